From an optimization exercise on the open Yosys and OpenROAD flow, aimed at small area, a short achievable clock period and few clock cycles; shortcuts taken in it are not production practice. RTL that was checked went through simulation tests only; none was proved equivalent to the original. The runs stand in the order in which they began. Some may have run side by side, so a run need not build on the results above it, and the first need not be the original design. The series may have gaps, and a smaller design here may also do less where the tests do not look. For runs 2 to 15, 22, 23, 28 to 31, 35 and 37 to 39, only the layout was checked, not whether the RTL still works. Power is estimated from default activity; no workload was simulated.

**run.sh**
```bash
#!/bin/bash
# synth_recipe.tcl (not shown) runs the flow's synth.tcl, then flattens the netlist and writes it again
# the make line also repeats each setting of config.mk as NAME=value (left out here)
make -C /OpenROAD-flow-scripts/flow DESIGN_CONFIG=/design/flow/config.mk WORK_HOME=/design/flow/orfs CLKGATE_MAP_FILE= SYNTH_SCRIPT=/design/flow/synth_recipe.tcl finish
```
**config.mk**
```make
export PLATFORM = sky130hd
export DESIGN_NAME = DALU
export DESIGN_NICKNAME = DALU
export VERILOG_FILES = /design/flow/design.v
export SDC_FILE = /design/flow/constraint.sdc
export NUM_CORES = 4
export LEC_CHECK = 0
export CAP_MARGIN = 20
export CORE_MARGIN = 2
export CORE_UTILIZATION = 40
export SLEW_MARGIN = 20
```
**constraint.sdc**
```tcl
create_clock -name core_clock -period 10.0 [get_ports {clk}]
set_input_delay 2.0000 -clock core_clock [delete_from_list [all_inputs] [get_ports {clk}]]
set_output_delay 2.0000 -clock core_clock [all_outputs]
set_load 0.01 [all_outputs]
```
**design.v**
```verilog
`timescale 1ns / 1ps
module DALU(
	clk,
	rst,
	in_valid,
	instruction,
  out_valid,
  out
    );
input [18:0] instruction;
input clk,rst,in_valid;
output reg [15:0] out;
output reg out_valid;
reg signed [15:0] spart,tpart,lpart;   
reg [4:0] mode_tmp;
reg [1:0] current_state,next_state;
parameter idle=0,getinput=1,ex=2,sendout=3;
always@(posedge clk)
begin
	if(rst)current_state<=idle;
	else current_state<=next_state;
end
always@(*)
begin
	case(current_state)
		idle:next_state=getinput;		
		getinput:if(in_valid)next_state=sendout;
			else next_state=getinput;
		sendout:next_state=idle;
		default:next_state=idle;
	endcase
end
always@(posedge clk)
begin
	if(rst)
	begin
		spart<=0;
		tpart<=0;
		lpart<=0;
		mode_tmp<=0;
	end
	else if(current_state==getinput&&in_valid)
	begin
		case(instruction[18:16])
		0:
		begin
			case(instruction[3:0])
			0:begin mode_tmp<=1; spart<={{10{instruction[15]}},instruction[15:10]}; tpart<={{10{instruction[9]}},instruction[9:4]}; end
			1:begin mode_tmp<=2; spart<={{10{instruction[15]}},instruction[15:10]}; tpart<={{10{instruction[9]}},instruction[9:4]}; end
			2:begin mode_tmp<=3; spart<={{10{instruction[15]}},instruction[15:10]}; tpart<={{10{instruction[9]}},instruction[9:4]}; end
			3:begin mode_tmp<=4; spart<={{10{instruction[15]}},instruction[15:10]}; tpart<={{10{instruction[9]}},instruction[9:4]}; end
			4:begin mode_tmp<=5; spart<={{10{instruction[15]}},instruction[15:10]}; tpart<={{10{instruction[9]}},instruction[9:4]}; end
			default
			begin
				spart<=spart;
				tpart<=tpart;
				lpart<=lpart;
				mode_tmp<=mode_tmp;
			end
			endcase
		end
		1:
		begin 
			mode_tmp<=6; spart<={{10{instruction[15]}},instruction[15:10]}; tpart<={{10{instruction[9]}},instruction[9:4]};
			lpart<={{12{instruction[3]}},instruction[3:0]}; 
		end
		2:
		begin 
			mode_tmp<=7; spart<={{10{instruction[15]}},instruction[15:10]}; tpart<={{10{instruction[9]}},instruction[9:4]};
			lpart<={{12{instruction[3]}},instruction[3:0]}; 
		end
		3:begin mode_tmp<=8; spart<={{10{instruction[15]}},instruction[15:10]}; tpart<={{6{instruction[9]}},instruction[9:0]}; end
		4:begin mode_tmp<=9; spart<={{10{instruction[15]}},instruction[15:10]}; tpart<={{6{instruction[9]}},instruction[9:0]}; end
		default
		begin
			spart<=spart;
			tpart<=tpart;
			lpart<=lpart;
			mode_tmp<=mode_tmp;
		end
		endcase
	end
	else
	begin
		spart<=spart;
		tpart<=tpart;
		lpart<=lpart;
		mode_tmp<=mode_tmp;
	end
end
always@(posedge clk)
begin
	if(rst)
		out_valid<=0;
	else if(current_state==sendout)
		out_valid<=1;
	else
		out_valid<=0;
end
always@(posedge clk)
begin
	if(rst)
		out<=0;
	else if(current_state==sendout)
	begin
		case(mode_tmp)
		1: out<=spart&tpart;
		2: out<=spart|tpart;
		3: out<=spart^tpart;
		4: out<=spart+tpart;
		5: out<=spart-tpart;
		6: out<=spart*tpart*lpart;
		7: out<=(spart+tpart+lpart)*(spart+tpart+lpart);
		8: out<=spart+tpart;
	    9: out<=spart-tpart;
		default:out<=0;
		endcase
	end
	else
		out<=0;
end
endmodule
```
==> results of run 1 <==
[metrics by stage]
stage / hold slack [ps] / instance area, sq um
floorplan: 439 / 11800
global placement: 466 / 12700
detailed placement: 482 / 12700
CTS: 487 / 12800
global route: 509 / 12800
finish: 485 / 12800
[metal layers]
layer  vias up  global-route usage, %  share of wire (%)
li1       4493                      -                  -
met1      4427                   27.2                 48
met2       205                   30.6                 45
met3        41                   1.84                4.6
met4         0                   6.85                3.1
met5         -                      0                  0
[placed cells by master (no fill, tap or decap), drive strengths merged, types with 19 or more instances in the layout]
cell type and count:
dfxtp 43, mux2i 24, clkdlybuf4s50 38, nand2 98
inv 287, and2 40, xor2 19, xnor2 73
nor2 124, a21oi 55, o21ai 39, buf 19
fa 164, ha 186
[area by class of cell]
cell class / instances / share of cell area, %
multi-input cells: 1020 / 75.7
inverters: 291 / 8.53
repair buffers: 57 / 4.09
clock inverters: 3 / 0.186
clock buffers: 5 / 0.977
flip-flops and latches: 43 / 6.72
well taps: 384 / 3.75
[flip-flops by register name, indices dropped and copies added (netlist names)]
signal         flops
out_valid          1
lpart              4
mode_tmp           4
out               16
current_state      2
spart              6
tpart             10
[worst max-delay path: cells and delay by family (launching register included)]
| family | cells | cell delay [ps] |
|---|---|---|
| AOI/OAI and AO/OA | 10 | 2140 |
| xor gates and xnor gates | 7 | 1420 |
| buffers and inverters | 3 | 550 |
| and+or+nand+nor | 4 | 790 |
| adders and majority gates | 8 | 3730 |
| DFF | 1 | 640 |
[cells by family (layout without fill, tap and decap cells)]
kind of cell    count (synthesis)  count (layout)  share of synthesized area [%]
compound gates                203             203                           11.3
fa+ha+maj                     350             350                           47.7
flops                          43              43                           7.31
buf+inv                       323             356                           10.3
simple gates                  348             348                           13.8
mux                            24              24                           2.04
xor+xnor                       95              95                           7.48
[power by group]
group	internal, mW	leakage, nW	total [mW]	switching (mW)
clock network	0.0939	0.0664	0.181	0.0869
logic	0.165	5.96	0.403	0.238
registers	0.176	0.349	0.185	0.00926
[how the worst max path moves through the flow]
stage / startpoint / endpoint / slack [ps] / cells past startpoint
after floorplan: spart[14]$_SDFFE_PP0P_ / out[15]$_SDFF_PP0_ / 1680 / 28
after global placement: spart[1]$_SDFFE_PP0P_ / out[15]$_SDFF_PP0_ / 790 / 32
after detailed placement: spart[1]$_SDFFE_PP0P_ / out[15]$_SDFF_PP0_ / 740 / 32
after CTS: spart[1]$_SDFFE_PP0P_ / out[15]$_SDFF_PP0_ / 680 / 32
after global routing: spart[1]$_SDFFE_PP0P_ / out[15]$_SDFF_PP0_ / 190 / 32
final: spart[1]$_SDFFE_PP0P_ / out[15]$_SDFF_PP0_ / 630 / 32
==> results.sh, run 1 <==
export IMPL_status="complete, no violations"
export IMPL_cts_hold_buf=0
export IMPL_synth_area_leaders="fa_1, ha_1, inv_1"
export IMPL_grt_pass1_wl_um=47100
export IMPL_grt_max_degree=31
export IMPL_min_to="current_state[0]$_SDFF_PP0_"
export IMPL_firstDrtPassIters=5
export IMPL_rr_worst_depth=32
export IMPL_area_delta_synth_final_pct=8.77
export IMPL_cts_buffer_depth=2
export IMPL_hpwl_um=24300
export IMPL_cts_resized=0
export IMPL_dp_cells=1795
export IMPL_synth_fp_nets=1758
export IMPL_slew_violations=0
export IMPL_critPathSlowestCell="dfxtp_1"
export IMPL_ys_seq_area_share_pct=7.31
export IMPL_hold_depth=1
export IMPL_drc=0
export IMPL_utilization_pct=44.4
export IMPL_skew_ps=8.96
export IMPL_synth_cells=1386
export IMPL_finalCriticalPeriod_ps=9370
export IMPL_end_kind="flop"
export IMPL_worstPathRequired_ps=10220
export IMPL_crit_fanout=9
export IMPL_h_tree_depth=2
export IMPL_path_clk_slew_ps=70
export IMPL_antenna_cells=0
export IMPL_rr_endpoint="out[15]$_SDFF_PP0_"
export IMPL_crit_top_cell="fa_1"
export IMPL_overflow=0
export IMPL_multi_input_area_sq_um=9700
export IMPL_cts_setup_buffers=0
export IMPL_nets=1790
export IMPL_worst_slew_pin_slew_ps=1020
export IMPL_start_util_pct=40.8
export IMPL_synth_edf_count=0
export IMPL_first_global_vias=9323
export IMPL_hp_start="current_state[1]$_SDFF_PP0_"
export IMPL_ys_types=69
export IMPL_ys_top_cells_by_count="inv_1, ha_1, fa_1, nor2_1, nand2_1"
export IMPL_start_kind="flop"
export IMPL_total_power_mw=0.769
export IMPL_hold_class="reg -> reg"
export IMPL_cts_sinks=43
export IMPL_layout_drive_gt1_share_pct=2.68
export IMPL_antenna_found_initial=0
export IMPL_path_class="reg -> reg"
export IMPL_die_w_um=176
export IMPL_p_leak_nw=6.37
export IMPL_die_area_sq_um=30800
export IMPL_synth_async_reset_ratio_pct=0
export IMPL_drt_initial_drc_count=524
export IMPL_synthesis_area_sq_um=11800
export IMPL_yosysWarnings=1
export IMPL_port_buffers=38
export IMPL_critPathArrivalTime_ps=9590
export IMPL_avgRoutedWirePerCell_um=15.9
export IMPL_num_vias=9166
export IMPL_grt_use_total_pct=19.2
export IMPL_slowest_delay_ps=640
export IMPL_fin_ws_ps=629
export IMPL_fillers=2893
export IMPL_drt_wl_total_um=28600
export IMPL_numCtsBuffers=5
export IMPL_synth_top_area_share_pct=27.9
export IMPL_insertion_delay_ps=310
export IMPL_via_per_inst=5.08
export IMPL_stdcell_count=1803
export IMPL_cts_root_buf="clkbuf_16"
export IMPL_syn_avg_cell_area_sq_um=8.49
export IMPL_coreArea_sq_um=28900
export IMPL_yosysMostFrequentCell="inv_1"
export IMPL_final_hold_viol_count=0
export IMPL_rsz0062_at_grt="false"
export IMPL_yosysTopAreaCell="fa_1"
export IMPL_fmax_ghz=0.107
export IMPL_post_place_ws_ps=740
export IMPL_rrSetupSlack_ps=630
export IMPL_setup_viol=0
export IMPL_rows=62
export IMPL_fin_crit_sh_pct=93.7
export IMPL_dieHeight_um=176
export IMPL_ir_worst_vdd_uv=66.9
export IMPL_seq_area_sq_um=861
export IMPL_io_pins=39
export IMPL_antenna_left=0
export IMPL_powerDensity_nw_per_um2=60.1
export IMPL_gp_congestion=0.900
export IMPL_max_cap_violations=0
export IMPL_slew_headroom_pct=31.6
export IMPL_synthFlopType="dfxtp_1"
export IMPL_synth_seq_cells=43
export IMPL_r2r_start="spart[1]$_SDFFE_PP0P_"
export IMPL_fin_setup_tns_ps=0
export IMPL_cts_tree="yes"
Testbench counts, summed over its fixed seeds: cycles 48,000.
==> run 2: changes to the inputs <==
==> design.v (replaced) <==
module DALU(
	clk,
	rst,
	in_valid,
	instruction,
	out_valid,
	out
);
input clk, rst, in_valid;
input [18:0] instruction;
output reg out_valid;
output [15:0] out;
wire [2:0] op_in = instruction[18:16];
wire defined = (op_in == 3'd0) ? (instruction[3:0] <= 4'd4) : (op_in <= 3'd4);
reg [18:0] ir;
always @(posedge clk) begin
	if (rst) begin
		out_valid <= 1'b0;
		ir <= 19'd0;
	end else begin
		out_valid <= in_valid;
		if (in_valid && defined)
			ir <= instruction;
	end
end
wire [2:0] op = ir[18:16];
wire [3:0] f = ir[3:0];
wire signed [15:0] s = {{10{ir[15]}}, ir[15:10]};
wire signed [15:0] t = {{10{ir[9]}}, ir[9:4]};
wire signed [15:0] l = {{12{ir[3]}}, ir[3:0]};
wire signed [15:0] T = {{6{ir[9]}}, ir[9:0]};
wire signed [15:0] u = s + t + l;
reg [15:0] r;
always @(*) begin
	case (op)
	3'd0:
		case (f)
		4'd0: r = s & t;
		4'd1: r = s | t;
		4'd2: r = s ^ t;
		4'd3: r = s + t;
		default: r = s - t;
		endcase
	3'd1: r = s * t * l;
	3'd2: r = u * u;
	3'd3: r = s + T;
	default: r = s - T;
	endcase
end
assign out = r;
endmodule
==> run 2 against run 1 <==
  * Still clean
  * Sequential share of layout area down 2.2 points
  * Sequential power down about 50%
  * Cell area down 30%
  * Utilization up 1.5 points
  * Final cell count down 28%
  * Clock skew down 9.0 ps
  * First-iteration DRC count down 24%
  * Hold slack better by 32 ps
  * Total power up 50%
  * Largest cell class unchanged
  * Largest power group unchanged
==> results.sh, run 2 <==
export IMPL_ys_seq_area_share_pct=5.08
export IMPL_fin_setup_tns_ps=0
export IMPL_start_kind="flop"
export IMPL_area_delta_synth_final_pct=13.0
export IMPL_layout_drive_gt1_share_pct=6.43
export IMPL_firstDrtPassIters=8
export IMPL_grt_max_degree=32
export IMPL_synth_xor_area_share_pct=7.78
export IMPL_worstPathRequired_ps=8000
export IMPL_io_pins=39
export IMPL_cts_tree="yes"
export IMPL_first_global_vias=6614
export IMPL_path_class="reg -> out"
export IMPL_synth_fp_nets=1216
export IMPL_post_place_ws_ps=167
export IMPL_synth_top_family_by_area="adder cells"
export IMPL_rsz0062_at_grt="false"
export IMPL_cp_num_buf_inv=6
export IMPL_powerDensity_nw_per_um2=129
export IMPL_synthFlopType="dfxtp_1"
export IMPL_ys_top_cells_by_count="inv_1, ha_1, fa_1, nor2_1, nand2_1"
export IMPL_hold_class="reg -> reg"
export IMPL_fmax_ghz=0.104
export IMPL_synth_async_reset_ratio_pct=0
export IMPL_pwr_share_seq_pct=8.0
export IMPL_ir_worst_vdd_uv=81.2
export IMPL_fin_ws_ps=397
export IMPL_cts_buffer_depth=2
export IMPL_synth_fa_ha_area_share_pct=44.2
export IMPL_rows=51
export IMPL_ys_types=64
export IMPL_synth_top_area_share_pct=24.4
export IMPL_grt_pass1_wl_um=32500
export IMPL_antenna_left=0
export IMPL_syn_avg_cell_area_sq_um=8.10
export IMPL_coreArea_sq_um=19400
export IMPL_power_frac_comb_pct=85.1
export IMPL_path_clk_slew_ps=50
export IMPL_slowest_delay_ps=550
export IMPL_fin_crit_sh_pct=96.0
export IMPL_synth_area_leaders="fa_1, ha_1, inv_1"
export IMPL_nets=1271
export IMPL_num_vias=6549
export IMPL_dieHeight_um=144
export IMPL_crit_top_cell="fa_1"
export IMPL_hpwl_um=16900
export IMPL_synthMuxAreaShare_pct=3.64
export IMPL_synthesis_area_sq_um=7880
export IMPL_drt_wl_total_um=19600
export IMPL_yosysWarnings=1
export IMPL_antenna_cells=0
export IMPL_cts_setup_buffers=0
export IMPL_p_leak_nw=4.59
export IMPL_numCtsBuffers=3
export IMPL_status="complete, no violations"
export IMPL_total_power_mw=1.15
export IMPL_mostFrequentLayoutCells="inv_1, ha_1, fa_1"
export IMPL_yosysMostFrequentCell="inv_1"
export IMPL_synth_compound_area_share_pct=14.7
export IMPL_end_kind="output port"
export IMPL_via_per_inst=5.07
export IMPL_finalCriticalPeriod_ps=9600
export IMPL_h_tree_depth=1
export IMPL_fillers=1969
export IMPL_largest_register="ir"
export IMPL_crit_fanout=6
export IMPL_cts_sinks=20
export IMPL_critPathSlowestCell="fa_1"
export IMPL_avgRoutedWirePerCell_um=15.2
export IMPL_die_area_sq_um=20800
export IMPL_power_internal_mw=0.566
export IMPL_final_common_cell="inv_1"
export IMPL_drt_initial_drc_count=398
export IMPL_synth_cells=973
export IMPL_setup_viol=0
export IMPL_insertion_delay_ps=250
export IMPL_die_w_um=144
export IMPL_clockPowerShare_pct=6.9
export IMPL_skew_ps=0
export IMPL_p_sw_share_pct=50.8
export IMPL_drc=0
export IMPL_gp_congestion=0.898
export IMPL_largest_register_ffs=19
export IMPL_final_hold_viol_count=0
export IMPL_slew_violations=0
export IMPL_synth_seq_cells=20
export IMPL_grt_use_total_pct=19.4
export IMPL_start_util_pct=40.6
export IMPL_worst_slew_pin_slew_ps=815
export IMPL_slew_headroom_pct=45.6
export IMPL_port_buffers=38
export IMPL_crit_family="adder cells"
export IMPL_cts_resized=2
export IMPL_antenna_found_initial=0
export IMPL_yosysTopAreaCell="fa_1"
export IMPL_critPathArrivalTime_ps=7600
export IMPL_overflow=0
export IMPL_max_cap_violations=0
export IMPL_p_switching_mw=0.585
export IMPL_synth_edf_count=0
export IMPL_reg_top3="ir x19, out_valid x1"
export IMPL_cts_hold_buf=0
export IMPL_cts_root_buf="clkbuf_16"
export IMPL_yosys_area_share_simple_pct=14.7
## run 2: metal layers
metal | up-vias | wire length [um] | GRT usage (%) | share of wire, %
li1 | 3258 | - | - | -
met1 | 3112 | 9470 | 27.9 | 48
met2 | 157 | 9020 | 32.6 | 46
met3 | 22 | 910 | 1.39 | 4.6
met4 | 0 | 221 | 2.96 | 1.1
met5 | - | 0 | 0 | 0
## run 2: power by group through the flow
stage,clock [mW],combinational (mW),sequential (mW)
finish,0.0799,0.979,0.0916
CTS,0.0819,0.986,0.0913
global route,0.0843,1.12,0.0924
floorplan,0,0.717,0.0925
global placement,0,0.974,0.0927
detailed placement,0,0.979,0.0929
## run 2: per-stage QoR
step                      cells  hold slack, ps  cell area [sq um]  util (%)
after floorplan             973             539               7880         -
after global placement     1288             480               8770      45.2
after detailed placement   1288             510               8770      45.2
after CTS                  1291             525               8840      45.6
after global routing       1291             558               8900      45.9
final                      1291             517               8900      45.9
## run 2: final timing paths
| path | slack [ps] | to | cells past startpoint | startpoint |
|---|---|---|---|---|
| worst max-delay path | 400 | out[15] | 27 | ir[4]$_SDFFE_PP0P_ |
| worst min-delay path | 520 | ir[3]$_SDFFE_PP0P_ | 2 | ir[3]$_SDFFE_PP0P_ |
| worst max register to register | 8210 | ir[18]$_SDFFE_PP0P_ | 4 | ir[18]$_SDFFE_PP0P_ |
| worst min register to register | 520 | ir[3]$_SDFFE_PP0P_ | 2 | ir[3]$_SDFFE_PP0P_ |
## run 2: cell type report
type	instances	area [sq um]	area share (%)
clock buffer	3	75.1	0.843
timing repair buffer	75	657	7.38
inverter	181	679	7.63
sequential	20	403	4.53
tap	265	332	3.72
multi-input combinational	747	6760	75.9
## run 2: kinds of logic (layout without fill, tap and decap cells)
family          Yosys count  count (layout)
flops                    20              20
fa+ha+maj               221             221
buf+inv                 206             259
compound gates          171             171
xor+xnor                 70              70
simple gates            258             258
mux                      27              27
## run 2: tightest hold or removal path, stage by stage, from the launching register on
cell	delay, ps
dfxtp_1	330
mux2i_1	70
nor2_1	80
==> run 3: changes to the inputs <==
==> design.v (replaced) <==
module DALU(
	clk,
	rst,
	in_valid,
	instruction,
	out_valid,
	out
);
input clk, rst, in_valid;
input [18:0] instruction;
output reg out_valid;
output reg [15:0] out;
wire [2:0] op = instruction[18:16];
wire [3:0] f = instruction[3:0];
wire defined = (op == 3'd0) ? (f <= 4'd4) : (op <= 3'd4);
wire signed [15:0] s = {{10{instruction[15]}}, instruction[15:10]};
wire signed [15:0] t = {{10{instruction[9]}}, instruction[9:4]};
wire signed [15:0] l = {{12{instruction[3]}}, instruction[3:0]};
wire signed [15:0] T = {{6{instruction[9]}}, instruction[9:0]};
wire signed [15:0] u = s + t + l;
reg [15:0] r;
always @(*) begin
	case (op)
	3'd0:
		case (f)
		4'd0: r = s & t;
		4'd1: r = s | t;
		4'd2: r = s ^ t;
		4'd3: r = s + t;
		default: r = s - t;
		endcase
	3'd1: r = s * t * l;
	3'd2: r = u * u;
	3'd3: r = s + T;
	default: r = s - T;
	endcase
end
always @(posedge clk) begin
	if (rst) begin
		out_valid <= 1'b0;
		out <= 16'd0;
	end else begin
		out_valid <= in_valid;
		if (in_valid && defined)
			out <= r;
	end
end
endmodule
==> run 3 against run 2 <==
  * Synthesized area shrank 2.3%
  * Cell area is 4.8% lower
  * First-iteration DRC count fell by 5.3%
  * Worst setup slack better by 430 ps
  * Fmax grew 4.7%
  * Flip-flop and latch count is 3 lower
==> results.sh, run 3 <==
export IMPL_status="complete, no violations"
export IMPL_synth_async_reset_ratio_pct=0
export IMPL_worstPathRequired_ps=10160
export IMPL_slew_headroom_pct=38.1
export IMPL_max_cap_violations=0
export IMPL_synthesis_area_sq_um=7700
export IMPL_yosysTopAreaCell="fa_1"
export IMPL_numCtsBuffers=3
export IMPL_fin_setup_tns_ps=0
export IMPL_final_common_cell="inv_1"
export IMPL_coreArea_sq_um=18800
export IMPL_drt_initial_drc_count=377
export IMPL_cts_hold_buf=0
export IMPL_nets=1226
export IMPL_reg_top3="out x16, out_valid x1"
export IMPL_synth_cells=948
export IMPL_via_per_inst=5.25
export IMPL_synth_seq_cells=17
export IMPL_start_util_pct=41.0
export IMPL_port_buffers=38
export IMPL_dieHeight_um=143
export IMPL_overflow=0
export IMPL_antenna_left=0
export IMPL_path_class="in -> reg"
export IMPL_mostFrequentLayoutCells="inv_1, ha_1, fa_1"
export IMPL_die_area_sq_um=20400
export IMPL_die_w_um=143
export IMPL_finalCriticalPeriod_ps=9170
export IMPL_critPathSlowestCell="fa_1"
export IMPL_antenna_found_initial=0
export IMPL_crit_fanout=11
export IMPL_fillers=1934
export IMPL_synth_edf_count=0
export IMPL_skew_ps=0
export IMPL_hold_class="reg -> reg"
export IMPL_yosysWarnings=1
export IMPL_h_tree_depth=1
export IMPL_gp_congestion=0.937
export IMPL_first_global_vias=6263
export IMPL_end_kind="flop"
export IMPL_drt_wl_total_um=19100
export IMPL_worst_slew_pin_slew_ps=926
export IMPL_fmax_ghz=0.109
export IMPL_synth_top_area_share_pct=25.0
export IMPL_rsz0062_at_grt="false"
export IMPL_synth_fp_nets=1191
export IMPL_io_pins=39
export IMPL_insertion_delay_ps=250
export IMPL_slowest_delay_ps=620
export IMPL_drc=0
export IMPL_holdWs_ps=450
export IMPL_syn_avg_cell_area_sq_um=8.12
export IMPL_yosysMostFrequentCell="inv_1"
export IMPL_setup_viol=0
export IMPL_slew_violations=0
export IMPL_cts_root_buf="clkbuf_16"
export IMPL_num_vias=6380
export IMPL_synthFlopType="dfxtp_1"
export IMPL_cts_setup_buffers=0
export IMPL_area_delta_synth_final_pct=10.1
export IMPL_cts_buffer_depth=2
export IMPL_avgRoutedWirePerCell_um=15.7
export IMPL_cts_resized=0
export IMPL_final_hold_viol_count=0
export IMPL_synth_area_leaders="fa_1, ha_1, inv_1"
export IMPL_rrSetupSlack_ps=9090
export IMPL_critPathArrivalTime_ps=9330
export IMPL_grt_pass1_wl_um=32200
export IMPL_layout_drive_gt1_share_pct=4.28
export IMPL_ys_types=71
export IMPL_start_kind="input pin"
export IMPL_cts_tree="yes"
export IMPL_largest_register="out"
export IMPL_rows=50
export IMPL_ys_top_cells_by_count="inv_1, ha_1, fa_1, nor2_1, nand2_1"
export IMPL_crit_top_cell="inv_1"
export IMPL_fin_crit_sh_pct=91.7
export IMPL_firstDrtPassIters=4
export IMPL_cts_sinks=17
export IMPL_antenna_cells=0
export IMPL_grt_use_total_pct=19.6
export IMPL_grt_max_degree=34
export IMPL_largest_register_ffs=16
export IMPL_path_clk_slew_ps=60
export IMPL_ys_seq_area_share_pct=4.42
export IMPL_hpwl_um=16200
-- run 3: changes by cell type after synthesis, sizes merged, moves of 6 or more --
cell	change
o21ai	-8
nand2	-10
a22oi	+7
mux2i	-21
nor2b	-6
-- run 3: routing by layer --
metal / vias up / global-route usage (%) / part of all wire (%)
met2: 152 / 30.4 / 44
met5: - / 0 / 0
li1: 3167 / - / -
met4: 0 / 3.86 / 1.3
met3: 15 / 1.64 / 4.1
met1: 3046 / 30.0 / 50
-- run 3: final timing paths --
path                                            from                    to  depth (start not counted)
worst min-delay path             out[0]$_SDFFE_PP0P_   out[0]$_SDFFE_PP0P_                          2
worst max-delay path                 instruction[10]  out[14]$_SDFFE_PP0P_                         31
worst min register to register   out[0]$_SDFFE_PP0P_   out[0]$_SDFFE_PP0P_                          2
worst max register to register  out[15]$_SDFFE_PP0P_  out[15]$_SDFFE_PP0P_                          4
-- run 3: kinds of logic (layout without fill, tap and decap cells) --
logic type	Yosys count	in the layout	share of synthesized area, %
buffers and inverters	202	236	10.1
flip-flops	17	17	4.42
adder cells (fa/ha/maj)	221	221	45.3
multiplexers	6	6	1.15
AO/OA/AOI/OAI	175	175	15.8
AND/OR/NAND/NOR	255	255	15.1
XOR/XNOR	72	72	8.19
-- run 3: area by class of cell --
type                            count  area [sq um]  share of cell area [%]
Clock buffer                        4          78.8                   0.930
Inverter                          176           661                    7.79
Multi-Input combinational cell    729          6590                    77.7
Sequential cell                    17           340                    4.02
Tap cell                          234           293                    3.45
Timing Repair Buffer               56           515                    6.08
-- run 3: per-stage QoR --
step           cell area, sq um  utilization [%]  setup WS (ps)  cells
6_report                   8480             45.2            828   1216
2_1_floorplan              7700                -           1460    948
5_1_grt                    8480             45.2            212   1216
3_5_place_dp               8390             44.7            515   1212
3_3_place_gp               8390             44.7            560   1212
4_1_cts                    8470             45.1            762   1216
-- run 3: critical path: cells and delay by family --
kind	cells	cell delay (ps)
and+or+nand+nor	9	1060
xor gates and xnor gates	1	150
AOI/OAI and AO/OA	5	1260
adders and majority gates	8	3520
buffers and inverters	8	1320
Power of run 3 is left out: the tool's default activity adds up to more than one toggle a clock period on the data nets, which glitch-free logic cannot reach.
==> run 4: changes to the inputs <==
==> design.v (replaced) <==
module DALU(
	clk,
	rst,
	in_valid,
	instruction,
	out_valid,
	out
);
input clk, rst, in_valid;
input [18:0] instruction;
output reg out_valid;
output [15:0] out;
wire [2:0] op = instruction[18:16];
wire [3:0] f = instruction[3:0];
wire op0 = (op == 3'd0);
wire defined = op0 ? (f <= 4'd4) : (op <= 3'd4);
wire load = in_valid & defined;
wire [5:0] ti = instruction[9:4];
wire [3:0] li = instruction[3:0];
wire [5:0] si = instruction[15:10];
wire ld0n = li[1]; wire ld01 = li[0]; wire ld02 = li[1] & ~li[0];
wire ld1n = li[3]; wire ld11 = li[2] ^ li[1]; wire ld12 = (li[3] & ~li[2] & ~li[1]) | (~li[3] & li[2] & li[1]);
wire qr0_0 = ((ld01 & ti[0])) ^ ld0n;
wire qr0_1 = ((ld01 & ti[1]) | (ld02 & ti[0])) ^ ld0n;
wire qr0_2 = ((ld01 & ti[2]) | (ld02 & ti[1])) ^ ld0n;
wire qr0_3 = ((ld01 & ti[3]) | (ld02 & ti[2])) ^ ld0n;
wire qr0_4 = ((ld01 & ti[4]) | (ld02 & ti[3])) ^ ld0n;
wire qr0_5 = ((ld01 & ti[5]) | (ld02 & ti[4])) ^ ld0n;
wire qr0_6 = ~(((ld01 & ti[5]) | (ld02 & ti[5])) ^ ld0n);
wire qr1_0 = ((ld11 & ti[0])) ^ ld1n;
wire qr1_1 = ((ld11 & ti[1]) | (ld12 & ti[0])) ^ ld1n;
wire qr1_2 = ((ld11 & ti[2]) | (ld12 & ti[1])) ^ ld1n;
wire qr1_3 = ((ld11 & ti[3]) | (ld12 & ti[2])) ^ ld1n;
wire qr1_4 = ((ld11 & ti[4]) | (ld12 & ti[3])) ^ ld1n;
wire qr1_5 = ((ld11 & ti[5]) | (ld12 & ti[4])) ^ ld1n;
wire qr1_6 = ~(((ld11 & ti[5]) | (ld12 & ti[5])) ^ ld1n);
wire qc0 = ld1n ^ qr0_2;
wire qc1 = ld1n & qr0_2;
wire qc2 = qr0_3 ^ qr1_1;
wire qc3 = qr0_3 & qr1_1;
wire qc4 = qr0_4 ^ qr1_2;
wire qc5 = qr0_4 & qr1_2;
wire qc6 = qr0_5 ^ qr1_3;
wire qc7 = qr0_5 & qr1_3;
wire qc8 = ~(qr0_6 ^ qr1_4);
wire qc9 = qr0_6 | qr1_4;
wire qc10 = ~qr1_5;
wire [9:0] q = {1'b1, qr1_5, qc10, qc7, qc5, qc3, qc1, qr1_0, qr0_1, ld0n} + {1'b0, qr1_6, qc9, qc8, qc6, qc4, qc2, qc0, 1'b0, qr0_0};
wire [7:0] u = {{2{si[5]}}, si} + {{2{ti[5]}}, ti} + {{4{li[3]}}, li};
wire sub = op0 ? f[2] : op[2];
wire [10:0] bo = op0 ? {{5{ti[5]}}, ti} : {instruction[9], instruction[9:0]};
wire [10:0] as = {{5{si[5]}}, si} + (bo ^ {11{sub}}) + {10'd0, sub};
wire [5:0] lg = (f[1:0] == 2'd0) ? (si & ti) : (f[1:0] == 2'd1) ? (si | ti) : (si ^ ti);
reg [10:0] b_in;
reg [7:0] a_in;
always @(*) begin
	a_in = 8'd1;
	if (op == 3'd1) begin
		a_in = {{2{si[5]}}, si};
		b_in = {q[9], q};
	end else if (op == 3'd2) begin
		a_in = u;
		b_in = {{3{u[7]}}, u};
	end else if (op0 && (f[3:2] == 2'd0) && (f[1:0] != 2'd3)) begin
		b_in = {{5{lg[5]}}, lg};
	end else begin
		b_in = as;
	end
end
wire [3:0] an_in, a1_in, a2_in;
genvar g;
generate for (g = 0; g < 4; g = g + 1) begin : bd
	wire y1 = a_in[2*g+1];
	wire y0 = a_in[2*g];
	wire ym = (g == 0) ? 1'b0 : a_in[2*g-1];
	assign an_in[g] = y1 & ~(y0 & ym);
	assign a1_in[g] = y0 ^ ym;
	assign a2_in[g] = (y1 & ~y0 & ~ym) | (~y1 & y0 & ym);
end endgenerate
reg [3:0] an, a1, a2;    
reg [10:0] b;            
always @(posedge clk) begin
	if (rst)
		out_valid <= 1'b0;
	else
		out_valid <= in_valid;
end
always @(posedge clk) begin
	if (rst) begin
		an <= 4'd0;
		a1 <= 4'd0;
		a2 <= 4'd0;
	end else if (load) begin
		an <= an_in;
		a1 <= a1_in;
		a2 <= a2_in;
	end
end
always @(posedge clk) begin
	if (load)
		b <= b_in;
end
wire pr0_0 = ((a1[0] & b[0])) ^ an[0];
wire pr0_1 = ((a1[0] & b[1]) | (a2[0] & b[0])) ^ an[0];
wire pr0_2 = ((a1[0] & b[2]) | (a2[0] & b[1])) ^ an[0];
wire pr0_3 = ((a1[0] & b[3]) | (a2[0] & b[2])) ^ an[0];
wire pr0_4 = ((a1[0] & b[4]) | (a2[0] & b[3])) ^ an[0];
wire pr0_5 = ((a1[0] & b[5]) | (a2[0] & b[4])) ^ an[0];
wire pr0_6 = ((a1[0] & b[6]) | (a2[0] & b[5])) ^ an[0];
wire pr0_7 = ((a1[0] & b[7]) | (a2[0] & b[6])) ^ an[0];
wire pr0_8 = ((a1[0] & b[8]) | (a2[0] & b[7])) ^ an[0];
wire pr0_9 = ((a1[0] & b[9]) | (a2[0] & b[8])) ^ an[0];
wire pr0_10 = ((a1[0] & b[10]) | (a2[0] & b[9])) ^ an[0];
wire pr0_11 = ~(((a1[0] & b[10]) | (a2[0] & b[10])) ^ an[0]);
wire pr1_0 = ((a1[1] & b[0])) ^ an[1];
wire pr1_1 = ((a1[1] & b[1]) | (a2[1] & b[0])) ^ an[1];
wire pr1_2 = ((a1[1] & b[2]) | (a2[1] & b[1])) ^ an[1];
wire pr1_3 = ((a1[1] & b[3]) | (a2[1] & b[2])) ^ an[1];
wire pr1_4 = ((a1[1] & b[4]) | (a2[1] & b[3])) ^ an[1];
wire pr1_5 = ((a1[1] & b[5]) | (a2[1] & b[4])) ^ an[1];
wire pr1_6 = ((a1[1] & b[6]) | (a2[1] & b[5])) ^ an[1];
wire pr1_7 = ((a1[1] & b[7]) | (a2[1] & b[6])) ^ an[1];
wire pr1_8 = ((a1[1] & b[8]) | (a2[1] & b[7])) ^ an[1];
wire pr1_9 = ((a1[1] & b[9]) | (a2[1] & b[8])) ^ an[1];
wire pr1_10 = ((a1[1] & b[10]) | (a2[1] & b[9])) ^ an[1];
wire pr1_11 = ~(((a1[1] & b[10]) | (a2[1] & b[10])) ^ an[1]);
wire pr2_0 = ((a1[2] & b[0])) ^ an[2];
wire pr2_1 = ((a1[2] & b[1]) | (a2[2] & b[0])) ^ an[2];
wire pr2_2 = ((a1[2] & b[2]) | (a2[2] & b[1])) ^ an[2];
wire pr2_3 = ((a1[2] & b[3]) | (a2[2] & b[2])) ^ an[2];
wire pr2_4 = ((a1[2] & b[4]) | (a2[2] & b[3])) ^ an[2];
wire pr2_5 = ((a1[2] & b[5]) | (a2[2] & b[4])) ^ an[2];
wire pr2_6 = ((a1[2] & b[6]) | (a2[2] & b[5])) ^ an[2];
wire pr2_7 = ((a1[2] & b[7]) | (a2[2] & b[6])) ^ an[2];
wire pr2_8 = ((a1[2] & b[8]) | (a2[2] & b[7])) ^ an[2];
wire pr2_9 = ((a1[2] & b[9]) | (a2[2] & b[8])) ^ an[2];
wire pr2_10 = ((a1[2] & b[10]) | (a2[2] & b[9])) ^ an[2];
wire pr2_11 = ~(((a1[2] & b[10]) | (a2[2] & b[10])) ^ an[2]);
wire pr3_0 = ((a1[3] & b[0])) ^ an[3];
wire pr3_1 = ((a1[3] & b[1]) | (a2[3] & b[0])) ^ an[3];
wire pr3_2 = ((a1[3] & b[2]) | (a2[3] & b[1])) ^ an[3];
wire pr3_3 = ((a1[3] & b[3]) | (a2[3] & b[2])) ^ an[3];
wire pr3_4 = ((a1[3] & b[4]) | (a2[3] & b[3])) ^ an[3];
wire pr3_5 = ((a1[3] & b[5]) | (a2[3] & b[4])) ^ an[3];
wire pr3_6 = ((a1[3] & b[6]) | (a2[3] & b[5])) ^ an[3];
wire pr3_7 = ((a1[3] & b[7]) | (a2[3] & b[6])) ^ an[3];
wire pr3_8 = ((a1[3] & b[8]) | (a2[3] & b[7])) ^ an[3];
wire pr3_9 = ((a1[3] & b[9]) | (a2[3] & b[8])) ^ an[3];
wire pc0 = an[3] ^ pr0_6;
wire pc1 = an[3] & pr0_6;
wire pc2 = pr0_7 ^ pr1_5;
wire pc3 = pr0_7 & pr1_5;
wire pc4 = pr0_8 ^ pr1_6;
wire pc5 = pr0_8 & pr1_6;
wire pc6 = pr0_9 ^ pr1_7;
wire pc7 = pr0_9 & pr1_7;
wire pc8 = pr0_10 ^ pr1_8;
wire pc9 = pr0_10 & pr1_8;
wire pc10 = ~(pr0_11 ^ pr1_9);
wire pc11 = pr0_11 | pr1_9;
wire pc12 = ~pr1_10;
wire pc13 = an[2] ^ pr0_4;
wire pc14 = an[2] & pr0_4;
wire pc15 = pr0_5 ^ pr1_3;
wire pc16 = pr0_5 & pr1_3;
wire pc17 = pr1_4 ^ pr2_2 ^ pr3_0;
wire pc18 = (pr1_4 & pr2_2) | (pr1_4 & pr3_0) | (pr2_2 & pr3_0);
wire pc19 = pr2_3 ^ pr3_1 ^ pc1;
wire pc20 = (pr2_3 & pr3_1) | (pr2_3 & pc1) | (pr3_1 & pc1);
wire pc21 = pr2_4 ^ pr3_2 ^ pc3;
wire pc22 = (pr2_4 & pr3_2) | (pr2_4 & pc3) | (pr3_2 & pc3);
wire pc23 = pr2_5 ^ pr3_3 ^ pc5;
wire pc24 = (pr2_5 & pr3_3) | (pr2_5 & pc5) | (pr3_3 & pc5);
wire pc25 = pr2_6 ^ pr3_4 ^ pc7;
wire pc26 = (pr2_6 & pr3_4) | (pr2_6 & pc7) | (pr3_4 & pc7);
wire pc27 = pr2_7 ^ pr3_5 ^ pc9;
wire pc28 = (pr2_7 & pr3_5) | (pr2_7 & pc9) | (pr3_5 & pc9);
wire pc29 = pr2_8 ^ pr3_6 ^ pc12;
wire pc30 = (pr2_8 & pr3_6) | (pr2_8 & pc12) | (pr3_6 & pc12);
wire pc31 = pr1_10 ^ pr1_11 ^ pr2_9;
wire pc32 = (pr1_10 & pr1_11) | (pr1_10 & pr2_9) | (pr1_11 & pr2_9);
wire pc33 = ~pr2_10;
wire pc34 = an[1] ^ pr0_2;
wire pc35 = an[1] & pr0_2;
wire pc36 = pr0_3 ^ pr1_1;
wire pc37 = pr0_3 & pr1_1;
wire pc38 = pr1_2 ^ pr2_0 ^ pc13;
wire pc39 = (pr1_2 & pr2_0) | (pr1_2 & pc13) | (pr2_0 & pc13);
wire pc40 = pr2_1 ^ pc14 ^ pc15;
wire pc41 = (pr2_1 & pc14) | (pr2_1 & pc15) | (pc14 & pc15);
wire pc42 = pc16 ^ pc0 ^ pc17;
wire pc43 = (pc16 & pc0) | (pc16 & pc17) | (pc0 & pc17);
wire pc44 = pc2 ^ pc18 ^ pc19;
wire pc45 = (pc2 & pc18) | (pc2 & pc19) | (pc18 & pc19);
wire pc46 = pc4 ^ pc20 ^ pc21;
wire pc47 = (pc4 & pc20) | (pc4 & pc21) | (pc20 & pc21);
wire pc48 = pc6 ^ pc22 ^ pc23;
wire pc49 = (pc6 & pc22) | (pc6 & pc23) | (pc22 & pc23);
wire pc50 = pc8 ^ pc24 ^ pc25;
wire pc51 = (pc8 & pc24) | (pc8 & pc25) | (pc24 & pc25);
wire pc52 = pc10 ^ pc26 ^ pc27;
wire pc53 = (pc10 & pc26) | (pc10 & pc27) | (pc26 & pc27);
wire pc54 = pc11 ^ pc29 ^ pc28;
wire pc55 = (pc11 & pc29) | (pc11 & pc28) | (pc29 & pc28);
wire pc56 = pr3_7 ^ pc31 ^ pc30;
wire pc57 = (pr3_7 & pc31) | (pr3_7 & pc30) | (pc31 & pc30);
wire pc58 = pr3_8 ^ pc33 ^ pc32;
wire pc59 = (pr3_8 & pc33) | (pr3_8 & pc32) | (pc33 & pc32);
wire pc60 = pr2_10 ^ pr2_11 ^ pr3_9;
wire pc61 = (pr2_10 & pr2_11) | (pr2_10 & pr3_9) | (pr2_11 & pr3_9);
wire [15:0] prod_a = {pc60, pc58, pc56, pc53, pc51, pc49, pc47, pc45, pc43, pc41, pc39, pc37, pc35, pr1_0, pr0_1, an[0]};
wire [15:0] prod_b = {pc59, pc57, pc55, pc54, pc52, pc50, pc48, pc46, pc44, pc42, pc40, pc38, pc36, pc34, 1'b0, pr0_0};
assign out = prod_a + prod_b;
endmodule
==> run 4 against run 3 <==
  * Still clean
  * Critical path depth fell by 17
  * Non-clock buffer count decreased by 15
  * First-iteration DRC count grew 24%
  * Clock skew is the same
  * Critical path type is now reg -> out
  * Critical endpoint is now out[14]
==> results.sh, run 4 <==
export IMPL_antenna_cells=0
export IMPL_antenna_left=0
export IMPL_yosys_area_share_simple_pct=13.2
export IMPL_yosysTopAreaCell="ha_1"
export IMPL_fin_ws_ps=3330
export IMPL_ys_types=59
export IMPL_rr_worst_depth=2
export IMPL_drc=0
export IMPL_cts_setup_buffers=0
export IMPL_cts_buffer_depth=2
export IMPL_cts_sinks=24
export IMPL_num_vias=4967
export IMPL_mostFrequentLayoutCells="ha_1, inv_1, xnor2_1"
export IMPL_synth_cells=684
export IMPL_syn_avg_cell_area_sq_um=7.88
export IMPL_critPathArrivalTime_ps=4670
export IMPL_nets=803
export IMPL_final_area_sq_um=5900
export IMPL_synth_fp_nets=803
export IMPL_p_switching_mw=0.377
export IMPL_worst_slew_pin_slew_ps=795
export IMPL_synth_top_area_share_pct=16.2
export IMPL_yosysMostFrequentCell="ha_1"
export IMPL_status="complete, no violations"
export IMPL_slew_violations=0
export IMPL_grt_pass1_wl_um=23800
export IMPL_grt_use_total_pct=19.9
export IMPL_port_buffers=38
export IMPL_layout_drive_gt1_share_pct=2.20
export IMPL_fin_setup_tns_ps=0
export IMPL_cts_hold_buf=0
export IMPL_synth_xor_area_share_pct=14.1
export IMPL_cts_tree="yes"
export IMPL_synth_area_leaders="ha_1, fa_1, xnor2_1"
export IMPL_r2r_start="an[0]$_SDFFE_PP0P_"
export IMPL_rrSetupSlack_ps=8880
export IMPL_hold_class="reg -> reg"
export IMPL_yosysWarnings=1
export IMPL_via_per_inst=5.78
export IMPL_crit_path_start="an[0]$_SDFFE_PP0P_"
export IMPL_avgRoutedWirePerCell_um=16.2
export IMPL_cts_resized=0
export IMPL_drt_wl_total_um=14000
export IMPL_ys_seq_area_share_pct=11.0
export IMPL_rows=42
export IMPL_p_sw_share_pct=45.0
export IMPL_wl_met3_um=617
export IMPL_grt_max_degree=40
export IMPL_ir_worst_vdd_uv=64.1
export IMPL_dr_wl_met2_um=6850
export IMPL_coreArea_sq_um=13200
export IMPL_fmax_ghz=0.150
export IMPL_io_pins=39
export IMPL_synthesis_area_sq_um=5390
export IMPL_synth_edf_count=11
export IMPL_final_common_cell="ha_1"
export IMPL_gp_congestion=0.873
export IMPL_skew_ps=0
export IMPL_worstPathRequired_ps=8000
export IMPL_rr_endpoint="an[0]$_SDFFE_PP0P_"
export IMPL_first_global_vias=4880
export IMPL_setup_viol=0
export IMPL_synth_async_reset_ratio_pct=0
export IMPL_power_internal_mw=0.461
export IMPL_start_kind="flop"
export IMPL_h_tree_depth=1
export IMPL_firstDrtPassIters=5
export IMPL_largest_register="b"
export IMPL_cts_root_buf="clkbuf_16"
export IMPL_post_place_ws_ps=3610
export IMPL_crit_fanout=14
export IMPL_die_w_um=120
export IMPL_finalCriticalPeriod_ps=6670
export IMPL_synth_top_family_by_area="adder cells"
export IMPL_antenna_found_initial=0
export IMPL_synth_seq_cells=24
export IMPL_path_class="reg -> out"
export IMPL_slew_headroom_pct=46.8
export IMPL_fin_crit_sh_pct=66.7
export IMPL_cp_endpoint="out[14]"
export IMPL_stdcell_count=859
export IMPL_detailed_place_area_sq_um=5820
export IMPL_powerDensity_nw_per_um2=142
export IMPL_largest_register_ffs=11
export IMPL_dieHeight_um=120
export IMPL_insertion_delay_ps=250
export IMPL_area_delta_synth_final_pct=9.42
export IMPL_dp_cells=855
export IMPL_power_frac_comb_pct=72.2
export IMPL_synth_compound_area_share_pct=25.6
export IMPL_clockPowerShare_pct=10.2
export IMPL_wl_met1_um=6350
export IMPL_pwr_share_seq_pct=17.6
export IMPL_die_area_sq_um=14400
export IMPL_max_cap_violations=0
export IMPL_p_leak_nw=2.47
export IMPL_final_hold_viol_count=0
export IMPL_rsz0062_at_grt="false"
export IMPL_synth_fa_ha_area_share_pct=26.6
export IMPL_start_util_pct=40.9
export IMPL_ys_top_cells_by_count="ha_1, inv_1, xnor2_1, a21oi_1, nand2_1"
export IMPL_top_layer="met4"
export IMPL_synthMuxAreaShare_pct=1.88
export IMPL_drt_initial_drc_count=469
export IMPL_hpwl_um=11200
export IMPL_path_clk_slew_ps=60
export IMPL_fillers=1291
export IMPL_synthFlopType="dfxtp_1"
export IMPL_overflow=0
export IMPL_numCtsBuffers=3
export IMPL_end_kind="output port"
run 4: worst max-delay path, stage by stage (launching register included):
cell and delay (ps):
dfxtp_1 760, xnor2_1 190, ha_1 170, inv_1 50, fa_1 470, inv_1 50
fa_1 430, ha_1 220, or4_1 510, o22ai_1 290, o21ai_1 180, a21o_1 210
a21oi_1 190, xnor2_1 140, clkdlybuf4s50_1 540
run 4: final cells by class:
type / count / area, sq um / share of cell area (%)
tap: 176 / 220 / 3.73
sequential: 24 / 591 / 10.0
inverter: 57 / 214 / 3.63
clock buffer: 3 / 75.1 / 1.27
timing repair buffer: 41 / 403 / 6.83
multi-input combinational: 557 / 4390 / 74.5
clock inverter: 1 / 3.75 / 0.0636
run 4: cell families (layout without fill, tap and decap cells):
kind of cell               count (synthesis)  after routing
AOI/OAI and AO/OA                        208            208
xor gates and xnor gates                  87             87
adders and majority gates                 99             99
buffers and inverters                    103            102
DFF                                       24             24
muxes                                     10             10
and+or+nand+nor                          153            153
run 4: routing by layer:
layer  GRT usage (%)  vias to the layer above
li1                -                     2425
met1            27.0                     2390
met2            35.5                      138
met3            1.43                       14
met4            2.65                        0
met5               0                        -
run 4: power groups by stage:
stage | Clock, mW | Sequential [mW] | Combinational [mW]
3_3_place_gp | 0 | 0.148 | 0.591
2_1_floorplan | 0 | 0.123 | 0.428
3_5_place_dp | 0 | 0.149 | 0.602
6_report | 0.0858 | 0.147 | 0.604
4_1_cts | 0.0865 | 0.147 | 0.606
5_1_grt | 0.0921 | 0.151 | 0.672
run 4: how the worst min path moves through the flow:
stage | startpoint | end | slack [ps] | cells after the start
floorplan | an[0]$_SDFFE_PP0P_ | an[0]$_SDFFE_PP0P_ | 620 | 3
global placement | a2[0]$_SDFFE_PP0P_ | a2[0]$_SDFFE_PP0P_ | 590 | 2
detailed placement | a2[0]$_SDFFE_PP0P_ | a2[0]$_SDFFE_PP0P_ | 620 | 2
CTS | a2[0]$_SDFFE_PP0P_ | a2[0]$_SDFFE_PP0P_ | 630 | 2
global route | a1[3]$_SDFFE_PP0P_ | a1[3]$_SDFFE_PP0P_ | 690 | 2
finish | a2[0]$_SDFFE_PP0P_ | a2[0]$_SDFFE_PP0P_ | 630 | 2
run 4: per-stage QoR:
stage / utilization (%) / power [mW] / hold WS [ps]
finish: 44.7 / 0.838 / 626
global placement: 44.1 / 0.739 / 588
CTS: 44.7 / 0.839 / 629
floorplan: - / 0.551 / 624
detailed placement: 44.1 / 0.751 / 617
global route: 44.7 / 0.915 / 688
==> run 5: changes to the inputs <==
--- a/design.v
+++ b/design.v
@@ -18,55 +18,28 @@
 wire [5:0] ti = instruction[9:4];
 wire [3:0] li = instruction[3:0];
 wire [5:0] si = instruction[15:10];
-wire ld0n = li[1]; wire ld01 = li[0]; wire ld02 = li[1] & ~li[0];
-wire ld1n = li[3]; wire ld11 = li[2] ^ li[1]; wire ld12 = (li[3] & ~li[2] & ~li[1]) | (~li[3] & li[2] & li[1]);
-wire qr0_0 = ((ld01 & ti[0])) ^ ld0n;
-wire qr0_1 = ((ld01 & ti[1]) | (ld02 & ti[0])) ^ ld0n;
-wire qr0_2 = ((ld01 & ti[2]) | (ld02 & ti[1])) ^ ld0n;
-wire qr0_3 = ((ld01 & ti[3]) | (ld02 & ti[2])) ^ ld0n;
-wire qr0_4 = ((ld01 & ti[4]) | (ld02 & ti[3])) ^ ld0n;
-wire qr0_5 = ((ld01 & ti[5]) | (ld02 & ti[4])) ^ ld0n;
-wire qr0_6 = ~(((ld01 & ti[5]) | (ld02 & ti[5])) ^ ld0n);
-wire qr1_0 = ((ld11 & ti[0])) ^ ld1n;
-wire qr1_1 = ((ld11 & ti[1]) | (ld12 & ti[0])) ^ ld1n;
-wire qr1_2 = ((ld11 & ti[2]) | (ld12 & ti[1])) ^ ld1n;
-wire qr1_3 = ((ld11 & ti[3]) | (ld12 & ti[2])) ^ ld1n;
-wire qr1_4 = ((ld11 & ti[4]) | (ld12 & ti[3])) ^ ld1n;
-wire qr1_5 = ((ld11 & ti[5]) | (ld12 & ti[4])) ^ ld1n;
-wire qr1_6 = ~(((ld11 & ti[5]) | (ld12 & ti[5])) ^ ld1n);
-wire qc0 = ld1n ^ qr0_2;
-wire qc1 = ld1n & qr0_2;
-wire qc2 = qr0_3 ^ qr1_1;
-wire qc3 = qr0_3 & qr1_1;
-wire qc4 = qr0_4 ^ qr1_2;
-wire qc5 = qr0_4 & qr1_2;
-wire qc6 = qr0_5 ^ qr1_3;
-wire qc7 = qr0_5 & qr1_3;
-wire qc8 = ~(qr0_6 ^ qr1_4);
-wire qc9 = qr0_6 | qr1_4;
-wire qc10 = ~qr1_5;
-wire [9:0] q = {1'b1, qr1_5, qc10, qc7, qc5, qc3, qc1, qr1_0, qr0_1, ld0n} + {1'b0, qr1_6, qc9, qc8, qc6, qc4, qc2, qc0, 1'b0, qr0_0};
-wire [7:0] u = {{2{si[5]}}, si} + {{2{ti[5]}}, ti} + {{4{li[3]}}, li};
+wire isop1 = (op == 3'd1);
+wire isop2 = (op == 3'd2);
+wire islog = op0 & ~f[2] & ~(f[1] & f[0]);
 wire sub = op0 ? f[2] : op[2];
-wire [10:0] bo = op0 ? {{5{ti[5]}}, ti} : {instruction[9], instruction[9:0]};
-wire [10:0] as = {{5{si[5]}}, si} + (bo ^ {11{sub}}) + {10'd0, sub};
+wire d0n = li[1];
+wire d01 = li[0];
+wire d02 = li[1] & ~li[0];
+wire d1n = li[3] & ~(li[2] & li[1]);
+wire d11 = li[2] ^ li[1];
+wire d12 = (li[3] & ~li[2] & ~li[1]) | (~li[3] & li[2] & li[1]);
+wire [6:0] tx = {ti[5], ti};
+wire [6:0] p0 = ({7{d01}} & tx) | ({7{d02}} & {tx[5:0], 1'b0});
+wire [6:0] p1 = ({7{d11}} & tx) | ({7{d12}} & {tx[5:0], 1'b0});
+wire [10:0] m0 = {{4{p0[6]}}, p0} ^ {11{d0n}};
+wire [8:0] m1 = {{2{p1[6]}}, p1} ^ {9{d1n}};
 wire [5:0] lg = (f[1:0] == 2'd0) ? (si & ti) : (f[1:0] == 2'd1) ? (si | ti) : (si ^ ti);
-reg [10:0] b_in;
-reg [7:0] a_in;
-always @(*) begin
-	a_in = 8'd1;
-	if (op == 3'd1) begin
-		a_in = {{2{si[5]}}, si};
-		b_in = {q[9], q};
-	end else if (op == 3'd2) begin
-		a_in = u;
-		b_in = {{3{u[7]}}, u};
-	end else if (op0 && (f[3:2] == 2'd0) && (f[1:0] != 2'd3)) begin
-		b_in = {{5{lg[5]}}, lg};
-	end else begin
-		b_in = as;
-	end
-end
+wire [10:0] bo = (op0 | isop2) ? {{5{ti[5]}}, ti} : {instruction[9], instruction[9:0]};
+wire [10:0] r1 = isop1 ? m0 : islog ? {{5{lg[5]}}, lg} : {{5{si[5]}}, si};
+wire [10:0] r2 = isop1 ? {m1, 2'b00} : islog ? 11'd0 : (bo ^ {11{sub & ~isop2}});
+wire [10:0] r3 = isop1 ? {8'd0, d1n, 1'b0, d0n} : isop2 ? {{7{li[3]}}, li} : {10'd0, sub & ~islog};
+wire [10:0] b_in = r1 + r2 + r3;
+wire [7:0] a_in = isop1 ? {{2{si[5]}}, si} : isop2 ? b_in[7:0] : 8'd1;
 wire [3:0] an_in, a1_in, a2_in;
 genvar g;
 generate for (g = 0; g < 4; g = g + 1) begin : bd
==> run 5 against run 4 <==
  * Clock power up 22%
  * Wire length down 19%
  * Synthesized area down 8.4%
  * Die area down 8.2%
  * Count of clock-buffer cells in the layout up 1
  * Via count down 14%
  * Cell area down 8.5%
  * Largest cell class unchanged
  * Still clean on timing, DRC and antenna
  * Hold slack better by 24 ps
  * Combinational power up 19%
  * First-iteration DRC count down 52%
  * Worst setup slack better by 200 ps
  * Non-clock buffer count down 2
==> results.sh, run 5 <==
export IMPL_holdWs_ps=651
export IMPL_wl_met1_um=5360
export IMPL_gp_congestion=0.856
export IMPL_die_area_sq_um=13200
export IMPL_ys_seq_area_share_pct=12.0
export IMPL_drt_initial_drc_count=226
export IMPL_setup_viol=0
export IMPL_port_buffers=38
export IMPL_synth_top_area_share_pct=12.4
export IMPL_cts_buffer_depth=2
export IMPL_coreArea_sq_um=12000
export IMPL_nets=691
export IMPL_fin_crit_sh_pct=64.7
export IMPL_final_common_cell="xnor2_1"
export IMPL_final_hold_viol_count=0
export IMPL_numCtsBuffers=3
export IMPL_worst_slew_pin_slew_ps=897
export IMPL_fin_setup_tns_ps=0
export IMPL_path_class="reg -> out"
export IMPL_antenna_cells=0
export IMPL_synth_edf_count=11
export IMPL_rrSetupSlack_ps=8800
export IMPL_ir_worst_vdd_uv=77.0
export IMPL_avgRoutedWirePerCell_um=15.3
export IMPL_synth_cells=596
export IMPL_cts_setup_buffers=0
export IMPL_die_w_um=115
export IMPL_finalCriticalPeriod_ps=6470
export IMPL_hpwl_um=8970
export IMPL_rsz0062_at_grt="false"
export IMPL_insertion_delay_ps=260
export IMPL_critPathArrivalTime_ps=4470
export IMPL_dieHeight_um=115
export IMPL_cts_tree="yes"
export IMPL_slowest_delay_ps=810
export IMPL_mostFrequentLayoutCells="xnor2_1, ha_1, inv_1"
export IMPL_ys_types=68
export IMPL_area_delta_synth_final_pct=9.31
export IMPL_end_kind="output port"
export IMPL_crit_family="adder cells"
export IMPL_io_pins=39
export IMPL_fillers=1196
export IMPL_drt_wl_total_um=11300
export IMPL_dr_wl_met2_um=5560
export IMPL_drc=0
export IMPL_start_util_pct=41.1
export IMPL_grt_pass1_wl_um=19900
export IMPL_crit_fanout=14
export IMPL_powerDensity_nw_per_um2=184
export IMPL_wl_met3_um=286
export IMPL_p_leak_nw=2.27
export IMPL_grt_use_total_pct=18.0
export IMPL_critPathSlowestCell="dfxtp_1"
export IMPL_slew_violations=0
export IMPL_synth_area_leaders="ha_1, fa_1, xnor2_1"
export IMPL_largest_register_ffs=11
export IMPL_worstPathCellList="xnor2_1, ha_1, fa_1, fa_1, ha_1, a2111o_1, o21ai_0, o21ai_0, a21oi_2, nor2_1, a211oi_1, clkdlybuf4s50_1"
export IMPL_path_clk_slew_ps=60
export IMPL_yosysMostFrequentCell="xnor2_1"
export IMPL_fmax_ghz=0.155
export IMPL_yosysTopAreaCell="ha_1"
export IMPL_cts_hold_buf=0
export IMPL_synthesis_area_sq_um=4930
export IMPL_start_kind="flop"
export IMPL_grt_max_degree=34
export IMPL_skew_ps=0
export IMPL_cts_sinks=24
export IMPL_rows=40
export IMPL_synth_fp_nets=697
export IMPL_antenna_found_initial=0
export IMPL_status="complete, no violations"
export IMPL_yosysWarnings=1
export IMPL_num_vias=4283
export IMPL_syn_avg_cell_area_sq_um=8.28
export IMPL_layout_drive_gt1_share_pct=4.41
export IMPL_h_tree_depth=1
export IMPL_antenna_left=0
export IMPL_via_per_inst=5.82
export IMPL_cts_resized=0
export IMPL_top_layer="met4"
export IMPL_firstDrtPassIters=5
export IMPL_largest_register="b"
export IMPL_hold_class="reg -> reg"
export IMPL_ys_top_cells_by_count="xnor2_1, ha_1, inv_1, a22oi_1, a21oi_1"
export IMPL_synth_async_reset_ratio_pct=0
export IMPL_worstPathRequired_ps=8000
export IMPL_overflow=0
export IMPL_cts_root_buf="clkbuf_16"
export IMPL_synthFlopType="dfxtp_1"
export IMPL_first_global_vias=4071
export IMPL_synth_seq_cells=24
export IMPL_slew_headroom_pct=40.0
export IMPL_max_cap_violations=0
export IMPL_cp_num_buf_inv=1
## run 5: cell type report
class / instances / area [sq um] / share of cell area [%]
sequential: 24 / 591 / 10.9
tap: 147 / 184 / 3.41
timing repair buffer: 39 / 383 / 7.10
inverter: 48 / 180 / 3.34
clock buffer: 4 / 100 / 1.86
multi-input combinational: 474 / 3960 / 73.3
## run 5: metrics by stage
stage	cells	cell area [sq um]	setup WS (ps)	utilization, %	power, mW
after global routing	736	5390	3230	44.9	1.09
final	736	5390	3530	44.9	0.994
after floorplan	596	4930	4240	-	0.677
after global placement	732	5290	3190	44.1	0.877
after CTS	736	5390	3270	44.9	1.00
after detailed placement	732	5290	3010	44.1	0.893
## run 5: kinds of logic (layout without fill, tap and decap cells)
| family | after synthesis | count (layout) | share of synthesized area (%) |
|---|---|---|---|
| xor+xnor | 90 | 90 | 16.1 |
| simple gates | 115 | 115 | 11.8 |
| mux | 13 | 13 | 2.64 |
| compound gates | 177 | 177 | 24.9 |
| flops | 24 | 24 | 12.0 |
| fa+ha+maj | 79 | 79 | 24.6 |
| buf+inv | 98 | 91 | 7.99 |
## run 5: final timing paths
check	startpoint	to	cells after the start
worst max-delay path	an[0]$_SDFFE_PP0P_	out[15]	12
worst min register to register	a2[0]$_SDFFE_PP0P_	a2[0]$_SDFFE_PP0P_	2
worst max register to register	an[0]$_SDFFE_PP0P_	an[0]$_SDFFE_PP0P_	2
worst min-delay path	a2[0]$_SDFFE_PP0P_	a2[0]$_SDFFE_PP0P_	2
## run 5: worst register-to-register path: cells and delay by family, from the launching register on
| kind | cells | cell delay (ps) |
|---|---|---|
| and+or+nand+nor | 2 | 310 |
| DFF | 1 | 810 |
## run 5: routing by layer
layer	track usage, %	up-vias
met5	0	-
met1	25.6	2080
li1	-	2093
met3	1.27	8
met2	30.9	102
met4	2.17	0
## run 5: power breakdown
| part | total [mW] | switching (mW) | internal (mW) |
|---|---|---|---|
| sequential | 0.169 | 0.0406 | 0.129 |
| clock | 0.105 | 0.0355 | 0.0695 |
| combinational | 0.720 | 0.372 | 0.348 |
| total | 0.994 | 0.448 | 0.547 |
==> run 6: changes to the inputs <==
--- a/config.mk
+++ b/config.mk
@@ -8,4 +8,5 @@
 export CAP_MARGIN = 20
 export CORE_MARGIN = 2
 export CORE_UTILIZATION = 40
+export SETUP_SLACK_MARGIN = 4.5
 export SLEW_MARGIN = 20
==> run 6 against run 5 <==
  * Combinational power increased by 18%
  * Clock skew unchanged
  * Synthesized cell count unchanged
  * Largest cell class unchanged
  * Hold slack got worse by 81 ps
  * Still clean
  * Highest routed layer unchanged
  * First-iteration DRC count decreased by 5.3%
==> results.sh, run 6 <==
export IMPL_power_internal_mw=0.606
export IMPL_rows=40
export IMPL_num_vias=4518
export IMPL_cts_root_buf="clkbuf_16"
export IMPL_synth_cells=596
export IMPL_wl_met1_um=5710
export IMPL_firstDrtPassIters=7
export IMPL_ir_worst_vdd_uv=87.7
export IMPL_avgRoutedWirePerCell_um=15.8
export IMPL_start_kind="flop"
export IMPL_rsz0062_at_grt="true"
export IMPL_hpwl_um=8930
export IMPL_fmax_ghz=0.173
export IMPL_die_area_sq_um=13200
export IMPL_grt_pass1_wl_um=21100
export IMPL_layout_drive_gt1_share_pct=25.4
export IMPL_worst_slew_pin_slew_ps=731
export IMPL_seq_area_sq_um=609
export IMPL_rr_worst_depth=2
export IMPL_top_layer="met4"
export IMPL_cts_hold_buf=0
export IMPL_drt_initial_drc_count=214
export IMPL_pwr_share_seq_pct=14.4
export IMPL_fillers=1118
export IMPL_gp_congestion=0.865
export IMPL_synthesis_area_sq_um=4930
export IMPL_dieHeight_um=115
export IMPL_path_class="reg -> out"
export IMPL_powerDensity_nw_per_um2=182
export IMPL_syn_avg_cell_area_sq_um=8.28
export IMPL_r2r_start="an[0]$_SDFFE_PP0P_"
export IMPL_synth_seq_cells=24
export IMPL_worstPathRequired_ps=8000
export IMPL_fin_setup_tns_ps=0
export IMPL_yosysTopAreaCell="ha_1"
export IMPL_antenna_left=0
export IMPL_coreArea_sq_um=12000
export IMPL_p_leak_nw=2.63
export IMPL_io_pins=39
export IMPL_max_cap_violations=0
export IMPL_status="complete, no violations"
export IMPL_yosysWarnings=1
export IMPL_p_sw_share_pct=45.4
export IMPL_dr_wl_met2_um=6230
export IMPL_overflow=0
export IMPL_ys_types=68
export IMPL_total_power_mw=1.11
export IMPL_largest_register_ffs=11
export IMPL_drt_wl_total_um=12400
export IMPL_finalCriticalPeriod_ps=5790
export IMPL_synth_async_reset_ratio_pct=0
export IMPL_clockPowerShare_pct=9.3
export IMPL_first_global_vias=4349
export IMPL_mostFrequentLayoutCells="xnor2_1, buf_4, inv_1"
export IMPL_start_util_pct=41.1
export IMPL_cts_buffer_depth=2
export IMPL_slew_violations=0
export IMPL_min_to="a1[1]$_SDFFE_PP0P_"
export IMPL_path_clk_slew_ps=60
export IMPL_hold_depth=2
export IMPL_synth_area_leaders="ha_1, fa_1, xnor2_1"
export IMPL_hold_class="reg -> reg"
export IMPL_slew_headroom_pct=51.1
export IMPL_yosysMostFrequentCell="xnor2_1"
export IMPL_p_switching_mw=0.504
export IMPL_hp_start="a1[1]$_SDFFE_PP0P_"
export IMPL_insertion_delay_ps=250
export IMPL_grt_use_total_pct=19.1
export IMPL_crit_fanout=6
export IMPL_synthFlopType="dfxtp_1"
export IMPL_grt_max_degree=34
export IMPL_cts_sinks=24
export IMPL_ys_top_cells_by_count="xnor2_1, ha_1, inv_1, a22oi_1, a21oi_1"
export IMPL_antenna_found_initial=0
export IMPL_wl_met3_um=421
export IMPL_rrSetupSlack_ps=9050
export IMPL_synth_top_area_share_pct=12.4
export IMPL_skew_ps=0
export IMPL_setup_viol=0
export IMPL_largest_register="b"
export IMPL_rr_endpoint="an[0]$_SDFFE_PP0P_"
export IMPL_die_w_um=115
export IMPL_final_common_cell="xnor2_1"
export IMPL_h_tree_depth=1
export IMPL_final_hold_viol_count=0
export IMPL_antenna_cells=0
export IMPL_numCtsBuffers=3
export IMPL_synth_edf_count=11
export IMPL_drc=0
export IMPL_area_delta_synth_final_pct=23.4
export IMPL_synth_fp_nets=697
export IMPL_multi_input_area_sq_um=4300
export IMPL_fin_crit_sh_pct=57.9
export IMPL_critPathArrivalTime_ps=3790
export IMPL_power_frac_comb_pct=76.3
export IMPL_nets=741
export IMPL_end_kind="output port"
export IMPL_ys_seq_area_share_pct=12.0
export IMPL_cts_tree="yes"
export IMPL_port_buffers=38
export IMPL_via_per_inst=5.75
## run 6: cell counts after synthesis
No cell type changed its count.
## run 6: repair_timing
item,4_1_cts,5_1_grt
pin swaps,32,39
setup endpoints to repair,29,20
setup buffers,35,14
cloned,1,0
resized for setup,111,73
## run 6: layout make-up
cell class | instances | share of cell area, %
inverter | 48 | 2.96
tap | 147 | 3.02
sequential | 24 | 10.0
timing repair buffer | 88 | 11.7
multi-input combinational | 475 | 70.7
clock buffer | 4 | 1.64
## run 6: cells by family after synthesis
| logic type | synth area share (%) |
|---|---|
| adder cells (fa/ha/maj) | 24.6 |
| AO/OA/AOI/OAI | 24.9 |
| multiplexers | 2.64 |
| XOR/XNOR | 16.1 |
| buffers and inverters | 7.99 |
| flip-flops | 12.0 |
| AND/OR/NAND/NOR | 11.8 |
## run 6: how the worst max path moves through the flow
stage	slack (ps)	to	cells past startpoint	from
3_3_place_gp	3190	a2[2]$_SDFFE_PP0P_	13	instruction[1]
6_report	4210	out[14]	16	b[5]$_DFFE_PP_
5_1_grt	4020	out[14]	17	b[5]$_DFFE_PP_
4_1_cts	4230	out[14]	17	b[5]$_DFFE_PP_
2_1_floorplan	4530	out[15]	14	a1[1]$_SDFFE_PP0P_
3_5_place_dp	3060	a2[2]$_SDFFE_PP0P_	13	instruction[1]
## run 6: per-stage QoR
step	setup slack [ps]	cell area [sq um]	cells	utilization (%)	hold slack, ps
2_1_floorplan	4530	4950	596	-	625
3_5_place_dp	3060	5300	732	44.1	637
3_3_place_gp	3190	5300	732	44.1	623
5_1_grt	4020	6090	786	50.7	599
6_report	4210	6090	786	50.7	570
4_1_cts	4230	5790	772	48.2	562
## run 6: power groups by stage
stage,registers (mW),logic [mW],clock network (mW)
finish,0.159,0.847,0.104
global route,0.162,0.943,0.109
CTS,0.159,0.779,0.105
detailed placement,0.170,0.728,0
global placement,0.169,0.711,0
floorplan,0.134,0.547,0
## run 6: critical path, stage by stage (launching register included)
cell and delay [ps]:
edfxtp_1 440, buf_4 160, buf_6 110, a22oi_2 160, xnor2_1 140, ha_2 200, fa_1 420, fa_1 540
ha_4 210, buf_4 150, a21o_1 180, a21oi_2 140, o21ai_2 90, a31oi_2 230, buf_4 140, o211ai_1 60
buf_2 150
## run 6: metal layers
metal / GRT usage, % / vias to the layer above
met5: 0 / -
met4: 3.05 / 0
met3: 1.53 / 8
met2: 33.4 / 118
met1: 26.3 / 2201
li1: - / 2191
==> run 7: changes to the inputs <==
--- a/design.v
+++ b/design.v
@@ -95,8 +95,7 @@
 wire pr1_7 = ((a1[1] & b[7]) | (a2[1] & b[6])) ^ an[1];
 wire pr1_8 = ((a1[1] & b[8]) | (a2[1] & b[7])) ^ an[1];
 wire pr1_9 = ((a1[1] & b[9]) | (a2[1] & b[8])) ^ an[1];
-wire pr1_10 = ((a1[1] & b[10]) | (a2[1] & b[9])) ^ an[1];
-wire pr1_11 = ~(((a1[1] & b[10]) | (a2[1] & b[10])) ^ an[1]);
+wire pr1_10 = ~(((a1[1] & b[9]) | (a2[1] & b[9])) ^ an[1]);
 wire pr2_0 = ((a1[2] & b[0])) ^ an[2];
 wire pr2_1 = ((a1[2] & b[1]) | (a2[2] & b[0])) ^ an[2];
 wire pr2_2 = ((a1[2] & b[2]) | (a2[2] & b[1])) ^ an[2];
@@ -107,8 +106,7 @@
 wire pr2_7 = ((a1[2] & b[7]) | (a2[2] & b[6])) ^ an[2];
 wire pr2_8 = ((a1[2] & b[8]) | (a2[2] & b[7])) ^ an[2];
 wire pr2_9 = ((a1[2] & b[9]) | (a2[2] & b[8])) ^ an[2];
-wire pr2_10 = ((a1[2] & b[10]) | (a2[2] & b[9])) ^ an[2];
-wire pr2_11 = ~(((a1[2] & b[10]) | (a2[2] & b[10])) ^ an[2]);
+wire pr2_10 = ~(((a1[2] & b[9]) | (a2[2] & b[9])) ^ an[2]);
 wire pr3_0 = ((a1[3] & b[0])) ^ an[3];
 wire pr3_1 = ((a1[3] & b[1]) | (a2[3] & b[0])) ^ an[3];
 wire pr3_2 = ((a1[3] & b[2]) | (a2[3] & b[1])) ^ an[3];
@@ -117,8 +115,7 @@
 wire pr3_5 = ((a1[3] & b[5]) | (a2[3] & b[4])) ^ an[3];
 wire pr3_6 = ((a1[3] & b[6]) | (a2[3] & b[5])) ^ an[3];
 wire pr3_7 = ((a1[3] & b[7]) | (a2[3] & b[6])) ^ an[3];
-wire pr3_8 = ((a1[3] & b[8]) | (a2[3] & b[7])) ^ an[3];
-wire pr3_9 = ((a1[3] & b[9]) | (a2[3] & b[8])) ^ an[3];
+wire pr3_8 = ~(((a1[3] & b[7]) | (a2[3] & b[7])) ^ an[3]);
 wire pc0 = an[3] ^ pr0_6;
 wire pc1 = an[3] & pr0_6;
 wire pc2 = pr0_7 ^ pr1_5;
@@ -131,57 +128,53 @@
 wire pc9 = pr0_10 & pr1_8;
 wire pc10 = ~(pr0_11 ^ pr1_9);
 wire pc11 = pr0_11 | pr1_9;
-wire pc12 = ~pr1_10;
-wire pc13 = an[2] ^ pr0_4;
-wire pc14 = an[2] & pr0_4;
-wire pc15 = pr0_5 ^ pr1_3;
-wire pc16 = pr0_5 & pr1_3;
-wire pc17 = pr1_4 ^ pr2_2 ^ pr3_0;
-wire pc18 = (pr1_4 & pr2_2) | (pr1_4 & pr3_0) | (pr2_2 & pr3_0);
-wire pc19 = pr2_3 ^ pr3_1 ^ pc1;
-wire pc20 = (pr2_3 & pr3_1) | (pr2_3 & pc1) | (pr3_1 & pc1);
-wire pc21 = pr2_4 ^ pr3_2 ^ pc3;
-wire pc22 = (pr2_4 & pr3_2) | (pr2_4 & pc3) | (pr3_2 & pc3);
-wire pc23 = pr2_5 ^ pr3_3 ^ pc5;
-wire pc24 = (pr2_5 & pr3_3) | (pr2_5 & pc5) | (pr3_3 & pc5);
-wire pc25 = pr2_6 ^ pr3_4 ^ pc7;
-wire pc26 = (pr2_6 & pr3_4) | (pr2_6 & pc7) | (pr3_4 & pc7);
-wire pc27 = pr2_7 ^ pr3_5 ^ pc9;
-wire pc28 = (pr2_7 & pr3_5) | (pr2_7 & pc9) | (pr3_5 & pc9);
-wire pc29 = pr2_8 ^ pr3_6 ^ pc12;
-wire pc30 = (pr2_8 & pr3_6) | (pr2_8 & pc12) | (pr3_6 & pc12);
-wire pc31 = pr1_10 ^ pr1_11 ^ pr2_9;
-wire pc32 = (pr1_10 & pr1_11) | (pr1_10 & pr2_9) | (pr1_11 & pr2_9);
-wire pc33 = ~pr2_10;
-wire pc34 = an[1] ^ pr0_2;
-wire pc35 = an[1] & pr0_2;
-wire pc36 = pr0_3 ^ pr1_1;
-wire pc37 = pr0_3 & pr1_1;
-wire pc38 = pr1_2 ^ pr2_0 ^ pc13;
-wire pc39 = (pr1_2 & pr2_0) | (pr1_2 & pc13) | (pr2_0 & pc13);
-wire pc40 = pr2_1 ^ pc14 ^ pc15;
-wire pc41 = (pr2_1 & pc14) | (pr2_1 & pc15) | (pc14 & pc15);
-wire pc42 = pc16 ^ pc0 ^ pc17;
-wire pc43 = (pc16 & pc0) | (pc16 & pc17) | (pc0 & pc17);
-wire pc44 = pc2 ^ pc18 ^ pc19;
-wire pc45 = (pc2 & pc18) | (pc2 & pc19) | (pc18 & pc19);
-wire pc46 = pc4 ^ pc20 ^ pc21;
-wire pc47 = (pc4 & pc20) | (pc4 & pc21) | (pc20 & pc21);
-wire pc48 = pc6 ^ pc22 ^ pc23;
-wire pc49 = (pc6 & pc22) | (pc6 & pc23) | (pc22 & pc23);
-wire pc50 = pc8 ^ pc24 ^ pc25;
-wire pc51 = (pc8 & pc24) | (pc8 & pc25) | (pc24 & pc25);
-wire pc52 = pc10 ^ pc26 ^ pc27;
-wire pc53 = (pc10 & pc26) | (pc10 & pc27) | (pc26 & pc27);
-wire pc54 = pc11 ^ pc29 ^ pc28;
-wire pc55 = (pc11 & pc29) | (pc11 & pc28) | (pc29 & pc28);
-wire pc56 = pr3_7 ^ pc31 ^ pc30;
-wire pc57 = (pr3_7 & pc31) | (pr3_7 & pc30) | (pc31 & pc30);
-wire pc58 = pr3_8 ^ pc33 ^ pc32;
-wire pc59 = (pr3_8 & pc33) | (pr3_8 & pc32) | (pc33 & pc32);
-wire pc60 = pr2_10 ^ pr2_11 ^ pr3_9;
-wire pc61 = (pr2_10 & pr2_11) | (pr2_10 & pr3_9) | (pr2_11 & pr3_9);
-wire [15:0] prod_a = {pc60, pc58, pc56, pc53, pc51, pc49, pc47, pc45, pc43, pc41, pc39, pc37, pc35, pr1_0, pr0_1, an[0]};
-wire [15:0] prod_b = {pc59, pc57, pc55, pc54, pc52, pc50, pc48, pc46, pc44, pc42, pc40, pc38, pc36, pc34, 1'b0, pr0_0};
+wire pc12 = an[2] ^ pr0_4;
+wire pc13 = an[2] & pr0_4;
+wire pc14 = pr0_5 ^ pr1_3;
+wire pc15 = pr0_5 & pr1_3;
+wire pc16 = pr1_4 ^ pr2_2 ^ pr3_0;
+wire pc17 = (pr1_4 & pr2_2) | (pr1_4 & pr3_0) | (pr2_2 & pr3_0);
+wire pc18 = pr2_3 ^ pr3_1 ^ pc1;
+wire pc19 = (pr2_3 & pr3_1) | (pr2_3 & pc1) | (pr3_1 & pc1);
+wire pc20 = pr2_4 ^ pr3_2 ^ pc3;
+wire pc21 = (pr2_4 & pr3_2) | (pr2_4 & pc3) | (pr3_2 & pc3);
+wire pc22 = pr2_5 ^ pr3_3 ^ pc5;
+wire pc23 = (pr2_5 & pr3_3) | (pr2_5 & pc5) | (pr3_3 & pc5);
+wire pc24 = pr2_6 ^ pr3_4 ^ pc7;
+wire pc25 = (pr2_6 & pr3_4) | (pr2_6 & pc7) | (pr3_4 & pc7);
+wire pc26 = pr2_7 ^ pr3_5 ^ pc9;
+wire pc27 = (pr2_7 & pr3_5) | (pr2_7 & pc9) | (pr3_5 & pc9);
+wire pc28 = pr1_10 ^ pr2_8 ^ pr3_6;
+wire pc29 = (pr1_10 & pr2_8) | (pr1_10 & pr3_6) | (pr2_8 & pr3_6);
+wire pc30 = ~pr2_9;
+wire pc31 = ~pr2_10;
+wire pc32 = an[1] ^ pr0_2;
+wire pc33 = an[1] & pr0_2;
+wire pc34 = pr0_3 ^ pr1_1;
+wire pc35 = pr0_3 & pr1_1;
+wire pc36 = pr1_2 ^ pr2_0 ^ pc12;
+wire pc37 = (pr1_2 & pr2_0) | (pr1_2 & pc12) | (pr2_0 & pc12);
+wire pc38 = pr2_1 ^ pc13 ^ pc14;
+wire pc39 = (pr2_1 & pc13) | (pr2_1 & pc14) | (pc13 & pc14);
+wire pc40 = pc15 ^ pc0 ^ pc16;
+wire pc41 = (pc15 & pc0) | (pc15 & pc16) | (pc0 & pc16);
+wire pc42 = pc2 ^ pc17 ^ pc18;
+wire pc43 = (pc2 & pc17) | (pc2 & pc18) | (pc17 & pc18);
+wire pc44 = pc4 ^ pc19 ^ pc20;
+wire pc45 = (pc4 & pc19) | (pc4 & pc20) | (pc19 & pc20);
+wire pc46 = pc6 ^ pc21 ^ pc22;
+wire pc47 = (pc6 & pc21) | (pc6 & pc22) | (pc21 & pc22);
+wire pc48 = pc8 ^ pc23 ^ pc24;
+wire pc49 = (pc8 & pc23) | (pc8 & pc24) | (pc23 & pc24);
+wire pc50 = pc10 ^ pc25 ^ pc26;
+wire pc51 = (pc10 & pc25) | (pc10 & pc26) | (pc25 & pc26);
+wire pc52 = pc11 ^ pc28 ^ pc27;
+wire pc53 = (pc11 & pc28) | (pc11 & pc27) | (pc28 & pc27);
+wire pc54 = pr3_7 ^ pc30 ^ pc29;
+wire pc55 = (pr3_7 & pc30) | (pr3_7 & pc29) | (pc30 & pc29);
+wire pc56 = pr2_9 ^ pr3_8 ^ pc31;
+wire pc57 = (pr2_9 & pr3_8) | (pr2_9 & pc31) | (pr3_8 & pc31);
+wire [15:0] prod_a = {pr2_10, pc56, pc54, pc51, pc49, pc47, pc45, pc43, pc41, pc39, pc37, pc35, pc33, pr1_0, pr0_1, an[0]};
+wire [15:0] prod_b = {pc57, pc55, pc53, pc52, pc50, pc48, pc46, pc44, pc42, pc40, pc38, pc36, pc34, pc32, 1'b0, pr0_0};
 assign out = prod_a + prod_b;
 endmodule
--- a/config.mk
+++ b/config.mk
@@ -8,5 +8,4 @@
 export CAP_MARGIN = 20
 export CORE_MARGIN = 2
 export CORE_UTILIZATION = 40
-export SETUP_SLACK_MARGIN = 4.5
 export SLEW_MARGIN = 20
==> run 7 against run 6 <==
  * Still clean
  * Critical path depth down 4
  * Utilization fell by 5.4 points
  * Clock skew stayed put
  * Final cell count decreased by 9.4%
  * First-iteration DRC count increased by 21%
  * Hold slack better by 74 ps
  * Worst setup slack worse by 860 ps
  * Sequential power increased by 4%
  * Cell area decreased by 15%
  * Die area is 4.3% lower
  * Synthesized cell count decreased by 4.9%
  * Largest cell class unchanged
==> results.sh, run 7 <==
export IMPL_yosysWarnings=1
export IMPL_via_per_inst=5.68
export IMPL_rrSetupSlack_ps=8800
export IMPL_die_w_um=113
export IMPL_critPathSlowestCell="dfxtp_1"
export IMPL_p_switching_mw=0.374
export IMPL_worstPathRequired_ps=8000
export IMPL_io_pins=39
export IMPL_slowest_delay_ps=840
export IMPL_start_kind="flop"
export IMPL_clockPowerShare_pct=12.3
export IMPL_cp_num_buf_inv=1
export IMPL_synth_top_family_by_area="adder cells"
export IMPL_rows=39
export IMPL_grt_use_total_pct=17.8
export IMPL_synth_compound_area_share_pct=23.0
export IMPL_gp_congestion=0.899
export IMPL_slew_headroom_pct=38.2
export IMPL_fin_ws_ps=3340
export IMPL_largest_register="b"
export IMPL_path_clk_slew_ps=60
export IMPL_antenna_cells=0
export IMPL_synth_seq_cells=24
export IMPL_hold_class="reg -> reg"
export IMPL_cts_tree="yes"
export IMPL_final_area_sq_um=5190
export IMPL_power_frac_comb_pct=68.5
export IMPL_final_hold_viol_count=0
export IMPL_die_area_sq_um=12700
export IMPL_synthMuxAreaShare_pct=3.19
export IMPL_cts_resized=0
export IMPL_crit_path_start="an[0]$_SDFFE_PP0P_"
export IMPL_p_leak_nw=2.18
export IMPL_start_util_pct=41.1
export IMPL_worstPathCellList="xnor2_1, ha_1, fa_1, fa_1, ha_1, a211oi_1, o21ai_0, a31oi_1, o311ai_1, a21oi_1, xnor2_1, clkdlybuf4s50_1"
export IMPL_fmax_ghz=0.150
export IMPL_seq_area_sq_um=591
export IMPL_antenna_left=0
export IMPL_post_place_ws_ps=2970
export IMPL_synth_area_leaders="ha_1, fa_1, xnor2_1"
export IMPL_drt_initial_drc_count=258
export IMPL_total_power_mw=0.857
export IMPL_detailed_place_area_sq_um=5100
export IMPL_dieHeight_um=113
export IMPL_area_delta_synth_final_pct=10.2
export IMPL_worst_slew_pin_slew_ps=925
export IMPL_h_tree_depth=1
export IMPL_firstDrtPassIters=4
export IMPL_yosysMostFrequentCell="xnor2_1"
export IMPL_ir_worst_vdd_uv=120
export IMPL_first_global_vias=3971
export IMPL_insertion_delay_ps=260
export IMPL_ys_seq_area_share_pct=12.5
export IMPL_layout_drive_gt1_share_pct=2.64
export IMPL_yosysTopAreaCell="ha_1"
export IMPL_hp_start="a2[0]$_SDFFE_PP0P_"
export IMPL_max_cap_violations=0
export IMPL_overflow=0
export IMPL_fin_crit_sh_pct=66.6
export IMPL_drt_wl_total_um=10800
export IMPL_fin_setup_tns_ps=0
export IMPL_synth_fa_ha_area_share_pct=25.3
export IMPL_p_sw_share_pct=43.7
export IMPL_drc=0
export IMPL_coreArea_sq_um=11500
export IMPL_synth_fp_nets=667
export IMPL_crit_fanout=16
export IMPL_syn_avg_cell_area_sq_um=8.31
export IMPL_largest_register_ffs=11
export IMPL_cts_hold_buf=0
export IMPL_synth_async_reset_ratio_pct=0
export IMPL_nets=670
export IMPL_path_class="reg -> out"
export IMPL_multi_input_area_sq_um=3780
export IMPL_num_vias=4042
export IMPL_fillers=1122
export IMPL_mostFrequentLayoutCells="xnor2_1, ha_1, inv_1"
export IMPL_holdWs_ps=644
export IMPL_pwr_share_seq_pct=19.3
export IMPL_synthesis_area_sq_um=4710
export IMPL_powerDensity_nw_per_um2=165
export IMPL_grt_pass1_wl_um=19100
export IMPL_grt_max_degree=34
export IMPL_crit_family="adder cells"
export IMPL_power_internal_mw=0.483
export IMPL_port_buffers=38
export IMPL_slew_violations=0
export IMPL_cts_buffer_depth=2
export IMPL_r2r_start="an[0]$_SDFFE_PP0P_"
export IMPL_status="complete, no violations"
export IMPL_synth_xor_area_share_pct=15.6
export IMPL_yosys_area_share_simple_pct=13.0
export IMPL_synth_top_area_share_pct=13.0
export IMPL_synthFlopType="dfxtp_1"
export IMPL_ys_types=60
export IMPL_hpwl_um=8670
export IMPL_cts_sinks=24
export IMPL_final_common_cell="xnor2_1"
export IMPL_avgRoutedWirePerCell_um=15.1
export IMPL_setup_viol=0
export IMPL_cts_setup_buffers=0
export IMPL_antenna_found_initial=0
export IMPL_rsz0062_at_grt="false"
export IMPL_end_kind="output port"
export IMPL_synth_cells=567
export IMPL_critPathArrivalTime_ps=4660
export IMPL_finalCriticalPeriod_ps=6660
export IMPL_numCtsBuffers=3
export IMPL_skew_ps=0
export IMPL_cts_root_buf="clkbuf_16"
export IMPL_ys_top_cells_by_count="xnor2_1, ha_1, inv_1, a22oi_1, nand2_1"
export IMPL_synth_edf_count=11
-- run 7: cell type report --
| class | instances | share of cell area (%) |
|---|---|---|
| multi-input cells | 458 | 72.7 |
| flip-flops and latches | 24 | 11.4 |
| repair buffers | 39 | 7.37 |
| well taps | 143 | 3.44 |
| inverters | 44 | 3.18 |
| clock buffers | 4 | 1.93 |
-- run 7: final timing paths --
path | end | cells after the start
worst max-delay path | out[15] | 12
worst min-delay path | a2[0]$_SDFFE_PP0P_ | 2
worst max register to register | an[0]$_SDFFE_PP0P_ | 2
worst min register to register | a2[0]$_SDFFE_PP0P_ | 2
-- run 7: metrics by stage --
step | util [%] | instances
final | 45.3 | 712
after global routing | 45.3 | 712
after CTS | 45.3 | 712
after detailed placement | 44.5 | 708
after global placement | 44.5 | 708
after floorplan | - | 567
-- run 7: worst min-delay path, stage by stage, from the launching register on --
cell and delay (ps):
dfxtp_1 430, nand2_1 110, a21oi_1 60
-- run 7: power groups by stage --
stage	registers (mW)	logic [mW]	clock network, mW
after floorplan	0.135	0.439	0
after global placement	0.165	0.574	0
after detailed placement	0.165	0.587	0
after CTS	0.164	0.591	0.106
after global routing	0.167	0.661	0.111
final	0.165	0.587	0.105
-- run 7: kinds of logic after synthesis --
kind of cell	Yosys count
muxes	15
xor gates and xnor gates	84
and+or+nand+nor	123
DFF	24
AOI/OAI and AO/OA	158
adders and majority gates	78
buffers and inverters	85
-- run 7: per-layer routing --
metal | share of wire [%] | vias to the layer above | GRT usage, %
li1 | - | 2003 | -
met1 | 46 | 1927 | 24.9
met2 | 49 | 103 | 31.0
met3 | 4.5 | 9 | 1.03
met4 | 0.79 | 0 | 2.68
met5 | 0 | - | 0
==> run 8: changes to the inputs <==
==> flow/run.sh (new file) <==
#!/bin/bash
# The standard layout, with the input and output ports buffered by buf_2
# cells instead of the default buffer cell.
set -euo pipefail
bash standard.sh "BUFFER_PORTS_ARGS=-buffer_cell sky130_fd_sc_hd__buf_2" finish > standard_flow.log 2>&1
==> standard.sh (new file) <==
#!/bin/bash
# synth_recipe.tcl (not shown) runs the flow's synth.tcl, then flattens the netlist and writes it again
# the make line also repeats each setting of config.mk as NAME=value (left out here)
make -C /OpenROAD-flow-scripts/flow DESIGN_CONFIG=/design/flow/config.mk WORK_HOME=/design/flow/orfs CLKGATE_MAP_FILE= SYNTH_SCRIPT=/design/flow/synth_recipe.tcl "${@:-finish}"
removed: run.sh
==> run 8 against run 7 <==
  * Final cell count fell by 0.14%
  * Synthesized cell count did not move
  * Utilization fell by 1.6 points
  * Via count fell by 0.54%
  * Sequential share of layout area rose by 0.43 points
  * Hold slack improved by 3.5 ps
  * Combinational power fell by 9.7%
  * Critical path depth fell by 1
  * Wire length fell by 3.1%
  * Non-clock buffer count fell by 1
  * Flip-flop and latch count did not move
  * Cell area fell by 3.6%
==> results.sh, run 8 <==
export IMPL_max_cap_violations=0
export IMPL_grt_max_degree=34
export IMPL_hpwl_um=8360
export IMPL_p_leak_nw=2.19
export IMPL_skew_ps=0
export IMPL_hold_class="reg -> reg"
export IMPL_cts_resized=0
export IMPL_drt_wl_total_um=10400
export IMPL_yosysTopAreaCell="ha_1"
export IMPL_grt_use_total_pct=17.2
export IMPL_firstDrtPassIters=5
export IMPL_use_met2_pct=29.7
export IMPL_largest_register="b"
export IMPL_finalCriticalPeriod_ps=6290
export IMPL_synth_cells=567
export IMPL_crit_fanout=16
export IMPL_fmax_ghz=0.159
export IMPL_stdcell_count=711
export IMPL_synth_async_reset_ratio_pct=0
export IMPL_coreArea_sq_um=11500
export IMPL_yosysMostFrequentCell="xnor2_1"
export IMPL_cts_tree="yes"
export IMPL_grt_pass1_wl_um=18500
export IMPL_fin_crit_sh_pct=62.9
export IMPL_path_class="reg -> out"
export IMPL_cts_hold_buf=0
export IMPL_synth_area_leaders="ha_1, fa_1, xnor2_1"
export IMPL_overflow=0
export IMPL_largest_register_ffs=11
export IMPL_synth_seq_cells=24
export IMPL_synth_edf_count=11
export IMPL_final_hold_viol_count=0
export IMPL_dp_cells=707
export IMPL_fillers=1154
export IMPL_antenna_found_initial=0
export IMPL_antenna_left=0
export IMPL_end_kind="output port"
export IMPL_synth_top_area_share_pct=13.0
export IMPL_dieHeight_um=113
export IMPL_cts_buffer_depth=2
export IMPL_final_area_sq_um=5000
export IMPL_area_delta_synth_final_pct=6.19
export IMPL_ir_worst_vdd_uv=104
export IMPL_status="complete, no violations"
export IMPL_die_area_sq_um=12700
export IMPL_post_place_ws_ps=3830
export IMPL_path_clk_slew_ps=60
export IMPL_nets=669
export IMPL_mostFrequentLayoutCells="xnor2_1, ha_1, inv_1"
export IMPL_port_buffers=38
export IMPL_synth_fp_nets=667
export IMPL_powerDensity_nw_per_um2=159
export IMPL_num_vias=4020
export IMPL_worstPathRequired_ps=8000
export IMPL_drc=0
export IMPL_die_w_um=113
export IMPL_drt_initial_drc_count=216
export IMPL_rsz0062_at_grt="false"
export IMPL_utilization_pct=43.6
export IMPL_syn_avg_cell_area_sq_um=8.31
export IMPL_ys_seq_area_share_pct=12.5
export IMPL_worst_slew_pin_slew_ps=838
export IMPL_yosysWarnings=1
export IMPL_layout_drive_gt1_share_pct=9.15
export IMPL_avgRoutedWirePerCell_um=14.6
export IMPL_ys_top_cells_by_count="xnor2_1, ha_1, inv_1, a22oi_1, nand2_1"
export IMPL_grt_util_met1_pct=24.0
export IMPL_h_tree_depth=1
export IMPL_slew_headroom_pct=44.0
export IMPL_fin_setup_tns_ps=0
export IMPL_antenna_cells=0
export IMPL_fin_ws_ps=3710
export IMPL_numCtsBuffers=3
export IMPL_insertion_delay_ps=250
export IMPL_cts_sinks=24
export IMPL_ys_types=60
export IMPL_via_per_inst=5.65
export IMPL_setup_viol=0
export IMPL_busiest_layer="met2"
export IMPL_gp_congestion=0.879
export IMPL_final_common_cell="xnor2_1"
export IMPL_synthFlopType="dfxtp_1"
export IMPL_synthesis_area_sq_um=4710
export IMPL_start_util_pct=41.1
export IMPL_cts_root_buf="clkbuf_16"
export IMPL_detailed_place_area_sq_um=4900
export IMPL_cts_setup_buffers=0
export IMPL_rows=39
export IMPL_slew_violations=0
export IMPL_first_global_vias=3832
export IMPL_met3_usage_pct=1.89
export IMPL_start_kind="flop"
export IMPL_io_pins=39
export IMPL_critPathArrivalTime_ps=4290
-- run 8: report_power, final --
group	internal [mW]	switching, mW
clock network	0.0695	0.0342
logic	0.234	0.296
registers	0.128	0.0359
total	0.432	0.366
-- run 8: worst max-delay path: stages, from the launching register on --
cell and delay, ps:
dfxtp_1 830, xnor2_1 210, ha_1 260, fa_1 490, fa_1 410, ha_1 430, nand4_1 280, nor3_1 410
o41a_1 230, mux2i_1 200, o2111ai_1 120, buf_2 150
-- run 8: layer usage --
layer	vias up	part of all wire (%)
met1	1914	47
li1	2008	-
met2	92	48
met4	0	0.40
met5	-	0
met3	6	3.9
-- run 8: worst paths after layout --
check,endpoint,cells after the start,start,slack (ps)
max reg2reg,an[0]$_SDFFE_PP0P_,2,an[0]$_SDFFE_PP0P_,8800
min reg2reg,a2[0]$_SDFFE_PP0P_,2,a2[0]$_SDFFE_PP0P_,650
max,out[14],11,an[0]$_SDFFE_PP0P_,3710
min,a2[0]$_SDFFE_PP0P_,2,a2[0]$_SDFFE_PP0P_,650
-- run 8: kinds of logic (layout without fill, tap and decap cells) --
kind of cell / Yosys count / in the layout / synth area share, %
multiplexers: 15 / 15 / 3.19
adder cells (fa/ha/maj): 78 / 78 / 25.3
AND/OR/NAND/NOR: 123 / 123 / 13.0
buffers and inverters: 85 / 86 / 7.35
XOR/XNOR: 84 / 84 / 15.6
AO/OA/AOI/OAI: 158 / 158 / 23.0
flip-flops: 24 / 24 / 12.5
-- run 8: area by class of cell --
cell class | instances | area [sq um] | share of cell area [%]
Tap cell | 143 | 179 | 3.58
Timing Repair Buffer | 38 | 190 | 3.80
Clock buffer | 4 | 100 | 2.00
Multi-Input combinational cell | 458 | 3780 | 75.5
Inverter | 44 | 165 | 3.30
Sequential cell | 24 | 591 | 11.8
-- run 8: metrics by stage --
stage	hold slack [ps]	power, mW
final	647	0.798
after global routing	698	0.886
after CTS	651	0.804
after detailed placement	640	0.696
after global placement	630	0.687
after floorplan	646	0.574
==> run 9: changes to the inputs <==
==> flow/run.sh (replaced) <==
#!/bin/bash
# The standard layout, with the ports buffered by buf_2 cells and timing
# repair aiming for setup slack beyond the requirement.
set -euo pipefail
bash standard.sh "BUFFER_PORTS_ARGS=-buffer_cell sky130_fd_sc_hd__buf_2" \
	SETUP_SLACK_MARGIN=4.5 finish > standard_flow.log 2>&1
==> run 9 against run 8 <==
  * Total power is 20% higher
  * Combinational power increased by 32%
  * Synthesized area did not move
  * Still clean on timing, DRC and antenna
  * Cell area increased by 13%
  * Worst setup slack improved by 340 ps
  * Final cell count increased by 5.1%
  * Non-clock buffer count rose by 35
  * Critical path type unchanged
  * Count of clock-buffer cells in the layout did not move
  * Die area unchanged
  * Wire length rose by 13%
==> results.sh, run 9 <==
export IMPL_die_w_um=113
export IMPL_numCtsBuffers=3
export IMPL_critPathArrivalTime_ps=3940
export IMPL_seq_area_sq_um=609
export IMPL_drt_wl_total_um=11800
export IMPL_first_global_vias=4077
export IMPL_ys_seq_area_share_pct=12.5
export IMPL_die_area_sq_um=12700
export IMPL_synth_seq_cells=24
export IMPL_skew_ps=0
export IMPL_fillers=1053
export IMPL_total_power_mw=0.959
export IMPL_crit_fanout=5
export IMPL_cts_hold_buf=0
export IMPL_fmax_ghz=0.168
export IMPL_path_class="reg -> out"
export IMPL_fin_ws_ps=4060
export IMPL_powerDensity_nw_per_um2=169
export IMPL_nets=705
export IMPL_synth_edf_count=11
export IMPL_synth_area_leaders="ha_1, fa_1, xnor2_1"
export IMPL_worstPathRequired_ps=8000
export IMPL_antenna_found_initial=0
export IMPL_insertion_delay_ps=260
export IMPL_ir_worst_vdd_uv=142
export IMPL_firstDrtPassIters=4
export IMPL_post_place_ws_ps=3820
export IMPL_hold_class="reg -> reg"
export IMPL_overflow=0
export IMPL_grt_use_total_pct=18.1
export IMPL_via_per_inst=5.68
export IMPL_cts_tree="yes"
export IMPL_setup_viol=0
export IMPL_syn_avg_cell_area_sq_um=8.31
export IMPL_h_tree_depth=1
export IMPL_layout_drive_gt1_share_pct=25.8
export IMPL_final_area_sq_um=5680
export IMPL_cts_buffer_depth=2
export IMPL_io_pins=39
export IMPL_num_vias=4242
export IMPL_yosysTopAreaCell="ha_1"
export IMPL_yosysWarnings=1
export IMPL_worst_slew_pin_slew_ps=673
export IMPL_cts_root_buf="clkbuf_16"
export IMPL_dieHeight_um=113
export IMPL_final_common_cell="xnor2_1"
export IMPL_multi_input_area_sq_um=4140
export IMPL_port_buffers=38
export IMPL_fin_crit_sh_pct=59.4
export IMPL_status="complete, no violations"
export IMPL_slew_violations=0
export IMPL_detailed_place_area_sq_um=4910
export IMPL_start_util_pct=41.1
export IMPL_final_hold_viol_count=0
export IMPL_slew_headroom_pct=55.0
export IMPL_largest_register="b"
export IMPL_end_kind="output port"
export IMPL_antenna_left=0
export IMPL_synthesis_area_sq_um=4710
export IMPL_stdcell_count=747
export IMPL_rows=39
export IMPL_synthFlopType="dfxtp_1"
export IMPL_hpwl_um=8460
export IMPL_antenna_cells=0
export IMPL_largest_register_ffs=11
export IMPL_avgRoutedWirePerCell_um=15.8
export IMPL_cts_sinks=24
export IMPL_ys_types=60
export IMPL_drc=0
export IMPL_grt_max_degree=34
export IMPL_rsz0062_at_grt="true"
export IMPL_dp_cells=707
export IMPL_fin_setup_tns_ps=0
export IMPL_synth_top_area_share_pct=13.0
export IMPL_finalCriticalPeriod_ps=5940
export IMPL_grt_pass1_wl_um=19300
export IMPL_synth_cells=567
export IMPL_gp_congestion=0.863
export IMPL_path_clk_slew_ps=60
export IMPL_p_leak_nw=2.42
export IMPL_ys_top_cells_by_count="xnor2_1, ha_1, inv_1, a22oi_1, nand2_1"
export IMPL_yosysMostFrequentCell="xnor2_1"
export IMPL_mostFrequentLayoutCells="xnor2_1, inv_1, a22oi_1, ha_1, buf_2"
export IMPL_area_delta_synth_final_pct=20.4
export IMPL_start_kind="flop"
export IMPL_synth_async_reset_ratio_pct=0
export IMPL_coreArea_sq_um=11500
export IMPL_drt_initial_drc_count=240
export IMPL_synth_fp_nets=667
export IMPL_max_cap_violations=0
==> run 9: changes by cell type in the layout (fill, tap and decap cells not counted), moves of 7 or more <==
| cell | before | now |
|---|---|---|
| dfxtp_1 | 13 | 2 |
| ha_1 | 49 | 36 |
| ha_4 | 0 | 7 |
| o21ai_0 | 26 | 19 |
| dfxtp_2 | 0 | 9 |
| buf_4 | 0 | 31 |
==> run 9: repair_timing <==
| action | 4_1_cts | 5_1_grt |
|---|---|---|
| endpoints found under the hold margin | 0 | 0 |
| setup endpoints to repair | 18 | 13 |
| buffers inserted | 28 | 7 |
| pin swaps | 19 | 23 |
| gates resized for setup | 55 | 43 |
| cloned | 0 | 1 |
==> run 9: final timing paths <==
check                      from                 end  cells after the start  slack (ps)
max              b[6]$_DFFE_PP_             out[14]                     14        4060
min          a2[0]$_SDFFE_PP0P_  a2[0]$_SDFFE_PP0P_                      2         570
max reg2reg  a2[3]$_SDFFE_PP0P_  a2[3]$_SDFFE_PP0P_                      2        9110
min reg2reg  a2[0]$_SDFFE_PP0P_  a2[0]$_SDFFE_PP0P_                      2         570
==> run 9: worst max-delay path, cell delays in order, from the launching register on <==
cell and delay [ps]:
edfxtp_1 450, buf_6 160, buf_6 120, a22oi_2 150
xnor2_1 150, ha_2 200, fa_1 420, fa_1 490
ha_4 310, nand4_1 170, nor3_2 350, o41a_1 250
mux2i_1 200, o2111ai_1 120, buf_2 150
==> run 9: cell families (layout without fill, tap and decap cells) <==
| logic type | after synthesis | count (layout) | share of synthesized area [%] |
|---|---|---|---|
| xor+xnor | 84 | 84 | 15.6 |
| flops | 24 | 24 | 12.5 |
| fa+ha+maj | 78 | 78 | 25.3 |
| simple gates | 123 | 124 | 13.0 |
| mux | 15 | 15 | 3.19 |
| buf+inv | 85 | 121 | 7.35 |
| compound gates | 158 | 158 | 23.0 |
==> run 9: area by class of cell <==
cell class                 instances  share of cell area [%]
timing repair buffer              73                    8.51
inverter                          44                    2.91
clock buffer                       4                    1.76
tap                              143                    3.15
sequential                        24                    10.7
multi-input combinational        459                    72.9
==> run 9: report_power, final <==
group	leakage, nW	total, mW	switching [mW]	internal (mW)
Clock	0.0493	0.105	0.0350	0.0695
Sequential	0.216	0.157	0.0286	0.128
Combinational	2.15	0.697	0.366	0.331
Total	2.42	0.959	0.429	0.529
==> run 9: metal layers <==
layer	vias to the layer above	GRT usage (%)	share of wire, %
met5	-	0	0
met4	0	3.58	1.1
met3	11	1.19	2.5
met2	82	31.7	50
met1	2067	24.7	47
li1	2082	-	-
==> run 9: per-stage QoR <==
stage | hold WS [ps] | util, %
after floorplan | 658 | -
after global placement | 633 | 42.8
after detailed placement | 634 | 42.8
after CTS | 561 | 47.3
after global routing | 609 | 49.5
final | 573 | 49.5
==> run 10: changes to the inputs <==
==> flow/run.sh (replaced) <==
#!/bin/bash
# The standard layout, with the ports buffered by buf_2 cells and timing
# repair aiming for setup slack beyond the requirement by sizing cells only.
set -euo pipefail
bash standard.sh "BUFFER_PORTS_ARGS=-buffer_cell sky130_fd_sc_hd__buf_2" \
	SETUP_SLACK_MARGIN=4.5 SETUP_MOVE_SEQUENCE=sizeup,swap finish > standard_flow.log 2>&1
==> run 10 against run 9 <==
  * Die area is the same
  * Clock power barely moved
  * Via count down 4.7%
==> results.sh, run 10 <==
export IMPL_numCtsBuffers=3
export IMPL_p_switching_mw=0.404
export IMPL_total_power_mw=0.881
export IMPL_firstDrtPassIters=4
export IMPL_fmax_ghz=0.168
export IMPL_skew_ps=0
export IMPL_synth_seq_cells=24
export IMPL_fin_crit_sh_pct=59.4
export IMPL_syn_avg_cell_area_sq_um=8.31
export IMPL_power_internal_mw=0.476
export IMPL_die_area_sq_um=12700
export IMPL_port_buffers=38
export IMPL_crit_fanout=8
export IMPL_crit_family="adder cells"
export IMPL_yosysTopAreaCell="ha_1"
export IMPL_final_common_cell="xnor2_1"
export IMPL_synthMuxAreaShare_pct=3.19
export IMPL_rsz0062_at_grt="true"
export IMPL_drt_initial_drc_count=197
export IMPL_antenna_cells=0
export IMPL_rows=39
export IMPL_die_w_um=113
export IMPL_overflow=0
export IMPL_setup_viol=0
export IMPL_worst_slew_pin_slew_ps=1110
export IMPL_insertion_delay_ps=260
export IMPL_ys_seq_area_share_pct=12.5
export IMPL_synthFlopType="dfxtp_1"
export IMPL_end_kind="output port"
export IMPL_antenna_found_initial=0
export IMPL_io_pins=39
export IMPL_cts_root_buf="clkbuf_16"
export IMPL_worstPathRequired_ps=8000
export IMPL_synth_top_area_share_pct=13.0
export IMPL_drc=0
export IMPL_cp_num_buf_inv=3
export IMPL_p_sw_share_pct=45.9
export IMPL_synth_fa_ha_area_share_pct=25.3
export IMPL_synth_cells=567
export IMPL_ys_top_cells_by_count="xnor2_1, ha_1, inv_1, a22oi_1, nand2_1"
export IMPL_layout_drive_gt1_share_pct=19.2
export IMPL_rr_worst_depth=2
export IMPL_drt_wl_total_um=11000
export IMPL_slew_violations=0
export IMPL_finalCriticalPeriod_ps=5940
export IMPL_synth_area_leaders="ha_1, fa_1, xnor2_1"
export IMPL_synth_fp_nets=667
export IMPL_area_delta_synth_final_pct=13.7
export IMPL_p_leak_nw=2.22
export IMPL_worstPathCellList="a22oi_2, xnor2_1, ha_1, inv_1, fa_1, inv_1, fa_1, ha_4, nand4_1, nor3_2, o41a_1, mux2i_1, o2111ai_1, buf_2"
export IMPL_hpwl_um=8460
export IMPL_via_per_inst=5.69
export IMPL_fillers=1104
export IMPL_yosysMostFrequentCell="xnor2_1"
export IMPL_start_util_pct=41.1
export IMPL_synthesis_area_sq_um=4710
export IMPL_nets=669
export IMPL_hold_class="reg -> reg"
export IMPL_synth_async_reset_ratio_pct=0
export IMPL_first_global_vias=3941
export IMPL_yosysWarnings=1
export IMPL_crit_cells=14
export IMPL_grt_use_total_pct=17.5
export IMPL_cts_buffer_depth=2
export IMPL_synth_compound_area_share_pct=23.0
export IMPL_path_class="reg -> out"
export IMPL_final_hold_viol_count=0
export IMPL_power_frac_comb_pct=69.2
export IMPL_grt_max_degree=34
export IMPL_slew_headroom_pct=25.7
export IMPL_start_kind="flop"
export IMPL_mostFrequentLayoutCells="xnor2_1, inv_1, ha_1"
export IMPL_h_tree_depth=1
export IMPL_critPathArrivalTime_ps=3940
export IMPL_grt_pass1_wl_um=18700
export IMPL_synth_top_family_by_area="adder cells"
export IMPL_yosys_area_share_simple_pct=13.0
export IMPL_dieHeight_um=113
export IMPL_coreArea_sq_um=11500
export IMPL_avgRoutedWirePerCell_um=15.4
export IMPL_status="complete, no violations"
export IMPL_pwr_share_seq_pct=18.9
export IMPL_fin_setup_tns_ps=0
export IMPL_clockPowerShare_pct=11.9
export IMPL_slowest_delay_ps=520
export IMPL_ir_worst_vdd_uv=102
export IMPL_largest_register="b"
export IMPL_ys_types=60
export IMPL_num_vias=4044
export IMPL_powerDensity_nw_per_um2=164
export IMPL_cts_sinks=24
export IMPL_synth_edf_count=11
export IMPL_cts_setup_buffers=0
export IMPL_antenna_left=0
export IMPL_gp_congestion=0.863
export IMPL_synth_xor_area_share_pct=15.6
export IMPL_path_clk_slew_ps=60
export IMPL_hold_depth=2
export IMPL_critPathSlowestCell="edfxtp_1"
export IMPL_cts_tree="yes"
export IMPL_max_cap_violations=0
export IMPL_largest_register_ffs=11
==> run 10: cell counts after synthesis <==
No cell type changed its count.
==> run 10: cells by family after synthesis <==
family | after synthesis
AOI/OAI and AO/OA | 158
xor gates and xnor gates | 84
adders and majority gates | 78
buffers and inverters | 85
DFF | 24
muxes | 15
and+or+nand+nor | 123
==> run 10: metrics by stage <==
step / hold WS, ps / instance area (sq um) / std cells / setup WS (ps) / utilization (%)
6_report: 572 / 5360 / 711 / 4060 / 46.7
5_1_grt: 612 / 5360 / 711 / 3880 / 46.7
4_1_cts: 567 / 5190 / 711 / 4050 / 45.3
3_5_place_dp: 634 / 4910 / 707 / 3820 / 42.8
3_3_place_gp: 633 / 4910 / 707 / 4020 / 42.8
2_1_floorplan: 658 / 4740 / 567 / 4500 / -
==> run 10: routing by layer <==
layer,part of all wire [%],GRT usage [%],vias up,wire length [um]
met5,0,0,-,0
met2,49,30.5,87,5400
li1,-,-,2004,-
met4,0.95,3.58,0,104
met3,3.0,1.40,13,333
met1,47,23.7,1940,5120
==> run 10: power by group through the flow <==
| stage | clock network (mW) | logic (mW) | registers, mW |
|---|---|---|---|
| after floorplan | 0 | 0.441 | 0.135 |
| after global placement | 0 | 0.523 | 0.166 |
| after global routing | 0.111 | 0.678 | 0.170 |
| after detailed placement | 0 | 0.536 | 0.166 |
| final | 0.105 | 0.609 | 0.167 |
| after CTS | 0.108 | 0.579 | 0.166 |
==> run 10: worst reg2reg max path: stages, from the launching register on <==
cell and delay (ps):
dfxtp_1 590, nor2_1 110, a311oi_2 230
==> run 10: final timing paths <==
check | startpoint | end | slack, ps
setup / recovery | b[6]$_DFFE_PP_ | out[14] | 4060
hold reg to reg | a2[0]$_SDFFE_PP0P_ | a2[0]$_SDFFE_PP0P_ | 570
setup reg to reg | a2[2]$_SDFFE_PP0P_ | a2[2]$_SDFFE_PP0P_ | 8990
hold / removal | a2[0]$_SDFFE_PP0P_ | a2[0]$_SDFFE_PP0P_ | 570
==> run 10: repair_timing <==
item | in CTS | in global routing
pin swaps | 13 | 18
resized for setup | 47 | 39
cloned | 0 | 0
hold buffers | 0 | 0
endpoints found under the setup margin | 18 | 16
==> run 10: cell type report <==
class / count / area [sq um] / area share, %
Clock buffer: 4 / 100 / 1.87
Sequential cell: 24 / 599 / 11.2
Multi-Input combinational cell: 458 / 4100 / 76.5
Tap cell: 143 / 179 / 3.34
Inverter: 44 / 165 / 3.08
Timing Repair Buffer: 38 / 214 / 3.99
==> run 11: changes to the inputs <==
==> flow/run.sh (replaced) <==
#!/bin/bash
# The standard layout, with the input and output ports buffered by buf_2
# cells instead of the default buffer cell.
set -euo pipefail
bash standard.sh "BUFFER_PORTS_ARGS=-buffer_cell sky130_fd_sc_hd__buf_2" finish > standard_flow.log 2>&1
--- a/config.mk
+++ b/config.mk
@@ -5,6 +5,7 @@
 export SDC_FILE = /design/flow/constraint.sdc
 export NUM_CORES = 4
 export LEC_CHECK = 0
+export ABC_AREA = 1
 export CAP_MARGIN = 20
 export CORE_MARGIN = 2
 export CORE_UTILIZATION = 40
==> run 11 against run 10 <==
  * Critical path depth is 3 higher
  * Synthesized area is 2.5% higher
  * Utilization is 3.1 points lower
  * Sequential share of layout area is 0.18 points higher
  * Die area is 2.4% higher
  * Final cell count is 19% higher
  * Clock power is 9.7% lower
  * Flip-flop and latch count stayed put
  * Fmax is 2.1% higher
  * Synthesized cell count is 19% higher
  * Wire length is 11% higher
  * Clock skew stayed put
  * Critical endpoint is now out[12]
==> results.sh, run 11 <==
export IMPL_skew_ps=0
export IMPL_critPathArrivalTime_ps=3820
export IMPL_syn_avg_cell_area_sq_um=7.18
export IMPL_antenna_found_initial=0
export IMPL_path_clk_slew_ps=60
export IMPL_antenna_cells=0
export IMPL_p_leak_nw=2.72
export IMPL_cts_resized=0
export IMPL_synth_seq_cells=24
export IMPL_first_global_vias=4456
export IMPL_final_area_sq_um=5190
export IMPL_synthesis_area_sq_um=4830
export IMPL_synth_area_leaders="ha_1, fa_1, xor2_1"
export IMPL_firstDrtPassIters=4
export IMPL_synth_async_reset_ratio_pct=0
export IMPL_crit_path_start="a1[0]$_SDFFE_PP0P_"
export IMPL_avgRoutedWirePerCell_um=14.4
export IMPL_drc=0
export IMPL_synth_cells=673
export IMPL_synth_edf_count=11
export IMPL_via_per_inst=5.34
export IMPL_worst_slew_pin_slew_ps=729
export IMPL_powerDensity_nw_per_um2=203
export IMPL_synthFlopType="dfxtp_1"
export IMPL_fillers=1253
export IMPL_port_buffers=38
export IMPL_holdWs_ps=510
export IMPL_hold_class="reg -> reg"
export IMPL_path_class="reg -> out"
export IMPL_numCtsBuffers=3
export IMPL_drt_wl_total_um=12200
export IMPL_cts_buffer_depth=2
export IMPL_slowest_delay_ps=480
export IMPL_ir_worst_vdd_uv=72.6
export IMPL_cts_setup_buffers=0
export IMPL_ys_types=54
export IMPL_io_pins=39
export IMPL_finalCriticalPeriod_ps=5820
export IMPL_grt_max_degree=26
export IMPL_multi_input_area_sq_um=3710
export IMPL_largest_register="b"
export IMPL_status="complete, no violations"
export IMPL_coreArea_sq_um=11900
export IMPL_cts_tree="yes"
export IMPL_synth_fp_nets=773
export IMPL_end_kind="output port"
export IMPL_layout_drive_gt1_share_pct=10.7
export IMPL_critPathSlowestCell="fa_1"
export IMPL_final_hold_viol_count=0
export IMPL_crit_family="adder cells"
export IMPL_seq_area_sq_um=591
export IMPL_fin_setup_tns_ps=0
export IMPL_worstPathCellList="clkinv_1, o22ai_1, xor2_1, ha_1, inv_1, fa_1, inv_1, fa_1, ha_1, a21oi_1, o21ai_0, o21bai_1, nand3_1, nand2_1, nand2_1, nand2_1, buf_2"
export IMPL_yosysWarnings=1
export IMPL_cts_root_buf="clkbuf_16"
export IMPL_ys_seq_area_share_pct=12.2
export IMPL_crit_top_cell="nand2_1"
export IMPL_die_area_sq_um=13000
export IMPL_crit_fanout=8
export IMPL_dieHeight_um=114
export IMPL_overflow=0
export IMPL_gp_congestion=0.890
export IMPL_grt_use_total_pct=19.6
export IMPL_yosysTopAreaCell="ha_1"
export IMPL_start_util_pct=40.5
export IMPL_detailed_place_area_sq_um=5100
export IMPL_num_vias=4514
export IMPL_hp_start="a2[0]$_SDFFE_PP0P_"
export IMPL_insertion_delay_ps=260
export IMPL_nets=800
export IMPL_rows=40
export IMPL_die_w_um=114
export IMPL_start_kind="flop"
export IMPL_hpwl_um=10300
export IMPL_setup_viol=0
export IMPL_cts_hold_buf=0
export IMPL_rsz0062_at_grt="false"
export IMPL_worstPathRequired_ps=8000
export IMPL_fin_crit_sh_pct=58.2
export IMPL_cp_num_buf_inv=4
export IMPL_slew_headroom_pct=51.3
export IMPL_synth_top_area_share_pct=12.7
export IMPL_mostFrequentLayoutCells="nand2_1, inv_1, xor2_1"
export IMPL_cts_sinks=24
export IMPL_slew_violations=0
export IMPL_largest_register_ffs=11
export IMPL_drt_initial_drc_count=143
export IMPL_final_common_cell="nand2_1"
export IMPL_r2r_start="an[0]$_SDFFE_PP0P_"
export IMPL_grt_pass1_wl_um=21000
export IMPL_h_tree_depth=1
export IMPL_fmax_ghz=0.172
export IMPL_max_cap_violations=0
export IMPL_antenna_left=0
export IMPL_ys_top_cells_by_count="nand2_1, inv_1, xor2_1, ha_1, o21ai_0"
export IMPL_yosysMostFrequentCell="nand2_1"
export IMPL_area_delta_synth_final_pct=7.54
[run 11: changes by cell type in the layout (fill, tap and decap cells not counted), sizes merged, moves of 20 or more]
cell and change:
nand3 +24, xnor2 -45, inv +60, o21ai +20, a22oi -42, xor2 +32
o22ai +35, nand2 +104
[run 11: final cells by class]
type                            instances  share of cell area (%)
Tap cell                              147                    3.54
Timing Repair Buffer                   38                    3.66
Sequential cell                        24                    11.4
Multi-Input combinational cell        520                    71.4
Inverter                              113                    8.34
Clock buffer                            4                    1.71
[run 11: tightest hold or removal path: stages (launching register included)]
cell	delay (ps)
dfxtp_1	330
nand2_1	70
a21oi_1	60
[run 11: path summary, 6_finish.rpt]
path                                            to  slack, ps  cells after the start
worst max-delay path                       out[12]       4180                     17
worst min register to register  a2[0]$_SDFFE_PP0P_        510                      2
worst max register to register  an[0]$_SDFFE_PP0P_       8880                      2
worst min-delay path            a2[0]$_SDFFE_PP0P_        510                      2
[run 11: layer usage]
layer	share of wire, %	up-vias	global-route usage [%]
met5	0	-	0
met4	3.2	0	7.07
met3	2.6	27	0.744
met2	52	99	37.5
met1	43	2096	23.3
li1	-	2292	-
[run 11: stage by stage]
step | cells | utilization [%] | worst slack, ps | power [mW]
6_report | 846 | 43.6 | 4180 | 1.05
5_1_grt | 846 | 43.6 | 3830 | 1.17
4_1_cts | 846 | 43.6 | 4210 | 1.06
3_5_place_dp | 842 | 42.9 | 4410 | 0.958
3_3_place_gp | 842 | 42.9 | 4400 | 0.943
2_1_floorplan | 673 | - | 4910 | 0.736
[run 11: where the power goes]
group          total (mW)  internal [mW]  switching, mW
Combinational       0.820          0.316          0.504
Clock              0.0948         0.0611         0.0336
Sequential          0.140          0.127         0.0128
Total                1.05          0.504          0.550
[run 11: cells by family after synthesis]
kind of cell	synth area share, %
compound gates	18.9
simple gates	20.1
xor+xnor	13.0
fa+ha+maj	24.7
flops	12.2
buf+inv	11.0
==> run 12: changes to the inputs <==
--- a/config.mk
+++ b/config.mk
@@ -5,8 +5,7 @@
 export SDC_FILE = /design/flow/constraint.sdc
 export NUM_CORES = 4
 export LEC_CHECK = 0
-export ABC_AREA = 1
 export CAP_MARGIN = 20
 export CORE_MARGIN = 2
-export CORE_UTILIZATION = 40
+export CORE_UTILIZATION = 70
 export SLEW_MARGIN = 20
==> run 12 against run 11 <==
  * Synthesized area shrank 2.4%
  * Highest routed layer unchanged
  * Non-clock buffer count is the same
  * Die area shrank 43%
  * Critical endpoint is now out[14]
  * Utilization grew 32 points
  * Critical path depth shrank 3
==> results.sh, run 12 <==
export IMPL_hpwl_um=8360
export IMPL_end_kind="output port"
export IMPL_ys_top_cells_by_count="xnor2_1, ha_1, inv_1, a22oi_1, nand2_1"
export IMPL_dieHeight_um=86.1
export IMPL_rr_worst_depth=2
export IMPL_coreArea_sq_um=6420
export IMPL_ir_worst_vdd_uv=104
export IMPL_crit_fanout=16
export IMPL_drc=0
export IMPL_avgRoutedWirePerCell_um=16.1
export IMPL_synth_cells=567
export IMPL_yosysTopAreaCell="ha_1"
export IMPL_skew_ps=0
export IMPL_area_delta_synth_final_pct=3.27
export IMPL_synth_area_leaders="ha_1, fa_1, xnor2_1"
export IMPL_worstPathRequired_ps=8000
export IMPL_fin_ws_ps=3690
export IMPL_ys_seq_area_share_pct=12.5
export IMPL_gp_congestion=0.891
export IMPL_cts_sinks=24
export IMPL_die_w_um=86.1
export IMPL_stdcell_count=645
export IMPL_grt_max_degree=34
export IMPL_rows=29
export IMPL_start_util_pct=73.4
export IMPL_holdWs_ps=680
export IMPL_numCtsBuffers=3
export IMPL_path_clk_slew_ps=80
export IMPL_synthesis_area_sq_um=4710
export IMPL_critPathSlowestCell="dfxtp_1"
export IMPL_critPathArrivalTime_ps=4310
export IMPL_yosysWarnings=1
export IMPL_rsz0062_at_grt="false"
export IMPL_final_common_cell="xnor2_1"
export IMPL_synth_async_reset_ratio_pct=0
export IMPL_slowest_delay_ps=830
export IMPL_fin_crit_sh_pct=63.1
export IMPL_cts_tree="yes"
export IMPL_firstDrtPassIters=5
export IMPL_synth_top_area_share_pct=13.0
export IMPL_final_hold_viol_count=0
export IMPL_cts_setup_buffers=0
export IMPL_start_kind="flop"
export IMPL_max_cap_violations=0
export IMPL_antenna_left=0
export IMPL_cts_root_buf="clkbuf_8"
export IMPL_largest_register="b"
export IMPL_port_buffers=38
export IMPL_status="complete, no violations"
export IMPL_fin_setup_tns_ps=0
export IMPL_drt_wl_total_um=10400
export IMPL_cts_buffer_depth=2
export IMPL_grt_pass1_wl_um=17500
export IMPL_cts_resized=0
export IMPL_syn_avg_cell_area_sq_um=8.31
export IMPL_yosysMostFrequentCell="xnor2_1"
export IMPL_cts_hold_buf=0
export IMPL_synth_edf_count=11
export IMPL_layout_drive_gt1_share_pct=8.98
export IMPL_hp_start="a2[1]$_SDFFE_PP0P_"
export IMPL_synth_fp_nets=667
export IMPL_first_global_vias=3942
export IMPL_insertion_delay_ps=260
export IMPL_slew_headroom_pct=45.1
export IMPL_die_area_sq_um=7410
export IMPL_antenna_found_initial=0
export IMPL_ys_types=60
export IMPL_setup_viol=0
export IMPL_p_leak_nw=2.16
export IMPL_num_vias=4120
export IMPL_worstPathCellList="xnor2_1, ha_1, inv_1, fa_1, inv_1, fa_1, ha_1, a21o_1, a211oi_1, nor2_1, o41a_1, mux2i_1, o2111ai_1, buf_2"
export IMPL_dp_cells=641
export IMPL_largest_register_ffs=11
export IMPL_hold_depth=2
export IMPL_antenna_cells=0
export IMPL_nets=669
export IMPL_synth_seq_cells=24
export IMPL_fmax_ghz=0.159
export IMPL_overflow=0
export IMPL_io_pins=39
export IMPL_h_tree_depth=1
export IMPL_r2r_start="an[0]$_SDFFE_PP0P_"
export IMPL_path_class="reg -> out"
export IMPL_drt_initial_drc_count=165
export IMPL_post_place_ws_ps=3820
export IMPL_grt_use_total_pct=28.7
export IMPL_worst_slew_pin_slew_ps=821
export IMPL_crit_path_start="an[0]$_SDFFE_PP0P_"
export IMPL_mostFrequentLayoutCells="xnor2_1, ha_1, inv_1"
export IMPL_hold_class="reg -> reg"
export IMPL_via_per_inst=6.39
export IMPL_finalCriticalPeriod_ps=6310
export IMPL_slew_violations=0
export IMPL_powerDensity_nw_per_um2=156
export IMPL_synthFlopType="dfxtp_1"
## run 12: final timing paths
kind                                           end  slack [ps]
worst max-delay path                       out[14]        3690
worst min-delay path            a2[1]$_SDFFE_PP0P_         680
worst max register to register  an[0]$_SDFFE_PP0P_        8790
worst min register to register  a2[1]$_SDFFE_PP0P_         680
## run 12: metrics by stage
| stage | cell area (sq um) | power (mW) | util (%) |
|---|---|---|---|
| finish | 4870 | 0.758 | 75.8 |
| global placement | 4820 | 0.676 | 75.0 |
| detailed placement | 4820 | 0.698 | 75.0 |
| global route | 4870 | 0.827 | 75.8 |
| floorplan | 4710 | 0.574 | - |
| CTS | 4860 | 0.756 | 75.7 |
## run 12: cell families after synthesis
group / Yosys count / share of synthesized area, %
XOR/XNOR: 84 / 15.6
AO/OA/AOI/OAI: 158 / 23.0
adder cells (fa/ha/maj): 78 / 25.3
multiplexers: 15 / 3.19
AND/OR/NAND/NOR: 123 / 13.0
flip-flops: 24 / 12.5
buffers and inverters: 85 / 7.35
## run 12: power breakdown
group,total [mW],internal (mW),switching [mW]
Clock,0.0574,0.0284,0.0289
Combinational,0.536,0.236,0.301
Sequential,0.164,0.128,0.0361
Total,0.758,0.392,0.366
## run 12: worst max-delay path, delay by kind of cell (launching register included)
kind            cells  cell delay, ps
compound gates      4            1040
xor+xnor            1             200
fa+ha+maj           4            1440
buf+inv             3             250
flops               1             830
mux                 1             170
simple gates        1             110
## run 12: routing by layer
metal  track usage, %  vias up  share of wire (%)
met5                0        -                  0
met4             9.96        0                2.3
met3             1.54       25                3.0
met2             55.0      122                 53
met1             33.5     1972                 42
li1                 -     2001                  -
## run 12: cell type report
cell class / count / area [sq um]
Sequential cell: 24 / 591
Fill cell: 512 / 1560
Clock buffer: 4 / 45.0
Timing Repair Buffer: 38 / 190
Tap cell: 77 / 96.3
Multi-Input combinational cell: 458 / 3780
Inverter: 44 / 165
==> run 13: changes to the inputs <==
==> design.v (replaced) <==
module DALU(
	clk,
	rst,
	in_valid,
	instruction,
	out_valid,
	out
);
input clk, rst, in_valid;
input [18:0] instruction;
output reg out_valid;
output [15:0] out;
wire [2:0] op = instruction[18:16];
wire [3:0] f = instruction[3:0];
wire op0 = (op == 3'd0);
wire defined = op0 ? (f <= 4'd4) : (op <= 3'd4);
wire load = in_valid & defined;
wire [5:0] ti = instruction[9:4];
wire [3:0] li = instruction[3:0];
wire [5:0] si = instruction[15:10];
wire isop1 = (op == 3'd1);
wire isop2 = (op == 3'd2);
wire islog = op0 & ~f[2] & ~(f[1] & f[0]);
wire sub = op0 ? f[2] : op[2];
wire d0n = li[1];
wire d01 = li[0];
wire d02 = li[1] & ~li[0];
wire d1n = li[3] & ~(li[2] & li[1]);
wire d11 = li[2] ^ li[1];
wire d12 = (li[3] & ~li[2] & ~li[1]) | (~li[3] & li[2] & li[1]);
wire [6:0] tx = {ti[5], ti};
wire [6:0] p0 = ({7{d01}} & tx) | ({7{d02}} & {tx[5:0], 1'b0});
wire [6:0] p1 = ({7{d11}} & tx) | ({7{d12}} & {tx[5:0], 1'b0});
wire [10:0] m0 = {{4{p0[6]}}, p0} ^ {11{d0n}};
wire [8:0] m1 = {{2{p1[6]}}, p1} ^ {9{d1n}};
wire [5:0] lg = (f[1:0] == 2'd0) ? (si & ti) : (f[1:0] == 2'd1) ? (si | ti) : (si ^ ti);
wire [10:0] bo = (op0 | isop2) ? {{5{ti[5]}}, ti} : {instruction[9], instruction[9:0]};
wire [10:0] r1 = isop1 ? m0 : islog ? {{5{lg[5]}}, lg} : {{5{si[5]}}, si};
wire [10:0] r2 = isop1 ? {m1, 2'b00} : islog ? 11'd0 : (bo ^ {11{sub & ~isop2}});
wire [10:0] r3 = isop1 ? {8'd0, d1n, 1'b0, d0n} : isop2 ? {{7{li[3]}}, li} : {10'd0, sub & ~islog};
wire [10:0] sum = r1 + r2 + r3;
wire [10:0] b_in = isop2 ? {sum[10:8], sum[6], sum[5], sum[5:0]} : sum;
wire c_in = isop2 & (sum[6] ^ sum[5]);
wire [5:0] a_in = isop1 ? si : isop2 ? sum[5:0] : 6'd1;
wire [2:0] an_in, a1_in, a2_in;
genvar g;
generate for (g = 0; g < 3; g = g + 1) begin : bd
	wire y1 = a_in[2*g+1];
	wire y0 = a_in[2*g];
	wire ym = (g == 0) ? 1'b0 : a_in[2*g-1];
	assign an_in[g] = y1 & ~(y0 & ym);
	assign a1_in[g] = y0 ^ ym;
	assign a2_in[g] = (y1 & ~y0 & ~ym) | (~y1 & y0 & ym);
end endgenerate
reg [2:0] an, a1, a2;    
reg c;                   
reg [10:0] b;            
always @(posedge clk) begin
	if (rst)
		out_valid <= 1'b0;
	else
		out_valid <= in_valid;
end
always @(posedge clk) begin
	if (rst) begin
		an <= 3'd0;
		a1 <= 3'd0;
		a2 <= 3'd0;
		c <= 1'b0;
	end else if (load) begin
		an <= an_in;
		a1 <= a1_in;
		a2 <= a2_in;
		c <= c_in;
	end
end
always @(posedge clk) begin
	if (load)
		b <= b_in;
end
wire pr0_0 = ((a1[0] & b[0])) ^ an[0];
wire pr0_1 = ((a1[0] & b[1]) | (a2[0] & b[0])) ^ an[0];
wire pr0_2 = ((a1[0] & b[2]) | (a2[0] & b[1])) ^ an[0];
wire pr0_3 = ((a1[0] & b[3]) | (a2[0] & b[2])) ^ an[0];
wire pr0_4 = ((a1[0] & b[4]) | (a2[0] & b[3])) ^ an[0];
wire pr0_5 = ((a1[0] & b[5]) | (a2[0] & b[4])) ^ an[0];
wire pr0_6 = ((a1[0] & b[6]) | (a2[0] & b[5])) ^ an[0];
wire pr0_7 = ((a1[0] & b[7]) | (a2[0] & b[6])) ^ an[0];
wire pr0_8 = ((a1[0] & b[8]) | (a2[0] & b[7])) ^ an[0];
wire pr0_9 = ((a1[0] & b[9]) | (a2[0] & b[8])) ^ an[0];
wire pr0_10 = ((a1[0] & b[10]) | (a2[0] & b[9])) ^ an[0];
wire pr0_11 = ~(((a1[0] & b[10]) | (a2[0] & b[10])) ^ an[0]);
wire pr1_0 = ((a1[1] & b[0])) ^ an[1];
wire pr1_1 = ((a1[1] & b[1]) | (a2[1] & b[0])) ^ an[1];
wire pr1_2 = ((a1[1] & b[2]) | (a2[1] & b[1])) ^ an[1];
wire pr1_3 = ((a1[1] & b[3]) | (a2[1] & b[2])) ^ an[1];
wire pr1_4 = ((a1[1] & b[4]) | (a2[1] & b[3])) ^ an[1];
wire pr1_5 = ((a1[1] & b[5]) | (a2[1] & b[4])) ^ an[1];
wire pr1_6 = ((a1[1] & b[6]) | (a2[1] & b[5])) ^ an[1];
wire pr1_7 = ((a1[1] & b[7]) | (a2[1] & b[6])) ^ an[1];
wire pr1_8 = ((a1[1] & b[8]) | (a2[1] & b[7])) ^ an[1];
wire pr1_9 = ((a1[1] & b[9]) | (a2[1] & b[8])) ^ an[1];
wire pr1_10 = ~(((a1[1] & b[9]) | (a2[1] & b[9])) ^ an[1]);
wire pr2_0 = ((a1[2] & b[0])) ^ an[2];
wire pr2_1 = ((a1[2] & b[1]) | (a2[2] & b[0])) ^ an[2];
wire pr2_2 = ((a1[2] & b[2]) | (a2[2] & b[1])) ^ an[2];
wire pr2_3 = ((a1[2] & b[3]) | (a2[2] & b[2])) ^ an[2];
wire pr2_4 = ((a1[2] & b[4]) | (a2[2] & b[3])) ^ an[2];
wire pr2_5 = ((a1[2] & b[5]) | (a2[2] & b[4])) ^ an[2];
wire pr2_6 = ((a1[2] & b[6]) | (a2[2] & b[5])) ^ an[2];
wire pr2_7 = ((a1[2] & b[7]) | (a2[2] & b[6])) ^ an[2];
wire pr2_8 = ((a1[2] & b[8]) | (a2[2] & b[7])) ^ an[2];
wire pr2_9 = ((a1[2] & b[9]) | (a2[2] & b[8])) ^ an[2];
wire pr2_10 = ~(((a1[2] & b[9]) | (a2[2] & b[9])) ^ an[2]);
wire pc0 = an[2] ^ pr0_4;
wire pc1 = an[2] & pr0_4;
wire pc2 = pr0_5 ^ pr1_3;
wire pc3 = pr0_5 & pr1_3;
wire pc4 = pr0_6 ^ pr1_4;
wire pc5 = pr0_6 & pr1_4;
wire pc6 = pr0_7 ^ pr1_5;
wire pc7 = pr0_7 & pr1_5;
wire pc8 = pr0_8 ^ pr1_6;
wire pc9 = pr0_8 & pr1_6;
wire pc10 = pr0_9 ^ pr1_7;
wire pc11 = pr0_9 & pr1_7;
wire pc12 = pr0_10 ^ pr1_8;
wire pc13 = pr0_10 & pr1_8;
wire pc14 = ~(pr0_11 ^ pr1_9);
wire pc15 = pr0_11 | pr1_9;
wire pc16 = c ^ pr1_10;
wire pc17 = c & pr1_10;
wire pc18 = an[1] ^ pr0_2;
wire pc19 = an[1] & pr0_2;
wire pc20 = pr0_3 ^ pr1_1;
wire pc21 = pr0_3 & pr1_1;
wire pc22 = pr1_2 ^ pr2_0 ^ pc0;
wire pc23 = (pr1_2 & pr2_0) | (pr1_2 & pc0) | (pr2_0 & pc0);
wire pc24 = pr2_1 ^ pc1 ^ pc2;
wire pc25 = (pr2_1 & pc1) | (pr2_1 & pc2) | (pc1 & pc2);
wire pc26 = pr2_2 ^ pc3 ^ pc4;
wire pc27 = (pr2_2 & pc3) | (pr2_2 & pc4) | (pc3 & pc4);
wire pc28 = pr2_3 ^ pc5 ^ pc6;
wire pc29 = (pr2_3 & pc5) | (pr2_3 & pc6) | (pc5 & pc6);
wire pc30 = pr2_4 ^ pc7 ^ pc8;
wire pc31 = (pr2_4 & pc7) | (pr2_4 & pc8) | (pc7 & pc8);
wire pc32 = pr2_5 ^ pc9 ^ pc10;
wire pc33 = (pr2_5 & pc9) | (pr2_5 & pc10) | (pc9 & pc10);
wire pc34 = pr2_6 ^ pc11 ^ pc12;
wire pc35 = (pr2_6 & pc11) | (pr2_6 & pc12) | (pc11 & pc12);
wire pc36 = pr2_7 ^ pc13 ^ pc14;
wire pc37 = (pr2_7 & pc13) | (pr2_7 & pc14) | (pc13 & pc14);
wire pc38 = pr2_8 ^ pc15 ^ pc16;
wire pc39 = (pr2_8 & pc15) | (pr2_8 & pc16) | (pc15 & pc16);
wire pc40 = ~(pr2_9 ^ pc17);
wire pc41 = pr2_9 | pc17;
wire [15:0] prod_a = {1'b1, pr2_10, pc40, pc37, pc35, pc33, pc31, pc29, pc27, pc25, pc23, pc21, pc19, pr1_0, pr0_1, an[0]};
wire [15:0] prod_b = {1'b0, pc41, pc39, pc38, pc36, pc34, pc32, pc30, pc28, pc26, pc24, pc22, pc20, pc18, 1'b0, pr0_0};
assign out = prod_a + prod_b;
endmodule
--- a/config.mk
+++ b/config.mk
@@ -5,7 +5,8 @@
 export SDC_FILE = /design/flow/constraint.sdc
 export NUM_CORES = 4
 export LEC_CHECK = 0
+export ABC_AREA = 1
 export CAP_MARGIN = 20
 export CORE_MARGIN = 2
-export CORE_UTILIZATION = 70
+export CORE_UTILIZATION = 40
 export SLEW_MARGIN = 20
==> run 13 against run 12 <==
  * Still clean on timing, DRC and antenna
  * Hold slack worse by 190 ps
  * Synthesized cell count up 14%
  * Critical path depth up 3
  * Critical endpoint is now out[13]
  * Largest power group unchanged
==> results.sh, run 13 <==
export IMPL_rsz0062_at_grt="false"
export IMPL_fillers=1147
export IMPL_cts_sinks=22
export IMPL_ys_seq_area_share_pct=12.5
export IMPL_hold_class="reg -> reg"
export IMPL_critPathSlowestCell="fa_1"
export IMPL_antenna_cells=0
export IMPL_status="complete, no violations"
export IMPL_die_area_sq_um=11900
export IMPL_total_power_mw=0.771
export IMPL_finalCriticalPeriod_ps=5600
export IMPL_yosysMostFrequentCell="nand2_1"
export IMPL_insertion_delay_ps=260
export IMPL_synth_edf_count=11
export IMPL_p_switching_mw=0.389
export IMPL_fmax_ghz=0.178
export IMPL_final_hold_viol_count=0
export IMPL_cts_buffer_depth=2
export IMPL_setup_viol=0
export IMPL_cts_resized=0
export IMPL_synth_area_leaders="ha_1, nand2_1, fa_1"
export IMPL_gp_congestion=1.03
export IMPL_path_clk_slew_ps=80
export IMPL_multi_input_area_sq_um=3350
export IMPL_powerDensity_nw_per_um2=161
export IMPL_ir_worst_vdd_uv=103
export IMPL_dieHeight_um=109
export IMPL_mostFrequentLayoutCells="nand2_1, inv_1, ha_1"
export IMPL_antenna_found_initial=0
export IMPL_end_kind="output port"
export IMPL_seq_area_sq_um=551
export IMPL_hpwl_um=10200
export IMPL_worstPathCellList="clkinv_1, o22ai_1, xor2_1, ha_1, inv_1, fa_1, inv_1, ha_1, nand2_1, nand2_1, a31oi_1, nor2_1, nor3_1, nand2_1, nand2_1, nand2_1, buf_2"
export IMPL_cp_num_buf_inv=4
export IMPL_rows=38
export IMPL_via_per_inst=5.31
export IMPL_ys_types=48
export IMPL_coreArea_sq_um=10800
export IMPL_avgRoutedWirePerCell_um=14.9
export IMPL_clockPowerShare_pct=10.6
export IMPL_synthesis_area_sq_um=4420
export IMPL_grt_max_degree=22
export IMPL_p_leak_nw=2.57
export IMPL_drt_wl_total_um=12100
export IMPL_port_buffers=38
export IMPL_synth_async_reset_ratio_pct=0
export IMPL_cts_tree="yes"
export IMPL_slew_headroom_pct=50.0
export IMPL_fin_setup_tns_ps=0
export IMPL_area_delta_synth_final_pct=8.21
export IMPL_numCtsBuffers=3
export IMPL_h_tree_depth=1
export IMPL_worstPathRequired_ps=8000
export IMPL_power_frac_comb_pct=72.8
export IMPL_layout_drive_gt1_share_pct=10.2
export IMPL_grt_pass1_wl_um=20000
export IMPL_yosysTopAreaCell="ha_1"
export IMPL_fin_crit_sh_pct=56.0
export IMPL_yosysWarnings=1
export IMPL_crit_family="adder cells"
export IMPL_largest_register_ffs=11
export IMPL_path_class="reg -> out"
export IMPL_overflow=0
export IMPL_firstDrtPassIters=4
export IMPL_antenna_left=0
export IMPL_synthFlopType="edfxtp_1"
export IMPL_worst_slew_pin_slew_ps=749
export IMPL_synth_seq_cells=22
export IMPL_first_global_vias=4178
export IMPL_slew_violations=0
export IMPL_crit_top_cell="nand2_1"
export IMPL_drc=0
export IMPL_cts_root_buf="clkbuf_8"
export IMPL_synth_cells=648
export IMPL_cts_hold_buf=0
export IMPL_largest_register="b"
export IMPL_final_common_cell="nand2_1"
export IMPL_crit_fanout=10
export IMPL_drt_initial_drc_count=305
export IMPL_slowest_delay_ps=470
export IMPL_power_internal_mw=0.382
export IMPL_cts_setup_buffers=0
export IMPL_critPathArrivalTime_ps=3600
export IMPL_io_pins=39
export IMPL_synth_top_area_share_pct=14.4
export IMPL_nets=770
export IMPL_start_kind="flop"
export IMPL_start_util_pct=41.0
export IMPL_num_vias=4329
export IMPL_max_cap_violations=0
export IMPL_pwr_share_seq_pct=16.6
export IMPL_ys_top_cells_by_count="nand2_1, inv_1, ha_1, xor2_1, nor2_1"
export IMPL_syn_avg_cell_area_sq_um=6.82
export IMPL_synth_fp_nets=741
export IMPL_skew_ps=0
export IMPL_grt_use_total_pct=21.2
export IMPL_p_sw_share_pct=50.4
export IMPL_die_w_um=109
run 13: changes by cell type after synthesis, sizes merged, moves of 8 or more:
cell	before	now
mux2i	15	0
fa	29	20
clkbuf	28	3
o22ai	5	35
inv	43	113
nor3	16	8
nand3	6	27
xor2	28	46
a22oi	44	2
nand2	34	136
o21ai	28	54
xnor2	56	7
run 13: stage by stage:
step / hold WS, ps / std cells / util [%] / worst slack, ps / instance area [sq um]
floorplan: 452 / 648 / - / 5160 / 4420
global placement: 478 / 812 / 43.7 / 4610 / 4710
detailed placement: 483 / 812 / 43.7 / 4620 / 4710
CTS: 497 / 816 / 44.3 / 4450 / 4780
global route: 508 / 816 / 44.3 / 4040 / 4780
finish: 486 / 816 / 44.3 / 4400 / 4780
run 13: kinds of logic (layout without fill, tap and decap cells):
family	after synthesis	after routing	synth area share, %
compound gates	150	150	20.7
xor+xnor	53	53	10.7
fa+ha+maj	71	71	23.5
buf+inv	133	161	11.8
flops	22	22	12.5
simple gates	219	219	20.9
run 13: cell type report:
cell class | instances | share of cell area [%]
clock buffer | 3 | 0.863
clock inverter | 1 | 0.628
inverter | 119 | 9.39
multi-input combinational | 493 | 70.0
sequential | 22 | 11.5
tap | 140 | 3.66
timing repair buffer | 38 | 3.98
run 13: layer usage:
metal	routed length, um	up-vias	part of all wire [%]	GRT usage (%)
li1	-	2202	-	-
met1	5080	1997	42	24.5
met2	6370	111	52	41.2
met3	434	19	3.6	1.49
met4	259	0	2.1	6.59
met5	0	-	0	0
run 13: power by group through the flow:
| stage | clock [mW] | combinational, mW | sequential [mW] |
|---|---|---|---|
| 2_1_floorplan | 0 | 0.417 | 0.124 |
| 3_3_place_gp | 0 | 0.551 | 0.129 |
| 3_5_place_dp | 0 | 0.558 | 0.130 |
| 4_1_cts | 0.0830 | 0.562 | 0.128 |
| 5_1_grt | 0.0860 | 0.642 | 0.129 |
| 6_report | 0.0819 | 0.562 | 0.128 |
run 13: path summary, 6_finish.rpt:
check                      from            endpoint  slack [ps]  cells after the start
max reg2reg  an[1]$_SDFFE_PP0P_  an[1]$_SDFFE_PP0P_        8760                      2
max          a1[1]$_SDFFE_PP0P_             out[13]        4400                     17
min              c$_SDFFE_PP0P_      c$_SDFFE_PP0P_         490                      2
min reg2reg      c$_SDFFE_PP0P_      c$_SDFFE_PP0P_         490                      2
run 13: worst register-to-register path: stages (launching register included):
cell	delay [ps]
dfxtp_1	720
inv_1	240
a211oi_2	210
==> run 14: changes to the inputs <==
--- a/design.v
+++ b/design.v
@@ -10,14 +10,29 @@
 input [18:0] instruction;
 output reg out_valid;
 output [15:0] out;
+function [8:0] booth3;
+	input [5:0] a;
+	integer k;
+	reg y1, y0, ym;
+	begin
+		for (k = 0; k < 3; k = k + 1) begin
+			y1 = a[2*k+1];
+			y0 = a[2*k];
+			ym = (k == 0) ? 1'b0 : a[2*k-1];
+			booth3[k] = y1 & ~(y0 & ym);
+			booth3[3+k] = y0 ^ ym;
+			booth3[6+k] = (y1 & ~y0 & ~ym) | (~y1 & y0 & ym);
+		end
+	end
+endfunction
 wire [2:0] op = instruction[18:16];
 wire [3:0] f = instruction[3:0];
+wire [5:0] si = instruction[15:10];
+wire [5:0] ti = instruction[9:4];
+wire [3:0] li = instruction[3:0];
 wire op0 = (op == 3'd0);
 wire defined = op0 ? (f <= 4'd4) : (op <= 3'd4);
 wire load = in_valid & defined;
-wire [5:0] ti = instruction[9:4];
-wire [3:0] li = instruction[3:0];
-wire [5:0] si = instruction[15:10];
 wire isop1 = (op == 3'd1);
 wire isop2 = (op == 3'd2);
 wire islog = op0 & ~f[2] & ~(f[1] & f[0]);
@@ -38,42 +53,118 @@
 wire [10:0] r1 = isop1 ? m0 : islog ? {{5{lg[5]}}, lg} : {{5{si[5]}}, si};
 wire [10:0] r2 = isop1 ? {m1, 2'b00} : islog ? 11'd0 : (bo ^ {11{sub & ~isop2}});
 wire [10:0] r3 = isop1 ? {8'd0, d1n, 1'b0, d0n} : isop2 ? {{7{li[3]}}, li} : {10'd0, sub & ~islog};
-wire [10:0] sum = r1 + r2 + r3;
+wire ic0 = r1[0] ^ r2[0];
+wire ic1 = r1[0] & r2[0];
+wire ic2 = r1[1] ^ r2[1] ^ r3[1];
+wire ic3 = (r1[1] & r2[1]) | (r1[1] & r3[1]) | (r2[1] & r3[1]);
+wire ic4 = r1[2] ^ r2[2] ^ r3[2];
+wire ic5 = (r1[2] & r2[2]) | (r1[2] & r3[2]) | (r2[2] & r3[2]);
+wire ic6 = r1[3] ^ r2[3] ^ r3[3];
+wire ic7 = (r1[3] & r2[3]) | (r1[3] & r3[3]) | (r2[3] & r3[3]);
+wire ic8 = r1[4] ^ r2[4] ^ r3[4];
+wire ic9 = (r1[4] & r2[4]) | (r1[4] & r3[4]) | (r2[4] & r3[4]);
+wire ic10 = r1[5] ^ r2[5] ^ r3[5];
+wire ic11 = (r1[5] & r2[5]) | (r1[5] & r3[5]) | (r2[5] & r3[5]);
+wire ic12 = r1[6] ^ r2[6] ^ r3[6];
+wire ic13 = (r1[6] & r2[6]) | (r1[6] & r3[6]) | (r2[6] & r3[6]);
+wire ic14 = r1[7] ^ r2[7] ^ r3[7];
+wire ic15 = (r1[7] & r2[7]) | (r1[7] & r3[7]) | (r2[7] & r3[7]);
+wire ic16 = r1[8] ^ r2[8] ^ r3[8];
+wire ic17 = (r1[8] & r2[8]) | (r1[8] & r3[8]) | (r2[8] & r3[8]);
+wire ic18 = r1[9] ^ r2[9] ^ r3[9];
+wire ic19 = (r1[9] & r2[9]) | (r1[9] & r3[9]) | (r2[9] & r3[9]);
+wire ic20 = r1[10] ^ r2[10] ^ r3[10];
+wire ic21 = (r1[10] & r2[10]) | (r1[10] & r3[10]) | (r2[10] & r3[10]);
+wire sum_0 = r3[0] ^ ic0;
+wire sum_1 = r3[0] & ic0;
+wire sum_2 = ic1 ^ ic2;
+wire sum_3 = ic1 & ic2;
+wire sum_4 = ic3 ^ ic4;
+wire sum_5 = ic3 & ic4;
+wire sum_6 = ic5 ^ ic6;
+wire sum_7 = ic5 & ic6;
+wire sum_8 = ic7 ^ ic8;
+wire sum_9 = ic7 & ic8;
+wire sum_10 = ic9 ^ ic10;
+wire sum_11 = ic9 & ic10;
+wire sum_12 = ic11 ^ ic12;
+wire sum_13 = ic11 & ic12;
+wire sum_14 = ic13 ^ ic14;
+wire sum_15 = ic13 & ic14;
+wire sum_16 = ic15 ^ ic16;
+wire sum_17 = ic15 & ic16;
+wire sum_18 = ic17 ^ ic18;
+wire sum_19 = ic17 & ic18;
+wire sum_20 = ic19 ^ ic20;
+wire sum_21 = ic19 & ic20;
+wire sum_22 = sum_3 | (sum_2 & sum_1);
+wire sum_23 = sum_2 & sum_0;
+wire sum_24 = sum_7 | (sum_6 & sum_5);
+wire sum_25 = sum_6 & sum_4;
+wire sum_26 = sum_11 | (sum_10 & sum_9);
+wire sum_27 = sum_10 & sum_8;
+wire sum_28 = sum_15 | (sum_14 & sum_13);
+wire sum_29 = sum_14 & sum_12;
+wire sum_30 = sum_19 | (sum_18 & sum_17);
+wire sum_31 = sum_18 & sum_16;
+wire sum_32 = sum_5 | (sum_4 & sum_22);
+wire sum_33 = sum_4 & sum_23;
+wire sum_34 = sum_24 | (sum_25 & sum_22);
+wire sum_35 = sum_25 & sum_23;
+wire sum_36 = sum_13 | (sum_12 & sum_26);
+wire sum_37 = sum_12 & sum_27;
+wire sum_38 = sum_28 | (sum_29 & sum_26);
+wire sum_39 = sum_29 & sum_27;
+wire sum_40 = sum_21 | (sum_20 & sum_30);
+wire sum_41 = sum_20 & sum_31;
+wire sum_42 = sum_9 | (sum_8 & sum_34);
+wire sum_43 = sum_8 & sum_35;
+wire sum_44 = sum_26 | (sum_27 & sum_34);
+wire sum_45 = sum_27 & sum_35;
+wire sum_46 = sum_36 | (sum_37 & sum_34);
+wire sum_47 = sum_37 & sum_35;
+wire sum_48 = sum_38 | (sum_39 & sum_34);
+wire sum_49 = sum_39 & sum_35;
+wire sum_50 = sum_17 | (sum_16 & sum_48);
+wire sum_51 = sum_16 & sum_49;
+wire sum_52 = sum_30 | (sum_31 & sum_48);
+wire sum_53 = sum_31 & sum_49;
+wire sum_54 = sum_40 | (sum_41 & sum_48);
+wire sum_55 = sum_41 & sum_49;
+wire sum_56 = sum_2 ^ sum_1;
+wire sum_57 = sum_4 ^ sum_22;
+wire sum_58 = sum_6 ^ sum_32;
+wire sum_59 = sum_8 ^ sum_34;
+wire sum_60 = sum_10 ^ sum_42;
+wire sum_61 = sum_12 ^ sum_44;
+wire sum_62 = sum_14 ^ sum_46;
+wire sum_63 = sum_16 ^ sum_48;
+wire sum_64 = sum_18 ^ sum_50;
+wire sum_65 = sum_20 ^ sum_52;
+wire [10:0] sum = {sum_65, sum_64, sum_63, sum_62, sum_61, sum_60, sum_59, sum_58, sum_57, sum_56, sum_0};
 wire [10:0] b_in = isop2 ? {sum[10:8], sum[6], sum[5], sum[5:0]} : sum;
 wire c_in = isop2 & (sum[6] ^ sum[5]);
 wire [5:0] a_in = isop1 ? si : isop2 ? sum[5:0] : 6'd1;
-wire [2:0] an_in, a1_in, a2_in;
-genvar g;
-generate for (g = 0; g < 3; g = g + 1) begin : bd
-	wire y1 = a_in[2*g+1];
-	wire y0 = a_in[2*g];
-	wire ym = (g == 0) ? 1'b0 : a_in[2*g-1];
-	assign an_in[g] = y1 & ~(y0 & ym);
-	assign a1_in[g] = y0 ^ ym;
-	assign a2_in[g] = (y1 & ~y0 & ~ym) | (~y1 & y0 & ym);
-end endgenerate
-reg [2:0] an, a1, a2;    
-reg c;                   
-reg [10:0] b;            
 always @(posedge clk) begin
 	if (rst)
 		out_valid <= 1'b0;
 	else
 		out_valid <= in_valid;
 end
+reg [5:0] a;             
+reg c;                   
+reg [10:0] b;            
 always @(posedge clk) begin
 	if (rst) begin
-		an <= 3'd0;
-		a1 <= 3'd0;
-		a2 <= 3'd0;
+		a <= 6'd0;
 		c <= 1'b0;
 	end else if (load) begin
-		an <= an_in;
-		a1 <= a1_in;
-		a2 <= a2_in;
+		a <= a_in;
 		c <= c_in;
 	end
 end
+wire [2:0] an, a1, a2;
+assign {a2, a1, an} = booth3(a);
 always @(posedge clk) begin
 	if (load)
 		b <= b_in;
@@ -154,7 +245,113 @@
 wire pc39 = (pr2_8 & pc15) | (pr2_8 & pc16) | (pc15 & pc16);
 wire pc40 = ~(pr2_9 ^ pc17);
 wire pc41 = pr2_9 | pc17;
-wire [15:0] prod_a = {1'b1, pr2_10, pc40, pc37, pc35, pc33, pc31, pc29, pc27, pc25, pc23, pc21, pc19, pr1_0, pr0_1, an[0]};
-wire [15:0] prod_b = {1'b0, pc41, pc39, pc38, pc36, pc34, pc32, pc30, pc28, pc26, pc24, pc22, pc20, pc18, 1'b0, pr0_0};
-assign out = prod_a + prod_b;
+wire prod_0 = an[0] ^ pr0_0;
+wire prod_1 = an[0] & pr0_0;
+wire prod_2 = pr1_0 ^ pc18;
+wire prod_3 = pr1_0 & pc18;
+wire prod_4 = pc19 ^ pc20;
+wire prod_5 = pc19 & pc20;
+wire prod_6 = pc21 ^ pc22;
+wire prod_7 = pc21 & pc22;
+wire prod_8 = pc23 ^ pc24;
+wire prod_9 = pc23 & pc24;
+wire prod_10 = pc25 ^ pc26;
+wire prod_11 = pc25 & pc26;
+wire prod_12 = pc27 ^ pc28;
+wire prod_13 = pc27 & pc28;
+wire prod_14 = pc29 ^ pc30;
+wire prod_15 = pc29 & pc30;
+wire prod_16 = pc31 ^ pc32;
+wire prod_17 = pc31 & pc32;
+wire prod_18 = pc33 ^ pc34;
+wire prod_19 = pc33 & pc34;
+wire prod_20 = pc35 ^ pc36;
+wire prod_21 = pc35 & pc36;
+wire prod_22 = pc37 ^ pc38;
+wire prod_23 = pc37 & pc38;
+wire prod_24 = pc40 ^ pc39;
+wire prod_25 = pc40 & pc39;
+wire prod_26 = pr2_10 ^ pc41;
+wire prod_27 = pr2_10 & pc41;
+wire prod_28 = pr0_1 & prod_1;
+wire prod_29 = pr0_1 & prod_0;
+wire prod_30 = prod_5 | (prod_4 & prod_3);
+wire prod_31 = prod_4 & prod_2;
+wire prod_32 = prod_9 | (prod_8 & prod_7);
+wire prod_33 = prod_8 & prod_6;
+wire prod_34 = prod_13 | (prod_12 & prod_11);
+wire prod_35 = prod_12 & prod_10;
+wire prod_36 = prod_17 | (prod_16 & prod_15);
+wire prod_37 = prod_16 & prod_14;
+wire prod_38 = prod_21 | (prod_20 & prod_19);
+wire prod_39 = prod_20 & prod_18;
+wire prod_40 = prod_25 | (prod_24 & prod_23);
+wire prod_41 = prod_24 & prod_22;
+wire prod_42 = 1'b1 & prod_27;
+wire prod_43 = 1'b1 & prod_26;
+wire prod_44 = prod_3 | (prod_2 & prod_28);
+wire prod_45 = prod_2 & prod_29;
+wire prod_46 = prod_30 | (prod_31 & prod_28);
+wire prod_47 = prod_31 & prod_29;
+wire prod_48 = prod_11 | (prod_10 & prod_32);
+wire prod_49 = prod_10 & prod_33;
+wire prod_50 = prod_34 | (prod_35 & prod_32);
+wire prod_51 = prod_35 & prod_33;
+wire prod_52 = prod_19 | (prod_18 & prod_36);
+wire prod_53 = prod_18 & prod_37;
+wire prod_54 = prod_38 | (prod_39 & prod_36);
+wire prod_55 = prod_39 & prod_37;
+wire prod_56 = prod_27 | (prod_26 & prod_40);
+wire prod_57 = prod_26 & prod_41;
+wire prod_58 = prod_42 | (prod_43 & prod_40);
+wire prod_59 = prod_43 & prod_41;
+wire prod_60 = prod_7 | (prod_6 & prod_46);
+wire prod_61 = prod_6 & prod_47;
+wire prod_62 = prod_32 | (prod_33 & prod_46);
+wire prod_63 = prod_33 & prod_47;
+wire prod_64 = prod_48 | (prod_49 & prod_46);
+wire prod_65 = prod_49 & prod_47;
+wire prod_66 = prod_50 | (prod_51 & prod_46);
+wire prod_67 = prod_51 & prod_47;
+wire prod_68 = prod_23 | (prod_22 & prod_54);
+wire prod_69 = prod_22 & prod_55;
+wire prod_70 = prod_40 | (prod_41 & prod_54);
+wire prod_71 = prod_41 & prod_55;
+wire prod_72 = prod_56 | (prod_57 & prod_54);
+wire prod_73 = prod_57 & prod_55;
+wire prod_74 = prod_58 | (prod_59 & prod_54);
+wire prod_75 = prod_59 & prod_55;
+wire prod_76 = prod_15 | (prod_14 & prod_66);
+wire prod_77 = prod_14 & prod_67;
+wire prod_78 = prod_36 | (prod_37 & prod_66);
+wire prod_79 = prod_37 & prod_67;
+wire prod_80 = prod_52 | (prod_53 & prod_66);
+wire prod_81 = prod_53 & prod_67;
+wire prod_82 = prod_54 | (prod_55 & prod_66);
+wire prod_83 = prod_55 & prod_67;
+wire prod_84 = prod_68 | (prod_69 & prod_66);
+wire prod_85 = prod_69 & prod_67;
+wire prod_86 = prod_70 | (prod_71 & prod_66);
+wire prod_87 = prod_71 & prod_67;
+wire prod_88 = prod_72 | (prod_73 & prod_66);
+wire prod_89 = prod_73 & prod_67;
+wire prod_90 = prod_74 | (prod_75 & prod_66);
+wire prod_91 = prod_75 & prod_67;
+wire prod_92 = pr0_1 ^ prod_1;
+wire prod_93 = prod_2 ^ prod_28;
+wire prod_94 = prod_4 ^ prod_44;
+wire prod_95 = prod_6 ^ prod_46;
+wire prod_96 = prod_8 ^ prod_60;
+wire prod_97 = prod_10 ^ prod_62;
+wire prod_98 = prod_12 ^ prod_64;
+wire prod_99 = prod_14 ^ prod_66;
+wire prod_100 = prod_16 ^ prod_76;
+wire prod_101 = prod_18 ^ prod_78;
+wire prod_102 = prod_20 ^ prod_80;
+wire prod_103 = prod_22 ^ prod_82;
+wire prod_104 = prod_24 ^ prod_84;
+wire prod_105 = prod_26 ^ prod_86;
+wire prod_106 = 1'b1 ^ prod_88;
+wire [15:0] prod = {prod_106, prod_105, prod_104, prod_103, prod_102, prod_101, prod_100, prod_99, prod_98, prod_97, prod_96, prod_95, prod_94, prod_93, prod_92, prod_0};
+assign out = prod;
 endmodule
--- a/config.mk
+++ b/config.mk
@@ -5,7 +5,6 @@
 export SDC_FILE = /design/flow/constraint.sdc
 export NUM_CORES = 4
 export LEC_CHECK = 0
-export ABC_AREA = 1
 export CAP_MARGIN = 20
 export CORE_MARGIN = 2
 export CORE_UTILIZATION = 40
==> run 14 against run 13 <==
  * Critical path type unchanged
  * Sequential power increased by 5%
  * Global-route usage decreased by 5.1 points
  * Flip-flop and latch count is 3 lower
  * Critical path depth fell by 4
  * Total power grew 0.88%
  * Hold slack gained 16 ps
  * Highest routed layer unchanged
  * Critical endpoint is now out[14]
==> results.sh, run 14 <==
export IMPL_cts_root_buf="clkbuf_8"
export IMPL_insertion_delay_ps=250
export IMPL_yosysMostFrequentCell="ha_1"
export IMPL_slew_violations=0
export IMPL_coreArea_sq_um=10300
export IMPL_synthFlopType="edfxtp_1"
export IMPL_grt_pass1_wl_um=15400
export IMPL_mostFrequentLayoutCells="ha_1, nand2_1, inv_1"
export IMPL_total_power_mw=0.778
export IMPL_ir_worst_vdd_uv=109
export IMPL_synth_seq_cells=19
export IMPL_start_util_pct=40.9
export IMPL_cts_tree="yes"
export IMPL_crit_fanout=15
export IMPL_status="complete, no violations"
export IMPL_slew_headroom_pct=33.4
export IMPL_yosysWarnings=1
export IMPL_dieHeight_um=106
export IMPL_port_buffers=38
export IMPL_path_class="reg -> out"
export IMPL_seq_area_sq_um=490
export IMPL_grt_use_total_pct=16.2
export IMPL_firstDrtPassIters=4
export IMPL_h_tree_depth=1
export IMPL_io_pins=39
export IMPL_fin_setup_tns_ps=0
export IMPL_syn_avg_cell_area_sq_um=8.25
export IMPL_ys_types=56
export IMPL_max_cap_violations=0
export IMPL_synth_async_reset_ratio_pct=0
export IMPL_fillers=1065
export IMPL_ys_top_cells_by_count="ha_1, inv_1, nand2_1, xnor2_1"
export IMPL_holdWs_ps=502
export IMPL_powerDensity_nw_per_um2=178
export IMPL_synth_edf_count=11
export IMPL_reg_top3="b x11, a x6"
export IMPL_drt_initial_drc_count=132
export IMPL_area_delta_synth_final_pct=4.14
export IMPL_multi_input_area_sq_um=3290
export IMPL_drt_wl_total_um=8960
export IMPL_num_vias=3486
export IMPL_die_area_sq_um=11300
export IMPL_fmax_ghz=0.155
export IMPL_grt_max_degree=33
export IMPL_final_hold_viol_count=0
export IMPL_critPathArrivalTime_ps=4450
export IMPL_cts_resized=0
export IMPL_worstPathRequired_ps=8000
export IMPL_cts_hold_buf=0
export IMPL_skew_ps=0
export IMPL_cts_sinks=19
export IMPL_layout_drive_gt1_share_pct=11.2
export IMPL_finalCriticalPeriod_ps=6450
export IMPL_hpwl_um=7250
export IMPL_start_kind="flop"
export IMPL_rows=37
export IMPL_via_per_inst=5.39
export IMPL_fin_crit_sh_pct=64.5
export IMPL_largest_register_ffs=11
export IMPL_detailed_place_area_sq_um=4330
export IMPL_drc=0
export IMPL_numCtsBuffers=3
export IMPL_path_clk_slew_ps=70
export IMPL_cts_setup_buffers=0
export IMPL_antenna_left=0
export IMPL_die_w_um=106
export IMPL_p_leak_nw=2.02
export IMPL_synth_fp_nets=606
export IMPL_synth_cells=509
export IMPL_cts_buffer_depth=2
export IMPL_ys_seq_area_share_pct=11.7
export IMPL_avgRoutedWirePerCell_um=13.8
export IMPL_rsz0062_at_grt="false"
export IMPL_utilization_pct=42.6
export IMPL_antenna_cells=0
export IMPL_worst_slew_pin_slew_ps=999
export IMPL_first_global_vias=3345
export IMPL_yosysTopAreaCell="ha_1"
export IMPL_setup_viol=0
export IMPL_end_kind="output port"
export IMPL_synthesis_area_sq_um=4200
export IMPL_synth_top_area_share_pct=15.2
export IMPL_nets=609
export IMPL_gp_congestion=0.844
export IMPL_synth_area_leaders="ha_1, fa_1, edfxtp_1"
export IMPL_largest_register="b"
export IMPL_antenna_found_initial=0
export IMPL_final_common_cell="ha_1"
export IMPL_final_area_sq_um=4380
export IMPL_overflow=0
export IMPL_hold_class="reg -> reg"
## run 14: cell count changes after synthesis, sizes merged, moves of 15 or more
| cell | change |
|---|---|
| xor2 | -15 |
| o21ai | -23 |
| buf | +15 |
| o22ai | -30 |
| inv | -65 |
| nand3 | -25 |
| xnor2 | +27 |
| nand2 | -89 |
| a22oi | +29 |
## run 14: final cells by class
class                   count  share of cell area, %
inverters                  48                   4.12
flip-flops and latches     19                   11.2
repair buffers             39                   4.52
clock buffers               4                   1.03
well taps                 136                   3.89
multi-input cells         401                   75.2
## run 14: per-layer routing
| layer | global-route usage (%) | part of all wire, % | vias up |
|---|---|---|---|
| met4 | 3.99 | 1.3 | 0 |
| met5 | 0 | 0 | - |
| met1 | 20.4 | 46 | 1662 |
| met2 | 30.4 | 51 | 56 |
| li1 | - | - | 1760 |
| met3 | 0.429 | 2.5 | 8 |
## run 14: final timing paths
| path | from | slack, ps | cells after the start | to |
|---|---|---|---|---|
| setup / recovery | a[1]$_SDFFE_PP0P_ | 3550 | 13 | out[14] |
| hold / removal | c$_SDFFE_PP0P_ | 500 | 2 | c$_SDFFE_PP0P_ |
| setup reg to reg | a[1]$_SDFFE_PP0P_ | 8850 | 2 | a[1]$_SDFFE_PP0P_ |
| hold reg to reg | c$_SDFFE_PP0P_ | 500 | 2 | c$_SDFFE_PP0P_ |
## run 14: worst max-delay path, stage by stage, from the launching register on
cell and delay [ps]:
dfxtp_1 740, nand2_1 100, o21ai_1 590, a22oi_1 180, xnor2_1 180, ha_1 290
fa_1 440, ha_1 340, o211ai_1 110, o211a_1 260, o31ai_2 390, nand2_1 170
a211o_1 270, buf_2 130
## run 14: metrics by stage
stage	instances	worst slack, ps
5_1_grt	647	3150
2_1_floorplan	509	4570
4_1_cts	647	3580
3_5_place_dp	643	3870
3_3_place_gp	643	4000
6_report	647	3550
## run 14: cell families (layout without fill, tap and decap cells)
| group | count (synthesis) | after routing | share of synthesized area, % |
|---|---|---|---|
| AOI/OAI and AO/OA | 140 | 140 | 22.7 |
| and+or+nand+nor | 107 | 107 | 12.1 |
| buffers and inverters | 89 | 91 | 10.1 |
| adders and majority gates | 75 | 75 | 26.6 |
| xor gates and xnor gates | 65 | 65 | 13.5 |
| DFF | 19 | 19 | 11.7 |
| muxes | 14 | 14 | 3.34 |
## run 14: power by group
part	internal, mW	total, mW	switching (mW)
sequential	0.108	0.135	0.0272
combinational	0.264	0.591	0.327
clock	0.0283	0.0516	0.0233
total	0.401	0.778	0.377
==> run 15: changes to the inputs <==
--- a/config.mk
+++ b/config.mk
@@ -5,6 +5,7 @@
 export SDC_FILE = /design/flow/constraint.sdc
 export NUM_CORES = 4
 export LEC_CHECK = 0
+export ABC_AREA = 1
 export CAP_MARGIN = 20
 export CORE_MARGIN = 2
 export CORE_UTILIZATION = 40
==> run 15 against run 14 <==
  * Fmax is 2.1% higher
  * Critical path depth stayed put
  * Via count is 4.6% higher
  * Utilization hardly changed
  * Count of clock-buffer cells in the layout is 1 lower
  * First-iteration DRC count is 17% higher
  * Wire length is 6.4% higher
  * Clock power hardly changed
  * Die area is 0.89% lower
  * Synthesized area is 0.92% lower
  * Highest routed layer unchanged
  * Sequential share of layout area hardly changed
==> results.sh, run 15 <==
export IMPL_powerDensity_nw_per_um2=195
export IMPL_port_buffers=38
export IMPL_cts_tree="yes"
export IMPL_critPathArrivalTime_ps=4320
export IMPL_ys_types=48
export IMPL_drt_wl_total_um=9540
export IMPL_die_w_um=106
export IMPL_p_leak_nw=2.29
export IMPL_hp_start="c$_SDFFE_PP0P_"
export IMPL_insertion_delay_ps=250
export IMPL_slew_headroom_pct=35.0
export IMPL_die_area_sq_um=11200
export IMPL_avgRoutedWirePerCell_um=13.3
export IMPL_crit_path_start="a[1]$_SDFFE_PP0P_"
export IMPL_mostFrequentLayoutCells="nand2_1, inv_1, ha_1"
export IMPL_start_kind="flop"
export IMPL_start_util_pct=40.7
export IMPL_synthesis_area_sq_um=4160
export IMPL_antenna_left=0
export IMPL_utilization_pct=42.6
export IMPL_first_global_vias=3548
export IMPL_yosysTopAreaCell="ha_1"
export IMPL_drc=0
export IMPL_crit_top_cell="ha_1"
export IMPL_h_tree_depth=1
export IMPL_synth_area_leaders="ha_1, fa_1, xor2_1"
export IMPL_firstDrtPassIters=4
export IMPL_fin_crit_sh_pct=63.2
export IMPL_ys_seq_area_share_pct=11.8
export IMPL_skew_ps=0
export IMPL_coreArea_sq_um=10200
export IMPL_path_clk_slew_ps=70
export IMPL_synth_async_reset_ratio_pct=0
export IMPL_fillers=1086
export IMPL_via_per_inst=5.10
export IMPL_largest_register_ffs=11
export IMPL_max_cap_violations=0
export IMPL_ir_worst_vdd_uv=133
export IMPL_synth_top_area_share_pct=15.3
export IMPL_worst_slew_pin_slew_ps=972
export IMPL_cts_setup_buffers=0
export IMPL_cts_hold_buf=0
export IMPL_largest_register="b"
export IMPL_seq_area_sq_um=490
export IMPL_path_class="reg -> out"
export IMPL_grt_max_degree=24
export IMPL_antenna_found_initial=0
export IMPL_post_place_ws_ps=3930
export IMPL_yosysWarnings=1
export IMPL_synthFlopType="edfxtp_1"
export IMPL_critPathSlowestCell="nor2_1"
export IMPL_dieHeight_um=106
export IMPL_fin_ws_ps=3680
export IMPL_num_vias=3645
export IMPL_status="complete, no violations"
export IMPL_synth_seq_cells=19
export IMPL_antenna_cells=0
export IMPL_yosysMostFrequentCell="nand2_1"
export IMPL_io_pins=39
export IMPL_slew_violations=0
export IMPL_hold_class="reg -> reg"
export IMPL_synth_cells=565
export IMPL_slowest_delay_ps=750
export IMPL_final_common_cell="nand2_1"
export IMPL_worstPathRequired_ps=8000
export IMPL_numCtsBuffers=3
export IMPL_layout_drive_gt1_share_pct=13.6
export IMPL_final_hold_viol_count=0
export IMPL_reg_top3="b x11, a x6"
export IMPL_cts_resized=0
export IMPL_r2r_start="a[1]$_SDFFE_PP0P_"
export IMPL_area_delta_synth_final_pct=4.75
export IMPL_ys_top_cells_by_count="nand2_1, inv_1, ha_1, xor2_1, a21oi_1"
export IMPL_worstPathCellList="ha_1, nor2_1, xor2_1, ha_1, fa_1, ha_1, a21o_1, o21bai_2, nand2_1, nand2_2, fa_1, xor2_1, buf_2"
export IMPL_multi_input_area_sq_um=3100
export IMPL_fin_setup_tns_ps=0
export IMPL_rsz0062_at_grt="false"
export IMPL_cts_sinks=19
export IMPL_finalCriticalPeriod_ps=6320
export IMPL_syn_avg_cell_area_sq_um=7.37
export IMPL_grt_pass1_wl_um=16700
export IMPL_nets=677
export IMPL_cts_root_buf="clkbuf_8"
export IMPL_synth_edf_count=11
export IMPL_grt_use_total_pct=17.8
export IMPL_synth_fp_nets=662
export IMPL_gp_congestion=0.910
export IMPL_setup_viol=0
export IMPL_rows=37
export IMPL_overflow=0
export IMPL_fmax_ghz=0.158
export IMPL_cts_buffer_depth=2
export IMPL_hpwl_um=7860
export IMPL_end_kind="output port"
export IMPL_crit_fanout=15
export IMPL_drt_initial_drc_count=155
run 15: cell types whose count changed after synthesis, sizes merged, moves of 14 or more:
cell | previous run | this run
a21oi | 25 | 42
inv | 48 | 91
xnor2 | 34 | 7
o21ai | 31 | 47
mux2i | 14 | 0
a22oi | 31 | 2
o22ai | 5 | 37
nand2 | 47 | 101
run 15: path summary, 6_finish.rpt:
kind | to | slack (ps) | depth (start not counted)
hold / removal | c$_SDFFE_PP0P_ | 480 | 2
setup reg to reg | a[1]$_SDFFE_PP0P_ | 8840 | 2
setup / recovery | out[9] | 3680 | 13
hold reg to reg | c$_SDFFE_PP0P_ | 480 | 2
run 15: power breakdown:
part           switching (mW)  leakage (nW)  internal [mW]
combinational           0.405          2.10          0.284
clock                  0.0240        0.0255         0.0276
sequential            0.00681         0.170          0.105
total                   0.436          2.29          0.417
run 15: critical path: cells and delay by family, from the launching register on:
family,cells,cell delay [ps]
adders and majority gates,5,1780
and+or+nand+nor,3,950
DFF,1,510
AOI/OAI and AO/OA,2,370
xor gates and xnor gates,2,310
buffers and inverters,1,140
run 15: cell type report:
| cell class | instances | area share, % |
|---|---|---|
| well taps | 136 | 3.90 |
| repair buffers | 38 | 4.36 |
| inverters | 94 | 8.26 |
| multi-input cells | 424 | 71.2 |
| flip-flops and latches | 19 | 11.2 |
| clock buffers | 3 | 0.947 |
| clock inverters | 1 | 0.115 |
run 15: cell families after synthesis:
logic type                 share of synthesized area (%)
buffers and inverters                               13.7
DFF                                                 11.8
AOI/OAI and AO/OA                                   20.9
and+or+nand+nor                                     16.3
adders and majority gates                           26.9
xor gates and xnor gates                            10.5
run 15: metal layers:
layer | global-route usage, % | vias up | share of wire, %
li1 | - | 1895 | -
met1 | 24.4 | 1687 | 48
met2 | 32.0 | 61 | 50
met3 | 0.552 | 2 | 2.0
met4 | 2.26 | 0 | 0.45
met5 | 0 | - | 0
run 15: through the flow:
step                      hold slack, ps  cell area [sq um]  power [mW]  cells
final                                485               4360       0.852    715
after global routing                 502               4360       0.966    715
after CTS                            490               4360       0.862    715
after detailed placement             478               4310       0.806    711
after global placement               472               4310       0.793    711
after floorplan                      442               4160       0.745    565
==> run 16: changes to the inputs <==
--- a/design.v
+++ b/design.v
@@ -151,20 +151,20 @@
 	else
 		out_valid <= in_valid;
 end
-reg [5:0] a;             
+reg [2:0] an, a1, a2;    
 reg c;                   
 reg [10:0] b;            
 always @(posedge clk) begin
 	if (rst) begin
-		a <= 6'd0;
+		an <= 3'd0;
+		a1 <= 3'd0;
+		a2 <= 3'd0;
 		c <= 1'b0;
 	end else if (load) begin
-		a <= a_in;
+		{a2, a1, an} <= booth3(a_in);
 		c <= c_in;
 	end
 end
-wire [2:0] an, a1, a2;
-assign {a2, a1, an} = booth3(a);
 always @(posedge clk) begin
 	if (load)
 		b <= b_in;
--- a/config.mk
+++ b/config.mk
@@ -5,7 +5,6 @@
 export SDC_FILE = /design/flow/constraint.sdc
 export NUM_CORES = 4
 export LEC_CHECK = 0
-export ABC_AREA = 1
 export CAP_MARGIN = 20
 export CORE_MARGIN = 2
 export CORE_UTILIZATION = 40
==> run 16 against run 15 <==
  * Sequential share of layout area grew 1.3 points
  * Die area grew 1.1%
  * Critical endpoint is now a1[2]$_SDFFE_PP0P_
  * Total power shrank 31%
  * Highest routed layer unchanged
  * Clock power grew 8.3%
  * Worst setup slack gained 390 ps
  * Largest power group unchanged
==> results.sh, run 16 <==
export IMPL_hpwl_um=7090
export IMPL_busiest_layer="met2"
export IMPL_start_kind="input pin"
export IMPL_crit_family="adder cells"
export IMPL_final_hold_viol_count=0
export IMPL_synth_cells=500
export IMPL_rsz0062_at_grt="false"
export IMPL_cts_sinks=22
export IMPL_met3_usage_pct=1.28
export IMPL_fin_setup_tns_ps=0
export IMPL_worstPathRequired_ps=10150
export IMPL_critPathSlowestCell="nor3b_2"
export IMPL_powerDensity_nw_per_um2=135
export IMPL_crit_fanout=16
export IMPL_finalCriticalPeriod_ps=5930
export IMPL_fin_crit_sh_pct=59.3
export IMPL_nets=599
export IMPL_drt_initial_drc_count=194
export IMPL_fin_ws_ps=4070
export IMPL_via_per_inst=5.39
export IMPL_drt_wl_total_um=8770
export IMPL_avgRoutedWirePerCell_um=13.8
export IMPL_start_util_pct=41.0
export IMPL_cts_buffer_depth=2
export IMPL_cp_num_buf_inv=3
export IMPL_syn_avg_cell_area_sq_um=8.42
export IMPL_synth_top_area_share_pct=15.2
export IMPL_insertion_delay_ps=250
export IMPL_seq_area_sq_um=551
export IMPL_post_place_ws_ps=3710
export IMPL_cts_resized=0
export IMPL_cts_tree="yes"
export IMPL_path_class="in -> reg"
export IMPL_synth_area_leaders="ha_1, fa_1, xnor2_1"
export IMPL_yosysMostFrequentCell="inv_1"
export IMPL_yosysTopAreaCell="ha_1"
export IMPL_drc=0
export IMPL_hold_depth=2
export IMPL_first_global_vias=3333
export IMPL_cts_setup_buffers=0
export IMPL_rows=37
export IMPL_die_w_um=107
export IMPL_numCtsBuffers=3
export IMPL_multi_input_area_sq_um=3210
export IMPL_max_cap_violations=0
export IMPL_crit_cells=16
export IMPL_h_tree_depth=1
export IMPL_path_clk_slew_ps=80
export IMPL_slew_violations=0
export IMPL_ys_types=52
export IMPL_die_area_sq_um=11400
export IMPL_slew_headroom_pct=33.7
export IMPL_p_leak_nw=2.00
export IMPL_antenna_found_initial=0
export IMPL_grt_max_degree=33
export IMPL_synth_edf_count=11
export IMPL_largest_register_ffs=11
export IMPL_grt_pass1_wl_um=15300
export IMPL_largest_register="b"
export IMPL_gp_congestion=0.854
export IMPL_io_pins=39
export IMPL_rr_worst_depth=2
export IMPL_area_delta_synth_final_pct=4.01
export IMPL_dieHeight_um=107
export IMPL_ir_worst_vdd_uv=55.0
export IMPL_synth_async_reset_ratio_pct=0
export IMPL_mostFrequentLayoutCells="inv_1, ha_1, xnor2_1"
export IMPL_antenna_left=0
export IMPL_antenna_cells=0
export IMPL_hold_class="reg -> reg"
export IMPL_skew_ps=0
export IMPL_cts_hold_buf=0
export IMPL_num_vias=3430
export IMPL_critPathArrivalTime_ps=6080
export IMPL_synth_seq_cells=22
export IMPL_synthesis_area_sq_um=4210
export IMPL_layout_drive_gt1_share_pct=11.0
export IMPL_synthFlopType="edfxtp_1"
export IMPL_status="complete, no violations"
export IMPL_fillers=1052
export IMPL_overflow=0
export IMPL_worstPathCellList="buf_2, nor3b_2, nor2_1, nand2_1, fa_1, fa_1, nor2b_1, o21a_1, nor2_1, fa_1, inv_1, a22oi_1, inv_1, ha_1, mux2i_1, nor2_1"
export IMPL_firstDrtPassIters=4
export IMPL_port_buffers=38
export IMPL_rrSetupSlack_ps=8910
export IMPL_final_common_cell="inv_1"
export IMPL_grt_util_met1_pct=21.7
export IMPL_coreArea_sq_um=10300
export IMPL_setup_viol=0
export IMPL_use_met2_pct=29.1
export IMPL_worst_slew_pin_slew_ps=990
export IMPL_yosysWarnings=1
export IMPL_cts_root_buf="clkbuf_8"
export IMPL_slowest_delay_ps=820
export IMPL_synth_fp_nets=598
export IMPL_end_kind="flop"
export IMPL_ys_seq_area_share_pct=13.1
export IMPL_ys_top_cells_by_count="inv_1, ha_1, xnor2_1, a22oi_1, nand2_1"
export IMPL_grt_use_total_pct=16.2
export IMPL_fmax_ghz=0.169
==> run 16: power by group <==
part | leakage, nW | switching [mW] | internal (mW)
Clock | 0.0228 | 0.0276 | 0.0284
Sequential | 0.193 | 0.0282 | 0.120
Combinational | 1.78 | 0.212 | 0.176
==> run 16: final timing paths <==
path | from | end
setup / recovery | instruction[16] | a1[2]$_SDFFE_PP0P_
hold / removal | c$_SDFFE_PP0P_ | c$_SDFFE_PP0P_
setup reg to reg | an[2]$_SDFFE_PP0P_ | an[2]$_SDFFE_PP0P_
hold reg to reg | c$_SDFFE_PP0P_ | c$_SDFFE_PP0P_
==> run 16: cells by family (layout without fill, tap and decap cells) <==
| group | count (synthesis) | count (layout) | synth area share (%) |
|---|---|---|---|
| xor gates and xnor gates | 66 | 66 | 13.7 |
| muxes | 15 | 15 | 3.56 |
| DFF | 22 | 22 | 13.1 |
| adders and majority gates | 76 | 76 | 27.0 |
| buffers and inverters | 99 | 99 | 10.8 |
| and+or+nand+nor | 90 | 90 | 10.2 |
| AOI/OAI and AO/OA | 132 | 132 | 21.6 |
==> run 16: worst register-to-register path, delay by kind of cell, from the launching register on <==
family           cells  cell delay (ps)
flip-flops           1              780
AND/OR/NAND/NOR      1              100
multiplexers         1              150
==> run 16: final cells by class <==
cell class / instances / area share (%)
inverter: 57 / 4.88
tap: 136 / 3.88
clock buffer: 4 / 1.03
timing repair buffer: 38 / 4.34
sequential: 22 / 12.6
multi-input combinational: 379 / 73.3
==> run 16: layer usage <==
| layer | wire, um | vias up |
|---|---|---|
| li1 | - | 1712 |
| met1 | 4180 | 1659 |
| met2 | 4320 | 57 |
| met4 | 13 | 0 |
| met3 | 262 | 2 |
| met5 | 0 | - |
==> run 16: stage by stage <==
stage	total power, mW	std cells	util [%]	hold slack [ps]	instance area [sq um]
after floorplan	0.489	500	-	457	4210
after global placement	0.531	632	42.1	502	4330
after detailed placement	0.539	632	42.1	509	4330
after CTS	0.598	636	42.6	521	4380
after global routing	0.658	636	42.6	537	4380
final	0.592	636	42.6	516	4380
Testbench counts for the RTL of run 16, summed over its fixed seeds: cycles 32,000.
==> run 17: changes to the inputs <==
--- a/config.mk
+++ b/config.mk
@@ -5,6 +5,7 @@
 export SDC_FILE = /design/flow/constraint.sdc
 export NUM_CORES = 4
 export LEC_CHECK = 0
+export ABC_AREA = 1
 export CAP_MARGIN = 20
 export CORE_MARGIN = 2
 export CORE_UTILIZATION = 40
==> run 17 against run 16 <==
  * Synthesized cell count is 22% higher
  * Largest power group unchanged
  * Global-route usage is 3.2 points higher
  * Sequential share of layout area is 0.50 points lower
  * Total power is 13% higher
  * Register-to-register slack worse by 70 ps
  * Critical path type unchanged
  * Wire length is 22% higher
  * Via count is 16% higher
  * Count of clock-buffer cells in the layout stayed put
  * Synthesized area is 2.7% higher
  * Critical path depth is 4 higher
==> results.sh, run 17 <==
export IMPL_start_kind="input pin"
export IMPL_status="complete, no violations"
export IMPL_synth_seq_cells=22
export IMPL_critPathSlowestCell="fa_1"
export IMPL_nets=726
export IMPL_cts_resized=0
export IMPL_p_switching_mw=0.327
export IMPL_dieHeight_um=108
export IMPL_cts_buffer_depth=2
export IMPL_synthMuxAreaShare_pct=0
export IMPL_fin_setup_tns_ps=0
export IMPL_first_global_vias=3815
export IMPL_drt_initial_drc_count=255
export IMPL_rows=37
export IMPL_total_power_mw=0.671
export IMPL_largest_register="b"
export IMPL_synthesis_area_sq_um=4330
export IMPL_avgRoutedWirePerCell_um=14.0
export IMPL_max_cap_violations=0
export IMPL_insertion_delay_ps=260
export IMPL_final_hold_viol_count=0
export IMPL_antenna_left=0
export IMPL_drt_wl_total_um=10700
export IMPL_end_kind="flop"
export IMPL_path_class="in -> reg"
export IMPL_cts_root_buf="clkbuf_8"
export IMPL_yosysTopAreaCell="ha_1"
export IMPL_die_area_sq_um=11700
export IMPL_synth_area_leaders="ha_1, fa_1, nand2_1"
export IMPL_slowest_delay_ps=560
export IMPL_pwr_share_seq_pct=19.2
export IMPL_fmax_ghz=0.169
export IMPL_yosysWarnings=1
export IMPL_p_sw_share_pct=48.7
export IMPL_cts_setup_buffers=0
export IMPL_yosys_area_share_simple_pct=17.6
export IMPL_fillers=1093
export IMPL_stdcell_count=763
export IMPL_detailed_place_area_sq_um=4510
export IMPL_synth_async_reset_ratio_pct=0
export IMPL_crit_fanout=24
export IMPL_antenna_found_initial=0
export IMPL_h_tree_depth=1
export IMPL_cp_num_buf_inv=6
export IMPL_synth_top_family_by_area="adder cells"
export IMPL_layout_drive_gt1_share_pct=9.57
export IMPL_power_frac_comb_pct=71.5
export IMPL_yosysMostFrequentCell="nand2_1"
export IMPL_gp_congestion=0.909
export IMPL_cts_hold_buf=0
export IMPL_port_buffers=38
export IMPL_via_per_inst=5.23
export IMPL_ir_worst_vdd_uv=81.3
export IMPL_p_leak_nw=2.47
export IMPL_synth_top_area_share_pct=14.7
export IMPL_dp_cells=759
export IMPL_final_common_cell="nand2_1"
export IMPL_syn_avg_cell_area_sq_um=7.08
export IMPL_antenna_cells=0
export IMPL_slew_violations=0
export IMPL_grt_use_total_pct=19.4
export IMPL_r2r_start="an[1]$_SDFFE_PP0P_"
export IMPL_hold_class="reg -> reg"
export IMPL_num_vias=3994
export IMPL_synth_edf_count=11
export IMPL_synth_fa_ha_area_share_pct=26.3
export IMPL_critPathArrivalTime_ps=6050
export IMPL_firstDrtPassIters=5
export IMPL_io_pins=39
export IMPL_rsz0062_at_grt="false"
export IMPL_crit_family="adder cells"
export IMPL_grt_pass1_wl_um=18200
export IMPL_slew_headroom_pct=59.4
export IMPL_fin_crit_sh_pct=59.1
export IMPL_area_delta_synth_final_pct=5.44
export IMPL_ys_types=43
export IMPL_worstPathCellList="buf_2, inv_1, nand3_2, inv_2, o21ai_0, a21oi_1, a21oi_1, fa_1, fa_1, inv_1, nand3_1, nand2_1, inv_1, fa_1, nor2_1, a21oi_1, inv_1, ha_1, o21ai_0, a21oi_1"
export IMPL_power_internal_mw=0.345
export IMPL_numCtsBuffers=3
export IMPL_grt_max_degree=25
export IMPL_mostFrequentLayoutCells="nand2_1, inv_1, ha_1"
export IMPL_drc=0
export IMPL_path_clk_slew_ps=80
export IMPL_ys_seq_area_share_pct=12.7
export IMPL_synth_cells=611
export IMPL_coreArea_sq_um=10400
export IMPL_holdWs_ps=492
export IMPL_hpwl_um=8820
export IMPL_overflow=0
export IMPL_synthFlopType="edfxtp_1"
export IMPL_clockPowerShare_pct=9.3
export IMPL_synth_compound_area_share_pct=18.4
export IMPL_worst_slew_pin_slew_ps=608
export IMPL_synth_fp_nets=709
export IMPL_skew_ps=0
export IMPL_die_w_um=108
export IMPL_synth_xor_area_share_pct=10.5
export IMPL_finalCriticalPeriod_ps=5910
export IMPL_hp_start="a2[0]$_SDFFE_PP0P_"
export IMPL_crit_path_start="instruction[17]"
export IMPL_cts_sinks=22
export IMPL_setup_viol=0
export IMPL_start_util_pct=41.5
export IMPL_cts_tree="yes"
export IMPL_final_area_sq_um=4560
export IMPL_worstPathRequired_ps=10140
export IMPL_largest_register_ffs=11
export IMPL_powerDensity_nw_per_um2=147
export IMPL_ys_top_cells_by_count="nand2_1, inv_1, ha_1, o21ai_0, xor2_1"
-- run 17: layout make-up --
cell class	instances	area [sq um]	area share [%]
multi-input combinational	445	3150	69.1
clock buffer	4	55.1	1.21
tap	136	170	3.73
sequential	22	551	12.1
timing repair buffer	38	190	4.17
inverter	118	443	9.71
-- run 17: worst reg2reg max path, stage by stage, from the launching register on --
cell     delay (ps)
dfxtp_1         710
inv_1           220
a21oi_1         160
-- run 17: worst paths after layout --
kind	endpoint	slack, ps	cells past startpoint
hold / removal	a2[0]$_SDFFE_PP0P_	490	2
setup / recovery	a1[2]$_SDFFE_PP0P_	4090	20
setup reg to reg	an[1]$_SDFFE_PP0P_	8840	2
hold reg to reg	a2[0]$_SDFFE_PP0P_	490	2
-- run 17: kinds of logic after synthesis --
group / count (synthesis)
simple gates: 181
buf+inv: 144
compound gates: 136
fa+ha+maj: 76
xor+xnor: 52
flops: 22
-- run 17: power by group through the flow --
| stage | sequential [mW] | combinational, mW | clock (mW) |
|---|---|---|---|
| final | 0.129 | 0.480 | 0.0627 |
| after floorplan | 0.125 | 0.421 | 0 |
| after global placement | 0.131 | 0.473 | 0 |
| after global routing | 0.131 | 0.557 | 0.0683 |
| after detailed placement | 0.131 | 0.484 | 0 |
| after CTS | 0.129 | 0.487 | 0.0636 |
-- run 17: metal layers --
layer	track usage, %	share of wire (%)
met5	0	0
met2	31.5	46
met3	1.93	4.1
met4	2.20	0.39
met1	28.8	50
-- run 17: through the flow --
stage	utilization (%)	setup slack [ps]
detailed placement	43.3	3850
global placement	43.3	3980
global route	43.8	3780
CTS	43.8	4130
finish	43.8	4090
floorplan	-	4630
==> run 18: changes to the inputs <==
--- a/config.mk
+++ b/config.mk
@@ -9,4 +9,5 @@
 export CAP_MARGIN = 20
 export CORE_MARGIN = 2
 export CORE_UTILIZATION = 40
+export CTS_BUF_LIST = sky130_fd_sc_hd__clkbuf_4
 export SLEW_MARGIN = 20
==> run 18 against run 17 <==
  * Critical path depth did not move
  * Die area unchanged
  * Via count is essentially flat
  * Hold slack improved by 2.9 ps
  * Cell area shrank 0.63%
  * Clock power decreased by 36%
  * Utilization fell by 0.28 points
  * Worst setup slack improved by 47 ps
  * Flip-flop and latch count stayed put
  * Wire length increased by 0.13%
  * First-iteration DRC count decreased by 16%
  * Critical endpoint unchanged
  * Highest routed layer unchanged
==> results.sh, run 18 <==
export IMPL_final_common_cell="nand2_1"
export IMPL_yosysMostFrequentCell="nand2_1"
export IMPL_setup_viol=0
export IMPL_ys_types=43
export IMPL_worst_slew_pin_slew_ps=603
export IMPL_dr_wl_met2_um=4840
export IMPL_post_place_ws_ps=3850
export IMPL_ys_top_cells_by_count="nand2_1, inv_1, ha_1, o21ai_0, xor2_1"
export IMPL_powerDensity_nw_per_um2=143
export IMPL_worstPathRequired_ps=10190
export IMPL_rows=37
export IMPL_dieHeight_um=108
export IMPL_grt_use_total_pct=19.4
export IMPL_syn_avg_cell_area_sq_um=7.08
export IMPL_skew_ps=0
export IMPL_synth_fp_nets=709
export IMPL_synth_async_reset_ratio_pct=0
export IMPL_fin_setup_tns_ps=0
export IMPL_io_pins=39
export IMPL_synth_area_leaders="ha_1, fa_1, nand2_1"
export IMPL_cts_resized=0
export IMPL_wl_met1_um=5400
export IMPL_slew_violations=0
export IMPL_avgRoutedWirePerCell_um=14.0
export IMPL_wl_met3_um=420
export IMPL_yosysWarnings=1
export IMPL_overflow=0
export IMPL_antenna_cells=0
export IMPL_yosysTopAreaCell="ha_1"
export IMPL_status="complete, no violations"
export IMPL_synthesis_area_sq_um=4330
export IMPL_synth_cells=611
export IMPL_port_buffers=38
export IMPL_path_clk_slew_ps=120
export IMPL_numCtsBuffers=3
export IMPL_cts_root_buf="clkbuf_4"
export IMPL_slew_headroom_pct=59.8
export IMPL_h_tree_depth=1
export IMPL_cts_tree="yes"
export IMPL_largest_register="b"
export IMPL_cts_buffer_depth=2
export IMPL_start_util_pct=41.5
export IMPL_die_w_um=108
export IMPL_p_leak_nw=2.46
export IMPL_drc=0
export IMPL_insertion_delay_ps=300
export IMPL_gp_congestion=0.909
export IMPL_grt_max_degree=25
export IMPL_antenna_left=0
export IMPL_largest_register_ffs=11
export IMPL_total_power_mw=0.649
export IMPL_path_class="in -> reg"
export IMPL_nets=726
export IMPL_grt_pass1_wl_um=18200
export IMPL_ys_seq_area_share_pct=12.7
export IMPL_cts_hold_buf=0
export IMPL_drt_wl_total_um=10700
export IMPL_num_vias=3996
export IMPL_antenna_found_initial=0
export IMPL_max_cap_violations=0
export IMPL_die_area_sq_um=11700
export IMPL_fin_crit_sh_pct=58.7
export IMPL_end_kind="flop"
export IMPL_drt_initial_drc_count=214
export IMPL_hpwl_um=8820
export IMPL_fmax_ghz=0.170
export IMPL_via_per_inst=5.24
export IMPL_hold_class="reg -> reg"
export IMPL_layout_drive_gt1_share_pct=9.41
export IMPL_detailed_place_area_sq_um=4510
export IMPL_start_kind="input pin"
export IMPL_area_delta_synth_final_pct=4.77
export IMPL_finalCriticalPeriod_ps=5870
export IMPL_rsz0062_at_grt="false"
export IMPL_final_hold_viol_count=0
export IMPL_coreArea_sq_um=10400
export IMPL_mostFrequentLayoutCells="nand2_1, inv_1, ha_1"
export IMPL_cts_setup_buffers=0
export IMPL_final_area_sq_um=4530
export IMPL_synth_top_area_share_pct=14.7
export IMPL_crit_fanout=24
export IMPL_fin_ws_ps=4130
export IMPL_synthFlopType="edfxtp_1"
export IMPL_synth_edf_count=11
export IMPL_synth_seq_cells=22
export IMPL_firstDrtPassIters=5
export IMPL_top_layer="met4"
export IMPL_ir_worst_vdd_uv=65.4
export IMPL_first_global_vias=3809
export IMPL_critPathArrivalTime_ps=6050
export IMPL_cts_sinks=22
-- run 18: cell counts after synthesis --
Identical to the previous run, type by type.
-- run 18: metrics by stage --
stage,util (%),hold WS [ps],instances
after floorplan,-,449,611
after global routing,43.5,511,763
after CTS,43.5,494,763
after global placement,43.3,469,759
final,43.5,495,763
after detailed placement,43.3,477,759
-- run 18: power breakdown --
part	switching, mW	internal (mW)	total [mW]	leakage [nW]
Clock	0.0256	0.0145	0.0402	0.0154
Combinational	0.289	0.191	0.480	2.25
Sequential	0.0100	0.119	0.129	0.194
Total	0.325	0.324	0.649	2.46
-- run 18: final timing paths --
path                      start  slack, ps            endpoint  depth (start not counted)
min reg2reg  a2[0]$_SDFFE_PP0P_        490  a2[0]$_SDFFE_PP0P_                          2
max reg2reg  an[1]$_SDFFE_PP0P_       8850  an[1]$_SDFFE_PP0P_                          2
min          a2[0]$_SDFFE_PP0P_        490  a2[0]$_SDFFE_PP0P_                          2
max             instruction[18]       4130  a1[2]$_SDFFE_PP0P_                         20
-- run 18: kinds of logic after synthesis --
logic type,after synthesis,share of synthesized area (%)
and+or+nand+nor,181,17.6
buffers and inverters,144,14.4
AOI/OAI and AO/OA,136,18.4
adders and majority gates,76,26.3
xor gates and xnor gates,52,10.5
DFF,22,12.7
-- run 18: cell type report --
cell class | instances | area, sq um
Inverter | 118 | 443
Tap cell | 136 | 170
Sequential cell | 22 | 551
Timing Repair Buffer | 38 | 190
Multi-Input combinational cell | 445 | 3150
Clock buffer | 3 | 22.5
Fill cell | 1097 | 5880
Clock inverter | 1 | 3.75
-- run 18: worst max-delay path, cell delays in order --
cell and delay (ps):
buf_2 150, inv_1 80, nand3_2 420, inv_2 360
o21ai_0 130, a21oi_1 150, a21oi_1 70, fa_1 490
fa_1 460, inv_1 80, nand3_1 70, nand2_1 110
inv_1 90, fa_1 560, nor2_1 50, a21oi_1 210
inv_1 70, ha_1 260, o21ai_0 170, a21oi_1 60
-- run 18: layer usage --
layer | vias up | track usage, %
li1 | 2015 | -
met1 | 1881 | 28.8
met2 | 96 | 31.5
met3 | 4 | 1.93
met4 | 0 | 2.20
met5 | - | 0
==> run 19: changes to the inputs <==
==> flow/run.sh (replaced) <==
#!/bin/bash
# The standard layout, with the ports buffered by buf_2 cells and timing
# repair aiming for setup slack beyond the requirement by sizing cells only.
set -euo pipefail
bash standard.sh "BUFFER_PORTS_ARGS=-buffer_cell sky130_fd_sc_hd__buf_2" \
	SETUP_SLACK_MARGIN=4.4 SETUP_MOVE_SEQUENCE=sizeup,swap finish > standard_flow.log 2>&1
--- a/config.mk
+++ b/config.mk
@@ -5,9 +5,7 @@
 export SDC_FILE = /design/flow/constraint.sdc
 export NUM_CORES = 4
 export LEC_CHECK = 0
-export ABC_AREA = 1
 export CAP_MARGIN = 20
 export CORE_MARGIN = 2
 export CORE_UTILIZATION = 40
-export CTS_BUF_LIST = sky130_fd_sc_hd__clkbuf_4
 export SLEW_MARGIN = 20
==> run 19 against run 18 <==
  * First-iteration DRC count decreased by 12%
  * Synthesized area decreased by 2.7%
  * Register-to-register slack improved by 210 ps
  * Final cell count decreased by 17%
  * Global-route usage decreased by 3.3 points
  * Utilization increased by 1.1 points
  * Wire length decreased by 17%
  * Clock skew unchanged
  * Total power decreased by 3.0%
  * Worst setup slack improved by 320 ps
  * Die area decreased by 2.6%
  * Via count decreased by 15%
  * Critical path type is now reg -> out
==> results.sh, run 19 <==
export IMPL_status="complete, no violations"
export IMPL_yosysMostFrequentCell="inv_1"
export IMPL_critPathArrivalTime_ps=3540
export IMPL_pwr_share_seq_pct=23.5
export IMPL_overflow=0
export IMPL_ir_worst_vdd_uv=57.2
export IMPL_power_frac_comb_pct=64.9
export IMPL_dieHeight_um=107
export IMPL_slowest_delay_ps=530
export IMPL_post_place_ws_ps=3750
export IMPL_final_area_sq_um=4580
export IMPL_stdcell_count=636
export IMPL_ys_seq_area_share_pct=13.1
export IMPL_p_leak_nw=2.05
export IMPL_cts_hold_buf=0
export IMPL_slew_violations=0
export IMPL_ys_top_cells_by_count="inv_1, ha_1, xnor2_1, a22oi_1, nand2_1"
export IMPL_synth_seq_cells=22
export IMPL_die_area_sq_um=11400
export IMPL_drt_initial_drc_count=188
export IMPL_worstPathRequired_ps=8000
export IMPL_insertion_delay_ps=260
export IMPL_cp_endpoint="out[9]"
export IMPL_crit_cells=14
export IMPL_yosysWarnings=1
export IMPL_cts_sinks=22
export IMPL_power_internal_mw=0.351
export IMPL_mostFrequentLayoutCells="inv_1, ha_1, xnor2_1"
export IMPL_rrSetupSlack_ps=9060
export IMPL_ys_types=52
export IMPL_largest_register_ffs=11
export IMPL_powerDensity_nw_per_um2=137
export IMPL_numCtsBuffers=3
export IMPL_io_pins=39
export IMPL_synth_top_area_share_pct=15.2
export IMPL_total_power_mw=0.629
export IMPL_max_cap_violations=0
export IMPL_dp_cells=632
export IMPL_synth_fp_nets=598
export IMPL_hpwl_um=7060
export IMPL_gp_congestion=0.847
export IMPL_r2r_start="a2[2]$_SDFFE_PP0P_"
export IMPL_final_common_cell="inv_1"
export IMPL_skew_ps=0
export IMPL_hold_class="reg -> reg"
export IMPL_cts_buffer_depth=2
export IMPL_p_switching_mw=0.278
export IMPL_fmax_ghz=0.180
export IMPL_finalCriticalPeriod_ps=5540
export IMPL_path_clk_slew_ps=80
export IMPL_utilization_pct=44.6
export IMPL_synth_edf_count=11
export IMPL_critPathSlowestCell="fa_1"
export IMPL_syn_avg_cell_area_sq_um=8.42
export IMPL_yosysTopAreaCell="ha_1"
export IMPL_start_kind="flop"
export IMPL_rsz0062_at_grt="true"
export IMPL_rows=37
export IMPL_via_per_inst=5.35
export IMPL_synth_cells=500
export IMPL_grt_use_total_pct=16.1
export IMPL_crit_fanout=6
export IMPL_worstPathCellList="a22oi_2, xnor2_1, ha_1, inv_2, fa_1, inv_1, ha_1, o211ai_1, o21ai_2, a21o_1, a21o_1, fa_2, xor2_1, buf_2"
export IMPL_hp_start="c$_SDFFE_PP0P_"
export IMPL_synth_area_leaders="ha_1, fa_1, xnor2_1"
export IMPL_h_tree_depth=1
export IMPL_antenna_left=0
export IMPL_final_hold_viol_count=0
export IMPL_synth_async_reset_ratio_pct=0
export IMPL_coreArea_sq_um=10300
export IMPL_clockPowerShare_pct=11.7
export IMPL_largest_register="b"
export IMPL_p_sw_share_pct=44.1
export IMPL_cts_root_buf="clkbuf_8"
export IMPL_rr_endpoint="a2[2]$_SDFFE_PP0P_"
export IMPL_fin_ws_ps=4460
export IMPL_setup_viol=0
export IMPL_antenna_cells=0
export IMPL_rr_worst_depth=2
export IMPL_die_w_um=107
export IMPL_drt_wl_total_um=8850
export IMPL_port_buffers=38
export IMPL_holdWs_ps=506
export IMPL_drc=0
export IMPL_cts_tree="yes"
export IMPL_crit_family="adder cells"
export IMPL_path_class="reg -> out"
export IMPL_fin_setup_tns_ps=0
export IMPL_worst_slew_pin_slew_ps=856
export IMPL_detailed_place_area_sq_um=4330
export IMPL_fin_crit_sh_pct=55.4
export IMPL_antenna_found_initial=0
export IMPL_cts_setup_buffers=0
export IMPL_crit_path_start="b[4]$_DFFE_PP_"
export IMPL_synthesis_area_sq_um=4210
export IMPL_grt_pass1_wl_um=15400
export IMPL_grt_max_degree=33
export IMPL_avgRoutedWirePerCell_um=13.9
export IMPL_area_delta_synth_final_pct=8.79
export IMPL_firstDrtPassIters=4
export IMPL_synthFlopType="edfxtp_1"
export IMPL_layout_drive_gt1_share_pct=18.2
export IMPL_slew_headroom_pct=42.8
export IMPL_cp_num_buf_inv=3
export IMPL_first_global_vias=3311
export IMPL_start_util_pct=41.0
export IMPL_end_kind="output port"
export IMPL_fillers=1060
export IMPL_nets=599
export IMPL_num_vias=3400
## run 19: changes by cell type in the layout (fill, tap and decap cells not counted), moves of 8 or more
cell      previous run  this run
a21oi_1             38        16
inv_1              107        55
clkinv_1             8         0
xor2_1              41        26
nand2_1            114        28
o21ai_0             41        21
nand3_1             26         2
o22ai_1             33         4
xnor2_1             11        40
a22oi_1              0        35
mux2i_1              0        14
## run 19: what timing repair did
action                                  in CTS  in global routing
gates resized for setup                     19                 40
cloned                                       0                  0
pin swaps                                    3                 17
endpoints found under the setup margin      14                 11
## run 19: area by class of cell
class	instances	area, sq um	area share (%)
Clock buffer	4	66.3	1.45
Sequential cell	22	559	12.2
Inverter	57	214	4.67
Tap cell	136	170	3.71
Multi-Input combinational cell	379	3340	72.9
Timing Repair Buffer	38	230	5.02
## run 19: how the worst min path moves through the flow
stage / to / slack (ps) / depth (start not counted)
floorplan: a2[0]$_SDFFE_PP0P_ / 460 / 2
global placement: c$_SDFFE_PP0P_ / 500 / 2
detailed placement: c$_SDFFE_PP0P_ / 490 / 2
CTS: c$_SDFFE_PP0P_ / 510 / 2
global route: c$_SDFFE_PP0P_ / 540 / 2
finish: c$_SDFFE_PP0P_ / 510 / 2
## run 19: logic make-up after synthesis
kind of cell,Yosys count,share of synthesized area (%)
compound gates,132,21.6
xor+xnor,66,13.7
fa+ha+maj,76,27.0
buf+inv,99,10.8
flops,22,13.1
mux,15,3.56
simple gates,90,10.2
## run 19: worst reg2reg max path, cell delays in order (launching register included)
cell	delay, ps
dfxtp_1	560
nor2_1	110
a211oi_2	200
## run 19: power by group through the flow
| stage | registers [mW] | logic (mW) | clock network [mW] |
|---|---|---|---|
| after detailed placement | 0.148 | 0.392 | 0 |
| final | 0.148 | 0.408 | 0.0733 |
| after global routing | 0.151 | 0.468 | 0.0782 |
| after CTS | 0.147 | 0.398 | 0.0752 |
| after global placement | 0.148 | 0.384 | 0 |
| after floorplan | 0.135 | 0.353 | 0 |
## run 19: metal layers
layer | GRT usage, % | up-vias | part of all wire (%)
met2 | 28.8 | 41 | 50
met3 | 1.34 | 5 | 2.7
met4 | 1.30 | 0 | 0.44
li1 | - | 1709 | -
met5 | 0 | - | 0
met1 | 22.1 | 1645 | 47
==> run 20: changes to the inputs <==
==> flow/run.sh (replaced) <==
#!/bin/bash
# The standard layout, with the ports buffered by buf_2 cells and timing
# repair aiming for setup slack beyond the requirement by sizing cells only.
set -euo pipefail
bash standard.sh "BUFFER_PORTS_ARGS=-buffer_cell sky130_fd_sc_hd__buf_2" \
	SETUP_SLACK_MARGIN=4.7 SETUP_MOVE_SEQUENCE=sizeup,swap finish > standard_flow.log 2>&1
==> run 20 against run 19 <==
  * Largest power group unchanged
  * Register-to-register slack lost 130 ps
  * Synthesized area did not move
  * Combinational power is 2% higher
  * Critical path type unchanged
  * Clock skew unchanged
  * Flip-flop and latch count unchanged
  * Largest cell class unchanged
  * Worst setup slack improved by 45 ps
  * Die area unchanged
  * Total power grew 1.6%
==> results.sh, run 20 <==
export IMPL_status="complete, no violations"
export IMPL_mostFrequentLayoutCells="inv_1, ha_1, xnor2_1"
export IMPL_die_area_sq_um=11400
export IMPL_synthFlopType="edfxtp_1"
export IMPL_ir_worst_vdd_uv=58.5
export IMPL_cts_buffer_depth=2
export IMPL_utilization_pct=45.1
export IMPL_detailed_place_area_sq_um=4350
export IMPL_layout_drive_gt1_share_pct=20.0
export IMPL_fin_ws_ps=4500
export IMPL_total_power_mw=0.639
export IMPL_port_buffers=38
export IMPL_stdcell_count=637
export IMPL_hold_class="reg -> reg"
export IMPL_hold_depth=2
export IMPL_synth_async_reset_ratio_pct=0
export IMPL_antenna_found_initial=0
export IMPL_dp_cells=633
export IMPL_power_frac_comb_pct=65.3
export IMPL_dieHeight_um=107
export IMPL_hpwl_um=7210
export IMPL_insertion_delay_ps=260
export IMPL_ys_top_cells_by_count="inv_1, ha_1, xnor2_1, a22oi_1, nand2_1"
export IMPL_cts_tree="yes"
export IMPL_slew_headroom_pct=54.8
export IMPL_synth_top_area_share_pct=15.2
export IMPL_drc=0
export IMPL_overflow=0
export IMPL_crit_path_start="b[3]$_DFFE_PP_"
export IMPL_ys_seq_area_share_pct=13.1
export IMPL_path_class="reg -> out"
export IMPL_largest_register="b"
export IMPL_cts_setup_buffers=0
export IMPL_drt_wl_total_um=9230
export IMPL_end_kind="output port"
export IMPL_worstPathRequired_ps=8000
export IMPL_final_common_cell="inv_1"
export IMPL_crit_fanout=6
export IMPL_synth_cells=500
export IMPL_p_switching_mw=0.284
export IMPL_synth_fp_nets=598
export IMPL_synth_seq_cells=22
export IMPL_path_clk_slew_ps=80
export IMPL_yosysTopAreaCell="ha_1"
export IMPL_fmax_ghz=0.182
export IMPL_final_hold_viol_count=0
export IMPL_fillers=1030
export IMPL_grt_use_total_pct=17.2
export IMPL_rr_endpoint="an[2]$_SDFFE_PP0P_"
export IMPL_via_per_inst=5.41
export IMPL_slew_violations=0
export IMPL_area_delta_synth_final_pct=10.0
export IMPL_die_w_um=107
export IMPL_cp_endpoint="out[9]"
export IMPL_synth_edf_count=11
export IMPL_coreArea_sq_um=10300
export IMPL_synthesis_area_sq_um=4210
export IMPL_rrSetupSlack_ps=8930
export IMPL_rows=37
export IMPL_clockPowerShare_pct=11.4
export IMPL_gp_congestion=0.844
export IMPL_fin_crit_sh_pct=55.0
export IMPL_antenna_left=0
export IMPL_critPathArrivalTime_ps=3500
export IMPL_p_sw_share_pct=44.4
export IMPL_power_internal_mw=0.356
export IMPL_io_pins=39
export IMPL_nets=600
export IMPL_worst_slew_pin_slew_ps=677
export IMPL_drt_initial_drc_count=140
export IMPL_first_global_vias=3466
export IMPL_rr_worst_depth=2
export IMPL_powerDensity_nw_per_um2=138
export IMPL_cts_sinks=22
export IMPL_r2r_start="an[2]$_SDFFE_PP0P_"
export IMPL_p_leak_nw=2.05
export IMPL_antenna_cells=0
export IMPL_yosysWarnings=1
export IMPL_rsz0062_at_grt="true"
export IMPL_skew_ps=0
export IMPL_h_tree_depth=1
export IMPL_max_cap_violations=0
export IMPL_cts_hold_buf=0
export IMPL_yosysMostFrequentCell="inv_1"
export IMPL_setup_viol=0
export IMPL_final_area_sq_um=4630
export IMPL_synth_area_leaders="ha_1, fa_1, xnor2_1"
export IMPL_start_util_pct=41.0
export IMPL_pwr_share_seq_pct=23.3
export IMPL_cts_root_buf="clkbuf_8"
export IMPL_grt_pass1_wl_um=16300
export IMPL_holdWs_ps=521
export IMPL_numCtsBuffers=3
export IMPL_fin_setup_tns_ps=0
export IMPL_grt_max_degree=33
export IMPL_avgRoutedWirePerCell_um=14.5
export IMPL_finalCriticalPeriod_ps=5500
export IMPL_ys_types=52
export IMPL_syn_avg_cell_area_sq_um=8.42
export IMPL_start_kind="flop"
export IMPL_post_place_ws_ps=3860
export IMPL_num_vias=3446
export IMPL_largest_register_ffs=11
export IMPL_firstDrtPassIters=4
==> run 20: changes by cell type in the layout (fill, tap and decap cells not counted), sizes merged <==
| cell | before | now |
|---|---|---|
| buf | 37 | 39 |
| clkbuf | 5 | 4 |
==> run 20: cells by family after synthesis <==
kind of cell	after synthesis	share of synthesized area, %
flip-flops	22	13.1
AND/OR/NAND/NOR	90	10.2
XOR/XNOR	66	13.7
buffers and inverters	99	10.8
AO/OA/AOI/OAI	132	21.6
multiplexers	15	3.56
adder cells (fa/ha/maj)	76	27.0
==> run 20: worst min-delay path by stage <==
stage                        from                 end
6_report           c$_SDFFE_PP0P_      c$_SDFFE_PP0P_
5_1_grt            c$_SDFFE_PP0P_      c$_SDFFE_PP0P_
4_1_cts            c$_SDFFE_PP0P_      c$_SDFFE_PP0P_
3_5_place_dp       c$_SDFFE_PP0P_      c$_SDFFE_PP0P_
3_3_place_gp       c$_SDFFE_PP0P_      c$_SDFFE_PP0P_
2_1_floorplan  a2[0]$_SDFFE_PP0P_  a2[0]$_SDFFE_PP0P_
==> run 20: power groups by stage <==
stage	combinational (mW)	sequential, mW	clock, mW
after detailed placement	0.394	0.148	0
final	0.418	0.149	0.0731
after global placement	0.385	0.147	0
after floorplan	0.355	0.135	0
after global routing	0.478	0.152	0.0771
after CTS	0.408	0.147	0.0741
==> run 20: layout make-up <==
class	instances	area, sq um	area share, %
clock buffers	4	66.3	1.43
inverters	57	214	4.62
well taps	136	170	3.67
flip-flops and latches	22	558	12.0
multi-input cells	379	3380	73.0
repair buffers	39	240	5.18
==> run 20: routing by layer <==
metal	part of all wire [%]	track usage, %	up-vias	wire length (um)
met5	0	0	-	0
met2	51	31.6	43	4670
met1	47	22.8	1682	4370
li1	-	-	1719	-
met4	0.13	1.11	0	12
met3	1.9	1.52	2	179
==> run 20: repair_timing <==
item                       CTS  global route
pin swaps                   12            18
gates resized for setup     41            19
cloned                       0             0
setup endpoints to repair   21            16
==> run 20: critical path: stages, from the launching register on <==
cell and delay [ps]:
edfxtp_1 520, a22oi_2 240, xnor2_1 140, ha_1 260, fa_1 440, ha_1 330
a21oi_1 170, o21ai_2 130, a21o_1 220, a21o_1 170, fa_2 330, xor2_1 160
buf_2 140
==> run 21: changes to the inputs <==
==> flow/run.sh (replaced) <==
#!/bin/bash
# The standard layout, with the ports buffered by buf_2 cells and timing
# repair aiming for setup slack beyond the requirement by sizing cells only.
set -euo pipefail
bash standard.sh "BUFFER_PORTS_ARGS=-buffer_cell sky130_fd_sc_hd__buf_2" \
	SETUP_SLACK_MARGIN=5.0 SETUP_MOVE_SEQUENCE=sizeup,swap finish > standard_flow.log 2>&1
==> run 21 against run 20 <==
  * Non-clock buffer count decreased by 1
  * Critical path depth unchanged
  * Via count decreased by 0.20%
  * Total power increased by 7.7%
  * Final cell count decreased by 0.16%
  * Largest cell class unchanged
==> results.sh, run 21 <==
export IMPL_num_vias=3439
export IMPL_synth_cells=500
export IMPL_synth_area_leaders="ha_1, fa_1, xnor2_1"
export IMPL_h_tree_depth=1
export IMPL_cts_root_buf="clkbuf_8"
export IMPL_final_hold_viol_count=0
export IMPL_area_delta_synth_final_pct=13.5
export IMPL_fmax_ghz=0.181
export IMPL_critPathArrivalTime_ps=3520
export IMPL_antenna_cells=0
export IMPL_overflow=0
export IMPL_yosysMostFrequentCell="inv_1"
export IMPL_start_kind="flop"
export IMPL_path_class="reg -> out"
export IMPL_end_kind="output port"
export IMPL_synth_top_area_share_pct=15.2
export IMPL_hold_class="reg -> reg"
export IMPL_synth_edf_count=11
export IMPL_synth_seq_cells=22
export IMPL_cts_sinks=22
export IMPL_coreArea_sq_um=10300
export IMPL_antenna_found_initial=0
export IMPL_via_per_inst=5.41
export IMPL_finalCriticalPeriod_ps=5520
export IMPL_hpwl_um=7210
export IMPL_insertion_delay_ps=260
export IMPL_drt_wl_total_um=9320
export IMPL_rsz0062_at_grt="true"
export IMPL_firstDrtPassIters=4
export IMPL_fin_ws_ps=4480
export IMPL_slew_violations=0
export IMPL_io_pins=39
export IMPL_numCtsBuffers=3
export IMPL_antenna_left=0
export IMPL_ys_seq_area_share_pct=13.1
export IMPL_port_buffers=38
export IMPL_grt_pass1_wl_um=16000
export IMPL_max_cap_violations=0
export IMPL_nets=599
export IMPL_setup_viol=0
export IMPL_skew_ps=0
export IMPL_synthFlopType="edfxtp_1"
export IMPL_avgRoutedWirePerCell_um=14.7
export IMPL_rr_worst_depth=2
export IMPL_cts_tree="yes"
export IMPL_mostFrequentLayoutCells="inv_1, ha_1, xnor2_1"
export IMPL_layout_drive_gt1_share_pct=24.0
export IMPL_largest_register_ffs=11
export IMPL_die_area_sq_um=11400
export IMPL_start_util_pct=41.0
export IMPL_yosysWarnings=1
export IMPL_final_common_cell="inv_1"
export IMPL_fin_setup_tns_ps=0
export IMPL_powerDensity_nw_per_um2=144
export IMPL_drc=0
export IMPL_p_leak_nw=2.08
export IMPL_cts_hold_buf=0
export IMPL_rrSetupSlack_ps=8890
export IMPL_synthesis_area_sq_um=4210
export IMPL_crit_fanout=6
export IMPL_synth_fp_nets=598
export IMPL_path_clk_slew_ps=90
export IMPL_ir_worst_vdd_uv=76.0
export IMPL_worst_slew_pin_slew_ps=758
export IMPL_holdWs_ps=521
export IMPL_status="complete, no violations"
export IMPL_yosysTopAreaCell="ha_1"
export IMPL_fin_crit_sh_pct=55.2
export IMPL_drt_initial_drc_count=193
export IMPL_syn_avg_cell_area_sq_um=8.42
export IMPL_hold_depth=2
export IMPL_largest_register="b"
export IMPL_slew_headroom_pct=49.4
export IMPL_ys_top_cells_by_count="inv_1, ha_1, xnor2_1, a22oi_1, nand2_1"
export IMPL_synth_async_reset_ratio_pct=0
export IMPL_grt_use_total_pct=16.9
export IMPL_rows=37
export IMPL_cts_buffer_depth=2
export IMPL_post_place_ws_ps=3890
export IMPL_die_w_um=107
export IMPL_grt_max_degree=33
export IMPL_dieHeight_um=107
export IMPL_gp_congestion=0.844
export IMPL_ys_types=52
export IMPL_first_global_vias=3485
export IMPL_worstPathRequired_ps=8000
## run 21: cell type report
class	count	area (sq um)
repair buffers	38	241
clock buffers	4	66.3
flip-flops and latches	22	558
well taps	136	170
multi-input cells	379	3530
inverters	57	214
fillers	1020	5500
## run 21: what timing repair did
| action | CTS | global route |
|---|---|---|
| setup endpoints to repair | 24 | 23 |
| resized for setup | 52 | 35 |
| pin swaps | 22 | 13 |
| buffers inserted | 0 | 0 |
## run 21: worst max-delay path, cell delays in order (launching register included)
cell,delay [ps]
edfxtp_1,520
a22oi_2,240
xnor2_1,160
ha_1,280
fa_1,540
ha_4,230
a21oi_2,180
nor2_1,70
a211oi_2,300
o21ai_4,130
or3_1,320
a31oi_1,140
buf_2,150
## run 21: cell families (layout without fill, tap and decap cells)
kind of cell	after synthesis	in the layout	share of synthesized area, %
muxes	15	15	3.56
and+or+nand+nor	90	90	10.2
buffers and inverters	99	99	10.8
AOI/OAI and AO/OA	132	132	21.6
xor gates and xnor gates	66	66	13.7
DFF	22	22	13.1
adders and majority gates	76	76	27.0
## run 21: per-stage QoR
step / power, mW / instance area (sq um) / utilization, % / cells
after global placement: 0.537 / 4370 / 42.5 / 632
after floorplan: 0.498 / 4280 / - / 500
final: 0.688 / 4780 / 46.5 / 636
after detailed placement: 0.548 / 4370 / 42.5 / 632
after CTS: 0.650 / 4610 / 44.9 / 636
after global routing: 0.752 / 4780 / 46.5 / 636
## run 21: final timing paths
path                                          from                 end
worst max register to register  an[2]$_SDFFE_PP0P_  an[2]$_SDFFE_PP0P_
worst max-delay path                b[7]$_DFFE_PP_             out[15]
worst min-delay path                c$_SDFFE_PP0P_      c$_SDFFE_PP0P_
worst min register to register      c$_SDFFE_PP0P_      c$_SDFFE_PP0P_
## run 21: report_power, final
group | switching [mW] | internal [mW] | leakage (nW)
clock | 0.0308 | 0.0435 | 0.0339
sequential | 0.0305 | 0.120 | 0.196
combinational | 0.246 | 0.218 | 1.85
total | 0.307 | 0.381 | 2.08
## run 21: routing by layer
layer	vias to the layer above	routed length (um)	GRT usage, %
met2	52	4690	30.3
met1	1668	4300	22.5
met4	0	65	2.41
met3	7	273	1.40
met5	-	0	0
li1	1712	-	-
==> run 22: changes to the inputs <==
--- a/design.v
+++ b/design.v
@@ -33,10 +33,11 @@
 wire op0 = (op == 3'd0);
 wire defined = op0 ? (f <= 4'd4) : (op <= 3'd4);
 wire load = in_valid & defined;
-wire isop1 = (op == 3'd1);
-wire isop2 = (op == 3'd2);
+wire isop1 = op[0] & ~op[1];
+wire isop2 = op[1] & ~op[0];
 wire islog = op0 & ~f[2] & ~(f[1] & f[0]);
-wire sub = op0 ? f[2] : op[2];
+wire sub = op[2] | (op0 & f[2]);
+wire selt = ~op[0] & ~op[2];    
 wire d0n = li[1];
 wire d01 = li[0];
 wire d02 = li[1] & ~li[0];
@@ -49,7 +50,7 @@
 wire [10:0] m0 = {{4{p0[6]}}, p0} ^ {11{d0n}};
 wire [8:0] m1 = {{2{p1[6]}}, p1} ^ {9{d1n}};
 wire [5:0] lg = (f[1:0] == 2'd0) ? (si & ti) : (f[1:0] == 2'd1) ? (si | ti) : (si ^ ti);
-wire [10:0] bo = (op0 | isop2) ? {{5{ti[5]}}, ti} : {instruction[9], instruction[9:0]};
+wire [10:0] bo = selt ? {{5{ti[5]}}, ti} : {instruction[9], instruction[9:0]};
 wire [10:0] r1 = isop1 ? m0 : islog ? {{5{lg[5]}}, lg} : {{5{si[5]}}, si};
 wire [10:0] r2 = isop1 ? {m1, 2'b00} : islog ? 11'd0 : (bo ^ {11{sub & ~isop2}});
 wire [10:0] r3 = isop1 ? {8'd0, d1n, 1'b0, d0n} : isop2 ? {{7{li[3]}}, li} : {10'd0, sub & ~islog};
@@ -99,49 +100,73 @@
 wire sum_21 = ic19 & ic20;
 wire sum_22 = sum_3 | (sum_2 & sum_1);
 wire sum_23 = sum_2 & sum_0;
-wire sum_24 = sum_7 | (sum_6 & sum_5);
-wire sum_25 = sum_6 & sum_4;
-wire sum_26 = sum_11 | (sum_10 & sum_9);
-wire sum_27 = sum_10 & sum_8;
-wire sum_28 = sum_15 | (sum_14 & sum_13);
-wire sum_29 = sum_14 & sum_12;
-wire sum_30 = sum_19 | (sum_18 & sum_17);
-wire sum_31 = sum_18 & sum_16;
-wire sum_32 = sum_5 | (sum_4 & sum_22);
-wire sum_33 = sum_4 & sum_23;
-wire sum_34 = sum_24 | (sum_25 & sum_22);
-wire sum_35 = sum_25 & sum_23;
-wire sum_36 = sum_13 | (sum_12 & sum_26);
-wire sum_37 = sum_12 & sum_27;
-wire sum_38 = sum_28 | (sum_29 & sum_26);
-wire sum_39 = sum_29 & sum_27;
-wire sum_40 = sum_21 | (sum_20 & sum_30);
-wire sum_41 = sum_20 & sum_31;
-wire sum_42 = sum_9 | (sum_8 & sum_34);
-wire sum_43 = sum_8 & sum_35;
-wire sum_44 = sum_26 | (sum_27 & sum_34);
-wire sum_45 = sum_27 & sum_35;
-wire sum_46 = sum_36 | (sum_37 & sum_34);
-wire sum_47 = sum_37 & sum_35;
-wire sum_48 = sum_38 | (sum_39 & sum_34);
-wire sum_49 = sum_39 & sum_35;
-wire sum_50 = sum_17 | (sum_16 & sum_48);
-wire sum_51 = sum_16 & sum_49;
-wire sum_52 = sum_30 | (sum_31 & sum_48);
-wire sum_53 = sum_31 & sum_49;
-wire sum_54 = sum_40 | (sum_41 & sum_48);
-wire sum_55 = sum_41 & sum_49;
-wire sum_56 = sum_2 ^ sum_1;
-wire sum_57 = sum_4 ^ sum_22;
-wire sum_58 = sum_6 ^ sum_32;
-wire sum_59 = sum_8 ^ sum_34;
-wire sum_60 = sum_10 ^ sum_42;
-wire sum_61 = sum_12 ^ sum_44;
-wire sum_62 = sum_14 ^ sum_46;
-wire sum_63 = sum_16 ^ sum_48;
-wire sum_64 = sum_18 ^ sum_50;
-wire sum_65 = sum_20 ^ sum_52;
-wire [10:0] sum = {sum_65, sum_64, sum_63, sum_62, sum_61, sum_60, sum_59, sum_58, sum_57, sum_56, sum_0};
+wire sum_24 = sum_5 | (sum_4 & sum_3);
+wire sum_25 = sum_4 & sum_2;
+wire sum_26 = sum_7 | (sum_6 & sum_5);
+wire sum_27 = sum_6 & sum_4;
+wire sum_28 = sum_9 | (sum_8 & sum_7);
+wire sum_29 = sum_8 & sum_6;
+wire sum_30 = sum_11 | (sum_10 & sum_9);
+wire sum_31 = sum_10 & sum_8;
+wire sum_32 = sum_13 | (sum_12 & sum_11);
+wire sum_33 = sum_12 & sum_10;
+wire sum_34 = sum_15 | (sum_14 & sum_13);
+wire sum_35 = sum_14 & sum_12;
+wire sum_36 = sum_17 | (sum_16 & sum_15);
+wire sum_37 = sum_16 & sum_14;
+wire sum_38 = sum_19 | (sum_18 & sum_17);
+wire sum_39 = sum_18 & sum_16;
+wire sum_40 = sum_21 | (sum_20 & sum_19);
+wire sum_41 = sum_20 & sum_18;
+wire sum_42 = sum_24 | (sum_25 & sum_1);
+wire sum_43 = sum_25 & sum_0;
+wire sum_44 = sum_26 | (sum_27 & sum_22);
+wire sum_45 = sum_27 & sum_23;
+wire sum_46 = sum_28 | (sum_29 & sum_24);
+wire sum_47 = sum_29 & sum_25;
+wire sum_48 = sum_30 | (sum_31 & sum_26);
+wire sum_49 = sum_31 & sum_27;
+wire sum_50 = sum_32 | (sum_33 & sum_28);
+wire sum_51 = sum_33 & sum_29;
+wire sum_52 = sum_34 | (sum_35 & sum_30);
+wire sum_53 = sum_35 & sum_31;
+wire sum_54 = sum_36 | (sum_37 & sum_32);
+wire sum_55 = sum_37 & sum_33;
+wire sum_56 = sum_38 | (sum_39 & sum_34);
+wire sum_57 = sum_39 & sum_35;
+wire sum_58 = sum_40 | (sum_41 & sum_36);
+wire sum_59 = sum_41 & sum_37;
+wire sum_60 = sum_46 | (sum_47 & sum_1);
+wire sum_61 = sum_47 & sum_0;
+wire sum_62 = sum_48 | (sum_49 & sum_22);
+wire sum_63 = sum_49 & sum_23;
+wire sum_64 = sum_50 | (sum_51 & sum_42);
+wire sum_65 = sum_51 & sum_43;
+wire sum_66 = sum_52 | (sum_53 & sum_44);
+wire sum_67 = sum_53 & sum_45;
+wire sum_68 = sum_54 | (sum_55 & sum_46);
+wire sum_69 = sum_55 & sum_47;
+wire sum_70 = sum_56 | (sum_57 & sum_48);
+wire sum_71 = sum_57 & sum_49;
+wire sum_72 = sum_58 | (sum_59 & sum_50);
+wire sum_73 = sum_59 & sum_51;
+wire sum_74 = sum_68 | (sum_69 & sum_1);
+wire sum_75 = sum_69 & sum_0;
+wire sum_76 = sum_70 | (sum_71 & sum_22);
+wire sum_77 = sum_71 & sum_23;
+wire sum_78 = sum_72 | (sum_73 & sum_42);
+wire sum_79 = sum_73 & sum_43;
+wire sum_80 = sum_2 ^ sum_1;
+wire sum_81 = sum_4 ^ sum_22;
+wire sum_82 = sum_6 ^ sum_42;
+wire sum_83 = sum_8 ^ sum_44;
+wire sum_84 = sum_10 ^ sum_60;
+wire sum_85 = sum_12 ^ sum_62;
+wire sum_86 = sum_14 ^ sum_64;
+wire sum_87 = sum_16 ^ sum_66;
+wire sum_88 = sum_18 ^ sum_74;
+wire sum_89 = sum_20 ^ sum_76;
+wire [10:0] sum = {sum_89, sum_88, sum_87, sum_86, sum_85, sum_84, sum_83, sum_82, sum_81, sum_80, sum_0};
 wire [10:0] b_in = isop2 ? {sum[10:8], sum[6], sum[5], sum[5:0]} : sum;
 wire c_in = isop2 & (sum[6] ^ sum[5]);
 wire [5:0] a_in = isop1 ? si : isop2 ? sum[5:0] : 6'd1;
@@ -155,14 +180,9 @@
 reg c;                   
 reg [10:0] b;            
 always @(posedge clk) begin
-	if (rst) begin
-		an <= 3'd0;
-		a1 <= 3'd0;
-		a2 <= 3'd0;
-		c <= 1'b0;
-	end else if (load) begin
-		{a2, a1, an} <= booth3(a_in);
-		c <= c_in;
+	if (load | rst) begin
+		{a2, a1, an} <= booth3(a_in) & {9{~rst}};
+		c <= c_in & ~rst;
 	end
 end
 always @(posedge clk) begin
@@ -275,83 +295,116 @@
 wire prod_27 = pr2_10 & pc41;
 wire prod_28 = pr0_1 & prod_1;
 wire prod_29 = pr0_1 & prod_0;
-wire prod_30 = prod_5 | (prod_4 & prod_3);
-wire prod_31 = prod_4 & prod_2;
-wire prod_32 = prod_9 | (prod_8 & prod_7);
-wire prod_33 = prod_8 & prod_6;
-wire prod_34 = prod_13 | (prod_12 & prod_11);
-wire prod_35 = prod_12 & prod_10;
-wire prod_36 = prod_17 | (prod_16 & prod_15);
-wire prod_37 = prod_16 & prod_14;
-wire prod_38 = prod_21 | (prod_20 & prod_19);
-wire prod_39 = prod_20 & prod_18;
-wire prod_40 = prod_25 | (prod_24 & prod_23);
-wire prod_41 = prod_24 & prod_22;
-wire prod_42 = 1'b1 & prod_27;
-wire prod_43 = 1'b1 & prod_26;
-wire prod_44 = prod_3 | (prod_2 & prod_28);
-wire prod_45 = prod_2 & prod_29;
-wire prod_46 = prod_30 | (prod_31 & prod_28);
-wire prod_47 = prod_31 & prod_29;
-wire prod_48 = prod_11 | (prod_10 & prod_32);
-wire prod_49 = prod_10 & prod_33;
-wire prod_50 = prod_34 | (prod_35 & prod_32);
-wire prod_51 = prod_35 & prod_33;
-wire prod_52 = prod_19 | (prod_18 & prod_36);
-wire prod_53 = prod_18 & prod_37;
-wire prod_54 = prod_38 | (prod_39 & prod_36);
-wire prod_55 = prod_39 & prod_37;
-wire prod_56 = prod_27 | (prod_26 & prod_40);
-wire prod_57 = prod_26 & prod_41;
-wire prod_58 = prod_42 | (prod_43 & prod_40);
-wire prod_59 = prod_43 & prod_41;
-wire prod_60 = prod_7 | (prod_6 & prod_46);
-wire prod_61 = prod_6 & prod_47;
-wire prod_62 = prod_32 | (prod_33 & prod_46);
-wire prod_63 = prod_33 & prod_47;
-wire prod_64 = prod_48 | (prod_49 & prod_46);
-wire prod_65 = prod_49 & prod_47;
-wire prod_66 = prod_50 | (prod_51 & prod_46);
-wire prod_67 = prod_51 & prod_47;
-wire prod_68 = prod_23 | (prod_22 & prod_54);
-wire prod_69 = prod_22 & prod_55;
-wire prod_70 = prod_40 | (prod_41 & prod_54);
-wire prod_71 = prod_41 & prod_55;
-wire prod_72 = prod_56 | (prod_57 & prod_54);
-wire prod_73 = prod_57 & prod_55;
-wire prod_74 = prod_58 | (prod_59 & prod_54);
-wire prod_75 = prod_59 & prod_55;
-wire prod_76 = prod_15 | (prod_14 & prod_66);
-wire prod_77 = prod_14 & prod_67;
-wire prod_78 = prod_36 | (prod_37 & prod_66);
-wire prod_79 = prod_37 & prod_67;
-wire prod_80 = prod_52 | (prod_53 & prod_66);
-wire prod_81 = prod_53 & prod_67;
-wire prod_82 = prod_54 | (prod_55 & prod_66);
-wire prod_83 = prod_55 & prod_67;
-wire prod_84 = prod_68 | (prod_69 & prod_66);
-wire prod_85 = prod_69 & prod_67;
-wire prod_86 = prod_70 | (prod_71 & prod_66);
-wire prod_87 = prod_71 & prod_67;
-wire prod_88 = prod_72 | (prod_73 & prod_66);
-wire prod_89 = prod_73 & prod_67;
-wire prod_90 = prod_74 | (prod_75 & prod_66);
-wire prod_91 = prod_75 & prod_67;
-wire prod_92 = pr0_1 ^ prod_1;
-wire prod_93 = prod_2 ^ prod_28;
-wire prod_94 = prod_4 ^ prod_44;
-wire prod_95 = prod_6 ^ prod_46;
-wire prod_96 = prod_8 ^ prod_60;
-wire prod_97 = prod_10 ^ prod_62;
-wire prod_98 = prod_12 ^ prod_64;
-wire prod_99 = prod_14 ^ prod_66;
-wire prod_100 = prod_16 ^ prod_76;
-wire prod_101 = prod_18 ^ prod_78;
-wire prod_102 = prod_20 ^ prod_80;
-wire prod_103 = prod_22 ^ prod_82;
-wire prod_104 = prod_24 ^ prod_84;
-wire prod_105 = prod_26 ^ prod_86;
-wire prod_106 = 1'b1 ^ prod_88;
-wire [15:0] prod = {prod_106, prod_105, prod_104, prod_103, prod_102, prod_101, prod_100, prod_99, prod_98, prod_97, prod_96, prod_95, prod_94, prod_93, prod_92, prod_0};
+wire prod_30 = prod_2 & pr0_1;
+wire prod_31 = prod_5 | (prod_4 & prod_3);
+wire prod_32 = prod_4 & prod_2;
+wire prod_33 = prod_7 | (prod_6 & prod_5);
+wire prod_34 = prod_6 & prod_4;
+wire prod_35 = prod_9 | (prod_8 & prod_7);
+wire prod_36 = prod_8 & prod_6;
+wire prod_37 = prod_11 | (prod_10 & prod_9);
+wire prod_38 = prod_10 & prod_8;
+wire prod_39 = prod_13 | (prod_12 & prod_11);
+wire prod_40 = prod_12 & prod_10;
+wire prod_41 = prod_15 | (prod_14 & prod_13);
+wire prod_42 = prod_14 & prod_12;
+wire prod_43 = prod_17 | (prod_16 & prod_15);
+wire prod_44 = prod_16 & prod_14;
+wire prod_45 = prod_19 | (prod_18 & prod_17);
+wire prod_46 = prod_18 & prod_16;
+wire prod_47 = prod_21 | (prod_20 & prod_19);
+wire prod_48 = prod_20 & prod_18;
+wire prod_49 = prod_23 | (prod_22 & prod_21);
+wire prod_50 = prod_22 & prod_20;
+wire prod_51 = prod_25 | (prod_24 & prod_23);
+wire prod_52 = prod_24 & prod_22;
+wire prod_53 = prod_27 | (prod_26 & prod_25);
+wire prod_54 = prod_26 & prod_24;
+wire prod_55 = 1'b1 & prod_27;
+wire prod_56 = 1'b1 & prod_26;
+wire prod_57 = prod_3 | (prod_30 & prod_1);
+wire prod_58 = prod_30 & prod_0;
+wire prod_59 = prod_31 | (prod_32 & prod_28);
+wire prod_60 = prod_32 & prod_29;
+wire prod_61 = prod_33 | (prod_34 & prod_3);
+wire prod_62 = prod_34 & prod_30;
+wire prod_63 = prod_35 | (prod_36 & prod_31);
+wire prod_64 = prod_36 & prod_32;
+wire prod_65 = prod_37 | (prod_38 & prod_33);
+wire prod_66 = prod_38 & prod_34;
+wire prod_67 = prod_39 | (prod_40 & prod_35);
+wire prod_68 = prod_40 & prod_36;
+wire prod_69 = prod_41 | (prod_42 & prod_37);
+wire prod_70 = prod_42 & prod_38;
+wire prod_71 = prod_43 | (prod_44 & prod_39);
+wire prod_72 = prod_44 & prod_40;
+wire prod_73 = prod_45 | (prod_46 & prod_41);
+wire prod_74 = prod_46 & prod_42;
+wire prod_75 = prod_47 | (prod_48 & prod_43);
+wire prod_76 = prod_48 & prod_44;
+wire prod_77 = prod_49 | (prod_50 & prod_45);
+wire prod_78 = prod_50 & prod_46;
+wire prod_79 = prod_51 | (prod_52 & prod_47);
+wire prod_80 = prod_52 & prod_48;
+wire prod_81 = prod_53 | (prod_54 & prod_49);
+wire prod_82 = prod_54 & prod_50;
+wire prod_83 = prod_55 | (prod_56 & prod_51);
+wire prod_84 = prod_56 & prod_52;
+wire prod_85 = prod_61 | (prod_62 & prod_1);
+wire prod_86 = prod_62 & prod_0;
+wire prod_87 = prod_63 | (prod_64 & prod_28);
+wire prod_88 = prod_64 & prod_29;
+wire prod_89 = prod_65 | (prod_66 & prod_57);
+wire prod_90 = prod_66 & prod_58;
+wire prod_91 = prod_67 | (prod_68 & prod_59);
+wire prod_92 = prod_68 & prod_60;
+wire prod_93 = prod_69 | (prod_70 & prod_61);
+wire prod_94 = prod_70 & prod_62;
+wire prod_95 = prod_71 | (prod_72 & prod_63);
+wire prod_96 = prod_72 & prod_64;
+wire prod_97 = prod_73 | (prod_74 & prod_65);
+wire prod_98 = prod_74 & prod_66;
+wire prod_99 = prod_75 | (prod_76 & prod_67);
+wire prod_100 = prod_76 & prod_68;
+wire prod_101 = prod_77 | (prod_78 & prod_69);
+wire prod_102 = prod_78 & prod_70;
+wire prod_103 = prod_79 | (prod_80 & prod_71);
+wire prod_104 = prod_80 & prod_72;
+wire prod_105 = prod_81 | (prod_82 & prod_73);
+wire prod_106 = prod_82 & prod_74;
+wire prod_107 = prod_83 | (prod_84 & prod_75);
+wire prod_108 = prod_84 & prod_76;
+wire prod_109 = prod_93 | (prod_94 & prod_1);
+wire prod_110 = prod_94 & prod_0;
+wire prod_111 = prod_95 | (prod_96 & prod_28);
+wire prod_112 = prod_96 & prod_29;
+wire prod_113 = prod_97 | (prod_98 & prod_57);
+wire prod_114 = prod_98 & prod_58;
+wire prod_115 = prod_99 | (prod_100 & prod_59);
+wire prod_116 = prod_100 & prod_60;
+wire prod_117 = prod_101 | (prod_102 & prod_85);
+wire prod_118 = prod_102 & prod_86;
+wire prod_119 = prod_103 | (prod_104 & prod_87);
+wire prod_120 = prod_104 & prod_88;
+wire prod_121 = prod_105 | (prod_106 & prod_89);
+wire prod_122 = prod_106 & prod_90;
+wire prod_123 = prod_107 | (prod_108 & prod_91);
+wire prod_124 = prod_108 & prod_92;
+wire prod_125 = pr0_1 ^ prod_1;
+wire prod_126 = prod_2 ^ prod_28;
+wire prod_127 = prod_4 ^ prod_57;
+wire prod_128 = prod_6 ^ prod_59;
+wire prod_129 = prod_8 ^ prod_85;
+wire prod_130 = prod_10 ^ prod_87;
+wire prod_131 = prod_12 ^ prod_89;
+wire prod_132 = prod_14 ^ prod_91;
+wire prod_133 = prod_16 ^ prod_109;
+wire prod_134 = prod_18 ^ prod_111;
+wire prod_135 = prod_20 ^ prod_113;
+wire prod_136 = prod_22 ^ prod_115;
+wire prod_137 = prod_24 ^ prod_117;
+wire prod_138 = prod_26 ^ prod_119;
+wire prod_139 = 1'b1 ^ prod_121;
+wire [15:0] prod = {prod_139, prod_138, prod_137, prod_136, prod_135, prod_134, prod_133, prod_132, prod_131, prod_130, prod_129, prod_128, prod_127, prod_126, prod_125, prod_0};
 assign out = prod;
 endmodule
==> flow/run.sh (replaced) <==
#!/bin/bash
# The standard layout, with the ports buffered by buf_2 cells and timing
# repair aiming for setup slack beyond the requirement by sizing cells only.
set -euo pipefail
bash standard.sh "BUFFER_PORTS_ARGS=-buffer_cell sky130_fd_sc_hd__buf_2" \
	SETUP_SLACK_MARGIN=4.4 SETUP_MOVE_SEQUENCE=sizeup,swap finish > standard_flow.log 2>&1
==> run 22 against run 21 <==
  * Via count up 3.5%
  * Synthesized cell count up 5.2%
  * Hold slack better by 1400 ps
  * Critical endpoint is now out[14]
  * Count of clock-buffer cells in the layout unchanged
  * Wire length up 0.53%
  * Sequential share of layout area up 2.3 points
  * Fmax down 2.1%
  * Non-clock buffer count up 2
  * Die area up 4.2%
==> results.sh, run 22 <==
export IMPL_status="complete, no violations"
export IMPL_synth_async_reset_ratio_pct=0
export IMPL_cts_tree="yes"
export IMPL_slew_headroom_pct=52.8
export IMPL_critPathSlowestCell="edfxtp_1"
export IMPL_finalCriticalPeriod_ps=5640
export IMPL_num_vias=3560
export IMPL_cts_root_buf="clkbuf_8"
export IMPL_start_util_pct=40.7
export IMPL_critPathArrivalTime_ps=3640
export IMPL_cp_num_buf_inv=3
export IMPL_synth_top_area_share_pct=14.8
export IMPL_port_buffers=38
export IMPL_yosysTopAreaCell="ha_1"
export IMPL_avgRoutedWirePerCell_um=14.2
export IMPL_synth_xor_area_share_pct=13.3
export IMPL_setup_viol=0
export IMPL_fin_crit_sh_pct=56.4
export IMPL_crit_fanout=14
export IMPL_start_kind="flop"
export IMPL_crit_cells=13
export IMPL_crit_family="adder cells"
export IMPL_synthFlopType="edfxtp_1"
export IMPL_mostFrequentLayoutCells="ha_1, xnor2_1, inv_1, buf_2, nor2_1"
export IMPL_syn_avg_cell_area_sq_um=8.36
export IMPL_area_delta_synth_final_pct=5.89
export IMPL_synth_fp_nets=619
export IMPL_synthesis_area_sq_um=4400
export IMPL_first_global_vias=3476
export IMPL_slew_violations=0
export IMPL_ys_top_cells_by_count="ha_1, xnor2_1, inv_1, a22oi_1, nor2_1"
export IMPL_drt_wl_total_um=9370
export IMPL_hold_class="in -> reg"
export IMPL_cts_buffer_depth=2
export IMPL_ys_types=57
export IMPL_cts_setup_buffers=0
export IMPL_gp_congestion=0.855
export IMPL_yosysMostFrequentCell="ha_1"
export IMPL_end_kind="output port"
export IMPL_h_tree_depth=1
export IMPL_path_clk_slew_ps=70
export IMPL_synth_cells=526
export IMPL_path_class="reg -> out"
export IMPL_synth_area_leaders="ha_1, edfxtp_1, xnor2_1"
export IMPL_synth_edf_count=21
export IMPL_via_per_inst=5.39
export IMPL_die_area_sq_um=11800
export IMPL_fin_setup_tns_ps=0
export IMPL_layout_drive_gt1_share_pct=15.6
export IMPL_numCtsBuffers=3
export IMPL_antenna_left=0
export IMPL_hpwl_um=7510
export IMPL_max_cap_violations=0
export IMPL_yosys_area_share_simple_pct=10.6
export IMPL_yosysWarnings=1
export IMPL_antenna_cells=0
export IMPL_cp_endpoint="out[14]"
export IMPL_drc=0
export IMPL_fmax_ghz=0.177
export IMPL_fillers=1073
export IMPL_dieHeight_um=109
export IMPL_synthMuxAreaShare_pct=2.56
export IMPL_grt_pass1_wl_um=16100
export IMPL_io_pins=39
export IMPL_antenna_found_initial=0
export IMPL_worstPathRequired_ps=8000
export IMPL_overflow=0
export IMPL_cts_sinks=22
export IMPL_final_common_cell="ha_1"
export IMPL_die_w_um=109
export IMPL_rows=38
export IMPL_coreArea_sq_um=10800
export IMPL_synth_seq_cells=22
export IMPL_synth_top_family_by_area="compound AO/OA/AOI/OAI gates"
export IMPL_rsz0062_at_grt="true"
export IMPL_drt_initial_drc_count=172
export IMPL_synth_fa_ha_area_share_pct=23.4
export IMPL_slowest_delay_ps=780
export IMPL_ys_seq_area_share_pct=14.8
export IMPL_grt_max_degree=34
export IMPL_final_hold_viol_count=0
export IMPL_worstPathCellList="xnor2_1, ha_1, inv_2, fa_1, inv_2, ha_4, a211o_1, o21bai_4, nand2_2, o221ai_2, mux2_2, a211oi_2, buf_2"
export IMPL_nets=614
export IMPL_largest_register="b"
export IMPL_grt_use_total_pct=16.5
export IMPL_worst_slew_pin_slew_ps=708
export IMPL_crit_path_start="an[0]$_DFFE_PP_"
export IMPL_cts_hold_buf=0
export IMPL_crit_top_cell="inv_2"
export IMPL_largest_register_ffs=11
export IMPL_firstDrtPassIters=4
export IMPL_synth_compound_area_share_pct=25.7
## run 22: cell types whose count changed in the layout (fill, tap and decap cells not counted), moves of 6 or more
| cell | change |
|---|---|
| xnor2_1 | +6 |
| a22oi_2 | -6 |
| mux2i_1 | -6 |
| nor2_1 | +13 |
| dfxtp_2 | -6 |
| o21ai_0 | +14 |
| inv_1 | -16 |
| a21oi_1 | +16 |
| edfxtp_1 | +10 |
| nor2b_1 | +8 |
| buf_2 | +7 |
## run 22: timing repair
item	in CTS	in global routing
gates resized for setup	13	8
setup endpoints to repair	7	17
pin swaps	7	8
## run 22: worst min-delay path by stage
stage	startpoint	to	depth (start not counted)	slack (ps)
2_1_floorplan	rst	out_valid$_SDFF_PP0_	1	2070
3_3_place_gp	in_valid	out_valid$_SDFF_PP0_	2	2220
3_5_place_dp	in_valid	out_valid$_SDFF_PP0_	2	2230
4_1_cts	in_valid	out_valid$_SDFF_PP0_	2	1970
5_1_grt	in_valid	out_valid$_SDFF_PP0_	2	2020
6_report	in_valid	out_valid$_SDFF_PP0_	2	1970
## run 22: kinds of logic (layout without fill, tap and decap cells)
family	after synthesis	after routing
AOI/OAI and AO/OA	165	165
and+or+nand+nor	101	101
buffers and inverters	89	83
adders and majority gates	71	71
xor gates and xnor gates	67	67
DFF	22	22
muxes	11	11
## run 22: final cells by class
cell class / count / area (sq um) / share of cell area (%)
Multi-Input combinational cell: 415 / 3420 / 73.5
Sequential cell: 22 / 651 / 14.0
Timing Repair Buffer: 40 / 208 / 4.46
Tap cell: 140 / 175 / 3.76
Inverter: 39 / 146 / 3.14
Clock buffer: 4 / 55.1 / 1.18
## run 22: stage by stage
step	hold slack, ps	setup WS, ps	util (%)	cells	instance area [sq um]
after floorplan	2070	4520	-	526	4400
after global placement	2220	4170	41.7	656	4500
after detailed placement	2230	4150	41.7	656	4500
after CTS	1970	4340	42.8	660	4620
after global routing	2020	4170	43.1	660	4660
final	1970	4360	43.1	660	4660
## run 22: per-layer routing
layer	vias to the layer above	global-route usage (%)	routed length, um
met4	0	2.47	51
met2	55	32.4	4840
li1	1843	-	-
met3	4	0.717	233
met5	-	0	0
met1	1658	20.2	4250
Power of run 22 is not shown: the default activity estimate is doubtful for this run.
==> run 23: changes to the inputs <==
--- a/design.v
+++ b/design.v
@@ -100,73 +100,49 @@
 wire sum_21 = ic19 & ic20;
 wire sum_22 = sum_3 | (sum_2 & sum_1);
 wire sum_23 = sum_2 & sum_0;
-wire sum_24 = sum_5 | (sum_4 & sum_3);
-wire sum_25 = sum_4 & sum_2;
-wire sum_26 = sum_7 | (sum_6 & sum_5);
-wire sum_27 = sum_6 & sum_4;
-wire sum_28 = sum_9 | (sum_8 & sum_7);
-wire sum_29 = sum_8 & sum_6;
-wire sum_30 = sum_11 | (sum_10 & sum_9);
-wire sum_31 = sum_10 & sum_8;
-wire sum_32 = sum_13 | (sum_12 & sum_11);
-wire sum_33 = sum_12 & sum_10;
-wire sum_34 = sum_15 | (sum_14 & sum_13);
-wire sum_35 = sum_14 & sum_12;
-wire sum_36 = sum_17 | (sum_16 & sum_15);
-wire sum_37 = sum_16 & sum_14;
-wire sum_38 = sum_19 | (sum_18 & sum_17);
-wire sum_39 = sum_18 & sum_16;
-wire sum_40 = sum_21 | (sum_20 & sum_19);
-wire sum_41 = sum_20 & sum_18;
-wire sum_42 = sum_24 | (sum_25 & sum_1);
-wire sum_43 = sum_25 & sum_0;
-wire sum_44 = sum_26 | (sum_27 & sum_22);
-wire sum_45 = sum_27 & sum_23;
-wire sum_46 = sum_28 | (sum_29 & sum_24);
-wire sum_47 = sum_29 & sum_25;
-wire sum_48 = sum_30 | (sum_31 & sum_26);
-wire sum_49 = sum_31 & sum_27;
-wire sum_50 = sum_32 | (sum_33 & sum_28);
-wire sum_51 = sum_33 & sum_29;
-wire sum_52 = sum_34 | (sum_35 & sum_30);
-wire sum_53 = sum_35 & sum_31;
-wire sum_54 = sum_36 | (sum_37 & sum_32);
-wire sum_55 = sum_37 & sum_33;
-wire sum_56 = sum_38 | (sum_39 & sum_34);
-wire sum_57 = sum_39 & sum_35;
-wire sum_58 = sum_40 | (sum_41 & sum_36);
-wire sum_59 = sum_41 & sum_37;
-wire sum_60 = sum_46 | (sum_47 & sum_1);
-wire sum_61 = sum_47 & sum_0;
-wire sum_62 = sum_48 | (sum_49 & sum_22);
-wire sum_63 = sum_49 & sum_23;
-wire sum_64 = sum_50 | (sum_51 & sum_42);
-wire sum_65 = sum_51 & sum_43;
-wire sum_66 = sum_52 | (sum_53 & sum_44);
-wire sum_67 = sum_53 & sum_45;
-wire sum_68 = sum_54 | (sum_55 & sum_46);
-wire sum_69 = sum_55 & sum_47;
-wire sum_70 = sum_56 | (sum_57 & sum_48);
-wire sum_71 = sum_57 & sum_49;
-wire sum_72 = sum_58 | (sum_59 & sum_50);
-wire sum_73 = sum_59 & sum_51;
-wire sum_74 = sum_68 | (sum_69 & sum_1);
-wire sum_75 = sum_69 & sum_0;
-wire sum_76 = sum_70 | (sum_71 & sum_22);
-wire sum_77 = sum_71 & sum_23;
-wire sum_78 = sum_72 | (sum_73 & sum_42);
-wire sum_79 = sum_73 & sum_43;
-wire sum_80 = sum_2 ^ sum_1;
-wire sum_81 = sum_4 ^ sum_22;
-wire sum_82 = sum_6 ^ sum_42;
-wire sum_83 = sum_8 ^ sum_44;
-wire sum_84 = sum_10 ^ sum_60;
-wire sum_85 = sum_12 ^ sum_62;
-wire sum_86 = sum_14 ^ sum_64;
-wire sum_87 = sum_16 ^ sum_66;
-wire sum_88 = sum_18 ^ sum_74;
-wire sum_89 = sum_20 ^ sum_76;
-wire [10:0] sum = {sum_89, sum_88, sum_87, sum_86, sum_85, sum_84, sum_83, sum_82, sum_81, sum_80, sum_0};
+wire sum_24 = sum_7 | (sum_6 & sum_5);
+wire sum_25 = sum_6 & sum_4;
+wire sum_26 = sum_11 | (sum_10 & sum_9);
+wire sum_27 = sum_10 & sum_8;
+wire sum_28 = sum_15 | (sum_14 & sum_13);
+wire sum_29 = sum_14 & sum_12;
+wire sum_30 = sum_19 | (sum_18 & sum_17);
+wire sum_31 = sum_18 & sum_16;
+wire sum_32 = sum_5 | (sum_4 & sum_22);
+wire sum_33 = sum_4 & sum_23;
+wire sum_34 = sum_24 | (sum_25 & sum_22);
+wire sum_35 = sum_25 & sum_23;
+wire sum_36 = sum_13 | (sum_12 & sum_26);
+wire sum_37 = sum_12 & sum_27;
+wire sum_38 = sum_28 | (sum_29 & sum_26);
+wire sum_39 = sum_29 & sum_27;
+wire sum_40 = sum_21 | (sum_20 & sum_30);
+wire sum_41 = sum_20 & sum_31;
+wire sum_42 = sum_9 | (sum_8 & sum_34);
+wire sum_43 = sum_8 & sum_35;
+wire sum_44 = sum_26 | (sum_27 & sum_34);
+wire sum_45 = sum_27 & sum_35;
+wire sum_46 = sum_36 | (sum_37 & sum_34);
+wire sum_47 = sum_37 & sum_35;
+wire sum_48 = sum_38 | (sum_39 & sum_34);
+wire sum_49 = sum_39 & sum_35;
+wire sum_50 = sum_17 | (sum_16 & sum_48);
+wire sum_51 = sum_16 & sum_49;
+wire sum_52 = sum_30 | (sum_31 & sum_48);
+wire sum_53 = sum_31 & sum_49;
+wire sum_54 = sum_40 | (sum_41 & sum_48);
+wire sum_55 = sum_41 & sum_49;
+wire sum_56 = sum_2 ^ sum_1;
+wire sum_57 = sum_4 ^ sum_22;
+wire sum_58 = sum_6 ^ sum_32;
+wire sum_59 = sum_8 ^ sum_34;
+wire sum_60 = sum_10 ^ sum_42;
+wire sum_61 = sum_12 ^ sum_44;
+wire sum_62 = sum_14 ^ sum_46;
+wire sum_63 = sum_16 ^ sum_48;
+wire sum_64 = sum_18 ^ sum_50;
+wire sum_65 = sum_20 ^ sum_52;
+wire [10:0] sum = {sum_65, sum_64, sum_63, sum_62, sum_61, sum_60, sum_59, sum_58, sum_57, sum_56, sum_0};
 wire [10:0] b_in = isop2 ? {sum[10:8], sum[6], sum[5], sum[5:0]} : sum;
 wire c_in = isop2 & (sum[6] ^ sum[5]);
 wire [5:0] a_in = isop1 ? si : isop2 ? sum[5:0] : 6'd1;
@@ -295,116 +271,83 @@
 wire prod_27 = pr2_10 & pc41;
 wire prod_28 = pr0_1 & prod_1;
 wire prod_29 = pr0_1 & prod_0;
-wire prod_30 = prod_2 & pr0_1;
-wire prod_31 = prod_5 | (prod_4 & prod_3);
-wire prod_32 = prod_4 & prod_2;
-wire prod_33 = prod_7 | (prod_6 & prod_5);
-wire prod_34 = prod_6 & prod_4;
-wire prod_35 = prod_9 | (prod_8 & prod_7);
-wire prod_36 = prod_8 & prod_6;
-wire prod_37 = prod_11 | (prod_10 & prod_9);
-wire prod_38 = prod_10 & prod_8;
-wire prod_39 = prod_13 | (prod_12 & prod_11);
-wire prod_40 = prod_12 & prod_10;
-wire prod_41 = prod_15 | (prod_14 & prod_13);
-wire prod_42 = prod_14 & prod_12;
-wire prod_43 = prod_17 | (prod_16 & prod_15);
-wire prod_44 = prod_16 & prod_14;
-wire prod_45 = prod_19 | (prod_18 & prod_17);
-wire prod_46 = prod_18 & prod_16;
-wire prod_47 = prod_21 | (prod_20 & prod_19);
-wire prod_48 = prod_20 & prod_18;
-wire prod_49 = prod_23 | (prod_22 & prod_21);
-wire prod_50 = prod_22 & prod_20;
-wire prod_51 = prod_25 | (prod_24 & prod_23);
-wire prod_52 = prod_24 & prod_22;
-wire prod_53 = prod_27 | (prod_26 & prod_25);
-wire prod_54 = prod_26 & prod_24;
-wire prod_55 = 1'b1 & prod_27;
-wire prod_56 = 1'b1 & prod_26;
-wire prod_57 = prod_3 | (prod_30 & prod_1);
-wire prod_58 = prod_30 & prod_0;
-wire prod_59 = prod_31 | (prod_32 & prod_28);
-wire prod_60 = prod_32 & prod_29;
-wire prod_61 = prod_33 | (prod_34 & prod_3);
-wire prod_62 = prod_34 & prod_30;
-wire prod_63 = prod_35 | (prod_36 & prod_31);
-wire prod_64 = prod_36 & prod_32;
-wire prod_65 = prod_37 | (prod_38 & prod_33);
-wire prod_66 = prod_38 & prod_34;
-wire prod_67 = prod_39 | (prod_40 & prod_35);
-wire prod_68 = prod_40 & prod_36;
-wire prod_69 = prod_41 | (prod_42 & prod_37);
-wire prod_70 = prod_42 & prod_38;
-wire prod_71 = prod_43 | (prod_44 & prod_39);
-wire prod_72 = prod_44 & prod_40;
-wire prod_73 = prod_45 | (prod_46 & prod_41);
-wire prod_74 = prod_46 & prod_42;
-wire prod_75 = prod_47 | (prod_48 & prod_43);
-wire prod_76 = prod_48 & prod_44;
-wire prod_77 = prod_49 | (prod_50 & prod_45);
-wire prod_78 = prod_50 & prod_46;
-wire prod_79 = prod_51 | (prod_52 & prod_47);
-wire prod_80 = prod_52 & prod_48;
-wire prod_81 = prod_53 | (prod_54 & prod_49);
-wire prod_82 = prod_54 & prod_50;
-wire prod_83 = prod_55 | (prod_56 & prod_51);
-wire prod_84 = prod_56 & prod_52;
-wire prod_85 = prod_61 | (prod_62 & prod_1);
-wire prod_86 = prod_62 & prod_0;
-wire prod_87 = prod_63 | (prod_64 & prod_28);
-wire prod_88 = prod_64 & prod_29;
-wire prod_89 = prod_65 | (prod_66 & prod_57);
-wire prod_90 = prod_66 & prod_58;
-wire prod_91 = prod_67 | (prod_68 & prod_59);
-wire prod_92 = prod_68 & prod_60;
-wire prod_93 = prod_69 | (prod_70 & prod_61);
-wire prod_94 = prod_70 & prod_62;
-wire prod_95 = prod_71 | (prod_72 & prod_63);
-wire prod_96 = prod_72 & prod_64;
-wire prod_97 = prod_73 | (prod_74 & prod_65);
-wire prod_98 = prod_74 & prod_66;
-wire prod_99 = prod_75 | (prod_76 & prod_67);
-wire prod_100 = prod_76 & prod_68;
-wire prod_101 = prod_77 | (prod_78 & prod_69);
-wire prod_102 = prod_78 & prod_70;
-wire prod_103 = prod_79 | (prod_80 & prod_71);
-wire prod_104 = prod_80 & prod_72;
-wire prod_105 = prod_81 | (prod_82 & prod_73);
-wire prod_106 = prod_82 & prod_74;
-wire prod_107 = prod_83 | (prod_84 & prod_75);
-wire prod_108 = prod_84 & prod_76;
-wire prod_109 = prod_93 | (prod_94 & prod_1);
-wire prod_110 = prod_94 & prod_0;
-wire prod_111 = prod_95 | (prod_96 & prod_28);
-wire prod_112 = prod_96 & prod_29;
-wire prod_113 = prod_97 | (prod_98 & prod_57);
-wire prod_114 = prod_98 & prod_58;
-wire prod_115 = prod_99 | (prod_100 & prod_59);
-wire prod_116 = prod_100 & prod_60;
-wire prod_117 = prod_101 | (prod_102 & prod_85);
-wire prod_118 = prod_102 & prod_86;
-wire prod_119 = prod_103 | (prod_104 & prod_87);
-wire prod_120 = prod_104 & prod_88;
-wire prod_121 = prod_105 | (prod_106 & prod_89);
-wire prod_122 = prod_106 & prod_90;
-wire prod_123 = prod_107 | (prod_108 & prod_91);
-wire prod_124 = prod_108 & prod_92;
-wire prod_125 = pr0_1 ^ prod_1;
-wire prod_126 = prod_2 ^ prod_28;
-wire prod_127 = prod_4 ^ prod_57;
-wire prod_128 = prod_6 ^ prod_59;
-wire prod_129 = prod_8 ^ prod_85;
-wire prod_130 = prod_10 ^ prod_87;
-wire prod_131 = prod_12 ^ prod_89;
-wire prod_132 = prod_14 ^ prod_91;
-wire prod_133 = prod_16 ^ prod_109;
-wire prod_134 = prod_18 ^ prod_111;
-wire prod_135 = prod_20 ^ prod_113;
-wire prod_136 = prod_22 ^ prod_115;
-wire prod_137 = prod_24 ^ prod_117;
-wire prod_138 = prod_26 ^ prod_119;
-wire prod_139 = 1'b1 ^ prod_121;
-wire [15:0] prod = {prod_139, prod_138, prod_137, prod_136, prod_135, prod_134, prod_133, prod_132, prod_131, prod_130, prod_129, prod_128, prod_127, prod_126, prod_125, prod_0};
+wire prod_30 = prod_5 | (prod_4 & prod_3);
+wire prod_31 = prod_4 & prod_2;
+wire prod_32 = prod_9 | (prod_8 & prod_7);
+wire prod_33 = prod_8 & prod_6;
+wire prod_34 = prod_13 | (prod_12 & prod_11);
+wire prod_35 = prod_12 & prod_10;
+wire prod_36 = prod_17 | (prod_16 & prod_15);
+wire prod_37 = prod_16 & prod_14;
+wire prod_38 = prod_21 | (prod_20 & prod_19);
+wire prod_39 = prod_20 & prod_18;
+wire prod_40 = prod_25 | (prod_24 & prod_23);
+wire prod_41 = prod_24 & prod_22;
+wire prod_42 = 1'b1 & prod_27;
+wire prod_43 = 1'b1 & prod_26;
+wire prod_44 = prod_3 | (prod_2 & prod_28);
+wire prod_45 = prod_2 & prod_29;
+wire prod_46 = prod_30 | (prod_31 & prod_28);
+wire prod_47 = prod_31 & prod_29;
+wire prod_48 = prod_11 | (prod_10 & prod_32);
+wire prod_49 = prod_10 & prod_33;
+wire prod_50 = prod_34 | (prod_35 & prod_32);
+wire prod_51 = prod_35 & prod_33;
+wire prod_52 = prod_19 | (prod_18 & prod_36);
+wire prod_53 = prod_18 & prod_37;
+wire prod_54 = prod_38 | (prod_39 & prod_36);
+wire prod_55 = prod_39 & prod_37;
+wire prod_56 = prod_27 | (prod_26 & prod_40);
+wire prod_57 = prod_26 & prod_41;
+wire prod_58 = prod_42 | (prod_43 & prod_40);
+wire prod_59 = prod_43 & prod_41;
+wire prod_60 = prod_7 | (prod_6 & prod_46);
+wire prod_61 = prod_6 & prod_47;
+wire prod_62 = prod_32 | (prod_33 & prod_46);
+wire prod_63 = prod_33 & prod_47;
+wire prod_64 = prod_48 | (prod_49 & prod_46);
+wire prod_65 = prod_49 & prod_47;
+wire prod_66 = prod_50 | (prod_51 & prod_46);
+wire prod_67 = prod_51 & prod_47;
+wire prod_68 = prod_23 | (prod_22 & prod_54);
+wire prod_69 = prod_22 & prod_55;
+wire prod_70 = prod_40 | (prod_41 & prod_54);
+wire prod_71 = prod_41 & prod_55;
+wire prod_72 = prod_56 | (prod_57 & prod_54);
+wire prod_73 = prod_57 & prod_55;
+wire prod_74 = prod_58 | (prod_59 & prod_54);
+wire prod_75 = prod_59 & prod_55;
+wire prod_76 = prod_15 | (prod_14 & prod_66);
+wire prod_77 = prod_14 & prod_67;
+wire prod_78 = prod_36 | (prod_37 & prod_66);
+wire prod_79 = prod_37 & prod_67;
+wire prod_80 = prod_52 | (prod_53 & prod_66);
+wire prod_81 = prod_53 & prod_67;
+wire prod_82 = prod_54 | (prod_55 & prod_66);
+wire prod_83 = prod_55 & prod_67;
+wire prod_84 = prod_68 | (prod_69 & prod_66);
+wire prod_85 = prod_69 & prod_67;
+wire prod_86 = prod_70 | (prod_71 & prod_66);
+wire prod_87 = prod_71 & prod_67;
+wire prod_88 = prod_72 | (prod_73 & prod_66);
+wire prod_89 = prod_73 & prod_67;
+wire prod_90 = prod_74 | (prod_75 & prod_66);
+wire prod_91 = prod_75 & prod_67;
+wire prod_92 = pr0_1 ^ prod_1;
+wire prod_93 = prod_2 ^ prod_28;
+wire prod_94 = prod_4 ^ prod_44;
+wire prod_95 = prod_6 ^ prod_46;
+wire prod_96 = prod_8 ^ prod_60;
+wire prod_97 = prod_10 ^ prod_62;
+wire prod_98 = prod_12 ^ prod_64;
+wire prod_99 = prod_14 ^ prod_66;
+wire prod_100 = prod_16 ^ prod_76;
+wire prod_101 = prod_18 ^ prod_78;
+wire prod_102 = prod_20 ^ prod_80;
+wire prod_103 = prod_22 ^ prod_82;
+wire prod_104 = prod_24 ^ prod_84;
+wire prod_105 = prod_26 ^ prod_86;
+wire prod_106 = 1'b1 ^ prod_88;
+wire [15:0] prod = {prod_106, prod_105, prod_104, prod_103, prod_102, prod_101, prod_100, prod_99, prod_98, prod_97, prod_96, prod_95, prod_94, prod_93, prod_92, prod_0};
 assign out = prod;
 endmodule
==> run 23 against run 22 <==
  * Count of clock-buffer cells in the layout is 1 lower
  * Worst setup slack worse by 98 ps
  * Wire length is 4.6% lower
  * Synthesized area is 4.6% lower
  * Final cell count shrank 5.0%
  * Utilization grew 1.2 points
  * Critical path type unchanged
==> results.sh, run 23 <==
export IMPL_rows=37
export IMPL_drc=0
export IMPL_rsz0062_at_grt="true"
export IMPL_dieHeight_um=106
export IMPL_multi_input_area_sq_um=3250
export IMPL_path_clk_slew_ps=70
export IMPL_nets=590
export IMPL_avgRoutedWirePerCell_um=14.3
export IMPL_yosysMostFrequentCell="inv_1"
export IMPL_post_place_ws_ps=3800
export IMPL_fin_ws_ps=4260
export IMPL_drt_wl_total_um=8940
export IMPL_port_buffers=38
export IMPL_synth_cells=488
export IMPL_stdcell_count=627
export IMPL_synth_edf_count=21
export IMPL_cts_tree="yes"
export IMPL_start_util_pct=41.0
export IMPL_area_delta_synth_final_pct=8.20
export IMPL_fin_setup_tns_ps=0
export IMPL_overflow=0
export IMPL_via_per_inst=5.38
export IMPL_grt_use_total_pct=16.4
export IMPL_start_kind="flop"
export IMPL_status="complete, no violations"
export IMPL_grt_max_degree=33
export IMPL_dp_cells=623
export IMPL_fin_crit_sh_pct=57.4
export IMPL_antenna_left=0
export IMPL_mostFrequentLayoutCells="inv_1, ha_1, xnor2_1"
export IMPL_firstDrtPassIters=4
export IMPL_num_vias=3375
export IMPL_largest_register="b"
export IMPL_layout_drive_gt1_share_pct=15.1
export IMPL_final_common_cell="inv_1"
export IMPL_critPathArrivalTime_ps=3740
export IMPL_die_area_sq_um=11300
export IMPL_end_kind="output port"
export IMPL_worstPathRequired_ps=8000
export IMPL_synthesis_area_sq_um=4200
export IMPL_fillers=990
export IMPL_coreArea_sq_um=10200
export IMPL_finalCriticalPeriod_ps=5740
export IMPL_syn_avg_cell_area_sq_um=8.60
export IMPL_synth_async_reset_ratio_pct=0
export IMPL_hold_class="in -> reg"
export IMPL_ys_seq_area_share_pct=15.5
export IMPL_cts_root_buf="clkbuf_8"
export IMPL_path_class="reg -> out"
export IMPL_synth_seq_cells=22
export IMPL_drt_initial_drc_count=175
export IMPL_grt_pass1_wl_um=15500
export IMPL_slew_violations=0
export IMPL_synth_top_area_share_pct=15.2
export IMPL_yosysTopAreaCell="ha_1"
export IMPL_io_pins=39
export IMPL_h_tree_depth=1
export IMPL_slew_headroom_pct=58.1
export IMPL_antenna_found_initial=0
export IMPL_gp_congestion=0.850
export IMPL_synthFlopType="edfxtp_1"
export IMPL_max_cap_violations=0
export IMPL_cts_buffer_depth=2
export IMPL_antenna_cells=0
export IMPL_setup_viol=0
export IMPL_yosysWarnings=1
export IMPL_worst_slew_pin_slew_ps=628
export IMPL_hpwl_um=7200
export IMPL_fmax_ghz=0.174
export IMPL_ys_top_cells_by_count="inv_1, ha_1, a22oi_1, xnor2_1"
export IMPL_ys_types=47
export IMPL_utilization_pct=44.4
export IMPL_synth_fp_nets=586
export IMPL_crit_fanout=11
export IMPL_cts_hold_buf=0
export IMPL_numCtsBuffers=3
export IMPL_die_w_um=106
export IMPL_first_global_vias=3337
export IMPL_seq_area_sq_um=651
export IMPL_largest_register_ffs=11
export IMPL_final_hold_viol_count=0
export IMPL_cts_sinks=22
export IMPL_synth_area_leaders="ha_1, edfxtp_1, fa_1"
export IMPL_cts_setup_buffers=0
## run 23: cell types whose count changed in the layout (fill, tap and decap cells not counted), moves of 5 or more
cell / change
inv_1: +15
nor2_1: -15
a21oi_1: -10
a211oi_1: -7
xnor2_1: -7
o21ai_0: -6
xor2_1: +5
## run 23: kinds of logic (layout without fill, tap and decap cells)
group	Yosys count	in the layout	synth area share [%]
AOI/OAI and AO/OA	129	129	20.4
xor gates and xnor gates	65	65	13.6
adders and majority gates	76	76	27.1
buffers and inverters	94	97	10.2
DFF	22	22	15.5
muxes	11	11	2.62
and+or+nand+nor	91	91	10.6
## run 23: final timing paths
kind / startpoint / end / slack (ps) / cells past startpoint
worst max-delay path: a1[1]$_DFFE_PP_ / out[8] / 4260 / 11
worst min-delay path: in_valid / out_valid$_SDFF_PP0_ / 2050 / 2
## run 23: metrics by stage
stage	instance area, sq um	hold WS, ps
floorplan	4200	2070
global placement	4350	2330
detailed placement	4350	2330
CTS	4460	2050
global route	4540	2050
finish	4540	2050
## run 23: critical path: stages (launching register included)
cell and delay, ps:
edfxtp_1 560, a22oi_1 280, xnor2_1 150, ha_1 280, fa_1 440, ha_1 330
a21o_1 190, or2_4 260, a21o_1 180, a21o_1 180, fa_2 530, buf_6 100
## run 23: per-layer routing
metal | routed length (um) | up-vias | track usage (%)
li1 | - | 1691 | -
met1 | 3970 | 1587 | 20.2
met2 | 4420 | 79 | 30.1
met3 | 319 | 18 | 1.23
met4 | 233 | 0 | 5.75
met5 | 0 | - | 0
## run 23: layout make-up
class                   instances  share of cell area (%)
clock buffers                   3                   0.910
clock inverters                 1                  0.0827
inverters                      53                    4.38
multi-input cells             372                    71.6
flip-flops and latches         22                    14.3
well taps                     136                    3.75
repair buffers                 40                    4.96
## run 23: what timing repair did
action	in CTS	in global routing
gates resized for setup	18	21
endpoints found under the setup margin	11	13
pin swaps	11	14
hold endpoints to repair	0	0
Power of run 23 is not shown: the default activity estimate is doubtful for this run.
==> run 24: changes to the inputs <==
--- a/design.v
+++ b/design.v
@@ -33,11 +33,10 @@
 wire op0 = (op == 3'd0);
 wire defined = op0 ? (f <= 4'd4) : (op <= 3'd4);
 wire load = in_valid & defined;
-wire isop1 = op[0] & ~op[1];
-wire isop2 = op[1] & ~op[0];
+wire isop1 = (op == 3'd1);
+wire isop2 = (op == 3'd2);
 wire islog = op0 & ~f[2] & ~(f[1] & f[0]);
-wire sub = op[2] | (op0 & f[2]);
-wire selt = ~op[0] & ~op[2];    
+wire sub = op0 ? f[2] : op[2];
 wire d0n = li[1];
 wire d01 = li[0];
 wire d02 = li[1] & ~li[0];
@@ -50,7 +49,7 @@
 wire [10:0] m0 = {{4{p0[6]}}, p0} ^ {11{d0n}};
 wire [8:0] m1 = {{2{p1[6]}}, p1} ^ {9{d1n}};
 wire [5:0] lg = (f[1:0] == 2'd0) ? (si & ti) : (f[1:0] == 2'd1) ? (si | ti) : (si ^ ti);
-wire [10:0] bo = selt ? {{5{ti[5]}}, ti} : {instruction[9], instruction[9:0]};
+wire [10:0] bo = (op0 | isop2) ? {{5{ti[5]}}, ti} : {instruction[9], instruction[9:0]};
 wire [10:0] r1 = isop1 ? m0 : islog ? {{5{lg[5]}}, lg} : {{5{si[5]}}, si};
 wire [10:0] r2 = isop1 ? {m1, 2'b00} : islog ? 11'd0 : (bo ^ {11{sub & ~isop2}});
 wire [10:0] r3 = isop1 ? {8'd0, d1n, 1'b0, d0n} : isop2 ? {{7{li[3]}}, li} : {10'd0, sub & ~islog};
@@ -156,9 +155,14 @@
 reg c;                   
 reg [10:0] b;            
 always @(posedge clk) begin
-	if (load | rst) begin
-		{a2, a1, an} <= booth3(a_in) & {9{~rst}};
-		c <= c_in & ~rst;
+	if (rst) begin
+		an <= 3'd0;
+		a1 <= 3'd0;
+		a2 <= 3'd0;
+		c <= 1'b0;
+	end else if (load) begin
+		{a2, a1, an} <= booth3(a_in);
+		c <= c_in;
 	end
 end
 always @(posedge clk) begin
==> flow/run.sh (replaced) <==
#!/bin/bash
# The standard layout, with the ports buffered by buf_1 cells and timing
# repair aiming for setup slack beyond the requirement by sizing cells only.
set -euo pipefail
bash standard.sh "BUFFER_PORTS_ARGS=-buffer_cell sky130_fd_sc_hd__buf_1" \
	SETUP_SLACK_MARGIN=4.4 SETUP_MOVE_SEQUENCE=sizeup,swap finish > standard_flow.log 2>&1
==> run 24 against run 23 <==
  * Still clean
  * First-iteration DRC count increased by 32%
  * Synthesized area grew 0.39%
  * Count of clock-buffer cells in the layout unchanged
  * Non-clock buffer count increased by 1
  * Wire length up 1.8%
  * Worst setup slack gained 180 ps
  * Cell area grew 0.52%
  * Synthesized cell count up 2.5%
  * Global-route usage up 0.47 points
  * Sequential share of layout area shrank 2.1 points
  * Utilization barely moved
==> results.sh, run 24 <==
export IMPL_status="complete, no violations"
export IMPL_cts_buffer_depth=2
export IMPL_layout_drive_gt1_share_pct=12.7
export IMPL_p_leak_nw=1.98
export IMPL_antenna_left=0
export IMPL_port_buffers=38
export IMPL_via_per_inst=5.43
export IMPL_final_common_cell="inv_1"
export IMPL_synth_async_reset_ratio_pct=0
export IMPL_cts_sinks=22
export IMPL_avgRoutedWirePerCell_um=14.2
export IMPL_firstDrtPassIters=4
export IMPL_cts_setup_buffers=0
export IMPL_setup_viol=0
export IMPL_worst_slew_pin_slew_ps=743
export IMPL_max_cap_violations=0
export IMPL_path_clk_slew_ps=90
export IMPL_crit_fanout=6
export IMPL_syn_avg_cell_area_sq_um=8.42
export IMPL_nets=602
export IMPL_grt_max_degree=33
export IMPL_largest_register_ffs=11
export IMPL_yosysWarnings=1
export IMPL_synth_top_area_share_pct=15.2
export IMPL_antenna_cells=0
export IMPL_cts_tree="yes"
export IMPL_numCtsBuffers=3
export IMPL_start_kind="flop"
export IMPL_io_pins=39
export IMPL_fmax_ghz=0.180
export IMPL_num_vias=3471
export IMPL_skew_ps=0
export IMPL_rows=37
export IMPL_synthFlopType="edfxtp_1"
export IMPL_hpwl_um=7190
export IMPL_die_area_sq_um=11400
export IMPL_grt_use_total_pct=16.9
export IMPL_fin_setup_tns_ps=0
export IMPL_slew_violations=0
export IMPL_slew_headroom_pct=50.4
export IMPL_final_hold_viol_count=0
export IMPL_coreArea_sq_um=10300
export IMPL_ys_types=52
export IMPL_final_area_sq_um=4560
export IMPL_synth_cells=500
export IMPL_multi_input_area_sq_um=3340
export IMPL_yosysMostFrequentCell="inv_1"
export IMPL_powerDensity_nw_per_um2=140
export IMPL_insertion_delay_ps=260
export IMPL_first_global_vias=3417
export IMPL_cts_hold_buf=0
export IMPL_fillers=1053
export IMPL_start_util_pct=41.0
export IMPL_yosysTopAreaCell="ha_1"
export IMPL_hold_class="reg -> reg"
export IMPL_area_delta_synth_final_pct=8.35
export IMPL_synth_fp_nets=598
export IMPL_drt_wl_total_um=9100
export IMPL_synthesis_area_sq_um=4210
export IMPL_fin_crit_sh_pct=55.6
export IMPL_mostFrequentLayoutCells="inv_1, ha_1, xnor2_1"
export IMPL_rrSetupSlack_ps=8840
export IMPL_critPathArrivalTime_ps=3560
export IMPL_seq_area_sq_um=558
export IMPL_antenna_found_initial=0
export IMPL_synth_area_leaders="ha_1, fa_1, xnor2_1"
export IMPL_ys_top_cells_by_count="inv_1, ha_1, xnor2_1, a22oi_1, nand2_1"
export IMPL_stdcell_count=639
export IMPL_die_w_um=107
export IMPL_overflow=0
export IMPL_end_kind="output port"
export IMPL_dieHeight_um=107
export IMPL_drt_initial_drc_count=231
export IMPL_ir_worst_vdd_uv=73.1
export IMPL_dp_cells=635
export IMPL_path_class="reg -> out"
export IMPL_gp_congestion=0.823
export IMPL_cts_root_buf="clkbuf_8"
export IMPL_total_power_mw=0.638
export IMPL_synth_seq_cells=22
export IMPL_largest_register="b"
export IMPL_rsz0062_at_grt="true"
export IMPL_finalCriticalPeriod_ps=5560
export IMPL_holdWs_ps=512
export IMPL_h_tree_depth=1
export IMPL_ys_seq_area_share_pct=13.1
export IMPL_drc=0
export IMPL_grt_pass1_wl_um=16100
export IMPL_synth_edf_count=11
export IMPL_detailed_place_area_sq_um=4310
export IMPL_worstPathRequired_ps=8000
-- run 24: timing repair --
item | in CTS | in global routing
gates resized for setup | 25 | 38
cloned | 0 | 0
setup endpoints to repair | 18 | 13
pin swaps | 3 | 10
-- run 24: area by class of cell --
class                      instances  area share (%)
clock buffer                       3           0.905
clock inverter                     1           0.658
inverter                          57            4.69
multi-input combinational        379            73.2
sequential                        22            12.2
tap                              136            3.73
timing repair buffer              41            4.58
-- run 24: power by group --
group / switching (mW) / internal (mW) / total (mW)
clock: 0.0299 / 0.0534 / 0.0833
sequential: 0.0288 / 0.120 / 0.149
combinational: 0.224 / 0.181 / 0.405
-- run 24: through the flow --
step,utilization [%],setup WS [ps]
detailed placement,41.9,3590
CTS,43.3,4400
floorplan,-,4450
global placement,41.9,3680
global route,44.4,4240
finish,44.4,4440
-- run 24: worst max-delay path: stages (launching register included) --
cell and delay [ps]:
edfxtp_1 520, a22oi_2 210, xnor2_1 80, ha_1 280, inv_1 50, fa_1 530, inv_1 60, ha_1 260
o211ai_1 100, o21ai_2 130, o31ai_4 300, o21ai_2 140, or3_1 330, a31oi_1 160, buf_2 150
-- run 24: layer usage --
metal | vias to the layer above | global-route usage [%] | wire [um]
li1 | 1727 | - | -
met1 | 1681 | 23.2 | 4380
met2 | 57 | 30.2 | 4420
met3 | 6 | 1.52 | 256
met4 | 0 | 1.11 | 41
met5 | - | 0 | 0
-- run 24: cells by family after synthesis --
logic type / share of synthesized area [%]
and+or+nand+nor: 10.2
buffers and inverters: 10.8
DFF: 13.1
AOI/OAI and AO/OA: 21.6
muxes: 3.56
adders and majority gates: 27.0
xor gates and xnor gates: 13.7
-- run 24: worst paths after layout --
path / start / endpoint / depth (start not counted)
hold / removal: c$_SDFFE_PP0P_ / c$_SDFFE_PP0P_ / 2
setup / recovery: b[4]$_DFFE_PP_ / out[15] / 14
setup reg to reg: an[2]$_SDFFE_PP0P_ / an[2]$_SDFFE_PP0P_ / 2
hold reg to reg: c$_SDFFE_PP0P_ / c$_SDFFE_PP0P_ / 2
Testbench counts for the RTL of run 24, summed over its fixed seeds: cycles 32,000.
==> run 25: changes to the inputs <==
==> flow/run.sh (replaced) <==
#!/bin/bash
# The standard layout, with the ports buffered by buf_2 cells and timing
# repair aiming for setup slack beyond the requirement by sizing cells only.
set -euo pipefail
bash standard.sh "BUFFER_PORTS_ARGS=-buffer_cell sky130_fd_sc_hd__buf_2" \
	SETUP_SLACK_MARGIN=4.4 SETUP_MOVE_SEQUENCE=sizeup,swap finish > standard_flow.log 2>&1
--- a/config.mk
+++ b/config.mk
@@ -7,5 +7,5 @@
 export LEC_CHECK = 0
 export CAP_MARGIN = 20
 export CORE_MARGIN = 2
-export CORE_UTILIZATION = 40
+export CORE_UTILIZATION = 70
 export SLEW_MARGIN = 20
==> run 25 against run 24 <==
  * Via count fell by 1.3%
  * Synthesized cell count is the same
  * Register-to-register slack better by 80 ps
  * Die area down 41%
  * Cell area fell by 2.7%
  * Fmax hardly changed
  * Clock power shrank 24%
  * Synthesized area unchanged
  * Global-route usage grew 10 points
==> results.sh, run 25 <==
export IMPL_fillers=447
export IMPL_area_delta_synth_final_pct=5.38
export IMPL_largest_register_ffs=11
export IMPL_seq_area_sq_um=558
export IMPL_antenna_found_initial=0
export IMPL_gp_congestion=0.941
export IMPL_critPathArrivalTime_ps=3560
export IMPL_antenna_cells=0
export IMPL_yosysMostFrequentCell="inv_1"
export IMPL_multi_input_area_sq_um=3310
export IMPL_first_global_vias=3266
export IMPL_crit_fanout=6
export IMPL_die_w_um=81.6
export IMPL_max_cap_violations=0
export IMPL_fin_setup_tns_ps=0
export IMPL_ys_types=52
export IMPL_drt_wl_total_um=8690
export IMPL_grt_pass1_wl_um=14200
export IMPL_syn_avg_cell_area_sq_um=8.42
export IMPL_overflow=0
export IMPL_fin_crit_sh_pct=55.6
export IMPL_synthesis_area_sq_um=4210
export IMPL_largest_register="b"
export IMPL_firstDrtPassIters=5
export IMPL_die_area_sq_um=6650
export IMPL_ys_top_cells_by_count="inv_1, ha_1, xnor2_1, a22oi_1, nand2_1"
export IMPL_p_leak_nw=2.04
export IMPL_cts_root_buf="clkbuf_8"
export IMPL_worstPathCellList="a22oi_2, xnor2_2, ha_1, inv_1, fa_1, inv_1, ha_1, o211ai_1, o21ai_2, o31ai_4, o21ai_2, or3_1, a31oi_1, buf_2"
export IMPL_yosysWarnings=1
export IMPL_ir_worst_vdd_uv=104
export IMPL_rr_worst_depth=2
export IMPL_final_area_sq_um=4440
export IMPL_slowest_delay_ps=530
export IMPL_num_vias=3426
export IMPL_cp_endpoint="out[15]"
export IMPL_fmax_ghz=0.180
export IMPL_start_util_pct=72.0
export IMPL_slew_violations=0
export IMPL_hold_class="reg -> reg"
export IMPL_skew_ps=0
export IMPL_mostFrequentLayoutCells="inv_1, ha_1, xnor2_1"
export IMPL_synth_seq_cells=22
export IMPL_via_per_inst=5.96
export IMPL_h_tree_depth=1
export IMPL_synth_cells=500
export IMPL_layout_drive_gt1_share_pct=16.4
export IMPL_path_clk_slew_ps=70
export IMPL_coreArea_sq_um=5850
export IMPL_start_kind="flop"
export IMPL_cts_tree="yes"
export IMPL_synth_async_reset_ratio_pct=0
export IMPL_drc=0
export IMPL_avgRoutedWirePerCell_um=15.1
export IMPL_slew_headroom_pct=45.8
export IMPL_r2r_start="an[2]$_SDFFE_PP0P_"
export IMPL_final_common_cell="inv_1"
export IMPL_antenna_left=0
export IMPL_synth_edf_count=11
export IMPL_port_buffers=38
export IMPL_detailed_place_area_sq_um=4250
export IMPL_setup_viol=0
export IMPL_synth_fp_nets=598
export IMPL_final_hold_viol_count=0
export IMPL_synth_top_area_share_pct=15.2
export IMPL_crit_path_start="b[4]$_DFFE_PP_"
export IMPL_synthFlopType="edfxtp_1"
export IMPL_synth_area_leaders="ha_1, fa_1, xnor2_1"
export IMPL_grt_use_total_pct=26.9
export IMPL_rr_endpoint="an[2]$_SDFFE_PP0P_"
export IMPL_rrSetupSlack_ps=8920
export IMPL_dieHeight_um=81.6
export IMPL_end_kind="output port"
export IMPL_yosysTopAreaCell="ha_1"
export IMPL_powerDensity_nw_per_um2=140
export IMPL_insertion_delay_ps=260
export IMPL_cts_hold_buf=0
export IMPL_nets=599
export IMPL_drt_initial_drc_count=153
export IMPL_cts_sinks=22
export IMPL_io_pins=39
export IMPL_ys_seq_area_share_pct=13.1
export IMPL_finalCriticalPeriod_ps=5560
export IMPL_critPathSlowestCell="fa_1"
export IMPL_grt_max_degree=33
export IMPL_dp_cells=571
export IMPL_numCtsBuffers=3
export IMPL_worst_slew_pin_slew_ps=812
export IMPL_rows=28
export IMPL_worstPathRequired_ps=8000
export IMPL_rsz0062_at_grt="true"
export IMPL_hpwl_um=6920
export IMPL_path_class="reg -> out"
export IMPL_total_power_mw=0.621
export IMPL_stdcell_count=575
export IMPL_cts_buffer_depth=2
export IMPL_status="complete, no violations"
run 25: worst min-delay path by stage:
stage	slack, ps	end	depth (start not counted)	startpoint
final	510	c$_SDFFE_PP0P_	2	c$_SDFFE_PP0P_
after global routing	540	c$_SDFFE_PP0P_	2	c$_SDFFE_PP0P_
after CTS	520	c$_SDFFE_PP0P_	2	c$_SDFFE_PP0P_
after detailed placement	510	c$_SDFFE_PP0P_	2	c$_SDFFE_PP0P_
after global placement	510	c$_SDFFE_PP0P_	2	c$_SDFFE_PP0P_
after floorplan	460	a2[0]$_SDFFE_PP0P_	2	a2[0]$_SDFFE_PP0P_
run 25: power by group:
part	switching, mW	internal [mW]	total (mW)
registers	0.0273	0.120	0.147
logic	0.223	0.187	0.411
clock network	0.0280	0.0351	0.0630
total	0.279	0.342	0.621
run 25: cell type report:
cell class                 instances  share of cell area [%]
clock buffer                       4                    1.24
inverter                          57                    4.82
multi-input combinational        379                    74.6
sequential                        22                    12.6
tap                               75                    2.11
timing repair buffer              38                    4.68
run 25: cells by family after synthesis:
kind of cell / after synthesis / share of synthesized area, %
buffers and inverters: 99 / 10.8
AOI/OAI and AO/OA: 132 / 21.6
and+or+nand+nor: 90 / 10.2
DFF: 22 / 13.1
xor gates and xnor gates: 66 / 13.7
adders and majority gates: 76 / 27.0
muxes: 15 / 3.56
run 25: repair_timing:
action / 4_1_cts / 5_1_grt
buffers inserted: 0 / 0
pin swaps: 3 / 5
gates resized for setup: 18 / 20
endpoints found under the setup margin: 12 / 12
run 25: stage by stage:
stage	util, %	setup WS, ps	hold WS [ps]
after floorplan	-	4450	457
after global placement	72.7	3900	506
after detailed placement	72.7	3790	507
after CTS	74.6	4390	518
after global routing	75.9	4270	541
final	75.9	4440	513
run 25: metal layers:
metal / global-route usage (%) / vias to the layer above / routed length, um
li1: - / 1721 / -
met3: 0.879 / 13 / 279
met2: 51.4 / 96 / 4560
met4: 10.0 / 0 / 131
met5: 0 / - / 0
met1: 31.6 / 1596 / 3710
run 25: worst max-delay path: cells and delay by family, from the launching register on:
kind	cells	cell delay (ps)
fa+ha+maj	3	1100
buf+inv	3	260
xor+xnor	1	100
flops	1	490
simple gates	1	330
compound gates	6	1040
==> run 26: changes to the inputs <==
==> flow/run.sh (replaced) <==
#!/bin/bash
# The standard layout, with the ports buffered by buf_2 cells and timing
# repair aiming for setup slack beyond the requirement (sizeup,swap,buffer).
set -euo pipefail
bash standard.sh "BUFFER_PORTS_ARGS=-buffer_cell sky130_fd_sc_hd__buf_2" \
	SETUP_SLACK_MARGIN=4.4 SETUP_MOVE_SEQUENCE=sizeup,swap,buffer finish > standard_flow.log 2>&1
==> run 26 against run 25 <==
  * Global-route usage about the same
  * Hold slack better by 1.8 ps
  * Count of clock-buffer cells in the layout stayed put
  * Clock skew stayed put
  * Fmax is 1.1% higher
  * Cell area is 1.7% higher
  * Clock power increased by 0.8%
  * Highest routed layer unchanged
==> results.sh, run 26 <==
export IMPL_insertion_delay_ps=270
export IMPL_synth_seq_cells=22
export IMPL_antenna_cells=0
export IMPL_critPathArrivalTime_ps=3500
export IMPL_ys_top_cells_by_count="inv_1, ha_1, xnor2_1, a22oi_1, nand2_1"
export IMPL_max_cap_violations=0
export IMPL_overflow=0
export IMPL_detailed_place_area_sq_um=4250
export IMPL_yosysWarnings=1
export IMPL_largest_register_ffs=11
export IMPL_cts_tree="yes"
export IMPL_layout_drive_gt1_share_pct=18.3
export IMPL_yosysMostFrequentCell="inv_1"
export IMPL_ir_worst_vdd_uv=104
export IMPL_post_place_ws_ps=3790
export IMPL_path_class="reg -> out"
export IMPL_utilization_pct=77.2
export IMPL_area_delta_synth_final_pct=7.22
export IMPL_crit_family="adder cells"
export IMPL_hold_depth=2
export IMPL_yosysTopAreaCell="ha_1"
export IMPL_port_buffers=38
export IMPL_end_kind="output port"
export IMPL_powerDensity_nw_per_um2=139
export IMPL_synth_cells=500
export IMPL_firstDrtPassIters=4
export IMPL_cts_hold_buf=0
export IMPL_synth_edf_count=11
export IMPL_gp_congestion=0.941
export IMPL_coreArea_sq_um=5850
export IMPL_drt_initial_drc_count=180
export IMPL_synth_async_reset_ratio_pct=0
export IMPL_slew_violations=0
export IMPL_hold_class="reg -> reg"
export IMPL_fin_crit_sh_pct=55.0
export IMPL_num_vias=3465
export IMPL_avgRoutedWirePerCell_um=15.1
export IMPL_finalCriticalPeriod_ps=5500
export IMPL_cts_root_buf="clkbuf_8"
export IMPL_final_area_sq_um=4520
export IMPL_grt_use_total_pct=26.9
export IMPL_status="complete, no violations"
export IMPL_path_clk_slew_ps=80
export IMPL_worstPathRequired_ps=8000
export IMPL_fin_setup_tns_ps=0
export IMPL_largest_register="b"
export IMPL_grt_pass1_wl_um=14300
export IMPL_synth_area_leaders="ha_1, fa_1, xnor2_1"
export IMPL_start_kind="flop"
export IMPL_ys_types=52
export IMPL_cts_buffer_depth=2
export IMPL_ys_seq_area_share_pct=13.1
export IMPL_synth_top_area_share_pct=15.2
export IMPL_drt_wl_total_um=8790
export IMPL_fmax_ghz=0.182
export IMPL_critPathSlowestCell="fa_1"
export IMPL_first_global_vias=3281
export IMPL_cp_num_buf_inv=3
export IMPL_fillers=431
export IMPL_syn_avg_cell_area_sq_um=8.42
export IMPL_setup_viol=0
export IMPL_skew_ps=0
export IMPL_rr_worst_depth=2
export IMPL_h_tree_depth=1
export IMPL_rsz0062_at_grt="true"
export IMPL_slew_headroom_pct=60.9
export IMPL_p_leak_nw=2.08
export IMPL_dieHeight_um=81.6
export IMPL_total_power_mw=0.626
export IMPL_start_util_pct=72.0
export IMPL_rows=28
export IMPL_antenna_left=0
export IMPL_drc=0
export IMPL_crit_cells=14
export IMPL_mostFrequentLayoutCells="inv_1, ha_1, xnor2_1"
export IMPL_worst_slew_pin_slew_ps=586
export IMPL_crit_fanout=12
export IMPL_die_area_sq_um=6650
export IMPL_grt_max_degree=33
export IMPL_synthesis_area_sq_um=4210
export IMPL_via_per_inst=5.94
export IMPL_antenna_found_initial=0
export IMPL_nets=607
export IMPL_fin_ws_ps=4500
export IMPL_worstPathCellList="a22oi_2, xnor2_2, ha_1, inv_1, fa_1, inv_1, ha_1, o211ai_1, o21ai_2, a21o_1, a21o_1, fa_1, xor2_1, buf_2"
export IMPL_synthFlopType="edfxtp_1"
export IMPL_final_common_cell="inv_1"
export IMPL_die_w_um=81.6
export IMPL_final_hold_viol_count=0
export IMPL_io_pins=39
export IMPL_cts_sinks=22
export IMPL_numCtsBuffers=3
export IMPL_hpwl_um=6920
export IMPL_slowest_delay_ps=530
export IMPL_synth_fp_nets=598
-- run 26: cell count changes in the layout (fill, tap and decap cells not counted), moves of 2 or more --
cell	previous run	this run
buf_4	1	9
dfxtp_4	0	2
a22oi_1	36	33
a22oi_2	3	6
-- run 26: kinds of logic (layout without fill, tap and decap cells) --
family	after synthesis	count (layout)	share of synthesized area (%)
compound gates	132	132	21.6
buf+inv	99	107	10.8
mux	15	15	3.56
xor+xnor	66	66	13.7
fa+ha+maj	76	76	27.0
simple gates	90	90	10.2
flops	22	22	13.1
-- run 26: worst paths after layout --
kind,from,end,slack [ps]
setup / recovery,a1[0]$_SDFFE_PP0P_,out[9],4500
hold / removal,c$_SDFFE_PP0P_,c$_SDFFE_PP0P_,520
setup reg to reg,a2[2]$_SDFFE_PP0P_,a2[2]$_SDFFE_PP0P_,9010
hold reg to reg,c$_SDFFE_PP0P_,c$_SDFFE_PP0P_,520
-- run 26: tightest hold or removal path: stages (launching register included) --
cell     delay [ps]
dfxtp_1         320
inv_1            70
o32ai_2          80
-- run 26: layout make-up --
type,instances,area (sq um),share of cell area [%]
tap,75,93.8,2.08
clock buffer,4,55.1,1.22
timing repair buffer,46,262,5.79
inverter,57,214,4.74
multi-input combinational,379,3330,73.7
sequential,22,564,12.5
-- run 26: timing repair --
action	CTS	global route
setup endpoints to repair	12	12
gates resized for setup	18	23
cloned	0	0
pin swaps	2	4
buffers inserted	3	5
-- run 26: report_power, final --
part           internal, mW  leakage (nW)  total [mW]  switching, mW
sequential            0.120         0.197       0.146         0.0259
clock                0.0351        0.0288      0.0635         0.0284
combinational         0.190          1.85       0.417          0.226
-- run 26: metal layers --
| layer | track usage (%) | up-vias | wire (um) |
|---|---|---|---|
| met5 | 0 | - | 0 |
| met4 | 10.0 | 0 | 168 |
| met3 | 0.879 | 19 | 345 |
| met2 | 51.4 | 103 | 4580 |
| met1 | 31.7 | 1606 | 3690 |
| li1 | - | 1737 | - |
-- run 26: metrics by stage --
step | std cells | hold slack [ps]
floorplan | 500 | 457
global placement | 571 | 506
detailed placement | 571 | 507
CTS | 578 | 518
global route | 583 | 541
finish | 583 | 515
==> run 27: changes to the inputs <==
==> flow/run.sh (replaced) <==
#!/bin/bash
# The standard layout, with the ports buffered by buf_1 cells and timing
# repair aiming for setup slack beyond the requirement (sizeup,swap).
set -euo pipefail
bash standard.sh "BUFFER_PORTS_ARGS=-buffer_cell sky130_fd_sc_hd__buf_1" \
	SETUP_SLACK_MARGIN=4.4 SETUP_MOVE_SEQUENCE=sizeup,swap finish > standard_flow.log 2>&1
==> run 27 against run 26 <==
  * Still clean on timing, DRC and antenna
  * Synthesized cell count unchanged
  * Clock power shrank 2%
  * Flip-flop and latch count stayed put
  * First-iteration DRC count shrank 21%
  * Cell area decreased by 0.94%
  * Count of clock-buffer cells in the layout stayed put
  * Non-clock buffer count decreased by 7
  * Die area unchanged
  * Critical path type unchanged
  * Largest power group unchanged
  * Highest routed layer unchanged
==> results.sh, run 27 <==
export IMPL_critPathSlowestCell="fa_1"
export IMPL_slew_headroom_pct=45.5
export IMPL_synthesis_area_sq_um=4210
export IMPL_hp_start="c$_SDFFE_PP0P_"
export IMPL_ir_worst_vdd_uv=110
export IMPL_yosysWarnings=1
export IMPL_synthMuxAreaShare_pct=3.57
export IMPL_die_w_um=81.6
export IMPL_via_per_inst=6.12
export IMPL_yosysTopAreaCell="ha_1"
export IMPL_p_leak_nw=1.97
export IMPL_grt_max_degree=33
export IMPL_rr_endpoint="an[2]$_SDFFE_PP0P_"
export IMPL_worst_slew_pin_slew_ps=817
export IMPL_rrSetupSlack_ps=8900
export IMPL_cts_setup_buffers=0
export IMPL_firstDrtPassIters=5
export IMPL_coreArea_sq_um=5850
export IMPL_fmax_ghz=0.181
export IMPL_crit_fanout=6
export IMPL_syn_avg_cell_area_sq_um=8.42
export IMPL_num_vias=3525
export IMPL_largest_register="b"
export IMPL_nets=600
export IMPL_synth_seq_cells=22
export IMPL_ys_types=52
export IMPL_slowest_delay_ps=520
export IMPL_hold_class="reg -> reg"
export IMPL_synth_async_reset_ratio_pct=0
export IMPL_crit_path_start="b[4]$_DFFE_PP_"
export IMPL_min_to="c$_SDFFE_PP0P_"
export IMPL_path_class="reg -> out"
export IMPL_insertion_delay_ps=260
export IMPL_cts_root_buf="clkbuf_8"
export IMPL_numCtsBuffers=3
export IMPL_synth_fp_nets=598
export IMPL_area_delta_synth_final_pct=6.21
export IMPL_dieHeight_um=81.6
export IMPL_final_common_cell="inv_1"
export IMPL_avgRoutedWirePerCell_um=15.3
export IMPL_worstPathRequired_ps=8000
export IMPL_fin_setup_tns_ps=0
export IMPL_rr_worst_depth=2
export IMPL_worstPathCellList="a22oi_2, xnor2_1, ha_1, inv_1, fa_1, inv_1, ha_1, o211ai_1, o21ai_2, a21o_1, a21o_1, fa_1, xor2_1, buf_2"
export IMPL_mostFrequentLayoutCells="inv_1, ha_1, xnor2_1"
export IMPL_setup_viol=0
export IMPL_skew_ps=0
export IMPL_start_kind="flop"
export IMPL_drt_initial_drc_count=142
export IMPL_grt_pass1_wl_um=14600
export IMPL_critPathArrivalTime_ps=3510
export IMPL_hpwl_um=6920
export IMPL_gp_congestion=0.906
export IMPL_antenna_cells=0
export IMPL_powerDensity_nw_per_um2=138
export IMPL_synthFlopType="edfxtp_1"
export IMPL_drc=0
export IMPL_start_util_pct=72.0
export IMPL_rows=28
export IMPL_final_area_sq_um=4470
export IMPL_cts_buffer_depth=2
export IMPL_path_clk_slew_ps=70
export IMPL_io_pins=39
export IMPL_r2r_start="an[2]$_SDFFE_PP0P_"
export IMPL_synth_top_area_share_pct=15.2
export IMPL_cts_sinks=22
export IMPL_synth_xor_area_share_pct=13.7
export IMPL_hold_depth=2
export IMPL_max_cap_violations=0
export IMPL_slew_violations=0
export IMPL_port_buffers=38
export IMPL_antenna_left=0
export IMPL_drt_wl_total_um=8800
export IMPL_yosysMostFrequentCell="inv_1"
export IMPL_cts_tree="yes"
export IMPL_finalCriticalPeriod_ps=5510
export IMPL_rsz0062_at_grt="true"
export IMPL_status="complete, no violations"
export IMPL_yosys_area_share_simple_pct=10.2
export IMPL_detailed_place_area_sq_um=4210
export IMPL_h_tree_depth=1
export IMPL_synth_fa_ha_area_share_pct=27.0
export IMPL_ys_seq_area_share_pct=13.1
export IMPL_final_hold_viol_count=0
export IMPL_synth_area_leaders="ha_1, fa_1, xnor2_1"
export IMPL_synth_cells=500
export IMPL_synth_edf_count=11
export IMPL_grt_use_total_pct=27.7
export IMPL_synth_top_family_by_area="adder cells"
export IMPL_die_area_sq_um=6650
export IMPL_antenna_found_initial=0
export IMPL_largest_register_ffs=11
export IMPL_ys_top_cells_by_count="inv_1, ha_1, xnor2_1, a22oi_1, nand2_1"
export IMPL_overflow=0
export IMPL_synth_compound_area_share_pct=21.6
export IMPL_layout_drive_gt1_share_pct=14.0
export IMPL_end_kind="output port"
export IMPL_fin_crit_sh_pct=55.1
export IMPL_first_global_vias=3327
[run 27: changes by cell type in the layout (fill, tap and decap cells not counted), sizes merged]
cell | before | now
buf | 45 | 35
clkbuf | 5 | 8
[run 27: per-stage QoR]
step | utilization, % | hold slack [ps] | std cells | setup slack (ps) | power (mW)
global route | 76.5 | 538 | 576 | 4330 | 0.682
detailed placement | 72.0 | 501 | 572 | 3430 | 0.529
global placement | 72.0 | 503 | 572 | 3680 | 0.515
finish | 76.5 | 509 | 576 | 4490 | 0.616
CTS | 74.3 | 513 | 576 | 4410 | 0.598
floorplan | - | 457 | 500 | 4450 | 0.489
[run 27: cell type report]
type                       instances  area [sq um]
tap                               75          93.8
multi-input combinational        379          3360
fill                             454          1380
inverter                          57           214
timing repair buffer              39           193
clock buffer                       4          55.1
sequential                        22           558
[run 27: worst max path at each step]
stage	endpoint	slack [ps]	cells after the start
6_report	out[9]	4490	14
5_1_grt	a1[2]$_SDFFE_PP0P_	4330	16
4_1_cts	out[15]	4410	14
3_5_place_dp	a1[2]$_SDFFE_PP0P_	3430	17
3_3_place_gp	a1[2]$_SDFFE_PP0P_	3680	17
2_1_floorplan	a1[2]$_SDFFE_PP0P_	4450	17
[run 27: per-layer routing]
layer	track usage, %	wire length (um)	vias to the layer above
li1	-	-	1721
met1	32.5	3770	1667
met2	52.9	4480	117
met3	0.879	332	20
met4	11.2	219	0
met5	0	0	-
[run 27: worst max-delay path, delay by kind of cell, from the launching register on]
kind / cells / cell delay [ps]
buffers and inverters: 3 / 250
xor gates and xnor gates: 2 / 250
AOI/OAI and AO/OA: 5 / 810
adders and majority gates: 4 / 1450
DFF: 1 / 500
[run 27: cell families (layout without fill, tap and decap cells)]
kind of cell | count (synthesis) | count (layout)
compound gates | 132 | 132
xor+xnor | 66 | 66
fa+ha+maj | 76 | 76
buf+inv | 99 | 100
flops | 22 | 22
mux | 15 | 15
simple gates | 90 | 90
[run 27: timing repair]
action / CTS / global route
gates cloned: 0 / 0
pin swaps: 3 / 15
setup endpoints to repair: 18 / 12
gates resized for setup: 32 / 43
hold buffers: 0 / 0
[run 27: report_power, final]
| part | internal (mW) | switching, mW | leakage (nW) |
|---|---|---|---|
| combinational | 0.179 | 0.226 | 1.75 |
| clock | 0.0351 | 0.0273 | 0.0288 |
| sequential | 0.120 | 0.0282 | 0.196 |
==> run 28: changes to the inputs <==
--- a/design.v
+++ b/design.v
@@ -33,10 +33,11 @@
 wire op0 = (op == 3'd0);
 wire defined = op0 ? (f <= 4'd4) : (op <= 3'd4);
 wire load = in_valid & defined;
-wire isop1 = (op == 3'd1);
-wire isop2 = (op == 3'd2);
+wire isop1 = op[0] & ~op[1];
+wire isop2 = op[1] & ~op[0];
 wire islog = op0 & ~f[2] & ~(f[1] & f[0]);
-wire sub = op0 ? f[2] : op[2];
+wire sub = op[2] | (op0 & f[2]);
+wire selt = ~op[0] & ~op[2];    
 wire d0n = li[1];
 wire d01 = li[0];
 wire d02 = li[1] & ~li[0];
@@ -49,7 +50,7 @@
 wire [10:0] m0 = {{4{p0[6]}}, p0} ^ {11{d0n}};
 wire [8:0] m1 = {{2{p1[6]}}, p1} ^ {9{d1n}};
 wire [5:0] lg = (f[1:0] == 2'd0) ? (si & ti) : (f[1:0] == 2'd1) ? (si | ti) : (si ^ ti);
-wire [10:0] bo = (op0 | isop2) ? {{5{ti[5]}}, ti} : {instruction[9], instruction[9:0]};
+wire [10:0] bo = selt ? {{5{ti[5]}}, ti} : {instruction[9], instruction[9:0]};
 wire [10:0] r1 = isop1 ? m0 : islog ? {{5{lg[5]}}, lg} : {{5{si[5]}}, si};
 wire [10:0] r2 = isop1 ? {m1, 2'b00} : islog ? 11'd0 : (bo ^ {11{sub & ~isop2}});
 wire [10:0] r3 = isop1 ? {8'd0, d1n, 1'b0, d0n} : isop2 ? {{7{li[3]}}, li} : {10'd0, sub & ~islog};
@@ -155,14 +156,9 @@
 reg c;                   
 reg [10:0] b;            
 always @(posedge clk) begin
-	if (rst) begin
-		an <= 3'd0;
-		a1 <= 3'd0;
-		a2 <= 3'd0;
-		c <= 1'b0;
-	end else if (load) begin
-		{a2, a1, an} <= booth3(a_in);
-		c <= c_in;
+	if (load | rst) begin
+		{a2, a1, an} <= booth3(a_in) & {9{~rst}};
+		c <= c_in & ~rst;
 	end
 end
 always @(posedge clk) begin
==> flow/run.sh (replaced) <==
#!/bin/bash
# The standard layout, with the ports buffered by buf_2 cells and timing
# repair aiming for setup slack beyond the requirement (sizeup,swap).
set -euo pipefail
bash standard.sh "BUFFER_PORTS_ARGS=-buffer_cell sky130_fd_sc_hd__buf_2" \
	SETUP_SLACK_MARGIN=4.4 SETUP_MOVE_SEQUENCE=sizeup,swap finish > standard_flow.log 2>&1
==> run 28 against run 27 <==
  * Wire length decreased by 5.4%
  * Final cell count decreased by 1.7%
  * Sequential share of layout area increased by 2.0 points
  * Non-clock buffer count increased by 1
  * Worst setup slack got worse by 210 ps
  * Fmax decreased by 3.6%
  * Flip-flop and latch count unchanged
  * Global-route usage decreased by 1.8 points
  * Synthesized area decreased by 0.39%
  * First-iteration DRC count decreased by 21%
  * Hold slack improved by 1500 ps
==> results.sh, run 28 <==
export IMPL_multi_input_area_sq_um=3250
export IMPL_layout_drive_gt1_share_pct=15.3
export IMPL_post_place_ws_ps=3800
export IMPL_nets=590
export IMPL_finalCriticalPeriod_ps=5720
export IMPL_cts_buffer_depth=2
export IMPL_ys_types=47
export IMPL_cts_root_buf="clkbuf_8"
export IMPL_critPathArrivalTime_ps=3720
export IMPL_detailed_place_area_sq_um=4270
export IMPL_slowest_delay_ps=580
export IMPL_fillers=451
export IMPL_dr_wl_met2_um=4420
export IMPL_syn_avg_cell_area_sq_um=8.60
export IMPL_synth_top_area_share_pct=15.2
export IMPL_hold_class="in -> reg"
export IMPL_gp_congestion=0.985
export IMPL_rows=28
export IMPL_overflow=0
export IMPL_via_per_inst=6.14
export IMPL_wl_met1_um=3360
export IMPL_yosysWarnings=1
export IMPL_cts_tree="yes"
export IMPL_critPathSlowestCell="edfxtp_1"
export IMPL_coreArea_sq_um=5850
export IMPL_num_vias=3476
export IMPL_end_kind="output port"
export IMPL_largest_register="b"
export IMPL_top_layer="met4"
export IMPL_worst_slew_pin_slew_ps=632
export IMPL_io_pins=39
export IMPL_cp_num_buf_inv=3
export IMPL_antenna_cells=0
export IMPL_dieHeight_um=81.4
export IMPL_crit_family="adder cells"
export IMPL_hold_depth=2
export IMPL_first_global_vias=3199
export IMPL_cts_hold_buf=0
export IMPL_antenna_found_initial=0
export IMPL_stdcell_count=566
export IMPL_grt_max_degree=33
export IMPL_synth_cells=488
export IMPL_min_to="out_valid$_SDFF_PP0_"
export IMPL_area_delta_synth_final_pct=7.01
export IMPL_worstPathRequired_ps=8000
export IMPL_max_cap_violations=0
export IMPL_synth_area_leaders="ha_1, edfxtp_1, fa_1"
export IMPL_cts_sinks=22
export IMPL_fmax_ghz=0.175
export IMPL_fin_setup_tns_ps=0
export IMPL_worstPathCellList="a22oi_2, xnor2_1, ha_1, inv_1, fa_1, inv_1, ha_1, nand2_1, a21oi_1, or2_4, a21o_1, a21o_1, fa_2, xor2_1, buf_2"
export IMPL_rsz0062_at_grt="true"
export IMPL_synth_edf_count=21
export IMPL_slew_violations=0
export IMPL_fin_crit_sh_pct=57.2
export IMPL_die_area_sq_um=6630
export IMPL_dp_cells=562
export IMPL_final_area_sq_um=4490
export IMPL_synthFlopType="edfxtp_1"
export IMPL_wl_met3_um=333
export IMPL_fin_ws_ps=4280
export IMPL_synthesis_area_sq_um=4200
export IMPL_grt_use_total_pct=25.9
export IMPL_die_w_um=81.4
export IMPL_drt_initial_drc_count=112
export IMPL_hp_start="in_valid"
export IMPL_cts_setup_buffers=0
export IMPL_avgRoutedWirePerCell_um=14.7
export IMPL_start_util_pct=71.7
export IMPL_numCtsBuffers=3
export IMPL_final_common_cell="inv_1"
export IMPL_setup_viol=0
export IMPL_drt_wl_total_um=8320
export IMPL_mostFrequentLayoutCells="inv_1, ha_1, xnor2_1"
export IMPL_yosysTopAreaCell="ha_1"
export IMPL_ys_top_cells_by_count="inv_1, ha_1, a22oi_1, xnor2_1"
export IMPL_yosysMostFrequentCell="inv_1"
export IMPL_start_kind="flop"
export IMPL_final_hold_viol_count=0
export IMPL_firstDrtPassIters=5
export IMPL_drc=0
export IMPL_crit_fanout=12
export IMPL_synth_async_reset_ratio_pct=0
export IMPL_ys_seq_area_share_pct=15.5
export IMPL_grt_pass1_wl_um=13900
export IMPL_slew_headroom_pct=57.9
export IMPL_synth_seq_cells=22
export IMPL_status="complete, no violations"
export IMPL_port_buffers=38
export IMPL_largest_register_ffs=11
export IMPL_synth_fp_nets=586
export IMPL_seq_area_sq_um=651
export IMPL_path_clk_slew_ps=70
export IMPL_antenna_left=0
export IMPL_path_class="reg -> out"
export IMPL_hpwl_um=6740
export IMPL_h_tree_depth=1
## run 28: cell types whose count changed in the layout (fill, tap and decap cells not counted), sizes merged, moves of 5 or more
| cell | delta |
|---|---|
| dfxtp | -10 |
| nand2 | -5 |
| a211oi | -5 |
| nor2b | +7 |
| nor3 | +5 |
| edfxtp | +10 |
## run 28: area by class of cell
class	count	area share [%]
Multi-Input combinational cell	372	72.4
Sequential cell	22	14.5
Timing Repair Buffer	40	4.96
Inverter	53	4.43
Tap cell	75	2.09
Clock buffer	3	0.920
Clock inverter	1	0.669
## run 28: how the worst max path moves through the flow
stage                               start               to  cells after the start
after global routing      a1[0]$_DFFE_PP_           out[9]                     12
after CTS                 a1[0]$_DFFE_PP_           out[9]                     15
after floorplan           instruction[16]  a1[2]$_DFFE_PP_                     18
after detailed placement   instruction[1]  a1[2]$_DFFE_PP_                     14
final                     a1[0]$_DFFE_PP_           out[9]                     15
after global placement     instruction[1]  a1[2]$_DFFE_PP_                     14
## run 28: kinds of logic after synthesis
logic type / count (synthesis) / synth area share [%]
compound gates: 129 / 20.4
buf+inv: 94 / 10.2
simple gates: 91 / 10.6
fa+ha+maj: 76 / 27.1
xor+xnor: 65 / 13.6
flops: 22 / 15.5
mux: 11 / 2.62
## run 28: what timing repair did
action / in CTS / in global routing
pin swaps: 8 / 12
setup endpoints to repair: 11 / 16
cloned: 0 / 0
resized for setup: 12 / 24
## run 28: stage by stage
step | hold slack (ps) | utilization (%)
after global placement | 2260 | 73.0
final | 2000 | 76.7
after global routing | 1990 | 76.7
after floorplan | 2070 | -
after CTS | 1990 | 75.0
after detailed placement | 2260 | 73.0
## run 28: per-layer routing
layer | vias up | global-route usage [%]
li1 | 1698 | -
met5 | - | 0
met3 | 18 | 0.769
met2 | 112 | 51.3
met1 | 1648 | 29.3
met4 | 0 | 9.32
Power of run 28 is not shown: the default activity estimate is doubtful for this run.
==> run 29: changes to the inputs <==
--- a/design.v
+++ b/design.v
@@ -33,11 +33,10 @@
 wire op0 = (op == 3'd0);
 wire defined = op0 ? (f <= 4'd4) : (op <= 3'd4);
 wire load = in_valid & defined;
-wire isop1 = op[0] & ~op[1];
-wire isop2 = op[1] & ~op[0];
+wire isop1 = (op == 3'd1);
+wire isop2 = (op == 3'd2);
 wire islog = op0 & ~f[2] & ~(f[1] & f[0]);
-wire sub = op[2] | (op0 & f[2]);
-wire selt = ~op[0] & ~op[2];    
+wire sub = op0 ? f[2] : op[2];
 wire d0n = li[1];
 wire d01 = li[0];
 wire d02 = li[1] & ~li[0];
@@ -50,7 +49,7 @@
 wire [10:0] m0 = {{4{p0[6]}}, p0} ^ {11{d0n}};
 wire [8:0] m1 = {{2{p1[6]}}, p1} ^ {9{d1n}};
 wire [5:0] lg = (f[1:0] == 2'd0) ? (si & ti) : (f[1:0] == 2'd1) ? (si | ti) : (si ^ ti);
-wire [10:0] bo = selt ? {{5{ti[5]}}, ti} : {instruction[9], instruction[9:0]};
+wire [10:0] bo = (op0 | isop2) ? {{5{ti[5]}}, ti} : {instruction[9], instruction[9:0]};
 wire [10:0] r1 = isop1 ? m0 : islog ? {{5{lg[5]}}, lg} : {{5{si[5]}}, si};
 wire [10:0] r2 = isop1 ? {m1, 2'b00} : islog ? 11'd0 : (bo ^ {11{sub & ~isop2}});
 wire [10:0] r3 = isop1 ? {8'd0, d1n, 1'b0, d0n} : isop2 ? {{7{li[3]}}, li} : {10'd0, sub & ~islog};
@@ -152,15 +151,20 @@
 	else
 		out_valid <= in_valid;
 end
-reg [2:0] an, a1, a2;    
+reg [5:0] a;             
 reg c;                   
 reg [10:0] b;            
 always @(posedge clk) begin
-	if (load | rst) begin
-		{a2, a1, an} <= booth3(a_in) & {9{~rst}};
-		c <= c_in & ~rst;
+	if (rst) begin
+		a <= 6'd0;
+		c <= 1'b0;
+	end else if (load) begin
+		a <= a_in;
+		c <= c_in;
 	end
 end
+wire [2:0] an, a1, a2;
+assign {a2, a1, an} = booth3(a);
 always @(posedge clk) begin
 	if (load)
 		b <= b_in;
==> run 29 against run 28 <==
  * Still clean
  * Die area rose by 0.15%
  * Count of clock-buffer cells in the layout did not move
  * Fmax rose by 1.5%
  * Sequential share of layout area fell by 3.3 points
  * Critical path depth fell by 2
  * First-iteration DRC count fell by 14%
  * Critical endpoint is now out[14]
  * Largest cell class unchanged
==> results.sh, run 29 <==
export IMPL_h_tree_depth=1
export IMPL_fin_setup_tns_ps=0
export IMPL_end_kind="output port"
export IMPL_largest_register_ffs=11
export IMPL_utilization_pct=75.6
export IMPL_largest_register="b"
export IMPL_area_delta_synth_final_pct=5.27
export IMPL_synth_top_area_share_pct=15.2
export IMPL_grt_pass1_wl_um=14100
export IMPL_final_common_cell="ha_1"
export IMPL_start_util_pct=71.8
export IMPL_synth_seq_cells=19
export IMPL_fillers=452
export IMPL_ys_top_cells_by_count="ha_1, inv_1, nand2_1, xnor2_1"
export IMPL_layout_drive_gt1_share_pct=14.7
export IMPL_drt_initial_drc_count=96
export IMPL_post_place_ws_ps=3950
export IMPL_drc=0
export IMPL_critPathArrivalTime_ps=3640
export IMPL_stdcell_count=585
export IMPL_synth_async_reset_ratio_pct=0
export IMPL_numCtsBuffers=3
export IMPL_ir_worst_vdd_uv=154
export IMPL_r2r_start="a[0]$_SDFFE_PP0P_"
export IMPL_worstPathRequired_ps=8000
export IMPL_cts_buffer_depth=2
export IMPL_mostFrequentLayoutCells="ha_1, inv_1, nand2_1"
export IMPL_overflow=0
export IMPL_insertion_delay_ps=250
export IMPL_cts_root_buf="clkbuf_8"
export IMPL_fin_crit_sh_pct=56.4
export IMPL_io_pins=39
export IMPL_num_vias=3452
export IMPL_synth_fp_nets=606
export IMPL_die_area_sq_um=6640
export IMPL_setup_viol=0
export IMPL_synth_edf_count=11
export IMPL_worst_slew_pin_slew_ps=967
export IMPL_port_buffers=38
export IMPL_crit_path_start="a[1]$_SDFFE_PP0P_"
export IMPL_dp_cells=581
export IMPL_die_w_um=81.5
export IMPL_finalCriticalPeriod_ps=5640
export IMPL_slew_violations=0
export IMPL_slew_headroom_pct=35.6
export IMPL_antenna_left=0
export IMPL_yosysTopAreaCell="ha_1"
export IMPL_crit_fanout=15
export IMPL_ys_types=56
export IMPL_gp_congestion=0.917
export IMPL_hold_class="reg -> reg"
export IMPL_synthesis_area_sq_um=4200
export IMPL_syn_avg_cell_area_sq_um=8.25
export IMPL_holdWs_ps=502
export IMPL_avgRoutedWirePerCell_um=14.5
export IMPL_first_global_vias=3165
export IMPL_via_per_inst=5.90
export IMPL_hp_start="c$_SDFFE_PP0P_"
export IMPL_powerDensity_nw_per_um2=184
export IMPL_yosysWarnings=1
export IMPL_cts_tree="yes"
export IMPL_max_cap_violations=0
export IMPL_final_hold_viol_count=0
export IMPL_hpwl_um=6890
export IMPL_antenna_cells=0
export IMPL_nets=608
export IMPL_fmax_ghz=0.177
export IMPL_start_kind="flop"
export IMPL_dieHeight_um=81.5
export IMPL_path_class="reg -> out"
export IMPL_synthFlopType="edfxtp_1"
export IMPL_rsz0062_at_grt="true"
export IMPL_firstDrtPassIters=4
export IMPL_synth_area_leaders="ha_1, fa_1, edfxtp_1"
export IMPL_drt_wl_total_um=8480
export IMPL_cts_hold_buf=0
export IMPL_rows=28
export IMPL_grt_use_total_pct=26.6
export IMPL_status="complete, no violations"
export IMPL_fin_ws_ps=4360
export IMPL_coreArea_sq_um=5850
export IMPL_yosysMostFrequentCell="ha_1"
export IMPL_synth_cells=509
export IMPL_grt_max_degree=33
export IMPL_reg_top3="b x11, a x6"
export IMPL_cts_sinks=19
export IMPL_skew_ps=0
export IMPL_p_leak_nw=2.03
export IMPL_ys_seq_area_share_pct=11.7
export IMPL_antenna_found_initial=0
export IMPL_path_clk_slew_ps=70
==> run 29: through the flow <==
| stage | power (mW) | area (sq um) |
|---|---|---|
| detailed placement | 0.724 | 4240 |
| global route | 0.899 | 4420 |
| CTS | 0.801 | 4390 |
| floorplan | 0.667 | 4200 |
| global placement | 0.707 | 4240 |
| finish | 0.812 | 4420 |
==> run 29: kinds of logic (layout without fill, tap and decap cells) <==
| kind of cell | after synthesis | after routing | synth area share, % |
|---|---|---|---|
| xor+xnor | 65 | 65 | 13.5 |
| mux | 14 | 14 | 3.34 |
| fa+ha+maj | 75 | 75 | 26.6 |
| flops | 19 | 19 | 11.7 |
| buf+inv | 89 | 90 | 10.1 |
| simple gates | 107 | 107 | 12.1 |
| compound gates | 140 | 140 | 22.7 |
==> run 29: report_power, final <==
group          switching [mW]  total (mW)  internal [mW]
Sequential             0.0293       0.137          0.108
Clock                  0.0246      0.0523         0.0277
Combinational           0.340       0.622          0.282
==> run 29: cell type report <==
class	count	area [sq um]	area share (%)
timing repair buffer	38	193	4.36
multi-input combinational	401	3410	77.0
clock buffer	3	41.3	0.934
inverter	48	188	4.24
tap	75	93.8	2.12
sequential	19	495	11.2
clock inverter	1	5.00	0.113
==> run 29: worst max-delay path, cell delays in order, from the launching register on <==
cell and delay [ps]:
dfxtp_4 480, nand2_2 90, o21ai_4 280, a22oi_2 100, xnor2_1 140, ha_1 290
fa_1 480, ha_4 310, o211ai_1 110, o211a_1 290, o31ai_4 260, nand2_1 140
a211o_1 270, buf_2 140
==> run 29: repair_timing <==
action                     in CTS  in global routing
gates resized for setup        22                  8
pin swaps                       4                  1
setup endpoints to repair      12                 11
buffers inserted                0                  0
==> run 29: final timing paths <==
check | to | slack (ps) | depth (start not counted)
max | out[14] | 4360 | 13
max reg2reg | a[0]$_SDFFE_PP0P_ | 8910 | 2
min reg2reg | c$_SDFFE_PP0P_ | 500 | 2
min | c$_SDFFE_PP0P_ | 500 | 2
==> run 29: metal layers <==
metal  GRT usage (%)  vias up  share of wire (%)
met5               0        -                  0
met1            30.7     1606                 42
li1                -     1769                  -
met2            52.5       60                 52
met3           0.879       17                2.6
met4            7.97        0                2.5
==> run 30: changes to the inputs <==
--- a/design.v
+++ b/design.v
@@ -33,10 +33,11 @@
 wire op0 = (op == 3'd0);
 wire defined = op0 ? (f <= 4'd4) : (op <= 3'd4);
 wire load = in_valid & defined;
-wire isop1 = (op == 3'd1);
-wire isop2 = (op == 3'd2);
+wire isop1 = op[0] & ~op[1];
+wire isop2 = op[1] & ~op[0];
 wire islog = op0 & ~f[2] & ~(f[1] & f[0]);
-wire sub = op0 ? f[2] : op[2];
+wire sub = op[2] | (op0 & f[2]);
+wire selt = ~op[0] & ~op[2];    
 wire d0n = li[1];
 wire d01 = li[0];
 wire d02 = li[1] & ~li[0];
@@ -49,7 +50,7 @@
 wire [10:0] m0 = {{4{p0[6]}}, p0} ^ {11{d0n}};
 wire [8:0] m1 = {{2{p1[6]}}, p1} ^ {9{d1n}};
 wire [5:0] lg = (f[1:0] == 2'd0) ? (si & ti) : (f[1:0] == 2'd1) ? (si | ti) : (si ^ ti);
-wire [10:0] bo = (op0 | isop2) ? {{5{ti[5]}}, ti} : {instruction[9], instruction[9:0]};
+wire [10:0] bo = selt ? {{5{ti[5]}}, ti} : {instruction[9], instruction[9:0]};
 wire [10:0] r1 = isop1 ? m0 : islog ? {{5{lg[5]}}, lg} : {{5{si[5]}}, si};
 wire [10:0] r2 = isop1 ? {m1, 2'b00} : islog ? 11'd0 : (bo ^ {11{sub & ~isop2}});
 wire [10:0] r3 = isop1 ? {8'd0, d1n, 1'b0, d0n} : isop2 ? {{7{li[3]}}, li} : {10'd0, sub & ~islog};
@@ -151,20 +152,20 @@
 	else
 		out_valid <= in_valid;
 end
-reg [5:0] a;             
+reg [2:0] an, a1, a2;    
 reg c;                   
 reg [10:0] b;            
 always @(posedge clk) begin
 	if (rst) begin
-		a <= 6'd0;
+		an <= 3'd0;
+		a1 <= 3'd0;
+		a2 <= 3'd0;
 		c <= 1'b0;
 	end else if (load) begin
-		a <= a_in;
+		{a2, a1, an} <= booth3(a_in);
 		c <= c_in;
 	end
 end
-wire [2:0] an, a1, a2;
-assign {a2, a1, an} = booth3(a);
 always @(posedge clk) begin
 	if (load)
 		b <= b_in;
==> run 30 against run 29 <==
  * Still clean
  * Clock skew stayed put
  * Clock power is 36% higher
  * Combinational power is 12% lower
  * Via count is 1.9% higher
  * Hold slack better by 72 ps
  * Fmax is 4.3% lower
  * Non-clock buffer count stayed put
  * Register-to-register slack better by 40 ps
  * Total power is 4.2% lower
  * Final cell count is 1.4% lower
  * Critical path type is now in -> reg
  * Critical endpoint is now a2[2]$_SDFFE_PP0P_
==> results.sh, run 30 <==
export IMPL_synthesis_area_sq_um=4260
export IMPL_holdWs_ps=574
export IMPL_hold_class="reg -> reg"
export IMPL_skew_ps=0
export IMPL_coreArea_sq_um=5890
export IMPL_synth_cells=503
export IMPL_cts_hold_buf=0
export IMPL_drc=0
export IMPL_cts_setup_buffers=0
export IMPL_cts_sinks=22
export IMPL_largest_register_ffs=11
export IMPL_final_hold_viol_count=0
export IMPL_first_global_vias=3236
export IMPL_mostFrequentLayoutCells="inv_1, ha_1, xnor2_1"
export IMPL_fillers=428
export IMPL_port_buffers=38
export IMPL_insertion_delay_ps=260
export IMPL_antenna_left=0
export IMPL_worstPathRequired_ps=10170
export IMPL_grt_use_total_pct=27.6
export IMPL_drt_wl_total_um=9080
export IMPL_yosysTopAreaCell="ha_1"
export IMPL_cts_root_buf="clkbuf_8"
export IMPL_yosysWarnings=1
export IMPL_finalCriticalPeriod_ps=5890
export IMPL_avgRoutedWirePerCell_um=15.7
export IMPL_ys_types=58
export IMPL_slew_headroom_pct=38.4
export IMPL_grt_pass1_wl_um=14600
export IMPL_crit_fanout=11
export IMPL_path_class="in -> reg"
export IMPL_area_delta_synth_final_pct=7.08
export IMPL_ys_seq_area_share_pct=12.9
export IMPL_grt_max_degree=32
export IMPL_p_leak_nw=2.04
export IMPL_slew_violations=0
export IMPL_largest_register="b"
export IMPL_dieHeight_um=82.0
export IMPL_overflow=0
export IMPL_start_util_pct=72.3
export IMPL_synth_top_area_share_pct=15.0
export IMPL_fmax_ghz=0.170
export IMPL_antenna_found_initial=0
export IMPL_numCtsBuffers=3
export IMPL_num_vias=3518
export IMPL_h_tree_depth=1
export IMPL_nets=601
export IMPL_final_common_cell="inv_1"
export IMPL_layout_drive_gt1_share_pct=18.3
export IMPL_fin_setup_tns_ps=0
export IMPL_cts_tree="yes"
export IMPL_synth_edf_count=11
export IMPL_yosysMostFrequentCell="inv_1"
export IMPL_path_clk_slew_ps=80
export IMPL_ir_worst_vdd_uv=189
export IMPL_rows=28
export IMPL_syn_avg_cell_area_sq_um=8.46
export IMPL_status="complete, no violations"
export IMPL_synth_async_reset_ratio_pct=0
export IMPL_synthFlopType="edfxtp_1"
export IMPL_die_w_um=82.0
export IMPL_io_pins=39
export IMPL_synth_fp_nets=601
export IMPL_max_cap_violations=0
export IMPL_start_kind="input pin"
export IMPL_ys_top_cells_by_count="inv_1, ha_1, xnor2_1, a22oi_1, nand2_1"
export IMPL_antenna_cells=0
export IMPL_synth_area_leaders="ha_1, fa_1, xnor2_1"
export IMPL_critPathArrivalTime_ps=6060
export IMPL_setup_viol=0
export IMPL_cts_buffer_depth=2
export IMPL_firstDrtPassIters=5
export IMPL_end_kind="flop"
export IMPL_via_per_inst=6.10
export IMPL_utilization_pct=77.5
export IMPL_drt_initial_drc_count=116
export IMPL_total_power_mw=0.778
export IMPL_gp_congestion=0.926
export IMPL_hpwl_um=7110
export IMPL_powerDensity_nw_per_um2=171
export IMPL_fin_crit_sh_pct=58.9
export IMPL_worst_slew_pin_slew_ps=923
export IMPL_synth_seq_cells=22
export IMPL_rsz0062_at_grt="true"
export IMPL_die_area_sq_um=6720
run 30: cell types whose count changed after synthesis, moves of 4 or more:
cell	previous run	this run
a22oi_1	31	36
a211oi_2	4	0
inv_1	46	54
nand2_1	46	28
buf_1	2	6
xnor2_1	34	42
o31ai_1	12	1
o21ai_1	3	7
nand2b_1	9	3
nand3_1	2	7
xor2_1	31	24
o21ai_0	28	15
run 30: final cells by class:
cell class                 count  area [sq um]  area share [%]
multi-input combinational    382          3410            74.8
sequential                    22           561            12.3
timing repair buffer          38           218            4.77
inverter                      56           210            4.61
tap                           75          93.8            2.06
clock buffer                   4          66.3            1.45
run 30: critical path: stages:
cell,delay (ps)
buf_8,110
or2_4,300
a2111oi_4,590
mux2i_1,290
nor2_1,70
a21oi_2,150
fa_1,440
fa_2,400
nor2b_4,150
o21a_4,160
nor2_2,40
fa_2,350
xor2_2,180
nor2_2,140
a21oi_2,70
or3_1,360
a311oi_2,260
run 30: final timing paths:
path / slack [ps] / cells after the start / end / from
setup / recovery: 4110 / 17 / a2[2]$_SDFFE_PP0P_ / instruction[18]
hold / removal: 570 / 2 / a2[0]$_SDFFE_PP0P_ / a2[0]$_SDFFE_PP0P_
setup reg to reg: 8950 / 2 / an[2]$_SDFFE_PP0P_ / an[2]$_SDFFE_PP0P_
hold reg to reg: 570 / 2 / a2[0]$_SDFFE_PP0P_ / a2[0]$_SDFFE_PP0P_
run 30: power breakdown:
group / internal, mW / switching, mW / leakage, nW
sequential: 0.123 / 0.0337 / 0.196
combinational: 0.252 / 0.297 / 1.81
clock: 0.0434 / 0.0279 / 0.0339
run 30: routing by layer:
layer | wire, um | GRT usage (%)
met2 | 4900 | 53.5
met4 | 151 | 9.33
met3 | 245 | 0.769
met5 | 0 | 0
met1 | 3780 | 32.3
run 30: through the flow:
stage | std cells | area, sq um | worst slack [ps]
4_1_cts | 577 | 4490 | 4060
6_report | 577 | 4560 | 4110
3_5_place_dp | 573 | 4290 | 3630
5_1_grt | 577 | 4560 | 3890
2_1_floorplan | 503 | 4270 | 4360
3_3_place_gp | 573 | 4290 | 3810
run 30: timing repair:
action,4_1_cts,5_1_grt
resized for setup,34,19
pin swaps,28,21
setup endpoints to repair,15,20
run 30: kinds of logic after synthesis:
group | Yosys count | synth area share [%]
adder cells (fa/ha/maj) | 76 | 26.7
XOR/XNOR | 66 | 13.6
AND/OR/NAND/NOR | 96 | 10.7
flip-flops | 22 | 12.9
AO/OA/AOI/OAI | 132 | 22.1
buffers and inverters | 99 | 11.1
multiplexers | 12 | 2.82
==> run 31: changes to the inputs <==
--- a/design.v
+++ b/design.v
@@ -33,11 +33,10 @@
 wire op0 = (op == 3'd0);
 wire defined = op0 ? (f <= 4'd4) : (op <= 3'd4);
 wire load = in_valid & defined;
-wire isop1 = op[0] & ~op[1];
-wire isop2 = op[1] & ~op[0];
+wire isop1 = (op == 3'd1);
+wire isop2 = (op == 3'd2);
 wire islog = op0 & ~f[2] & ~(f[1] & f[0]);
-wire sub = op[2] | (op0 & f[2]);
-wire selt = ~op[0] & ~op[2];    
+wire sub = op0 ? f[2] : op[2];
 wire d0n = li[1];
 wire d01 = li[0];
 wire d02 = li[1] & ~li[0];
@@ -50,7 +49,7 @@
 wire [10:0] m0 = {{4{p0[6]}}, p0} ^ {11{d0n}};
 wire [8:0] m1 = {{2{p1[6]}}, p1} ^ {9{d1n}};
 wire [5:0] lg = (f[1:0] == 2'd0) ? (si & ti) : (f[1:0] == 2'd1) ? (si | ti) : (si ^ ti);
-wire [10:0] bo = selt ? {{5{ti[5]}}, ti} : {instruction[9], instruction[9:0]};
+wire [10:0] bo = (op0 | isop2) ? {{5{ti[5]}}, ti} : {instruction[9], instruction[9:0]};
 wire [10:0] r1 = isop1 ? m0 : islog ? {{5{lg[5]}}, lg} : {{5{si[5]}}, si};
 wire [10:0] r2 = isop1 ? {m1, 2'b00} : islog ? 11'd0 : (bo ^ {11{sub & ~isop2}});
 wire [10:0] r3 = isop1 ? {8'd0, d1n, 1'b0, d0n} : isop2 ? {{7{li[3]}}, li} : {10'd0, sub & ~islog};
@@ -276,83 +275,116 @@
 wire prod_27 = pr2_10 & pc41;
 wire prod_28 = pr0_1 & prod_1;
 wire prod_29 = pr0_1 & prod_0;
-wire prod_30 = prod_5 | (prod_4 & prod_3);
-wire prod_31 = prod_4 & prod_2;
-wire prod_32 = prod_9 | (prod_8 & prod_7);
-wire prod_33 = prod_8 & prod_6;
-wire prod_34 = prod_13 | (prod_12 & prod_11);
-wire prod_35 = prod_12 & prod_10;
-wire prod_36 = prod_17 | (prod_16 & prod_15);
-wire prod_37 = prod_16 & prod_14;
-wire prod_38 = prod_21 | (prod_20 & prod_19);
-wire prod_39 = prod_20 & prod_18;
-wire prod_40 = prod_25 | (prod_24 & prod_23);
-wire prod_41 = prod_24 & prod_22;
-wire prod_42 = 1'b1 & prod_27;
-wire prod_43 = 1'b1 & prod_26;
-wire prod_44 = prod_3 | (prod_2 & prod_28);
-wire prod_45 = prod_2 & prod_29;
-wire prod_46 = prod_30 | (prod_31 & prod_28);
-wire prod_47 = prod_31 & prod_29;
-wire prod_48 = prod_11 | (prod_10 & prod_32);
-wire prod_49 = prod_10 & prod_33;
-wire prod_50 = prod_34 | (prod_35 & prod_32);
-wire prod_51 = prod_35 & prod_33;
-wire prod_52 = prod_19 | (prod_18 & prod_36);
-wire prod_53 = prod_18 & prod_37;
-wire prod_54 = prod_38 | (prod_39 & prod_36);
-wire prod_55 = prod_39 & prod_37;
-wire prod_56 = prod_27 | (prod_26 & prod_40);
-wire prod_57 = prod_26 & prod_41;
-wire prod_58 = prod_42 | (prod_43 & prod_40);
-wire prod_59 = prod_43 & prod_41;
-wire prod_60 = prod_7 | (prod_6 & prod_46);
-wire prod_61 = prod_6 & prod_47;
-wire prod_62 = prod_32 | (prod_33 & prod_46);
-wire prod_63 = prod_33 & prod_47;
-wire prod_64 = prod_48 | (prod_49 & prod_46);
-wire prod_65 = prod_49 & prod_47;
-wire prod_66 = prod_50 | (prod_51 & prod_46);
-wire prod_67 = prod_51 & prod_47;
-wire prod_68 = prod_23 | (prod_22 & prod_54);
-wire prod_69 = prod_22 & prod_55;
-wire prod_70 = prod_40 | (prod_41 & prod_54);
-wire prod_71 = prod_41 & prod_55;
-wire prod_72 = prod_56 | (prod_57 & prod_54);
-wire prod_73 = prod_57 & prod_55;
-wire prod_74 = prod_58 | (prod_59 & prod_54);
-wire prod_75 = prod_59 & prod_55;
-wire prod_76 = prod_15 | (prod_14 & prod_66);
-wire prod_77 = prod_14 & prod_67;
-wire prod_78 = prod_36 | (prod_37 & prod_66);
-wire prod_79 = prod_37 & prod_67;
-wire prod_80 = prod_52 | (prod_53 & prod_66);
-wire prod_81 = prod_53 & prod_67;
-wire prod_82 = prod_54 | (prod_55 & prod_66);
-wire prod_83 = prod_55 & prod_67;
-wire prod_84 = prod_68 | (prod_69 & prod_66);
-wire prod_85 = prod_69 & prod_67;
-wire prod_86 = prod_70 | (prod_71 & prod_66);
-wire prod_87 = prod_71 & prod_67;
-wire prod_88 = prod_72 | (prod_73 & prod_66);
-wire prod_89 = prod_73 & prod_67;
-wire prod_90 = prod_74 | (prod_75 & prod_66);
-wire prod_91 = prod_75 & prod_67;
-wire prod_92 = pr0_1 ^ prod_1;
-wire prod_93 = prod_2 ^ prod_28;
-wire prod_94 = prod_4 ^ prod_44;
-wire prod_95 = prod_6 ^ prod_46;
-wire prod_96 = prod_8 ^ prod_60;
-wire prod_97 = prod_10 ^ prod_62;
-wire prod_98 = prod_12 ^ prod_64;
-wire prod_99 = prod_14 ^ prod_66;
-wire prod_100 = prod_16 ^ prod_76;
-wire prod_101 = prod_18 ^ prod_78;
-wire prod_102 = prod_20 ^ prod_80;
-wire prod_103 = prod_22 ^ prod_82;
-wire prod_104 = prod_24 ^ prod_84;
-wire prod_105 = prod_26 ^ prod_86;
-wire prod_106 = 1'b1 ^ prod_88;
-wire [15:0] prod = {prod_106, prod_105, prod_104, prod_103, prod_102, prod_101, prod_100, prod_99, prod_98, prod_97, prod_96, prod_95, prod_94, prod_93, prod_92, prod_0};
+wire prod_30 = prod_2 & pr0_1;
+wire prod_31 = prod_5 | (prod_4 & prod_3);
+wire prod_32 = prod_4 & prod_2;
+wire prod_33 = prod_7 | (prod_6 & prod_5);
+wire prod_34 = prod_6 & prod_4;
+wire prod_35 = prod_9 | (prod_8 & prod_7);
+wire prod_36 = prod_8 & prod_6;
+wire prod_37 = prod_11 | (prod_10 & prod_9);
+wire prod_38 = prod_10 & prod_8;
+wire prod_39 = prod_13 | (prod_12 & prod_11);
+wire prod_40 = prod_12 & prod_10;
+wire prod_41 = prod_15 | (prod_14 & prod_13);
+wire prod_42 = prod_14 & prod_12;
+wire prod_43 = prod_17 | (prod_16 & prod_15);
+wire prod_44 = prod_16 & prod_14;
+wire prod_45 = prod_19 | (prod_18 & prod_17);
+wire prod_46 = prod_18 & prod_16;
+wire prod_47 = prod_21 | (prod_20 & prod_19);
+wire prod_48 = prod_20 & prod_18;
+wire prod_49 = prod_23 | (prod_22 & prod_21);
+wire prod_50 = prod_22 & prod_20;
+wire prod_51 = prod_25 | (prod_24 & prod_23);
+wire prod_52 = prod_24 & prod_22;
+wire prod_53 = prod_27 | (prod_26 & prod_25);
+wire prod_54 = prod_26 & prod_24;
+wire prod_55 = 1'b1 & prod_27;
+wire prod_56 = 1'b1 & prod_26;
+wire prod_57 = prod_3 | (prod_30 & prod_1);
+wire prod_58 = prod_30 & prod_0;
+wire prod_59 = prod_31 | (prod_32 & prod_28);
+wire prod_60 = prod_32 & prod_29;
+wire prod_61 = prod_33 | (prod_34 & prod_3);
+wire prod_62 = prod_34 & prod_30;
+wire prod_63 = prod_35 | (prod_36 & prod_31);
+wire prod_64 = prod_36 & prod_32;
+wire prod_65 = prod_37 | (prod_38 & prod_33);
+wire prod_66 = prod_38 & prod_34;
+wire prod_67 = prod_39 | (prod_40 & prod_35);
+wire prod_68 = prod_40 & prod_36;
+wire prod_69 = prod_41 | (prod_42 & prod_37);
+wire prod_70 = prod_42 & prod_38;
+wire prod_71 = prod_43 | (prod_44 & prod_39);
+wire prod_72 = prod_44 & prod_40;
+wire prod_73 = prod_45 | (prod_46 & prod_41);
+wire prod_74 = prod_46 & prod_42;
+wire prod_75 = prod_47 | (prod_48 & prod_43);
+wire prod_76 = prod_48 & prod_44;
+wire prod_77 = prod_49 | (prod_50 & prod_45);
+wire prod_78 = prod_50 & prod_46;
+wire prod_79 = prod_51 | (prod_52 & prod_47);
+wire prod_80 = prod_52 & prod_48;
+wire prod_81 = prod_53 | (prod_54 & prod_49);
+wire prod_82 = prod_54 & prod_50;
+wire prod_83 = prod_55 | (prod_56 & prod_51);
+wire prod_84 = prod_56 & prod_52;
+wire prod_85 = prod_61 | (prod_62 & prod_1);
+wire prod_86 = prod_62 & prod_0;
+wire prod_87 = prod_63 | (prod_64 & prod_28);
+wire prod_88 = prod_64 & prod_29;
+wire prod_89 = prod_65 | (prod_66 & prod_57);
+wire prod_90 = prod_66 & prod_58;
+wire prod_91 = prod_67 | (prod_68 & prod_59);
+wire prod_92 = prod_68 & prod_60;
+wire prod_93 = prod_69 | (prod_70 & prod_61);
+wire prod_94 = prod_70 & prod_62;
+wire prod_95 = prod_71 | (prod_72 & prod_63);
+wire prod_96 = prod_72 & prod_64;
+wire prod_97 = prod_73 | (prod_74 & prod_65);
+wire prod_98 = prod_74 & prod_66;
+wire prod_99 = prod_75 | (prod_76 & prod_67);
+wire prod_100 = prod_76 & prod_68;
+wire prod_101 = prod_77 | (prod_78 & prod_69);
+wire prod_102 = prod_78 & prod_70;
+wire prod_103 = prod_79 | (prod_80 & prod_71);
+wire prod_104 = prod_80 & prod_72;
+wire prod_105 = prod_81 | (prod_82 & prod_73);
+wire prod_106 = prod_82 & prod_74;
+wire prod_107 = prod_83 | (prod_84 & prod_75);
+wire prod_108 = prod_84 & prod_76;
+wire prod_109 = prod_93 | (prod_94 & prod_1);
+wire prod_110 = prod_94 & prod_0;
+wire prod_111 = prod_95 | (prod_96 & prod_28);
+wire prod_112 = prod_96 & prod_29;
+wire prod_113 = prod_97 | (prod_98 & prod_57);
+wire prod_114 = prod_98 & prod_58;
+wire prod_115 = prod_99 | (prod_100 & prod_59);
+wire prod_116 = prod_100 & prod_60;
+wire prod_117 = prod_101 | (prod_102 & prod_85);
+wire prod_118 = prod_102 & prod_86;
+wire prod_119 = prod_103 | (prod_104 & prod_87);
+wire prod_120 = prod_104 & prod_88;
+wire prod_121 = prod_105 | (prod_106 & prod_89);
+wire prod_122 = prod_106 & prod_90;
+wire prod_123 = prod_107 | (prod_108 & prod_91);
+wire prod_124 = prod_108 & prod_92;
+wire prod_125 = pr0_1 ^ prod_1;
+wire prod_126 = prod_2 ^ prod_28;
+wire prod_127 = prod_4 ^ prod_57;
+wire prod_128 = prod_6 ^ prod_59;
+wire prod_129 = prod_8 ^ prod_85;
+wire prod_130 = prod_10 ^ prod_87;
+wire prod_131 = prod_12 ^ prod_89;
+wire prod_132 = prod_14 ^ prod_91;
+wire prod_133 = prod_16 ^ prod_109;
+wire prod_134 = prod_18 ^ prod_111;
+wire prod_135 = prod_20 ^ prod_113;
+wire prod_136 = prod_22 ^ prod_115;
+wire prod_137 = prod_24 ^ prod_117;
+wire prod_138 = prod_26 ^ prod_119;
+wire prod_139 = 1'b1 ^ prod_121;
+wire [15:0] prod = {prod_139, prod_138, prod_137, prod_136, prod_135, prod_134, prod_133, prod_132, prod_131, prod_130, prod_129, prod_128, prod_127, prod_126, prod_125, prod_0};
 assign out = prod;
 endmodule
==> run 31 against run 30 <==
  * Global-route usage fell by 1.2 points
  * Via count rose by 8.1%
  * Register-to-register slack improved by 60 ps
  * Fmax rose by 6.7%
  * Worst setup slack improved by 370 ps
  * Final cell count rose by 5.4%
  * Wire length rose by 6.5%
  * Cell area rose by 5.5%
==> results.sh, run 31 <==
export IMPL_yosysTopAreaCell="ha_1"
export IMPL_mostFrequentLayoutCells="inv_1, ha_1, xnor2_1"
export IMPL_power_internal_mw=0.372
export IMPL_synth_edf_count=11
export IMPL_rows=28
export IMPL_drt_initial_drc_count=101
export IMPL_cts_buffer_depth=2
export IMPL_final_area_sq_um=4810
export IMPL_fin_setup_tns_ps=0
export IMPL_worst_slew_pin_slew_ps=924
export IMPL_path_clk_slew_ps=80
export IMPL_grt_pass1_wl_um=15700
export IMPL_synthesis_area_sq_um=4380
export IMPL_critPathArrivalTime_ps=5690
export IMPL_dieHeight_um=83.1
export IMPL_h_tree_depth=1
export IMPL_synth_async_reset_ratio_pct=0
export IMPL_stdcell_count=608
export IMPL_slew_headroom_pct=38.4
export IMPL_drc=0
export IMPL_cts_hold_buf=0
export IMPL_yosysMostFrequentCell="ha_1"
export IMPL_die_area_sq_um=6900
export IMPL_fmax_ghz=0.181
export IMPL_avgRoutedWirePerCell_um=15.9
export IMPL_fillers=400
export IMPL_insertion_delay_ps=260
export IMPL_max_cap_violations=0
export IMPL_p_switching_mw=0.304
export IMPL_first_global_vias=3535
export IMPL_ys_top_cells_by_count="ha_1, inv_1, xnor2_1, a22oi_1"
export IMPL_firstDrtPassIters=5
export IMPL_area_delta_synth_final_pct=9.89
export IMPL_cts_tree="yes"
export IMPL_layout_drive_gt1_share_pct=18.9
export IMPL_cts_setup_buffers=0
export IMPL_largest_register="b"
export IMPL_clockPowerShare_pct=10.6
export IMPL_antenna_cells=0
export IMPL_synth_area_leaders="ha_1, fa_1, xnor2_1"
export IMPL_dp_cells=604
export IMPL_numCtsBuffers=3
export IMPL_ys_types=58
export IMPL_synth_seq_cells=22
export IMPL_cts_root_buf="clkbuf_8"
export IMPL_end_kind="flop"
export IMPL_overflow=0
export IMPL_synth_cells=534
export IMPL_coreArea_sq_um=5990
export IMPL_hpwl_um=7490
export IMPL_powerDensity_nw_per_um2=140
export IMPL_power_frac_comb_pct=67.5
export IMPL_detailed_place_area_sq_um=4440
export IMPL_path_class="in -> reg"
export IMPL_skew_ps=0
export IMPL_slew_violations=0
export IMPL_start_util_pct=73.1
export IMPL_worstPathRequired_ps=10180
export IMPL_p_leak_nw=2.21
export IMPL_synth_top_area_share_pct=14.6
export IMPL_ir_worst_vdd_uv=105
export IMPL_utilization_pct=80.3
export IMPL_synthFlopType="edfxtp_1"
export IMPL_gp_congestion=0.912
export IMPL_setup_viol=0
export IMPL_fin_crit_sh_pct=55.2
export IMPL_antenna_found_initial=0
export IMPL_start_kind="input pin"
export IMPL_grt_max_degree=33
export IMPL_largest_register_ffs=11
export IMPL_cts_sinks=22
export IMPL_nets=629
export IMPL_synth_fp_nets=629
export IMPL_total_power_mw=0.675
export IMPL_syn_avg_cell_area_sq_um=8.20
export IMPL_pwr_share_seq_pct=21.9
export IMPL_rsz0062_at_grt="true"
export IMPL_io_pins=39
export IMPL_via_per_inst=6.25
export IMPL_die_w_um=83.1
export IMPL_final_hold_viol_count=0
export IMPL_ys_seq_area_share_pct=12.6
export IMPL_antenna_left=0
export IMPL_hold_class="reg -> reg"
export IMPL_num_vias=3802
export IMPL_drt_wl_total_um=9670
export IMPL_status="complete, no violations"
export IMPL_finalCriticalPeriod_ps=5520
export IMPL_port_buffers=38
export IMPL_grt_use_total_pct=26.4
export IMPL_yosysWarnings=1
export IMPL_p_sw_share_pct=45.0
export IMPL_crit_fanout=8
run 31: logic make-up after synthesis:
| family | after synthesis | synth area share (%) |
|---|---|---|
| fa+ha+maj | 73 | 24.6 |
| xor+xnor | 68 | 13.9 |
| mux | 13 | 2.97 |
| flops | 22 | 12.6 |
| buf+inv | 92 | 9.43 |
| simple gates | 118 | 13.6 |
| compound gates | 148 | 22.9 |
run 31: repair_timing:
| item | CTS | global route |
|---|---|---|
| setup endpoints to repair | 13 | 10 |
| pin swaps | 0 | 32 |
| hold endpoints to repair | 0 | 0 |
| gates resized for setup | 22 | 73 |
run 31: power groups by stage:
stage	Clock, mW	Combinational (mW)	Sequential [mW]
6_report	0.0715	0.456	0.148
5_1_grt	0.0734	0.512	0.151
4_1_cts	0.0701	0.433	0.146
3_5_place_dp	0	0.426	0.148
3_3_place_gp	0	0.408	0.147
2_1_floorplan	0	0.377	0.135
run 31: critical path: stages:
cell and delay [ps]:
clkbuf_4 180, and3b_1 220, or2_4 280, a22oi_2 140, xor2_1 160, a22oi_1 120, fa_1 530, inv_1 60
ha_4 270, o21a_1 140, nor2_2 60, fa_2 530, inv_2 40, a22oi_2 120, nor2_2 70, or4_4 510
a311oi_2 250
run 31: metrics by stage:
| step | setup slack [ps] | hold WS (ps) |
|---|---|---|
| after floorplan | 4410 | 471 |
| after global placement | 3790 | 635 |
| after detailed placement | 3610 | 653 |
| after CTS | 4360 | 597 |
| after global routing | 4290 | 632 |
| final | 4480 | 607 |
run 31: cell type report:
class	count	area [sq um]	area share (%)
Inverter	49	186	3.88
Sequential cell	22	559	11.6
Tap cell	75	93.8	1.95
Multi-Input combinational cell	420	3640	75.8
Clock buffer	4	66.3	1.38
Timing Repair Buffer	38	260	5.41
run 31: per-layer routing:
metal	share of wire (%)	routed length, um	vias up	global-route usage, %
met1	41	3930	1812	31.8
met2	53	5150	106	49.7
met4	2.3	224	0	9.24
met3	3.9	373	18	1.39
met5	0	0	-	0
li1	-	-	1866	-
run 31: worst paths after layout:
path	start	to	slack [ps]	cells after the start
max	instruction[2]	a2[2]$_SDFFE_PP0P_	4480	17
max reg2reg	a1[0]$_SDFFE_PP0P_	a1[0]$_SDFFE_PP0P_	9010	2
min	a2[0]$_SDFFE_PP0P_	a2[0]$_SDFFE_PP0P_	610	2
min reg2reg	a2[0]$_SDFFE_PP0P_	a2[0]$_SDFFE_PP0P_	610	2
==> run 32: changes to the inputs <==
==> design.v: back to that of run 16 <==
==> flow/run.sh (replaced) <==
#!/bin/bash
# The standard layout, with the ports buffered by buf_2 cells and timing
# repair aiming for setup slack beyond the requirement (sizeup,swap).
set -euo pipefail
bash standard.sh "BUFFER_PORTS_ARGS=-buffer_cell sky130_fd_sc_hd__buf_2" \
	SETUP_SLACK_MARGIN=4.6 SETUP_MOVE_SEQUENCE=sizeup,swap finish > standard_flow.log 2>&1
==> run 32 against run 31 <==
  * Cell area decreased by 5.6%
  * Worst setup slack improved by 8.9 ps
  * Total power decreased by 7.3%
  * Critical endpoint is now out[8]
  * Largest cell class unchanged
==> results.sh, run 32 <==
export IMPL_io_pins=39
export IMPL_rsz0062_at_grt="true"
export IMPL_nets=599
export IMPL_rr_worst_depth=2
export IMPL_ys_types=52
export IMPL_antenna_left=0
export IMPL_fin_setup_tns_ps=0
export IMPL_mostFrequentLayoutCells="inv_1, ha_1, xnor2_1"
export IMPL_fillers=451
export IMPL_rr_endpoint="an[2]$_SDFFE_PP0P_"
export IMPL_insertion_delay_ps=270
export IMPL_slew_headroom_pct=47.1
export IMPL_antenna_found_initial=0
export IMPL_overflow=0
export IMPL_power_internal_mw=0.345
export IMPL_critPathSlowestCell="fa_1"
export IMPL_pwr_share_seq_pct=23.5
export IMPL_p_switching_mw=0.281
export IMPL_ys_seq_area_share_pct=13.1
export IMPL_yosysMostFrequentCell="inv_1"
export IMPL_slew_violations=0
export IMPL_rrSetupSlack_ps=8860
export IMPL_critPathArrivalTime_ps=3510
export IMPL_end_kind="output port"
export IMPL_die_area_sq_um=6650
export IMPL_hold_class="reg -> reg"
export IMPL_cp_endpoint="out[8]"
export IMPL_grt_pass1_wl_um=14300
export IMPL_port_buffers=38
export IMPL_p_leak_nw=2.05
export IMPL_fin_crit_sh_pct=55.1
export IMPL_drt_wl_total_um=8710
export IMPL_worstPathRequired_ps=8000
export IMPL_cts_hold_buf=0
export IMPL_dieHeight_um=81.6
export IMPL_cts_root_buf="clkbuf_8"
export IMPL_power_frac_comb_pct=66.1
export IMPL_ys_top_cells_by_count="inv_1, ha_1, xnor2_1, a22oi_1, nand2_1"
export IMPL_setup_viol=0
export IMPL_stdcell_count=575
export IMPL_crit_path_start="b[4]$_DFFE_PP_"
export IMPL_path_clk_slew_ps=80
export IMPL_start_kind="flop"
export IMPL_coreArea_sq_um=5850
export IMPL_synthesis_area_sq_um=4210
export IMPL_ir_worst_vdd_uv=103
export IMPL_multi_input_area_sq_um=3380
export IMPL_dp_cells=571
export IMPL_synthFlopType="edfxtp_1"
export IMPL_cts_buffer_depth=2
export IMPL_largest_register="b"
export IMPL_skew_ps=0
export IMPL_numCtsBuffers=3
export IMPL_synth_cells=500
export IMPL_path_class="reg -> out"
export IMPL_yosysTopAreaCell="ha_1"
export IMPL_synth_fp_nets=598
export IMPL_first_global_vias=3281
export IMPL_synth_async_reset_ratio_pct=0
export IMPL_status="complete, no violations"
export IMPL_firstDrtPassIters=5
export IMPL_max_cap_violations=0
export IMPL_avgRoutedWirePerCell_um=15.1
export IMPL_die_w_um=81.6
export IMPL_largest_register_ffs=11
export IMPL_grt_max_degree=33
export IMPL_synth_top_area_share_pct=15.2
export IMPL_grt_use_total_pct=27.0
export IMPL_slowest_delay_ps=530
export IMPL_seq_area_sq_um=559
export IMPL_fmax_ghz=0.182
export IMPL_r2r_start="an[2]$_SDFFE_PP0P_"
export IMPL_cts_sinks=22
export IMPL_synth_seq_cells=22
export IMPL_clockPowerShare_pct=10.3
export IMPL_layout_drive_gt1_share_pct=19.4
export IMPL_worstPathCellList="a22oi_2, xnor2_1, ha_1, inv_1, fa_1, inv_1, ha_1, o211ai_1, o21ai_2, a21o_1, a21o_1, fa_2, buf_2"
export IMPL_finalCriticalPeriod_ps=5510
export IMPL_start_util_pct=72.0
export IMPL_final_hold_viol_count=0
export IMPL_drc=0
export IMPL_drt_initial_drc_count=117
export IMPL_synth_edf_count=11
export IMPL_powerDensity_nw_per_um2=138
export IMPL_p_sw_share_pct=44.9
export IMPL_rows=28
export IMPL_synth_area_leaders="ha_1, fa_1, xnor2_1"
export IMPL_yosysWarnings=1
export IMPL_antenna_cells=0
export IMPL_worst_slew_pin_slew_ps=793
export IMPL_final_common_cell="inv_1"
export IMPL_area_delta_synth_final_pct=7.78
export IMPL_num_vias=3465
export IMPL_h_tree_depth=1
export IMPL_gp_congestion=0.949
export IMPL_cts_tree="yes"
export IMPL_crit_fanout=6
export IMPL_via_per_inst=6.03
export IMPL_syn_avg_cell_area_sq_um=8.42
export IMPL_hpwl_um=6880
## run 32: cell count changes in the layout (fill, tap and decap cells not counted), moves of 4 or more
cell,change
nor2_1,-6
inv_1,+9
a21o_1,-4
buf_2,+5
nand3_1,-5
a21oi_1,-5
## run 32: kinds of logic (layout without fill, tap and decap cells)
family	count (synthesis)	count (layout)	synth area share, %
compound gates	132	132	21.6
xor+xnor	66	66	13.7
fa+ha+maj	76	76	27.0
buf+inv	99	99	10.8
flops	22	22	13.1
mux	15	15	3.56
simple gates	90	90	10.2
## run 32: through the flow
| step | power, mW | utilization, % | hold WS [ps] | cell area, sq um | setup WS, ps |
|---|---|---|---|---|---|
| after floorplan | 0.490 | - | 457 | 4220 | 4600 |
| after detailed placement | 0.539 | 72.8 | 516 | 4260 | 3870 |
| after global routing | 0.690 | 77.6 | 555 | 4540 | 4290 |
| after global placement | 0.525 | 72.8 | 494 | 4260 | 4000 |
| final | 0.626 | 77.6 | 521 | 4540 | 4490 |
| after CTS | 0.613 | 75.7 | 529 | 4430 | 4460 |
## run 32: worst min-delay path by stage
stage	start	end	slack (ps)	depth (start not counted)
2_1_floorplan	a2[0]$_SDFFE_PP0P_	a2[0]$_SDFFE_PP0P_	460	2
6_report	c$_SDFFE_PP0P_	c$_SDFFE_PP0P_	520	2
5_1_grt	c$_SDFFE_PP0P_	c$_SDFFE_PP0P_	550	2
4_1_cts	c$_SDFFE_PP0P_	c$_SDFFE_PP0P_	530	2
3_5_place_dp	c$_SDFFE_PP0P_	c$_SDFFE_PP0P_	520	2
3_3_place_gp	c$_SDFFE_PP0P_	c$_SDFFE_PP0P_	490	2
## run 32: critical path, delay by kind of cell (launching register included)
family | cells | cell delay [ps]
compound gates | 5 | 830
xor+xnor | 1 | 90
fa+ha+maj | 4 | 1600
buf+inv | 3 | 230
flops | 1 | 490
## run 32: repair_timing
| item | 4_1_cts | 5_1_grt |
|---|---|---|
| gates cloned | 0 | 0 |
| hold endpoints to repair | 0 | 0 |
| setup endpoints to repair | 18 | 15 |
| pin swaps | 18 | 30 |
| buffers inserted | 0 | 0 |
| gates resized for setup | 34 | 31 |
## run 32: cell type report
type,instances,area share (%)
clock buffer,4,1.21
inverter,57,4.71
multi-input combinational,379,74.5
sequential,22,12.3
tap,75,2.07
timing repair buffer,38,5.21
## run 32: power groups by stage
stage	sequential, mW	clock (mW)	combinational (mW)
floorplan	0.135	0	0.355
global placement	0.146	0	0.379
detailed placement	0.147	0	0.392
CTS	0.145	0.0637	0.404
global route	0.150	0.0674	0.473
finish	0.147	0.0648	0.414
## run 32: routing by layer
layer | wire (um) | GRT usage [%] | up-vias
li1 | - | - | 1715
met1 | 3630 | 31.4 | 1644
met4 | 181 | 7.97 | 0
met5 | 0 | 0 | -
met2 | 4600 | 52.8 | 87
met3 | 297 | 1.10 | 19
Testbench counts for the RTL of run 32, summed over its fixed seeds: cycles 32,000.
==> run 33: changes to the inputs <==
==> flow/run.sh (replaced) <==
#!/bin/bash
# The standard layout, with the ports buffered by buf_2 cells and timing
# repair aiming for setup slack beyond the requirement (sizeup,swap).
set -euo pipefail
bash standard.sh "BUFFER_PORTS_ARGS=-buffer_cell sky130_fd_sc_hd__buf_2" \
	SETUP_SLACK_MARGIN=4.4 SETUP_MOVE_SEQUENCE=sizeup,swap finish > standard_flow.log 2>&1
--- a/config.mk
+++ b/config.mk
@@ -8,4 +8,5 @@
 export CAP_MARGIN = 20
 export CORE_MARGIN = 2
 export CORE_UTILIZATION = 70
+export CTS_BUF_LIST = sky130_fd_sc_hd__clkbuf_8
 export SLEW_MARGIN = 20
==> run 33 against run 32 <==
  * Still clean on timing, DRC and antenna
  * Final cell count unchanged
  * Critical path type unchanged
  * First-iteration DRC count up 31%
  * Die area unchanged
  * Register-to-register slack better by 60 ps
  * Hold slack worse by 7.2 ps
  * Count of clock-buffer cells in the layout unchanged
  * Worst setup slack worse by 49 ps
  * Via count down 1.1%
  * Critical path depth up 1
  * Fmax down 0.89%
==> results.sh, run 33 <==
export IMPL_status="complete, no violations"
export IMPL_end_kind="output port"
export IMPL_final_hold_viol_count=0
export IMPL_cts_sinks=22
export IMPL_synth_seq_cells=22
export IMPL_drt_wl_total_um=8690
export IMPL_clockPowerShare_pct=10.1
export IMPL_stdcell_count=575
export IMPL_dr_wl_met2_um=4560
export IMPL_rsz0062_at_grt="true"
export IMPL_ys_top_cells_by_count="inv_1, ha_1, xnor2_1, a22oi_1, nand2_1"
export IMPL_die_area_sq_um=6650
export IMPL_total_power_mw=0.621
export IMPL_hold_depth=2
export IMPL_rr_worst_depth=2
export IMPL_gp_congestion=0.941
export IMPL_p_leak_nw=2.04
export IMPL_slew_headroom_pct=45.8
export IMPL_power_frac_comb_pct=66.1
export IMPL_path_clk_slew_ps=70
export IMPL_synth_fp_nets=598
export IMPL_via_per_inst=5.96
export IMPL_p_sw_share_pct=44.9
export IMPL_ir_worst_vdd_uv=104
export IMPL_overflow=0
export IMPL_num_vias=3426
export IMPL_grt_max_degree=33
export IMPL_crit_family="adder cells"
export IMPL_critPathArrivalTime_ps=3560
export IMPL_path_class="reg -> out"
export IMPL_final_common_cell="inv_1"
export IMPL_ys_seq_area_share_pct=13.1
export IMPL_cts_buffer_depth=2
export IMPL_start_kind="flop"
export IMPL_final_area_sq_um=4440
export IMPL_die_w_um=81.6
export IMPL_drt_initial_drc_count=153
export IMPL_crit_fanout=6
export IMPL_insertion_delay_ps=260
export IMPL_ys_types=52
export IMPL_grt_pass1_wl_um=14200
export IMPL_power_internal_mw=0.342
export IMPL_cts_root_buf="clkbuf_8"
export IMPL_firstDrtPassIters=5
export IMPL_synthesis_area_sq_um=4210
export IMPL_area_delta_synth_final_pct=5.38
export IMPL_rows=28
export IMPL_max_cap_violations=0
export IMPL_yosysTopAreaCell="ha_1"
export IMPL_r2r_start="an[2]$_SDFFE_PP0P_"
export IMPL_hpwl_um=6920
export IMPL_drc=0
export IMPL_hp_start="c$_SDFFE_PP0P_"
export IMPL_yosysWarnings=1
export IMPL_nets=599
export IMPL_syn_avg_cell_area_sq_um=8.42
export IMPL_worstPathRequired_ps=8000
export IMPL_multi_input_area_sq_um=3310
export IMPL_cts_setup_buffers=0
export IMPL_numCtsBuffers=3
export IMPL_min_to="c$_SDFFE_PP0P_"
export IMPL_wl_met3_um=279
export IMPL_wl_met1_um=3710
export IMPL_pwr_share_seq_pct=23.7
export IMPL_synthFlopType="edfxtp_1"
export IMPL_setup_viol=0
export IMPL_antenna_found_initial=0
export IMPL_largest_register="b"
export IMPL_first_global_vias=3266
export IMPL_finalCriticalPeriod_ps=5560
export IMPL_top_layer="met4"
export IMPL_synth_async_reset_ratio_pct=0
export IMPL_antenna_cells=0
export IMPL_p_switching_mw=0.279
export IMPL_avgRoutedWirePerCell_um=15.1
export IMPL_hold_class="reg -> reg"
export IMPL_fillers=447
export IMPL_skew_ps=0
export IMPL_cp_num_buf_inv=3
export IMPL_dieHeight_um=81.6
export IMPL_start_util_pct=72.0
export IMPL_dp_cells=571
export IMPL_worst_slew_pin_slew_ps=812
export IMPL_fin_setup_tns_ps=0
export IMPL_synth_edf_count=11
export IMPL_slew_violations=0
export IMPL_fmax_ghz=0.180
export IMPL_synth_top_area_share_pct=15.2
export IMPL_mostFrequentLayoutCells="inv_1, ha_1, xnor2_1"
export IMPL_critPathSlowestCell="fa_1"
export IMPL_largest_register_ffs=11
export IMPL_grt_use_total_pct=26.9
export IMPL_fin_crit_sh_pct=55.6
export IMPL_rrSetupSlack_ps=8920
export IMPL_synth_area_leaders="ha_1, fa_1, xnor2_1"
export IMPL_rr_endpoint="an[2]$_SDFFE_PP0P_"
export IMPL_io_pins=39
export IMPL_detailed_place_area_sq_um=4250
export IMPL_coreArea_sq_um=5850
export IMPL_synth_cells=500
export IMPL_yosysMostFrequentCell="inv_1"
export IMPL_h_tree_depth=1
export IMPL_port_buffers=38
export IMPL_antenna_left=0
export IMPL_cts_tree="yes"
export IMPL_layout_drive_gt1_share_pct=16.4
export IMPL_worstPathCellList="a22oi_2, xnor2_2, ha_1, inv_1, fa_1, inv_1, ha_1, o211ai_1, o21ai_2, o31ai_4, o21ai_2, or3_1, a31oi_1, buf_2"
export IMPL_slowest_delay_ps=530
export IMPL_seq_area_sq_um=558
export IMPL_powerDensity_nw_per_um2=140
export IMPL_utilization_pct=75.9
run 33: worst max path at each step:
stage	startpoint	cells after the start	slack [ps]	endpoint
after global placement	instruction[17]	17	3900	a1[2]$_SDFFE_PP0P_
final	b[4]$_DFFE_PP_	14	4440	out[15]
after CTS	b[4]$_DFFE_PP_	14	4390	out[9]
after detailed placement	instruction[17]	17	3790	a1[2]$_SDFFE_PP0P_
after floorplan	instruction[17]	17	4450	a1[2]$_SDFFE_PP0P_
after global routing	instruction[17]	17	4270	an[2]$_SDFFE_PP0P_
run 33: area by class of cell:
cell class / count / area share [%]
Clock buffer: 4 / 1.24
Timing Repair Buffer: 38 / 4.68
Inverter: 57 / 4.82
Multi-Input combinational cell: 379 / 74.6
Sequential cell: 22 / 12.6
Tap cell: 75 / 2.11
run 33: through the flow:
step                      worst slack, ps  hold WS, ps
after detailed placement             3790          507
after global placement               3900          506
after CTS                            4390          518
after floorplan                      4450          457
final                                4440          513
after global routing                 4270          541
run 33: worst register-to-register path, stage by stage, from the launching register on:
cell and delay (ps):
dfxtp_1 770, mux2i_1 150, nor2_1 110
run 33: metal layers:
layer	vias to the layer above	track usage, %
met5	-	0
met4	0	10.0
met3	13	0.879
met2	96	51.4
met1	1596	31.6
li1	1721	-
run 33: what timing repair did:
action,in CTS,in global routing
pin swaps,3,5
gates resized for setup,18,20
hold buffers,0,0
endpoints found under the setup margin,12,12
run 33: power by group through the flow:
stage | combinational, mW | sequential, mW | clock [mW]
3_3_place_gp | 0.377 | 0.147 | 0
5_1_grt | 0.464 | 0.150 | 0.0669
6_report | 0.411 | 0.147 | 0.0630
2_1_floorplan | 0.353 | 0.135 | 0
3_5_place_dp | 0.394 | 0.147 | 0
4_1_cts | 0.398 | 0.146 | 0.0631
run 33: kinds of logic (layout without fill, tap and decap cells):
| kind of cell | Yosys count | count (layout) | share of synthesized area [%] |
|---|---|---|---|
| AO/OA/AOI/OAI | 132 | 132 | 21.6 |
| buffers and inverters | 99 | 99 | 10.8 |
| AND/OR/NAND/NOR | 90 | 90 | 10.2 |
| adder cells (fa/ha/maj) | 76 | 76 | 27.0 |
| XOR/XNOR | 66 | 66 | 13.7 |
| flip-flops | 22 | 22 | 13.1 |
| multiplexers | 15 | 15 | 3.56 |
==> run 34: changes to the inputs <==
==> flow/run.sh (replaced) <==
#!/bin/bash
# The standard layout (standard.sh), with two changes:
#  - the input and output ports are buffered by buf_2 cells rather than the
#    default buffer cell;
#  - timing repair aims for 4.4 ns of setup slack beyond the requirement,
#    using cell sizing and pin swapping only.
# The full output of the make run is kept in standard_flow.log.
set -euo pipefail
bash standard.sh "BUFFER_PORTS_ARGS=-buffer_cell sky130_fd_sc_hd__buf_2" \
	SETUP_SLACK_MARGIN=4.4 SETUP_MOVE_SEQUENCE=sizeup,swap finish > standard_flow.log 2>&1
--- a/config.mk
+++ b/config.mk
@@ -8,5 +8,4 @@
 export CAP_MARGIN = 20
 export CORE_MARGIN = 2
 export CORE_UTILIZATION = 70
-export CTS_BUF_LIST = sky130_fd_sc_hd__clkbuf_8
 export SLEW_MARGIN = 20
==> run 34 against run 33 <==
  * Hold slack unchanged
  * Utilization is the same
  * Fmax is the same
  * Clock power is essentially flat
  * Largest cell class unchanged
  * Largest power group unchanged
==> results.sh, run 34 <==
export IMPL_layout_drive_gt1_share_pct=16.4
export IMPL_nets=599
export IMPL_met3_usage_pct=0.879
export IMPL_start_kind="flop"
export IMPL_synth_fa_ha_area_share_pct=27.0
export IMPL_synth_cells=500
export IMPL_synth_async_reset_ratio_pct=0
export IMPL_area_delta_synth_final_pct=5.38
export IMPL_synthMuxAreaShare_pct=3.57
export IMPL_port_buffers=38
export IMPL_cts_tree="yes"
export IMPL_synthesis_area_sq_um=4210
export IMPL_die_area_sq_um=6650
export IMPL_hpwl_um=6920
export IMPL_fillers=447
export IMPL_antenna_found_initial=0
export IMPL_yosys_area_share_simple_pct=10.2
export IMPL_largest_register_ffs=11
export IMPL_synth_top_area_share_pct=15.2
export IMPL_drt_initial_drc_count=153
export IMPL_via_per_inst=5.96
export IMPL_fin_crit_sh_pct=55.6
export IMPL_rows=28
export IMPL_crit_fanout=6
export IMPL_rsz0062_at_grt="true"
export IMPL_antenna_left=0
export IMPL_max_cap_violations=0
export IMPL_start_util_pct=72.0
export IMPL_fin_ws_ps=4440
export IMPL_num_vias=3426
export IMPL_path_class="reg -> out"
export IMPL_critPathSlowestCell="fa_1"
export IMPL_h_tree_depth=1
export IMPL_synth_area_leaders="ha_1, fa_1, xnor2_1"
export IMPL_end_kind="output port"
export IMPL_cts_sinks=22
export IMPL_grt_max_degree=33
export IMPL_antenna_cells=0
export IMPL_grt_use_total_pct=26.9
export IMPL_synth_compound_area_share_pct=21.6
export IMPL_yosysMostFrequentCell="inv_1"
export IMPL_slowest_delay_ps=530
export IMPL_slew_violations=0
export IMPL_yosysWarnings=1
export IMPL_post_place_ws_ps=3790
export IMPL_p_leak_nw=2.04
export IMPL_ys_seq_area_share_pct=13.1
export IMPL_synth_fp_nets=598
export IMPL_busiest_layer="met2"
export IMPL_ir_worst_vdd_uv=104
export IMPL_critPathArrivalTime_ps=3560
export IMPL_largest_register="b"
export IMPL_final_common_cell="inv_1"
export IMPL_grt_util_met1_pct=31.6
export IMPL_synth_xor_area_share_pct=13.7
export IMPL_cts_root_buf="clkbuf_8"
export IMPL_numCtsBuffers=3
export IMPL_worstPathRequired_ps=8000
export IMPL_fmax_ghz=0.180
export IMPL_synth_edf_count=11
export IMPL_slew_headroom_pct=45.8
export IMPL_status="complete, no violations"
export IMPL_finalCriticalPeriod_ps=5560
export IMPL_coreArea_sq_um=5850
export IMPL_skew_ps=0
export IMPL_grt_pass1_wl_um=14200
export IMPL_syn_avg_cell_area_sq_um=8.42
export IMPL_overflow=0
export IMPL_worstPathCellList="a22oi_2, xnor2_2, ha_1, inv_1, fa_1, inv_1, ha_1, o211ai_1, o21ai_2, o31ai_4, o21ai_2, or3_1, a31oi_1, buf_2"
export IMPL_cts_hold_buf=0
export IMPL_drc=0
export IMPL_io_pins=39
export IMPL_hold_class="reg -> reg"
export IMPL_worst_slew_pin_slew_ps=812
export IMPL_final_hold_viol_count=0
export IMPL_first_global_vias=3266
export IMPL_synthFlopType="edfxtp_1"
export IMPL_fin_setup_tns_ps=0
export IMPL_synth_top_family_by_area="adder cells"
export IMPL_die_w_um=81.6
export IMPL_firstDrtPassIters=5
export IMPL_gp_congestion=0.941
export IMPL_ys_top_cells_by_count="inv_1, ha_1, xnor2_1, a22oi_1, nand2_1"
export IMPL_path_clk_slew_ps=70
export IMPL_synth_seq_cells=22
export IMPL_avgRoutedWirePerCell_um=15.1
export IMPL_setup_viol=0
export IMPL_drt_wl_total_um=8690
export IMPL_use_met2_pct=51.4
export IMPL_powerDensity_nw_per_um2=140
export IMPL_dieHeight_um=81.6
export IMPL_cts_buffer_depth=2
export IMPL_mostFrequentLayoutCells="inv_1, ha_1, xnor2_1"
export IMPL_insertion_delay_ps=260
export IMPL_ys_types=52
export IMPL_yosysTopAreaCell="ha_1"
-- run 34: cell counts after synthesis --
Identical to the previous run, type by type.
-- run 34: routing by layer --
metal  vias to the layer above  wire length, um
met2                        96             4560
met4                         0              131
met5                         -                0
li1                       1721                -
met1                      1596             3710
met3                        13              279
-- run 34: worst paths after layout --
| path | start | to | slack (ps) | depth (start not counted) |
|---|---|---|---|---|
| setup / recovery | b[4]$_DFFE_PP_ | out[15] | 4440 | 14 |
| hold / removal | c$_SDFFE_PP0P_ | c$_SDFFE_PP0P_ | 510 | 2 |
| setup reg to reg | an[2]$_SDFFE_PP0P_ | an[2]$_SDFFE_PP0P_ | 8920 | 2 |
| hold reg to reg | c$_SDFFE_PP0P_ | c$_SDFFE_PP0P_ | 510 | 2 |
-- run 34: layout make-up --
type / count / area, sq um / share of cell area, %
sequential: 22 / 558 / 12.6
clock buffer: 4 / 55.1 / 1.24
tap: 75 / 93.8 / 2.11
timing repair buffer: 38 / 208 / 4.68
multi-input combinational: 379 / 3310 / 74.6
inverter: 57 / 214 / 4.82
-- run 34: metrics by stage --
stage          power (mW)  std cells  cell area, sq um  hold WS (ps)  utilization (%)
3_5_place_dp        0.541        571              4250           507             72.7
5_1_grt             0.681        575              4440           541             75.9
3_3_place_gp        0.524        571              4250           506             72.7
6_report            0.621        575              4440           513             75.9
2_1_floorplan       0.489        500              4210           457                -
4_1_cts             0.607        575              4370           518             74.6
-- run 34: timing repair --
| item | CTS | global route |
|---|---|---|
| cloned | 0 | 0 |
| buffers inserted | 0 | 0 |
| pin swaps | 3 | 5 |
| resized for setup | 18 | 20 |
| hold endpoints to repair | 0 | 0 |
| setup endpoints to repair | 12 | 12 |
-- run 34: kinds of logic (layout without fill, tap and decap cells) --
logic type / Yosys count / after routing
AO/OA/AOI/OAI: 132 / 132
XOR/XNOR: 66 / 66
adder cells (fa/ha/maj): 76 / 76
buffers and inverters: 99 / 99
flip-flops: 22 / 22
multiplexers: 15 / 15
AND/OR/NAND/NOR: 90 / 90
-- run 34: worst max-delay path, delay by kind of cell (launching register included) --
family	cells	cell delay, ps
xor+xnor	1	100
simple gates	1	330
flops	1	490
buf+inv	3	260
fa+ha+maj	3	1100
compound gates	6	1040
-- run 34: power breakdown --
part           switching [mW]  internal (mW)
combinational           0.223          0.187
clock                  0.0280         0.0351
sequential             0.0273          0.120
==> run 35: changes to the inputs <==
--- a/design.v
+++ b/design.v
@@ -107,41 +107,37 @@
 wire sum_29 = sum_14 & sum_12;
 wire sum_30 = sum_19 | (sum_18 & sum_17);
 wire sum_31 = sum_18 & sum_16;
-wire sum_32 = sum_5 | (sum_4 & sum_22);
-wire sum_33 = sum_4 & sum_23;
-wire sum_34 = sum_24 | (sum_25 & sum_22);
-wire sum_35 = sum_25 & sum_23;
-wire sum_36 = sum_13 | (sum_12 & sum_26);
-wire sum_37 = sum_12 & sum_27;
-wire sum_38 = sum_28 | (sum_29 & sum_26);
-wire sum_39 = sum_29 & sum_27;
-wire sum_40 = sum_21 | (sum_20 & sum_30);
-wire sum_41 = sum_20 & sum_31;
-wire sum_42 = sum_9 | (sum_8 & sum_34);
-wire sum_43 = sum_8 & sum_35;
-wire sum_44 = sum_26 | (sum_27 & sum_34);
-wire sum_45 = sum_27 & sum_35;
-wire sum_46 = sum_36 | (sum_37 & sum_34);
-wire sum_47 = sum_37 & sum_35;
-wire sum_48 = sum_38 | (sum_39 & sum_34);
-wire sum_49 = sum_39 & sum_35;
-wire sum_50 = sum_17 | (sum_16 & sum_48);
-wire sum_51 = sum_16 & sum_49;
-wire sum_52 = sum_30 | (sum_31 & sum_48);
-wire sum_53 = sum_31 & sum_49;
-wire sum_54 = sum_40 | (sum_41 & sum_48);
-wire sum_55 = sum_41 & sum_49;
-wire sum_56 = sum_2 ^ sum_1;
-wire sum_57 = sum_4 ^ sum_22;
-wire sum_58 = sum_6 ^ sum_32;
-wire sum_59 = sum_8 ^ sum_34;
-wire sum_60 = sum_10 ^ sum_42;
-wire sum_61 = sum_12 ^ sum_44;
-wire sum_62 = sum_14 ^ sum_46;
-wire sum_63 = sum_16 ^ sum_48;
-wire sum_64 = sum_18 ^ sum_50;
-wire sum_65 = sum_20 ^ sum_52;
-wire [10:0] sum = {sum_65, sum_64, sum_63, sum_62, sum_61, sum_60, sum_59, sum_58, sum_57, sum_56, sum_0};
+wire sum_32 = sum_24 | (sum_25 & sum_22);
+wire sum_33 = sum_25 & sum_23;
+wire sum_34 = sum_28 | (sum_29 & sum_26);
+wire sum_35 = sum_29 & sum_27;
+wire sum_36 = sum_34 | (sum_35 & sum_32);
+wire sum_37 = sum_35 & sum_33;
+wire sum_38 = sum_26 | (sum_27 & sum_32);
+wire sum_39 = sum_27 & sum_33;
+wire sum_40 = sum_30 | (sum_31 & sum_36);
+wire sum_41 = sum_31 & sum_37;
+wire sum_42 = sum_5 | (sum_4 & sum_22);
+wire sum_43 = sum_4 & sum_23;
+wire sum_44 = sum_9 | (sum_8 & sum_32);
+wire sum_45 = sum_8 & sum_33;
+wire sum_46 = sum_13 | (sum_12 & sum_38);
+wire sum_47 = sum_12 & sum_39;
+wire sum_48 = sum_17 | (sum_16 & sum_36);
+wire sum_49 = sum_16 & sum_37;
+wire sum_50 = sum_21 | (sum_20 & sum_40);
+wire sum_51 = sum_20 & sum_41;
+wire sum_52 = sum_2 ^ sum_1;
+wire sum_53 = sum_4 ^ sum_22;
+wire sum_54 = sum_6 ^ sum_42;
+wire sum_55 = sum_8 ^ sum_32;
+wire sum_56 = sum_10 ^ sum_44;
+wire sum_57 = sum_12 ^ sum_38;
+wire sum_58 = sum_14 ^ sum_46;
+wire sum_59 = sum_16 ^ sum_36;
+wire sum_60 = sum_18 ^ sum_48;
+wire sum_61 = sum_20 ^ sum_40;
+wire [10:0] sum = {sum_61, sum_60, sum_59, sum_58, sum_57, sum_56, sum_55, sum_54, sum_53, sum_52, sum_0};
 wire [10:0] b_in = isop2 ? {sum[10:8], sum[6], sum[5], sum[5:0]} : sum;
 wire c_in = isop2 & (sum[6] ^ sum[5]);
 wire [5:0] a_in = isop1 ? si : isop2 ? sum[5:0] : 6'd1;
@@ -289,69 +285,57 @@
 wire prod_41 = prod_24 & prod_22;
 wire prod_42 = 1'b1 & prod_27;
 wire prod_43 = 1'b1 & prod_26;
-wire prod_44 = prod_3 | (prod_2 & prod_28);
-wire prod_45 = prod_2 & prod_29;
-wire prod_46 = prod_30 | (prod_31 & prod_28);
-wire prod_47 = prod_31 & prod_29;
-wire prod_48 = prod_11 | (prod_10 & prod_32);
-wire prod_49 = prod_10 & prod_33;
-wire prod_50 = prod_34 | (prod_35 & prod_32);
-wire prod_51 = prod_35 & prod_33;
-wire prod_52 = prod_19 | (prod_18 & prod_36);
-wire prod_53 = prod_18 & prod_37;
-wire prod_54 = prod_38 | (prod_39 & prod_36);
-wire prod_55 = prod_39 & prod_37;
-wire prod_56 = prod_27 | (prod_26 & prod_40);
-wire prod_57 = prod_26 & prod_41;
-wire prod_58 = prod_42 | (prod_43 & prod_40);
-wire prod_59 = prod_43 & prod_41;
-wire prod_60 = prod_7 | (prod_6 & prod_46);
-wire prod_61 = prod_6 & prod_47;
-wire prod_62 = prod_32 | (prod_33 & prod_46);
-wire prod_63 = prod_33 & prod_47;
-wire prod_64 = prod_48 | (prod_49 & prod_46);
-wire prod_65 = prod_49 & prod_47;
-wire prod_66 = prod_50 | (prod_51 & prod_46);
-wire prod_67 = prod_51 & prod_47;
-wire prod_68 = prod_23 | (prod_22 & prod_54);
-wire prod_69 = prod_22 & prod_55;
-wire prod_70 = prod_40 | (prod_41 & prod_54);
-wire prod_71 = prod_41 & prod_55;
-wire prod_72 = prod_56 | (prod_57 & prod_54);
-wire prod_73 = prod_57 & prod_55;
-wire prod_74 = prod_58 | (prod_59 & prod_54);
-wire prod_75 = prod_59 & prod_55;
-wire prod_76 = prod_15 | (prod_14 & prod_66);
-wire prod_77 = prod_14 & prod_67;
-wire prod_78 = prod_36 | (prod_37 & prod_66);
-wire prod_79 = prod_37 & prod_67;
-wire prod_80 = prod_52 | (prod_53 & prod_66);
-wire prod_81 = prod_53 & prod_67;
-wire prod_82 = prod_54 | (prod_55 & prod_66);
-wire prod_83 = prod_55 & prod_67;
-wire prod_84 = prod_68 | (prod_69 & prod_66);
-wire prod_85 = prod_69 & prod_67;
-wire prod_86 = prod_70 | (prod_71 & prod_66);
-wire prod_87 = prod_71 & prod_67;
-wire prod_88 = prod_72 | (prod_73 & prod_66);
-wire prod_89 = prod_73 & prod_67;
-wire prod_90 = prod_74 | (prod_75 & prod_66);
-wire prod_91 = prod_75 & prod_67;
-wire prod_92 = pr0_1 ^ prod_1;
-wire prod_93 = prod_2 ^ prod_28;
-wire prod_94 = prod_4 ^ prod_44;
-wire prod_95 = prod_6 ^ prod_46;
-wire prod_96 = prod_8 ^ prod_60;
-wire prod_97 = prod_10 ^ prod_62;
-wire prod_98 = prod_12 ^ prod_64;
-wire prod_99 = prod_14 ^ prod_66;
-wire prod_100 = prod_16 ^ prod_76;
-wire prod_101 = prod_18 ^ prod_78;
-wire prod_102 = prod_20 ^ prod_80;
-wire prod_103 = prod_22 ^ prod_82;
-wire prod_104 = prod_24 ^ prod_84;
-wire prod_105 = prod_26 ^ prod_86;
-wire prod_106 = 1'b1 ^ prod_88;
-wire [15:0] prod = {prod_106, prod_105, prod_104, prod_103, prod_102, prod_101, prod_100, prod_99, prod_98, prod_97, prod_96, prod_95, prod_94, prod_93, prod_92, prod_0};
+wire prod_44 = prod_30 | (prod_31 & prod_28);
+wire prod_45 = prod_31 & prod_29;
+wire prod_46 = prod_34 | (prod_35 & prod_32);
+wire prod_47 = prod_35 & prod_33;
+wire prod_48 = prod_38 | (prod_39 & prod_36);
+wire prod_49 = prod_39 & prod_37;
+wire prod_50 = prod_42 | (prod_43 & prod_40);
+wire prod_51 = prod_43 & prod_41;
+wire prod_52 = prod_46 | (prod_47 & prod_44);
+wire prod_53 = prod_47 & prod_45;
+wire prod_54 = prod_50 | (prod_51 & prod_48);
+wire prod_55 = prod_51 & prod_49;
+wire prod_56 = prod_54 | (prod_55 & prod_52);
+wire prod_57 = prod_55 & prod_53;
+wire prod_58 = prod_48 | (prod_49 & prod_52);
+wire prod_59 = prod_49 & prod_53;
+wire prod_60 = prod_32 | (prod_33 & prod_44);
+wire prod_61 = prod_33 & prod_45;
+wire prod_62 = prod_36 | (prod_37 & prod_52);
+wire prod_63 = prod_37 & prod_53;
+wire prod_64 = prod_40 | (prod_41 & prod_58);
+wire prod_65 = prod_41 & prod_59;
+wire prod_66 = prod_3 | (prod_2 & prod_28);
+wire prod_67 = prod_2 & prod_29;
+wire prod_68 = prod_7 | (prod_6 & prod_44);
+wire prod_69 = prod_6 & prod_45;
+wire prod_70 = prod_11 | (prod_10 & prod_60);
+wire prod_71 = prod_10 & prod_61;
+wire prod_72 = prod_15 | (prod_14 & prod_52);
+wire prod_73 = prod_14 & prod_53;
+wire prod_74 = prod_19 | (prod_18 & prod_62);
+wire prod_75 = prod_18 & prod_63;
+wire prod_76 = prod_23 | (prod_22 & prod_58);
+wire prod_77 = prod_22 & prod_59;
+wire prod_78 = prod_27 | (prod_26 & prod_64);
+wire prod_79 = prod_26 & prod_65;
+wire prod_80 = pr0_1 ^ prod_1;
+wire prod_81 = prod_2 ^ prod_28;
+wire prod_82 = prod_4 ^ prod_66;
+wire prod_83 = prod_6 ^ prod_44;
+wire prod_84 = prod_8 ^ prod_68;
+wire prod_85 = prod_10 ^ prod_60;
+wire prod_86 = prod_12 ^ prod_70;
+wire prod_87 = prod_14 ^ prod_52;
+wire prod_88 = prod_16 ^ prod_72;
+wire prod_89 = prod_18 ^ prod_62;
+wire prod_90 = prod_20 ^ prod_74;
+wire prod_91 = prod_22 ^ prod_58;
+wire prod_92 = prod_24 ^ prod_76;
+wire prod_93 = prod_26 ^ prod_64;
+wire prod_94 = 1'b1 ^ prod_78;
+wire [15:0] prod = {prod_94, prod_93, prod_92, prod_91, prod_90, prod_89, prod_88, prod_87, prod_86, prod_85, prod_84, prod_83, prod_82, prod_81, prod_80, prod_0};
 assign out = prod;
 endmodule
==> flow/run.sh (replaced) <==
#!/bin/bash
# The standard layout, with the ports buffered by buf_2 cells and timing
# repair aiming for setup slack beyond the requirement (sizeup,swap).
set -euo pipefail
bash standard.sh "BUFFER_PORTS_ARGS=-buffer_cell sky130_fd_sc_hd__buf_2" \
	SETUP_SLACK_MARGIN=4.4 SETUP_MOVE_SEQUENCE=sizeup,swap finish > standard_flow.log 2>&1
==> run 35 against run 34 <==
  * Fmax shrank 2.4%
  * Clock power grew 14%
  * Clock skew is the same
  * Non-clock buffer count grew 1
  * Worst setup slack lost 140 ps
  * First-iteration DRC count shrank 39%
  * Synthesized cell count grew 1.0%
  * Total power grew 6.8%
  * Combinational power grew 7.3%
  * Largest cell class unchanged
==> results.sh, run 35 <==
export IMPL_path_clk_slew_ps=80
export IMPL_slowest_delay_ps=520
export IMPL_setup_viol=0
export IMPL_seq_area_sq_um=558
export IMPL_crit_top_cell="fa_1"
export IMPL_path_class="reg -> out"
export IMPL_ys_top_cells_by_count="inv_1, ha_1, xnor2_1, a22oi_1, nand2_1"
export IMPL_cts_sinks=22
export IMPL_first_global_vias=3306
export IMPL_largest_register_ffs=11
export IMPL_synthFlopType="edfxtp_1"
export IMPL_dieHeight_um=81.9
export IMPL_antenna_left=0
export IMPL_cts_root_buf="clkbuf_8"
export IMPL_hpwl_um=6800
export IMPL_avgRoutedWirePerCell_um=15.0
export IMPL_h_tree_depth=1
export IMPL_start_kind="flop"
export IMPL_largest_register="b"
export IMPL_p_leak_nw=2.12
export IMPL_finalCriticalPeriod_ps=5690
export IMPL_fin_ws_ps=4310
export IMPL_num_vias=3423
export IMPL_insertion_delay_ps=260
export IMPL_detailed_place_area_sq_um=4340
export IMPL_synth_area_leaders="ha_1, fa_1, xnor2_1"
export IMPL_synth_seq_cells=22
export IMPL_worst_slew_pin_slew_ps=690
export IMPL_yosysMostFrequentCell="inv_1"
export IMPL_skew_ps=0
export IMPL_crit_family="adder cells"
export IMPL_layout_drive_gt1_share_pct=21.9
export IMPL_multi_input_area_sq_um=3530
export IMPL_drc=0
export IMPL_grt_use_total_pct=26.7
export IMPL_synthesis_area_sq_um=4250
export IMPL_fmax_ghz=0.176
export IMPL_gp_congestion=0.917
export IMPL_start_util_pct=72.2
export IMPL_slew_violations=0
export IMPL_syn_avg_cell_area_sq_um=8.41
export IMPL_fillers=412
export IMPL_die_area_sq_um=6710
export IMPL_cts_tree="yes"
export IMPL_critPathSlowestCell="edfxtp_1"
export IMPL_antenna_found_initial=0
export IMPL_numCtsBuffers=3
export IMPL_fin_crit_sh_pct=56.9
export IMPL_antenna_cells=0
export IMPL_nets=611
export IMPL_status="complete, no violations"
export IMPL_grt_max_degree=33
export IMPL_final_common_cell="inv_1"
export IMPL_die_w_um=81.9
export IMPL_cts_hold_buf=0
export IMPL_drt_wl_total_um=8750
export IMPL_fin_setup_tns_ps=0
export IMPL_synth_cells=505
export IMPL_critPathArrivalTime_ps=3690
export IMPL_synth_fp_nets=607
export IMPL_yosysWarnings=1
export IMPL_port_buffers=38
export IMPL_drt_initial_drc_count=94
export IMPL_worstPathCellList="a22oi_2, xnor2_1, ha_1, fa_1, ha_4, nand4_1, o21ai_2, nand3_2, o21ba_4, fa_1, inv_1, buf_2"
export IMPL_synth_top_area_share_pct=14.7
export IMPL_final_hold_viol_count=0
export IMPL_mostFrequentLayoutCells="inv_1, ha_1, xnor2_1"
export IMPL_max_cap_violations=0
export IMPL_area_delta_synth_final_pct=11.1
export IMPL_io_pins=39
export IMPL_slew_headroom_pct=53.9
export IMPL_yosysTopAreaCell="ha_1"
export IMPL_cts_buffer_depth=2
export IMPL_final_area_sq_um=4720
export IMPL_via_per_inst=5.87
export IMPL_coreArea_sq_um=5890
export IMPL_synth_edf_count=11
export IMPL_rsz0062_at_grt="true"
export IMPL_end_kind="output port"
export IMPL_grt_pass1_wl_um=14300
export IMPL_ir_worst_vdd_uv=110
export IMPL_ys_seq_area_share_pct=13.0
export IMPL_overflow=0
export IMPL_post_place_ws_ps=3570
export IMPL_firstDrtPassIters=4
export IMPL_worstPathRequired_ps=8000
export IMPL_cp_num_buf_inv=2
export IMPL_crit_fanout=6
export IMPL_rows=28
export IMPL_powerDensity_nw_per_um2=141
export IMPL_holdWs_ps=527
export IMPL_synth_async_reset_ratio_pct=0
export IMPL_hold_class="reg -> reg"
export IMPL_total_power_mw=0.664
export IMPL_ys_types=51
## run 35: tightest hold or removal path, cell delays in order, from the launching register on
cell	delay, ps
dfxtp_1	340
mux2i_1	70
nor2_1	80
## run 35: cell families after synthesis
| logic type | Yosys count | synth area share [%] |
|---|---|---|
| AOI/OAI and AO/OA | 125 | 19.8 |
| buffers and inverters | 103 | 10.8 |
| and+or+nand+nor | 98 | 11.2 |
| adders and majority gates | 80 | 28.9 |
| xor gates and xnor gates | 63 | 13.0 |
| DFF | 22 | 13.0 |
| muxes | 14 | 3.30 |
## run 35: stage by stage
step	utilization [%]	std cells
finish	80.2	583
global route	80.2	583
CTS	77.0	583
detailed placement	73.8	579
global placement	73.8	579
floorplan	-	505
## run 35: power by group
part / internal (mW) / switching [mW]
combinational: 0.204 / 0.237
sequential: 0.121 / 0.0304
clock: 0.0434 / 0.0283
## run 35: per-layer routing
metal	global-route usage [%]	vias up	share of wire [%]
li1	-	1727	-
met1	29.8	1625	43
met2	52.1	55	53
met3	1.76	16	1.7
met4	10.3	0	1.8
met5	0	-	0
## run 35: final cells by class
| class | instances | share of cell area [%] |
|---|---|---|
| inverters | 63 | 5.01 |
| clock buffers | 4 | 1.40 |
| flip-flops and latches | 22 | 11.8 |
| repair buffers | 39 | 5.01 |
| multi-input cells | 380 | 74.8 |
| well taps | 75 | 1.99 |
## run 35: worst paths after layout
| check | slack [ps] | startpoint | endpoint | cells after the start |
|---|---|---|---|---|
| max | 4310 | b[5]$_DFFE_PP_ | out[14] | 12 |
| min | 530 | c$_SDFFE_PP0P_ | c$_SDFFE_PP0P_ | 2 |
| max reg2reg | 8920 | an[2]$_SDFFE_PP0P_ | an[2]$_SDFFE_PP0P_ | 2 |
| min reg2reg | 530 | c$_SDFFE_PP0P_ | c$_SDFFE_PP0P_ | 2 |
## run 35: repair_timing
item,4_1_cts,5_1_grt
endpoints found under the hold margin,0,0
endpoints found under the setup margin,18,13
gates cloned,0,0
buffers inserted,0,0
pin swaps,7,34
gates resized for setup,34,49
==> run 36: changes to the inputs <==
==> design.v: back to that of run 16 <==
--- a/config.mk
+++ b/config.mk
@@ -5,6 +5,7 @@
 export SDC_FILE = /design/flow/constraint.sdc
 export NUM_CORES = 4
 export LEC_CHECK = 0
+export ABC_AREA = 1
 export CAP_MARGIN = 20
 export CORE_MARGIN = 2
 export CORE_UTILIZATION = 70
==> run 36 against run 35 <==
  * Combinational power grew 16%
  * Total power up 5.1%
  * Synthesized cell count rose by 21%
  * Critical path type unchanged
  * Largest power group unchanged
==> results.sh, run 36 <==
export IMPL_status="complete, no violations"
export IMPL_synth_area_leaders="ha_1, fa_1, nand2_1"
export IMPL_fin_crit_sh_pct=54.5
export IMPL_num_vias=4188
export IMPL_start_kind="flop"
export IMPL_rows=28
export IMPL_die_area_sq_um=6830
export IMPL_port_buffers=38
export IMPL_antenna_left=0
export IMPL_area_delta_synth_final_pct=7.43
export IMPL_cts_sinks=22
export IMPL_mostFrequentLayoutCells="nand2_1, inv_1, ha_1"
export IMPL_hold_class="reg -> reg"
export IMPL_fin_ws_ps=4550
export IMPL_critPathSlowestCell="fa_1"
export IMPL_grt_pass1_wl_um=16600
export IMPL_synthesis_area_sq_um=4330
export IMPL_max_cap_violations=0
export IMPL_yosysWarnings=1
export IMPL_start_util_pct=72.6
export IMPL_post_place_ws_ps=3890
export IMPL_avgRoutedWirePerCell_um=15.5
export IMPL_rr_worst_depth=2
export IMPL_hold_depth=2
export IMPL_insertion_delay_ps=260
export IMPL_numCtsBuffers=3
export IMPL_path_class="reg -> out"
export IMPL_gp_congestion=1.00
export IMPL_crit_fanout=10
export IMPL_coreArea_sq_um=5960
export IMPL_firstDrtPassIters=5
export IMPL_antenna_cells=0
export IMPL_cts_hold_buf=0
export IMPL_synth_top_area_share_pct=14.7
export IMPL_crit_family="adder cells"
export IMPL_slew_violations=0
export IMPL_synthFlopType="edfxtp_1"
export IMPL_synth_async_reset_ratio_pct=0
export IMPL_grt_max_degree=25
export IMPL_cp_num_buf_inv=2
export IMPL_largest_register="b"
export IMPL_final_common_cell="nand2_1"
export IMPL_dieHeight_um=82.6
export IMPL_worstPathCellList="clkinvlp_4, o22ai_2, xor2_1, ha_1, fa_1, ha_1, a21oi_1, a21boi_2, nand2_2, fa_1, xor2_1, buf_2"
export IMPL_detailed_place_area_sq_um=4430
export IMPL_synth_fp_nets=709
export IMPL_h_tree_depth=1
export IMPL_holdWs_ps=489
export IMPL_fillers=439
export IMPL_hpwl_um=8670
export IMPL_p_leak_nw=2.49
export IMPL_cts_tree="yes"
export IMPL_yosysMostFrequentCell="nand2_1"
export IMPL_rsz0062_at_grt="true"
export IMPL_end_kind="output port"
export IMPL_synth_cells=611
export IMPL_hp_start="c$_SDFFE_PP0P_"
export IMPL_crit_path_start="a2[1]$_SDFFE_PP0P_"
export IMPL_setup_viol=0
export IMPL_slew_headroom_pct=59.1
export IMPL_r2r_start="an[2]$_SDFFE_PP0P_"
export IMPL_antenna_found_initial=0
export IMPL_utilization_pct=78.0
export IMPL_overflow=0
export IMPL_path_clk_slew_ps=70
export IMPL_via_per_inst=5.97
export IMPL_slowest_delay_ps=460
export IMPL_critPathArrivalTime_ps=3450
export IMPL_fin_setup_tns_ps=0
export IMPL_synth_seq_cells=22
export IMPL_synth_edf_count=11
export IMPL_worstPathRequired_ps=8000
export IMPL_first_global_vias=3746
export IMPL_crit_cells=12
export IMPL_final_area_sq_um=4650
export IMPL_ys_seq_area_share_pct=12.7
export IMPL_yosysTopAreaCell="ha_1"
export IMPL_die_w_um=82.6
export IMPL_grt_use_total_pct=31.5
export IMPL_powerDensity_nw_per_um2=150
export IMPL_final_hold_viol_count=0
export IMPL_cts_buffer_depth=2
export IMPL_ir_worst_vdd_uv=146
export IMPL_drc=0
export IMPL_worst_slew_pin_slew_ps=612
export IMPL_syn_avg_cell_area_sq_um=7.08
export IMPL_rrSetupSlack_ps=8950
export IMPL_layout_drive_gt1_share_pct=14.7
export IMPL_largest_register_ffs=11
export IMPL_skew_ps=0
export IMPL_finalCriticalPeriod_ps=5450
export IMPL_ys_types=43
export IMPL_fmax_ghz=0.183
export IMPL_drt_wl_total_um=10900
export IMPL_io_pins=39
export IMPL_cts_root_buf="clkbuf_8"
export IMPL_nets=726
export IMPL_drt_initial_drc_count=340
export IMPL_ys_top_cells_by_count="nand2_1, inv_1, ha_1, o21ai_0, xor2_1"
run 36: cell types whose count changed after synthesis, sizes merged, moves of 31 or more:
cell / change
a22oi: -39
inv: +48
nand2: +81
o22ai: +31
xnor2: -32
run 36: cell families (layout without fill, tap and decap cells):
| group | after synthesis | in the layout | synth area share (%) |
|---|---|---|---|
| adder cells (fa/ha/maj) | 76 | 76 | 26.3 |
| AND/OR/NAND/NOR | 181 | 181 | 17.6 |
| AO/OA/AOI/OAI | 136 | 136 | 18.4 |
| flip-flops | 22 | 22 | 12.7 |
| XOR/XNOR | 52 | 52 | 10.5 |
| buffers and inverters | 144 | 160 | 14.4 |
run 36: layout make-up:
| type | instances | area (sq um) | share of cell area, % |
|---|---|---|---|
| clock buffers | 4 | 45.0 | 0.969 |
| inverters | 118 | 473 | 10.2 |
| multi-input cells | 445 | 3270 | 70.4 |
| flip-flops and latches | 22 | 554 | 11.9 |
| well taps | 75 | 93.8 | 2.02 |
| repair buffers | 38 | 210 | 4.52 |
run 36: layer usage:
layer	routed length (um)	global-route usage [%]
met3	738	2.93
met2	5640	62.1
met4	541	17.4
met1	3960	32.1
met5	0	0
run 36: worst paths after layout:
| check | to |
|---|---|
| setup / recovery | out[9] |
| hold / removal | c$_SDFFE_PP0P_ |
| setup reg to reg | an[2]$_SDFFE_PP0P_ |
| hold reg to reg | c$_SDFFE_PP0P_ |
run 36: timing repair:
item	in CTS	in global routing
buffers inserted	0	0
setup endpoints to repair	5	12
gates resized for setup	10	56
pin swaps	0	14
run 36: through the flow:
step / power, mW / instances
after floorplan: 0.546 / 611
after detailed placement: 0.614 / 698
after global routing: 0.778 / 702
after global placement: 0.591 / 698
final: 0.697 / 702
after CTS: 0.670 / 702
run 36: worst min-delay path, stage by stage (launching register included):
cell     delay (ps)
dfxtp_1         320
nand3_1          80
nand2_1          50
run 36: report_power, final:
part / switching, mW / internal, mW
Combinational: 0.309 / 0.203
Sequential: 0.0111 / 0.119
Clock: 0.0267 / 0.0284
Total: 0.347 / 0.350
Testbench counts for the RTL of run 36, summed over its fixed seeds: cycles 32,000.
==> run 37: changes to the inputs <==
--- a/design.v
+++ b/design.v
@@ -202,7 +202,6 @@
 wire pr2_7 = ((a1[2] & b[7]) | (a2[2] & b[6])) ^ an[2];
 wire pr2_8 = ((a1[2] & b[8]) | (a2[2] & b[7])) ^ an[2];
 wire pr2_9 = ((a1[2] & b[9]) | (a2[2] & b[8])) ^ an[2];
-wire pr2_10 = ~(((a1[2] & b[9]) | (a2[2] & b[9])) ^ an[2]);
 wire pc0 = an[2] ^ pr0_4;
 wire pc1 = an[2] & pr0_4;
 wire pc2 = pr0_5 ^ pr1_3;
@@ -271,87 +270,69 @@
 wire prod_23 = pc37 & pc38;
 wire prod_24 = pc40 ^ pc39;
 wire prod_25 = pc40 & pc39;
-wire prod_26 = pr2_10 ^ pc41;
-wire prod_27 = pr2_10 & pc41;
-wire prod_28 = pr0_1 & prod_1;
-wire prod_29 = pr0_1 & prod_0;
-wire prod_30 = prod_5 | (prod_4 & prod_3);
-wire prod_31 = prod_4 & prod_2;
-wire prod_32 = prod_9 | (prod_8 & prod_7);
-wire prod_33 = prod_8 & prod_6;
-wire prod_34 = prod_13 | (prod_12 & prod_11);
-wire prod_35 = prod_12 & prod_10;
-wire prod_36 = prod_17 | (prod_16 & prod_15);
-wire prod_37 = prod_16 & prod_14;
-wire prod_38 = prod_21 | (prod_20 & prod_19);
-wire prod_39 = prod_20 & prod_18;
-wire prod_40 = prod_25 | (prod_24 & prod_23);
-wire prod_41 = prod_24 & prod_22;
-wire prod_42 = 1'b1 & prod_27;
-wire prod_43 = 1'b1 & prod_26;
-wire prod_44 = prod_3 | (prod_2 & prod_28);
-wire prod_45 = prod_2 & prod_29;
-wire prod_46 = prod_30 | (prod_31 & prod_28);
-wire prod_47 = prod_31 & prod_29;
-wire prod_48 = prod_11 | (prod_10 & prod_32);
-wire prod_49 = prod_10 & prod_33;
-wire prod_50 = prod_34 | (prod_35 & prod_32);
-wire prod_51 = prod_35 & prod_33;
-wire prod_52 = prod_19 | (prod_18 & prod_36);
-wire prod_53 = prod_18 & prod_37;
-wire prod_54 = prod_38 | (prod_39 & prod_36);
-wire prod_55 = prod_39 & prod_37;
-wire prod_56 = prod_27 | (prod_26 & prod_40);
-wire prod_57 = prod_26 & prod_41;
-wire prod_58 = prod_42 | (prod_43 & prod_40);
-wire prod_59 = prod_43 & prod_41;
-wire prod_60 = prod_7 | (prod_6 & prod_46);
-wire prod_61 = prod_6 & prod_47;
-wire prod_62 = prod_32 | (prod_33 & prod_46);
-wire prod_63 = prod_33 & prod_47;
-wire prod_64 = prod_48 | (prod_49 & prod_46);
-wire prod_65 = prod_49 & prod_47;
-wire prod_66 = prod_50 | (prod_51 & prod_46);
-wire prod_67 = prod_51 & prod_47;
-wire prod_68 = prod_23 | (prod_22 & prod_54);
-wire prod_69 = prod_22 & prod_55;
-wire prod_70 = prod_40 | (prod_41 & prod_54);
-wire prod_71 = prod_41 & prod_55;
-wire prod_72 = prod_56 | (prod_57 & prod_54);
-wire prod_73 = prod_57 & prod_55;
-wire prod_74 = prod_58 | (prod_59 & prod_54);
-wire prod_75 = prod_59 & prod_55;
-wire prod_76 = prod_15 | (prod_14 & prod_66);
-wire prod_77 = prod_14 & prod_67;
-wire prod_78 = prod_36 | (prod_37 & prod_66);
-wire prod_79 = prod_37 & prod_67;
-wire prod_80 = prod_52 | (prod_53 & prod_66);
-wire prod_81 = prod_53 & prod_67;
-wire prod_82 = prod_54 | (prod_55 & prod_66);
-wire prod_83 = prod_55 & prod_67;
-wire prod_84 = prod_68 | (prod_69 & prod_66);
-wire prod_85 = prod_69 & prod_67;
-wire prod_86 = prod_70 | (prod_71 & prod_66);
-wire prod_87 = prod_71 & prod_67;
-wire prod_88 = prod_72 | (prod_73 & prod_66);
-wire prod_89 = prod_73 & prod_67;
-wire prod_90 = prod_74 | (prod_75 & prod_66);
-wire prod_91 = prod_75 & prod_67;
-wire prod_92 = pr0_1 ^ prod_1;
-wire prod_93 = prod_2 ^ prod_28;
-wire prod_94 = prod_4 ^ prod_44;
-wire prod_95 = prod_6 ^ prod_46;
-wire prod_96 = prod_8 ^ prod_60;
-wire prod_97 = prod_10 ^ prod_62;
-wire prod_98 = prod_12 ^ prod_64;
-wire prod_99 = prod_14 ^ prod_66;
-wire prod_100 = prod_16 ^ prod_76;
-wire prod_101 = prod_18 ^ prod_78;
-wire prod_102 = prod_20 ^ prod_80;
-wire prod_103 = prod_22 ^ prod_82;
-wire prod_104 = prod_24 ^ prod_84;
-wire prod_105 = prod_26 ^ prod_86;
-wire prod_106 = 1'b1 ^ prod_88;
-wire [15:0] prod = {prod_106, prod_105, prod_104, prod_103, prod_102, prod_101, prod_100, prod_99, prod_98, prod_97, prod_96, prod_95, prod_94, prod_93, prod_92, prod_0};
-assign out = prod;
+wire prod_26 = pr0_1 & prod_1;
+wire prod_27 = pr0_1 & prod_0;
+wire prod_28 = prod_5 | (prod_4 & prod_3);
+wire prod_29 = prod_4 & prod_2;
+wire prod_30 = prod_9 | (prod_8 & prod_7);
+wire prod_31 = prod_8 & prod_6;
+wire prod_32 = prod_13 | (prod_12 & prod_11);
+wire prod_33 = prod_12 & prod_10;
+wire prod_34 = prod_17 | (prod_16 & prod_15);
+wire prod_35 = prod_16 & prod_14;
+wire prod_36 = prod_21 | (prod_20 & prod_19);
+wire prod_37 = prod_20 & prod_18;
+wire prod_38 = prod_25 | (prod_24 & prod_23);
+wire prod_39 = prod_24 & prod_22;
+wire prod_40 = prod_3 | (prod_2 & prod_26);
+wire prod_41 = prod_2 & prod_27;
+wire prod_42 = prod_28 | (prod_29 & prod_26);
+wire prod_43 = prod_29 & prod_27;
+wire prod_44 = prod_11 | (prod_10 & prod_30);
+wire prod_45 = prod_10 & prod_31;
+wire prod_46 = prod_32 | (prod_33 & prod_30);
+wire prod_47 = prod_33 & prod_31;
+wire prod_48 = prod_19 | (prod_18 & prod_34);
+wire prod_49 = prod_18 & prod_35;
+wire prod_50 = prod_36 | (prod_37 & prod_34);
+wire prod_51 = prod_37 & prod_35;
+wire prod_52 = prod_7 | (prod_6 & prod_42);
+wire prod_53 = prod_6 & prod_43;
+wire prod_54 = prod_30 | (prod_31 & prod_42);
+wire prod_55 = prod_31 & prod_43;
+wire prod_56 = prod_44 | (prod_45 & prod_42);
+wire prod_57 = prod_45 & prod_43;
+wire prod_58 = prod_46 | (prod_47 & prod_42);
+wire prod_59 = prod_47 & prod_43;
+wire prod_60 = prod_23 | (prod_22 & prod_50);
+wire prod_61 = prod_22 & prod_51;
+wire prod_62 = prod_38 | (prod_39 & prod_50);
+wire prod_63 = prod_39 & prod_51;
+wire prod_64 = prod_15 | (prod_14 & prod_58);
+wire prod_65 = prod_14 & prod_59;
+wire prod_66 = prod_34 | (prod_35 & prod_58);
+wire prod_67 = prod_35 & prod_59;
+wire prod_68 = prod_48 | (prod_49 & prod_58);
+wire prod_69 = prod_49 & prod_59;
+wire prod_70 = prod_50 | (prod_51 & prod_58);
+wire prod_71 = prod_51 & prod_59;
+wire prod_72 = prod_60 | (prod_61 & prod_58);
+wire prod_73 = prod_61 & prod_59;
+wire prod_74 = prod_62 | (prod_63 & prod_58);
+wire prod_75 = prod_63 & prod_59;
+wire prod_76 = pr0_1 ^ prod_1;
+wire prod_77 = prod_2 ^ prod_26;
+wire prod_78 = prod_4 ^ prod_40;
+wire prod_79 = prod_6 ^ prod_42;
+wire prod_80 = prod_8 ^ prod_52;
+wire prod_81 = prod_10 ^ prod_54;
+wire prod_82 = prod_12 ^ prod_56;
+wire prod_83 = prod_14 ^ prod_58;
+wire prod_84 = prod_16 ^ prod_64;
+wire prod_85 = prod_18 ^ prod_66;
+wire prod_86 = prod_20 ^ prod_68;
+wire prod_87 = prod_22 ^ prod_70;
+wire prod_88 = prod_24 ^ prod_72;
+wire [13:0] prod = {prod_88, prod_87, prod_86, prod_85, prod_84, prod_83, prod_82, prod_81, prod_80, prod_79, prod_78, prod_77, prod_76, prod_0};
+assign out = {{2{prod[13]}}, prod};
 endmodule
==> flow/run.sh (replaced) <==
#!/bin/bash
# The standard layout (standard.sh), with two changes:
#  - the input and output ports are buffered by buf_2 cells rather than the
#    default buffer cell;
#  - timing repair aims for 4.4 ns of setup slack beyond the requirement,
#    using cell sizing and pin swapping only.
# The full output of the make run is kept in standard_flow.log.
set -euo pipefail
bash standard.sh "BUFFER_PORTS_ARGS=-buffer_cell sky130_fd_sc_hd__buf_2" \
	SETUP_SLACK_MARGIN=4.4 SETUP_MOVE_SEQUENCE=sizeup,swap finish > standard_flow.log 2>&1
--- a/config.mk
+++ b/config.mk
@@ -5,7 +5,6 @@
 export SDC_FILE = /design/flow/constraint.sdc
 export NUM_CORES = 4
 export LEC_CHECK = 0
-export ABC_AREA = 1
 export CAP_MARGIN = 20
 export CORE_MARGIN = 2
 export CORE_UTILIZATION = 70
==> run 37 against run 36 <==
  * Fmax shrank 3.2%
  * Synthesized cell count decreased by 18%
  * Wire length shrank 14%
  * Die area shrank 2.5%
  * Total power shrank 7.5%
  * Clock power grew 32%
  * Combinational power fell by 17%
  * Cell area barely moved
  * Non-clock buffer count grew 2
  * Flip-flop and latch count is the same
  * Count of clock-buffer cells in the layout unchanged
  * Critical path type is now in -> reg
  * Highest routed layer is now met5
==> results.sh, run 37 <==
export IMPL_synthesis_area_sq_um=4210
export IMPL_rows=28
export IMPL_cp_num_buf_inv=3
export IMPL_slew_violations=0
export IMPL_antenna_found_initial=1
export IMPL_r2r_start="an[2]$_SDFFE_PP0P_"
export IMPL_fin_ws_ps=4370
export IMPL_status="complete, no violations"
export IMPL_cts_setup_buffers=0
export IMPL_avgRoutedWirePerCell_um=16.1
export IMPL_crit_family="simple AND/OR/NAND/NOR gates"
export IMPL_worst_slew_pin_slew_ps=662
export IMPL_critPathArrivalTime_ps=5810
export IMPL_hpwl_um=7340
export IMPL_crit_path_start="instruction[1]"
export IMPL_pwr_share_seq_pct=22.7
export IMPL_die_area_sq_um=6660
export IMPL_cts_root_buf="clkbuf_8"
export IMPL_path_class="in -> reg"
export IMPL_synth_async_reset_ratio_pct=0
export IMPL_antenna_cells=0
export IMPL_drt_initial_drc_count=212
export IMPL_yosysMostFrequentCell="inv_1"
export IMPL_fin_setup_tns_ps=0
export IMPL_start_util_pct=71.6
export IMPL_grt_max_degree=33
export IMPL_path_clk_slew_ps=80
export IMPL_ys_top_cells_by_count="inv_1, ha_1, xnor2_1, a22oi_1, nand2_1"
export IMPL_yosysWarnings=1
export IMPL_ys_seq_area_share_pct=13.1
export IMPL_grt_pass1_wl_um=15300
export IMPL_dp_cells=575
export IMPL_p_leak_nw=2.10
export IMPL_critPathSlowestCell="fa_2"
export IMPL_coreArea_sq_um=5890
export IMPL_hold_class="reg -> reg"
export IMPL_insertion_delay_ps=260
export IMPL_num_vias=3565
export IMPL_stdcell_count=579
export IMPL_seq_area_sq_um=558
export IMPL_ir_worst_vdd_uv=94.6
export IMPL_die_w_um=81.6
export IMPL_firstDrtPassIters=5
export IMPL_grt_use_total_pct=29.0
export IMPL_post_place_ws_ps=3510
export IMPL_synth_fp_nets=596
export IMPL_port_buffers=38
export IMPL_overflow=0
export IMPL_max_cap_violations=0
export IMPL_cts_sinks=22
export IMPL_total_power_mw=0.645
export IMPL_skew_ps=0
export IMPL_io_pins=39
export IMPL_via_per_inst=6.16
export IMPL_synthFlopType="edfxtp_1"
export IMPL_finalCriticalPeriod_ps=5630
export IMPL_nets=600
export IMPL_layout_drive_gt1_share_pct=19.4
export IMPL_crit_top_cell="a22oi_2"
export IMPL_largest_register_ffs=11
export IMPL_final_hold_viol_count=0
export IMPL_yosysTopAreaCell="ha_1"
export IMPL_powerDensity_nw_per_um2=139
export IMPL_syn_avg_cell_area_sq_um=8.41
export IMPL_largest_register="b"
export IMPL_h_tree_depth=1
export IMPL_synth_area_leaders="ha_1, fa_1, xnor2_1"
export IMPL_power_frac_comb_pct=66.0
export IMPL_power_internal_mw=0.356
export IMPL_worstPathRequired_ps=10180
export IMPL_synth_edf_count=11
export IMPL_end_kind="flop"
export IMPL_worstPathCellList="buf_12, and3b_1, or2_4, a22oi_2, xor2_1, a22oi_2, fa_1, inv_1, ha_4, and3b_2, nor2_4, fa_2, inv_2, a22oi_2, nor2_2, or4_4, a311oi_2"
export IMPL_holdWs_ps=521
export IMPL_drc=0
export IMPL_gp_congestion=0.913
export IMPL_rsz0062_at_grt="true"
export IMPL_fillers=420
export IMPL_synth_seq_cells=22
export IMPL_fin_crit_sh_pct=56.3
export IMPL_dieHeight_um=81.6
export IMPL_synth_cells=501
export IMPL_ys_types=52
export IMPL_drt_wl_total_um=9340
export IMPL_crit_fanout=32
export IMPL_cts_tree="yes"
export IMPL_antenna_left=0
export IMPL_fmax_ghz=0.178
export IMPL_final_area_sq_um=4650
export IMPL_area_delta_synth_final_pct=10.2
export IMPL_start_kind="input pin"
export IMPL_hp_start="c$_SDFFE_PP0P_"
export IMPL_detailed_place_area_sq_um=4330
export IMPL_final_common_cell="inv_1"
export IMPL_numCtsBuffers=3
export IMPL_mostFrequentLayoutCells="inv_1, ha_1, xnor2_1"
export IMPL_setup_viol=0
export IMPL_slowest_delay_ps=540
export IMPL_multi_input_area_sq_um=3450
export IMPL_first_global_vias=3443
export IMPL_slew_headroom_pct=55.8
export IMPL_p_switching_mw=0.289
export IMPL_cts_buffer_depth=2
export IMPL_clockPowerShare_pct=11.2
export IMPL_utilization_pct=78.9
export IMPL_p_sw_share_pct=44.8
export IMPL_synth_top_area_share_pct=14.3
[run 37: changes by cell type in the layout (fill, tap and decap cells not counted), sizes merged, moves of 20 or more]
cell,previous run,this run
a22oi,0,40
nand3,27,0
o22ai,34,4
inv,114,51
a21oi,40,20
o21ai,47,24
nand2,116,29
xnor2,11,44
[run 37: cells by family (layout without fill, tap and decap cells)]
group | Yosys count | after routing | share of synthesized area, %
AO/OA/AOI/OAI | 133 | 133 | 21.6
XOR/XNOR | 66 | 66 | 13.7
adder cells (fa/ha/maj) | 73 | 73 | 26.1
buffers and inverters | 93 | 96 | 9.95
flip-flops | 22 | 22 | 13.1
multiplexers | 12 | 12 | 2.85
AND/OR/NAND/NOR | 102 | 102 | 12.7
[run 37: power by group through the flow]
stage / clock network [mW] / registers (mW) / logic [mW]
after floorplan: 0 / 0.135 / 0.344
after global placement: 0 / 0.146 / 0.380
after detailed placement: 0 / 0.147 / 0.394
after CTS: 0.0730 / 0.146 / 0.405
after global routing: 0.0754 / 0.151 / 0.478
final: 0.0726 / 0.147 / 0.426
[run 37: layout make-up]
class	count	share of cell area (%)
Timing Repair Buffer	40	5.93
Tap cell	75	2.02
Inverter	52	4.28
Multi-Input combinational cell	386	74.3
Sequential cell	22	12.0
Clock buffer	4	1.43
[run 37: worst reg2reg max path, cell delays in order, from the launching register on]
cell	delay [ps]
dfxtp_1	750
mux2i_1	150
nor2_1	110
[run 37: final timing paths]
| kind | end | slack (ps) | cells past startpoint |
|---|---|---|---|
| min reg2reg | c$_SDFFE_PP0P_ | 520 | 2 |
| max | a2[2]$_SDFFE_PP0P_ | 4370 | 17 |
| min | c$_SDFFE_PP0P_ | 520 | 2 |
| max reg2reg | an[2]$_SDFFE_PP0P_ | 8940 | 2 |
[run 37: routing by layer]
metal / vias to the layer above / track usage, % / routed length, um
met3: 15 / 2.86 / 386
met2: 102 / 55.6 / 5050
li1: 1756 / - / -
met1: 1690 / 33.9 / 3770
met5: - / 0 / 13
met4: 2 / 8.33 / 113
[run 37: repair_timing]
| action | 4_1_cts | 5_1_grt |
|---|---|---|
| endpoints found under the setup margin | 20 | 10 |
| resized for setup | 27 | 45 |
| hold buffers | 0 | 0 |
| pin swaps | 5 | 27 |
==> run 38: changes to the inputs <==
--- a/design.v
+++ b/design.v
@@ -33,10 +33,11 @@
 wire op0 = (op == 3'd0);
 wire defined = op0 ? (f <= 4'd4) : (op <= 3'd4);
 wire load = in_valid & defined;
-wire isop1 = (op == 3'd1);
-wire isop2 = (op == 3'd2);
+wire isop1 = op[0] & ~op[1];
+wire isop2 = op[1] & ~op[0];
 wire islog = op0 & ~f[2] & ~(f[1] & f[0]);
-wire sub = op0 ? f[2] : op[2];
+wire sub = op[2] | (op0 & f[2]);
+wire selt = ~op[0] & ~op[2];    
 wire d0n = li[1];
 wire d01 = li[0];
 wire d02 = li[1] & ~li[0];
@@ -49,7 +50,7 @@
 wire [10:0] m0 = {{4{p0[6]}}, p0} ^ {11{d0n}};
 wire [8:0] m1 = {{2{p1[6]}}, p1} ^ {9{d1n}};
 wire [5:0] lg = (f[1:0] == 2'd0) ? (si & ti) : (f[1:0] == 2'd1) ? (si | ti) : (si ^ ti);
-wire [10:0] bo = (op0 | isop2) ? {{5{ti[5]}}, ti} : {instruction[9], instruction[9:0]};
+wire [10:0] bo = selt ? {{5{ti[5]}}, ti} : {instruction[9], instruction[9:0]};
 wire [10:0] r1 = isop1 ? m0 : islog ? {{5{lg[5]}}, lg} : {{5{si[5]}}, si};
 wire [10:0] r2 = isop1 ? {m1, 2'b00} : islog ? 11'd0 : (bo ^ {11{sub & ~isop2}});
 wire [10:0] r3 = isop1 ? {8'd0, d1n, 1'b0, d0n} : isop2 ? {{7{li[3]}}, li} : {10'd0, sub & ~islog};
==> run 38 against run 37 <==
  * Die area about the same
  * Count of clock-buffer cells in the layout unchanged
  * Cell area decreased by 3.7%
  * Via count decreased by 4.3%
  * Sequential share of layout area increased by 0.46 points
  * Clock skew unchanged
  * Flip-flop and latch count unchanged
  * First-iteration DRC count decreased by 39%
  * Non-clock buffer count unchanged
  * Synthesized cell count decreased by 0.80%
  * Critical endpoint unchanged
  * Largest cell class unchanged
==> results.sh, run 38 <==
export IMPL_ys_types=56
export IMPL_cts_root_buf="clkbuf_8"
export IMPL_dp_cells=566
export IMPL_grt_pass1_wl_um=14300
export IMPL_rrSetupSlack_ps=8940
export IMPL_drt_initial_drc_count=130
export IMPL_io_pins=39
export IMPL_h_tree_depth=1
export IMPL_path_class="in -> reg"
export IMPL_ys_seq_area_share_pct=13.1
export IMPL_worstPathRequired_ps=10170
export IMPL_setup_viol=0
export IMPL_rsz0062_at_grt="true"
export IMPL_final_common_cell="inv_1"
export IMPL_status="complete, no violations"
export IMPL_rows=28
export IMPL_total_power_mw=0.749
export IMPL_ir_worst_vdd_uv=186
export IMPL_antenna_found_initial=0
export IMPL_holdWs_ps=502
export IMPL_crit_path_start="instruction[16]"
export IMPL_cp_endpoint="a2[2]$_SDFFE_PP0P_"
export IMPL_synth_area_leaders="ha_1, fa_1, xnor2_1"
export IMPL_end_kind="flop"
export IMPL_num_vias=3412
export IMPL_firstDrtPassIters=5
export IMPL_slew_violations=0
export IMPL_via_per_inst=5.99
export IMPL_start_util_pct=71.7
export IMPL_mostFrequentLayoutCells="inv_1, xnor2_1, ha_1"
export IMPL_yosysWarnings=1
export IMPL_post_place_ws_ps=3760
export IMPL_powerDensity_nw_per_um2=168
export IMPL_start_kind="input pin"
export IMPL_insertion_delay_ps=250
export IMPL_largest_register_ffs=11
export IMPL_crit_fanout=14
export IMPL_synth_edf_count=11
export IMPL_cts_setup_buffers=0
export IMPL_path_clk_slew_ps=70
export IMPL_stdcell_count=570
export IMPL_finalCriticalPeriod_ps=5760
export IMPL_avgRoutedWirePerCell_um=14.8
export IMPL_final_area_sq_um=4470
export IMPL_synth_fp_nets=592
export IMPL_drt_wl_total_um=8450
export IMPL_layout_drive_gt1_share_pct=17.4
export IMPL_detailed_place_area_sq_um=4270
export IMPL_max_cap_violations=0
export IMPL_synth_top_area_share_pct=14.2
export IMPL_rr_endpoint="an[2]$_SDFFE_PP0P_"
export IMPL_fmax_ghz=0.174
export IMPL_hpwl_um=6780
export IMPL_grt_use_total_pct=26.5
export IMPL_antenna_cells=0
export IMPL_slew_headroom_pct=29.7
export IMPL_worst_slew_pin_slew_ps=1060
export IMPL_area_delta_synth_final_pct=6.08
export IMPL_dieHeight_um=81.6
export IMPL_synthesis_area_sq_um=4220
export IMPL_utilization_pct=76.0
export IMPL_grt_max_degree=34
export IMPL_drc=0
export IMPL_ys_top_cells_by_count="ha_1, inv_1, xnor2_1, a22oi_1, nor2_1"
export IMPL_overflow=0
export IMPL_hold_class="reg -> reg"
export IMPL_die_w_um=81.6
export IMPL_cts_tree="yes"
export IMPL_coreArea_sq_um=5890
export IMPL_r2r_start="an[2]$_SDFFE_PP0P_"
export IMPL_cts_buffer_depth=2
export IMPL_fin_crit_sh_pct=57.6
export IMPL_synth_cells=497
export IMPL_yosysTopAreaCell="ha_1"
export IMPL_final_hold_viol_count=0
export IMPL_skew_ps=0
export IMPL_largest_register="b"
export IMPL_antenna_left=0
export IMPL_synthFlopType="edfxtp_1"
export IMPL_fin_setup_tns_ps=0
export IMPL_p_leak_nw=1.98
export IMPL_critPathArrivalTime_ps=5930
export IMPL_synth_seq_cells=22
export IMPL_nets=591
export IMPL_synth_async_reset_ratio_pct=0
export IMPL_first_global_vias=3127
export IMPL_port_buffers=38
export IMPL_numCtsBuffers=3
export IMPL_rr_worst_depth=2
export IMPL_syn_avg_cell_area_sq_um=8.49
export IMPL_die_area_sq_um=6660
export IMPL_gp_congestion=0.842
export IMPL_fin_ws_ps=4240
export IMPL_cts_sinks=22
run 38: changes by cell type in the layout (fill, tap and decap cells not counted), sizes merged, moves of 3 or more:
| cell | change |
|---|---|
| and3b | -3 |
| nand3 | +3 |
| nor2b | +4 |
| o22ai | +5 |
| nand2b | -5 |
| a211oi | -3 |
| mux2i | +5 |
| a21oi | +7 |
| nand2 | -6 |
| o211ai | -9 |
| nor2 | +5 |
| or3 | +3 |
| nor3b | -4 |
run 38: logic make-up after synthesis:
logic type | count (synthesis) | synth area share [%]
and+or+nand+nor | 94 | 10.9
muxes | 17 | 4.03
adders and majority gates | 73 | 26.1
buffers and inverters | 96 | 10.7
AOI/OAI and AO/OA | 127 | 20.7
DFF | 22 | 13.1
xor gates and xnor gates | 68 | 14.5
run 38: cell type report:
cell class                      instances  area, sq um
Tap cell                               75         93.8
Timing Repair Buffer                   40          238
Fill cell                             455         1410
Clock buffer                            4         55.1
Inverter                               50          188
Sequential cell                        22          558
Multi-Input combinational cell        379         3340
run 38: worst min path at each step:
stage | from | to | slack (ps) | cells past startpoint
CTS | c$_SDFFE_PP0P_ | c$_SDFFE_PP0P_ | 500 | 2
global route | c$_SDFFE_PP0P_ | c$_SDFFE_PP0P_ | 550 | 2
floorplan | a2[0]$_SDFFE_PP0P_ | a2[0]$_SDFFE_PP0P_ | 460 | 2
finish | c$_SDFFE_PP0P_ | c$_SDFFE_PP0P_ | 500 | 2
detailed placement | c$_SDFFE_PP0P_ | c$_SDFFE_PP0P_ | 490 | 2
global placement | c$_SDFFE_PP0P_ | c$_SDFFE_PP0P_ | 500 | 2
run 38: metal layers:
metal  wire [um]  share of wire (%)  GRT usage [%]  up-vias
li1            -                  -              -     1706
met1        3730                 44           33.5     1613
met2        4340                 51           50.0       81
met3         258                3.1          0.769       12
met4         119                1.4           6.50        0
met5           0                  0              0        -
run 38: timing repair:
action                     in CTS  in global routing
cloned                          0                  0
pin swaps                      14                 11
gates resized for setup        26                 12
hold buffers                    0                  0
setup endpoints to repair      13                 14
run 38: power by group:
group	switching (mW)	total [mW]	internal, mW
Sequential	0.0316	0.155	0.123
Combinational	0.280	0.535	0.254
Clock	0.0253	0.0602	0.0349
run 38: worst max-delay path: stages:
cell and delay, ps:
buf_12 120, or4_4 540, a21oi_4 330, mux2i_1 250, nor2_1 80, a21oi_2 140
fa_1 450, fa_2 380, nor2b_1 120, o21ai_1 100, nor2b_4 140, fa_2 380
xnor2_4 230, a22oi_2 110, or3_1 350, a311oi_2 230
==> run 39: changes to the inputs <==
--- a/config.mk
+++ b/config.mk
@@ -7,5 +7,5 @@
 export LEC_CHECK = 0
 export CAP_MARGIN = 20
 export CORE_MARGIN = 2
-export CORE_UTILIZATION = 70
+export CORE_UTILIZATION = 40
 export SLEW_MARGIN = 20
==> run 39 against run 38 <==
  * Register-to-register slack lost 20 ps
  * Synthesized cell count is the same
  * Cell area grew 2.2%
  * First-iteration DRC count grew 17%
  * Die area grew 71%
  * Clock skew is the same
  * Utilization shrank 32 points
  * Final cell count grew 11%
  * Clock power shrank 9.5%
  * Count of clock-buffer cells in the layout is the same
  * Synthesized area is the same
  * Critical path depth shrank 1
==> results.sh, run 39 <==
export IMPL_drt_wl_total_um=9080
export IMPL_slew_headroom_pct=56.2
export IMPL_start_kind="flop"
export IMPL_rr_worst_depth=2
export IMPL_worstPathRequired_ps=8000
export IMPL_status="complete, no violations"
export IMPL_synth_seq_cells=22
export IMPL_critPathSlowestCell="fa_2"
export IMPL_worstPathCellList="a22oi_2, xnor2_1, ha_1, inv_2, fa_2, inv_2, ha_4, a21oi_2, nor2b_1, a311o_1, and2_4, o21ai_2, nand2b_1, fa_2, buf_6"
export IMPL_path_class="reg -> out"
export IMPL_fmax_ghz=0.174
export IMPL_ys_seq_area_share_pct=13.1
export IMPL_syn_avg_cell_area_sq_um=8.49
export IMPL_worst_slew_pin_slew_ps=656
export IMPL_crit_family="adder cells"
export IMPL_synthesis_area_sq_um=4220
export IMPL_port_buffers=38
export IMPL_mostFrequentLayoutCells="inv_1, xnor2_1, ha_1"
export IMPL_overflow=0
export IMPL_synth_async_reset_ratio_pct=0
export IMPL_antenna_left=0
export IMPL_finalCriticalPeriod_ps=5740
export IMPL_synth_top_area_share_pct=14.2
export IMPL_path_clk_slew_ps=70
export IMPL_cts_hold_buf=0
export IMPL_skew_ps=0
export IMPL_cts_tree="yes"
export IMPL_grt_use_total_pct=16.5
export IMPL_yosysWarnings=1
export IMPL_cts_setup_buffers=0
export IMPL_final_hold_viol_count=0
export IMPL_die_area_sq_um=11400
export IMPL_ys_types=56
export IMPL_start_util_pct=41.0
export IMPL_yosysTopAreaCell="ha_1"
export IMPL_powerDensity_nw_per_um2=165
export IMPL_nets=591
export IMPL_first_global_vias=3324
export IMPL_fin_crit_sh_pct=57.4
export IMPL_rsz0062_at_grt="true"
export IMPL_cts_buffer_depth=2
export IMPL_max_cap_violations=0
export IMPL_num_vias=3369
export IMPL_grt_max_degree=34
export IMPL_dieHeight_um=107
export IMPL_ys_top_cells_by_count="ha_1, inv_1, xnor2_1, a22oi_1, nor2_1"
export IMPL_area_delta_synth_final_pct=8.40
export IMPL_via_per_inst=5.34
export IMPL_hpwl_um=7060
export IMPL_grt_pass1_wl_um=15600
export IMPL_ir_worst_vdd_uv=86.2
export IMPL_p_leak_nw=1.98
export IMPL_cts_root_buf="clkbuf_8"
export IMPL_io_pins=39
export IMPL_seq_area_sq_um=556
export IMPL_fillers=1040
export IMPL_coreArea_sq_um=10300
export IMPL_synth_fp_nets=592
export IMPL_gp_congestion=0.850
export IMPL_antenna_cells=0
export IMPL_synth_cells=497
export IMPL_numCtsBuffers=3
export IMPL_antenna_found_initial=0
export IMPL_critPathArrivalTime_ps=3740
export IMPL_final_common_cell="inv_1"
export IMPL_synth_area_leaders="ha_1, fa_1, xnor2_1"
export IMPL_total_power_mw=0.753
export IMPL_drt_initial_drc_count=152
export IMPL_rows=37
export IMPL_cp_num_buf_inv=3
export IMPL_cts_sinks=22
export IMPL_firstDrtPassIters=4
export IMPL_avgRoutedWirePerCell_um=14.4
export IMPL_largest_register_ffs=11
export IMPL_h_tree_depth=1
export IMPL_fin_setup_tns_ps=0
export IMPL_drc=0
export IMPL_largest_register="b"
export IMPL_hold_class="reg -> reg"
export IMPL_synthFlopType="edfxtp_1"
export IMPL_layout_drive_gt1_share_pct=18.6
export IMPL_slew_violations=0
export IMPL_slowest_delay_ps=550
export IMPL_crit_cells=15
export IMPL_hold_depth=2
export IMPL_end_kind="output port"
export IMPL_crit_fanout=6
export IMPL_insertion_delay_ps=250
export IMPL_die_w_um=107
export IMPL_synth_edf_count=11
export IMPL_setup_viol=0
export IMPL_multi_input_area_sq_um=3380
-- run 39: cell count changes in the layout (fill, tap and decap cells not counted), moves of 2 or more --
cell,change
nor2_1,-2
dfxtp_2,-2
o21ai_0,-2
dfxtp_1,+2
nor2_2,+2
-- run 39: metal layers --
layer / vias to the layer above / routed length [um] / GRT usage (%)
li1: 1703 / - / -
met1: 1609 / 4270 / 22.2
met2: 53 / 4470 / 29.8
met3: 4 / 264 / 0.912
met4: 0 / 69 / 2.60
met5: - / 0 / 0
-- run 39: worst paths after layout --
kind,start,endpoint,slack (ps)
hold / removal,c$_SDFFE_PP0P_,c$_SDFFE_PP0P_,520
setup / recovery,b[3]$_DFFE_PP_,out[8],4260
setup reg to reg,an[2]$_SDFFE_PP0P_,an[2]$_SDFFE_PP0P_,8920
hold reg to reg,c$_SDFFE_PP0P_,c$_SDFFE_PP0P_,520
-- run 39: kinds of logic (layout without fill, tap and decap cells) --
group,count (synthesis),count (layout),synth area share [%]
adders and majority gates,73,73,26.1
xor gates and xnor gates,68,68,14.5
AOI/OAI and AO/OA,127,127,20.7
muxes,17,17,4.03
DFF,22,22,13.1
buffers and inverters,96,94,10.7
and+or+nand+nor,94,94,10.9
-- run 39: through the flow --
step | cell area (sq um) | hold WS [ps] | instances | util [%] | setup WS (ps)
after floorplan | 4240 | 458 | 497 | - | 4260
after global routing | 4570 | 544 | 631 | 44.5 | 4070
final | 4570 | 524 | 631 | 44.5 | 4260
after CTS | 4500 | 514 | 631 | 43.8 | 4220
after global placement | 4350 | 495 | 627 | 42.3 | 3850
after detailed placement | 4350 | 503 | 627 | 42.3 | 3770
-- run 39: area by class of cell --
type | count | share of cell area (%)
tap | 136 | 3.72
timing repair buffer | 40 | 5.20
inverter | 50 | 4.11
multi-input combinational | 379 | 73.8
clock buffer | 4 | 0.985
sequential | 22 | 12.2
-- run 39: report_power, final --
group	switching [mW]	internal, mW	leakage, nW	total (mW)
logic	0.287	0.257	1.76	0.544
clock network	0.0262	0.0283	0.0228	0.0545
registers	0.0317	0.123	0.195	0.154
-- run 39: repair_timing --
item,CTS,global route
pin swaps,14,10
hold endpoints to repair,0,0
gates cloned,0,0
setup endpoints to repair,14,14
resized for setup,26,21
-- run 39: worst min-delay path, cell delays in order (launching register included) --
cell and delay, ps:
dfxtp_1 320, inv_1 70, o32ai_2 80
==> run 40: changes to the inputs <==
==> design.v: back to that of run 16 <==
==> flow/run.sh (replaced) <==
#!/bin/bash
# The standard layout, with the ports buffered by buf_2 cells and timing
# repair aiming for setup slack beyond the requirement (sizeup,swap,clone).
set -euo pipefail
bash standard.sh "BUFFER_PORTS_ARGS=-buffer_cell sky130_fd_sc_hd__buf_2" \
	SETUP_SLACK_MARGIN=4.4 SETUP_MOVE_SEQUENCE=sizeup,swap,clone finish > standard_flow.log 2>&1
--- a/config.mk
+++ b/config.mk
@@ -7,5 +7,5 @@
 export LEC_CHECK = 0
 export CAP_MARGIN = 20
 export CORE_MARGIN = 2
-export CORE_UTILIZATION = 40
+export CORE_UTILIZATION = 70
 export SLEW_MARGIN = 20
==> run 40 against run 39 <==
  * Utilization is 32 points higher
  * Cell area is 2.7% lower
  * Clock skew stayed put
  * First-iteration DRC count is 36% higher
  * Register-to-register slack hardly changed
  * Sequential share of layout area is 0.39 points higher
  * Via count is 2.6% higher
  * Final cell count is 8.6% lower
  * Worst setup slack better by 190 ps
  * Flip-flop and latch count stayed put
  * Critical endpoint is now out[15]
  * Highest routed layer unchanged
==> results.sh, run 40 <==
export IMPL_p_sw_share_pct=44.9
export IMPL_yosysWarnings=1
export IMPL_port_buffers=38
export IMPL_power_frac_comb_pct=66.1
export IMPL_drc=0
export IMPL_synthMuxAreaShare_pct=3.57
export IMPL_finalCriticalPeriod_ps=5550
export IMPL_status="complete, no violations"
export IMPL_final_common_cell="inv_1"
export IMPL_met3_usage_pct=1.10
export IMPL_largest_register="b"
export IMPL_crit_cells=14
export IMPL_start_kind="flop"
export IMPL_power_internal_mw=0.342
export IMPL_io_pins=39
export IMPL_dieHeight_um=81.6
export IMPL_setup_viol=0
export IMPL_grt_util_met1_pct=31.4
export IMPL_num_vias=3456
export IMPL_via_per_inst=5.99
export IMPL_synth_edf_count=11
export IMPL_holdWs_ps=514
export IMPL_start_util_pct=72.0
export IMPL_grt_max_degree=33
export IMPL_area_delta_synth_final_pct=5.62
export IMPL_cts_hold_buf=0
export IMPL_avgRoutedWirePerCell_um=15.1
export IMPL_cts_buffer_depth=2
export IMPL_antenna_found_initial=0
export IMPL_yosys_area_share_simple_pct=10.2
export IMPL_final_hold_viol_count=0
export IMPL_critPathSlowestCell="fa_1"
export IMPL_cp_num_buf_inv=3
export IMPL_syn_avg_cell_area_sq_um=8.42
export IMPL_slowest_delay_ps=530
export IMPL_cts_root_buf="clkbuf_8"
export IMPL_overflow=0
export IMPL_rrSetupSlack_ps=8930
export IMPL_fillers=446
export IMPL_die_w_um=81.6
export IMPL_p_switching_mw=0.279
export IMPL_gp_congestion=0.941
export IMPL_rr_endpoint="an[2]$_SDFFE_PP0P_"
export IMPL_firstDrtPassIters=5
export IMPL_drt_initial_drc_count=206
export IMPL_worstPathCellList="a22oi_2, xnor2_2, ha_1, inv_1, fa_1, inv_1, ha_1, o211ai_1, o21ai_2, o31ai_4, o21ai_2, or3_1, a31oi_1, buf_2"
export IMPL_crit_path_start="b[4]$_DFFE_PP_"
export IMPL_fmax_ghz=0.180
export IMPL_cp_endpoint="out[15]"
export IMPL_synth_seq_cells=22
export IMPL_die_area_sq_um=6650
export IMPL_busiest_layer="met2"
export IMPL_ys_types=52
export IMPL_mostFrequentLayoutCells="inv_1, ha_1, xnor2_1"
export IMPL_seq_area_sq_um=558
export IMPL_ys_seq_area_share_pct=13.1
export IMPL_hpwl_um=6920
export IMPL_worst_slew_pin_slew_ps=672
export IMPL_synth_area_leaders="ha_1, fa_1, xnor2_1"
export IMPL_synth_compound_area_share_pct=21.6
export IMPL_slew_violations=0
export IMPL_antenna_left=0
export IMPL_ir_worst_vdd_uv=104
export IMPL_h_tree_depth=1
export IMPL_drt_wl_total_um=8710
export IMPL_layout_drive_gt1_share_pct=16.3
export IMPL_grt_pass1_wl_um=14400
export IMPL_end_kind="output port"
export IMPL_synth_async_reset_ratio_pct=0
export IMPL_max_cap_violations=0
export IMPL_rr_worst_depth=2
export IMPL_synth_top_family_by_area="adder cells"
export IMPL_fin_crit_sh_pct=55.5
export IMPL_r2r_start="an[2]$_SDFFE_PP0P_"
export IMPL_clockPowerShare_pct=10.2
export IMPL_synthFlopType="edfxtp_1"
export IMPL_hold_class="reg -> reg"
export IMPL_p_leak_nw=2.04
export IMPL_synth_fa_ha_area_share_pct=27.0
export IMPL_synthesis_area_sq_um=4210
export IMPL_grt_use_total_pct=27.3
export IMPL_largest_register_ffs=11
export IMPL_synth_cells=500
export IMPL_use_met2_pct=52.8
export IMPL_final_area_sq_um=4450
export IMPL_slew_headroom_pct=55.1
export IMPL_yosysTopAreaCell="ha_1"
export IMPL_synth_xor_area_share_pct=13.7
export IMPL_synth_top_area_share_pct=15.2
export IMPL_pwr_share_seq_pct=23.7
export IMPL_crit_fanout=6
export IMPL_synth_fp_nets=598
export IMPL_nets=601
export IMPL_crit_family="adder cells"
export IMPL_multi_input_area_sq_um=3320
export IMPL_path_clk_slew_ps=70
export IMPL_fin_ws_ps=4450
export IMPL_cts_sinks=22
export IMPL_cts_setup_buffers=0
export IMPL_path_class="reg -> out"
export IMPL_first_global_vias=3288
export IMPL_post_place_ws_ps=3790
export IMPL_rows=28
export IMPL_cts_tree="yes"
export IMPL_rsz0062_at_grt="true"
export IMPL_numCtsBuffers=3
export IMPL_fin_setup_tns_ps=0
export IMPL_insertion_delay_ps=260
export IMPL_yosysMostFrequentCell="inv_1"
export IMPL_coreArea_sq_um=5850
export IMPL_critPathArrivalTime_ps=3550
export IMPL_skew_ps=0
export IMPL_worstPathRequired_ps=8000
export IMPL_ys_top_cells_by_count="inv_1, ha_1, xnor2_1, a22oi_1, nand2_1"
export IMPL_antenna_cells=0
export IMPL_detailed_place_area_sq_um=4250
export IMPL_powerDensity_nw_per_um2=140
==> run 40: cell families (layout without fill, tap and decap cells) <==
family          count (synthesis)  after routing
simple gates                   90             92
fa+ha+maj                      76             76
compound gates                132            132
xor+xnor                       66             66
flops                          22             22
mux                            15             15
buf+inv                        99             99
==> run 40: power groups by stage <==
stage	logic [mW]	clock network [mW]	registers, mW
floorplan	0.353	0	0.135
global placement	0.377	0	0.147
detailed placement	0.394	0	0.147
CTS	0.399	0.0631	0.146
global route	0.464	0.0669	0.150
finish	0.411	0.0633	0.147
==> run 40: final cells by class <==
cell class / count / share of cell area (%)
repair buffers: 38 / 4.61
well taps: 75 / 2.11
inverters: 57 / 4.81
clock buffers: 4 / 1.24
multi-input cells: 381 / 74.7
flip-flops and latches: 22 / 12.5
==> run 40: stage by stage <==
step | instances | total power [mW] | util [%]
after floorplan | 500 | 0.489 | -
after global placement | 571 | 0.524 | 72.7
after detailed placement | 571 | 0.541 | 72.7
after CTS | 576 | 0.608 | 75.0
after global routing | 577 | 0.680 | 76.0
final | 577 | 0.621 | 76.0
==> run 40: worst min path at each step <==
| stage | start | end | slack (ps) | cells past startpoint |
|---|---|---|---|---|
| after global placement | c$_SDFFE_PP0P_ | c$_SDFFE_PP0P_ | 510 | 2 |
| after floorplan | a2[0]$_SDFFE_PP0P_ | a2[0]$_SDFFE_PP0P_ | 460 | 2 |
| after global routing | c$_SDFFE_PP0P_ | c$_SDFFE_PP0P_ | 540 | 2 |
| after detailed placement | c$_SDFFE_PP0P_ | c$_SDFFE_PP0P_ | 510 | 2 |
| after CTS | c$_SDFFE_PP0P_ | c$_SDFFE_PP0P_ | 520 | 2 |
| final | c$_SDFFE_PP0P_ | c$_SDFFE_PP0P_ | 510 | 2 |
==> run 40: timing repair <==
item | 4_1_cts | 5_1_grt
hold endpoints to repair | 0 | 0
endpoints found under the setup margin | 12 | 11
cloned | 1 | 1
pin swaps | 3 | 2
gates resized for setup | 19 | 16
==> run 40: worst reg2reg max path, stage by stage (launching register included) <==
cell and delay (ps):
dfxtp_1 760, mux2i_1 150, nor2_1 110
==> run 40: metal layers <==
| layer | vias to the layer above | share of wire [%] |
|---|---|---|
| met5 | - | 0 |
| met4 | 0 | 1.6 |
| met3 | 16 | 5.0 |
| met2 | 107 | 52 |
| met1 | 1607 | 41 |
| li1 | 1726 | - |
Testbench counts for the RTL of run 40, summed over its fixed seeds: cycles 32,000.
==> run 41: changes to the inputs <==
==> flow/run.sh (replaced) <==
#!/bin/bash
# The standard layout, with the ports buffered by buf_2 cells and timing
# repair aiming for setup slack beyond the requirement (sizeup,swap,split).
set -euo pipefail
bash standard.sh "BUFFER_PORTS_ARGS=-buffer_cell sky130_fd_sc_hd__buf_2" \
	SETUP_SLACK_MARGIN=4.4 SETUP_MOVE_SEQUENCE=sizeup,swap,split finish > standard_flow.log 2>&1
==> run 41 against run 40 <==
  * Via count grew 0.17%
  * Critical path depth is the same
  * Critical path type unchanged
  * Global-route usage is essentially flat
  * Largest power group unchanged
  * Total power shrank 0.33%
  * Cell area shrank 0.42%
  * Highest routed layer unchanged
==> results.sh, run 41 <==
export IMPL_antenna_left=0
export IMPL_insertion_delay_ps=260
export IMPL_largest_register_ffs=11
export IMPL_synth_seq_cells=22
export IMPL_r2r_start="an[2]$_SDFFE_PP0P_"
export IMPL_hold_class="reg -> reg"
export IMPL_status="complete, no violations"
export IMPL_dieHeight_um=81.6
export IMPL_die_w_um=81.6
export IMPL_setup_viol=0
export IMPL_layout_drive_gt1_share_pct=16.2
export IMPL_nets=600
export IMPL_end_kind="output port"
export IMPL_yosysMostFrequentCell="inv_1"
export IMPL_worst_slew_pin_slew_ps=682
export IMPL_slew_headroom_pct=54.5
export IMPL_port_buffers=38
export IMPL_antenna_cells=0
export IMPL_via_per_inst=6.01
export IMPL_crit_family="adder cells"
export IMPL_synth_fp_nets=598
export IMPL_finalCriticalPeriod_ps=5550
export IMPL_area_delta_synth_final_pct=5.17
export IMPL_critPathArrivalTime_ps=3550
export IMPL_worstPathCellList="a22oi_2, xnor2_2, ha_1, inv_1, fa_1, inv_1, ha_1, o211ai_1, o21ai_2, o31ai_4, o21ai_2, or3_1, a31oi_1, buf_2"
export IMPL_die_area_sq_um=6650
export IMPL_synth_area_leaders="ha_1, fa_1, xnor2_1"
export IMPL_ys_seq_area_share_pct=13.1
export IMPL_powerDensity_nw_per_um2=140
export IMPL_hpwl_um=6920
export IMPL_synthFlopType="edfxtp_1"
export IMPL_io_pins=39
export IMPL_yosysTopAreaCell="ha_1"
export IMPL_power_frac_comb_pct=66.3
export IMPL_p_leak_nw=2.04
export IMPL_ys_types=52
export IMPL_slowest_delay_ps=530
export IMPL_start_util_pct=72.0
export IMPL_mostFrequentLayoutCells="inv_1, ha_1, xnor2_1"
export IMPL_synth_async_reset_ratio_pct=0
export IMPL_rsz0062_at_grt="true"
export IMPL_p_switching_mw=0.277
export IMPL_critPathSlowestCell="fa_1"
export IMPL_cts_root_buf="clkbuf_8"
export IMPL_grt_pass1_wl_um=14400
export IMPL_fin_setup_tns_ps=0
export IMPL_hold_depth=2
export IMPL_drt_wl_total_um=8760
export IMPL_fmax_ghz=0.180
export IMPL_fin_crit_sh_pct=55.5
export IMPL_antenna_found_initial=0
export IMPL_largest_register="b"
export IMPL_grt_use_total_pct=27.2
export IMPL_ys_top_cells_by_count="inv_1, ha_1, xnor2_1, a22oi_1, nand2_1"
export IMPL_rows=28
export IMPL_final_common_cell="inv_1"
export IMPL_coreArea_sq_um=5850
export IMPL_num_vias=3462
export IMPL_cp_num_buf_inv=3
export IMPL_synth_cells=500
export IMPL_worstPathRequired_ps=8000
export IMPL_crit_cells=14
export IMPL_rr_worst_depth=2
export IMPL_drt_initial_drc_count=164
export IMPL_syn_avg_cell_area_sq_um=8.42
export IMPL_pwr_share_seq_pct=23.7
export IMPL_cts_hold_buf=0
export IMPL_fillers=447
export IMPL_yosysWarnings=1
export IMPL_crit_path_start="b[4]$_DFFE_PP_"
export IMPL_first_global_vias=3266
export IMPL_power_internal_mw=0.342
export IMPL_firstDrtPassIters=4
export IMPL_clockPowerShare_pct=10.0
export IMPL_cts_sinks=22
export IMPL_avgRoutedWirePerCell_um=15.2
export IMPL_h_tree_depth=1
export IMPL_synthesis_area_sq_um=4210
export IMPL_fin_ws_ps=4450
export IMPL_skew_ps=0
export IMPL_gp_congestion=0.941
export IMPL_drc=0
export IMPL_numCtsBuffers=3
export IMPL_grt_max_degree=33
export IMPL_start_kind="flop"
export IMPL_synth_edf_count=11
export IMPL_overflow=0
export IMPL_crit_fanout=6
export IMPL_path_class="reg -> out"
export IMPL_post_place_ws_ps=3790
export IMPL_max_cap_violations=0
export IMPL_cts_buffer_depth=2
export IMPL_rr_endpoint="an[2]$_SDFFE_PP0P_"
export IMPL_slew_violations=0
export IMPL_cp_endpoint="out[15]"
export IMPL_rrSetupSlack_ps=8920
export IMPL_cts_tree="yes"
export IMPL_ir_worst_vdd_uv=104
export IMPL_synth_top_area_share_pct=15.2
export IMPL_final_hold_viol_count=0
export IMPL_path_clk_slew_ps=70
export IMPL_p_sw_share_pct=44.7
[run 41: cell counts after synthesis]
Identical to the previous run, type by type.
[run 41: routing by layer]
layer	vias to the layer above	share of wire (%)	track usage (%)
met1	1617	42	31.8
met5	-	0	0
met4	0	1.7	9.66
met2	109	52	52.7
met3	16	4.2	0.769
li1	1720	-	-
[run 41: cells by family after synthesis]
kind of cell,after synthesis,share of synthesized area (%)
AOI/OAI and AO/OA,132,21.6
buffers and inverters,99,10.8
adders and majority gates,76,27.0
DFF,22,13.1
xor gates and xnor gates,66,13.7
and+or+nand+nor,90,10.2
muxes,15,3.56
[run 41: per-stage QoR]
stage	power [mW]	util, %	hold WS [ps]	std cells	area [sq um]
after floorplan	0.489	-	457	500	4210
after global placement	0.524	72.7	506	571	4250
after detailed placement	0.541	72.7	507	571	4250
after CTS	0.607	74.7	518	576	4370
after global routing	0.679	75.7	541	576	4430
final	0.619	75.7	514	576	4430
[run 41: worst min-delay path, delay by kind of cell, from the launching register on]
kind | cells | cell delay [ps]
flops | 1 | 320
compound gates | 1 | 80
buf+inv | 1 | 70
[run 41: cell type report]
class | instances | area, sq um | share of cell area (%)
Clock buffer | 4 | 55.1 | 1.24
Inverter | 57 | 214 | 4.83
Sequential cell | 22 | 558 | 12.6
Multi-Input combinational cell | 379 | 3300 | 74.5
Timing Repair Buffer | 39 | 210 | 4.75
Tap cell | 75 | 93.8 | 2.12
[run 41: how the worst min path moves through the flow]
stage,startpoint,endpoint
floorplan,a2[0]$_SDFFE_PP0P_,a2[0]$_SDFFE_PP0P_
global placement,c$_SDFFE_PP0P_,c$_SDFFE_PP0P_
detailed placement,c$_SDFFE_PP0P_,c$_SDFFE_PP0P_
CTS,c$_SDFFE_PP0P_,c$_SDFFE_PP0P_
global route,c$_SDFFE_PP0P_,c$_SDFFE_PP0P_
finish,c$_SDFFE_PP0P_,c$_SDFFE_PP0P_
[run 41: repair_timing]
item                                    CTS  global route
pin swaps                                 3             1
resized for setup                        18            16
endpoints found under the setup margin   12            12
gates cloned                              0             0
buffers inserted                          1             0
[run 41: power groups by stage]
stage	logic, mW	clock network, mW	registers, mW
after detailed placement	0.394	0	0.147
final	0.410	0.0619	0.147
after global routing	0.463	0.0669	0.150
after floorplan	0.353	0	0.135
after CTS	0.398	0.0631	0.146
after global placement	0.377	0	0.147

port drivers added, routing unchanged:
In the flow no input, the clock included, has a driving cell. The finished layouts below were timed again as built, in two steps. Step 1, drivers: a clkbuf_16 drives clk and a buf_2 each remaining input, both assumed. Step 2, shift: input delay + t, output delay - t, t = (earliest + latest rising clock arrival at the registers) / 2. This alone moves slack from input paths to output paths. Slacks: ideal ports / drivers / drivers and shift; pairs: ideal ports / drivers.
run	t (ns)	setup slack, ns	worst setup path after step 2	worst data-port slew with drivers (ns)
run 1	0.350	0.629 / 0.629 / 0.629	register to register	0.04
run 2	0.274	0.397 / 0.371 / 0.645	register to output	0.03
run 3	0.287	0.828 / 0.837 / 0.549	input to register	0.04
run 4	0.288	3.332 / 3.297 / 3.585	register to output	0.03
run 5	0.291	3.532 / 3.499 / 3.357	input to register	0.04
run 6	0.285	4.205 / 4.174 / 4.374	input to register	0.04
run 7	0.289	3.341 / 3.308 / 3.089	input to register	0.03
run 8	0.286	3.714 / 3.681 / 3.788	input to register	0.03
run 9	0.290	4.057 / 4.025 / 4.316	register to output	0.03
run 10	0.289	4.057 / 4.027 / 4.229	input to register	0.04
run 11	0.288	4.179 / 4.146 / 4.388	input to register	0.03
run 12	0.285	3.692 / 3.668 / 3.766	input to register	0.03
run 13	0.293	4.396 / 4.365 / 4.619	input to register	0.03
run 14	0.277	3.545 / 3.519 / 3.796	register to output	0.03
run 15	0.275	3.678 / 3.653 / 3.927	register to output	0.03
run 16	0.285	4.069 / 4.077 / 3.791	input to register	0.03
run 17	0.281	4.087 / 4.092 / 3.810	input to register	0.04
run 18	0.320	4.135 / 4.138 / 3.818	input to register	0.04
run 19	0.286	4.457 / 4.433 / 4.195	input to register	0.05
run 20	0.286	4.502 / 4.475 / 4.290	input to register	0.06
run 21	0.289	4.476 / 4.452 / 4.222	input to register	0.06
run 22	0.282	4.360 / 4.329 / 4.386	input to register	0.03
run 23	0.286	4.262 / 4.233 / 4.275	input to register	0.04
run 24	0.285	4.440 / 4.414 / 4.264	input to register	0.04
run 25	0.285	4.443 / 4.418 / 4.195	input to register	0.04
run 26	0.287	4.503 / 4.478 / 4.323	input to register	0.04
run 27	0.285	4.487 / 4.461 / 4.208	input to register	0.06
run 28	0.278	4.280 / 4.259 / 4.275	input to register	0.04
run 29	0.277	4.364 / 4.340 / 4.361	input to register	0.03
run 30	0.287	4.112 / 4.099 / 3.812	input to register	0.05
run 31	0.284	4.484 / 4.478 / 4.194	input to register	0.06
run 32	0.293	4.493 / 4.466 / 4.231	input to register	0.06
run 33	0.285	4.443 / 4.418 / 4.195	input to register	0.04
run 34	0.285	4.443 / 4.418 / 4.195	input to register	0.04
run 35	0.287	4.305 / 4.280 / 4.234	input to register	0.06
run 36	0.287	4.550 / 4.522 / 4.318	input to register	0.04
run 37	0.290	4.372 / 4.347 / 4.057	input to register	0.06
run 38	0.274	4.237 / 4.214 / 3.941	input to register	0.06
run 39	0.284	4.259 / 4.227 / 3.954	input to register	0.08
run 40	0.286	4.449 / 4.424 / 4.316	input to register	0.04
run 41	0.284	4.454 / 4.429 / 4.296	input to register	0.04
After both steps setup and hold are still met in every run listed. For run 18, which loses most, drivers alone change the setup slack by +0.003 ns; drivers and shift together by -0.317 ns.
